What follows belongs to an exercise in optimizing a design on an open flow for small area, a short achievable clock period and few clock cycles; a production flow would make more cautious choices.
At most, simulation tests tie the RTL to the original design; equivalence was not proved.
Order is by start time. A run may have started before the one above it ended, and the first run may already hold edits.
Some runs may be left out. An edit can pass the tests and still lose a function that they never use.
No functional check of the RTL was part of runs 5 to 12, 17 to 19, 21 to 23, 29 to 36, 38 and 39.
No activity file was given, so power comes from the tool's default toggle rates.

--- design/flow/run.sh ---
#!/bin/bash
# synth_recipe.tcl (not shown) runs the flow's synth.tcl, then flattens the netlist and writes it again
# the make line also repeats each setting of config.mk as NAME=value (left out here)
make -C /OpenROAD-flow-scripts/flow DESIGN_CONFIG=/design/flow/config.mk WORK_HOME=/design/flow/orfs CLKGATE_MAP_FILE= SYNTH_SCRIPT=/design/flow/synth_recipe.tcl finish
--- design/flow/config.mk ---
export PLATFORM = sky130hd
export DESIGN_NAME = np_read_req_gen
export DESIGN_NICKNAME = np_read_req_gen
export VERILOG_FILES = /design/flow/design.v
export SDC_FILE = /design/flow/constraint.sdc
export NUM_CORES = 4
export LEC_CHECK = 0
export CAP_MARGIN = 20
export CORE_MARGIN = 2
export CORE_UTILIZATION = 40
export PLACE_DENSITY = 0.6
export SLEW_MARGIN = 20
--- design/flow/constraint.sdc ---
create_clock -name core_clock -period 4.5 [get_ports {clk}]
set_input_delay 0.9000 -clock core_clock [delete_from_list [all_inputs] [get_ports {clk}]]
set_output_delay 0.9000 -clock core_clock [all_outputs]
set_load 0.01 [all_outputs]
--- design/flow/design.v ---
`timescale 1ns / 1ps
module non_posted_pkt_slicer(
    input         clk,
    input         rst,
    input         transferstart,	 
    input         rd_dma_start,
    input [31:0]  dmarad,
    input [31:0]  dmarxs,
    input [63:0]  dmaras,
    input [2:0]   read_req_size, 
	 input         rd_TX_des_start_one,
	 input [63:0]  TX_des_addr,
	 output reg    isDes,
    input         ack,
    output reg    go,
    output reg [31:0] dmarad_reg,
    output reg [63:0] dmaras_reg,
    output [9:0]  length,
    output        idle
);
    localparam IDLE = 4'h0; 
    localparam IDLE_WAIT = 4'h1;
    localparam START = 4'h2; 
    localparam NORMAL = 4'h3; 
    localparam CROSS = 4'h4; 
    localparam LAST = 4'h5;
    localparam WAIT_FOR_ACK = 4'h6;
    localparam REGISTER_DMA_REG = 4'h7;
	 localparam START_TX_DES_REQ = 4'h8;
    (*EQUIVALENT_REGISTER_REMOVAL="NO"*)    reg [31:0]  dmarad_new,dmarad_reg2;
    (*EQUIVALENT_REGISTER_REMOVAL="NO"*)    reg [31:0]  dmarxs_new,dmarxs_reg,
                                                        dmarxs_reg2;
    (*EQUIVALENT_REGISTER_REMOVAL="NO"*)    reg [63:0]  dmaras_new,dmaras_reg2;
    wire [31:0] dmarad_add, dmarad_term;
    wire [31:0] dmarxs_sub, dmarxs_term;
    wire [63:0] dmaras_add, dmaras_term;
    reg [3:0]   state;
    reg         update_dma_reg;
    reg         stay_2x;  
    reg [12:0]   length_byte;
    wire [63:0] dmaras_temp;
    wire        four_kb_cross;  
    (*EQUIVALENT_REGISTER_REMOVAL="NO"*)    reg [12:0] four_kb_xfer, 
                                                       four_kb_xfer2;
    wire        less_than_rrs; 
    wire [12:0] read_req_size_bytes;
    reg         last_flag;
    reg   rst_reg;
    always@(posedge clk) rst_reg <= rst;
assign read_req_size_bytes =13'h0001<<(read_req_size+7);
assign dmaras_temp = dmaras_reg + read_req_size_bytes;
assign four_kb_cross = (dmaras_temp[12] == dmaras_reg2[12]) ? 1'b0 : 1'b1;
assign less_than_rrs = (dmarxs_reg <= read_req_size_bytes) ? 1'b1 : 1'b0; 
always@(posedge clk)begin
    four_kb_xfer[12:0] <= 13'h1000 - dmaras_reg[11:0]; 
    four_kb_xfer2[12:0] <= 13'h1000 - dmaras_reg2[11:0]; 
end
  always @ (posedge clk) begin
  if (rst_reg | (~transferstart)) begin
      state <= IDLE;
      update_dma_reg <= 0;
      stay_2x <= 1'b0;
      go <= 0;
      last_flag <= 1'b0;
  end else begin
      case (state)
        IDLE : begin
           update_dma_reg <= 0;
           stay_2x <= 1'b0;
           go <= 0;
           last_flag <= 1'b0;
           if(rd_dma_start) 
             state <= IDLE_WAIT;
           else if(rd_TX_des_start_one)     
			    state <= START_TX_DES_REQ;     
			  else                            
             state <= IDLE;
           end
         IDLE_WAIT: begin  
             state <= START;
         end
			START_TX_DES_REQ: begin
			  go <= 1;   
           if(stay_2x == 1'b0)begin
              state <= START_TX_DES_REQ;
              stay_2x <= 1'b1;
           end else begin
			     last_flag <= 1;
              stay_2x <= 1'b0; 
              state <= WAIT_FOR_ACK;
           end
			end
         START : begin         
           update_dma_reg <= 0;
           stay_2x <= 1'b0;
           go <= 0;
            case ({four_kb_cross, less_than_rrs})
               2'b00:
                  state <= NORMAL;
               2'b01:
                  state <= LAST;
               2'b10:
                  state <= CROSS;
               2'b11: 
                 if(dmarxs_reg > four_kb_xfer)
                  state <= CROSS;
                 else
                  state <= LAST;
            endcase      
         end
         NORMAL : begin  
           go <= 1;   
           if(stay_2x == 1'b0)begin
              state <= NORMAL;
              stay_2x <= 1'b1;
           end else begin
              stay_2x <= 1'b0; 
              state <= WAIT_FOR_ACK;
           end
          end
         CROSS : begin  
           go <= 1;           
           if(stay_2x == 1'b0)begin
              state <= CROSS;
              stay_2x <= 1'b1;
           end else begin
              stay_2x <= 1'b0; 
              state <= WAIT_FOR_ACK;
           end
         end
         LAST : begin  
           go <= 1;          
           last_flag <= 1'b1;           
           if(stay_2x == 1'b0)begin
              state <= LAST;
              stay_2x <= 1'b1;
           end else begin
              stay_2x <= 1'b0; 
              state <= WAIT_FOR_ACK;
           end
          end
         WAIT_FOR_ACK : begin
           if(ack)begin
             update_dma_reg <= 1'b1;
             go <= 1'b0;
             if(last_flag)begin
               state <= IDLE;
             end else begin
               state <= REGISTER_DMA_REG;
             end
           end else begin 
             update_dma_reg <= 1'b0;
             go <= 1'b1;
             state <= WAIT_FOR_ACK;
           end
         end
         REGISTER_DMA_REG: begin
           update_dma_reg <= 1'b0;
           state <= IDLE_WAIT;
         end
         default : begin
           update_dma_reg <= 0;
           go <= 0;
           state <= IDLE;
         end
      endcase   
     end
    end
assign dmarad_term = (state == NORMAL) ? read_req_size_bytes : 
                     (state == CROSS)  ? four_kb_xfer : 
                     (state == LAST)   ? dmarxs_reg : 
                                         read_req_size_bytes;
assign dmarad_add = dmarad_reg2 + dmarad_term;
assign dmaras_term = (state == NORMAL) ? read_req_size_bytes : 
                     (state == CROSS)  ? four_kb_xfer2 : 
                     (state == LAST)   ? dmarxs_reg : 
                                         read_req_size_bytes;
assign dmaras_add = dmaras_reg2 + dmaras_term;
assign dmarxs_term = (state == NORMAL) ? read_req_size_bytes : 
                     (state == CROSS)  ? four_kb_xfer2 : 
                     (state == LAST)   ? dmarxs_reg : 
                                         read_req_size_bytes;
assign dmarxs_sub = dmarxs_reg2 - dmarxs_term;
always@(posedge clk)begin
   if(stay_2x)begin
           dmarad_new <= dmarad_add;
           dmaras_new <= dmaras_add;
           dmarxs_new <= dmarxs_sub;
   end
end
always@(posedge clk)begin
   if(rst_reg)begin
      dmarad_reg <= 32'h0000_0000;
      dmarxs_reg <= 32'h0000_0000;
      dmaras_reg <= 64'h0000_0000_0000_0000;
      dmarad_reg2 <= 32'h0000_0000;
      dmarxs_reg2 <= 32'h0000_0000;
      dmaras_reg2 <= 64'h0000_0000_0000_0000;      
   end else if(rd_dma_start)begin
      dmarad_reg <= dmarad;
      dmarxs_reg <= dmarxs;
      dmaras_reg <= dmaras;
      dmarad_reg2 <= dmarad;
      dmarxs_reg2 <= dmarxs;
      dmaras_reg2 <= dmaras;      
   end else if(update_dma_reg)begin
      dmarad_reg <= dmarad_new; 
      dmarxs_reg <= dmarxs_new;
      dmaras_reg <= dmaras_new;   
      dmarad_reg2 <= dmarad_new; 
      dmarxs_reg2 <= dmarxs_new;
      dmaras_reg2 <= dmaras_new;      
   end else if(rd_TX_des_start_one)begin     
	   dmaras_reg <= TX_des_addr;             
	end
end   
always@(posedge clk)begin
   if(rst_reg)
      length_byte[12:0] <= 0;
   else if(state == NORMAL)
      length_byte[12:0] <= read_req_size_bytes[12:0];
   else if (state == LAST)
      length_byte[12:0] <= dmarxs_reg2[12:0];
   else if (state == CROSS)
      length_byte[12:0] <= four_kb_xfer2[12:0];
   else if (state == START_TX_DES_REQ)       
	   length_byte[12:0] <= 13'h0020;         
	else
      length_byte <= length_byte;
end
assign length[9:0] = length_byte[11:2];  
assign idle = (state == IDLE) & ~update_dma_reg & ~rst_reg;
always@ (posedge clk)begin
   if(rst_reg)
	   isDes <= 0;
	else if ((state == NORMAL) | (state == LAST) | (state == CROSS))
	   isDes <= 0;
	else if (state == START_TX_DES_REQ)
	   isDes <= 1;
	else
	   isDes <= isDes;
end 
endmodule
`timescale 1ns / 1ps
module non_posted_pkt_builder(
    input clk,
    input rst,
    input [15:0] req_id,  
    input go,
    output reg ack,
    input [63:0] dmaras,
    input [31:0] dmarad,
    input [9:0] length,
	 input isDes,
    input [7:0] tag_value,
    input tag_gnt,
    output reg tag_inc,
    output reg [63:0] header_data_out,
    output reg header_data_wren,
    output reg [4:0] tx_waddr,
    output reg [31:0] tx_wdata,
    output reg tx_we,
    output idle
);
localparam IDLE = 4'h0; 
localparam HEAD1 = 4'h1; 
localparam HEAD2 = 4'h2;    
localparam WAIT_FOR_GO_DEASSERT = 4'h3;
localparam rsvd = 1'b0;  
localparam MRd = 5'b00000;  
localparam TC = 3'b000;     
localparam TD = 1'b0;       
localparam EP = 1'b0;       
localparam ATTR = 2'b00;      
localparam LastBE = 4'b1111;  
localparam FirstBE = 4'b1111; 
wire [1:0] fmt;
reg [3:0] state;
reg [63:0] dmaras_reg;
reg [31:0] dmarad_reg;
reg   rst_reg;
always@(posedge clk) rst_reg <= rst;
assign idle = (state == IDLE);
assign fmt[1:0] = (dmaras_reg[63:32] == 0) ? 2'b00 : 2'b01;
always@(posedge clk)begin
  if(rst_reg)begin
    dmaras_reg[63:0] <= 0;
  end else if(go)begin
    dmaras_reg <= dmaras;
  end
end
always@(posedge clk)begin
  if(rst_reg)begin
    dmarad_reg[31:0] <= 0;
  end else if(go)begin
    dmarad_reg <= dmarad;
  end
end
always @ (posedge clk) begin
  if (rst_reg) begin
      header_data_out <= 0;
      header_data_wren <= 1'b0;
      ack <= 1'b0;
      tag_inc <=1'b0;   
      tx_waddr[4:0] <= 0;
      tx_wdata[31:0] <= 0;
      tx_we <= 1'b0;
      state <= IDLE;
  end else begin
      case (state)
        IDLE : begin
           header_data_out <= 0;
           header_data_wren <= 1'b0;
           ack <= 1'b0;
           tag_inc <=1'b0;   
           tx_waddr[4:0] <= 0;
           tx_wdata[31:0] <= 0;
           tx_we <= 1'b0;
           if(go)
             state<= HEAD1;
           else
             state<= IDLE;
         end
         HEAD1 : begin
           header_data_out <= {rsvd,fmt[1:0],MRd,rsvd,TC,rsvd,rsvd,rsvd,rsvd,
                               TD,EP,ATTR,rsvd,rsvd,length[9:0],req_id[15:0],
                               tag_value[7:0],LastBE,FirstBE};
           ack <= 0;
           tag_inc <=1'b0;   
           tx_waddr[4:0] <= 0;
           tx_wdata[31:0] <= 0;
           tx_we <= 1'b0;
           if(tag_gnt == 1'b0)begin
             state <= HEAD1;
             header_data_wren <= 1'b0;
           end else begin
             header_data_wren <= 1'b1;
             state <= HEAD2;
           end
         end
         HEAD2 : begin
             header_data_out <= (fmt[0]==1'b1) 
                                ? {dmaras_reg[63:2],2'b00} 
                                : {dmaras_reg[31:2], 2'b00, dmaras_reg[63:32]};
             header_data_wren <= 1'b1;
             tx_waddr[4:0] <= tag_value[4:0];
             tx_wdata[31:0] <= {isDes,9'b0_0000_0000,dmarad_reg[27:6]};
             tx_we <= 1'b1;
             ack <= 1'b1;  
             tag_inc <=1'b1; 
             state <= WAIT_FOR_GO_DEASSERT;
         end
         WAIT_FOR_GO_DEASSERT : begin
             header_data_wren <= 1'b0;
             tx_we <= 1'b0;
             tag_inc <=1'b0; 
             ack <= 1'b0;                
             state <= IDLE;
         end
         default : begin
             header_data_out <= 0;
             header_data_wren <= 1'b0;
             ack <= 1'b0;
             tag_inc <=1'b0;  
             tx_waddr[4:0] <= 0;
             tx_wdata[31:0] <= 0;
             tx_we <= 1'b0;
             state <= IDLE;
         end
      endcase
   end
 end
endmodule
`timescale 1ns / 1ps
module non_posted_pkt_gen(
    input         clk,
    input         rst,
	 input         transferstart,
    input [63:0]  dmaras,
    input [31:0]  dmarad,
    input [31:0]  dmarxs,
    input         rd_dma_start_one,
	 input         rd_TX_des_start_one,
	 input [63:0]  TX_des_addr,
    input [2:0]   read_req_size,
    input [15:0]  req_id,
    output        non_posted_fifo_wren,
    output [63:0] non_posted_fifo_data,
    output        tag_inc,
    input         tag_gnt,
    input [7:0]   tag_value,
    output [4:0] tx_waddr,
    output [31:0] tx_wdata,
    output tx_we,
    output ready
    );
wire [31:0] dmarad_reg;
wire [63:0] dmaras_reg;
wire [9:0]  length;
wire ack,go;  
wire isDes;
wire slicer_idle, builder_idle;
assign ready = slicer_idle & builder_idle;
non_posted_pkt_slicer non_posted_pkt_slicer_inst(
                .clk(clk), 
                .rst(rst), 
					 .transferstart(transferstart),
					 .rd_TX_des_start_one(rd_TX_des_start_one), 
                .TX_des_addr(TX_des_addr),                 
					 .isDes(isDes),                             
					 .rd_dma_start(rd_dma_start_one), 
                .dmarad(dmarad), 
                .dmarxs(dmarxs), 
                .dmaras(dmaras), 
                .read_req_size(read_req_size),  
                .ack(ack), 
                .go(go), 
                .dmarad_reg(dmarad_reg[31:0]), 
                .dmaras_reg(dmaras_reg[63:0]), 
                .length(length[9:0]),
                .idle(slicer_idle)
                );
non_posted_pkt_builder non_posted_pkt_builder_inst(    
                .clk(clk),
                .rst(rst),
                .req_id(req_id[15:0]),  
                .go(go),
                .ack(ack),
                .dmaras(dmaras_reg[63:0]),
                .dmarad(dmarad_reg[31:0]),
                .length(length[9:0]),
					 .isDes(isDes),                             
                .tag_value(tag_value[7:0]),
                .tag_gnt(tag_gnt),
                .tag_inc(tag_inc),
                .header_data_out(non_posted_fifo_data[63:0]),
                .header_data_wren(non_posted_fifo_wren),
                .tx_waddr(tx_waddr[4:0]),
                .tx_wdata(tx_wdata[31:0]),
                .tx_we(tx_we),
                .idle(builder_idle)
                );
endmodule
`timescale 1ns / 1ps
module tag_generator(
    input clk,
    input rst,
    output reg np_tag_gnt,
    input np_tag_inc,
    output [7:0] tag_value,
    input [31:0] completion_pending);
reg   rst_reg;
reg [4:0] tag_value_i;
always@(posedge clk) rst_reg <= rst;
always@(posedge clk)begin
  if(completion_pending[tag_value_i[4:0]])
     np_tag_gnt <= 1'b0;
  else
     np_tag_gnt <= 1'b1;
end
assign tag_value[7:0] = {3'b000,tag_value_i[4:0]};
  always@(posedge clk)begin   
    if(rst_reg)begin
       tag_value_i[4:0] <= 5'b00000;
    end else if(np_tag_inc)begin
       tag_value_i <= tag_value_i + 1;
    end
  end
endmodule
`timescale 1ns / 1ps
module np_read_req_gen(
    input         clk,
    input         rst,
    input         transferstart,
    input         rd_dma_start_one,
    input  [63:0] dmaras,
    input  [31:0] dmarad,
    input  [31:0] dmarxs,
    input         rd_TX_des_start_one,
    input  [63:0] TX_des_addr,
    input  [2:0]  read_req_size,
    input  [15:0] req_id,
    input  [31:0] completion_pending,
    output        ready,
    output        non_posted_fifo_wren,
    output [63:0] non_posted_fifo_data,
    output [4:0]  tx_waddr,
    output [31:0] tx_wdata,
    output        tx_we
    );
wire       tag_inc, tag_gnt;
wire [7:0] tag_value;
non_posted_pkt_gen non_posted_pkt_gen_inst(
    .clk(clk),
    .rst(rst),
    .transferstart(transferstart),
    .dmaras(dmaras),
    .dmarad(dmarad),
    .dmarxs(dmarxs),
    .rd_dma_start_one(rd_dma_start_one),
    .rd_TX_des_start_one(rd_TX_des_start_one),
    .TX_des_addr(TX_des_addr),
    .read_req_size(read_req_size),
    .req_id(req_id),
    .non_posted_fifo_wren(non_posted_fifo_wren),
    .non_posted_fifo_data(non_posted_fifo_data),
    .tag_inc(tag_inc),
    .tag_gnt(tag_gnt),
    .tag_value(tag_value),
    .tx_waddr(tx_waddr),
    .tx_wdata(tx_wdata),
    .tx_we(tx_we),
    .ready(ready)
    );
tag_generator tag_generator_inst(
    .clk(clk),
    .rst(rst),
    .np_tag_gnt(tag_gnt),
    .np_tag_inc(tag_inc),
    .tag_value(tag_value),
    .completion_pending(completion_pending)
    );
endmodule
==> results of run 1 <==
cell families (layout without fill, tap and decap cells):
logic type,count (synthesis),in the layout
buf+inv,280,687
flops,544,544
simple gates,992,992
mux,158,158
other cells,2,22
compound gates,831,831
xor+xnor,132,132
fa+ha+maj,138,138
metrics by stage:
stage / setup TNS (ns) / hold slack, ns / power [mW] / utilization, % / instances
6_report: 0 / 0.444 / 12.0 / 51.1 / 4377
5_1_grt: 0 / 0.455 / 12.4 / 51.1 / 4377
4_1_cts: 0 / 0.442 / 12.0 / 51.1 / 4377
3_5_place_dp: -1.36 / 0.409 / 6.86 / 47.9 / 4261
3_3_place_gp: -1.04 / 0.414 / 6.84 / 47.9 / 4261
2_1_floorplan: 0 / 0.377 / 6.21 / - / 3097
cell type report:
class / count / area share, %
Clock buffer: 95 / 5.38
Clock inverter: 21 / 0.794
Inverter: 90 / 0.983
Multi-Input combinational cell: 2273 / 41.1
Sequential cell: 544 / 35.4
Tap cell: 873 / 3.18
Timing Repair Buffer: 481 / 13.2
cell usage after synthesis, types with 26 or more instances:
| library cell | count |
|---|---|
| a211oi_1 | 75 |
| a21o_1 | 63 |
| a21oi_1 | 341 |
| a22oi_1 | 97 |
| buf_1 | 26 |
| clkbuf_1 | 146 |
| dfxtp_1 | 420 |
| edfxtp_1 | 124 |
| ha_1 | 135 |
| inv_1 | 90 |
| mux2i_1 | 148 |
| nand2_1 | 231 |
| nand3_1 | 28 |
| nor2_1 | 546 |
| nor3_1 | 30 |
| o21ai_0 | 137 |
| xnor2_1 | 80 |
| xor2_1 | 52 |
worst min-delay path by stage:
stage / startpoint / end / cells after the start
global placement: register / register / 0
floorplan: register / register / 0
detailed placement: register / register / 0
global route: register / register / 0
finish: register / register / 0
CTS: register / register / 0
metal layers:
layer	share of wire (%)	global-route usage [%]	wire length [um]	up-vias
li1	-	-	-	11600
met1	45	36.2	42300	11700
met2	44	39.8	40800	862
met3	7.5	4.79	6990	176
met4	3.7	9.59	3430	8
met5	0.052	0	49	-
worst max-delay path, stage by stage (launching register included):
cell	delay, ns
dfxtp_1	0.31
nand2b_1	0.16
nor2_1	0.34
buf_4	0.27
nand2_1	0.25
ha_1	0.47
nand4_1	0.16
a2111oi_0	0.63
buf_4	0.23
nor2_1	0.04
a21boi_0	0.22
o21a_1	0.17
o21ai_0	0.11
a22oi_1	0.26
mux2i_1	0.22
o2111ai_1	0.13
power groups by stage:
stage | logic (mW) | registers (mW) | clock network, mW
global route | 1.56 | 5.37 | 5.50
CTS | 1.41 | 5.36 | 5.28
floorplan | 0.827 | 5.38 | 0
global placement | 1.38 | 5.46 | 0
finish | 1.42 | 5.36 | 5.21
detailed placement | 1.40 | 5.46 | 0
==> results.txt, run 1 <==
max frequency - 236 MHz
worst slew pin tran - 1.09 ns
number of global-route vias before repair - 23400
worst reg2reg path depth - 15
MaxCap Viol Count - 0
All-Layer GR Usage - 25.9%
number of flops mapped to enable cells by yosys - 124
WL final - 93600 um
Yosys Warn Count - 3
Top FF cell, synth - dfxtp_1
Hold Fails Final Rpt - 0
power density over the cells - 349 mW/mm^2
post-synthesis sequential area ratio - 44.6%
remaining global-route overflow - 0
TritonCTS clock tree - built
antenna-violating nets left - 0
area grow syn2layout - 26.2%
CTS clock-pin slew for the worst setup and hold paths - 0.06 ns
die width - 265 um
CORE AREA - 0.0673 sq mm
switching part of the total - 25.6%
commonest cells after routing, fill and taps aside - nor2_1, dfxtp_1, a21oi_1
clk buf depth - 3
status - timing/DRC/antenna clean
die area - 0.0702 sq mm
Post-Synth XOR/XNOR Area - 4.25%
Crit. End Element - register
mux contribution to synthesized area - 6.27%
Rel. slew slack - 27.4%
DR WL/cell - 21.4 um
# rows - 95
Final Max Slew Viols - 0
Die H - 265 um
synthesized flop and latch total - 544
# nets final - 3837
layout cells sized above 1 - 7.93%
H-tree levels - 2
DRC errors left - 0
critical path type - reg -> reg
combinational family with the most area after synthesis - compound AO/OA/AOI/OAI gates
ant diodes - 0
Reg2Reg Setup Slack - 0.27 ns
adder-cell share of the synthesized area - 6.42%
Worst Path Max Fanout - 13
Synth Area in Compound Gates - 18.9%
Detailed Route Iter0 Violations - 2058
synthesized area - 0.0272 sq mm
cell taking the most area after synthesis - dfxtp_1
async set-reset flop share out of synthesis - 0%
WP data required - 4.88 ns
distinct cell type count after synthesis - 77
largest net degree at the start of global routing - 206
Clk Latency, worst-skew pair - 0.65 ns
clock share of power - 43.4%
detailed placer's ending HPWL - 69700 um
post-CTS setup buffers - 0
Psw - 3.07 mW
Post-DP Area - 0.0322 sq mm
# fillers - 6187
combinational power share - 11.8%
PnR worst setup slack - 0.266 ns
PostCTS Resize Cnt - 0
number of antenna violations at the first check in global routing - 5
static leakage - 13.6 nW
Final Setup Violations - 0
Synth top area share - 30.9%
arrival time at the worst endpoint - 4.61 ns
peak supply drop - 269 uV
vias per std cell - 5.56
CP startpoint kind - register
crit path time final - 4.23 ns
Setup Skew - 0.0241 ns
TritonCTS Buffers - 61
multi-input logic area - 0.0141 sq mm
commonest non-fill, non-tap cell in the layout - nor2_1
Reg area - 0.0121 sq mm
Boundary Pins - 352
hold_buf cts - 0
Synth Area per Inst - 8.85 sq um
HP Class - reg -> reg
IO Port Bufs - 338
root buf cell - clkbuf_16
Vias - 24300
Cell Int Power - 8.91 mW
unrepaired setup endpoints after global routing - no
sequential share of power - 44.7%
period utilization - 94.1%
Synth Instances - 3077
CTS sink count - 544
Initial Util - 40.5%
Synth Area in Simple Gates - 15.6%
final instance area - 0.0344 sq mm
first-pass GRT wire length - 140000 um
pre-CTS setup slack - -0.229 ns
Final GP Congestion - 0.950
top area cells in the synthesized netlist - dfxtp_1, edfxtp_1, nor2_1
DR pass1 iterations - 5
Testbench counts, summed over its fixed seeds: cycles 200,680.
==> run 2, diff against run 1 <==
==> design/flow/design.v (replaced) <==
`timescale 1ns / 1ps
module np_read_req_gen(
    input         clk,
    input         rst,
    input         transferstart,
    input         rd_dma_start_one,
    input  [63:0] dmaras,
    input  [31:0] dmarad,
    input  [31:0] dmarxs,
    input         rd_TX_des_start_one,
    input  [63:0] TX_des_addr,
    input  [2:0]  read_req_size,
    input  [15:0] req_id,
    input  [31:0] completion_pending,
    output        ready,
    output        non_posted_fifo_wren,
    output [63:0] non_posted_fifo_data,
    output [4:0]  tx_waddr,
    output [31:0] tx_wdata,
    output        tx_we
    );
reg        rdy, s_calc, s_w1, s_w2;
reg        des;           
reg        last;          
reg        ok;            
reg        fmt;           
reg [63:2] a;             
reg [27:2] d;             
reg [31:2] n;             
reg [12:2] fkb;           
reg [12:2] L;             
reg [4:0]  T;             
wire start_dma = rdy & rd_dma_start_one;
wire start_des = rdy & rd_TX_des_start_one;
wire fire1 = s_w1 & ok;   
wire [12:2] R = 11'd1 << ({1'b0, read_req_size} + 4'd5);
wire nR = (n <= {19'd0, R});
wire nF = (n[31:13] == 19'd0) & (n[12:2] <= fkb);
wire FR = (fkb <= R);
wire lst = nR & nF;
wire [12:2] Lnx = lst ? n[12:2] : (FR ? fkb : R);
wire [12:2] lo_sum = {1'b0, a[11:2]} + {1'b0, L[11:2]};
wire        inc = lo_sum[12] | L[12];
wire [63:12] hi_sum = a[63:12] + {51'd0, inc};
wire        c32 = inc & (&a[31:12]);
wire [63:0] ld_addr = rd_dma_start_one ? dmaras : TX_des_addr;
always @(posedge clk) begin
    if (rst) begin
        rdy <= 1'b1;
        s_calc <= 1'b0;
        s_w1 <= 1'b0;
        s_w2 <= 1'b0;
    end else begin
        if (start_dma) begin
            rdy <= 1'b0;
            s_calc <= 1'b1;
        end else if (start_des) begin
            rdy <= 1'b0;
            s_w1 <= 1'b1;
        end
        if (s_calc) begin
            s_calc <= 1'b0;
            if (transferstart) s_w1 <= 1'b1;
            else rdy <= 1'b1;
        end
        if (s_w1) begin
            if (ok) begin
                s_w1 <= 1'b0;
                s_w2 <= 1'b1;
            end else if (!transferstart) begin
                s_w1 <= 1'b0;
                rdy <= 1'b1;
            end
        end
        if (s_w2) begin
            s_w2 <= 1'b0;
            if (last | ~transferstart) rdy <= 1'b1;
            else s_w1 <= 1'b1;
        end
    end
end
always @(posedge clk) begin
    if (s_w2) T <= T + 5'd1;
    ok <= ~completion_pending[s_w2 ? T + 5'd1 : T];
    if (start_dma | start_des) begin
        a <= ld_addr[63:2];
        fmt <= |ld_addr[63:32];
    end else if (s_w2) begin
        a <= {hi_sum, lo_sum[11:2]};
        if (c32) fmt <= ~(&a[63:32]);
    end
    if (start_dma) d <= dmarad[27:2];
    else if (s_w2) d <= d + {15'd0, L};
    if (start_dma | start_des) des <= start_des;
    if (start_dma) begin
        n <= dmarxs[31:2];
        fkb <= 11'd1024 - {1'b0, dmaras[11:2]};
    end else if (fire1) begin
        n <= n - {19'd0, L};
        fkb <= (fkb == L) ? 11'd1024 : fkb - L;
    end
    if (start_des) begin
        L <= 11'd8;
        last <= 1'b1;
    end else if (s_calc | s_w2) begin
        L <= Lnx;
        last <= lst;
    end else if (s_w1 & ~transferstart) begin
        last <= 1'b1;
    end
end
wire [63:0] word1 = {1'b0, 1'b0, fmt, 5'b0, 1'b0, 3'b0, 4'b0, 1'b0, 1'b0, 2'b00, 2'b00,
                     L[11:2], req_id, 3'b000, T, 4'hF, 4'hF};
wire [63:0] word2 = fmt ? {a[63:2], 2'b00} : {a[31:2], 2'b00, 32'h0};
assign ready = rdy;
assign non_posted_fifo_wren = fire1 | s_w2;
assign non_posted_fifo_data = s_w2 ? word2 : word1;
assign tx_we = s_w2;
assign tx_waddr = T;
assign tx_wdata = {des, 9'b0, d[27:6]};
endmodule
==> run 2 against run 1 <==
Compared with the run above:
- design area fell by 50%
- flip-flop and latch count fell by 391
- critical path type unchanged
- largest power group is now combinational logic
- fmax rose by 4.6%
- still clean
- global-route usage fell by 0.37 points
- core utilization rose by 2.8 points
- critical path depth rose by 1
- sequential share of layout area fell by 9.7 points
==> results.txt, run 2 <==
Reg with most FFs - a
Hold Fails Final Rpt - 0 (unchanged)
max frequency - 247 MHz (+4.6%)
Die H - 183 um (-31%)
hold_buf cts - 0 (unchanged)
Synth Instances - 1464 (-52%)
Detailed Route Iter0 Violations - 853 (-59%)
Synth Area per Inst - 8.78 sq um (-0.72%)
Setup Skew - 0.0190 ns (-0.00517 ns)
vias per std cell - 5.56 (about the same)
# fillers - 2964 (-52%)
# nets final - 2086 (-46%)
post-synthesis sequential area ratio - 34.0% (-11 points)
synthesized flop and latch total - 153 (-72%)
H-tree levels - 4 (+2)
clk buf depth - 2 (-1)
top post-synthesis cells by count - nand2_1, edfxtp_1, nor2_1
crit path time final - 4.05 ns (-0.187 ns)
die width - 183 um (-31%)
first-pass GRT wire length - 66000 um (-53%)
HP Class - reg -> reg
unrepaired setup endpoints after global routing - no
Boundary Pins - 352 (unchanged)
DR pass1 iterations - 5 (unchanged)
largest net degree at the start of global routing - 63 (-69%)
IO Port Bufs - 330 (-2.4%)
period utilization - 89.9% (-4.2 points)
Hold Crit Start - s_calc
met2 global-route usage - 42.2% (+2.4 points)
Top Registers - a (62), n (30), d (26)
Top FF cell, synth - edfxtp_1
CTS clock-pin slew for the worst setup and hold paths - 0.07 ns (about the same)
Final Max Slew Viols - 0 (unchanged)
GRT busiest layer - met2
worst reg2reg path depth - 16 (+1)
Crit. End Element - register
Initial Util - 40.7% (+0.18 points)
commonest non-fill, non-tap cell in the layout - clkdlybuf4s50_1
number of antenna violations at the first check in global routing - 1 (-4)
commonest cells after routing, fill and taps aside - clkdlybuf4s50_1, nand2_1, edfxtp_1
top-count cell post-synth - nand2_1
cell taking the most area after synthesis - edfxtp_1
hold depth - 1 (+1)
Clk Latency, worst-skew pair - 0.43 ns (-0.22 ns)
TritonCTS clock tree - built
Final GP Congestion - 0.885 (-6.9%)
antenna-violating nets left - 0 (unchanged)
DR WL/cell - 20.3 um (-5.3%)
All-Layer GR Usage - 25.5% (-0.37 points)
number of global-route vias before repair - 11600 (-50%)
# rows - 65 (-32%)
synthesized area - 0.0129 sq mm (-53%)
Reg-to-Reg End - a[60]
WP data required - 4.66 ns (-0.22 ns)
PostCTS Resize Cnt - 0 (unchanged)
worst slew pin tran - 1.04 ns (-0.0486 ns)
Reg area - 0.00438 sq mm (-64%)
area grow syn2layout - 32.5%
status - timing/DRC/antenna clean
WL final - 44000 um (-53%)
power density over the cells - 392 mW/mm^2 (+12%)
Yosys Warn Count - 1 (-2)
DRC errors left - 0 (unchanged)
distinct cell type count after synthesis - 70 (-9.1%)
layout cells sized above 1 - 4.69% (-3.2 points)
Final Setup Violations - 0 (unchanged)
CP startpoint kind - register
hold path endpoint - s_calc
root buf cell - clkbuf_16
Worst Path Max Fanout - 6 (-7)
async set-reset flop share out of synthesis - 0% (unchanged)
number of flops mapped to enable cells by yosys - 131 (+5.6%)
static leakage - 6.69 nW (-51%)
max FFs per register - 62
Rel. slew slack - 30.4% (+3.0 points)
MaxCap Viol Count - 0 (unchanged)
die area - 0.0336 sq mm (-52%)
remaining global-route overflow - 0 (unchanged)
Post-Layout Cell Count - 2171 (-50%)
detailed placer's ending HPWL - 34500 um (-50%)
RR Startpoint - a[2]
Synth top area share - 30.6% (-0.29 points)
met3 Track Usage GR - 4.63% (-0.17 points)
post-placement cell count - 2138 (-50%)
CORE AREA - 0.0316 sq mm (-53%)
GRT met1 Usage - 33.9% (-2.3 points)
post-CTS setup buffers - 0 (unchanged)
post-route total power - 6.68 mW (-44%)
multi-input logic area - 0.00782 sq mm (-45%)
top area cells in the synthesized netlist - edfxtp_1, ha_1, mux2i_1
Post-Route Setup TNS - 0 ns (unchanged)
peak supply drop - 179 uV (-33%)
CTS sink count - 153 (-72%)
arrival time at the worst endpoint - 4.21 ns (-0.40 ns)
TritonCTS Buffers - 17 (-72%)
Reg2Reg Setup Slack - 0.45 ns (+0.19 ns)
critical path type - reg -> reg
Vias - 12100 (-50%)
run 2: cell count changes after synthesis, sizes merged, moves of 26 or more:
cell / change
nor2: -430
dfxtp: -398
a21oi: -236
a22oi: -95
clkbuf: -93
nand2: -81
mux2i: -64
ha: -56
a21o: -51
a211oi: -49
nand3: +34
o21ai: -27
inv: -26
run 2: power by group:
part           leakage (nW)  switching (mW)  internal, mW
Clock                 0.298           0.614         0.930
Sequential             1.45           0.367          1.94
Combinational          4.94            1.48          1.35
Total                  6.69            2.46          4.21
run 2: routing by layer:
metal,up-vias,part of all wire [%]
li1,5872,-
met1,5720,43
met2,426,47
met3,58,7.2
met4,2,2.6
met5,-,0.030
run 2: how the worst max path moves through the flow:
stage,end,start,cells after the start,slack (ns)
final,a[60],a[2],16,0.45
after global routing,a[60],a[2],16,0.23
after floorplan,a[10],rd_dma_start_one,6,0.25
after CTS,a[60],a[2],16,0.47
after global placement,L[5],read_req_size[2],11,0.53
after detailed placement,a[60],a[2],16,0.49
run 2: worst max-delay path: stages (launching register included):
cell and delay (ns):
edfxtp_1 0.39, ha_1 0.21, fa_1 0.22, a21o_1 0.16, a21oi_1 0.09, o21ai_0 0.20, nand2_1 0.11, o21ai_0 0.30
ha_1 0.25, ha_1 0.19, and4_1 0.35, nand2_1 0.15, or4_4 0.57, nor3_2 0.23, nand4_1 0.14, xor2_1 0.16
a21oi_1 0.08
run 2: logic make-up after synthesis:
family                     count (synthesis)  share of synthesized area, %
and+or+nand+nor                          518                          20.0
AOI/OAI and AO/OA                        334                          15.4
buffers and inverters                    164                          5.91
DFF                                      153                          34.0
xor gates and xnor gates                 112                          7.63
muxes                                     98                          8.76
adders and majority gates                 83                          8.31
other                                      2                        0.0584
run 2: through the flow:
step	area, sq um	setup WS [ns]	hold slack (ns)	utilization [%]
3_5_place_dp	16400	0.488	0.508	51.9
2_1_floorplan	12900	0.253	0.467	-
3_3_place_gp	16400	0.532	0.503	51.9
6_report	17000	0.453	0.517	53.8
5_1_grt	17000	0.228	0.549	53.8
4_1_cts	17000	0.465	0.517	53.8
run 2: cell type report:
type / count / area share (%)
Sequential cell: 153 / 25.7
Multi-Input combinational cell: 1164 / 45.9
Inverter: 65 / 1.43
Clock buffer: 20 / 2.56
Tap cell: 402 / 2.95
Timing Repair Buffer: 354 / 20.4
Clock inverter: 12 / 1.02
Antenna cell: 1 / 0.0147
Testbench counts for the RTL of run 2, summed over its fixed seeds: cycles 52,910.
==> run 3, diff against run 2 <==
==> design/flow/flow/run.sh (new file) <==
#!/bin/bash
# Standard layout, with small drive-2 buffers on the ports instead of the default delay buffers.
set -euo pipefail
export BUFFER_PORTS_ARGS="-buffer_cell sky130_fd_sc_hd__buf_2"
bash standard.sh > standard_flow.log 2>&1
==> design/flow/standard.sh (new file) <==
#!/bin/bash
# synth_recipe.tcl (not shown) runs the flow's synth.tcl, then flattens the netlist and writes it again
# the make line also repeats each setting of config.mk as NAME=value (left out here)
make -C /OpenROAD-flow-scripts/flow DESIGN_CONFIG=/design/flow/config.mk WORK_HOME=/design/flow/orfs CLKGATE_MAP_FILE= SYNTH_SCRIPT=/design/flow/synth_recipe.tcl "${@:-finish}"
removed: design/flow/run.sh
==> run 3 against run 2 <==
Compared with the run above:
- still clean
- count of clock-buffer cells in the layout down 3
- area after synthesis unchanged
- clock skew fell by 0.0038 ns
- wire length shrank 5.5%
- global-route usage shrank 1.4 points
- sequential share of layout area is 2.8 points higher
- core utilization decreased by 5.3 points
- sequential power barely moved
- critical path type unchanged
- largest power group unchanged
- highest routed layer unchanged
==> results.txt, run 3 <==
Final GP Congestion - 0.875 (-1.1%)
TritonCTS Buffers - 17 (unchanged)
critical path type - reg -> reg
Die H - 183 um (unchanged)
unrepaired setup endpoints after global routing - no
PnR worst setup slack - 0.439 ns (-0.0144 ns)
area grow syn2layout - 19.4%
Reg with most FFs - a
H-tree levels - 4 (unchanged)
# nets final - 2080 (-0.29%)
peak supply drop - 250 uV (+39%)
worst reg2reg path depth - 16 (unchanged)
largest net degree at the start of global routing - 70 (+11%)
sequential share of power - 36.0% (+1.5 points)
TritonCTS clock tree - built
Final Setup Violations - 0 (unchanged)
Setup Skew - 0.0152 ns (-0.00380 ns)
detailed placer's ending HPWL - 32200 um (-6.8%)
Rel. slew slack - 27.9% (-2.5 points)
top-count cell post-synth - nand2_1
# rows - 65 (unchanged)
MaxCap Viol Count - 0 (unchanged)
HP Class - reg -> reg
Final Max Slew Viols - 0 (unchanged)
vias per std cell - 5.52 (-0.80%)
synthesized area - 0.0129 sq mm (unchanged)
status - timing/DRC/antenna clean
commonest non-fill, non-tap cell in the layout - buf_2
hold depth - 1 (unchanged)
worst slew pin tran - 1.08 ns (+0.0375 ns)
DRC errors left - 0 (unchanged)
hold_buf cts - 0 (unchanged)
Post-Synth XOR/XNOR Area - 7.63% (unchanged)
IO Port Bufs - 330 (unchanged)
Synth Area per Inst - 8.78 sq um (unchanged)
WP data required - 4.68 ns (+0.02 ns)
DR WL/cell - 19.2 um (-5.3%)
hold_ws - 0.528 ns (+0.0101 ns)
number of antenna violations at the first check in global routing - 4 (+3)
root buf cell - clkbuf_16
All-Layer GR Usage - 24.2% (-1.4 points)
first-pass GRT wire length - 63000 um (-4.6%)
Synth top area share - 30.6% (unchanged)
combinational family with the most area after synthesis - simple AND/OR/NAND/NOR gates
pre-CTS setup slack - 0.488 ns (-0.000156 ns)
Initial Util - 40.7% (unchanged)
Synth Instances - 1464 (unchanged)
WL final - 41500 um (-5.5%)
die width - 183 um (unchanged)
DR pass1 iterations - 5 (unchanged)
CORE AREA - 0.0316 sq mm (unchanged)
top area cells in the synthesized netlist - edfxtp_1, ha_1, mux2i_1
Hold Crit Start - s_calc
combinational power share - 40.8% (-1.6 points)
Reg2Reg Setup Slack - 0.44 ns (about the same)
CP startpoint kind - register
die area - 0.0336 sq mm (unchanged)
distinct cell type count after synthesis - 70 (unchanged)
switching part of the total - 39.3% (+2.4 points)
Cell Int Power - 3.87 mW (-8.3%)
clk buf depth - 2 (unchanged)
CTS sink count - 153 (unchanged)
Synth Area in Simple Gates - 20.0% (unchanged)
Worst Path Max Fanout - 6 (unchanged)
antenna-violating nets left - 0 (unchanged)
hold path endpoint - s_calc
layout cells sized above 1 - 23.2% (+19 points)
max FFs per register - 62 (unchanged)
remaining global-route overflow - 0 (unchanged)
Top Registers - a (62), n (30), d (26)
commonest cells after routing, fill and taps aside - buf_2, nand2_1, edfxtp_1
Detailed Route Iter0 Violations - 836 (-2.0%)
Hold Fails Final Rpt - 0 (unchanged)
# fillers - 3120 (+5.3%)
period utilization - 90.2% (+0.32 points)
Yosys Warn Count - 1 (unchanged)
post-placement cell count - 2131 (-0.33%)
post-synthesis sequential area ratio - 34.0% (unchanged)
adder-cell share of the synthesized area - 8.31% (unchanged)
top post-synthesis cells by count - nand2_1, edfxtp_1, nor2_1
number of global-route vias before repair - 11300 (-3.0%)
Vias - 11900 (-1.1%)
Post-Route Setup TNS - 0 ns (unchanged)
Reg-to-Reg End - a[60]
RR Startpoint - a[2]
CTS clock-pin slew for the worst setup and hold paths - 0.08 ns (about the same)
crit path time final - 4.06 ns (+0.0144 ns)
max frequency - 246 MHz (-0.35%)
post-CTS setup buffers - 0 (unchanged)
cell taking the most area after synthesis - edfxtp_1
clock share of power - 23.2% (about the same)
power density over the cells - 415 mW/mm^2 (+5.9%)
Psw - 2.51 mW (+1.7%)
synthesized flop and latch total - 153 (unchanged)
Post-Layout Cell Count - 2165 (-0.28%)
Crit. End Element - register
mux contribution to synthesized area - 8.76% (unchanged)
Top FF cell, synth - edfxtp_1
number of flops mapped to enable cells by yosys - 131 (unchanged)
Synth Area in Compound Gates - 15.4% (unchanged)
static leakage - 6.73 nW (+0.59%)
Boundary Pins - 352 (unchanged)
PostCTS Resize Cnt - 0 (unchanged)
arrival time at the worst endpoint - 4.24 ns (+0.03 ns)
Clk Latency, worst-skew pair - 0.44 ns (about the same)
async set-reset flop share out of synthesis - 0% (unchanged)
## run 3: cell count changes in the layout (fill, tap and decap cells not counted), sizes merged
cell,previous run,this run
inv,65,71
buf,25,347
clkdlybuf4s50,329,0
bufinv,4,1
clkbuf,20,18
## run 3: worst max path at each step
stage	startpoint	endpoint	slack, ns	depth (start not counted)
finish	a[2]	a[60]	0.44	16
CTS	a[2]	a[60]	0.48	16
global route	a[2]	a[62]	0.07	17
global placement	a[2]	a[60]	0.55	16
detailed placement	a[2]	a[60]	0.49	16
floorplan	rd_dma_start_one	a[10]	0.25	6
## run 3: cell families (layout without fill, tap and decap cells)
| kind of cell | count (synthesis) | after routing |
|---|---|---|
| AO/OA/AOI/OAI | 334 | 334 |
| XOR/XNOR | 112 | 112 |
| multiplexers | 98 | 98 |
| AND/OR/NAND/NOR | 518 | 518 |
| flip-flops | 153 | 153 |
| buffers and inverters | 164 | 445 |
| adder cells (fa/ha/maj) | 83 | 83 |
| other | 2 | 20 |
## run 3: power groups by stage
| stage | Sequential (mW) | Combinational (mW) | Clock (mW) |
|---|---|---|---|
| 5_1_grt | 2.33 | 2.91 | 1.55 |
| 3_3_place_gp | 2.31 | 2.53 | 0 |
| 4_1_cts | 2.29 | 2.60 | 1.50 |
| 3_5_place_dp | 2.32 | 2.58 | 0 |
| 6_report | 2.29 | 2.60 | 1.48 |
| 2_1_floorplan | 2.18 | 1.90 | 0 |
## run 3: worst max-delay path, stage by stage (launching register included)
cell and delay [ns]:
edfxtp_1 0.39, ha_1 0.21, fa_1 0.22, a21o_1 0.15, a21oi_1 0.09, o21ai_0 0.19, nand2_1 0.11, o21ai_0 0.33
ha_1 0.27, ha_1 0.22, and4_1 0.33, nand2_1 0.15, or4_4 0.57, nor3_2 0.21, nand4_1 0.13, xor2_1 0.15
a21oi_1 0.08
## run 3: area by class of cell
type                            count  area (sq um)  area share [%]
Tap cell                          402           503            3.28
Clock buffer                       17           425            2.77
Timing Repair Buffer              348          1820            11.8
Sequential cell                   153          4380            28.5
Clock inverter                     15           159            1.03
Inverter                           65           244            1.59
Multi-Input combinational cell   1164          7830            51.0
Antenna cell                        1          2.50          0.0163
## run 3: per-stage QoR
stage | area [sq um] | utilization [%] | power [mW]
after floorplan | 12900 | - | 4.08
final | 15400 | 48.5 | 6.37
after global placement | 14700 | 46.6 | 4.84
after global routing | 15400 | 48.5 | 6.80
after CTS | 15300 | 48.4 | 6.38
after detailed placement | 14700 | 46.6 | 4.90
## run 3: per-layer routing
metal	global-route usage, %	up-vias	routed length, um
met5	0	-	38
met4	7.39	6	1050
met3	4.92	56	2620
met2	40.3	398	19800
met1	31.6	5622	18100
li1	-	5866	-
==> run 4, diff against run 3 <==
--- a/design/flow/config.mk
+++ b/design/flow/config.mk
@@ -7,2 +7,3 @@
 export LEC_CHECK = 0
+export ABC_CLOCK_PERIOD_IN_PS = 2000
 export CAP_MARGIN = 20
@@ -11,2 +12,3 @@
 export PLACE_DENSITY = 0.6
+export SETUP_SLACK_MARGIN = 2.0
 export SLEW_MARGIN = 20
==> run 4 against run 3 <==
Compared with the run above:
- wire length increased by 13%
- core utilization increased by 8.5 points
- power increased by 14%
- largest power group unchanged
==> results.txt, run 4 <==
status - timing/DRC/antenna clean
TritonCTS clock tree - built
Post-DP Area - 0.0148 sq mm (+0.59%)
hold_ws - 0.565 ns (+0.0376 ns)
CP startpoint kind - register
detailed placer's ending HPWL - 32300 um (+0.43%)
Setup Skew - 0.0181 ns (+0.00294 ns)
Synth Area per Inst - 8.78 sq um (unchanged)
Worst path max stage delay - 0.40 ns (-0.17 ns)
Final Setup Violations - 0 (unchanged)
number of flops mapped to enable cells by yosys - 131 (unchanged)
commonest cells after routing, fill and taps aside - buf_2, nand2_1, edfxtp_1
Top FF cell, synth - edfxtp_1
DR pass1 iterations - 5 (unchanged)
power density over the cells - 403 mW/mm^2 (-2.8%)
synthesized flop and latch total - 153 (unchanged)
Post-Layout Cell Count - 2275 (+5.1%)
WP data required - 4.68 ns (about the same)
crit path time final - 3.39 ns (-0.666 ns)
switching part of the total - 39.8% (+0.48 points)
worst slew pin tran - 0.964 ns (-0.114 ns)
Hold Fails Final Rpt - 0 (unchanged)
first-pass GRT wire length - 67600 um (+7.4%)
remaining global-route overflow - 0 (unchanged)
TritonCTS Buffers - 17 (unchanged)
final instance area - 0.0180 sq mm (+17%)
number of antenna violations at the first check in global routing - 5 (+1)
post-layout util - 57.0% (+8.5 points)
die width - 183 um (unchanged)
async set-reset flop share out of synthesis - 0% (unchanged)
Initial Util - 40.7% (unchanged)
All-Layer GR Usage - 26.2% (+2.0 points)
Top Registers - a (62), n (30), d (26)
post-synthesis sequential area ratio - 34.0% (unchanged)
static leakage - 7.75 nW (+15%)
critical path, cell by cell - ha_2, fa_2, a21o_1, a21oi_2, o21ai_1, nand2_1, o21ai_2, ha_2, ha_4, and4_4, buf_4, buf_6, buf_6, and3_1, and3_1, xor2_1, nor2_1, a21oi_1
die area - 0.0336 sq mm (unchanged)
multi-input logic area - 0.00902 sq mm (+15%)
arrival time at the worst endpoint - 3.58 ns (-0.66 ns)
cell taking the most area after synthesis - edfxtp_1
top-count cell post-synth - nand2_1
layout cells sized above 1 - 37.7% (+15 points)
synthesized area - 0.0129 sq mm (unchanged)
critical path type - reg -> reg
antenna-violating nets left - 0 (unchanged)
Reg area - 0.00440 sq mm (+0.51%)
combinational power share - 46.9% (+6.1 points)
Boundary Pins - 352 (unchanged)
Rel. slew slack - 35.5% (+7.6 points)
HP Class - reg -> reg
unrepaired setup endpoints after global routing - yes
vias per std cell - 5.65 (+2.5%)
root buf cell - clkbuf_16
kind of cell adding the most delay to the critical path - adder cells
CTS sink count - 153 (unchanged)
Final GP Congestion - 0.861 (-1.7%)
Post-Route Setup TNS - 0 ns (unchanged)
Synth Instances - 1464 (unchanged)
commonest non-fill, non-tap cell in the layout - buf_2
max FFs per register - 62 (unchanged)
area grow syn2layout - 40.2%
Psw - 2.90 mW (+16%)
top post-synthesis cells by count - nand2_1, edfxtp_1, nor2_1
H-tree levels - 4 (unchanged)
period utilization - 75.4% (-15 points)
peak supply drop - 245 uV (-2.1%)
distinct cell type count after synthesis - 70 (unchanged)
Clk Latency, worst-skew pair - 0.45 ns (about the same)
CORE AREA - 0.0316 sq mm (unchanged)
DR WL/cell - 20.6 um (+7.5%)
max frequency - 295 MHz (+20%)
top area cells in the synthesized netlist - edfxtp_1, ha_1, mux2i_1
Yosys Warn Count - 1 (unchanged)
Reg with most FFs - a
Final Max Slew Viols - 0 (unchanged)
sequential share of power - 32.2% (-3.8 points)
Crit. End Element - register
clk buf depth - 2 (unchanged)
Synth top area share - 30.6% (unchanged)
post-placement cell count - 2125 (-0.28%)
Worst Path Max Fanout - 4 (-2)
# rows - 65 (unchanged)
IO Port Bufs - 330 (unchanged)
Vias - 12900 (+7.7%)
# nets final - 2189 (+5.2%)
CTS clock-pin slew for the worst setup and hold paths - 0.07 ns (about the same)
Detailed Route Iter0 Violations - 919 (+9.9%)
DRC errors left - 0 (unchanged)
# fillers - 2801 (-10%)
Buf/Inv on CP - 3 (+3)
slowest CP cell - edfxtp_1
number of global-route vias before repair - 12100 (+7.2%)
MaxCap Viol Count - 0 (unchanged)
Cell Int Power - 4.38 mW (+13%)
largest net degree at the start of global routing - 66 (-5.7%)
clock share of power - 21.0% (-2.2 points)
WL final - 46900 um (+13%)
Die H - 183 um (unchanged)
[run 4: cell counts after synthesis]
Identical to the previous run, type by type.
[run 4: final cells by class]
type                            instances  share of cell area (%)
Antenna cell                            2                  0.0277
Clock buffer                           17                    2.36
Clock inverter                         15                   0.916
Inverter                               65                    1.39
Multi-Input combinational cell       1166                    50.0
Sequential cell                       153                    24.4
Tap cell                              402                    2.79
Timing Repair Buffer                  454                    18.1
Timing Repair inverter                  1                  0.0416
[run 4: per-layer routing]
layer | track usage, % | wire length [um] | vias to the layer above | part of all wire, %
li1 | - | - | 6103 | -
met1 | 31.8 | 18700 | 6115 | 40
met3 | 4.41 | 3270 | 93 | 7.0
met4 | 10.7 | 1700 | 6 | 3.6
met2 | 46.1 | 23300 | 548 | 50
met5 | 0 | 40 | - | 0.085
[run 4: repair_timing]
action,CTS,global route
resized for setup,182,185
cloned,12,4
endpoints found under the hold margin,0,0
setup buffers,61,39
pin swaps,67,100
hold buffers,0,0
endpoints found under the setup margin,224,219
[run 4: cells by family (layout without fill, tap and decap cells)]
kind of cell / count (synthesis) / count (layout) / synth area share, %
fa+ha+maj: 83 / 83 / 8.31
flops: 153 / 153 / 34.0
other cells: 2 / 21 / 0.0584
mux: 98 / 98 / 8.76
xor+xnor: 112 / 112 / 7.63
simple gates: 518 / 518 / 20.0
compound gates: 334 / 336 / 15.4
buf+inv: 164 / 552 / 5.91
[run 4: stage by stage]
step           power, mW  worst slack, ns
2_1_floorplan       4.11             1.34
3_3_place_gp        4.87            0.925
3_5_place_dp        4.93            0.883
4_1_cts             6.89             1.13
5_1_grt             7.70            0.944
6_report            7.28             1.11
[run 4: power by group through the flow]
stage | Combinational, mW | Sequential, mW | Clock [mW]
6_report | 3.41 | 2.34 | 1.52
5_1_grt | 3.73 | 2.38 | 1.59
4_1_cts | 3.03 | 2.32 | 1.54
3_5_place_dp | 2.58 | 2.34 | 0
3_3_place_gp | 2.53 | 2.34 | 0
2_1_floorplan | 1.93 | 2.19 | 0
[run 4: path summary, 6_finish.rpt]
path | startpoint | cells past startpoint | slack, ns | end
max reg2reg | a[2] | 18 | 1.11 | a[26]
max | a[2] | 18 | 1.11 | a[26]
min reg2reg | s_calc | 1 | 0.57 | s_calc
min | s_calc | 1 | 0.57 | s_calc
==> run 5, diff against run 4 <==
==> design/flow/design.v (replaced) <==
`timescale 1ns / 1ps
module np_read_req_gen(
    input         clk,
    input         rst,
    input         transferstart,
    input         rd_dma_start_one,
    input  [63:0] dmaras,
    input  [31:0] dmarad,
    input  [31:0] dmarxs,
    input         rd_TX_des_start_one,
    input  [63:0] TX_des_addr,
    input  [2:0]  read_req_size,
    input  [15:0] req_id,
    input  [31:0] completion_pending,
    output        ready,
    output        non_posted_fifo_wren,
    output [63:0] non_posted_fifo_data,
    output [4:0]  tx_waddr,
    output [31:0] tx_wdata,
    output        tx_we
    );
function [11:0] add11(input [10:0] x, input [10:0] y, input cin);
    reg [10:0] g, p, G, P;
    integer l, i, j;
    begin
        g = x & y;
        p = x ^ y;
        G = g;
        P = p;
        G[0] = g[0] | (p[0] & cin);
        for (l = 0; l < 4; l = l + 1)
            for (i = 0; i < 11; i = i + 1)
                if (i & (1 << l)) begin
                    j = ((i >> l) << l) - 1;
                    G[i] = G[i] | (P[i] & G[j]);
                    P[i] = P[i] & P[j];
                end
        add11 = {G[10], p ^ {G[9:0], cin}};
    end
endfunction
function [51:0] pand52(input [51:0] x);
    reg [51:0] s;
    integer l, i, j;
    begin
        s = x;
        for (l = 0; l < 6; l = l + 1)
            for (i = 0; i < 52; i = i + 1)
                if (i & (1 << l)) begin
                    j = ((i >> l) << l) - 1;
                    s[i] = s[i] & s[j];
                end
        pand52 = s;
    end
endfunction
function le11(input [10:0] x, input [10:0] y);
    reg [11:0] r;
    begin
        r = add11(y, ~x, 1'b1);    
        le11 = r[11];
    end
endfunction
reg        rdy, s_calc, s_w1, s_w2;
reg        des;           
reg        last;          
reg        ok;            
reg        fmt;           
reg        inc;           
reg [63:2] a;             
reg [27:2] d;             
reg [31:2] n;             
reg [12:2] fkb;           
reg [12:2] L;             
reg [4:0]  T;             
reg        wren;
reg [63:0] data;
wire start_dma = rdy & rd_dma_start_one;
wire start_des = rdy & rd_TX_des_start_one;
wire fire1 = s_w1 & ok;   
wire [12:2] R = 11'd1 << ({1'b0, read_req_size} + 4'd5);
reg nR, FR;
integer k;
always @(*) begin
    nR = 1'b0;
    FR = 1'b0;
    for (k = 0; k < 6; k = k + 1)
        if (read_req_size == k) begin
            nR = ((n & ~((30'd2 << (k + 5)) - 30'd1)) == 30'd0)
               & (((n & (30'd1 << (k + 5))) == 30'd0) | ((n & ((30'd1 << (k + 5)) - 30'd1)) == 30'd0));
            FR = ((fkb & ~((11'd2 << (k + 5)) - 11'd1)) == 11'd0)
               & (((fkb & (11'd1 << (k + 5))) == 11'd0) | ((fkb & ((11'd1 << (k + 5)) - 11'd1)) == 11'd0));
        end
end
wire nF = (n[31:13] == 19'd0) & le11(n[12:2], fkb);
wire lst = nR & nF;
wire [12:2] Lnx = lst ? n[12:2] : (FR ? fkb : R);
wire s_calc_d = ~rst & start_dma;
wire s_w1_d = ~rst & (start_des | (transferstart & (s_calc | (s_w1 & ~ok) | (s_w2 & ~last))));
wire s_w2_d = ~rst & fire1;
wire rdy_d = rst | (rdy & ~rd_dma_start_one & ~rd_TX_des_start_one)
           | (~transferstart & (s_calc | (s_w1 & ~ok))) | (s_w2 & (last | ~transferstart));
wire [12:2] L_d = start_des ? 11'd8 : (s_calc | s_w2) ? Lnx : L;
wire [4:0] T_d = s_w2 ? T + 5'd1 : T;
wire ok_d = ~completion_pending[T_d];
wire [11:0] lo_sum = add11({1'b0, a[11:2]}, {1'b0, L[11:2]}, 1'b0);
wire [51:0] hi_all = pand52(a[63:12]);
wire [63:12] hi_sum = a[63:12] ^ ({hi_all[50:0], 1'b1} & {52{inc}});
wire c32 = inc & hi_all[19];
wire [63:0] ld_addr = rd_dma_start_one ? dmaras : TX_des_addr;
wire ld_fmt = |ld_addr[63:32];
wire fmt_d = start_dma | start_des ? ld_fmt
           : (s_w2 & c32) ? ~hi_all[51] : fmt;
wire [11:0] d_lo = add11(d[12:2], L, 1'b0);
wire [14:0] d_hiall = pand52({37'd0, d[27:13]});
wire [27:13] d_hi = d[27:13] ^ ({d_hiall[13:0], 1'b1} & {15{d_lo[11]}});
wire [11:0] n_lo = add11(n[12:2], ~L, 1'b1);            
wire [18:0] n_hiz = pand52({33'd0, ~n[31:13]});
wire [31:13] n_hi = n[31:13] ^ ({n_hiz[17:0], 1'b1} & {19{~n_lo[11]}});
wire [11:0] f_lo = add11(fkb, ~L, 1'b1);
wire [11:0] f0 = add11(11'd0, {1'b0, ~dmaras[11:2]}, 1'b1);  
wire [63:0] word1_d = {1'b0, 1'b0, fmt_d, 5'b0, 1'b0, 3'b0, 4'b0, 1'b0, 1'b0, 2'b00, 2'b00,
                       L_d[11:2], req_id, 3'b000, T_d, 4'hF, 4'hF};
wire [63:0] word2_d = fmt ? {a[63:2], 2'b00} : {a[31:2], 2'b00, 32'h0};
always @(posedge clk) begin
    rdy <= rdy_d;
    s_calc <= s_calc_d;
    s_w1 <= s_w1_d;
    s_w2 <= s_w2_d;
    wren <= s_w2_d | (s_w1_d & ok_d);
    data <= fire1 ? word2_d : word1_d;
    T <= T_d;
    ok <= ok_d;
    L <= L_d;
    fmt <= fmt_d;
    if (start_dma | start_des) a <= ld_addr[63:2];
    else if (s_w2) a <= {hi_sum, lo_sum[9:0]};
    if (fire1) inc <= lo_sum[10] | L[12];
    if (start_dma) d <= dmarad[27:2];
    else if (s_w2) d <= {d_hi, d_lo[10:0]};
    if (start_dma | start_des) des <= start_des;
    if (start_dma) begin
        n <= dmarxs[31:2];
        fkb <= f0[10:0];
    end else if (fire1) begin
        n <= {n_hi, n_lo[10:0]};
        fkb <= (f_lo[10:0] == 11'd0) ? 11'd1024 : f_lo[10:0];
    end
    if (start_des) last <= 1'b1;
    else if (s_calc | s_w2) last <= lst;
    else if (s_w1 & ~transferstart) last <= 1'b1;
end
assign ready = rdy;
assign non_posted_fifo_wren = wren;
assign non_posted_fifo_data = data;
assign tx_we = s_w2;
assign tx_waddr = T;
assign tx_wdata = {des, 9'b0, d[27:6]};
endmodule
--- a/design/flow/config.mk
+++ b/design/flow/config.mk
@@ -7,3 +7,2 @@
 export LEC_CHECK = 0
-export ABC_CLOCK_PERIOD_IN_PS = 2000
 export CAP_MARGIN = 20
@@ -12,3 +11,2 @@
 export PLACE_DENSITY = 0.6
-export SETUP_SLACK_MARGIN = 2.0
 export SLEW_MARGIN = 20
==> run 5 against run 4 <==
Compared with the run above:
- critical path depth down 4
- non-clock buffer count down 102
- clock power up 38%
- flip-flop and latch count up 65
- die area up 6.2%
- register-to-register slack worse by 0.04 ns
- setup slack worse by 0.038 ns
- area after synthesis up 6.3%
- critical path type unchanged
- largest cell class unchanged
==> results.txt, run 5 <==
Final Max Slew Viols - 0 (unchanged)
IO Port Bufs - 330 (unchanged)
Crit. End Element - register
Reg-to-Reg End - fkb[12]
power density over the cells - 517 mW/mm^2 (+28%)
antenna-violating nets left - 0 (unchanged)
crit path time final - 3.43 ns (+0.0378 ns)
PostCTS Resize Cnt - 0 (-100%)
number of flops mapped to enable cells by yosys - 131 (unchanged)
static leakage - 7.28 nW (-6.0%)
first-pass GRT wire length - 63100 um (-6.7%)
period utilization - 76.3% (+0.84 points)
Final Setup Violations - 0 (unchanged)
async set-reset flop share out of synthesis - 0% (unchanged)
DR pass1 iterations - 5 (unchanged)
All-Layer GR Usage - 22.6% (-3.6 points)
DRC errors left - 0 (unchanged)
Vias - 11700 (-9.4%)
Top Registers - data (63), a (62), n (30)
worst slew pin tran - 0.856 ns (-0.108 ns)
detailed placer's ending HPWL - 31600 um (-2.2%)
Reg with most FFs - data
distinct cell type count after synthesis - 71 (+1.4%)
synthesized area - 0.0137 sq mm (+6.3%)
Hold Fails Final Rpt - 0 (unchanged)
Detailed Route Iter0 Violations - 760 (-17%)
# rows - 67 (+3.1%)
root buf cell - clkbuf_16
TritonCTS Buffers - 27 (+10)
hold path endpoint - data[3]
Yosys Warn Count - 1 (unchanged)
layout cells sized above 1 - 24.8% (-13 points)
post-synthesis sequential area ratio - 41.5% (+7.5 points)
die width - 189 um (+3.0%)
clk buf depth - 3 (+1)
post-CTS setup buffers - 0 (-100%)
top-count cell post-synth - nand2_1
vias per std cell - 5.27 (-6.8%)
Worst Path Max Fanout - 5 (+1)
CORE AREA - 0.0336 sq mm (+6.3%)
hold_buf cts - 0 (unchanged)
Synth Area per Inst - 9.42 sq um (+7.3%)
number of global-route vias before repair - 11200 (-7.3%)
Boundary Pins - 352 (unchanged)
TritonCTS clock tree - built
max FFs per register - 63 (+1.6%)
Synth Instances - 1451 (-0.89%)
DR WL/cell - 18.6 um (-10%)
MaxCap Viol Count - 0 (unchanged)
Reg2Reg Setup Slack - 1.07 ns (-0.04 ns)
cell taking the most area after synthesis - edfxtp_1
Post-Route Setup TNS - 0 ns (unchanged)
Die H - 189 um (+3.0%)
unrepaired setup endpoints after global routing - no
CTS sink count - 218 (+42%)
DRT met1 WL - 17700 um (-5.3%)
area grow syn2layout - 20.6%
Top FF cell, synth - edfxtp_1
top post-synthesis cells by count - nand2_1, edfxtp_1, nor2_1
commonest cells after routing, fill and taps aside - buf_2, nand2_1, edfxtp_1
WP data required - 4.79 ns (+0.11 ns)
Rel. slew slack - 42.4% (+6.9 points)
remaining global-route overflow - 0 (unchanged)
Synth top area share - 28.8% (-1.8 points)
arrival time at the worst endpoint - 3.72 ns (+0.14 ns)
DR WL met3 - 2700 um (-17%)
Final GP Congestion - 0.909 (+5.6%)
HP Class - reg -> reg
largest net degree at the start of global routing - 73 (+11%)
synthesized flop and latch total - 218 (+42%)
commonest non-fill, non-tap cell in the layout - buf_2
status - timing/DRC/antenna clean
CP startpoint kind - register
number of antenna violations at the first check in global routing - 6 (+1)
Setup Skew - 0.0111 ns (-0.00701 ns)
critical path type - reg -> reg
RR Startpoint - L[2]
highest routed layer - met5
Clk Latency, worst-skew pair - 0.54 ns (+0.09 ns)
WL final - 41100 um (-12%)
die area - 0.0357 sq mm (+6.2%)
Initial Util - 40.7% (about the same)
# nets final - 2060 (-5.9%)
peak supply drop - 311 uV (+27%)
wire length on met2 - 19400 um (-17%)
pre-CTS setup slack - 0.910 ns (+0.0274 ns)
max frequency - 291 MHz (-1.1%)
H-tree levels - 1 (-3)
top area cells in the synthesized netlist - edfxtp_1, dfxtp_1, mux2i_1
hold depth - 2 (+1)
PnR worst setup slack - 1.07 ns (-0.0378 ns)
worst reg2reg path depth - 14 (-4)
Hold Crit Start - a[3]
CTS clock-pin slew for the worst setup and hold paths - 0.06 ns (about the same)
==> run 5: cell count changes after synthesis, sizes merged, moves of 21 or more <==
| cell | delta |
|---|---|
| and3 | -21 |
| a21oi | -24 |
| xnor2 | -30 |
| dfxtp | +65 |
| ha | -22 |
| o21ai | -26 |
| nand2 | +43 |
==> run 5: logic make-up (layout without fill, tap and decap cells) <==
logic type,after synthesis,after routing,share of synthesized area [%]
adders and majority gates,73,73,7.56
buffers and inverters,158,459,5.34
AOI/OAI and AO/OA,270,270,12.2
other,1,12,0.0274
muxes,104,104,8.12
and+or+nand+nor,525,525,18.6
DFF,218,218,41.5
xor gates and xnor gates,102,102,6.59
==> run 5: area by class of cell <==
class	instances	area, sq um
diodes	3	7.51
well taps	448	561
clock buffers	40	818
repair buffers	352	1830
fillers	3217	17100
clock inverters	10	52.6
inverters	57	214
multi-input cells	1083	7320
flip-flops and latches	218	5680
==> run 5: metrics by stage <==
step	hold slack, ns	utilization, %	instances	total power, mW	cell area (sq um)
CTS	0.478	49.0	2208	8.58	16500
global placement	0.459	46.4	2158	6.38	15600
detailed placement	0.467	46.4	2158	6.45	15600
finish	0.476	49.0	2211	8.52	16500
floorplan	0.443	-	1459	5.40	13700
global route	0.512	49.0	2209	9.12	16500
==> run 5: per-layer routing <==
| layer | vias up | track usage (%) |
|---|---|---|
| met3 | 71 | 4.15 |
| met1 | 5455 | 29.3 |
| met4 | 4 | 7.15 |
| met2 | 394 | 38.2 |
| met5 | - | 0 |
| li1 | 5729 | - |
==> run 5: power breakdown <==
group | internal (mW) | total (mW) | leakage, nW | switching (mW)
registers | 2.76 | 3.31 | 2.00 | 0.557
clock network | 1.25 | 2.10 | 0.437 | 0.847
logic | 1.39 | 3.11 | 4.85 | 1.72
total | 5.40 | 8.52 | 7.28 | 3.13
==> run 5: critical path: stages, from the launching register on <==
cell and delay [ns]:
dfxtp_1 0.53, ha_1 0.23, fa_1 0.17, inv_1 0.06
a21o_1 0.15, a21o_1 0.19, a2111oi_0 0.55, nor4b_1 0.15
nor2_1 0.15, fa_1 0.47, nand3_1 0.09, nor3_1 0.06
nand3_1 0.09, nor3_1 0.05, a221o_1 0.26
==> run 5: worst max path at each step <==
stage	from	to	slack [ns]	cells past startpoint
after floorplan	rd_dma_start_one	a[10]	1.17	4
after global placement	read_req_size[0]	data[32]	0.92	9
after detailed placement	read_req_size[0]	data[32]	0.91	9
after CTS	L[2]	fkb[12]	1.08	14
after global routing	L[2]	fkb[12]	0.68	14
final	L[2]	fkb[12]	1.07	14
==> run 6, diff against run 5 <==
--- a/design/flow/design.v
+++ b/design/flow/design.v
@@ -100,20 +100,24 @@
            | (~transferstart & (s_calc | (s_w1 & ~ok))) | (s_w2 & (last | ~transferstart));
-wire [12:2] L_d = start_des ? 11'd8 : (s_calc | s_w2) ? Lnx : L;
-wire [4:0] T_d = s_w2 ? T + 5'd1 : T;
+wire [12:2] L_d = (start_des | des) ? 11'd8 : Lnx;    
+wire [4:0] T_d = T + {4'd0, s_w2};
 wire ok_d = ~completion_pending[T_d];
-wire [11:0] lo_sum = add11({1'b0, a[11:2]}, {1'b0, L[11:2]}, 1'b0);
+wire [12:2] Lw2 = L & {11{s_w2}};
+wire [11:0] lo_sum = add11({1'b0, a[11:2]}, {1'b0, Lw2[11:2]}, 1'b0);
+wire [11:0] lo_cy = add11({1'b0, a[11:2]}, {1'b0, L[11:2]}, 1'b0);
+wire inc_w2 = inc & s_w2;
 wire [51:0] hi_all = pand52(a[63:12]);
-wire [63:12] hi_sum = a[63:12] ^ ({hi_all[50:0], 1'b1} & {52{inc}});
-wire c32 = inc & hi_all[19];
+wire [63:12] hi_sum = a[63:12] ^ ({hi_all[50:0], 1'b1} & {52{inc_w2}});
+wire c32 = inc_w2 & hi_all[19];
 wire [63:0] ld_addr = rd_dma_start_one ? dmaras : TX_des_addr;
 wire ld_fmt = |ld_addr[63:32];
-wire fmt_d = start_dma | start_des ? ld_fmt
-           : (s_w2 & c32) ? ~hi_all[51] : fmt;
-wire [11:0] d_lo = add11(d[12:2], L, 1'b0);
+wire start = start_dma | start_des;
+wire fmt_d = start ? ld_fmt : c32 ? ~hi_all[51] : fmt;
+wire [11:0] d_lo = add11(d[12:2], Lw2, 1'b0);
 wire [14:0] d_hiall = pand52({37'd0, d[27:13]});
 wire [27:13] d_hi = d[27:13] ^ ({d_hiall[13:0], 1'b1} & {15{d_lo[11]}});
-wire [11:0] n_lo = add11(n[12:2], ~L, 1'b1);            
+wire [12:2] Lw1 = L & {11{fire1}};
+wire [11:0] n_lo = add11(n[12:2], ~Lw1, 1'b1);            
 wire [18:0] n_hiz = pand52({33'd0, ~n[31:13]});
 wire [31:13] n_hi = n[31:13] ^ ({n_hiz[17:0], 1'b1} & {19{~n_lo[11]}});
-wire [11:0] f_lo = add11(fkb, ~L, 1'b1);
+wire [11:0] f_lo = add11(fkb, ~Lw1, 1'b1);
 wire [11:0] f0 = add11(11'd0, {1'b0, ~dmaras[11:2]}, 1'b1);  
@@ -132,19 +136,10 @@
     L <= L_d;
+    last <= lst | start_des | des | (s_w1 & ~transferstart);
     fmt <= fmt_d;
-    if (start_dma | start_des) a <= ld_addr[63:2];
-    else if (s_w2) a <= {hi_sum, lo_sum[9:0]};
-    if (fire1) inc <= lo_sum[10] | L[12];
-    if (start_dma) d <= dmarad[27:2];
-    else if (s_w2) d <= {d_hi, d_lo[10:0]};
-    if (start_dma | start_des) des <= start_des;
-    if (start_dma) begin
-        n <= dmarxs[31:2];
-        fkb <= f0[10:0];
-    end else if (fire1) begin
-        n <= {n_hi, n_lo[10:0]};
-        fkb <= (f_lo[10:0] == 11'd0) ? 11'd1024 : f_lo[10:0];
-    end
-    if (start_des) last <= 1'b1;
-    else if (s_calc | s_w2) last <= lst;
-    else if (s_w1 & ~transferstart) last <= 1'b1;
+    inc <= lo_cy[10] | L[12];
+    des <= start_des | (des & ~start_dma);
+    a <= start ? ld_addr[63:2] : {hi_sum, lo_sum[9:0]};
+    d <= start_dma ? dmarad[27:2] : {d_hi, d_lo[10:0]};
+    n <= start_dma ? dmarxs[31:2] : {n_hi, n_lo[10:0]};
+    fkb <= start_dma ? f0[10:0] : (f_lo[10:0] == 11'd0) ? 11'd1024 : f_lo[10:0];
 end
==> run 6 against run 5 <==
Compared with the run above:
- still clean on timing, DRC and antenna
- global-route usage is 0.85 points higher
- first-iteration DRC count is 10% lower
- final cell count is 1.9% lower
- setup slack worse by 0.25 ns
- sequential share of layout area is 5.6 points lower
- wire length is 4.1% lower
- count of clock-buffer cells in the layout is 4 lower
- synthesized cell count is 1.4% higher
- design area is 8.2% lower
- core utilization is 0.42 points higher
- clock power is 6% higher
- largest power group unchanged
- highest routed layer unchanged
==> results.txt, run 6 <==
# rows - 64 (-4.5%)
power density over the cells - 501 mW/mm^2 (-3.2%)
Detailed Route Iter0 Violations - 683 (-10%)
Boundary Pins - 352 (unchanged)
worst slew pin tran - 0.938 ns (+0.0823 ns)
Reg with most FFs - data
DR pass1 iterations - 5 (unchanged)
Setup Skew - 0.0244 ns (+0.0133 ns)
Post-DP Area - 0.0142 sq mm (-8.9%)
clk buf depth - 3 (unchanged)
post-CTS setup buffers - 0 (unchanged)
WL final - 39400 um (-4.1%)
Synth Instances - 1472 (+1.4%)
unrepaired setup endpoints after global routing - no
vias per std cell - 5.31 (+0.80%)
H-tree levels - 1 (unchanged)
commonest cells after routing, fill and taps aside - buf_2, dfxtp_1, nand2_1
Reg-to-Reg End - fkb[12]
MaxCap Viol Count - 0 (unchanged)
Final GP Congestion - 0.918 (+0.99%)
post-synthesis sequential area ratio - 35.1% (-6.4 points)
Hold Crit Start - n[15]
kind of cell adding the most delay to the critical path - simple AND/OR/NAND/NOR gates
die width - 180 um (-4.5%)
Top Registers - data (63), a (62), n (30)
async set-reset flop share out of synthesis - 0% (unchanged)
Levels on crit path - 14 (unchanged)
static leakage - 7.19 nW (-1.3%)
Critical Path End - fkb[12]
Final Setup Violations - 0 (unchanged)
distinct cell type count after synthesis - 71 (unchanged)
final instance area - 0.0151 sq mm (-8.2%)
Final Max Slew Viols - 0 (unchanged)
max FFs per register - 63 (unchanged)
IO Port Bufs - 330 (unchanged)
critical path type - reg -> reg
Clk Latency, worst-skew pair - 0.54 ns (about the same)
CORE AREA - 0.0306 sq mm (-9.0%)
first-pass GRT wire length - 61400 um (-2.7%)
TritonCTS Buffers - 26 (-3.7%)
crit path time final - 3.69 ns (+0.254 ns)
post-route total power - 7.57 mW (-11%)
detailed placer's ending HPWL - 30900 um (-2.1%)
cell taking the most area after synthesis - dfxtp_1
synthesized area - 0.0124 sq mm (-9.1%)
Worst Path Max Fanout - 7 (+2)
# fillers - 2984 (-7.2%)
peak supply drop - 281 uV (-9.7%)
worst reg2reg path depth - 14 (unchanged)
Crit. End Element - register
CP Launch Point - s_w1
largest net degree at the start of global routing - 96 (+32%)
Synth Area per Inst - 8.44 sq um (-10%)
DRC errors left - 0 (unchanged)
number of flops mapped to enable cells by yosys - 0 (-100%)
DR WL/cell - 18.2 um (-2.2%)
Vias - 11500 (-1.2%)
Synth top area share - 35.1% (+6.3 points)
CTS sink count - 218 (unchanged)
PostCTS Resize Cnt - 0 (unchanged)
synthesized flop and latch total - 218 (unchanged)
Top FF cell, synth - dfxtp_1
Initial Util - 40.6% (about the same)
CTS clock-pin slew for the worst setup and hold paths - 0.06 ns (about the same)
PnR worst setup slack - 0.813 ns (-0.254 ns)
commonest non-fill, non-tap cell in the layout - buf_2
HP Class - reg -> reg
RR Startpoint - s_w1
top-count cell post-synth - dfxtp_1
CP startpoint kind - register
number of antenna violations at the first check in global routing - 5 (-1)
hold_ws - 0.483 ns (+0.00718 ns)
arrival time at the worst endpoint - 4.15 ns (+0.43 ns)
Die H - 180 um (-4.5%)
Buf/Inv on CP - 0 (-1)
All-Layer GR Usage - 23.4% (+0.85 points)
area grow syn2layout - 21.7%
Yosys Warn Count - 1 (unchanged)
number of global-route vias before repair - 11200 (+0.21%)
# nets final - 2078 (+0.87%)
Reg2Reg Setup Slack - 0.81 ns (-0.25 ns)
critical path, cell by cell - and2_1, nand2_1, ha_1, nor2b_1, o21ai_0, a21oi_1, o21ai_0, fa_1, xnor2_1, or3b_2, or3_1, nor3_1, nor3_1, a21oi_1
Reg area - 0.00437 sq mm (-23%)
hold_buf cts - 0 (unchanged)
remaining global-route overflow - 0 (unchanged)
WP data required - 4.96 ns (+0.17 ns)
Worst path max stage delay - 0.50 ns (-0.05 ns)
Hold Fails Final Rpt - 0 (unchanged)
top area cells in the synthesized netlist - dfxtp_1, mux2i_1, ha_1
multi-input logic area - 0.00741 sq mm (+1.2%)
slowest CP cell - or3b_2
pre-CTS setup slack - 0.841 ns (-0.0693 ns)
root buf cell - clkbuf_16
Post-Route Setup TNS - 0 ns (unchanged)
layout cells sized above 1 - 23.7% (-1.1 points)
Rel. slew slack - 37.5% (-5.0 points)
top post-synthesis cells by count - dfxtp_1, nand2_1, nor2_1
status - timing/DRC/antenna clean
TritonCTS clock tree - built
antenna-violating nets left - 0 (unchanged)
die area - 0.0325 sq mm (-8.9%)
period utilization - 81.9% (+5.7 points)
max frequency - 271 MHz (-6.9%)
-- run 6: layer usage --
metal / wire [um] / global-route usage [%] / vias up
met3: 2850 / 5.01 / 88
met5: 37 / 0 / -
met4: 1400 / 8.32 / 6
li1: - / - / 5694
met2: 18300 / 39.0 / 407
met1: 16800 / 30.0 / 5323
-- run 6: worst register-to-register path, delay by kind of cell, from the launching register on --
| family | cells | cell delay, ns |
|---|---|---|
| flip-flops | 1 | 0.41 |
| XOR/XNOR | 1 | 0.16 |
| adder cells (fa/ha/maj) | 2 | 0.73 |
| AND/OR/NAND/NOR | 7 | 1.73 |
| AO/OA/AOI/OAI | 4 | 0.60 |
-- run 6: cells by family after synthesis --
kind of cell | after synthesis | synth area share [%]
AND/OR/NAND/NOR | 551 | 21.0
AO/OA/AOI/OAI | 272 | 13.3
flip-flops | 218 | 35.1
buffers and inverters | 151 | 5.64
XOR/XNOR | 100 | 7.05
multiplexers | 98 | 8.77
adder cells (fa/ha/maj) | 81 | 9.12
other | 1 | 0.0302
-- run 6: layout make-up --
| class | count | share of cell area, % |
|---|---|---|
| Antenna cell | 3 | 0.0496 |
| Multi-Input combinational cell | 1111 | 49.0 |
| Timing Repair Buffer | 342 | 11.5 |
| Clock buffer | 36 | 5.02 |
| Clock inverter | 12 | 1.03 |
| Tap cell | 396 | 3.28 |
| Sequential cell | 218 | 28.9 |
| Inverter | 50 | 1.25 |
-- run 6: stage by stage --
| step | utilization [%] | cells |
|---|---|---|
| floorplan | - | 1480 |
| global placement | 46.4 | 2117 |
| detailed placement | 46.4 | 2117 |
| CTS | 49.4 | 2165 |
| global route | 49.4 | 2165 |
| finish | 49.5 | 2168 |
-- run 6: worst min-delay path by stage --
stage,end,slack [ns],depth (start not counted)
final,n[15],0.48,2
after detailed placement,n[15],0.48,2
after global placement,n[15],0.47,2
after global routing,n[21],0.50,2
after CTS,n[15],0.48,2
after floorplan,inc,0.43,1
-- run 6: power breakdown --
| part | internal, mW | total [mW] | switching [mW] | leakage (nW) |
|---|---|---|---|---|
| registers | 2.37 | 2.91 | 0.538 | 1.82 |
| logic | 1.10 | 2.44 | 1.34 | 4.93 |
| clock network | 1.36 | 2.22 | 0.868 | 0.442 |
| total | 4.83 | 7.57 | 2.74 | 7.19 |
==> run 7, diff against run 6 <==
--- a/design/flow/config.mk
+++ b/design/flow/config.mk
@@ -7,2 +7,3 @@
 export LEC_CHECK = 0
+export ABC_CLOCK_PERIOD_IN_PS = 2000
 export CAP_MARGIN = 20
@@ -11,2 +12,3 @@
 export PLACE_DENSITY = 0.6
+export SETUP_SLACK_MARGIN = 2.0
 export SLEW_MARGIN = 20
==> run 7 against run 6 <==
Compared with the run above:
- worst hold slack improved by 0.0043 ns
- fmax increased by 13%
- global-route usage increased by 1.1 points
- clock skew increased by 0.0025 ns
- clock power about the same
- core utilization increased by 5.4 points
- wire length increased by 5.9%
- largest power group is now combinational logic
- setup slack improved by 0.43 ns
- die area unchanged
==> results.txt, run 7 <==
first-pass GRT wire length - 63800 um (+3.9%)
CORE AREA - 0.0306 sq mm (unchanged)
unrepaired setup endpoints after global routing - yes
remaining global-route overflow - 0 (unchanged)
distinct cell type count after synthesis - 71 (unchanged)
cell taking the most area after synthesis - dfxtp_1
Cell Int Power - 5.18 mW (+7.2%)
top post-synthesis cells by count - dfxtp_1, nand2_1, nor2_1
Post-Layout Cell Count - 2228 (+2.8%)
synthesized area - 0.0124 sq mm (unchanged)
Worst path max stage delay - 0.40 ns (-0.10 ns)
post-layout util - 54.9% (+5.4 points)
Final GP Congestion - 0.854 (-7.0%)
synthesized flop and latch total - 218 (unchanged)
Reg-to-Reg End - fkb[12]
DRC errors left - 0 (unchanged)
DR pass1 iterations - 7 (+2)
Final Setup Violations - 0 (unchanged)
post-synthesis sequential area ratio - 35.1% (unchanged)
Setup Skew - 0.0268 ns (+0.00247 ns)
Crit. End Element - register
Top Registers - data (63), a (62), n (30)
worst slew pin tran - 0.948 ns (+0.0102 ns)
IO Port Bufs - 330 (unchanged)
Detailed Route Iter0 Violations - 673 (-1.5%)
worst reg2reg path depth - 14 (unchanged)
H-tree levels - 1 (unchanged)
root buf cell - clkbuf_16
MaxCap Viol Count - 0 (unchanged)
post-placement cell count - 2117 (unchanged)
number of flops mapped to enable cells by yosys - 0 (unchanged)
critical path, cell by cell - and3_4, ha_1, fa_2, nor2b_1, o21ai_1, a21oi_2, o21ai_2, fa_2, xnor2_2, or3b_4, or3_1, nor3_2, nor3_1, a21oi_1
# rows - 64 (unchanged)
number of global-route vias before repair - 11600 (+3.0%)
sequential share of power - 36.0% (-2.4 points)
Worst Path Max Fanout - 4 (-3)
vias per std cell - 5.37 (+1.0%)
Synth top area share - 35.1% (unchanged)
die width - 180 um (unchanged)
status - timing/DRC/antenna clean
most used cell, CP - fa_2
CTS clock-pin slew for the worst setup and hold paths - 0.06 ns (about the same)
Rel. slew slack - 36.8% (-0.68 points)
die area - 0.0325 sq mm (unchanged)
clock share of power - 26.9% (-2.5 points)
CP startpoint kind - register
Hold Fails Final Rpt - 0 (unchanged)
Reg with most FFs - data
period utilization - 72.4% (-9.5 points)
Yosys Warn Count - 1 (unchanged)
clk buf depth - 3 (unchanged)
power density over the cells - 490 mW/mm^2 (-2.2%)
# nets final - 2135 (+2.7%)
WL final - 41700 um (+5.9%)
wire length on met2 - 21100 um (+15%)
max frequency - 307 MHz (+13%)
Psw - 3.04 mW (+11%)
CTS sink count - 218 (unchanged)
antenna-violating nets left - 0 (unchanged)
WP data required - 4.95 ns (about the same)
number of antenna violations at the first check in global routing - 6 (+1)
crit path time final - 3.26 ns (-0.428 ns)
highest routed layer - met4
All-Layer GR Usage - 24.6% (+1.1 points)
arrival time at the worst endpoint - 3.71 ns (-0.44 ns)
RR Startpoint - ok
commonest cells after routing, fill and taps aside - buf_2, nand2_1, dfxtp_1
Post-Route Setup TNS - 0 ns (unchanged)
DR WL/cell - 18.7 um (+3.1%)
TritonCTS Buffers - 26 (unchanged)
Clk Latency, worst-skew pair - 0.54 ns (about the same)
Top FF cell, synth - dfxtp_1
largest net degree at the start of global routing - 96 (unchanged)
layout cells sized above 1 - 34.7% (+11 points)
Boundary Pins - 352 (unchanged)
top-count cell post-synth - dfxtp_1
critical path type - reg -> reg
Initial Util - 40.6% (unchanged)
hold path endpoint - n[23]
pre-CTS setup slack - 0.975 ns (+0.133 ns)
TritonCTS clock tree - built
HP Class - reg -> reg
top area cells in the synthesized netlist - dfxtp_1, mux2i_1, ha_1
DRT met1 WL - 16900 um (+0.57%)
detailed placer's ending HPWL - 30600 um (-0.97%)
slowest CP cell - or3b_4
Reg2Reg Setup Slack - 1.24 ns (+0.43 ns)
Final Max Slew Viols - 0 (unchanged)
Hold Crit Start - n[23]
DR WL met3 - 2170 um (-24%)
Die H - 180 um (unchanged)
Vias - 12000 (+3.8%)
area grow syn2layout - 35.0%
Synth Instances - 1472 (unchanged)
PnR worst setup slack - 1.24 ns (+0.428 ns)
peak supply drop - 413 uV (+47%)
commonest non-fill, non-tap cell in the layout - buf_2
static leakage - 7.79 nW (+8.3%)
hold depth - 2 (unchanged)
async set-reset flop share out of synthesis - 0% (unchanged)
Synth Area per Inst - 8.44 sq um (unchanged)
combinational power share - 37.1% (+4.9 points)
max FFs per register - 63 (unchanged)
switching part of the total - 37.0% (+0.73 points)
## run 7: cell count changes in the layout (fill, tap and decap cells not counted), sizes merged
cell,previous run,this run
clkbuf,36,37
bufbuf,0,1
diode,3,6
clkinvlp,3,0
clkinv,6,8
a21oi,67,68
inv,50,51
buf,342,396
## run 7: cell families (layout without fill, tap and decap cells)
group,after synthesis,count (layout),share of synthesized area [%]
simple gates,551,551,21.0
compound gates,272,273,13.3
flops,218,218,35.1
buf+inv,151,496,5.64
xor+xnor,100,100,7.05
mux,98,98,8.77
fa+ha+maj,81,81,9.12
other cells,1,15,0.0302
## run 7: layout make-up
| class | instances | area [sq um] |
|---|---|---|
| clock inverter | 12 | 154 |
| tap | 396 | 495 |
| timing repair buffer | 398 | 2400 |
| sequential | 218 | 4410 |
| fill | 2914 | 13800 |
| multi-input combinational | 1112 | 8370 |
| clock buffer | 36 | 748 |
| antenna | 6 | 15.0 |
| inverter | 50 | 188 |
## run 7: critical path: cells and delay by family, from the launching register on
family	cells	cell delay (ns)
XOR/XNOR	1	0.15
adder cells (fa/ha/maj)	3	0.89
AO/OA/AOI/OAI	4	0.51
AND/OR/NAND/NOR	6	1.27
flip-flops	1	0.36
## run 7: per-layer routing
layer	up-vias	track usage (%)
met1	5660	29.1
met4	0	8.71
li1	5817	-
met5	-	0
met2	394	44.6
met3	88	4.00
## run 7: worst max path at each step
| stage | startpoint | cells after the start | to |
|---|---|---|---|
| floorplan | s_w1 | 16 | fkb[12] |
| finish | ok | 14 | fkb[12] |
| global placement | s_w1 | 14 | fkb[12] |
| global route | ok | 14 | fkb[12] |
| CTS | ok | 14 | fkb[12] |
| detailed placement | fkb[2] | 13 | fkb[12] |
## run 7: metrics by stage
stage | hold slack [ns] | cell area, sq um | power, mW
finish | 0.487 | 16800 | 8.22
global route | 0.517 | 16800 | 8.69
CTS | 0.490 | 16300 | 8.06
detailed placement | 0.468 | 14500 | 5.48
global placement | 0.469 | 14500 | 5.42
floorplan | 0.425 | 12800 | 4.66
## run 7: repair_timing
item	4_1_cts	5_1_grt
pin swaps	34	51
gates resized for setup	133	80
hold endpoints to repair	0	0
hold buffers	0	0
gates cloned	3	1
endpoints found under the setup margin	88	84
buffers inserted	37	16
## run 7: power groups by stage
stage	Sequential (mW)	Clock [mW]	Combinational [mW]
2_1_floorplan	2.79	0	1.87
3_3_place_gp	2.95	0	2.48
3_5_place_dp	2.95	0	2.53
4_1_cts	2.93	2.24	2.89
5_1_grt	3.01	2.32	3.36
6_report	2.96	2.21	3.05
==> run 8, diff against run 7 <==
--- a/design/flow/design.v
+++ b/design/flow/design.v
@@ -71,3 +71,5 @@
 reg [12:2] fkb;           
-reg [12:2] L;             
+reg [12:2] LA;            
+reg [12:2] LB;            
+reg [5:0]  rsh;           
 reg [4:0]  T;             
@@ -77,4 +79,5 @@
 wire start_des = rdy & rd_TX_des_start_one;
+wire start = start_dma | start_des;
 wire fire1 = s_w1 & ok;   
-wire [12:2] R = 11'd1 << ({1'b0, read_req_size} + 4'd5);
+wire [12:2] R = {rsh, 5'd0};
 reg nR, FR;
@@ -84,9 +87,8 @@
     FR = 1'b0;
-    for (k = 0; k < 6; k = k + 1)
-        if (read_req_size == k) begin
-            nR = ((n & ~((30'd2 << (k + 5)) - 30'd1)) == 30'd0)
-               & (((n & (30'd1 << (k + 5))) == 30'd0) | ((n & ((30'd1 << (k + 5)) - 30'd1)) == 30'd0));
-            FR = ((fkb & ~((11'd2 << (k + 5)) - 11'd1)) == 11'd0)
-               & (((fkb & (11'd1 << (k + 5))) == 11'd0) | ((fkb & ((11'd1 << (k + 5)) - 11'd1)) == 11'd0));
-        end
+    for (k = 0; k < 6; k = k + 1) begin
+        nR = nR | (rsh[k] & ((n & ~((30'd2 << (k + 5)) - 30'd1)) == 30'd0)
+               & (((n & (30'd1 << (k + 5))) == 30'd0) | ((n & ((30'd1 << (k + 5)) - 30'd1)) == 30'd0)));
+        FR = FR | (rsh[k] & ((fkb & ~((11'd2 << (k + 5)) - 11'd1)) == 11'd0)
+               & (((fkb & (11'd1 << (k + 5))) == 11'd0) | ((fkb & ((11'd1 << (k + 5)) - 11'd1)) == 11'd0)));
+    end
 end
@@ -100,24 +102,21 @@
            | (~transferstart & (s_calc | (s_w1 & ~ok))) | (s_w2 & (last | ~transferstart));
-wire [12:2] L_d = (start_des | des) ? 11'd8 : Lnx;    
+wire [12:2] L_d = (start_des | des) ? 11'd8 : Lnx;
 wire [4:0] T_d = T + {4'd0, s_w2};
 wire ok_d = ~completion_pending[T_d];
-wire [12:2] Lw2 = L & {11{s_w2}};
-wire [11:0] lo_sum = add11({1'b0, a[11:2]}, {1'b0, Lw2[11:2]}, 1'b0);
-wire [11:0] lo_cy = add11({1'b0, a[11:2]}, {1'b0, L[11:2]}, 1'b0);
-wire inc_w2 = inc & s_w2;
+wire fire1_d = s_w1_d & ok_d;
+wire [11:0] lo_sum = add11({1'b0, a[11:2]}, {1'b0, LB[11:2]}, 1'b0);
+wire [11:0] lo_cy = add11({1'b0, a[11:2]}, {1'b0, LA[11:2]}, 1'b0);
 wire [51:0] hi_all = pand52(a[63:12]);
-wire [63:12] hi_sum = a[63:12] ^ ({hi_all[50:0], 1'b1} & {52{inc_w2}});
-wire c32 = inc_w2 & hi_all[19];
+wire [63:12] hi_sum = a[63:12] ^ ({hi_all[50:0], 1'b1} & {52{inc}});
+wire c32 = inc & hi_all[19];
 wire [63:0] ld_addr = rd_dma_start_one ? dmaras : TX_des_addr;
 wire ld_fmt = |ld_addr[63:32];
-wire start = start_dma | start_des;
 wire fmt_d = start ? ld_fmt : c32 ? ~hi_all[51] : fmt;
-wire [11:0] d_lo = add11(d[12:2], Lw2, 1'b0);
+wire [11:0] d_lo = add11(d[12:2], LB, 1'b0);
 wire [14:0] d_hiall = pand52({37'd0, d[27:13]});
 wire [27:13] d_hi = d[27:13] ^ ({d_hiall[13:0], 1'b1} & {15{d_lo[11]}});
-wire [12:2] Lw1 = L & {11{fire1}};
-wire [11:0] n_lo = add11(n[12:2], ~Lw1, 1'b1);            
+wire [11:0] n_lo = add11(n[12:2], ~LA, 1'b1);            
 wire [18:0] n_hiz = pand52({33'd0, ~n[31:13]});
 wire [31:13] n_hi = n[31:13] ^ ({n_hiz[17:0], 1'b1} & {19{~n_lo[11]}});
-wire [11:0] f_lo = add11(fkb, ~Lw1, 1'b1);
+wire [11:0] f_lo = add11(fkb, ~LA, 1'b1);
 wire [11:0] f0 = add11(11'd0, {1'b0, ~dmaras[11:2]}, 1'b1);  
@@ -131,3 +130,3 @@
     s_w2 <= s_w2_d;
-    wren <= s_w2_d | (s_w1_d & ok_d);
+    wren <= s_w2_d | fire1_d;
     data <= fire1 ? word2_d : word1_d;
@@ -135,7 +134,9 @@
     ok <= ok_d;
-    L <= L_d;
+    LA <= fire1_d ? L_d : 11'd0;
+    LB <= LA;
     last <= lst | start_des | des | (s_w1 & ~transferstart);
     fmt <= fmt_d;
-    inc <= lo_cy[10] | L[12];
+    inc <= lo_cy[10] | LA[12];
     des <= start_des | (des & ~start_dma);
+    rsh <= 6'd1 << read_req_size;
     a <= start ? ld_addr[63:2] : {hi_sum, lo_sum[9:0]};
@@ -143,3 +144,3 @@
     n <= start_dma ? dmarxs[31:2] : {n_hi, n_lo[10:0]};
-    fkb <= start_dma ? f0[10:0] : (f_lo[10:0] == 11'd0) ? 11'd1024 : f_lo[10:0];
+    fkb <= start_dma ? f0[10:0] : (fkb == LA) ? 11'd1024 : f_lo[10:0];
 end
--- a/design/flow/config.mk
+++ b/design/flow/config.mk
@@ -7,3 +7,2 @@
 export LEC_CHECK = 0
-export ABC_CLOCK_PERIOD_IN_PS = 2000
 export CAP_MARGIN = 20
@@ -12,3 +11,2 @@
 export PLACE_DENSITY = 0.6
-export SETUP_SLACK_MARGIN = 2.0
 export SLEW_MARGIN = 20
==> run 8 against run 7 <==
Compared with the run above:
- worst hold slack worse by 0.10 ns
- final cell count is 3.4% lower
- fmax decreased by 13%
- sequential share of layout area up 4.4 points
- die area is 1.6% higher
- via count down 5.0%
- register-to-register slack worse by 0.48 ns
- global-route usage decreased by 0.95 points
- power down 6.5%
- largest cell class unchanged
==> results.txt, run 8 <==
status - timing/DRC/antenna clean
# fillers - 3085 (+5.9%)
commonest cells after routing, fill and taps aside - buf_2, dfxtp_1, nand2_1
DR pass1 iterations - 7 (unchanged)
All-Layer GR Usage - 23.6% (-0.95 points)
largest net degree at the start of global routing - 49 (-49%)
MaxCap Viol Count - 0 (unchanged)
final instance area - 0.0153 sq mm (-8.6%)
max FFs per register - 63 (unchanged)
Initial Util - 40.3% (-0.30 points)
Worst Path Max Fanout - 16 (+12)
layout cells sized above 1 - 24.1% (-11 points)
cell taking the most area after synthesis - dfxtp_1
number of flops mapped to enable cells by yosys - 0 (unchanged)
Synth Instances - 1451 (-1.4%)
remaining global-route overflow - 0 (unchanged)
die width - 182 um (+0.78%)
synthesized area - 0.0126 sq mm (+1.6%)
Reg area - 0.00471 sq mm (+6.8%)
area grow syn2layout - 21.4%
period utilization - 83.2% (+11 points)
static leakage - 7.04 nW (-9.6%)
vias per std cell - 5.27 (-1.7%)
post-placement cell count - 2106 (-0.52%)
first-pass GRT wire length - 61100 um (-4.2%)
async set-reset flop share out of synthesis - 0% (unchanged)
Detailed Route Iter0 Violations - 638 (-5.2%)
Post-DP Area - 0.0144 sq mm (-0.20%)
unrepaired setup endpoints after global routing - no
Final GP Congestion - 0.898 (+5.1%)
post-route total power - 7.68 mW (-6.5%)
Setup Skew - 0.0135 ns (-0.0133 ns)
CTS clock-pin slew for the worst setup and hold paths - 0.06 ns (about the same)
top area cells in the synthesized netlist - dfxtp_1, ha_1, mux2i_1
# nets final - 2062 (-3.4%)
DRC errors left - 0 (unchanged)
Reg with most FFs - data
top-count cell post-synth - dfxtp_1
crit path time final - 3.74 ns (+0.483 ns)
CP startpoint kind - register
Worst path max stage delay - 0.70 ns (+0.30 ns)
WP data required - 4.95 ns (about the same)
die area - 0.0330 sq mm (+1.6%)
Top FF cell, synth - dfxtp_1
slowest CP cell - or4_4
Top Registers - data (63), a (62), n (30)
hold_buf cts - 0 (unchanged)
IO Port Bufs - 330 (unchanged)
post-CTS setup buffers - 0 (-100%)
# rows - 65 (+1.6%)
Die H - 182 um (+0.78%)
WL final - 40300 um (-3.4%)
TritonCTS clock tree - built
clk buf depth - 3 (unchanged)
top post-synthesis cells by count - dfxtp_1, nand2_1, nor2_1
most used cell, CP - or4_4
Clk Latency, worst-skew pair - 0.54 ns (about the same)
Crit. End Element - register
TritonCTS Buffers - 27 (+3.8%)
Hold Fails Final Rpt - 0 (unchanged)
worst slew pin tran - 0.941 ns (-0.00743 ns)
Rel. slew slack - 37.0% (+0.21 points)
Final Max Slew Viols - 0 (unchanged)
antenna-violating nets left - 0 (unchanged)
root buf cell - clkbuf_16
CTS sink count - 235 (+7.8%)
number of global-route vias before repair - 10900 (-5.7%)
peak supply drop - 294 uV (-29%)
arrival time at the worst endpoint - 4.20 ns (+0.49 ns)
post-synthesis sequential area ratio - 37.2% (+2.1 points)
HP Class - reg -> reg
Post-Route Setup TNS - 0 ns (unchanged)
CORE AREA - 0.0313 sq mm (+2.4%)
distinct cell type count after synthesis - 64 (-9.9%)
Boundary Pins - 352 (unchanged)
max frequency - 267 MHz (-13%)
power density over the cells - 501 mW/mm^2 (+2.4%)
Final Setup Violations - 0 (unchanged)
multi-input logic area - 0.00725 sq mm (-13%)
DR WL/cell - 18.7 um (about the same)
commonest non-fill, non-tap cell in the layout - buf_2
Yosys Warn Count - 1 (unchanged)
PostCTS Resize Cnt - 0 (-100%)
H-tree levels - 1 (unchanged)
Post-Layout Cell Count - 2153 (-3.4%)
Synth top area share - 37.2% (+2.1 points)
synthesized flop and latch total - 235 (+7.8%)
critical path, cell by cell - or4_4, or4_4, or3_1, or4_4, or4_4, mux2_4, o22ai_2
Synth Area per Inst - 8.70 sq um (+3.1%)
detailed placer's ending HPWL - 31900 um (+4.1%)
critical path type - reg -> reg
number of antenna violations at the first check in global routing - 1 (-5)
Vias - 11400 (-5.0%)
==> run 8: cell count changes after synthesis, sizes merged, moves of 11 or more <==
cell and delta:
xor2 -13, nand2 -49, nor2b +11, a21oi +15, mux2i -14, a211oi +18, o21ai -27, dfxtp +17
==> run 8: path summary, 6_finish.rpt <==
check,from,endpoint,slack (ns),cells past startpoint
setup reg to reg,n[17],data[41],0.76,7
setup / recovery,n[17],data[41],0.76,7
hold / removal,LA[5],LB[5],0.39,0
hold reg to reg,LA[5],LB[5],0.39,0
==> run 8: area by class of cell <==
type | instances | share of cell area [%]
multi-input combinational | 1068 | 47.3
sequential | 235 | 30.7
timing repair buffer | 346 | 11.6
clock buffer | 40 | 5.25
tap | 402 | 3.28
inverter | 55 | 1.35
clock inverter | 6 | 0.563
antenna | 1 | 0.0163
==> run 8: per-stage QoR <==
step           utilization (%)  setup WS (ns)  hold slack, ns
2_1_floorplan                -          0.894           0.355
3_3_place_gp              46.1          0.781           0.365
3_5_place_dp              46.1          0.766           0.371
4_1_cts                   49.0          0.743           0.383
5_1_grt                   49.0          0.644           0.397
6_report                  49.0          0.758           0.387
==> run 8: critical path, delay by kind of cell, from the launching register on <==
family,cells,cell delay (ns)
simple gates,5,2.84
mux,1,0.36
flops,1,0.32
compound gates,1,0.13
==> run 8: kinds of logic after synthesis <==
kind of cell | share of synthesized area (%)
flip-flops | 37.2
AO/OA/AOI/OAI | 14.5
AND/OR/NAND/NOR | 19.6
other | 0.0297
XOR/XNOR | 6.66
multiplexers | 7.28
adder cells (fa/ha/maj) | 8.97
buffers and inverters | 5.76
==> run 8: metal layers <==
layer / up-vias / GRT usage, % / wire length, um
met5: - / 0 / 0
met1: 5314 / 29.8 / 17600
met2: 327 / 42.0 / 19600
met4: 0 / 6.96 / 1180
met3: 60 / 3.11 / 1880
li1: 5656 / - / -
==> run 8: report_power, final <==
group	switching (mW)	internal, mW	total, mW
clock	0.865	1.34	2.20
combinational	1.34	1.09	2.43
sequential	0.523	2.53	3.05
==> run 9, diff against run 8 <==
--- a/design/flow/design.v
+++ b/design/flow/design.v
@@ -82,15 +82,8 @@
 wire [12:2] R = {rsh, 5'd0};
-reg nR, FR;
-integer k;
-always @(*) begin
-    nR = 1'b0;
-    FR = 1'b0;
-    for (k = 0; k < 6; k = k + 1) begin
-        nR = nR | (rsh[k] & ((n & ~((30'd2 << (k + 5)) - 30'd1)) == 30'd0)
-               & (((n & (30'd1 << (k + 5))) == 30'd0) | ((n & ((30'd1 << (k + 5)) - 30'd1)) == 30'd0)));
-        FR = FR | (rsh[k] & ((fkb & ~((11'd2 << (k + 5)) - 11'd1)) == 11'd0)
-               & (((fkb & (11'd1 << (k + 5))) == 11'd0) | ((fkb & ((11'd1 << (k + 5)) - 11'd1)) == 11'd0)));
-    end
-end
-wire nF = (n[31:13] == 19'd0) & le11(n[12:2], fkb);
+wire [10:0] m_lo = {rsh, 5'd0} - 11'd1;
+wire [10:0] m_hi = ~(m_lo | {rsh, 5'd0});
+wire n_hz = ~|n[31:13];
+wire nR = n_hz & ~|(n[12:2] & m_hi) & (~|(n[12:2] & R) | ~|(n[12:2] & m_lo));
+wire FR = ~|(fkb & m_hi) & (~|(fkb & R) | ~|(fkb & m_lo));
+wire nF = n_hz & le11(n[12:2], fkb);
 wire lst = nR & nF;
==> run 9 against run 8 <==
Compared with the run above:
- power increased by 5.7%
- non-clock buffer count decreased by 3
- still clean
- sequential power about the same
- register-to-register slack improved by 0.34 ns
- highest routed layer unchanged
- wire length decreased by 1.6%
- count of clock-buffer cells in the layout decreased by 4
- largest power group unchanged
==> results.txt, run 9 <==
status - timing/DRC/antenna clean
Post-Synth XOR/XNOR Area - 6.10% (-0.55 points)
Clk Latency, worst-skew pair - 0.55 ns (about the same)
Buf/Inv on CP - 0 (unchanged)
remaining global-route overflow - 0 (unchanged)
cell taking the most area after synthesis - dfxtp_1
Reg with most FFs - data
number of flops mapped to enable cells by yosys - 0 (unchanged)
antenna-violating nets left - 0 (unchanged)
Setup Skew - 0.0134 ns (-0.0000999 ns)
synthesized area - 0.0128 sq mm (+1.1%)
first-pass GRT wire length - 60900 um (-0.35%)
static leakage - 7.12 nW (+1.2%)
distinct cell type count after synthesis - 71 (+11%)
DR WL/cell - 18.3 um (-2.4%)
adder-cell share of the synthesized area - 9.46% (+0.49 points)
pre-CTS setup slack - 1.04 ns (+0.274 ns)
# nets final - 2076 (+0.68%)
HP Class - reg -> reg
top post-synthesis cells by count - dfxtp_1, nand2_1, nor2_1
MaxCap Viol Count - 0 (unchanged)
PostCTS Resize Cnt - 0 (unchanged)
die width - 183 um (+0.56%)
post-placement cell count - 2113 (+0.33%)
Crit. End Element - register
post-layout util - 49.5% (+0.52 points)
hold_buf cts - 0 (unchanged)
Synth Area in Compound Gates - 15.9% (+1.4 points)
Top FF cell, synth - dfxtp_1
post-synthesis sequential area ratio - 36.8% (-0.42 points)
Rel. slew slack - 30.0% (-7.0 points)
arrival time at the worst endpoint - 3.86 ns (-0.34 ns)
H-tree levels - 1 (unchanged)
unrepaired setup endpoints after global routing - no
Post-Route Setup TNS - 0 ns (unchanged)
TritonCTS clock tree - built
crit path time final - 3.40 ns (-0.339 ns)
vias per std cell - 5.32 (+0.80%)
detailed placer's ending HPWL - 30600 um (-4.0%)
WL final - 39600 um (-1.6%)
critical path, cell by cell - ha_1, mux4_2, mux4_2, mux2i_1, nand3_1, a211oi_1
Final Max Slew Viols - 0 (unchanged)
combinational family with the most area after synthesis - simple AND/OR/NAND/NOR gates
IO Port Bufs - 330 (unchanged)
CTS sink count - 235 (unchanged)
Boundary Pins - 352 (unchanged)
TritonCTS Buffers - 28 (+3.7%)
synthesized flop and latch total - 235 (unchanged)
async set-reset flop share out of synthesis - 0% (unchanged)
top area cells in the synthesized netlist - dfxtp_1, ha_1, mux2i_1
critical path type - reg -> reg
slowest CP cell - ha_1
# fillers - 3073 (-0.39%)
final instance area - 0.0156 sq mm (+1.6%)
Reg area - 0.00471 sq mm (about the same)
area grow syn2layout - 21.9%
Worst path max stage delay - 0.64 ns (-0.06 ns)
CTS clock-pin slew for the worst setup and hold paths - 0.06 ns (about the same)
Post-DP Area - 0.0146 sq mm (+0.79%)
WP data required - 4.96 ns (about the same)
Final GP Congestion - 0.929 (+3.5%)
post-route total power - 8.12 mW (+5.7%)
DR pass1 iterations - 7 (unchanged)
number of antenna violations at the first check in global routing - 5 (+4)
mux contribution to synthesized area - 7.05% (-0.23 points)
Synth Area per Inst - 8.73 sq um (+0.24%)
Synth Area in Simple Gates - 18.6% (-0.95 points)
# rows - 65 (unchanged)
PnR worst setup slack - 1.10 ns (+0.339 ns)
Yosys Warn Count - 1 (unchanged)
DRC errors left - 0 (unchanged)
power density over the cells - 521 mW/mm^2 (+4.0%)
period utilization - 75.6% (-7.5 points)
Top Registers - data (63), a (62), n (30)
peak supply drop - 352 uV (+20%)
most used cell, CP - mux4_2
top-count cell post-synth - dfxtp_1
number of global-route vias before repair - 11300 (+3.1%)
Hold Fails Final Rpt - 0 (unchanged)
Worst Path Max Fanout - 10 (-6)
Final Setup Violations - 0 (unchanged)
worst slew pin tran - 1.04 ns (+0.0994 ns)
post-CTS setup buffers - 0 (unchanged)
max frequency - 294 MHz (+10%)
All-Layer GR Usage - 23.1% (-0.47 points)
Synth Instances - 1464 (+0.90%)
Die H - 183 um (+0.56%)
die area - 0.0334 sq mm (+1.1%)
commonest non-fill, non-tap cell in the layout - buf_2
clk buf depth - 3 (unchanged)
multi-input logic area - 0.00735 sq mm (+1.4%)
Initial Util - 40.6% (+0.25 points)
hold_ws - 0.392 ns (+0.00477 ns)
CORE AREA - 0.0315 sq mm (+0.52%)
max FFs per register - 63 (unchanged)
Post-Layout Cell Count - 2169 (+0.74%)
CP startpoint kind - register
Vias - 11500 (+1.5%)
root buf cell - clkbuf_16
commonest cells after routing, fill and taps aside - buf_2, dfxtp_1, nand2_1
largest net degree at the start of global routing - 65 (+33%)
Detailed Route Iter0 Violations - 688 (+7.8%)
layout cells sized above 1 - 24.4% (+0.28 points)
Synth top area share - 36.8% (-0.42 points)
kind of cell adding the most delay to the critical path - multiplexers
[run 9: cell types whose count changed after synthesis, sizes merged, moves of 7 or more]
| cell | previous run | this run |
|---|---|---|
| nand2 | 167 | 152 |
| nor2 | 100 | 114 |
| mux2i | 69 | 57 |
| xnor2 | 52 | 42 |
| a22oi | 3 | 11 |
| clkbuf | 54 | 61 |
| inv | 55 | 62 |
| nor2b | 36 | 29 |
[run 9: area by class of cell]
class                      count  area share [%]
inverter                      63            1.52
clock buffer                  36            5.01
multi-input combinational   1070            47.2
antenna                        4          0.0643
clock inverter                16            1.49
tap                          402            3.23
sequential                   235            30.2
timing repair buffer         343            11.2
[run 9: path summary, 6_finish.rpt]
check	startpoint	endpoint	slack, ns	cells after the start
worst min-delay path	LA[4]	LB[4]	0.39	0
worst min register to register	LA[4]	LB[4]	0.39	0
worst max register to register	s_w2	LA[12]	1.10	6
worst max-delay path	s_w2	LA[12]	1.10	6
[run 9: kinds of logic (layout without fill, tap and decap cells)]
family,count (synthesis),count (layout)
compound gates,317,317
buf+inv,167,458
other cells,1,13
flops,235,235
xor+xnor,89,89
fa+ha+maj,87,87
mux,76,76
simple gates,492,492
[run 9: per-layer routing]
layer	share of wire (%)	GRT usage (%)	vias to the layer above
li1	-	-	5723
met4	3.4	7.94	0
met1	43	29.0	5358
met2	47	40.1	370
met3	5.8	3.97	82
met5	0	0	-
[run 9: where the power goes]
part	internal, mW	switching, mW	total [mW]
Combinational	1.15	1.45	2.60
Sequential	2.54	0.525	3.06
Clock	1.52	0.943	2.46
Total	5.20	2.92	8.12
==> run 10, diff against run 9 <==
--- a/design/flow/config.mk
+++ b/design/flow/config.mk
@@ -11,2 +11,3 @@
 export PLACE_DENSITY = 0.6
+export SETUP_SLACK_MARGIN = 1.5
 export SLEW_MARGIN = 20
==> run 10 against run 9 <==
Compared with the run above:
- global-route usage hardly changed
- die area stayed put
- flip-flop and latch count stayed put
- largest power group unchanged
==> results.txt, run 10 <==
Crit. End Element - register
Post-Route Setup TNS - 0 ns (unchanged)
power density over the cells - 522 mW/mm^2 (about the same)
clk buf depth - 3 (unchanged)
Top FF cell, synth - dfxtp_1
worst slew pin tran - 0.893 ns (-0.147 ns)
period utilization - 63.2% (-12 points)
WP data required - 4.96 ns (about the same)
DR pass1 iterations - 7 (unchanged)
Vias - 11600 (+0.53%)
detailed placer's ending HPWL - 30600 um (unchanged)
CP startpoint kind - register
post-layout util - 49.9% (+0.39 points)
H-tree levels - 1 (unchanged)
number of antenna violations at the first check in global routing - 5 (unchanged)
root buf cell - clkbuf_16
Final Max Slew Viols - 0 (unchanged)
MaxCap Viol Count - 0 (unchanged)
post-placement cell count - 2113 (unchanged)
async set-reset flop share out of synthesis - 0% (unchanged)
first-pass GRT wire length - 61000 um (+0.12%)
Hold Fails Final Rpt - 0 (unchanged)
Die H - 183 um (unchanged)
number of global-route vias before repair - 11300 (+0.12%)
IO Port Bufs - 330 (unchanged)
area grow syn2layout - 22.9%
top-count cell post-synth - dfxtp_1
TritonCTS Buffers - 28 (unchanged)
Rel. slew slack - 40.5% (+10 points)
number of flops mapped to enable cells by yosys - 0 (unchanged)
Worst Path Max Fanout - 13 (+3)
All-Layer GR Usage - 23.2% (+0.031 points)
layout cells sized above 1 - 25.2% (+0.82 points)
cell taking the most area after synthesis - dfxtp_1
DRC errors left - 0 (unchanged)
Final GP Congestion - 0.929 (unchanged)
DR WL/cell - 18.2 um (-0.14%)
combinational power share - 32.5% (+0.5 points)
antenna-violating nets left - 0 (unchanged)
Final Setup Violations - 0 (unchanged)
crit path time final - 2.85 ns (-0.558 ns)
# fillers - 3062 (-0.36%)
# nets final - 2086 (+0.48%)
distinct cell type count after synthesis - 71 (unchanged)
max frequency - 351 MHz (+20%)
Cell Int Power - 5.24 mW (+0.82%)
Reg with most FFs - data
Post-Layout Cell Count - 2179 (+0.46%)
static leakage - 7.17 nW (+0.63%)
CTS sink count - 235 (unchanged)
hold_ws - 0.392 ns (+0.000257 ns)
CTS clock-pin slew for the worst setup and hold paths - 0.06 ns (about the same)
Psw - 2.94 mW (+0.78%)
arrival time at the worst endpoint - 3.31 ns (-0.55 ns)
remaining global-route overflow - 0 (unchanged)
Synth Area per Inst - 8.73 sq um (unchanged)
switching part of the total - 35.9% (about the same)
Synth top area share - 36.8% (unchanged)
Yosys Warn Count - 1 (unchanged)
Initial Util - 40.6% (unchanged)
TritonCTS clock tree - built
die width - 183 um (unchanged)
post-route total power - 8.18 mW (+0.81%)
Clk Latency, worst-skew pair - 0.55 ns (about the same)
# rows - 65 (unchanged)
max FFs per register - 63 (unchanged)
top area cells in the synthesized netlist - dfxtp_1, ha_1, mux2i_1
post-synthesis sequential area ratio - 36.8% (unchanged)
HP Class - reg -> reg
WL final - 39700 um (+0.32%)
vias per std cell - 5.32 (about the same)
Hold Crit Start - LA[4]
CORE AREA - 0.0315 sq mm (unchanged)
top post-synthesis cells by count - dfxtp_1, nand2_1, nor2_1
Top Registers - data (63), a (62), n (30)
largest net degree at the start of global routing - 65 (unchanged)
commonest non-fill, non-tap cell in the layout - buf_2
unrepaired setup endpoints after global routing - no
die area - 0.0334 sq mm (unchanged)
synthesized area - 0.0128 sq mm (unchanged)
critical path type - reg -> reg
synthesized flop and latch total - 235 (unchanged)
status - timing/DRC/antenna clean
CP Launch Point - n[15]
clock share of power - 30.1% (-0.2 points)
RR Startpoint - n[15]
commonest cells after routing, fill and taps aside - buf_2, dfxtp_1, nand2_1
Synth Instances - 1464 (unchanged)
Boundary Pins - 352 (unchanged)
Setup Skew - 0.0130 ns (-0.000427 ns)
Detailed Route Iter0 Violations - 653 (-5.1%)
peak supply drop - 351 uV (-0.29%)
sequential share of power - 37.4% (-0.3 points)
## run 10: final timing paths
check | end | slack, ns | depth (start not counted)
max reg2reg | data[36] | 1.65 | 6
min | LB[4] | 0.39 | 0
max | data[36] | 1.65 | 6
min reg2reg | LB[4] | 0.39 | 0
## run 10: kinds of logic after synthesis
| logic type | synth area share, % |
|---|---|
| other cells | 0.0294 |
| mux | 7.05 |
| fa+ha+maj | 9.46 |
| xor+xnor | 6.10 |
| simple gates | 18.6 |
| flops | 36.8 |
| buf+inv | 5.98 |
| compound gates | 15.9 |
## run 10: worst max-delay path, cell delays in order (launching register included)
cell and delay [ns]:
dfxtp_1 0.33, or4_4 0.54, or3_4 0.46, nor4b_4 0.50, o2111ai_4 0.35, mux2_4 0.42, o22ai_2 0.14
## run 10: layout make-up
cell class              instances  area, sq um  share of cell area [%]
diodes                          4         10.0                  0.0638
clock buffers                  36          781                    4.97
clock inverters                16          231                    1.47
inverters                      63          236                    1.51
multi-input cells            1070         7400                    47.1
flip-flops and latches        235         4710                    30.0
well taps                     402          503                    3.20
repair buffers                353         1830                    11.6
## run 10: power groups by stage
stage / clock (mW) / combinational (mW) / sequential (mW)
finish: 2.46 / 2.66 / 3.06
CTS: 2.50 / 2.63 / 3.06
detailed placement: 0 / 2.57 / 3.10
global route: 2.59 / 2.98 / 3.12
floorplan: 0 / 1.82 / 2.96
global placement: 0 / 2.54 / 3.09
## run 10: what timing repair did
item                                    4_1_cts  5_1_grt
resized for setup                             6        4
hold buffers                                  0        0
setup buffers                                 0       10
endpoints found under the setup margin       19       22
pin swaps                                     0        3
## run 10: stage by stage
| stage | worst slack [ns] | area (sq um) |
|---|---|---|
| 2_1_floorplan | 1.80 | 12800 |
| 3_3_place_gp | 1.12 | 14600 |
| 3_5_place_dp | 1.04 | 14600 |
| 4_1_cts | 1.52 | 15600 |
| 5_1_grt | 1.50 | 15700 |
| 6_report | 1.65 | 15700 |
## run 10: metal layers
| layer | track usage (%) | up-vias | share of wire, % |
|---|---|---|---|
| li1 | - | 5756 | - |
| met1 | 29.1 | 5391 | 43 |
| met2 | 40.1 | 373 | 48 |
| met3 | 3.97 | 74 | 6.0 |
| met4 | 7.94 | 0 | 3.2 |
| met5 | 0 | - | 0 |
==> run 11, diff against run 10 <==
--- a/design/flow/design.v
+++ b/design/flow/design.v
@@ -66,3 +66,2 @@
 reg        fmt;           
-reg        inc;           
 reg [63:2] a;             
@@ -75,4 +74,5 @@
 reg [4:0]  T;             
+reg [4:0]  T1;            
 reg        wren;
-reg [63:0] data;
+reg        w2f, w2n;      
 wire start_dma = rdy & rd_dma_start_one;
@@ -96,3 +96,3 @@
 wire [12:2] L_d = (start_des | des) ? 11'd8 : Lnx;
-wire [4:0] T_d = T + {4'd0, s_w2};
+wire [4:0] T_d = s_w2 ? T1 : T;
 wire ok_d = ~completion_pending[T_d];
@@ -100,3 +100,3 @@
 wire [11:0] lo_sum = add11({1'b0, a[11:2]}, {1'b0, LB[11:2]}, 1'b0);
-wire [11:0] lo_cy = add11({1'b0, a[11:2]}, {1'b0, LA[11:2]}, 1'b0);
+wire inc = lo_sum[10] | LB[12];    
 wire [51:0] hi_all = pand52(a[63:12]);
@@ -115,5 +115,2 @@
 wire [11:0] f0 = add11(11'd0, {1'b0, ~dmaras[11:2]}, 1'b1);  
-wire [63:0] word1_d = {1'b0, 1'b0, fmt_d, 5'b0, 1'b0, 3'b0, 4'b0, 1'b0, 1'b0, 2'b00, 2'b00,
-                       L_d[11:2], req_id, 3'b000, T_d, 4'hF, 4'hF};
-wire [63:0] word2_d = fmt ? {a[63:2], 2'b00} : {a[31:2], 2'b00, 32'h0};
 always @(posedge clk) begin
@@ -124,4 +121,6 @@
     wren <= s_w2_d | fire1_d;
-    data <= fire1 ? word2_d : word1_d;
+    w2f <= fire1 & fmt;
+    w2n <= fire1 & ~fmt;
     T <= T_d;
+    T1 <= T_d + 5'd1;
     ok <= ok_d;
@@ -131,3 +130,2 @@
     fmt <= fmt_d;
-    inc <= lo_cy[10] | LA[12];
     des <= start_des | (des & ~start_dma);
@@ -141,3 +139,13 @@
 assign non_posted_fifo_wren = wren;
-assign non_posted_fifo_data = data;
+assign non_posted_fifo_data[63]    = (w2f & a[63]) | (w2n & a[31]);
+assign non_posted_fifo_data[62]    = (w2f & a[62]) | (w2n & a[30]);
+assign non_posted_fifo_data[61]    = (w2f & a[61]) | (w2n & a[29]) | (s_w1 & fmt);
+assign non_posted_fifo_data[60:42] = ({19{w2f}} & a[60:42]) | ({19{w2n}} & a[28:10]);
+assign non_posted_fifo_data[41:34] = ({8{w2f}} & a[41:34]) | ({8{w2n}} & a[9:2]) | ({8{s_w1}} & LA[11:4]);
+assign non_posted_fifo_data[33:32] = ({2{w2f}} & a[33:32]) | ({2{s_w1}} & LA[3:2]);
+assign non_posted_fifo_data[31:16] = ({16{w2f}} & a[31:16]) | ({16{s_w1}} & req_id);
+assign non_posted_fifo_data[15:13] = {3{w2f}} & a[15:13];
+assign non_posted_fifo_data[12:8]  = ({5{w2f}} & a[12:8]) | ({5{s_w1}} & T);
+assign non_posted_fifo_data[7:2]   = ({6{w2f}} & a[7:2]) | {6{s_w1}};
+assign non_posted_fifo_data[1:0]   = {2{s_w1}};
 assign tx_we = s_w2;
--- a/design/flow/config.mk
+++ b/design/flow/config.mk
@@ -11,3 +11,3 @@
 export PLACE_DENSITY = 0.6
-export SETUP_SLACK_MARGIN = 1.5
+export SETUP_SLACK_MARGIN = 2.2
 export SLEW_MARGIN = 20
==> run 11 against run 10 <==
Compared with the run above:
- register-to-register slack better by 0.20 ns
- wire length up 7.7%
- design area increased by 4.3%
- non-clock buffer count up 88
- core utilization grew 7.2 points
- synthesized cell count decreased by 6.3%
- worst hold slack lost 0.0022 ns
- critical endpoint is now LA[8]
==> results.txt, run 11 <==
Reg with most FFs - a
MaxCap Viol Count - 0 (unchanged)
critical path type - reg -> reg
commonest cells after routing, fill and taps aside - buf_2, dfxtp_1, nand2_1
number of flops mapped to enable cells by yosys - 1 (+1)
layout cells sized above 1 - 37.8% (+13 points)
Synth Instances - 1372 (-6.3%)
Rel. slew slack - 32.0% (-8.4 points)
number of antenna violations at the first check in global routing - 4 (-1)
CORE AREA - 0.0287 sq mm (-8.8%)
status - timing/DRC/antenna clean
DR pass1 iterations - 8 (+1)
distinct cell type count after synthesis - 71 (unchanged)
peak supply drop - 323 uV (-7.8%)
first-pass GRT wire length - 63300 um (+3.7%)
power density over the cells - 457 mW/mm^2 (-12%)
largest net degree at the start of global routing - 77 (+18%)
Clk Latency, worst-skew pair - 0.43 ns (-0.12 ns)
IO Port Bufs - 330 (unchanged)
top-count cell post-synth - dfxtp_1
multi-input logic area - 0.00817 sq mm (+10%)
Boundary Pins - 352 (unchanged)
mux contribution to synthesized area - 4.67% (-2.4 points)
die width - 175 um (-4.4%)
TritonCTS Buffers - 17 (-39%)
hold_ws - 0.390 ns (-0.00216 ns)
critical path, cell by cell - or3_4, nand4b_4, or4_4, or4_4, nand4b_4, buf_12, buf_16, nor2_4, a211oi_2
TritonCTS clock tree - built
crit path time final - 2.64 ns (-0.201 ns)
Setup Skew - 0.0148 ns (+0.00181 ns)
Post-Route Setup TNS - 0 ns (unchanged)
CTS clock-pin slew for the worst setup and hold paths - 0.08 ns (+0.02 ns)
unrepaired setup endpoints after global routing - yes
detailed placer's ending HPWL - 29000 um (-5.1%)
async set-reset flop share out of synthesis - 0% (unchanged)
Worst Path Max Fanout - 4 (-9)
cell taking the most area after synthesis - dfxtp_1
# fillers - 2612 (-15%)
Synth top area share - 30.4% (-6.4 points)
Synth Area per Inst - 8.49 sq um (-2.7%)
worst slew pin tran - 1.02 ns (+0.124 ns)
number of global-route vias before repair - 11500 (+1.9%)
Final Setup Violations - 0 (unchanged)
Worst path max stage delay - 0.45 ns (-0.09 ns)
vias per std cell - 5.59 (+5.1%)
Die H - 175 um (-4.4%)
# nets final - 2063 (-1.1%)
period utilization - 58.8% (-4.5 points)
die area - 0.0305 sq mm (-8.6%)
Final Max Slew Viols - 0 (unchanged)
post-placement cell count - 1998 (-5.4%)
Vias - 12000 (+3.1%)
hold_buf cts - 0 (unchanged)
H-tree levels - 4 (+3)
met2 global-route usage - 46.6% (+6.5 points)
met3 Track Usage GR - 4.22% (+0.25 points)
top area cells in the synthesized netlist - dfxtp_1, ha_1, xor2_1
All-Layer GR Usage - 26.6% (+3.5 points)
Initial Util - 40.6% (about the same)
Synth Area in Compound Gates - 21.9% (+5.9 points)
Crit. End Element - register
top post-synthesis cells by count - dfxtp_1, nand2_1, nor2_1
kind of cell adding the most delay to the critical path - simple AND/OR/NAND/NOR gates
Detailed Route Iter0 Violations - 1082 (+66%)
post-route total power - 7.48 mW (-8.6%)
Post-Layout Cell Count - 2137 (-1.9%)
max frequency - 378 MHz (+7.6%)
CP startpoint kind - register
DRC errors left - 0 (unchanged)
Top FF cell, synth - dfxtp_1
adder-cell share of the synthesized area - 9.52% (+0.057 points)
Yosys Warn Count - 1 (unchanged)
GRT met1 Usage - 31.9% (+2.8 points)
# rows - 62 (-4.6%)
WL final - 42800 um (+7.7%)
Buf/Inv on CP - 2 (+2)
area grow syn2layout - 40.6%
synthesized flop and latch total - 178 (-24%)
synthesized area - 0.0116 sq mm (-8.8%)
root buf cell - clkbuf_16
Final GP Congestion - 0.874 (-5.9%)
CTS sink count - 178 (-24%)
static leakage - 7.31 nW (+2.0%)
HP Class - reg -> reg
antenna-violating nets left - 0 (unchanged)
Hold Fails Final Rpt - 0 (unchanged)
Top Registers - a (62), n (30), d (26)
commonest non-fill, non-tap cell in the layout - buf_2
post-synthesis sequential area ratio - 30.7% (-6.1 points)
post-layout util - 57.1% (+7.2 points)
slowest CP cell - or4_4
DR WL/cell - 20.0 um (+9.8%)
remaining global-route overflow - 0 (unchanged)
clk buf depth - 2 (-1)
Reg area - 0.00365 sq mm (-22%)
GRT busiest layer - met2
WP data required - 4.77 ns (-0.19 ns)
Synth Area in Simple Gates - 19.4% (+0.78 points)
max FFs per register - 62 (-1.6%)
arrival time at the worst endpoint - 2.92 ns (-0.39 ns)
combinational family with the most area after synthesis - compound AO/OA/AOI/OAI gates
Post-Synth XOR/XNOR Area - 6.84% (+0.74 points)
## run 11: cell types whose count changed after synthesis, sizes merged, moves of 15 or more
cell / delta
a22o: +45
nor2: -37
nand2: -52
mux2i: -15
nand3: -18
nand2b: +28
dfxtp: -58
## run 11: final timing paths
kind,from,to,slack [ns],cells after the start
max,n[19],LA[8],1.86,9
min,LA[4],LB[4],0.39,0
max reg2reg,n[19],LA[8],1.86,9
min reg2reg,LA[4],LB[4],0.39,0
## run 11: cell type report
type / instances / area share, %
Antenna cell: 4 / 0.0611
Clock buffer: 18 / 2.62
Clock inverter: 14 / 0.810
Inverter: 74 / 1.71
Multi-Input combinational cell: 1024 / 49.9
Sequential cell: 178 / 22.3
Tap cell: 384 / 2.93
Timing Repair Buffer: 441 / 19.7
## run 11: logic make-up (layout without fill, tap and decap cells)
| kind of cell | after synthesis | after routing |
|---|---|---|
| other | 1 | 13 |
| adder cells (fa/ha/maj) | 79 | 79 |
| AO/OA/AOI/OAI | 362 | 362 |
| XOR/XNOR | 91 | 91 |
| multiplexers | 52 | 52 |
| buffers and inverters | 179 | 547 |
| flip-flops | 178 | 178 |
| AND/OR/NAND/NOR | 430 | 431 |
## run 11: what timing repair did
item	CTS	global route
endpoints found under the hold margin	0	0
setup endpoints to repair	184	172
setup buffers	55	30
pin swaps	133	70
gates cloned	16	2
gates resized for setup	213	94
## run 11: metal layers
metal  part of all wire, %  vias to the layer above
met2                    49                      477
li1                      -                     5698
met3                   6.1                       92
met1                    40                     5683
met5                     0                        -
met4                   4.5                        0
## run 11: through the flow
stage	setup WS, ns	cell area [sq um]
after floorplan	1.93	11900
after global placement	1.23	13500
after detailed placement	1.15	13500
after CTS	1.83	15700
after global routing	1.79	16400
final	1.86	16400
## run 11: where the power goes
group          internal [mW]  total [mW]  switching [mW]
Combinational           1.69        3.43            1.74
Clock                  0.740        1.46           0.716
Sequential              1.98        2.59           0.617
Total                   4.40        7.48            3.08
==> run 12, diff against run 11 <==
--- a/design/flow/config.mk
+++ b/design/flow/config.mk
@@ -11,3 +11,3 @@
 export PLACE_DENSITY = 0.6
-export SETUP_SLACK_MARGIN = 2.2
+export SETUP_SLACK_MARGIN = 1.5
 export SLEW_MARGIN = 20
==> run 12 against run 11 <==
Compared with the run above:
- still clean on timing, DRC and antenna
- synthesized cell count unchanged
- flip-flop and latch count unchanged
- via count down 7.6%
- non-clock buffer count down 92
- register-to-register slack worse by 0.19 ns
- sequential share of layout area up 3.1 points
- worst hold slack worse by 0.0066 ns
- clock power about the same
- critical path type is now reg -> out
==> results.txt, run 12 <==
CORE AREA - 0.0287 sq mm (unchanged)
root buf cell - clkbuf_16
Yosys Warn Count - 1 (unchanged)
async set-reset flop share out of synthesis - 0% (unchanged)
adder-cell share of the synthesized area - 9.52% (unchanged)
final instance area - 0.0141 sq mm (-14%)
DR WL/cell - 18.7 um (-6.4%)
synthesized area - 0.0116 sq mm (unchanged)
post-placement cell count - 2002 (+0.20%)
CTS sink count - 178 (unchanged)
Post-DP Area - 0.0134 sq mm (-0.64%)
Crit. End Element - output port
MaxCap Viol Count - 0 (unchanged)
TritonCTS clock tree - built
Rel. slew slack - 28.7% (-3.4 points)
status - timing/DRC/antenna clean
max frequency - 342 MHz (-9.5%)
DRC errors left - 0 (unchanged)
mux contribution to synthesized area - 4.67% (unchanged)
layout cells sized above 1 - 25.7% (-12 points)
number of global-route vias before repair - 10800 (-6.3%)
detailed placer's ending HPWL - 29500 um (+1.7%)
die area - 0.0305 sq mm (unchanged)
number of flops mapped to enable cells by yosys - 1 (unchanged)
Initial Util - 40.6% (unchanged)
static leakage - 6.43 nW (-12%)
Die H - 175 um (unchanged)
Synth Area per Inst - 8.49 sq um (unchanged)
worst reg2reg path depth - 12 (+3)
Synth Area in Compound Gates - 21.9% (unchanged)
worst slew pin tran - 1.06 ns (+0.0386 ns)
max FFs per register - 62 (unchanged)
Reg with most FFs - a
# nets final - 1970 (-4.5%)
hold_buf cts - 0 (unchanged)
hold depth - 0 (unchanged)
Reg-to-Reg End - n[26]
cell taking the most area after synthesis - dfxtp_1
Final Setup Violations - 0 (unchanged)
arrival time at the worst endpoint - 2.02 ns (-0.90 ns)
distinct cell type count after synthesis - 71 (unchanged)
top-count cell post-synth - dfxtp_1
RR Startpoint - n[2]
Final Max Slew Viols - 0 (unchanged)
Vias - 11000 (-7.6%)
remaining global-route overflow - 0 (unchanged)
Hold Crit Start - LA[5]
combinational power share - 40.2% (-5.7 points)
combinational family with the most area after synthesis - compound AO/OA/AOI/OAI gates
critical path, cell by cell - buf_4, a22o_1, buf_2
post-synthesis sequential area ratio - 30.7% (unchanged)
WL final - 38200 um (-11%)
clock share of power - 21.8% (+2.3 points)
Reg2Reg Setup Slack - 1.67 ns (-0.19 ns)
Synth Area in Simple Gates - 19.4% (unchanged)
peak supply drop - 199 uV (-38%)
unrepaired setup endpoints after global routing - no
antenna-violating nets left - 0 (unchanged)
commonest cells after routing, fill and taps aside - buf_2, dfxtp_1, nand2_1
period utilization - 64.9% (+6.2 points)
top post-synthesis cells by count - dfxtp_1, nand2_1, nor2_1
Synth top area share - 30.4% (unchanged)
first-pass GRT wire length - 58400 um (-7.6%)
area grow syn2layout - 21.0%
Worst path max stage delay - 0.84 ns (+0.39 ns)
critical path type - reg -> out
Detailed Route Iter0 Violations - 720 (-33%)
Setup Skew - 0.0168 ns (+0.00202 ns)
commonest non-fill, non-tap cell in the layout - buf_2
hold_ws - 0.384 ns (-0.00658 ns)
DR pass1 iterations - 6 (-2)
H-tree levels - 4 (unchanged)
crit path time final - 2.92 ns (+0.278 ns)
TritonCTS Buffers - 17 (unchanged)
Top FF cell, synth - dfxtp_1
power density over the cells - 482 mW/mm^2 (+5.5%)
Cell Int Power - 4.07 mW (-7.7%)
vias per std cell - 5.41 (-3.3%)
IO Port Bufs - 330 (unchanged)
clk buf depth - 2 (unchanged)
WP data required - 3.60 ns (-1.17 ns)
Post-Synth XOR/XNOR Area - 6.84% (unchanged)
All-Layer GR Usage - 24.4% (-2.2 points)
die width - 175 um (unchanged)
largest net degree at the start of global routing - 106 (+38%)
Post-Route Setup TNS - 0 ns (unchanged)
# rows - 62 (unchanged)
Boundary Pins - 352 (unchanged)
CP startpoint kind - register
synthesized flop and latch total - 178 (unchanged)
sequential share of power - 38.0% (+3.3 points)
hold path endpoint - LB[5]
HP Class - reg -> reg
top area cells in the synthesized netlist - dfxtp_1, ha_1, xor2_1
switching part of the total - 40.1% (-1.0 points)
number of antenna violations at the first check in global routing - 2 (-2)
CTS clock-pin slew for the worst setup and hold paths - 0.07 ns (about the same)
Synth Instances - 1372 (unchanged)
Post-Layout Cell Count - 2042 (-4.4%)
Final GP Congestion - 0.908 (+3.8%)
Psw - 2.72 mW (-12%)
Top Registers - a (62), n (30), d (26)
Hold Fails Final Rpt - 0 (unchanged)
post-route total power - 6.79 mW (-9.3%)
slowest CP cell - dfxtp_2
Clk Latency, worst-skew pair - 0.43 ns (about the same)
Worst Path Max Fanout - 39 (+35)
## run 12: what timing repair did
action / CTS / global route
resized for setup: 2 / 12
setup endpoints to repair: 13 / 28
buffers inserted: 0 / 6
pin swaps: 1 / 3
## run 12: worst max path at each step
stage / start / to / slack [ns]
6_report: w2f / non_posted_fifo_data[55] / 1.58
5_1_grt: n[2] / n[26] / 1.50
4_1_cts: n[2] / n[14] / 1.44
3_5_place_dp: rd_dma_start_one / fmt / 1.16
3_3_place_gp: rd_dma_start_one / fmt / 1.18
2_1_floorplan: rd_dma_start_one / fmt / 1.68
## run 12: area by class of cell
| class | count | area, sq um |
|---|---|---|
| fillers | 2899 | 14600 |
| multi-input cells | 1023 | 7350 |
| flip-flops and latches | 178 | 3580 |
| repair buffers | 349 | 1830 |
| well taps | 384 | 480 |
| clock buffers | 19 | 433 |
| inverters | 74 | 278 |
| clock inverters | 13 | 136 |
| diodes | 2 | 5.00 |
## run 12: kinds of logic (layout without fill, tap and decap cells)
family,Yosys count,count (layout)
and+or+nand+nor,430,430
AOI/OAI and AO/OA,362,362
buffers and inverters,179,455
DFF,178,178
xor gates and xnor gates,91,91
adders and majority gates,79,79
muxes,52,52
other,1,11
## run 12: power by group through the flow
stage	clock, mW	sequential (mW)	combinational [mW]
finish	1.48	2.58	2.73
global route	1.58	2.63	3.05
CTS	1.52	2.57	2.64
detailed placement	0	2.60	2.61
global placement	0	2.60	2.56
floorplan	0	2.32	2.03
## run 12: per-layer routing
| layer | GRT usage (%) | wire, um |
|---|---|---|
| met1 | 30.1 | 16000 |
| met2 | 43.4 | 19200 |
| met3 | 4.11 | 2060 |
| met4 | 7.71 | 969 |
| met5 | 0 | 0 |
## run 12: metrics by stage
stage	worst slack [ns]	util (%)
after global routing	1.50	49.1
after detailed placement	1.16	46.7
final	1.58	49.1
after floorplan	1.68	-
after global placement	1.18	46.7
after CTS	1.44	48.7
## run 12: critical path: cells and delay by family (launching register included)
kind | cells | cell delay [ns]
DFF | 1 | 0.84
buffers and inverters | 2 | 0.54
AOI/OAI and AO/OA | 1 | 0.22
==> run 13, diff against run 12 <==
--- a/design/flow/design.v
+++ b/design/flow/design.v
@@ -82,4 +82,4 @@
 wire [12:2] R = {rsh, 5'd0};
-wire [10:0] m_lo = {rsh, 5'd0} - 11'd1;
-wire [10:0] m_hi = ~(m_lo | {rsh, 5'd0});
+wire [10:0] m_lo = {|rsh[5:5], |rsh[5:4], |rsh[5:3], |rsh[5:2], |rsh[5:1], 5'b11111};
+wire [10:0] m_hi = {|rsh[4:0], |rsh[3:0], |rsh[2:0], |rsh[1:0], rsh[0], 6'b0};
 wire n_hz = ~|n[31:13];
@@ -96,3 +96,3 @@
 wire [12:2] L_d = (start_des | des) ? 11'd8 : Lnx;
-wire [4:0] T_d = s_w2 ? T1 : T;
+wire [4:0] T_d = rst ? 5'd0 : s_w2 ? T1 : T;
 wire ok_d = ~completion_pending[T_d];
@@ -106,3 +106,3 @@
 wire ld_fmt = |ld_addr[63:32];
-wire fmt_d = start ? ld_fmt : c32 ? ~hi_all[51] : fmt;
+wire fmt_d = start ? ld_fmt : (fmt & ~(c32 & hi_all[51])) | (c32 & ~hi_all[51]);
 wire [11:0] d_lo = add11(d[12:2], LB, 1'b0);
==> run 13 against run 12 <==
Compared with the run above:
- non-clock buffer count increased by 6
- count of clock-buffer cells in the layout is 1 lower
- setup slack improved by 0.077 ns
- register-to-register slack is essentially flat
- synthesized cell count is essentially flat
- still clean
- core utilization rose by 0.094 points
- critical endpoint is now fkb[11]
- fmax up 2.7%
- global-route usage grew 0.87 points
- flip-flop and latch count did not move
- wire length increased by 3.2%
- power down 15%
==> results.txt, run 13 <==
slowest CP cell - fa_1
CTS sink count - 178 (unchanged)
peak supply drop - 246 uV (+24%)
synthesized flop and latch total - 178 (unchanged)
Setup Skew - 0.0155 ns (-0.00139 ns)
Worst Path Max Fanout - 3 (-92%)
MaxCap Viol Count - 0 (unchanged)
max frequency - 352 MHz (+2.7%)
TritonCTS Buffers - 17 (unchanged)
post-placement cell count - 1999 (-0.15%)
critical path type - reg -> reg
Post-Route Setup TNS - 0 ns (unchanged)
kind of cell adding the most delay to the critical path - compound AO/OA/AOI/OAI gates
WP data required - 4.76 ns (+1.16 ns)
antenna-violating nets left - 0 (unchanged)
Detailed Route Iter0 Violations - 640 (-11%)
power density over the cells - 410 mW/mm^2 (-15%)
largest net degree at the start of global routing - 51 (-52%)
PnR worst setup slack - 1.66 ns (+0.0775 ns)
post-synthesis sequential area ratio - 30.8% (+0.12 points)
Synth Area per Inst - 8.45 sq um (-0.45%)
die area - 0.0304 sq mm (-0.37%)
Yosys Warn Count - 1 (unchanged)
WL final - 39500 um (+3.2%)
max FFs per register - 62 (unchanged)
die width - 174 um (-0.18%)
commonest non-fill, non-tap cell in the layout - buf_2
distinct cell type count after synthesis - 80 (+13%)
number of antenna violations at the first check in global routing - 0 (-2)
CTS clock-pin slew for the worst setup and hold paths - 0.08 ns (about the same)
most used cell, CP - a21o_1
TritonCTS clock tree - built
ant diodes - 0 (-2)
crit path time final - 2.84 ns (-0.0775 ns)
Boundary Pins - 352 (unchanged)
# nets final - 1966 (-0.20%)
root buf cell - clkbuf_16
Post-Layout Cell Count - 2041 (-0.049%)
CORE AREA - 0.0286 sq mm (-0.27%)
DRC errors left - 0 (unchanged)
All-Layer GR Usage - 25.3% (+0.87 points)
Initial Util - 40.5% (-0.043 points)
cell taking the most area after synthesis - dfxtp_1
Synth top area share - 30.5% (+0.11 points)
worst slew pin tran - 1.04 ns (-0.0134 ns)
CP startpoint kind - register
Buf/Inv on CP - 2 (unchanged)
period utilization - 63.2% (-1.7 points)
first-pass GRT wire length - 60300 um (+3.3%)
Final GP Congestion - 0.924 (+1.8%)
IO Port Bufs - 330 (unchanged)
Vias - 11300 (+2.3%)
H-tree levels - 4 (unchanged)
top area cells in the synthesized netlist - dfxtp_1, ha_1, a21oi_1
Clk Latency, worst-skew pair - 0.43 ns (about the same)
remaining global-route overflow - 0 (unchanged)
vias per std cell - 5.53 (+2.3%)
Hold Fails Final Rpt - 0 (unchanged)
DR WL/cell - 19.3 um (+3.2%)
Synth Instances - 1373 (+0.073%)
detailed placer's ending HPWL - 31000 um (+5.0%)
Reg2Reg Setup Slack - 1.66 ns (about the same)
worst reg2reg path depth - 12 (unchanged)
top post-synthesis cells by count - dfxtp_1, nand2_1, a21oi_1
status - timing/DRC/antenna clean
Crit. End Element - register
Die H - 174 um (-0.18%)
Reg with most FFs - a
Final Setup Violations - 0 (unchanged)
hold depth - 0 (unchanged)
static leakage - 6.21 nW (-3.5%)
arrival time at the worst endpoint - 3.11 ns (+1.09 ns)
synthesized area - 0.0116 sq mm (-0.38%)
Rel. slew slack - 29.6% (+0.91 points)
hold_buf cts - 0 (unchanged)
commonest cells after routing, fill and taps aside - buf_2, dfxtp_1, nand2_1
Final Max Slew Viols - 0 (unchanged)
DR pass1 iterations - 6 (unchanged)
clk buf depth - 2 (unchanged)
# rows - 62 (unchanged)
number of flops mapped to enable cells by yosys - 1 (unchanged)
top-count cell post-synth - dfxtp_1
pre-CTS setup slack - 1.09 ns (-0.0681 ns)
Levels on crit path - 12 (+9)
area grow syn2layout - 21.3%
number of global-route vias before repair - 10600 (-1.0%)
layout cells sized above 1 - 25.9% (+0.17 points)
unrepaired setup endpoints after global routing - yes
async set-reset flop share out of synthesis - 0% (unchanged)
Top FF cell, synth - dfxtp_1
critical path, cell by cell - inv_1, ha_1, inv_1, fa_1, a21o_1, a21o_1, a21o_1, o31a_1, a21o_1, fa_1, xnor2_1, o22ai_1
Top Registers - a (62), n (30), d (26)
Worst path max stage delay - 0.39 ns (-0.45 ns)
HP Class - reg -> reg
==> run 13: power breakdown <==
group / switching (mW) / internal, mW / leakage, nW / total, mW
combinational: 1.03 / 0.894 / 4.42 / 1.92
clock: 0.698 / 0.843 / 0.294 / 1.54
sequential: 0.424 / 1.88 / 1.49 / 2.30
==> run 13: what timing repair did <==
action	CTS	global route
resized for setup	4	7
hold endpoints to repair	0	0
setup buffers	5	6
setup endpoints to repair	14	19
pin swaps	1	3
==> run 13: routing by layer <==
layer  global-route usage (%)  routed length, um  part of all wire [%]  up-vias
met1                     32.1              16800                    43     5325
met5                        0                  0                     0        -
met4                     8.30               1080                   2.7        0
met3                     3.30               2210                   5.6       53
li1                         -                  -                     -     5524
met2                     44.3              19400                    49      391
==> run 13: layout make-up <==
class | count | area [sq um]
clock buffers | 18 | 429
clock inverters | 13 | 164
fillers | 2841 | 14500
inverters | 60 | 228
multi-input cells | 1033 | 7320
flip-flops and latches | 178 | 3580
well taps | 384 | 480
repair buffers | 355 | 1870
==> run 13: cells by family after synthesis <==
family / after synthesis / share of synthesized area (%)
simple gates: 426 / 19.3
compound gates: 387 / 23.1
flops: 178 / 30.8
buf+inv: 170 / 6.70
xor+xnor: 99 / 7.47
fa+ha+maj: 73 / 8.91
mux: 39 / 3.73
other cells: 1 / 0.0323
==> run 13: per-stage QoR <==
step	total power, mW	utilization (%)	instance area (sq um)	hold WS [ns]
2_1_floorplan	3.59	-	11600	0.350
3_3_place_gp	4.17	46.6	13400	0.380
3_5_place_dp	4.21	46.6	13400	0.388
4_1_cts	5.77	48.9	14000	0.401
5_1_grt	6.12	49.2	14100	0.412
6_report	5.77	49.2	14100	0.404
==> run 13: worst paths after layout <==
check,from,endpoint
hold / removal,LA[8],LB[8]
hold reg to reg,LA[8],LB[8]
setup reg to reg,fkb[2],fkb[11]
setup / recovery,fkb[2],fkb[11]
Testbench counts for the RTL of run 13, summed over its fixed seeds: cycles 52,910.
==> run 14, diff against run 13 <==
--- a/design/flow/config.mk
+++ b/design/flow/config.mk
@@ -11,3 +11,4 @@
 export PLACE_DENSITY = 0.6
-export SETUP_SLACK_MARGIN = 1.5
+export SETUP_SLACK_MARGIN = 2.0
 export SLEW_MARGIN = 20
+export TNS_END_PERCENT = 10
==> run 14 against run 13 <==
Compared with the run above:
- design area rose by 3.6%
- combinational power increased by 8%
- sequential power about the same
- synthesized cell count unchanged
- core utilization increased by 1.8 points
- sequential share of layout area decreased by 0.72 points
- register-to-register slack gained 0.10 ns
- wire length grew 4.6%
- first-iteration DRC count grew 23%
- area after synthesis stayed put
- fmax increased by 3.8%
- clock skew is 0.0024 ns higher
- highest routed layer is now met5
==> results.txt, run 14 <==
DRC errors left - 0 (unchanged)
commonest non-fill, non-tap cell in the layout - buf_2
detailed placer's ending HPWL - 31200 um (+0.61%)
root buf cell - clkbuf_16
max FFs per register - 62 (unchanged)
top area cells in the synthesized netlist - dfxtp_1, ha_1, a21oi_1
clk buf depth - 2 (unchanged)
antenna-violating nets left - 0 (unchanged)
# fillers - 2849 (+0.28%)
cell taking the most area after synthesis - dfxtp_1
Setup Skew - 0.0179 ns (+0.00243 ns)
WP data required - 4.82 ns (+0.06 ns)
top-count cell post-synth - dfxtp_1
Reg with most FFs - a
MaxCap Viol Count - 0 (unchanged)
async set-reset flop share out of synthesis - 0% (unchanged)
synthesized flop and latch total - 178 (unchanged)
Boundary Pins - 352 (unchanged)
Synth Area per Inst - 8.45 sq um (unchanged)
Yosys Warn Count - 1 (unchanged)
CTS clock-pin slew for the worst setup and hold paths - 0.07 ns (about the same)
static leakage - 6.42 nW (+3.5%)
layout cells sized above 1 - 29.7% (+3.8 points)
Final Max Slew Viols - 0 (unchanged)
vias per std cell - 5.53 (about the same)
Clk Latency, worst-skew pair - 0.44 ns (about the same)
Detailed Route Iter0 Violations - 790 (+23%)
area grow syn2layout - 25.7%
status - timing/DRC/antenna clean
max frequency - 365 MHz (+3.8%)
first-pass GRT wire length - 61700 um (+2.2%)
Worst Path Max Fanout - 3 (unchanged)
peak supply drop - 277 uV (+13%)
Vias - 11500 (+1.7%)
power density over the cells - 402 mW/mm^2 (-1.7%)
WL final - 41300 um (+4.6%)
IO Port Bufs - 330 (unchanged)
commonest cells after routing, fill and taps aside - buf_2, dfxtp_1, nand2_1
Synth Instances - 1373 (unchanged)
post-layout util - 50.9% (+1.8 points)
DR WL/cell - 19.9 um (+2.7%)
DR pass1 iterations - 7 (+1)
# rows - 62 (unchanged)
Crit. End Element - register
number of antenna violations at the first check in global routing - 3 (+3)
post-synthesis sequential area ratio - 30.8% (unchanged)
HP Class - reg -> reg
crit path time final - 2.74 ns (-0.105 ns)
unrepaired setup endpoints after global routing - yes
Die H - 174 um (unchanged)
die area - 0.0304 sq mm (unchanged)
remaining global-route overflow - 0 (unchanged)
All-Layer GR Usage - 26.0% (+0.72 points)
Final Setup Violations - 0 (unchanged)
critical path type - reg -> reg
arrival time at the worst endpoint - 3.06 ns (-0.05 ns)
Synth top area share - 30.5% (unchanged)
die width - 174 um (unchanged)
Post-Layout Cell Count - 2078 (+1.8%)
# nets final - 2001 (+1.8%)
Top FF cell, synth - dfxtp_1
synthesized area - 0.0116 sq mm (unchanged)
Initial Util - 40.5% (unchanged)
Final GP Congestion - 0.918 (-0.56%)
Post-Route Setup TNS - 0 ns (unchanged)
distinct cell type count after synthesis - 80 (unchanged)
CORE AREA - 0.0286 sq mm (unchanged)
CP startpoint kind - register
number of flops mapped to enable cells by yosys - 1 (unchanged)
post-placement cell count - 2000 (+0.050%)
Top Registers - a (62), n (30), d (26)
TritonCTS clock tree - built
worst slew pin tran - 1.02 ns (-0.0271 ns)
CTS sink count - 178 (unchanged)
period utilization - 60.9% (-2.3 points)
largest net degree at the start of global routing - 94 (+84%)
TritonCTS Buffers - 17 (unchanged)
number of global-route vias before repair - 11000 (+3.7%)
Rel. slew slack - 31.4% (+1.8 points)
top post-synthesis cells by count - dfxtp_1, nand2_1, a21oi_1
H-tree levels - 4 (unchanged)
Hold Fails Final Rpt - 0 (unchanged)
==> run 14: what timing repair did <==
| action | in CTS | in global routing |
|---|---|---|
| buffers inserted | 26 | 16 |
| pin swaps | 19 | 22 |
| hold buffers | 0 | 0 |
| cloned | 1 | 2 |
| setup endpoints to repair | 155 | 120 |
| endpoints found under the hold margin | 0 | 0 |
| gates resized for setup | 29 | 34 |
==> run 14: kinds of logic (layout without fill, tap and decap cells) <==
kind of cell | Yosys count | in the layout | synth area share [%]
simple gates | 426 | 426 | 19.3
compound gates | 387 | 387 | 23.1
flops | 178 | 178 | 30.8
buf+inv | 170 | 481 | 6.70
xor+xnor | 99 | 99 | 7.47
fa+ha+maj | 73 | 73 | 8.91
mux | 39 | 39 | 3.73
other cells | 1 | 11 | 0.0323
==> run 14: layer usage <==
metal  global-route usage, %  wire length [um]  vias to the layer above
met5                       0                14                        -
met4                    9.80              1390                        2
met3                    4.00              2420                       76
met2                    45.6             20000                      390
met1                    32.1             17400                     5434
li1                        -                 -                     5585
==> run 14: path summary, 6_finish.rpt <==
kind                            startpoint    end  slack [ns]  cells after the start
worst max-delay path                  a[2]  a[11]        1.76                     13
worst min-delay path                 LA[9]  LB[9]        0.40                      0
worst max register to register        a[2]  a[11]        1.76                     13
worst min register to register       LA[9]  LB[9]        0.40                      0
==> run 14: worst max-delay path, stage by stage (launching register included) <==
cell	delay, ns
dfxtp_2	0.34
ha_4	0.16
fa_2	0.38
a21o_1	0.16
a21o_1	0.21
a21oi_2	0.16
o21a_1	0.19
nor2b_1	0.07
o21ai_1	0.18
nand2b_1	0.12
fa_2	0.37
xor2_1	0.17
nand2_1	0.06
o21ai_1	0.05
==> run 14: where the power goes <==
part | switching, mW | internal (mW) | leakage, nW | total (mW)
Sequential | 0.413 | 1.88 | 1.49 | 2.30
Clock | 0.697 | 0.803 | 0.279 | 1.50
Combinational | 1.10 | 0.969 | 4.65 | 2.07
==> run 14: area by class of cell <==
class,count,area (sq um),share of cell area (%)
multi-input combinational,1033,7450,51.1
tap,384,480,3.30
sequential,178,3610,24.7
clock inverter,12,123,0.841
inverter,60,243,1.66
timing repair buffer,390,2220,15.2
antenna,2,5.00,0.0343
clock buffer,19,453,3.11
==> run 14: per-stage QoR <==
stage / total power [mW] / cell area, sq um / worst slack, ns / hold slack [ns]
2_1_floorplan: 3.60 / 11700 / 1.95 / 0.350
3_3_place_gp: 4.18 / 13400 / 1.33 / 0.397
3_5_place_dp: 4.24 / 13400 / 1.29 / 0.399
4_1_cts: 5.81 / 14300 / 1.85 / 0.397
5_1_grt: 6.21 / 14600 / 1.69 / 0.413
6_report: 5.87 / 14600 / 1.76 / 0.397
==> run 15, diff against run 14 <==
==> design/flow/flow/run.sh (replaced) <==
#!/bin/bash
# Standard layout, with small drive-1 buffers on the ports instead of the default delay buffers.
set -euo pipefail
export BUFFER_PORTS_ARGS="-buffer_cell sky130_fd_sc_hd__buf_1"
bash standard.sh > standard_flow.log 2>&1
--- a/design/flow/config.mk
+++ b/design/flow/config.mk
@@ -9,6 +9,5 @@
 export CORE_MARGIN = 2
-export CORE_UTILIZATION = 40
-export PLACE_DENSITY = 0.6
-export SETUP_SLACK_MARGIN = 2.0
+export CORE_UTILIZATION = 55
+export PLACE_DENSITY = 0.7
+export SETUP_SLACK_MARGIN = 1.5
 export SLEW_MARGIN = 20
-export TNS_END_PERCENT = 10
==> run 15 against run 14 <==
Compared with the run above:
- design area fell by 6.9%
- clock power grew 11%
- clock skew fell by 0.0079 ns
- setup slack got worse by 0.15 ns
- still clean on timing, DRC and antenna
- largest cell class unchanged
- highest routed layer is now met4
- largest power group unchanged
- global-route usage is 4.7 points higher
==> results.txt, run 15 <==
WL final - 35700 um (-14%)
Final Setup Violations - 0 (unchanged)
power density over the cells - 429 mW/mm^2 (+6.7%)
max FFs per register - 62 (unchanged)
DR pass1 iterations - 5 (-2)
async set-reset flop share out of synthesis - 0% (unchanged)
first-pass GRT wire length - 53400 um (-13%)
DR WL/cell - 18.5 um (-7.1%)
critical path type - reg -> reg
Die H - 149 um (-14%)
number of flops mapped to enable cells by yosys - 1 (unchanged)
Setup Skew - 0.0100 ns (-0.00786 ns)
# nets final - 1963 (-1.9%)
Crit. End Element - register
unrepaired setup endpoints after global routing - no
CORE AREA - 0.0209 sq mm (-27%)
critical path, cell by cell - ha_1, fa_1, a21o_1, a21o_1, a21oi_2, o31a_1, buf_4, inv_4, nand4_1, a41oi_1, a21o_1
area grow syn2layout - 17.0%
clk buf depth - 2 (unchanged)
root buf cell - clkbuf_16
cell taking the most area after synthesis - dfxtp_1
Initial Util - 55.5% (+15 points)
Worst path max stage delay - 0.40 ns (+0.02 ns)
Reg with most FFs - a
layout cells sized above 1 - 6.04% (-24 points)
max frequency - 346 MHz (-5.2%)
clock share of power - 28.7% (+3.1 points)
Final Max Slew Viols - 0 (unchanged)
commonest non-fill, non-tap cell in the layout - buf_1
largest net degree at the start of global routing - 86 (-8.5%)
period utilization - 64.2% (+3.3 points)
MaxCap Viol Count - 0 (unchanged)
Final GP Congestion - 0.934 (+1.7%)
Synth Instances - 1373 (unchanged)
Detailed Route Iter0 Violations - 881 (+12%)
top area cells in the synthesized netlist - dfxtp_1, ha_1, a21oi_1
combinational power share - 31.8% (-3.5 points)
All-Layer GR Usage - 30.7% (+4.7 points)
switching part of the total - 36.2% (-1.5 points)
Top FF cell, synth - dfxtp_1
vias per std cell - 5.82 (+5.3%)
post-synthesis sequential area ratio - 30.8% (unchanged)
Clk Latency, worst-skew pair - 0.43 ns (about the same)
synthesized flop and latch total - 178 (unchanged)
arrival time at the worst endpoint - 3.08 ns (+0.02 ns)
distinct cell type count after synthesis - 80 (unchanged)
DRC errors left - 0 (unchanged)
PnR worst setup slack - 1.61 ns (-0.149 ns)
number of antenna violations at the first check in global routing - 4 (+1)
top-count cell post-synth - dfxtp_1
crit path time final - 2.89 ns (+0.149 ns)
HP Class - reg -> reg
die width - 149 um (-14%)
H-tree levels - 4 (unchanged)
Psw - 2.11 mW (-4.5%)
CTS sink count - 178 (unchanged)
Synth Area per Inst - 8.45 sq um (unchanged)
# rows - 53 (-15%)
Top Registers - a (62), n (30), d (26)
Boundary Pins - 352 (unchanged)
Synth top area share - 30.5% (unchanged)
# fillers - 1914 (-33%)
number of global-route vias before repair - 10200 (-7.5%)
Cell Int Power - 3.72 mW (+1.7%)
pre-CTS setup slack - 0.863 ns (-0.423 ns)
remaining global-route overflow - 0 (unchanged)
static leakage - 5.20 nW (-19%)
CTS clock-pin slew for the worst setup and hold paths - 0.07 ns (about the same)
Worst Path Max Fanout - 29 (+26)
Hold Fails Final Rpt - 0 (unchanged)
Rel. slew slack - 37.0% (+5.6 points)
CP startpoint kind - register
Vias - 11300 (-2.0%)
worst slew pin tran - 0.933 ns (-0.0826 ns)
TritonCTS clock tree - built
synthesized area - 0.0116 sq mm (unchanged)
Post-Route Setup TNS - 0 ns (unchanged)
top post-synthesis cells by count - dfxtp_1, nand2_1, a21oi_1
WP data required - 4.69 ns (-0.13 ns)
detailed placer's ending HPWL - 27400 um (-12%)
antenna-violating nets left - 0 (unchanged)
slowest CP cell - fa_1
IO Port Bufs - 330 (unchanged)
peak supply drop - 309 uV (+11%)
die area - 0.0223 sq mm (-27%)
status - timing/DRC/antenna clean
commonest cells after routing, fill and taps aside - buf_1, dfxtp_1, nand2_1
TritonCTS Buffers - 17 (unchanged)
sequential share of power - 39.5% (+0.4 points)
most used cell, CP - a21o_1
Yosys Warn Count - 1 (unchanged)
==> run 15: cell types whose count changed in the layout (fill, tap and decap cells not counted), sizes merged <==
cell,delta
bufinv,+4
bufbuf,-1
clkinvlp,-1
clkinv,+1
buf,-37
clkbuf,-2
nor2,+1
inv,-2
diode,+2
==> run 15: layer usage <==
metal | up-vias | part of all wire, % | track usage (%)
met4 | 0 | 2.9 | 11.4
met1 | 5220 | 40 | 38.1
met2 | 453 | 48 | 51.5
met3 | 67 | 8.6 | 8.04
met5 | - | 0 | 0
li1 | 5517 | - | -
==> run 15: final timing paths <==
path,from,endpoint,slack [ns],cells after the start
worst min register to register,LA[2],LB[2],0.41,0
worst max register to register,a[2],register,1.61,11
worst max-delay path,a[2],register,1.61,11
worst min-delay path,LA[2],LB[2],0.41,0
==> run 15: per-stage QoR <==
step / instances / power [mW] / cell area [sq um] / hold WS [ns] / util [%]
3_3_place_gp: 1887 / 4.08 / 12800 / 0.406 / 61.2
4_1_cts: 1922 / 5.80 / 13500 / 0.414 / 64.6
5_1_grt: 1930 / 6.18 / 13600 / 0.420 / 64.9
2_1_floorplan: 1381 / 3.59 / 11600 / 0.350 / -
3_5_place_dp: 1887 / 4.13 / 12800 / 0.402 / 61.2
6_report: 1934 / 5.83 / 13600 / 0.412 / 65.0
==> run 15: layout make-up <==
class,count,area (sq um),area share (%)
multi-input combinational,1034,7340,54.1
sequential,178,3580,26.4
timing repair buffer,351,1410,10.4
clock buffer,18,429,3.16
tap,275,344,2.53
inverter,60,230,1.70
clock inverter,14,224,1.65
antenna,4,10.0,0.0737
==> run 15: cell families after synthesis <==
kind of cell | Yosys count | share of synthesized area [%]
flip-flops | 178 | 30.8
buffers and inverters | 170 | 6.70
adder cells (fa/ha/maj) | 73 | 8.91
multiplexers | 39 | 3.73
XOR/XNOR | 99 | 7.47
AO/OA/AOI/OAI | 387 | 23.1
other | 1 | 0.0323
AND/OR/NAND/NOR | 426 | 19.3
==> run 15: power by group through the flow <==
stage	combinational (mW)	sequential, mW	clock, mW
4_1_cts	1.82	2.29	1.68
2_1_floorplan	1.44	2.16	0
3_3_place_gp	1.76	2.32	0
3_5_place_dp	1.80	2.33	0
5_1_grt	2.09	2.34	1.75
6_report	1.86	2.30	1.67
==> run 15: what timing repair did <==
item | CTS | global route
resized for setup | 8 | 9
gates cloned | 0 | 1
pin swaps | 1 | 6
hold buffers | 0 | 0
buffers inserted | 3 | 7
endpoints found under the setup margin | 25 | 49
==> run 15: critical path, delay by kind of cell, from the launching register on <==
family,cells,cell delay [ns]
buffers and inverters,2,0.49
flip-flops,1,0.33
AO/OA/AOI/OAI,6,0.99
adder cells (fa/ha/maj),2,0.62
AND/OR/NAND/NOR,1,0.20
==> run 16, diff against run 15 <==
--- a/design/flow/design.v
+++ b/design/flow/design.v
@@ -106,3 +106,3 @@
 wire ld_fmt = |ld_addr[63:32];
-wire fmt_d = start ? ld_fmt : (fmt & ~(c32 & hi_all[51])) | (c32 & ~hi_all[51]);
+wire fmt_d = start ? ld_fmt : ((|a[63:32]) & ~(c32 & hi_all[51])) | (c32 & ~hi_all[51]);
 wire [11:0] d_lo = add11(d[12:2], LB, 1'b0);
==> design/flow/flow/run.sh (replaced) <==
#!/bin/bash
# Layout flow: the standard flow (standard.sh) with two changes.
#  1. Synthesis runs the standard script (synth_recipe.tcl) except that ABC maps with
#     flow/abc_delay.script (delay-driven) and adders are not pre-mapped to ripple
#     full/half-adder cells (ADDER_MAP_FILE empty). The registers, their names and cell
#     types are the same as in the standard synthesis.
#  2. Ports get sky130_fd_sc_hd__buf_1 buffers instead of the default delay-buffer cell.
# Each tool's output goes to a log file in this folder (synth.log, standard_flow.log) and
# ORFS's own logs under orfs/logs.
set -euo pipefail
here=$(pwd)
sed 's|^source \$::env(SCRIPTS_DIR)/synth.tcl$|source '"$here"'/flow/synth_delay.tcl|' synth_recipe.tcl > synth_delay_top.tcl
grep -q 'flow/synth_delay.tcl' synth_delay_top.tcl
sed 's|SYNTH_SCRIPT=[^ ]*|SYNTH_SCRIPT='"$here"'/synth_delay_top.tcl|' standard.sh > standard_delay.sh
grep -q 'synth_delay_top.tcl' standard_delay.sh
MY_ABC_SCRIPT=$here/flow/abc_delay.script ADDER_MAP_FILE= bash standard_delay.sh synth > synth.log 2>&1
export BUFFER_PORTS_ARGS="-buffer_cell sky130_fd_sc_hd__buf_1"
bash standard.sh > standard_flow.log 2>&1
==> design/flow/flow/abc_delay.script (new file) <==
strash
dch
map -D 1500
buffer -p
upsize -D 1500
dnsize -D 1500
stime -p
==> design/flow/flow/synth_delay.tcl (new file) <==
# ORFS's synth.tcl, with its ABC call given flow/abc_delay.script (a delay-driven mapping)
# in place of the platform's default ABC script. Everything else is unchanged.
set f [open $::env(SCRIPTS_DIR)/synth.tcl]
set txt [read $f]
close $f
set old {log_cmd abc {*}$abc_args}
if {[string first $old $txt] < 0} { error "synth_delay.tcl: ABC call not found in synth.tcl" }
set txt [string map [list $old {log_cmd abc -script $::env(MY_ABC_SCRIPT) {*}[lrange $abc_args 2 end]}] $txt]
uplevel #0 $txt
==> run 16 against run 15 <==
Compared with the run above:
- final cell count up 13%
- clock power down 8%
- combinational power is essentially flat
- register-to-register slack better by 0.12 ns
- sequential share of layout area rose by 1.9 points
- flip-flop and latch count stayed put
==> results.txt, run 16 <==
peak supply drop - 330 uV (+7.0%)
distinct cell type count after synthesis - 56 (-30%)
Top Registers - a (62), n (30), d (26)
number of flops mapped to enable cells by yosys - 0 (-1)
DR WL met3 - 3170 um (+2.8%)
Cell Int Power - 3.34 mW (-10%)
max FFs per register - 62 (unchanged)
Worst Path Max Fanout - 21 (-28%)
antenna-violating nets left - 0 (unchanged)
top post-synthesis cells by count - nand2_1, nor2_1, dfxtp_1
Post-Route Setup TNS - 0 ns (unchanged)
critical path type - reg -> out
TritonCTS Buffers - 17 (unchanged)
layout cells sized above 1 - 4.50% (-1.5 points)
Setup Skew - 0.0162 ns (+0.00618 ns)
DRC errors left - 0 (unchanged)
# fillers - 1906 (-0.42%)
TritonCTS clock tree - built
# rows - 51 (-3.8%)
PnR worst setup slack - 1.61 ns (-0.00466 ns)
die width - 144 um (-3.5%)
highest routed layer - met5
DR WL/cell - 17.1 um (-7.4%)
final instance area - 0.0126 sq mm (-6.9%)
CTS clock-pin slew for the worst setup and hold paths - 0.08 ns (about the same)
commonest non-fill, non-tap cell in the layout - buf_1
hold_buf cts - 0 (unchanged)
Initial Util - 55.8% (+0.27 points)
Final Setup Violations - 0 (unchanged)
Hold Fails Final Rpt - 0 (unchanged)
Detailed Route Iter0 Violations - 940 (+6.7%)
area grow syn2layout - 17.1% (about the same)
Die H - 144 um (-3.5%)
pre-CTS setup slack - 0.888 ns (+0.0255 ns)
DR pass1 iterations - 7 (+2)
Post-DP Area - 0.0120 sq mm (-6.0%)
H-tree levels - 4 (unchanged)
Reg with most FFs - a
commonest cells after routing, fill and taps aside - buf_1, nand2_1, nor2_1
arrival time at the worst endpoint - 1.99 ns (-1.09 ns)
clk buf depth - 2 (unchanged)
top area cells in the synthesized netlist - dfxtp_1, nand2_1, nor2_1
Boundary Pins - 352 (unchanged)
Clk Latency, worst-skew pair - 0.44 ns (about the same)
Psw - 2.24 mW (+5.9%)
top-count cell post-synth - nand2_1
HP Class - reg -> reg
Final Max Slew Viols - 0 (unchanged)
post-route total power - 5.58 mW (-4.3%)
unrepaired setup endpoints after global routing - yes
Worst path max stage delay - 0.55 ns (+0.15 ns)
Rel. slew slack - 42.4% (+5.4 points)
async set-reset flop share out of synthesis - 0% (unchanged)
IO Port Bufs - 330 (unchanged)
crit path time final - 2.89 ns (+0.00466 ns)
switching part of the total - 40.1% (+3.9 points)
die area - 0.0208 sq mm (-6.8%)
critical path, cell by cell - inv_1, o22ai_1, buf_1
sequential share of power - 39.6% (about the same)
worst slew pin tran - 0.864 ns (-0.0689 ns)
cell taking the most area after synthesis - dfxtp_1
vias per std cell - 5.59 (-4.0%)
Crit. End Element - output port
number of antenna violations at the first check in global routing - 1 (-3)
Synth Area per Inst - 6.66 sq um (-21%)
combinational power share - 33.1% (+1.3 points)
MaxCap Viol Count - 0 (unchanged)
detailed placer's ending HPWL - 28700 um (+4.8%)
CTS sink count - 178 (unchanged)
# nets final - 2146 (+9.3%)
period utilization - 64.3% (+0.10 points)
Vias - 12200 (+8.0%)
slowest CP cell - dfxtp_1
number of global-route vias before repair - 10900 (+7.2%)
remaining global-route overflow - 0 (unchanged)
Yosys Warn Count - 1 (unchanged)
Final GP Congestion - 0.957 (+2.5%)
post-synthesis sequential area ratio - 33.0% (+2.2 points)
WL final - 37200 um (+4.2%)
synthesized area - 0.0108 sq mm (-7.0%)
ant diodes - 0 (-4)
root buf cell - clkbuf_16
largest net degree at the start of global routing - 85 (-1.2%)
hold_ws - 0.414 ns (+0.00152 ns)
DRT met1 WL - 14400 um (-0.34%)
first-pass GRT wire length - 55700 um (+4.4%)
max frequency - 346 MHz (-0.16%)
status - timing/DRC/antenna clean
WP data required - 3.60 ns (-1.09 ns)
All-Layer GR Usage - 34.8% (+4.0 points)
static leakage - 5.27 nW (+1.2%)
clock share of power - 27.3% (-1.4 points)
synthesized flop and latch total - 178 (unchanged)
CP startpoint kind - register
Top FF cell, synth - dfxtp_1
CORE AREA - 0.0193 sq mm (-7.4%)
power density over the cells - 442 mW/mm^2 (+2.9%)
Synth Instances - 1621 (+18%)
wire length on met2 - 17800 um (+3.7%)
Synth top area share - 33.0% (+2.5 points)
==> run 16: metal layers <==
metal / global-route usage [%] / vias to the layer above
met5: 0 / -
met4: 18.8 / 2
met3: 7.55 / 107
met2: 59.3 / 548
met1: 40.7 / 5513
li1: - / 5985
==> run 16: cells by family after synthesis <==
group                  Yosys count  share of synthesized area, %
AND/OR/NAND/NOR                696                          27.1
AO/OA/AOI/OAI                  385                          21.3
buffers and inverters          268                          10.6
multiplexers                    39                          3.62
XOR/XNOR                        54                          4.38
flip-flops                     178                          33.0
other                            1                        0.0347
==> run 16: metrics by stage <==
stage | utilization [%] | std cells
6_report | 65.4 | 2176
5_1_grt | 65.4 | 2176
4_1_cts | 65.3 | 2175
3_5_place_dp | 62.1 | 2143
3_3_place_gp | 62.1 | 2143
2_1_floorplan | - | 1629
==> run 16: worst max-delay path: cells and delay by family (launching register included) <==
| family | cells | cell delay, ns |
|---|---|---|
| AOI/OAI and AO/OA | 1 | 0.39 |
| buffers and inverters | 2 | 0.62 |
| DFF | 1 | 0.55 |
==> run 16: path summary, 6_finish.rpt <==
check / startpoint / endpoint / slack [ns] / depth (start not counted)
setup reg to reg: a[17] / a[62] / 1.73 / 11
hold reg to reg: LA[2] / LB[2] / 0.41 / 0
hold / removal: LA[2] / LB[2] / 0.41 / 0
setup / recovery: w2n / non_posted_fifo_data[63] / 1.61 / 3
==> run 16: layout make-up <==
class                   instances  area (sq um)  share of cell area, %
multi-input cells            1183          6140                   48.6
flip-flops and latches        178          3570                   28.2
repair buffers                339          1310                   10.4
inverters                     178           684                   5.42
clock buffers                  18           439                   3.47
well taps                     265           332                   2.62
clock inverters                14           163                   1.29
repair inverters                1          5.00                 0.0396
==> run 16: timing repair <==
item / in CTS / in global routing
gates resized for setup: 6 / 5
cloned: 0 / 1
pin swaps: 0 / 0
buffers inserted: 0 / 0
setup endpoints to repair: 63 / 20
hold endpoints to repair: 0 / 0
==> run 16: power groups by stage <==
stage	sequential (mW)	clock, mW	combinational, mW
after floorplan	2.12	0	1.39
after global routing	2.24	1.60	2.08
after detailed placement	2.22	0	1.81
final	2.21	1.53	1.85
after CTS	2.19	1.55	1.82
after global placement	2.22	0	1.78
Testbench counts for the RTL of run 16, summed over its fixed seeds: cycles 52,910.
==> run 17, diff against run 16 <==
--- a/design/flow/design.v
+++ b/design/flow/design.v
@@ -96,3 +96,3 @@
 wire [12:2] L_d = (start_des | des) ? 11'd8 : Lnx;
-wire [4:0] T_d = rst ? 5'd0 : s_w2 ? T1 : T;
+wire [4:0] T_d = s_w2 ? T1 : T;
 wire ok_d = ~completion_pending[T_d];
@@ -123,4 +123,4 @@
     w2n <= fire1 & ~fmt;
-    T <= T_d;
-    T1 <= T_d + 5'd1;
+    T <= rst ? 5'd0 : T_d;
+    T1 <= rst ? 5'd1 : T_d + 5'd1;
     ok <= ok_d;
==> run 17 against run 16 <==
Compared with the run above:
- global-route usage fell by 2.4 points
- still clean
- die area up 1.5%
- wire length shrank 4.6%
- register-to-register slack about the same
- sequential share of layout area shrank 0.52 points
- critical path type unchanged
- count of clock-buffer cells in the layout up 2
- clock power is 7% higher
- power increased by 7.4%
- final cell count is 0.64% higher
- fmax down 1.5%
==> results.txt, run 17 <==
Die H - 145 um (+0.74%)
synthesized area - 0.0110 sq mm (+1.5%)
Clk Latency, worst-skew pair - 0.43 ns (about the same)
TritonCTS clock tree - built
kind of cell adding the most delay to the critical path - buffers and inverters
post-synthesis sequential area ratio - 32.5% (-0.50 points)
Initial Util - 56.1% (+0.30 points)
post-placement cell count - 2150 (+0.33%)
async set-reset flop share out of synthesis - 0% (unchanged)
hold_buf cts - 0 (unchanged)
Hold Fails Final Rpt - 0 (unchanged)
die area - 0.0211 sq mm (+1.5%)
Detailed Route Iter0 Violations - 939 (-0.11%)
vias per std cell - 5.52 (-1.2%)
antenna-violating nets left - 0 (unchanged)
# fillers - 1917 (+0.58%)
hold_ws - 0.401 ns (-0.0124 ns)
top area cells in the synthesized netlist - dfxtp_1, nand2_1, nor2_1
top-count cell post-synth - nand2_1
critical path, cell by cell - clkinvlp_2, o22ai_1, buf_1
Crit. End Element - output port
number of flops mapped to enable cells by yosys - 0 (unchanged)
Final GP Congestion - 0.953 (-0.43%)
DRC errors left - 0 (unchanged)
layout cells sized above 1 - 4.73% (+0.23 points)
Boundary Pins - 352 (unchanged)
commonest cells after routing, fill and taps aside - buf_1, nand2_1, nor2_1
Worst path max stage delay - 0.59 ns (+0.04 ns)
Synth Area per Inst - 6.72 sq um (+0.91%)
Reg with most FFs - a
IO Port Bufs - 330 (unchanged)
CORE AREA - 0.0195 sq mm (+0.99%)
first-pass GRT wire length - 55300 um (-0.74%)
WP data required - 3.60 ns (about the same)
cell taking the most area after synthesis - dfxtp_1
period utilization - 65.3% (+0.97 points)
root buf cell - clkbuf_16
Final Setup Violations - 0 (unchanged)
Post-Route Setup TNS - 0 ns (unchanged)
commonest non-fill, non-tap cell in the layout - buf_1
worst reg2reg path depth - 12 (+1)
slowest CP cell - clkinvlp_2
largest net degree at the start of global routing - 84 (-1.2%)
WL final - 35500 um (-4.6%)
peak supply drop - 284 uV (-14%)
area grow syn2layout - 17.4%
H-tree levels - 4 (unchanged)
Levels on crit path - 3 (unchanged)
max FFs per register - 62 (unchanged)
synthesized flop and latch total - 178 (unchanged)
PnR worst setup slack - 1.56 ns (-0.0435 ns)
CTS sink count - 178 (unchanged)
worst slew pin tran - 1.03 ns (+0.168 ns)
CP startpoint kind - register
Final Max Slew Viols - 0 (unchanged)
power density over the cells - 466 mW/mm^2 (+5.5%)
Rel. slew slack - 31.2% (-11 points)
Buf/Inv on CP - 2 (unchanged)
HP Class - reg -> reg
DR WL/cell - 16.2 um (-5.2%)
# rows - 51 (unchanged)
Synth top area share - 32.5% (-0.50 points)
Vias - 12100 (-0.58%)
die width - 145 um (+0.74%)
Setup Skew - 0.0108 ns (-0.00540 ns)
distinct cell type count after synthesis - 62 (+11%)
# nets final - 2159 (+0.61%)
Post-DP Area - 0.0121 sq mm (+1.0%)
crit path time final - 2.94 ns (+0.0435 ns)
static leakage - 5.44 nW (+3.2%)
All-Layer GR Usage - 32.4% (-2.4 points)
CTS clock-pin slew for the worst setup and hold paths - 0.07 ns (about the same)
DR pass1 iterations - 8 (+1)
Top Registers - a (62), n (30), d (26)
arrival time at the worst endpoint - 2.04 ns (+0.05 ns)
hold depth - 0 (unchanged)
top post-synthesis cells by count - nand2_1, nor2_1, dfxtp_1
Synth Instances - 1631 (+0.62%)
clk buf depth - 2 (unchanged)
remaining global-route overflow - 0 (unchanged)
number of global-route vias before repair - 11000 (+0.56%)
critical path type - reg -> out
Worst Path Max Fanout - 14 (-33%)
MaxCap Viol Count - 0 (unchanged)
Yosys Warn Count - 1 (unchanged)
TritonCTS Buffers - 17 (unchanged)
detailed placer's ending HPWL - 27000 um (-5.9%)
max frequency - 340 MHz (-1.5%)
Top FF cell, synth - dfxtp_1
final instance area - 0.0129 sq mm (+1.8%)
number of antenna violations at the first check in global routing - 3 (+2)
status - timing/DRC/antenna clean
Post-Layout Cell Count - 2190 (+0.64%)
pre-CTS setup slack - 1.38 ns (+0.496 ns)
unrepaired setup endpoints after global routing - yes
[run 17: cells by family (layout without fill, tap and decap cells)]
family                    count (synthesis)  count (layout)  synth area share [%]
AOI/OAI and AO/OA                       366             366                  19.9
xor gates and xnor gates                 49              49                  3.92
buffers and inverters                   274             557                  10.9
DFF                                     178             178                  32.5
muxes                                    51              51                  4.66
other                                     1              12                0.0342
and+or+nand+nor                         712             712                  28.0
[run 17: layout make-up]
cell class / count / area [sq um] / area share [%]
repair inverters: 2 / 10.0 / 0.0778
flip-flops and latches: 178 / 3570 / 27.7
well taps: 265 / 332 / 2.58
multi-input cells: 1187 / 6260 / 48.7
clock buffers: 20 / 457 / 3.55
clock inverters: 10 / 183 / 1.42
repair buffers: 343 / 1360 / 10.5
diodes: 3 / 7.51 / 0.0583
inverters: 182 / 694 / 5.40
[run 17: path summary, 6_finish.rpt]
kind	start	to	slack (ns)
setup / recovery	w2f	non_posted_fifo_data[49]	1.56
hold / removal	LA[5]	LB[5]	0.40
setup reg to reg	a[14]	a[55]	1.73
hold reg to reg	LA[5]	LB[5]	0.40
[run 17: worst reg2reg max path: stages, from the launching register on]
cell	delay [ns]
dfxtp_1	0.33
inv_1	0.09
nor4_2	0.36
nand4_1	0.25
nor3_2	0.32
inv_2	0.14
nor2_4	0.17
nand4_4	0.15
inv_1	0.20
nand3_1	0.15
nor3_2	0.23
xor2_1	0.19
mux2i_1	0.08
[run 17: repair_timing]
item / CTS / global route
endpoints found under the setup margin: 16 / 30
gates resized for setup: 2 / 9
buffers inserted: 4 / 0
gates cloned: 0 / 2
[run 17: where the power goes]
group          switching, mW  internal [mW]
logic                   1.33          0.758
clock network          0.627           1.01
registers              0.355           1.91
total                   2.31           3.68
[run 17: metal layers]
| layer | global-route usage [%] | share of wire (%) |
|---|---|---|
| met3 | 7.48 | 8.3 |
| met4 | 11.6 | 2.9 |
| met2 | 53.1 | 46 |
| met1 | 41.8 | 43 |
| met5 | 0 | 0 |
[run 17: metrics by stage]
step / util (%) / power, mW
after floorplan: - / 3.78
after global placement: 62.1 / 4.28
after detailed placement: 62.1 / 4.31
after CTS: 65.6 / 5.96
after global routing: 65.9 / 6.37
final: 65.9 / 5.99
==> run 18, diff against run 17 <==
--- a/design/flow/config.mk
+++ b/design/flow/config.mk
@@ -11,3 +11,3 @@
 export PLACE_DENSITY = 0.7
-export SETUP_SLACK_MARGIN = 1.5
+export SETUP_SLACK_MARGIN = 2.4
 export SLEW_MARGIN = 20
==> run 18 against run 17 <==
Compared with the run above:
- wire length increased by 42%
- sequential share of layout area decreased by 5.7 points
- register-to-register slack improved by 0.06 ns
- critical path type is now reg -> reg
- final cell count increased by 7.4%
- still clean
- largest cell class unchanged
- combinational power increased by 46%
- fmax increased by 8.4%
- highest routed layer is now met5
- count of clock-buffer cells in the layout decreased by 2
- critical endpoint is now fmt
- clock power decreased by 11%
- flip-flop and latch count unchanged
==> results.txt, run 18 <==
peak supply drop - 352 uV (+24%)
Top Registers - a (62), n (30), d (26)
hold_ws - 0.385 ns (-0.0163 ns)
period utilization - 60.2% (-5.1 points)
pre-CTS setup slack - 1.31 ns (-0.0757 ns)
max frequency - 369 MHz (+8.4%)
largest net degree at the start of global routing - 84 (unchanged)
Final GP Congestion - 0.939 (-1.4%)
H-tree levels - 4 (unchanged)
async set-reset flop share out of synthesis - 0% (unchanged)
Crit. End Element - register
# fillers - 1128 (-41%)
PnR worst setup slack - 1.79 ns (+0.228 ns)
number of global-route vias before repair - 12800 (+16%)
post-synthesis sequential area ratio - 32.5% (unchanged)
Post-Route Setup TNS - 0 ns (unchanged)
DRC errors left - 0 (unchanged)
Top FF cell, synth - dfxtp_1
critical path type - reg -> reg
Reg with most FFs - a
IO Port Bufs - 330 (unchanged)
arrival time at the worst endpoint - 3.03 ns (+0.99 ns)
# nets final - 2320 (+7.5%)
worst slew pin tran - 0.778 ns (-0.254 ns)
Final Setup Violations - 0 (unchanged)
die area - 0.0211 sq mm (unchanged)
layout cells sized above 1 - 29.3% (+25 points)
Yosys Warn Count - 1 (unchanged)
commonest non-fill, non-tap cell in the layout - buf_1
distinct cell type count after synthesis - 62 (unchanged)
Setup Skew - 0.0193 ns (+0.00846 ns)
WL final - 50400 um (+42%)
DR WL/cell - 21.4 um (+32%)
MaxCap Viol Count - 0 (unchanged)
HP Class - reg -> reg
unrepaired setup endpoints after global routing - yes
vias per std cell - 6.24 (+13%)
cell taking the most area after synthesis - dfxtp_1
critical path, cell by cell - inv_1, nor2_1, nand4_1, buf_4, nor3_2, nand3_1, nor4_1, o21ai_1, nor2_1, a31oi_1
Clk Latency, worst-skew pair - 0.46 ns (+0.03 ns)
# rows - 51 (unchanged)
detailed placer's ending HPWL - 26700 um (-1.2%)
Final Max Slew Viols - 0 (unchanged)
Worst Path Max Fanout - 4 (-10)
number of flops mapped to enable cells by yosys - 0 (unchanged)
CTS clock-pin slew for the worst setup and hold paths - 0.07 ns (about the same)
most used cell, CP - nor2_1
synthesized flop and latch total - 178 (unchanged)
Post-DP Area - 0.0122 sq mm (+0.59%)
CORE AREA - 0.0195 sq mm (unchanged)
clk buf depth - 2 (unchanged)
synthesized area - 0.0110 sq mm (unchanged)
top area cells in the synthesized netlist - dfxtp_1, nand2_1, nor2_1
CTS sink count - 178 (unchanged)
multi-input logic area - 0.00784 sq mm (+25%)
Initial Util - 56.1% (unchanged)
DR pass1 iterations - 13 (+5)
CP startpoint kind - register
commonest cells after routing, fill and taps aside - buf_1, nand2_1, nor2_1
top post-synthesis cells by count - nand2_1, nor2_1, dfxtp_1
first-pass GRT wire length - 66100 um (+19%)
top-count cell post-synth - nand2_1
Synth top area share - 32.5% (unchanged)
status - timing/DRC/antenna clean
TritonCTS clock tree - built
crit path time final - 2.71 ns (-0.228 ns)
Die H - 145 um (unchanged)
power density over the cells - 417 mW/mm^2 (-11%)
TritonCTS Buffers - 17 (unchanged)
Synth Area per Inst - 6.72 sq um (unchanged)
Worst path max stage delay - 0.53 ns (-0.06 ns)
Detailed Route Iter0 Violations - 1880 (+100%)
area grow syn2layout - 50.7%
slowest CP cell - nor3_2
number of antenna violations at the first check in global routing - 3 (unchanged)
WP data required - 4.82 ns (+1.22 ns)
hold_buf cts - 0 (unchanged)
post-route total power - 6.88 mW (+15%)
final instance area - 0.0165 sq mm (+28%)
antenna-violating nets left - 0 (unchanged)
Reg area - 0.00363 sq mm (+1.8%)
Vias - 14700 (+21%)
Boundary Pins - 352 (unchanged)
Hold Fails Final Rpt - 0 (unchanged)
Rel. slew slack - 48.1% (+17 points)
die width - 145 um (unchanged)
remaining global-route overflow - 0 (unchanged)
static leakage - 7.16 nW (+32%)
Synth Instances - 1631 (unchanged)
max FFs per register - 62 (unchanged)
root buf cell - clkbuf_16
All-Layer GR Usage - 38.7% (+6.3 points)
==> run 18: cell counts after synthesis <==
No cell type changed its count.
==> run 18: repair_timing <==
| item | in CTS | in global routing |
|---|---|---|
| buffers inserted | 98 | 44 |
| cloned | 17 | 5 |
| endpoints found under the setup margin | 181 | 177 |
| pin swaps | 107 | 97 |
| gates resized for setup | 449 | 211 |
==> run 18: metrics by stage <==
step / cells / utilization [%]
global placement: 2154 / 62.5
CTS: 2301 / 78.1
detailed placement: 2154 / 62.5
global route: 2351 / 84.5
finish: 2351 / 84.5
floorplan: 1639 / -
==> run 18: path summary, 6_finish.rpt <==
path	to	startpoint	cells past startpoint	slack, ns
min	LB[4]	LA[4]	0	0.39
max	fmt	a[17]	10	1.79
min reg2reg	LB[4]	LA[4]	0	0.39
max reg2reg	fmt	a[17]	10	1.79
==> run 18: layer usage <==
layer  vias up  wire length [um]  global-route usage [%]
met4         4              4160                    17.6
met3       429              6170                    7.23
met5         -                27                       0
met1      6640             17200                    47.3
li1       6368                 -                       -
met2      1233             22800                    66.2
==> run 18: final cells by class <==
cell class | count | share of cell area [%]
timing repair inverter | 5 | 0.296
antenna | 1 | 0.0152
multi-input combinational | 1189 | 47.5
sequential | 178 | 22.0
clock inverter | 14 | 0.720
tap | 265 | 2.01
inverter | 182 | 4.55
timing repair buffer | 499 | 20.3
clock buffer | 18 | 2.60
==> run 18: power by group <==
part	leakage, nW	internal [mW]	switching (mW)
combinational	5.41	1.20	1.85
sequential	1.50	1.92	0.452
clock	0.259	0.725	0.734
==> run 18: worst max-delay path: cells and delay by family, from the launching register on <==
family / cells / cell delay [ns]
buf+inv: 2 / 0.31
flops: 1 / 0.37
compound gates: 2 / 0.21
simple gates: 6 / 1.68
==> run 18: kinds of logic after synthesis <==
logic type,synth area share [%]
muxes,4.66
xor gates and xnor gates,3.92
other,0.0342
AOI/OAI and AO/OA,19.9
buffers and inverters,10.9
DFF,32.5
and+or+nand+nor,28.0
==> run 19, diff against run 18 <==
--- a/design/flow/design.v
+++ b/design/flow/design.v
@@ -71,2 +71,3 @@
 reg [12:2] LA;            
+reg        inc, dinc;     
 reg [12:2] LB;            
@@ -100,3 +101,2 @@
 wire [11:0] lo_sum = add11({1'b0, a[11:2]}, {1'b0, LB[11:2]}, 1'b0);
-wire inc = lo_sum[10] | LB[12];    
 wire [51:0] hi_all = pand52(a[63:12]);
@@ -109,7 +109,10 @@
 wire [14:0] d_hiall = pand52({37'd0, d[27:13]});
-wire [27:13] d_hi = d[27:13] ^ ({d_hiall[13:0], 1'b1} & {15{d_lo[11]}});
-wire [11:0] n_lo = add11(n[12:2], ~LA, 1'b1);            
+wire [27:13] d_hi = d[27:13] ^ ({d_hiall[13:0], 1'b1} & {15{dinc}});
+wire [12:2] LF = LA & {11{ok}};    
+wire [11:0] a_cy = add11({1'b0, a[11:2]}, {1'b0, LF[11:2]}, 1'b0);
+wire [11:0] d_cy = add11(d[12:2], LF, 1'b0);
+wire [11:0] n_lo = add11(n[12:2], ~LF, 1'b1);            
 wire [18:0] n_hiz = pand52({33'd0, ~n[31:13]});
 wire [31:13] n_hi = n[31:13] ^ ({n_hiz[17:0], 1'b1} & {19{~n_lo[11]}});
-wire [11:0] f_lo = add11(fkb, ~LA, 1'b1);
+wire [11:0] f_lo = add11(fkb, ~LF, 1'b1);
 wire [11:0] f0 = add11(11'd0, {1'b0, ~dmaras[11:2]}, 1'b1);  
@@ -126,4 +129,6 @@
     ok <= ok_d;
-    LA <= fire1_d ? L_d : 11'd0;
-    LB <= LA;
+    LA <= s_w1_d ? L_d : 11'd0;
+    LB <= LF;
+    inc <= a_cy[10] | LF[12];
+    dinc <= d_cy[11];
     last <= lst | start_des | des | (s_w1 & ~transferstart);
@@ -135,3 +140,3 @@
     n <= start_dma ? dmarxs[31:2] : {n_hi, n_lo[10:0]};
-    fkb <= start_dma ? f0[10:0] : (fkb == LA) ? 11'd1024 : f_lo[10:0];
+    fkb <= start_dma ? f0[10:0] : (fkb == LF) ? 11'd1024 : f_lo[10:0];
 end
--- a/design/flow/config.mk
+++ b/design/flow/config.mk
@@ -11,3 +11,3 @@
 export PLACE_DENSITY = 0.7
-export SETUP_SLACK_MARGIN = 2.4
+export SETUP_SLACK_MARGIN = 2.0
 export SLEW_MARGIN = 20
==> run 19 against run 18 <==
Compared with the run above:
- critical path depth is 6 lower
- first-iteration DRC count is 46% lower
- flip-flop and latch count is 2 higher
- fmax is 7.2% higher
- count of clock-buffer cells in the layout stayed put
- largest cell class unchanged
- still clean on timing, DRC and antenna
- core utilization is 14 points lower
- global-route usage is 5.1 points lower
- via count is 12% lower
- register-to-register slack better by 0.23 ns
- critical endpoint is now non_posted_fifo_data[39]
==> results.txt, run 19 <==
Die H - 146 um (+0.47%)
CORE AREA - 0.0196 sq mm (+0.33%)
number of antenna violations at the first check in global routing - 0 (-3)
H-tree levels - 4 (unchanged)
top post-synthesis cells by count - nand2_1, nor2_1, dfxtp_1, o21ai_0, inv_1
period utilization - 56.1% (-4.1 points)
Final Max Slew Viols - 0 (unchanged)
distinct cell type count after synthesis - 58 (-6.5%)
clk buf depth - 2 (unchanged)
async set-reset flop share out of synthesis - 0% (unchanged)
status - timing/DRC/antenna clean
Vias - 12900 (-12%)
Buf/Inv on CP - 3 (+1)
Hold Fails Final Rpt - 0 (unchanged)
die area - 0.0213 sq mm (+0.93%)
clock share of power - 23.8% (+2.6 points)
kind of cell adding the most delay to the critical path - buffers and inverters
Psw - 2.73 mW (-10%)
CP startpoint kind - register
detailed placer's ending HPWL - 28500 um (+6.9%)
post-synthesis sequential area ratio - 32.6% (+0.053 points)
peak supply drop - 334 uV (-5.0%)
area grow syn2layout - 25.4%
adder-cell share of the synthesized area - 0% (unchanged)
Top Registers - a (62), n (30), d (26)
Post-Route Setup TNS - 0 ns (unchanged)
Reg with most FFs - a
root buf cell - clkbuf_16
critical path type - reg -> out
Cell Int Power - 3.76 mW (-2.3%)
vias per std cell - 5.67 (-9.2%)
combinational family with the most area after synthesis - simple AND/OR/NAND/NOR gates
Detailed Route Iter0 Violations - 1014 (-46%)
DR pass1 iterations - 5 (-8)
switching part of the total - 42.1% (-2.0 points)
Clk Latency, worst-skew pair - 0.44 ns (-0.02 ns)
WL final - 38500 um (-24%)
Final Setup Violations - 0 (unchanged)
HP Class - reg -> reg
# nets final - 2253 (-2.9%)
Crit. End Element - output port
max FFs per register - 62 (unchanged)
largest net degree at the start of global routing - 79 (-6.0%)
ant diodes - 0 (-1)
antenna-violating nets left - 0 (unchanged)
Initial Util - 56.5% (+0.35 points)
synthesized flop and latch total - 180 (+1.1%)
commonest cells after routing, fill and taps aside - nand2_1, buf_1, nor2_1
Synth top area share - 32.6% (+0.053 points)
Setup Skew - 0.0102 ns (-0.00909 ns)
combinational power share - 39.5% (-4.8 points)
CTS clock-pin slew for the worst setup and hold paths - 0.07 ns (about the same)
Top FF cell, synth - dfxtp_1
static leakage - 5.76 nW (-20%)
Boundary Pins - 352 (unchanged)
worst slew pin tran - 0.762 ns (-0.0160 ns)
TritonCTS Buffers - 17 (unchanged)
crit path time final - 2.53 ns (-0.183 ns)
first-pass GRT wire length - 57800 um (-13%)
remaining global-route overflow - 0 (unchanged)
mux contribution to synthesized area - 2.17% (-2.5 points)
Synth Area per Inst - 6.55 sq um (-2.6%)
number of flops mapped to enable cells by yosys - 0 (unchanged)
Synth Instances - 1690 (+3.6%)
Final GP Congestion - 0.982 (+4.5%)
max frequency - 396 MHz (+7.2%)
TritonCTS clock tree - built
cell taking the most area after synthesis - dfxtp_1
# fillers - 1770 (+57%)
number of global-route vias before repair - 11300 (-12%)
top-count cell post-synth - nand2_1
All-Layer GR Usage - 33.6% (-5.1 points)
Worst path max stage delay - 0.38 ns (-0.15 ns)
slowest CP cell - dfxtp_2
Synth Area in Simple Gates - 28.1% (+0.073 points)
# rows - 51 (unchanged)
post-route total power - 6.49 mW (-5.8%)
die width - 146 um (+0.47%)
sequential share of power - 36.7% (+2.2 points)
arrival time at the worst endpoint - 1.63 ns (-1.40 ns)
unrepaired setup endpoints after global routing - yes
power density over the cells - 468 mW/mm^2 (+12%)
synthesized area - 0.0111 sq mm (+0.96%)
WP data required - 3.60 ns (-1.22 ns)
Post-Synth XOR/XNOR Area - 4.20% (+0.28 points)
Synth Area in Compound Gates - 22.1% (+2.1 points)
post-layout util - 70.8% (-14 points)
DRC errors left - 0 (unchanged)
Yosys Warn Count - 1 (unchanged)
CTS sink count - 180 (+1.1%)
Worst Path Max Fanout - 8 (+4)
layout cells sized above 1 - 11.4% (-18 points)
DR WL/cell - 16.8 um (-21%)
top area cells in the synthesized netlist - dfxtp_1, nand2_1, nor2_1
Rel. slew slack - 49.2% (+1.1 points)
critical path, cell by cell - buf_12, clkinvlp_4, o21ai_1, buf_1
IO Port Bufs - 330 (unchanged)
MaxCap Viol Count - 0 (unchanged)
run 19: path summary, 6_finish.rpt:
check,from,slack (ns),end,depth (start not counted)
max,s_w1,1.97,non_posted_fifo_data[39],4
min,fmt,0.42,w2n,1
max reg2reg,ok,2.02,n[25],15
min reg2reg,fmt,0.42,w2n,1
run 19: what timing repair did:
item,4_1_cts,5_1_grt
gates resized for setup,58,129
setup endpoints to repair,124,99
pin swaps,1,35
setup buffers,8,28
cloned,3,4
hold buffers,0,0
run 19: area by class of cell:
| cell class | instances | area, sq um | area share, % |
|---|---|---|---|
| repair buffers | 376 | 1680 | 12.1 |
| multi-input cells | 1239 | 6840 | 49.3 |
| repair inverters | 6 | 48.8 | 0.352 |
| clock buffers | 18 | 429 | 3.09 |
| well taps | 265 | 332 | 2.39 |
| clock inverters | 14 | 168 | 1.21 |
| flip-flops and latches | 180 | 3620 | 26.1 |
| inverters | 185 | 749 | 5.40 |
run 19: worst register-to-register path: cells and delay by family, from the launching register on:
kind	cells	cell delay, ns
AO/OA/AOI/OAI	3	0.62
buffers and inverters	4	0.40
flip-flops	1	0.38
AND/OR/NAND/NOR	8	0.96
run 19: per-stage QoR:
stage / hold slack, ns / worst slack (ns) / instances / area (sq um)
2_1_floorplan: 0.393 / 2.04 / 1698 / 11100
3_3_place_gp: 0.416 / 1.52 / 2208 / 12300
3_5_place_dp: 0.419 / 1.50 / 2208 / 12300
4_1_cts: 0.418 / 2.00 / 2251 / 13100
5_1_grt: 0.433 / 1.87 / 2283 / 13900
6_report: 0.417 / 1.97 / 2283 / 13900
run 19: power by group through the flow:
stage | logic [mW] | registers (mW) | clock network (mW)
after detailed placement | 2.08 | 2.38 | 0
after global placement | 2.04 | 2.37 | 0
after global routing | 2.83 | 2.43 | 1.61
final | 2.56 | 2.38 | 1.54
after floorplan | 1.66 | 2.23 | 0
after CTS | 2.17 | 2.36 | 1.55
run 19: cell families after synthesis:
| family | after synthesis |
|---|---|
| and+or+nand+nor | 744 |
| AOI/OAI and AO/OA | 409 |
| buffers and inverters | 279 |
| DFF | 180 |
| xor gates and xnor gates | 53 |
| muxes | 24 |
| other | 1 |
run 19: routing by layer:
| metal | track usage [%] | vias up | routed length [um] |
|---|---|---|---|
| li1 | - | 6291 | - |
| met3 | 4.55 | 80 | 2990 |
| met2 | 55.5 | 608 | 18300 |
| met4 | 12.7 | 0 | 1310 |
| met5 | 0 | - | 0 |
| met1 | 44.7 | 5966 | 15800 |
==> run 20, diff against run 19 <==
--- a/design/flow/design.v
+++ b/design/flow/design.v
@@ -71,3 +71,2 @@
 reg [12:2] LA;            
-reg        inc, dinc;     
 reg [12:2] LB;            
@@ -97,3 +96,3 @@
 wire [12:2] L_d = (start_des | des) ? 11'd8 : Lnx;
-wire [4:0] T_d = s_w2 ? T1 : T;
+wire [4:0] T_d = rst ? 5'd0 : s_w2 ? T1 : T;
 wire ok_d = ~completion_pending[T_d];
@@ -101,2 +100,3 @@
 wire [11:0] lo_sum = add11({1'b0, a[11:2]}, {1'b0, LB[11:2]}, 1'b0);
+wire inc = lo_sum[10] | LB[12];    
 wire [51:0] hi_all = pand52(a[63:12]);
@@ -109,10 +109,7 @@
 wire [14:0] d_hiall = pand52({37'd0, d[27:13]});
-wire [27:13] d_hi = d[27:13] ^ ({d_hiall[13:0], 1'b1} & {15{dinc}});
-wire [12:2] LF = LA & {11{ok}};    
-wire [11:0] a_cy = add11({1'b0, a[11:2]}, {1'b0, LF[11:2]}, 1'b0);
-wire [11:0] d_cy = add11(d[12:2], LF, 1'b0);
-wire [11:0] n_lo = add11(n[12:2], ~LF, 1'b1);            
+wire [27:13] d_hi = d[27:13] ^ ({d_hiall[13:0], 1'b1} & {15{d_lo[11]}});
+wire [11:0] n_lo = add11(n[12:2], ~LA, 1'b1);            
 wire [18:0] n_hiz = pand52({33'd0, ~n[31:13]});
 wire [31:13] n_hi = n[31:13] ^ ({n_hiz[17:0], 1'b1} & {19{~n_lo[11]}});
-wire [11:0] f_lo = add11(fkb, ~LF, 1'b1);
+wire [11:0] f_lo = add11(fkb, ~LA, 1'b1);
 wire [11:0] f0 = add11(11'd0, {1'b0, ~dmaras[11:2]}, 1'b1);  
@@ -126,9 +123,7 @@
     w2n <= fire1 & ~fmt;
-    T <= rst ? 5'd0 : T_d;
-    T1 <= rst ? 5'd1 : T_d + 5'd1;
+    T <= T_d;
+    T1 <= T_d + 5'd1;
     ok <= ok_d;
-    LA <= s_w1_d ? L_d : 11'd0;
-    LB <= LF;
-    inc <= a_cy[10] | LF[12];
-    dinc <= d_cy[11];
+    LA <= fire1_d ? L_d : 11'd0;
+    LB <= LA;
     last <= lst | start_des | des | (s_w1 & ~transferstart);
@@ -140,3 +135,3 @@
     n <= start_dma ? dmarxs[31:2] : {n_hi, n_lo[10:0]};
-    fkb <= start_dma ? f0[10:0] : (fkb == LF) ? 11'd1024 : f_lo[10:0];
+    fkb <= start_dma ? f0[10:0] : (fkb == LA) ? 11'd1024 : f_lo[10:0];
 end
==> run 20 against run 19 <==
Compared with the run above:
- largest power group is now registers
- critical endpoint is now non_posted_fifo_data[38]
- setup slack better by 0.025 ns
- design area is 3.3% lower
- first-iteration DRC count is 6.9% lower
- via count is 4.3% lower
- clock power hardly changed
- register-to-register slack better by 0.05 ns
- sequential power is 7% lower
- wire length hardly changed
- highest routed layer is now met5
==> results.txt, run 20 <==
status - timing/DRC/antenna clean
Rel. slew slack - 54.7% (+5.5 points)
first-pass GRT wire length - 57000 um (-1.4%)
largest net degree at the start of global routing - 85 (+7.6%)
Clk Latency, worst-skew pair - 0.45 ns (about the same)
top area cells in the synthesized netlist - dfxtp_1, nand2_1, nor2_1
Worst path max stage delay - 0.38 ns (about the same)
Boundary Pins - 352 (unchanged)
layout cells sized above 1 - 10.3% (-1.1 points)
DRC errors left - 0 (unchanged)
static leakage - 5.55 nW (-3.6%)
Yosys Warn Count - 1 (unchanged)
Synth top area share - 33.0% (+0.44 points)
post-route total power - 5.72 mW (-12%)
Crit. End Element - output port
critical path type - reg -> out
Final Max Slew Viols - 0 (unchanged)
Synth Area per Inst - 6.66 sq um (+1.7%)
remaining global-route overflow - 0 (unchanged)
async set-reset flop share out of synthesis - 0% (unchanged)
TritonCTS Buffers - 17 (unchanged)
period utilization - 55.6% (-0.55 points)
max frequency - 400 MHz (+0.98%)
# nets final - 2194 (-2.6%)
Post-Route Setup TNS - 0 ns (unchanged)
Final Setup Violations - 0 (unchanged)
arrival time at the worst endpoint - 1.60 ns (-0.03 ns)
peak supply drop - 360 uV (+8.0%)
Detailed Route Iter0 Violations - 944 (-6.9%)
Top Registers - a (62), n (30), d (26)
# rows - 51 (unchanged)
WP data required - 3.60 ns (about the same)
cell taking the most area after synthesis - dfxtp_1
multi-input logic area - 0.00641 sq mm (-6.2%)
Reg with most FFs - a
die area - 0.0208 sq mm (-2.4%)
Synth Instances - 1621 (-4.1%)
Top FF cell, synth - dfxtp_1
Die H - 144 um (-1.2%)
antenna-violating nets left - 0 (unchanged)
Initial Util - 55.8% (-0.65 points)
pre-CTS setup slack - 0.844 ns (-0.657 ns)
worst slew pin tran - 0.680 ns (-0.0824 ns)
DR pass1 iterations - 8 (+3)
Vias - 12400 (-4.3%)
All-Layer GR Usage - 35.5% (+2.0 points)
hold_ws - 0.396 ns (-0.0201 ns)
synthesized area - 0.0108 sq mm (-2.4%)
distinct cell type count after synthesis - 56 (-3.4%)
Final GP Congestion - 0.936 (-4.6%)
detailed placer's ending HPWL - 28500 um (-0.15%)
commonest non-fill, non-tap cell in the layout - buf_1
top-count cell post-synth - nand2_1
Post-DP Area - 0.0120 sq mm (-2.2%)
unrepaired setup endpoints after global routing - yes
slowest CP cell - dfxtp_4
synthesized flop and latch total - 178 (-1.1%)
commonest cells after routing, fill and taps aside - buf_1, nand2_1, nor2_1
number of antenna violations at the first check in global routing - 3 (+3)
area grow syn2layout - 24.2%
die width - 144 um (-1.2%)
HP Class - reg -> reg
H-tree levels - 4 (unchanged)
MaxCap Viol Count - 0 (unchanged)
TritonCTS clock tree - built
final instance area - 0.0134 sq mm (-3.3%)
# fillers - 1783 (+0.73%)
hold_buf cts - 0 (unchanged)
number of flops mapped to enable cells by yosys - 0 (unchanged)
PnR worst setup slack - 2.00 ns (+0.0246 ns)
post-synthesis sequential area ratio - 33.0% (+0.44 points)
vias per std cell - 5.56 (-1.9%)
CTS sink count - 178 (-1.1%)
Hold Fails Final Rpt - 0 (unchanged)
CP startpoint kind - register
Worst Path Max Fanout - 8 (unchanged)
clk buf depth - 2 (unchanged)
power density over the cells - 426 mW/mm^2 (-8.8%)
critical path, cell by cell - buf_12, a22oi_1, o21ai_0, buf_1
DR WL/cell - 17.3 um (+2.6%)
Reg area - 0.00360 sq mm (-0.76%)
CORE AREA - 0.0193 sq mm (-1.3%)
root buf cell - clkbuf_16
top post-synthesis cells by count - nand2_1, nor2_1, dfxtp_1
Setup Skew - 0.0161 ns (+0.00597 ns)
Reg2Reg Setup Slack - 2.07 ns (+0.05 ns)
WL final - 38500 um (about the same)
crit path time final - 2.50 ns (-0.0246 ns)
CTS clock-pin slew for the worst setup and hold paths - 0.09 ns (+0.02 ns)
number of global-route vias before repair - 10900 (-3.4%)
IO Port Bufs - 330 (unchanged)
max FFs per register - 62 (unchanged)
run 20: cell count changes in the layout (fill, tap and decap cells not counted), sizes merged, moves of 6 or more:
cell	change
o21ai	-26
a21oi	+7
mux2i	+15
nand2	-30
a221oi	-7
buf	+9
inv	-11
o22ai	+19
nand3	-11
a22oi	-8
nor2	-6
nand4	+13
run 20: cell type report:
type                    count  area share [%]
repair inverters            4           0.224
multi-input cells        1185            47.8
flip-flops and latches    178            26.8
clock inverters            15            1.35
well taps                 265            2.47
clock buffers              17            3.17
inverters                 178            5.23
diodes                      2          0.0373
repair buffers            382            12.9
run 20: routing by layer:
| metal | track usage [%] | wire length (um) |
|---|---|---|
| met4 | 21.7 | 2370 |
| met3 | 7.32 | 3250 |
| met2 | 60.0 | 18200 |
| met5 | 0 | 13 |
| met1 | 41.5 | 14600 |
run 20: timing repair:
action                                  CTS  global route
setup buffers                            26            18
endpoints found under the setup margin  141            99
resized for setup                        42            79
cloned                                    6             0
pin swaps                                 8            20
hold endpoints to repair                  0             0
run 20: report_power, final:
| part | internal [mW] | switching (mW) | leakage [nW] |
|---|---|---|---|
| clock network | 0.758 | 0.770 | 0.290 |
| logic | 0.722 | 1.25 | 3.77 |
| registers | 1.88 | 0.338 | 1.49 |
run 20: worst paths after layout:
path,cells past startpoint,from,to
max,4,w2n,non_posted_fifo_data[38]
min,0,LA[3],LB[3]
max reg2reg,13,a[3],fmt
min reg2reg,0,LA[3],LB[3]
run 20: cell families after synthesis:
kind of cell / share of synthesized area (%)
simple gates: 27.1
compound gates: 21.3
buf+inv: 10.6
flops: 33.0
xor+xnor: 4.38
mux: 3.62
other cells: 0.0347
run 20: worst max-delay path, delay by kind of cell (launching register included):
kind,cells,cell delay [ns]
flops,1,0.38
buf+inv,2,0.32
compound gates,2,0.46
run 20: through the flow:
stage | util, % | instances
after floorplan | - | 1629
after global placement | 62.0 | 2142
after detailed placement | 62.0 | 2142
after CTS | 67.2 | 2206
after global routing | 69.3 | 2224
final | 69.3 | 2226
Testbench counts for the RTL of run 20, summed over its fixed seeds: cycles 52,910.
==> run 21, diff against run 20 <==
--- a/design/flow/design.v
+++ b/design/flow/design.v
@@ -96,3 +96,3 @@
 wire [12:2] L_d = (start_des | des) ? 11'd8 : Lnx;
-wire [4:0] T_d = rst ? 5'd0 : s_w2 ? T1 : T;
+wire [4:0] T_d = s_w2 ? T1 : T;
 wire ok_d = ~completion_pending[T_d];
@@ -123,4 +123,4 @@
     w2n <= fire1 & ~fmt;
-    T <= T_d;
-    T1 <= T_d + 5'd1;
+    T <= rst ? 5'd0 : T_d;
+    T1 <= rst ? 5'd1 : T_d + 5'd1;
     ok <= ok_d;
--- a/design/flow/config.mk
+++ b/design/flow/config.mk
@@ -9,4 +9,4 @@
 export CORE_MARGIN = 2
-export CORE_UTILIZATION = 55
-export PLACE_DENSITY = 0.7
+export CORE_UTILIZATION = 65
+export PLACE_DENSITY = 0.8
 export SETUP_SLACK_MARGIN = 2.0
==> run 21 against run 20 <==
Compared with the run above:
- die area fell by 14%
- clock skew fell by 0.0058 ns
- register-to-register slack worse by 0.03 ns
- synthesized cell count is 0.62% higher
- final cell count decreased by 2.5%
- area after synthesis rose by 1.5%
- count of clock-buffer cells in the layout unchanged
- setup slack worse by 0.0071 ns
- worst hold slack better by 0.0060 ns
- largest cell class unchanged
==> results.txt, run 21 <==
synthesized flop and latch total - 178 (unchanged)
post-synthesis sequential area ratio - 32.5% (-0.50 points)
Worst path max stage delay - 0.49 ns (+0.11 ns)
CORE AREA - 0.0165 sq mm (-15%)
Final Max Slew Viols - 0 (unchanged)
critical path type - reg -> out
root buf cell - clkbuf_16
number of global-route vias before repair - 11500 (+4.6%)
# rows - 47 (-7.8%)
max FFs per register - 62 (unchanged)
CTS clock-pin slew for the worst setup and hold paths - 0.07 ns (-0.02 ns)
power density over the cells - 460 mW/mm^2 (+7.8%)
Vias - 13100 (+5.9%)
first-pass GRT wire length - 57900 um (+1.7%)
Die H - 134 um (-7.1%)
unrepaired setup endpoints after global routing - yes
H-tree levels - 4 (unchanged)
Worst Path Max Fanout - 12 (+4)
DR pass1 iterations - 6 (-2)
Reg with most FFs - a
top-count cell post-synth - nand2_1
WP data required - 3.60 ns (about the same)
Synth Instances - 1631 (+0.62%)
hold_buf cts - 0 (unchanged)
async set-reset flop share out of synthesis - 0% (unchanged)
PnR worst setup slack - 1.99 ns (-0.00705 ns)
top post-synthesis cells by count - nand2_1, nor2_1, dfxtp_1
Detailed Route Iter0 Violations - 1689 (+79%)
layout cells sized above 1 - 10.5% (+0.20 points)
combinational power share - 37.1% (+2.6 points)
max frequency - 399 MHz (-0.28%)
Top FF cell, synth - dfxtp_1
peak supply drop - 385 uV (+6.9%)
slowest CP cell - dfxtp_4
Post-Route Setup TNS - 0 ns (unchanged)
switching part of the total - 41.4% (+0.16 points)
Cell Int Power - 3.62 mW (+7.6%)
number of flops mapped to enable cells by yosys - 0 (unchanged)
Final Setup Violations - 0 (unchanged)
ant diodes - 0 (-2)
commonest cells after routing, fill and taps aside - buf_1, nand2_1, nor2_1
Setup Skew - 0.0104 ns (-0.00576 ns)
WL final - 38900 um (+1.1%)
pre-CTS setup slack - 1.38 ns (+0.533 ns)
TritonCTS Buffers - 17 (unchanged)
Synth top area share - 32.5% (-0.50 points)
CP Launch Point - w2n
status - timing/DRC/antenna clean
Rel. slew slack - 33.3% (-21 points)
IO Port Bufs - 330 (unchanged)
Yosys Warn Count - 1 (unchanged)
top area cells in the synthesized netlist - dfxtp_1, nand2_1, nor2_1
Final GP Congestion - 0.973 (+4.0%)
Top Registers - a (62), n (30), d (26)
commonest non-fill, non-tap cell in the layout - buf_1
Post-DP Area - 0.0121 sq mm (+0.71%)
Synth Area per Inst - 6.72 sq um (+0.91%)
vias per std cell - 6.04 (+8.6%)
# nets final - 2186 (-0.36%)
CTS sink count - 178 (unchanged)
antenna-violating nets left - 0 (unchanged)
hold_ws - 0.402 ns (+0.00602 ns)
HP Class - reg -> reg
largest net degree at the start of global routing - 83 (-2.4%)
Boundary Pins - 352 (unchanged)
worst slew pin tran - 1.00 ns (+0.321 ns)
DRC errors left - 0 (unchanged)
arrival time at the worst endpoint - 1.61 ns (about the same)
die width - 134 um (-7.1%)
synthesized area - 0.0110 sq mm (+1.5%)
multi-input logic area - 0.00659 sq mm (+2.8%)
clock share of power - 25.9% (-0.8 points)
Reg area - 0.00359 sq mm (-0.28%)
post-layout util - 81.2% (+12 points)
MaxCap Viol Count - 0 (unchanged)
period utilization - 55.8% (+0.16 points)
Crit. End Element - output port
static leakage - 5.73 nW (+3.2%)
cell taking the most area after synthesis - dfxtp_1
Hold Fails Final Rpt - 0 (unchanged)
die area - 0.0179 sq mm (-14%)
DR WL/cell - 17.9 um (+3.6%)
# fillers - 1233 (-31%)
sequential share of power - 36.9% (-1.9 points)
All-Layer GR Usage - 40.7% (+5.1 points)
detailed placer's ending HPWL - 27800 um (-2.4%)
Hold Crit Start - LA[3]
area grow syn2layout - 22.5%
distinct cell type count after synthesis - 62 (+11%)
CP startpoint kind - register
number of antenna violations at the first check in global routing - 1 (-2)
TritonCTS clock tree - built
crit path time final - 2.51 ns (+0.00705 ns)
critical path, cell by cell - clkinvlp_4, o22ai_1, buf_1
RR Startpoint - a[12]
clk buf depth - 2 (unchanged)
Clk Latency, worst-skew pair - 0.44 ns (about the same)
Initial Util - 66.3% (+10 points)
Psw - 2.55 mW (+8.4%)
remaining global-route overflow - 0 (unchanged)
final instance area - 0.0134 sq mm (+0.11%)
run 21: cell types whose count changed after synthesis, moves of 5 or more:
cell      change
nand2_1       -6
xnor2_1       -8
a22oi_1       -5
nor2_1        -8
a21oi_1      -15
o22ai_1      -14
o221ai_1      +6
nand3_1      +14
mux2i_1      +12
run 21: final cells by class:
| cell class | instances | area share [%] |
|---|---|---|
| clock inverter | 15 | 1.43 |
| sequential | 178 | 26.7 |
| timing repair buffer | 367 | 12.0 |
| tap | 220 | 2.05 |
| timing repair inverter | 4 | 0.196 |
| multi-input combinational | 1188 | 49.1 |
| inverter | 182 | 5.29 |
| clock buffer | 17 | 3.17 |
run 21: what timing repair did:
action                                  in CTS  in global routing
endpoints found under the hold margin        0                  0
cloned                                       4                  2
buffers inserted                             8                 19
gates resized for setup                     57                 95
endpoints found under the setup margin     151                114
pin swaps                                    5                 25
run 21: cells by family after synthesis:
group	count (synthesis)	share of synthesized area [%]
simple gates	712	28.0
compound gates	366	19.9
buf+inv	274	10.9
flops	178	32.5
mux	51	4.66
xor+xnor	49	3.92
other cells	1	0.0342
run 21: worst max-delay path, delay by kind of cell (launching register included):
kind	cells	cell delay [ns]
AOI/OAI and AO/OA	1	0.26
buffers and inverters	2	0.42
DFF	1	0.49
run 21: final timing paths:
path,cells after the start,slack (ns),end
setup reg to reg,11,2.04,a[60]
hold / removal,0,0.40,LB[3]
setup / recovery,3,1.99,non_posted_fifo_data[43]
hold reg to reg,0,0.40,LB[3]
run 21: routing by layer:
layer / wire, um / track usage [%] / up-vias / share of wire [%]
li1: - / - / 6086 / -
met1: 15100 / 55.5 / 5932 / 39
met2: 17400 / 64.3 / 971 / 45
met3: 4930 / 8.81 / 124 / 13
met4: 1420 / 13.3 / 2 / 3.6
met5: 14 / 0 / - / 0.036
run 21: stage by stage:
stage | std cells | power, mW
3_5_place_dp | 2106 | 4.34
2_1_floorplan | 1639 | 3.78
4_1_cts | 2150 | 5.97
5_1_grt | 2171 | 6.47
6_report | 2171 | 6.17
3_3_place_gp | 2106 | 4.28
run 21: power groups by stage:
stage | combinational [mW] | clock, mW | sequential (mW)
2_1_floorplan | 1.60 | 0 | 2.18
3_3_place_gp | 2.01 | 0 | 2.28
3_5_place_dp | 2.05 | 0 | 2.28
4_1_cts | 2.13 | 1.59 | 2.25
5_1_grt | 2.50 | 1.65 | 2.32
6_report | 2.29 | 1.60 | 2.28
==> run 22, diff against run 21 <==
--- a/design/flow/design.v
+++ b/design/flow/design.v
@@ -74,3 +74,2 @@
 reg [4:0]  T;             
-reg [4:0]  T1;            
 reg        wren;
@@ -96,3 +95,3 @@
 wire [12:2] L_d = (start_des | des) ? 11'd8 : Lnx;
-wire [4:0] T_d = s_w2 ? T1 : T;
+wire [4:0] T_d = T + {4'd0, s_w2};
 wire ok_d = ~completion_pending[T_d];
@@ -124,3 +123,2 @@
     T <= rst ? 5'd0 : T_d;
-    T1 <= rst ? 5'd1 : T_d + 5'd1;
     ok <= ok_d;
--- a/design/flow/config.mk
+++ b/design/flow/config.mk
@@ -9,4 +9,4 @@
 export CORE_MARGIN = 2
-export CORE_UTILIZATION = 65
-export PLACE_DENSITY = 0.8
+export CORE_UTILIZATION = 55
+export PLACE_DENSITY = 0.7
 export SETUP_SLACK_MARGIN = 2.0
==> run 22 against run 21 <==
Compared with the run above:
- still clean
- setup slack worse by 0.00076 ns
- clock skew is 0.0028 ns higher
- synthesized cell count is 0.67% lower
- non-clock buffer count is 19 higher
- register-to-register slack better by 0.03 ns
- final cell count is 2.6% higher
- critical path depth is 1 higher
- count of clock-buffer cells in the layout stayed put
- clock power is 3% lower
- first-iteration DRC count is 49% lower
- power is 8.0% lower
- design area is 1.3% higher
- highest routed layer is now met4
==> results.txt, run 22 <==
top post-synthesis cells by count - nand2_1, nor2_1, inv_1
async set-reset flop share out of synthesis - 0% (unchanged)
commonest cells after routing, fill and taps aside - buf_1, nand2_1, nor2_1
layout cells sized above 1 - 11.6% (+1.1 points)
Hold Fails Final Rpt - 0 (unchanged)
Detailed Route Iter0 Violations - 869 (-49%)
Worst Path Max Fanout - 14 (+2)
Reg with most FFs - a
static leakage - 5.68 nW (-0.79%)
synthesized flop and latch total - 173 (-2.8%)
Top Registers - a (62), n (30), d (26)
WL final - 38300 um (-1.6%)
peak supply drop - 329 uV (-15%)
worst reg2reg path depth - 12 (+1)
critical path type - reg -> out
Final GP Congestion - 0.967 (-0.68%)
Post-Synth XOR/XNOR Area - 3.82% (-0.092 points)
max FFs per register - 62 (unchanged)
period utilization - 55.8% (about the same)
DRC errors left - 0 (unchanged)
DR WL/cell - 17.2 um (-4.1%)
WP data required - 3.60 ns (about the same)
Synth top area share - 32.2% (-0.34 points)
Die H - 144 um (+7.5%)
All-Layer GR Usage - 34.2% (-6.4 points)
Reg area - 0.00349 sq mm (-2.6%)
detailed placer's ending HPWL - 27600 um (-0.54%)
MaxCap Viol Count - 0 (unchanged)
Hold Crit Start - LA[3]
CORE AREA - 0.0193 sq mm (+17%)
hold_ws - 0.386 ns (-0.0162 ns)
synthesized area - 0.0108 sq mm (-1.8%)
Synth Area per Inst - 6.64 sq um (-1.1%)
Vias - 12600 (-4.2%)
# rows - 51 (+8.5%)
CTS clock-pin slew for the worst setup and hold paths - 0.08 ns (about the same)
Synth Area in Simple Gates - 27.5% (-0.51 points)
post-synthesis sequential area ratio - 32.2% (-0.34 points)
antenna-violating nets left - 0 (unchanged)
unrepaired setup endpoints after global routing - yes
Synth Instances - 1620 (-0.67%)
top-count cell post-synth - nand2_1
power density over the cells - 418 mW/mm^2 (-9.2%)
Setup Skew - 0.0132 ns (+0.00279 ns)
IO Port Bufs - 330 (unchanged)
Initial Util - 55.7% (-11 points)
area grow syn2layout - 26.3%
remaining global-route overflow - 0 (unchanged)
Crit. End Element - output port
Post-Route Setup TNS - 0 ns (unchanged)
largest net degree at the start of global routing - 72 (-13%)
DR pass1 iterations - 8 (+2)
RR Startpoint - a[13]
TritonCTS Buffers - 17 (unchanged)
worst slew pin tran - 0.727 ns (-0.274 ns)
post-route total power - 5.68 mW (-8.0%)
crit path time final - 2.51 ns (+0.000760 ns)
die width - 144 um (+7.5%)
cell taking the most area after synthesis - dfxtp_1
Synth Area in Compound Gates - 20.4% (+0.49 points)
distinct cell type count after synthesis - 53 (-15%)
combinational family with the most area after synthesis - simple AND/OR/NAND/NOR gates
CTS sink count - 173 (-2.8%)
TritonCTS clock tree - built
Reg2Reg Setup Slack - 2.07 ns (+0.03 ns)
number of global-route vias before repair - 11000 (-4.2%)
H-tree levels - 4 (unchanged)
Yosys Warn Count - 1 (unchanged)
Top FF cell, synth - dfxtp_1
number of flops mapped to enable cells by yosys - 0 (unchanged)
arrival time at the worst endpoint - 1.61 ns (about the same)
status - timing/DRC/antenna clean
mux contribution to synthesized area - 4.93% (+0.27 points)
root buf cell - clkbuf_16
first-pass GRT wire length - 55200 um (-4.8%)
multi-input logic area - 0.00662 sq mm (+0.44%)
CP startpoint kind - register
CP Launch Point - w2f
number of antenna violations at the first check in global routing - 0 (-1)
HP Class - reg -> reg
clk buf depth - 2 (unchanged)
Final Setup Violations - 0 (unchanged)
Clk Latency, worst-skew pair - 0.44 ns (about the same)
commonest non-fill, non-tap cell in the layout - buf_1
vias per std cell - 5.64 (-6.7%)
# nets final - 2198 (+0.55%)
Boundary Pins - 352 (unchanged)
adder-cell share of the synthesized area - 0% (unchanged)
Critical Path End - non_posted_fifo_data[6]
top area cells in the synthesized netlist - dfxtp_1, nand2_1, nor2_1
die area - 0.0207 sq mm (+16%)
max frequency - 398 MHz (about the same)
# fillers - 1785 (+45%)
Reg-to-Reg End - a[34]
Final Max Slew Viols - 0 (unchanged)
Rel. slew slack - 51.5% (+18 points)
ant diodes - 0 (unchanged)
==> run 22: through the flow <==
step / util (%) / instances / setup slack (ns) / instance area [sq um]
finish: 70.3 / 2228 / 1.99 / 13600
floorplan: - / 1628 / 2.06 / 10800
CTS: 66.8 / 2193 / 1.99 / 12900
global route: 70.3 / 2228 / 1.91 / 13600
detailed placement: 61.8 / 2139 / 1.07 / 12000
global placement: 61.8 / 2139 / 1.15 / 12000
==> run 22: kinds of logic (layout without fill, tap and decap cells) <==
family                 after synthesis  count (layout)
AND/OR/NAND/NOR                    695             697
AO/OA/AOI/OAI                      373             373
buffers and inverters              278             611
flip-flops                         173             173
multiplexers                        53              53
XOR/XNOR                            47              47
other                                1               9
==> run 22: worst min path at each step <==
stage | to | slack (ns) | depth (start not counted)
3_3_place_gp | LB[5] | 0.38 | 0
5_1_grt | LB[3] | 0.40 | 0
3_5_place_dp | LB[5] | 0.40 | 0
2_1_floorplan | LB[4] | 0.36 | 0
4_1_cts | LB[3] | 0.40 | 0
6_report | LB[3] | 0.39 | 0
==> run 22: report_power, final <==
group	leakage, nW	switching (mW)	total [mW]	internal [mW]
combinational	3.93	1.25	1.97	0.720
clock	0.304	0.746	1.55	0.809
sequential	1.45	0.320	2.15	1.83
==> run 22: what timing repair did <==
| action | 4_1_cts | 5_1_grt |
|---|---|---|
| resized for setup | 50 | 119 |
| buffers inserted | 17 | 30 |
| cloned | 5 | 5 |
| setup endpoints to repair | 146 | 127 |
| hold buffers | 0 | 0 |
| pin swaps | 3 | 33 |
==> run 22: layout make-up <==
cell class,instances,share of cell area [%]
Timing Repair inverter,7,0.341
Multi-Input combinational cell,1179,48.7
Timing Repair Buffer,386,12.9
Clock buffer,17,3.13
Tap cell,265,2.44
Clock inverter,15,1.42
Inverter,186,5.38
Sequential cell,173,25.7
==> run 22: layer usage <==
layer	track usage, %	part of all wire, %	vias to the layer above
met5	0	0	-
met1	40.3	39	5703
met4	20.8	6.0	0
li1	-	-	6084
met2	57.2	47	616
met3	7.06	8.1	156
==> run 22: critical path, cell delays in order, from the launching register on <==
cell and delay (ns):
dfxtp_4 0.38, clkinvlp_4 0.09, buf_4 0.19, o21ai_0 0.31, buf_1 0.19
==> run 23, diff against run 22 <==
--- a/design/flow/design.v
+++ b/design/flow/design.v
@@ -74,2 +74,3 @@
 reg [4:0]  T;             
+reg [4:0]  T1;            
 reg        wren;
@@ -95,3 +96,3 @@
 wire [12:2] L_d = (start_des | des) ? 11'd8 : Lnx;
-wire [4:0] T_d = T + {4'd0, s_w2};
+wire [4:0] T_d = s_w2 ? T1 : T;
 wire ok_d = ~completion_pending[T_d];
@@ -123,2 +124,3 @@
     T <= rst ? 5'd0 : T_d;
+    T1 <= rst ? 5'd1 : T_d + 5'd1;
     ok <= ok_d;
--- a/design/flow/config.mk
+++ b/design/flow/config.mk
@@ -11,3 +11,3 @@
 export PLACE_DENSITY = 0.7
-export SETUP_SLACK_MARGIN = 2.0
+export SETUP_SLACK_MARGIN = 1.8
 export SLEW_MARGIN = 20
==> run 23 against run 22 <==
Compared with the run above:
- clock power is 5% higher
- synthesized cell count increased by 0.68%
- setup slack got worse by 0.12 ns
- first-iteration DRC count grew 2.2%
- critical path type unchanged
- sequential share of layout area is 1.5 points higher
- critical endpoint is now non_posted_fifo_data[43]
- fmax is 4.6% lower
- die area up 1.8%
==> results.txt, run 23 <==
status - timing/DRC/antenna clean
TritonCTS clock tree - built
Post-Route Setup TNS - 0 ns (unchanged)
CORE AREA - 0.0195 sq mm (+0.99%)
top post-synthesis cells by count - nand2_1, nor2_1, dfxtp_1
CTS sink count - 178 (+2.9%)
remaining global-route overflow - 0 (unchanged)
final instance area - 0.0132 sq mm (-3.2%)
Reg with most FFs - a
post-synthesis sequential area ratio - 32.5% (+0.34 points)
# rows - 51 (unchanged)
top area cells in the synthesized netlist - dfxtp_1, nand2_1, nor2_1
critical path, cell by cell - clkinvlp_4, buf_4, o22ai_1, buf_1
RR Startpoint - a[14]
H-tree levels - 4 (unchanged)
distinct cell type count after synthesis - 62 (+17%)
HP Class - reg -> reg
cell taking the most area after synthesis - dfxtp_1
Synth top area share - 32.5% (+0.34 points)
WL final - 35900 um (-6.1%)
Worst Path Max Fanout - 10 (-4)
async set-reset flop share out of synthesis - 0% (unchanged)
Initial Util - 56.1% (+0.45 points)
die width - 145 um (+0.87%)
vias per std cell - 5.52 (-2.1%)
peak supply drop - 285 uV (-13%)
DRC errors left - 0 (unchanged)
Crit. End Element - output port
slowest CP cell - dfxtp_2
number of antenna violations at the first check in global routing - 2 (+2)
Setup Skew - 0.0126 ns (-0.000600 ns)
Final Max Slew Viols - 0 (unchanged)
hold_buf cts - 0 (unchanged)
commonest cells after routing, fill and taps aside - buf_1, nand2_1, nor2_1
post-layout util - 67.4% (-3.0 points)
Final GP Congestion - 0.953 (-1.5%)
IO Port Bufs - 330 (unchanged)
arrival time at the worst endpoint - 1.73 ns (+0.12 ns)
Buf/Inv on CP - 3 (unchanged)
Clk Latency, worst-skew pair - 0.43 ns (about the same)
number of flops mapped to enable cells by yosys - 0 (unchanged)
WP data required - 3.60 ns (about the same)
MaxCap Viol Count - 0 (unchanged)
synthesized area - 0.0110 sq mm (+1.8%)
CTS clock-pin slew for the worst setup and hold paths - 0.07 ns (about the same)
hold_ws - 0.397 ns (+0.0110 ns)
DR WL/cell - 16.3 um (-5.3%)
kind of cell adding the most delay to the critical path - buffers and inverters
largest net degree at the start of global routing - 84 (+17%)
max FFs per register - 62 (unchanged)
Yosys Warn Count - 1 (unchanged)
max frequency - 380 MHz (-4.6%)
die area - 0.0211 sq mm (+1.8%)
Hold Fails Final Rpt - 0 (unchanged)
synthesized flop and latch total - 178 (+2.9%)
TritonCTS Buffers - 17 (unchanged)
power density over the cells - 458 mW/mm^2 (+9.8%)
unrepaired setup endpoints after global routing - yes
Vias - 12200 (-2.9%)
top-count cell post-synth - nand2_1
Boundary Pins - 352 (unchanged)
crit path time final - 2.63 ns (+0.121 ns)
CP Launch Point - w2f
Die H - 145 um (+0.87%)
critical path type - reg -> out
All-Layer GR Usage - 32.7% (-1.5 points)
worst slew pin tran - 0.819 ns (+0.0923 ns)
antenna-violating nets left - 0 (unchanged)
number of global-route vias before repair - 11100 (+1.1%)
layout cells sized above 1 - 6.74% (-4.8 points)
area grow syn2layout - 20.0%
period utilization - 58.5% (+2.7 points)
DR pass1 iterations - 7 (-1)
clk buf depth - 2 (unchanged)
Detailed Route Iter0 Violations - 888 (+2.2%)
static leakage - 5.59 nW (-1.5%)
first-pass GRT wire length - 55800 um (+1.2%)
commonest non-fill, non-tap cell in the layout - buf_1
Worst path max stage delay - 0.42 ns (+0.04 ns)
Final Setup Violations - 0 (unchanged)
Synth Instances - 1631 (+0.68%)
root buf cell - clkbuf_16
Top Registers - a (62), n (30), d (26)
CP startpoint kind - register
detailed placer's ending HPWL - 27000 um (-2.3%)
post-route total power - 6.03 mW (+6.2%)
Synth Area per Inst - 6.72 sq um (+1.1%)
Hold Crit Start - LA[5]
Rel. slew slack - 45.4% (-6.2 points)
Top FF cell, synth - dfxtp_1
Post-DP Area - 0.0121 sq mm (+1.5%)
# nets final - 2180 (-0.82%)
-- run 23: changes by cell type after synthesis, sizes merged, moves of 6 or more --
| cell | delta |
|---|---|
| a21oi | -14 |
| a221oi | +7 |
| nand2 | +6 |
| nand3 | +9 |
| nor2 | -14 |
| o21ai | +11 |
| o22ai | -12 |
| or2 | +7 |
-- run 23: final cells by class --
type                       instances  area (sq um)
antenna                            2          5.00
clock buffer                      20           457
clock inverter                    10           183
fill                            1882          6370
inverter                         182           703
multi-input combinational       1187          6360
sequential                       178          3580
tap                              265           332
timing repair buffer             364          1520
timing repair inverter             2          15.0
-- run 23: power breakdown --
part           switching, mW  total, mW  leakage [nW]  internal, mW
combinational           1.36       2.13          3.79         0.772
clock                  0.625       1.63         0.316          1.01
sequential             0.356       2.27          1.49          1.91
-- run 23: timing repair --
item | CTS | global route
setup buffers | 10 | 15
gates cloned | 2 | 0
pin swaps | 0 | 9
endpoints found under the setup margin | 72 | 119
resized for setup | 13 | 36
-- run 23: cell families after synthesis --
family	after synthesis	synth area share [%]
xor gates and xnor gates	49	3.92
other	1	0.0342
DFF	178	32.5
AOI/OAI and AO/OA	366	19.9
and+or+nand+nor	712	28.0
buffers and inverters	274	10.9
muxes	51	4.66
-- run 23: final timing paths --
| check | end | slack (ns) | cells past startpoint |
|---|---|---|---|
| worst max-delay path | non_posted_fifo_data[43] | 1.87 | 4 |
| worst min-delay path | LB[5] | 0.40 | 0 |
| worst max register to register | a[47] | 1.93 | 11 |
| worst min register to register | LB[5] | 0.40 | 0 |
-- run 23: through the flow --
stage / instances / worst slack, ns
finish: 2210 / 1.87
global route: 2210 / 1.78
detailed placement: 2150 / 1.38
floorplan: 1639 / 1.99
CTS: 2192 / 1.79
global placement: 2150 / 1.41
-- run 23: routing by layer --
| layer | part of all wire (%) | GRT usage [%] | vias to the layer above |
|---|---|---|---|
| li1 | - | - | 6075 |
| met1 | 42 | 42.2 | 5542 |
| met3 | 8.1 | 7.33 | 71 |
| met4 | 3.2 | 12.9 | 0 |
| met2 | 46 | 53.4 | 507 |
| met5 | 0 | 0 | - |
==> run 24, diff against run 23 <==
--- a/design/flow/design.v
+++ b/design/flow/design.v
@@ -72,5 +72,6 @@
 reg [12:2] LB;            
+reg        inc, dinc;     
 reg [5:0]  rsh;           
 reg [4:0]  T;             
-reg [4:0]  T1;            
+reg [5:0]  blk;           
 reg        wren;
@@ -96,3 +97,3 @@
 wire [12:2] L_d = (start_des | des) ? 11'd8 : Lnx;
-wire [4:0] T_d = s_w2 ? T1 : T;
+wire [4:0] T_d = T + {4'd0, s_w2};
 wire ok_d = ~completion_pending[T_d];
@@ -100,12 +101,25 @@
 wire [11:0] lo_sum = add11({1'b0, a[11:2]}, {1'b0, LB[11:2]}, 1'b0);
-wire inc = lo_sum[10] | LB[12];    
-wire [51:0] hi_all = pand52(a[63:12]);
-wire [63:12] hi_sum = a[63:12] ^ ({hi_all[50:0], 1'b1} & {52{inc}});
-wire c32 = inc & hi_all[19];
+wire [11:0] a_cy = add11({1'b0, a[11:2]}, {1'b0, LA[11:2]}, 1'b0);    
+wire [5:0] blk_d = {&a[63:56], &a[55:48], &a[47:40], &a[39:32], &a[31:22], &a[21:12]};
+wire [5:0] bcin = {&blk[4:0], &blk[3:0], &blk[2:0], &blk[1:0], blk[0], 1'b1};    
+reg [63:12] bpre;    
+integer bi;
+always @(*) begin
+    for (bi = 12; bi < 64; bi = bi + 1)
+        if (bi == 12 || bi == 22 || bi == 32 || bi == 40 || bi == 48 || bi == 56)
+            bpre[bi] = 1'b1;
+        else
+            bpre[bi] = bpre[bi-1] & a[bi-1];
+end
+wire [63:12] hcy = bpre & {{8{bcin[5]}}, {8{bcin[4]}}, {8{bcin[3]}}, {8{bcin[2]}}, {10{bcin[1]}}, {10{bcin[0]}}};
+wire [63:12] hi_sum = a[63:12] ^ (hcy & {52{inc}});
+wire c32 = inc & blk[0] & blk[1];
+wire hi_ones = &blk[5:2];    
 wire [63:0] ld_addr = rd_dma_start_one ? dmaras : TX_des_addr;
 wire ld_fmt = |ld_addr[63:32];
-wire fmt_d = start ? ld_fmt : ((|a[63:32]) & ~(c32 & hi_all[51])) | (c32 & ~hi_all[51]);
+wire fmt_d = start ? ld_fmt : ((|a[63:32]) & ~(c32 & hi_ones)) | (c32 & ~hi_ones);
 wire [11:0] d_lo = add11(d[12:2], LB, 1'b0);
+wire [11:0] d_cy = add11(d[12:2], LA, 1'b0);    
 wire [14:0] d_hiall = pand52({37'd0, d[27:13]});
-wire [27:13] d_hi = d[27:13] ^ ({d_hiall[13:0], 1'b1} & {15{d_lo[11]}});
+wire [27:13] d_hi = d[27:13] ^ ({d_hiall[13:0], 1'b1} & {15{dinc}});
 wire [11:0] n_lo = add11(n[12:2], ~LA, 1'b1);            
@@ -124,3 +138,3 @@
     T <= rst ? 5'd0 : T_d;
-    T1 <= rst ? 5'd1 : T_d + 5'd1;
+    blk <= blk_d;
     ok <= ok_d;
@@ -128,2 +142,4 @@
     LB <= LA;
+    inc <= a_cy[10] | LA[12];
+    dinc <= d_cy[11];
     last <= lst | start_des | des | (s_w1 & ~transferstart);
--- a/design/flow/config.mk
+++ b/design/flow/config.mk
@@ -11,3 +11,3 @@
 export PLACE_DENSITY = 0.7
-export SETUP_SLACK_MARGIN = 1.8
+export SETUP_SLACK_MARGIN = 2.3
 export SLEW_MARGIN = 20
==> run 24 against run 23 <==
Compared with the run above:
- still clean
- non-clock buffer count rose by 56
- combinational power is 12% higher
- die area fell by 1.4%
- global-route usage grew 3.2 points
- final cell count grew 3.0%
- clock skew down 0.0010 ns
- sequential power is essentially flat
- critical path depth unchanged
- wire length grew 13%
- register-to-register slack improved by 0.14 ns
- critical endpoint is now non_posted_fifo_data[44]
==> results.txt, run 24 <==
IO Port Bufs - 330 (unchanged)
WP data required - 3.60 ns (about the same)
commonest non-fill, non-tap cell in the layout - buf_1
Clk Latency, worst-skew pair - 0.44 ns (about the same)
root buf cell - clkbuf_16
remaining global-route overflow - 0 (unchanged)
Synth top area share - 33.5% (+1.0 points)
TritonCTS Buffers - 17 (unchanged)
status - timing/DRC/antenna clean
number of antenna violations at the first check in global routing - 3 (+1)
antenna-violating nets left - 0 (unchanged)
Synth Area in Simple Gates - 25.7% (-2.4 points)
DR WL/cell - 17.9 um (+10%)
commonest cells after routing, fill and taps aside - buf_1, nor2_1, nand2_1
Vias - 13100 (+7.3%)
Hold Fails Final Rpt - 0 (unchanged)
hold_buf cts - 0 (unchanged)
CTS clock-pin slew for the worst setup and hold paths - 0.07 ns (about the same)
synthesized flop and latch total - 181 (+1.7%)
worst reg2reg path depth - 13 (+2)
crit path time final - 2.58 ns (-0.0483 ns)
CTS sink count - 181 (+1.7%)
Synth Instances - 1626 (-0.31%)
# rows - 51 (unchanged)
TritonCTS clock tree - built
adder-cell share of the synthesized area - 0% (unchanged)
Rel. slew slack - 55.8% (+10 points)
max FFs per register - 62 (unchanged)
area grow syn2layout - 36.5%
static leakage - 6.11 nW (+9.2%)
number of global-route vias before repair - 11300 (+1.8%)
Top FF cell, synth - dfxtp_1
Boundary Pins - 352 (unchanged)
Final GP Congestion - 0.959 (+0.66%)
Setup Skew - 0.0116 ns (-0.00101 ns)
Reg-to-Reg End - LA[12]
DRC errors left - 0 (unchanged)
period utilization - 57.4% (-1.1 points)
All-Layer GR Usage - 35.9% (+3.2 points)
arrival time at the worst endpoint - 1.68 ns (-0.05 ns)
post-synthesis sequential area ratio - 33.5% (+1.0 points)
die area - 0.0208 sq mm (-1.4%)
detailed placer's ending HPWL - 28100 um (+3.9%)
Synth Area in Compound Gates - 23.0% (+3.1 points)
combinational family with the most area after synthesis - simple AND/OR/NAND/NOR gates
max frequency - 387 MHz (+1.9%)
hold path endpoint - LB[7]
Die H - 144 um (-0.68%)
Detailed Route Iter0 Violations - 1191 (+34%)
vias per std cell - 5.75 (+4.2%)
Top Registers - a (62), n (30), d (26)
number of flops mapped to enable cells by yosys - 0 (unchanged)
synthesized area - 0.0108 sq mm (-1.4%)
RR Startpoint - n[15]
Initial Util - 55.7% (-0.42 points)
Post-Synth XOR/XNOR Area - 3.08% (-0.84 points)
mux contribution to synthesized area - 3.52% (-1.1 points)
Reg2Reg Setup Slack - 2.07 ns (+0.14 ns)
Final Max Slew Viols - 0 (unchanged)
HP Class - reg -> reg
PnR worst setup slack - 1.92 ns (+0.0483 ns)
hold depth - 0 (unchanged)
critical path type - reg -> out
top area cells in the synthesized netlist - dfxtp_1, nor2_1, nand2_1
layout cells sized above 1 - 21.8% (+15 points)
top-count cell post-synth - nor2_1
top post-synthesis cells by count - nor2_1, nand2_1, inv_1
CORE AREA - 0.0194 sq mm (-0.65%)
# nets final - 2242 (+2.8%)
CP startpoint kind - register
Worst Path Max Fanout - 7 (-3)
peak supply drop - 339 uV (+19%)
die width - 144 um (-0.68%)
async set-reset flop share out of synthesis - 0% (unchanged)
Yosys Warn Count - 1 (unchanged)
WL final - 40800 um (+13%)
unrepaired setup endpoints after global routing - yes
power density over the cells - 418 mW/mm^2 (-8.8%)
MaxCap Viol Count - 0 (unchanged)
Reg with most FFs - a
DR pass1 iterations - 6 (-1)
worst slew pin tran - 0.664 ns (-0.156 ns)
clk buf depth - 2 (unchanged)
largest net degree at the start of global routing - 95 (+13%)
distinct cell type count after synthesis - 53 (-15%)
Synth Area per Inst - 6.64 sq um (-1.1%)
Final Setup Violations - 0 (unchanged)
multi-input logic area - 0.00701 sq mm (+10%)
cell taking the most area after synthesis - dfxtp_1
pre-CTS setup slack - 1.35 ns (-0.0371 ns)
# fillers - 1561 (-17%)
Reg area - 0.00368 sq mm (+2.9%)
H-tree levels - 4 (unchanged)
Crit. End Element - output port
Post-Route Setup TNS - 0 ns (unchanged)
Hold Crit Start - LA[7]
first-pass GRT wire length - 57600 um (+3.3%)
## run 24: cell count changes after synthesis, sizes merged, moves of 12 or more
cell	previous run	this run
nand2	304	274
inv	179	194
o22ai	44	69
a21oi	55	69
nor2	250	288
nand3	52	32
mux2i	51	38
o21ai	158	172
a31oi	39	27
## run 24: worst max path at each step
stage                                 from                        to  slack, ns
final                                  w2f  non_posted_fifo_data[44]       1.92
after detailed placement  rd_dma_start_one                       fmt       1.35
after floorplan           rd_dma_start_one                       fmt       2.26
after CTS                              w2f  non_posted_fifo_data[23]       2.03
after global routing                   w2f  non_posted_fifo_data[44]       1.92
after global placement    rd_dma_start_one                       fmt       1.43
## run 24: through the flow
step	hold slack, ns	total power [mW]	utilization [%]	cell area [sq um]	std cells
finish	0.415	6.16	76.0	14700	2276
detailed placement	0.405	4.06	61.9	12000	2147
floorplan	0.364	3.57	-	10900	1634
global placement	0.398	4.03	61.9	12000	2147
global route	0.417	6.48	76.0	14700	2275
CTS	0.413	5.81	70.8	13700	2236
## run 24: final cells by class
cell class                      count  area share, %
Tap cell                          265           2.25
Clock inverter                     12          0.798
Sequential cell                   181           25.0
Clock buffer                       20           3.17
Inverter                          194           5.39
Multi-Input combinational cell   1173           47.5
Timing Repair Buffer              420           15.5
Timing Repair inverter              7          0.365
Antenna cell                        4         0.0679
## run 24: power breakdown
| group | internal (mW) | total [mW] | switching (mW) |
|---|---|---|---|
| Combinational | 0.947 | 2.39 | 1.44 |
| Clock | 0.815 | 1.50 | 0.688 |
| Sequential | 1.91 | 2.27 | 0.360 |
## run 24: timing repair
action | 4_1_cts | 5_1_grt
buffers inserted | 47 | 31
resized for setup | 264 | 189
setup endpoints to repair | 118 | 163
pin swaps | 38 | 40
cloned | 10 | 5
## run 24: cell families (layout without fill, tap and decap cells)
family / after synthesis / after routing
DFF: 181 / 181
and+or+nand+nor: 671 / 674
other: 1 / 13
muxes: 38 / 38
AOI/OAI and AO/OA: 414 / 414
xor gates and xnor gates: 38 / 38
buffers and inverters: 283 / 653
## run 24: worst max-delay path: stages (launching register included)
cell        delay, ns
dfxtp_4          0.40
clkinvlp_4       0.23
buf_6            0.22
o22ai_1          0.20
buf_2            0.18
## run 24: routing by layer
metal	part of all wire [%]	routed length, um	GRT usage, %	vias to the layer above
li1	-	-	-	6203
met1	40	16500	46.9	6050
met2	46	18700	56.4	707
met3	10	4060	9.11	131
met4	3.8	1570	15.5	0
met5	0	0	0	-
Testbench counts for the RTL of run 24, summed over its fixed seeds: cycles 52,910.
==> run 25, diff against run 24 <==
--- a/design/flow/config.mk
+++ b/design/flow/config.mk
@@ -11,3 +11,3 @@
 export PLACE_DENSITY = 0.7
-export SETUP_SLACK_MARGIN = 2.3
+export SETUP_SLACK_MARGIN = 2.0
 export SLEW_MARGIN = 20
==> run 25 against run 24 <==
Compared with the run above:
- critical path depth fell by 1
- die area did not move
- design area fell by 11%
- worst hold slack barely moved
- fmax rose by 2.5%
- core utilization fell by 8.5 points
- area after synthesis did not move
- via count fell by 5.9%
- setup slack improved by 0.062 ns
- non-clock buffer count fell by 61
- global-route usage fell by 1.7 points
- clock power barely moved
- largest cell class unchanged
- highest routed layer unchanged
==> results.txt, run 25 <==
max FFs per register - 62 (unchanged)
Setup Skew - 0.00883 ns (-0.00274 ns)
power density over the cells - 435 mW/mm^2 (+4.1%)
Vias - 12300 (-5.9%)
WL final - 37200 um (-8.7%)
arrival time at the worst endpoint - 1.62 ns (-0.06 ns)
TritonCTS Buffers - 17 (unchanged)
Clk Latency, worst-skew pair - 0.44 ns (about the same)
post-placement cell count - 2147 (unchanged)
Reg-to-Reg End - n[21]
hold path endpoint - w2n
top post-synthesis cells by count - nor2_1, nand2_1, inv_1
Worst Path Max Fanout - 12 (+5)
# fillers - 1819 (+17%)
Synth Area per Inst - 6.64 sq um (unchanged)
DR WL met3 - 3630 um (-11%)
Final Max Slew Viols - 0 (unchanged)
synthesized flop and latch total - 181 (unchanged)
hold depth - 1 (+1)
# nets final - 2176 (-2.9%)
WP data required - 3.60 ns (about the same)
status - timing/DRC/antenna clean
Post-Route Setup TNS - 0 ns (unchanged)
Final Setup Violations - 0 (unchanged)
async set-reset flop share out of synthesis - 0% (unchanged)
number of global-route vias before repair - 10800 (-4.2%)
antenna-violating nets left - 0 (unchanged)
CTS clock-pin slew for the worst setup and hold paths - 0.07 ns (about the same)
Reg2Reg Setup Slack - 2.11 ns (+0.04 ns)
commonest non-fill, non-tap cell in the layout - buf_1
cell taking the most area after synthesis - dfxtp_1
worst slew pin tran - 0.958 ns (+0.294 ns)
CP startpoint kind - register
wire length on met2 - 16500 um (-12%)
clk buf depth - 2 (unchanged)
Crit. End Element - output port
Hold Fails Final Rpt - 0 (unchanged)
highest routed layer - met4
static leakage - 5.31 nW (-13%)
die area - 0.0208 sq mm (unchanged)
# rows - 51 (unchanged)
Post-DP Area - 0.0120 sq mm (about the same)
root buf cell - clkbuf_16
Post-Layout Cell Count - 2208 (-3.0%)
Detailed Route Iter0 Violations - 1028 (-14%)
hold_ws - 0.415 ns (-0.0000520 ns)
period utilization - 56.0% (-1.4 points)
commonest cells after routing, fill and taps aside - buf_1, nor2_1, nand2_1
critical path, cell by cell - clkinvlp_4, o221ai_1, buf_1
hold_buf cts - 0 (unchanged)
critical path type - reg -> out
CTS sink count - 181 (unchanged)
TritonCTS clock tree - built
Boundary Pins - 352 (unchanged)
synthesized area - 0.0108 sq mm (unchanged)
Hold Crit Start - fmt
top-count cell post-synth - nor2_1
DR WL/cell - 16.9 um (-5.9%)
number of antenna violations at the first check in global routing - 2 (-1)
layout cells sized above 1 - 8.14% (-14 points)
unrepaired setup endpoints after global routing - yes
Worst path max stage delay - 0.49 ns (+0.09 ns)
first-pass GRT wire length - 55000 um (-4.5%)
remaining global-route overflow - 0 (unchanged)
top area cells in the synthesized netlist - dfxtp_1, nor2_1, nand2_1
Rel. slew slack - 36.1% (-20 points)
crit path time final - 2.52 ns (-0.0622 ns)
post-synthesis sequential area ratio - 33.5% (unchanged)
RR Startpoint - LA[2]
Synth top area share - 33.5% (unchanged)
DRT met1 WL - 15900 um (-3.2%)
Reg with most FFs - a
final instance area - 0.0131 sq mm (-11%)
Yosys Warn Count - 1 (unchanged)
Initial Util - 55.7% (unchanged)
detailed placer's ending HPWL - 27800 um (-1.1%)
DRC errors left - 0 (unchanged)
number of flops mapped to enable cells by yosys - 0 (unchanged)
IO Port Bufs - 330 (unchanged)
peak supply drop - 397 uV (+17%)
slowest CP cell - dfxtp_4
CORE AREA - 0.0194 sq mm (unchanged)
Synth Instances - 1626 (unchanged)
HP Class - reg -> reg
MaxCap Viol Count - 0 (unchanged)
largest net degree at the start of global routing - 95 (unchanged)
vias per std cell - 5.58 (-3.0%)
worst reg2reg path depth - 11 (-2)
Final GP Congestion - 0.990 (+3.3%)
DR pass1 iterations - 6 (unchanged)
distinct cell type count after synthesis - 53 (unchanged)
Die H - 144 um (unchanged)
max frequency - 397 MHz (+2.5%)
area grow syn2layout - 21.1%
H-tree levels - 4 (unchanged)
Top FF cell, synth - dfxtp_1
All-Layer GR Usage - 34.2% (-1.7 points)
Top Registers - a (62), n (30), d (26)
die width - 144 um (unchanged)
## run 25: cell types whose count changed in the layout (fill, tap and decap cells not counted), moves of 14 or more
cell,change
buf_1,+53
buf_2,-44
buf_4,-38
o21ai_0,+37
buf_6,-25
o21ai_2,-24
nand2_1,+23
nor2_1,+22
inv_1,+14
mux2i_1,+14
## run 25: report_power, final
| part | leakage [nW] | switching [mW] | internal [mW] |
|---|---|---|---|
| Clock | 0.273 | 0.669 | 0.811 |
| Combinational | 3.52 | 1.25 | 0.734 |
| Sequential | 1.52 | 0.329 | 1.90 |
## run 25: stage by stage
stage	setup slack, ns	total power, mW	util (%)
global route	1.96	6.02	67.5
detailed placement	1.32	4.05	61.8
CTS	1.91	5.55	66.0
floorplan	2.03	3.57	-
finish	1.98	5.69	67.5
global placement	1.36	4.01	61.8
## run 25: cell type report
cell class	count	area [sq um]	share of cell area, %
clock inverters	10	97.6	0.746
repair inverters	4	27.5	0.210
inverters	194	754	5.76
repair buffers	359	1550	11.8
well taps	265	332	2.53
diodes	2	5.00	0.0382
flip-flops and latches	181	3650	27.9
multi-input cells	1171	6200	47.4
clock buffers	22	474	3.62
## run 25: worst max path at each step
stage,start,to,slack [ns],cells past startpoint
after detailed placement,rd_dma_start_one,fmt,1.32,8
after CTS,LA[11],non_posted_fifo_data[41],1.91,3
after floorplan,rd_dma_start_one,fmt,2.03,8
after global placement,rd_dma_start_one,fmt,1.36,8
final,w2n,non_posted_fifo_data[61],1.98,3
after global routing,blk[0],a[47],1.96,13
## run 25: cells by family after synthesis
kind of cell	synth area share, %
muxes	3.52
and+or+nand+nor	25.7
buffers and inverters	11.2
AOI/OAI and AO/OA	23.0
DFF	33.5
other	0.0347
xor gates and xnor gates	3.08
## run 25: timing repair
item / 4_1_cts / 5_1_grt
endpoints found under the hold margin: 0 / 0
setup endpoints to repair: 87 / 53
pin swaps: 1 / 5
gates resized for setup: 54 / 49
cloned: 4 / 2
setup buffers: 9 / 12
## run 25: critical path: cells and delay by family, from the launching register on
| family | cells | cell delay, ns |
|---|---|---|
| compound gates | 1 | 0.25 |
| flops | 1 | 0.49 |
| buf+inv | 2 | 0.44 |
## run 25: layer usage
metal  vias to the layer above  GRT usage [%]
met2                       614           52.8
met5                         -              0
li1                       6044              -
met1                      5569           47.5
met3                        88           6.72
met4                         0           12.8
==> run 26, diff against run 25 <==
--- a/design/flow/config.mk
+++ b/design/flow/config.mk
@@ -10,2 +10,4 @@
 export CORE_UTILIZATION = 55
+export CTS_CLUSTER_DIAMETER = 150
+export CTS_CLUSTER_SIZE = 50
 export PLACE_DENSITY = 0.7
==> run 26 against run 25 <==
Compared with the run above:
- critical endpoint unchanged
- flip-flop and latch count stayed put
- non-clock buffer count unchanged
- register-to-register slack about the same
- design area stayed put
- critical path type unchanged
- setup slack stayed put
==> results.txt, run 26 <==
number of antenna violations at the first check in global routing - 2 (unchanged)
vias per std cell - 5.58 (unchanged)
CORE AREA - 0.0194 sq mm (unchanged)
status - timing/DRC/antenna clean
cell taking the most area after synthesis - dfxtp_1
number of global-route vias before repair - 10800 (unchanged)
die width - 144 um (unchanged)
DR pass1 iterations - 6 (unchanged)
peak supply drop - 397 uV (unchanged)
H-tree levels - 4 (unchanged)
multi-input logic area - 0.00620 sq mm (unchanged)
max FFs per register - 62 (unchanged)
Top Registers - a (62), n (30), d (26)
commonest non-fill, non-tap cell in the layout - buf_1
distinct cell type count after synthesis - 53 (unchanged)
Synth Area in Compound Gates - 23.0% (unchanged)
Initial Util - 55.7% (unchanged)
Synth Instances - 1626 (unchanged)
IO Port Bufs - 330 (unchanged)
arrival time at the worst endpoint - 1.62 ns (about the same)
# rows - 51 (unchanged)
largest net degree at the start of global routing - 95 (unchanged)
TritonCTS Buffers - 17 (unchanged)
TritonCTS clock tree - built
Cell Int Power - 3.45 mW (unchanged)
first-pass GRT wire length - 55000 um (unchanged)
CTS clock-pin slew for the worst setup and hold paths - 0.07 ns (about the same)
die area - 0.0208 sq mm (unchanged)
HP Class - reg -> reg
Post-Route Setup TNS - 0 ns (unchanged)
# fillers - 1819 (unchanged)
sequential share of power - 39.2% (about the same)
Reg area - 0.00365 sq mm (unchanged)
clk buf depth - 2 (unchanged)
Hold Fails Final Rpt - 0 (unchanged)
Setup Skew - 0.00883 ns (unchanged)
top area cells in the synthesized netlist - dfxtp_1, nor2_1, nand2_1
power density over the cells - 435 mW/mm^2 (unchanged)
Synth Area per Inst - 6.64 sq um (unchanged)
Final GP Congestion - 0.990 (unchanged)
Worst Path Max Fanout - 12 (unchanged)
Boundary Pins - 352 (unchanged)
period utilization - 56.0% (unchanged)
switching part of the total - 39.4% (unchanged)
worst slew pin tran - 0.958 ns (unchanged)
Yosys Warn Count - 1 (unchanged)
# nets final - 2176 (unchanged)
async set-reset flop share out of synthesis - 0% (unchanged)
final instance area - 0.0131 sq mm (unchanged)
remaining global-route overflow - 0 (unchanged)
WL final - 37200 um (unchanged)
Clk Latency, worst-skew pair - 0.44 ns (about the same)
CTS sink count - 181 (unchanged)
WP data required - 3.60 ns (about the same)
Vias - 12300 (unchanged)
adder-cell share of the synthesized area - 0% (unchanged)
post-synthesis sequential area ratio - 33.5% (unchanged)
layout cells sized above 1 - 8.14% (unchanged)
max frequency - 397 MHz (unchanged)
DR WL/cell - 16.9 um (unchanged)
commonest cells after routing, fill and taps aside - buf_1, nor2_1, nand2_1
synthesized area - 0.0108 sq mm (unchanged)
Die H - 144 um (unchanged)
Reg with most FFs - a
combinational family with the most area after synthesis - simple AND/OR/NAND/NOR gates
MaxCap Viol Count - 0 (unchanged)
Post-Synth XOR/XNOR Area - 3.08% (unchanged)
number of flops mapped to enable cells by yosys - 0 (unchanged)
CP startpoint kind - register
hold_ws - 0.415 ns (unchanged)
synthesized flop and latch total - 181 (unchanged)
All-Layer GR Usage - 34.2% (unchanged)
Post-DP Area - 0.0120 sq mm (unchanged)
Crit. End Element - output port
top-count cell post-synth - nor2_1
area grow syn2layout - 21.1% (unchanged)
Synth top area share - 33.5% (unchanged)
Final Max Slew Viols - 0 (unchanged)
clock share of power - 26.0% (about the same)
top post-synthesis cells by count - nor2_1, nand2_1, inv_1
Synth Area in Simple Gates - 25.7% (unchanged)
Top FF cell, synth - dfxtp_1
Final Setup Violations - 0 (unchanged)
crit path time final - 2.52 ns (unchanged)
Detailed Route Iter0 Violations - 1028 (unchanged)
mux contribution to synthesized area - 3.52% (unchanged)
static leakage - 5.31 nW (unchanged)
detailed placer's ending HPWL - 27800 um (unchanged)
unrepaired setup endpoints after global routing - yes
root buf cell - clkbuf_16
critical path type - reg -> out
Psw - 2.25 mW (unchanged)
Rel. slew slack - 36.1% (unchanged)
combinational power share - 34.8% (about the same)
DRC errors left - 0 (unchanged)
antenna-violating nets left - 0 (unchanged)
==> run 26: cell counts after synthesis <==
Identical to the previous run, type by type.
==> run 26: cells by family (layout without fill, tap and decap cells) <==
| logic type | Yosys count | after routing |
|---|---|---|
| simple gates | 671 | 672 |
| compound gates | 414 | 414 |
| mux | 38 | 38 |
| other cells | 1 | 11 |
| xor+xnor | 38 | 38 |
| buf+inv | 283 | 589 |
| flops | 181 | 181 |
==> run 26: area by class of cell <==
cell class	count	area share [%]
multi-input cells	1171	47.4
flip-flops and latches	181	27.9
repair buffers	359	11.8
inverters	194	5.76
clock buffers	22	3.62
well taps	265	2.53
clock inverters	10	0.746
repair inverters	4	0.210
diodes	2	0.0382
==> run 26: worst paths after layout <==
| path | endpoint | slack, ns | cells past startpoint | start |
|---|---|---|---|---|
| max | non_posted_fifo_data[61] | 1.98 | 3 | w2n |
| min | w2n | 0.41 | 1 | fmt |
| max reg2reg | n[21] | 2.11 | 11 | LA[2] |
| min reg2reg | w2n | 0.41 | 1 | fmt |
==> run 26: timing repair <==
| item | 4_1_cts | 5_1_grt |
|---|---|---|
| pin swaps | 1 | 5 |
| gates resized for setup | 54 | 49 |
| setup endpoints to repair | 87 | 53 |
| gates cloned | 4 | 2 |
| setup buffers | 9 | 12 |
| hold buffers | 0 | 0 |
==> run 26: per-layer routing <==
metal	part of all wire (%)	up-vias	track usage (%)	wire length, um
met5	0	-	0	0
met4	3.2	0	12.8	1200
met3	9.7	88	6.72	3630
met2	44	614	52.8	16500
met1	43	5569	47.5	15900
li1	-	6044	-	-
==> run 26: per-stage QoR <==
stage,util [%],instances,worst slack (ns),power [mW]
final,67.5,2208,1.98,5.69
after floorplan,-,1634,2.03,3.57
after global routing,67.5,2208,1.96,6.02
after global placement,61.8,2147,1.36,4.01
after CTS,66.0,2192,1.91,5.55
after detailed placement,61.8,2147,1.32,4.05
==> run 26: critical path, stage by stage (launching register included) <==
cell	delay [ns]
dfxtp_4	0.49
clkinvlp_4	0.24
o221ai_1	0.25
buf_1	0.20
==> run 26: power groups by stage <==
| stage | sequential [mW] | combinational [mW] | clock [mW] |
|---|---|---|---|
| after global placement | 2.24 | 1.77 | 0 |
| after global routing | 2.27 | 2.20 | 1.55 |
| after floorplan | 2.15 | 1.42 | 0 |
| after CTS | 2.21 | 1.85 | 1.48 |
| after detailed placement | 2.25 | 1.80 | 0 |
| final | 2.23 | 1.98 | 1.48 |
==> run 27, diff against run 26 <==
==> design/flow/flow/abc_delay.script (replaced) <==
strash
dch
map -D 1200
buffer -p
upsize -D 1200
dnsize -D 1200
stime -p
--- a/design/flow/config.mk
+++ b/design/flow/config.mk
@@ -10,4 +10,2 @@
 export CORE_UTILIZATION = 55
-export CTS_CLUSTER_DIAMETER = 150
-export CTS_CLUSTER_SIZE = 50
 export PLACE_DENSITY = 0.7
==> run 27 against run 26 <==
Compared with the run above:
- largest power group unchanged
- area after synthesis up 4.1%
- global-route usage down 0.88 points
- via count up 3.9%
- die area up 4.0%
- setup slack worse by 0.038 ns
- worst hold slack worse by 0.017 ns
- wire length up 2.0%
==> results.txt, run 27 <==
die width - 147 um (+2.0%)
top-count cell post-synth - nand2_1
critical path, cell by cell - clkinvlp_4, buf_6, clkbuf_16, o221ai_1, buf_2
WL final - 38000 um (+2.0%)
Clk Latency, worst-skew pair - 0.45 ns (about the same)
HP Class - reg -> reg
CP startpoint kind - register
Top Registers - a (62), n (30), d (26)
CTS sink count - 181 (unchanged)
top area cells in the synthesized netlist - dfxtp_1, nand2_1, nor2_1
# fillers - 1916 (+5.3%)
die area - 0.0216 sq mm (+4.0%)
Detailed Route Iter0 Violations - 1191 (+16%)
distinct cell type count after synthesis - 68 (+28%)
cell taking the most area after synthesis - dfxtp_1
CTS clock-pin slew for the worst setup and hold paths - 0.07 ns (about the same)
TritonCTS Buffers - 17 (unchanged)
Yosys Warn Count - 1 (unchanged)
DR pass1 iterations - 6 (unchanged)
Synth Instances - 1679 (+3.3%)
peak supply drop - 308 uV (-22%)
root buf cell - clkbuf_16
Top FF cell, synth - dfxtp_1
post-route total power - 5.70 mW (about the same)
max frequency - 391 MHz (-1.5%)
number of antenna violations at the first check in global routing - 2 (unchanged)
WP data required - 3.60 ns (about the same)
top post-synthesis cells by count - nand2_1, nor2_1, inv_1
slowest CP cell - dfxtp_4
hold_buf cts - 0 (unchanged)
power density over the cells - 421 mW/mm^2 (-3.3%)
Synth Area per Inst - 6.70 sq um (+0.82%)
largest net degree at the start of global routing - 97 (+2.1%)
commonest non-fill, non-tap cell in the layout - buf_1
Die H - 147 um (+2.0%)
Reg area - 0.00364 sq mm (-0.24%)
IO Port Bufs - 330 (unchanged)
crit path time final - 2.56 ns (+0.0378 ns)
Hold Fails Final Rpt - 0 (unchanged)
All-Layer GR Usage - 33.3% (-0.88 points)
# nets final - 2226 (+2.3%)
synthesized flop and latch total - 181 (unchanged)
clk buf depth - 2 (unchanged)
Rel. slew slack - 39.9% (+3.9 points)
Vias - 12800 (+3.9%)
number of global-route vias before repair - 11200 (+3.2%)
kind of cell adding the most delay to the critical path - buffers and inverters
antenna-violating nets left - 0 (unchanged)
critical path type - reg -> out
detailed placer's ending HPWL - 28200 um (+1.6%)
arrival time at the worst endpoint - 1.66 ns (+0.04 ns)
post-synthesis sequential area ratio - 32.2% (-1.3 points)
max FFs per register - 62 (unchanged)
multi-input logic area - 0.00656 sq mm (+5.9%)
CORE AREA - 0.0202 sq mm (+4.0%)
DRC errors left - 0 (unchanged)
Synth top area share - 32.2% (-1.3 points)
TritonCTS clock tree - built
Reg with most FFs - a
Final Max Slew Viols - 0 (unchanged)
vias per std cell - 5.66 (+1.4%)
# rows - 52 (+2.0%)
first-pass GRT wire length - 57600 um (+4.7%)
Final Setup Violations - 0 (unchanged)
Initial Util - 55.8% (+0.074 points)
static leakage - 5.76 nW (+8.4%)
period utilization - 56.9% (+0.84 points)
commonest cells after routing, fill and taps aside - buf_1, nand2_1, nor2_1
layout cells sized above 1 - 10.6% (+2.5 points)
number of flops mapped to enable cells by yosys - 0 (unchanged)
Worst path max stage delay - 0.38 ns (-0.11 ns)
async set-reset flop share out of synthesis - 0% (unchanged)
Boundary Pins - 352 (unchanged)
unrepaired setup endpoints after global routing - yes
Setup Skew - 0.0185 ns (+0.00967 ns)
Crit. End Element - output port
H-tree levels - 4 (unchanged)
DR WL/cell - 16.8 um (-0.47%)
Post-Route Setup TNS - 0 ns (unchanged)
status - timing/DRC/antenna clean
Final GP Congestion - 0.967 (-2.3%)
worst slew pin tran - 0.901 ns (-0.0567 ns)
Buf/Inv on CP - 4 (+2)
MaxCap Viol Count - 0 (unchanged)
synthesized area - 0.0112 sq mm (+4.1%)
Worst Path Max Fanout - 11 (-1)
remaining global-route overflow - 0 (unchanged)
area grow syn2layout - 20.4%
run 27: changes by cell type in the layout (fill, tap and decap cells not counted), moves of 15 or more:
| cell | delta |
|---|---|
| a31oi_1 | +15 |
| nand3_1 | +26 |
| clkbuf_2 | +17 |
| nand2_1 | +18 |
| buf_1 | -30 |
| o21ai_1 | +23 |
| o21ai_0 | -36 |
run 27: cell families after synthesis:
logic type / Yosys count / synth area share [%]
AO/OA/AOI/OAI: 403 / 21.7
XOR/XNOR: 27 / 2.10
buffers and inverters: 298 / 11.4
flip-flops: 181 / 32.2
multiplexers: 40 / 3.56
other: 1 / 0.0333
AND/OR/NAND/NOR: 729 / 29.0
run 27: metrics by stage:
step	hold WS [ns]	util, %	setup WS [ns]	instances	cell area (sq um)
final	0.398	67.2	1.94	2263	13500
after CTS	0.394	65.4	2.00	2246	13200
after detailed placement	0.389	61.7	1.52	2204	12400
after floorplan	0.351	-	2.09	1687	11300
after global routing	0.418	67.1	1.92	2262	13500
after global placement	0.387	61.7	1.58	2204	12400
run 27: routing by layer:
metal	part of all wire, %	GRT usage [%]	vias up	wire [um]
met5	0.032	0	-	12
met4	2.4	9.09	2	920
met3	9.8	6.52	69	3740
met2	45	52.8	636	17100
met1	43	46.6	5848	16200
li1	-	-	6245	-
run 27: final timing paths:
kind / slack [ns] / from / depth (start not counted) / end
worst max-delay path: 1.94 / w2f / 5 / non_posted_fifo_data[61]
worst min-delay path: 0.40 / LA[7] / 0 / LB[7]
worst max register to register: 2.19 / rsh[5] / 11 / LA[9]
worst min register to register: 0.40 / LA[7] / 0 / LB[7]
run 27: final cells by class:
cell class	count	share of cell area (%)
inverters	204	5.80
clock inverters	14	0.961
multi-input cells	1208	48.5
clock buffers	18	3.24
well taps	270	2.49
repair buffers	364	12.0
repair inverters	2	0.111
flip-flops and latches	181	26.9
diodes	2	0.0370
run 27: report_power, final:
group / internal (mW) / switching [mW] / total [mW] / leakage (nW)
clock network: 0.748 / 0.736 / 1.48 / 0.276
logic: 0.717 / 1.27 / 1.98 / 3.97
registers: 1.89 / 0.339 / 2.23 / 1.51
total: 3.36 / 2.34 / 5.70 / 5.76
run 27: what timing repair did:
item,4_1_cts,5_1_grt
pin swaps,0,2
buffers inserted,8,12
gates resized for setup,34,88
cloned,2,3
endpoints found under the setup margin,75,60
==> run 28, diff against run 27 <==
==> design/flow/flow/abc_delay.script (replaced) <==
strash
dch
map -D 2000
buffer -p
upsize -D 2000
dnsize -D 2000
stime -p
==> run 28 against run 27 <==
Compared with the run above:
- design area grew 1.3%
- power down 0.33%
- sequential power about the same
- critical endpoint is now non_posted_fifo_data[15]
- via count decreased by 3.1%
- highest routed layer is now met4
- area after synthesis down 4.6%
- final cell count fell by 0.88%
- fmax up 1.3%
- core utilization up 3.8 points
- non-clock buffer count grew 19
==> results.txt, run 28 <==
status - timing/DRC/antenna clean
Synth Instances - 1634 (-2.7%)
Final GP Congestion - 0.948 (-2.0%)
Final Setup Violations - 0 (unchanged)
commonest cells after routing, fill and taps aside - buf_1, nor2_1, nand2_1
Hold Fails Final Rpt - 0 (unchanged)
hold path endpoint - LB[7]
largest net degree at the start of global routing - 82 (-15%)
distinct cell type count after synthesis - 46 (-32%)
# nets final - 2213 (-0.58%)
WP data required - 3.60 ns (about the same)
H-tree levels - 4 (unchanged)
remaining global-route overflow - 0 (unchanged)
root buf cell - clkbuf_16
pre-CTS setup slack - 1.19 ns (-0.331 ns)
post-placement cell count - 2157 (-2.1%)
async set-reset flop share out of synthesis - 0% (unchanged)
period utilization - 56.1% (-0.70 points)
CP startpoint kind - register
Detailed Route Iter0 Violations - 719 (-40%)
Synth top area share - 33.8% (+1.5 points)
first-pass GRT wire length - 55700 um (-3.3%)
MaxCap Viol Count - 0 (unchanged)
Synth Area per Inst - 6.57 sq um (-2.0%)
detailed placer's ending HPWL - 28000 um (-0.87%)
max FFs per register - 62 (unchanged)
DR WL/cell - 16.9 um (+0.58%)
worst slew pin tran - 0.706 ns (-0.194 ns)
crit path time final - 2.53 ns (-0.0317 ns)
Worst Path Max Fanout - 10 (-1)
hold depth - 0 (unchanged)
synthesized area - 0.0107 sq mm (-4.6%)
Buf/Inv on CP - 4 (unchanged)
arrival time at the worst endpoint - 1.63 ns (-0.03 ns)
Psw - 2.31 mW (-1.3%)
Vias - 12400 (-3.1%)
area grow syn2layout - 27.9%
peak supply drop - 310 uV (+0.73%)
number of global-route vias before repair - 10900 (-2.2%)
Reg with most FFs - a
Clk Latency, worst-skew pair - 0.44 ns (about the same)
Worst path max stage delay - 0.42 ns (+0.04 ns)
Yosys Warn Count - 1 (unchanged)
combinational power share - 35.6% (+0.8 points)
die width - 144 um (-2.3%)
Final Max Slew Viols - 0 (unchanged)
power density over the cells - 414 mW/mm^2 (-1.6%)
layout cells sized above 1 - 12.8% (+2.2 points)
clock share of power - 25.0% (-1.0 points)
Cell Int Power - 3.37 mW (+0.37%)
HP Class - reg -> reg
unrepaired setup endpoints after global routing - yes
commonest non-fill, non-tap cell in the layout - buf_1
vias per std cell - 5.53 (-2.3%)
kind of cell adding the most delay to the critical path - buffers and inverters
Top FF cell, synth - dfxtp_1
Rel. slew slack - 52.9% (+13 points)
Setup Skew - 0.0119 ns (-0.00658 ns)
sequential share of power - 39.5% (+0.4 points)
Post-Layout Cell Count - 2243 (-0.88%)
top post-synthesis cells by count - nor2_1, nand2_1, inv_1
Post-DP Area - 0.0119 sq mm (-4.0%)
max frequency - 396 MHz (+1.3%)
Top Registers - a (62), n (30), d (26)
All-Layer GR Usage - 34.7% (+1.4 points)
CORE AREA - 0.0193 sq mm (-4.1%)
Die H - 144 um (-2.3%)
synthesized flop and latch total - 181 (unchanged)
Post-Route Setup TNS - 0 ns (unchanged)
TritonCTS Buffers - 17 (unchanged)
RR Startpoint - n[14]
switching part of the total - 40.7% (-0.41 points)
final instance area - 0.0137 sq mm (+1.3%)
Boundary Pins - 352 (unchanged)
antenna-violating nets left - 0 (unchanged)
DR pass1 iterations - 5 (-1)
critical path type - reg -> out
top area cells in the synthesized netlist - dfxtp_1, nor2_1, o21ai_0
PnR worst setup slack - 1.97 ns (+0.0317 ns)
post-layout util - 71.0% (+3.8 points)
WL final - 37800 um (-0.31%)
IO Port Bufs - 330 (unchanged)
critical path, cell by cell - buf_12, clkinvlp_4, buf_4, nor2_1, buf_1
static leakage - 5.51 nW (-4.3%)
number of flops mapped to enable cells by yosys - 0 (unchanged)
post-synthesis sequential area ratio - 33.8% (+1.5 points)
Reg2Reg Setup Slack - 2.03 ns (-0.16 ns)
slowest CP cell - dfxtp_4
CTS clock-pin slew for the worst setup and hold paths - 0.07 ns (about the same)
cell taking the most area after synthesis - dfxtp_1
die area - 0.0206 sq mm (-4.5%)
TritonCTS clock tree - built
ant diodes - 0 (-2)
Hold Crit Start - LA[7]
top-count cell post-synth - nor2_1
# rows - 51 (-1.9%)
Crit. End Element - output port
number of antenna violations at the first check in global routing - 0 (-2)
clk buf depth - 2 (unchanged)
DRC errors left - 0 (unchanged)
Reg-to-Reg End - LA[11]
Initial Util - 55.5% (-0.26 points)
worst reg2reg path depth - 14 (+3)
CTS sink count - 181 (unchanged)
run 28: cell count changes in the layout (fill, tap and decap cells not counted), moves of 12 or more:
cell	change
nand2_1	-71
o21ai_0	+22
inv_1	+21
nand3_1	-19
a31oi_1	-17
nor2_1	+17
buf_1	+14
clkbuf_2	-13
nor2_2	+13
buf_4	+12
o21ai_1	-12
run 28: routing by layer:
layer / track usage [%] / vias up / share of wire, %
li1: - / 6115 / -
met1: 40.8 / 5612 / 38
met2: 59.1 / 533 / 48
met3: 5.53 / 137 / 7.0
met4: 21.7 / 0 / 6.4
met5: 0 / - / 0
run 28: final cells by class:
class / instances / area, sq um
Fill cell: 1724 / 5610
Tap cell: 265 / 332
Inverter: 223 / 867
Timing Repair inverter: 8 / 55.1
Timing Repair Buffer: 383 / 1860
Multi-Input combinational cell: 1151 / 6410
Clock inverter: 14 / 115
Clock buffer: 18 / 429
Sequential cell: 181 / 3660
run 28: timing repair:
action | in CTS | in global routing
buffers inserted | 26 | 18
endpoints found under the setup margin | 126 | 93
hold buffers | 0 | 0
gates cloned | 7 | 3
pin swaps | 12 | 33
endpoints found under the hold margin | 0 | 0
resized for setup | 86 | 157
run 28: worst reg2reg max path, stage by stage (launching register included):
cell and delay (ns):
dfxtp_2 0.33, nor3_2 0.21, nand3b_1 0.17, nor3_4 0.22, nand3_2 0.12, nor2_2 0.10, inv_2 0.05, nor3_2 0.13
inv_2 0.08, a2111oi_4 0.29, nand2_2 0.19, buf_6 0.16, clkinvlp_4 0.16, nand2_1 0.07, a21oi_1 0.11
run 28: worst max-delay path by stage:
stage / startpoint / cells past startpoint / to / slack, ns
detailed placement: rd_dma_start_one / 7 / fkb[9] / 1.19
global placement: rd_dma_start_one / 7 / fkb[9] / 1.26
CTS: w2f / 5 / non_posted_fifo_data[44] / 1.93
finish: w2f / 5 / non_posted_fifo_data[15] / 1.97
global route: inc / 20 / a[63] / 1.87
floorplan: rd_dma_start_one / 8 / fmt / 2.07
run 28: per-stage QoR:
step | total power [mW] | hold slack (ns)
after global placement | 3.97 | 0.399
after detailed placement | 4.00 | 0.397
after CTS | 5.51 | 0.412
after floorplan | 3.50 | 0.364
final | 5.68 | 0.411
after global routing | 6.02 | 0.427
run 28: power by group through the flow:
stage               sequential [mW]  clock, mW  combinational (mW)
floorplan                      2.14          0                1.36
global placement               2.24          0                1.73
detailed placement             2.24          0                1.76
finish                         2.24       1.42                2.02
global route                   2.28       1.49                2.25
CTS                            2.21       1.42                1.88
run 28: kinds of logic (layout without fill, tap and decap cells):
| group | count (synthesis) | count (layout) | synth area share, % |
|---|---|---|---|
| buf+inv | 311 | 646 | 12.1 |
| other cells | 1 | 9 | 0.0349 |
| xor+xnor | 35 | 35 | 2.86 |
| simple gates | 660 | 661 | 25.2 |
| mux | 42 | 42 | 3.92 |
| flops | 181 | 181 | 33.8 |
| compound gates | 404 | 404 | 22.2 |
==> run 29, diff against run 28 <==
--- a/design/flow/design.v
+++ b/design/flow/design.v
@@ -69,2 +69,3 @@
 reg [31:2] n;             
+reg        nhz;           
 reg [12:2] fkb;           
@@ -85,6 +86,5 @@
 wire [10:0] m_hi = {|rsh[4:0], |rsh[3:0], |rsh[2:0], |rsh[1:0], rsh[0], 6'b0};
-wire n_hz = ~|n[31:13];
-wire nR = n_hz & ~|(n[12:2] & m_hi) & (~|(n[12:2] & R) | ~|(n[12:2] & m_lo));
+wire nR = nhz & ~|(n[12:2] & m_hi) & (~|(n[12:2] & R) | ~|(n[12:2] & m_lo));
 wire FR = ~|(fkb & m_hi) & (~|(fkb & R) | ~|(fkb & m_lo));
-wire nF = n_hz & le11(n[12:2], fkb);
+wire nF = nhz & le11(n[12:2], fkb);
 wire lst = nR & nF;
@@ -127,2 +127,4 @@
 wire [31:13] n_hi = n[31:13] ^ ({n_hiz[17:0], 1'b1} & {19{~n_lo[11]}});
+wire n_is1 = n[13] & ~|n[31:14];
+wire nhz_d = start_dma ? ~|dmarxs[31:13] : n_lo[11] ? nhz : n_is1;
 wire [11:0] f_lo = add11(fkb, ~LA, 1'b1);
@@ -151,2 +153,3 @@
     n <= start_dma ? dmarxs[31:2] : {n_hi, n_lo[10:0]};
+    nhz <= nhz_d;
     fkb <= start_dma ? f0[10:0] : (fkb == LA) ? 11'd1024 : f_lo[10:0];
==> design/flow/flow/abc_delay.script (replaced) <==
strash
dch
map -D 1500
buffer -p
upsize -D 1500
dnsize -D 1500
stime -p
==> run 29 against run 28 <==
Compared with the run above:
- synthesized cell count rose by 0.55%
- fmax fell by 0.14%
- combinational power rose by 4%
- final cell count fell by 0.58%
- sequential share of layout area rose by 1.1 points
- area after synthesis rose by 1.4%
- clock skew fell by 0.0014 ns
- largest power group unchanged
==> results.txt, run 29 <==
period utilization - 56.2% (+0.077 points)
die area - 0.0209 sq mm (+1.4%)
status - timing/DRC/antenna clean
H-tree levels - 4 (unchanged)
Setup Skew - 0.0105 ns (-0.00144 ns)
commonest cells after routing, fill and taps aside - buf_1, nand2_1, nor2_1
antenna-violating nets left - 0 (unchanged)
distinct cell type count after synthesis - 57 (+24%)
arrival time at the worst endpoint - 1.63 ns (about the same)
max FFs per register - 62 (unchanged)
crit path time final - 2.53 ns (+0.00345 ns)
unrepaired setup endpoints after global routing - yes
Rel. slew slack - 47.5% (-5.4 points)
# nets final - 2198 (-0.68%)
detailed placer's ending HPWL - 28100 um (+0.39%)
TritonCTS Buffers - 17 (unchanged)
power density over the cells - 443 mW/mm^2 (+7.0%)
WL final - 37800 um (-0.26%)
static leakage - 5.39 nW (-2.1%)
Synth Instances - 1643 (+0.55%)
Worst Path Max Fanout - 10 (unchanged)
Post-Route Setup TNS - 0 ns (unchanged)
die width - 145 um (+0.69%)
Top FF cell, synth - dfxtp_1
commonest non-fill, non-tap cell in the layout - buf_1
slowest CP cell - dfxtp_4
Boundary Pins - 352 (unchanged)
Hold Fails Final Rpt - 0 (unchanged)
# rows - 51 (unchanged)
number of flops mapped to enable cells by yosys - 1 (+1)
root buf cell - clkbuf_16
remaining global-route overflow - 0 (unchanged)
Cell Int Power - 3.50 mW (+4.0%)
combinational power share - 35.9% (+0.3 points)
layout cells sized above 1 - 8.30% (-4.5 points)
Psw - 2.37 mW (+2.7%)
critical path, cell by cell - clkinvlp_4, buf_4, o22ai_2, clkbuf_2
largest net degree at the start of global routing - 79 (-3.7%)
async set-reset flop share out of synthesis - 0% (unchanged)
IO Port Bufs - 330 (unchanged)
switching part of the total - 40.4% (-0.29 points)
Top Registers - a (62), n (30), d (26)
top post-synthesis cells by count - nand2_1, nor2_1, inv_1
first-pass GRT wire length - 56800 um (+1.9%)
worst slew pin tran - 0.788 ns (+0.0811 ns)
Final GP Congestion - 0.949 (about the same)
All-Layer GR Usage - 34.9% (+0.23 points)
number of antenna violations at the first check in global routing - 2 (+2)
Die H - 145 um (+0.69%)
CP startpoint kind - register
cell taking the most area after synthesis - dfxtp_1
CTS clock-pin slew for the worst setup and hold paths - 0.07 ns (about the same)
area grow syn2layout - 21.8%
hold_buf cts - 0 (unchanged)
post-route total power - 5.88 mW (+3.5%)
critical path type - reg -> out
Final Max Slew Viols - 0 (unchanged)
Detailed Route Iter0 Violations - 947 (+32%)
MaxCap Viol Count - 0 (unchanged)
WP data required - 3.60 ns (about the same)
DR pass1 iterations - 6 (+1)
Final Setup Violations - 0 (unchanged)
Vias - 12500 (+0.67%)
peak supply drop - 415 uV (+34%)
Worst path max stage delay - 0.40 ns (-0.02 ns)
clock share of power - 25.5% (+0.5 points)
Crit. End Element - output port
sequential share of power - 38.6% (-0.9 points)
clk buf depth - 2 (unchanged)
synthesized area - 0.0109 sq mm (+1.4%)
DR WL/cell - 16.9 um (+0.33%)
CTS sink count - 182 (+0.55%)
number of global-route vias before repair - 11100 (+1.5%)
Reg with most FFs - a
top-count cell post-synth - nand2_1
Initial Util - 55.9% (+0.43 points)
post-synthesis sequential area ratio - 33.6% (-0.20 points)
TritonCTS clock tree - built
synthesized flop and latch total - 182 (+0.55%)
Synth top area share - 33.3% (-0.48 points)
Synth Area per Inst - 6.63 sq um (+0.88%)
max frequency - 395 MHz (-0.14%)
Clk Latency, worst-skew pair - 0.44 ns (about the same)
Yosys Warn Count - 1 (unchanged)
CORE AREA - 0.0195 sq mm (+0.66%)
vias per std cell - 5.60 (+1.3%)
HP Class - reg -> reg
DRC errors left - 0 (unchanged)
top area cells in the synthesized netlist - dfxtp_1, nand2_1, nor2_1
[run 29: routing by layer]
metal / vias up / track usage, % / part of all wire (%)
met4: 0 / 15.2 / 3.9
met3: 106 / 6.02 / 7.6
met2: 573 / 57.9 / 47
li1: 6111 / - / -
met1: 5690 / 44.9 / 42
met5: - / 0 / 0
[run 29: worst max-delay path, delay by kind of cell (launching register included)]
family	cells	cell delay (ns)
buf+inv	3	0.50
flops	1	0.40
compound gates	1	0.29
[run 29: path summary, 6_finish.rpt]
kind                              end  cells after the start    from  slack, ns
max          non_posted_fifo_data[44]                      4     w2f       1.97
min                             LB[2]                      0   LA[2]       0.41
max reg2reg                    LA[10]                     10  rsh[4]       2.13
min reg2reg                     LB[2]                      0   LA[2]       0.41
[run 29: cells by family (layout without fill, tap and decap cells)]
kind of cell | after synthesis | count (layout) | synth area share [%]
compound gates | 392 | 392 | 21.8
xor+xnor | 46 | 46 | 3.70
buf+inv | 275 | 585 | 10.8
flops | 182 | 182 | 33.6
mux | 33 | 33 | 3.03
other cells | 1 | 11 | 0.0344
simple gates | 714 | 716 | 27.1
[run 29: power by group through the flow]
stage	clock network [mW]	registers, mW	logic [mW]
finish	1.50	2.27	2.11
global route	1.56	2.31	2.35
CTS	1.50	2.25	2.04
detailed placement	0	2.28	1.94
global placement	0	2.28	1.91
floorplan	0	2.18	1.54
[run 29: area by class of cell]
type	instances	area, sq um
Multi-Input combinational cell	1196	6340
Fill cell	1864	6200
Sequential cell	182	3670
Timing Repair Buffer	362	1590
Inverter	187	726
Clock buffer	19	453
Tap cell	265	332
Clock inverter	13	124
Timing Repair inverter	4	30.0
Antenna cell	2	5.00
[run 29: repair_timing]
action,4_1_cts,5_1_grt
resized for setup,46,68
pin swaps,3,4
gates cloned,6,1
setup buffers,19,2
setup endpoints to repair,106,80
[run 29: per-stage QoR]
step | setup slack (ns) | instance area (sq um) | util, % | hold slack, ns | std cells
floorplan | 2.04 | 10900 | - | 0.365 | 1651
global placement | 1.36 | 12100 | 62.2 | 0.407 | 2168
detailed placement | 1.31 | 12100 | 62.2 | 0.402 | 2168
CTS | 1.98 | 13000 | 67.0 | 0.412 | 2225
global route | 1.95 | 13300 | 68.2 | 0.431 | 2230
finish | 1.97 | 13300 | 68.2 | 0.414 | 2230
==> run 30, diff against run 29 <==
--- a/design/flow/config.mk
+++ b/design/flow/config.mk
@@ -11,3 +11,3 @@
 export PLACE_DENSITY = 0.7
-export SETUP_SLACK_MARGIN = 2.0
+export SETUP_SLACK_MARGIN = 2.3
 export SLEW_MARGIN = 20
==> run 30 against run 29 <==
Compared with the run above:
- critical path type unchanged
- power increased by 7.1%
- still clean on timing, DRC and antenna
- flip-flop and latch count unchanged
- wire length increased by 1.5%
- non-clock buffer count increased by 41
- combinational power increased by 14%
- core utilization increased by 5.5 points
==> results.txt, run 30 <==
status - timing/DRC/antenna clean
Boundary Pins - 352 (unchanged)
kind of cell adding the most delay to the critical path - buffers and inverters
Die H - 145 um (unchanged)
crit path time final - 2.44 ns (-0.0941 ns)
pre-CTS setup slack - 1.17 ns (-0.140 ns)
Vias - 12800 (+2.2%)
DRC errors left - 0 (unchanged)
post-layout util - 73.6% (+5.5 points)
Setup Skew - 0.0107 ns (+0.000265 ns)
Buf/Inv on CP - 4 (+1)
post-route total power - 6.29 mW (+7.1%)
MaxCap Viol Count - 0 (unchanged)
slowest CP cell - dfxtp_4
layout cells sized above 1 - 18.8% (+10 points)
first-pass GRT wire length - 56200 um (-0.98%)
peak supply drop - 339 uV (-18%)
static leakage - 5.96 nW (+10%)
CTS sink count - 182 (unchanged)
Rel. slew slack - 51.6% (+4.1 points)
largest net degree at the start of global routing - 86 (+8.9%)
synthesized area - 0.0109 sq mm (unchanged)
async set-reset flop share out of synthesis - 0% (unchanged)
area grow syn2layout - 31.6%
CTS clock-pin slew for the worst setup and hold paths - 0.07 ns (about the same)
DR WL/cell - 16.9 um (-0.30%)
number of antenna violations at the first check in global routing - 1 (-1)
synthesized flop and latch total - 182 (unchanged)
max frequency - 411 MHz (+3.9%)
Worst Path Max Fanout - 6 (-4)
# nets final - 2240 (+1.9%)
WL final - 38300 um (+1.5%)
Initial Util - 55.9% (unchanged)
All-Layer GR Usage - 34.7% (-0.26 points)
Top FF cell, synth - dfxtp_1
multi-input logic area - 0.00682 sq mm (+7.6%)
Post-Route Setup TNS - 0 ns (unchanged)
post-synthesis sequential area ratio - 33.6% (unchanged)
detailed placer's ending HPWL - 27600 um (-1.5%)
arrival time at the worst endpoint - 1.54 ns (-0.09 ns)
Final GP Congestion - 0.939 (-1.1%)
PnR worst setup slack - 2.06 ns (+0.0941 ns)
die width - 145 um (unchanged)
clk buf depth - 2 (unchanged)
Hold Fails Final Rpt - 0 (unchanged)
TritonCTS clock tree - built
Synth top area share - 33.3% (unchanged)
DR pass1 iterations - 8 (+2)
Worst path max stage delay - 0.40 ns (about the same)
# rows - 51 (unchanged)
top area cells in the synthesized netlist - dfxtp_1, nand2_1, nor2_1
IO Port Bufs - 330 (unchanged)
antenna-violating nets left - 0 (unchanged)
top post-synthesis cells by count - nand2_1, nor2_1, inv_1
Final Max Slew Viols - 0 (unchanged)
CORE AREA - 0.0195 sq mm (unchanged)
WP data required - 3.60 ns (about the same)
period utilization - 54.1% (-2.1 points)
Detailed Route Iter0 Violations - 1016 (+7.3%)
HP Class - reg -> reg
Crit. End Element - output port
Synth Instances - 1643 (unchanged)
Synth Area per Inst - 6.63 sq um (unchanged)
Reg with most FFs - a
vias per std cell - 5.62 (+0.37%)
commonest cells after routing, fill and taps aside - nand2_1, buf_1, nor2_1
Final Setup Violations - 0 (unchanged)
# fillers - 1685 (-9.6%)
max FFs per register - 62 (unchanged)
power density over the cells - 439 mW/mm^2 (-0.81%)
TritonCTS Buffers - 17 (unchanged)
number of flops mapped to enable cells by yosys - 1 (unchanged)
unrepaired setup endpoints after global routing - yes
worst slew pin tran - 0.723 ns (-0.0646 ns)
CP startpoint kind - register
commonest non-fill, non-tap cell in the layout - nand2_1
H-tree levels - 4 (unchanged)
Reg area - 0.00371 sq mm (+1.0%)
Yosys Warn Count - 1 (unchanged)
critical path, cell by cell - buf_4, buf_6, clkinvlp_4, o22ai_2, buf_2
number of global-route vias before repair - 11100 (+0.17%)
Clk Latency, worst-skew pair - 0.44 ns (about the same)
Top Registers - a (62), n (30), d (26)
distinct cell type count after synthesis - 57 (unchanged)
critical path type - reg -> out
cell taking the most area after synthesis - dfxtp_1
remaining global-route overflow - 0 (unchanged)
top-count cell post-synth - nand2_1
root buf cell - clkbuf_16
die area - 0.0209 sq mm (unchanged)
[run 30: changes by cell type in the layout (fill, tap and decap cells not counted), moves of 14 or more]
cell and change:
buf_1 -43, buf_2 +49, buf_4 +28, dfxtp_1 -18, inv_1 -14, nand2_1 -14
nor2_1 -22, nor2_2 +18, o21ai_0 -26, o21ai_2 +19
[run 30: area by class of cell]
type	instances	share of cell area [%]
Antenna cell	1	0.0175
Clock buffer	19	3.24
Clock inverter	13	1.01
Inverter	187	5.29
Multi-Input combinational cell	1195	47.6
Sequential cell	182	25.9
Tap cell	265	2.31
Timing Repair Buffer	403	14.3
Timing Repair inverter	6	0.323
[run 30: power by group]
group	leakage, nW	internal, mW	switching, mW
registers	1.53	1.93	0.369
logic	4.13	0.927	1.49
clock network	0.297	0.874	0.702
[run 30: repair_timing]
action                                  CTS  global route
pin swaps                                22            57
hold buffers                              0             0
endpoints found under the setup margin  207           119
resized for setup                       199           176
cloned                                    7             1
buffers inserted                         39            23
[run 30: per-stage QoR]
stage          hold WS, ns  std cells  area (sq um)
2_1_floorplan        0.365       1651         10900
6_report             0.422       2271         14300
5_1_grt              0.425       2271         14300
4_1_cts              0.402       2246         13600
3_3_place_gp         0.400       2168         12100
3_5_place_dp         0.408       2168         12100
[run 30: worst paths after layout]
kind | start | slack, ns | endpoint | depth (start not counted)
max | w2f | 2.06 | non_posted_fifo_data[63] | 5
min | fmt | 0.42 | w2n | 1
max reg2reg | s_w1 | 2.17 | LA[10] | 9
min reg2reg | fmt | 0.42 | w2n | 1
[run 30: cell families after synthesis]
logic type             count (synthesis)  synth area share (%)
buffers and inverters                275                  10.8
XOR/XNOR                              46                  3.70
flip-flops                           182                  33.6
multiplexers                          33                  3.03
AND/OR/NAND/NOR                      714                  27.1
AO/OA/AOI/OAI                        392                  21.8
other                                  1                0.0344
[run 30: metal layers]
metal	routed length [um]	part of all wire [%]	track usage (%)
met1	15300	40	43.8
met5	0	0	0
met2	18300	48	59.4
met3	3250	8.5	5.86
met4	1470	3.8	13.3
==> run 31, diff against run 30 <==
--- a/design/flow/config.mk
+++ b/design/flow/config.mk
@@ -9,5 +9,5 @@
 export CORE_MARGIN = 2
-export CORE_UTILIZATION = 55
-export PLACE_DENSITY = 0.7
-export SETUP_SLACK_MARGIN = 2.3
+export CORE_UTILIZATION = 50
+export PLACE_DENSITY = 0.6
+export SETUP_SLACK_MARGIN = 2.0
 export SLEW_MARGIN = 20
==> run 31 against run 30 <==
Compared with the run above:
- synthesized cell count unchanged
- still clean
- largest cell class unchanged
- flip-flop and latch count unchanged
- worst hold slack got worse by 0.0048 ns
- clock power fell by 7%
- fmax fell by 2.7%
- via count is 4.0% lower
- first-iteration DRC count shrank 23%
- wire length decreased by 3.3%
- global-route usage is 3.5 points lower
- largest power group is now registers
- sequential share of layout area up 1.7 points
- power down 7.7%
==> results.txt, run 31 <==
status - timing/DRC/antenna clean
CP startpoint kind - register
DRC errors left - 0 (unchanged)
Setup Skew - 0.0120 ns (+0.00121 ns)
Synth Area per Inst - 6.63 sq um (unchanged)
Buf/Inv on CP - 3 (-1)
Detailed Route Iter0 Violations - 782 (-23%)
H-tree levels - 4 (unchanged)
mux contribution to synthesized area - 3.03% (unchanged)
Boundary Pins - 352 (unchanged)
hold path endpoint - LB[9]
synthesized flop and latch total - 182 (unchanged)
worst reg2reg path depth - 14 (+5)
async set-reset flop share out of synthesis - 0% (unchanged)
DR WL/cell - 16.5 um (-2.0%)
layout cells sized above 1 - 8.24% (-11 points)
Reg2Reg Setup Slack - 2.19 ns (+0.02 ns)
commonest cells after routing, fill and taps aside - buf_1, nand2_1, nor2_1
IO Port Bufs - 330 (unchanged)
Top Registers - a (62), n (30), d (26)
switching part of the total - 39.2% (-1.4 points)
MaxCap Viol Count - 0 (unchanged)
sequential share of power - 39.1% (+2.5 points)
WP data required - 3.60 ns (about the same)
max FFs per register - 62 (unchanged)
Reg with most FFs - a
Final GP Congestion - 0.948 (+0.99%)
CORE AREA - 0.0212 sq mm (+9.0%)
unrepaired setup endpoints after global routing - yes
Vias - 12300 (-4.0%)
Crit. End Element - output port
hold depth - 0 (-1)
number of flops mapped to enable cells by yosys - 1 (unchanged)
# nets final - 2201 (-1.7%)
post-synthesis sequential area ratio - 33.6% (unchanged)
root buf cell - clkbuf_16
die width - 152 um (+4.7%)
CTS sink count - 182 (unchanged)
crit path time final - 2.50 ns (+0.0671 ns)
CTS clock-pin slew for the worst setup and hold paths - 0.06 ns (about the same)
clk buf depth - 2 (unchanged)
max frequency - 399 MHz (-2.7%)
TritonCTS clock tree - built
Yosys Warn Count - 1 (unchanged)
PnR worst setup slack - 2.00 ns (-0.0671 ns)
WL final - 37100 um (-3.3%)
critical path, cell by cell - buf_12, clkinvlp_4, o21ai_1, buf_1
combinational family with the most area after synthesis - simple AND/OR/NAND/NOR gates
Initial Util - 51.3% (-4.6 points)
combinational power share - 35.6% (-2.7 points)
critical path type - reg -> out
period utilization - 55.6% (+1.5 points)
final instance area - 0.0133 sq mm (-7.3%)
# fillers - 2116 (+26%)
top area cells in the synthesized netlist - dfxtp_1, nand2_1, nor2_1
Synth Area in Compound Gates - 21.8% (unchanged)
largest net degree at the start of global routing - 79 (-8.1%)
clock share of power - 25.3% (+0.3 points)
Clk Latency, worst-skew pair - 0.43 ns (about the same)
Post-DP Area - 0.0121 sq mm (+0.24%)
antenna-violating nets left - 0 (unchanged)
Reg area - 0.00367 sq mm (-1.0%)
synthesized area - 0.0109 sq mm (unchanged)
peak supply drop - 359 uV (+5.9%)
Post-Route Setup TNS - 0 ns (unchanged)
Rel. slew slack - 47.7% (-3.9 points)
vias per std cell - 5.47 (-2.7%)
Hold Crit Start - LA[9]
Synth top area share - 33.3% (unchanged)
remaining global-route overflow - 0 (unchanged)
Final Setup Violations - 0 (unchanged)
worst slew pin tran - 0.784 ns (+0.0614 ns)
post-layout util - 62.6% (-11 points)
top-count cell post-synth - nand2_1
slowest CP cell - dfxtp_4
Worst Path Max Fanout - 6 (unchanged)
Final Max Slew Viols - 0 (unchanged)
Reg-to-Reg End - LA[10]
Cell Int Power - 3.53 mW (-5.5%)
hold_buf cts - 0 (unchanged)
number of global-route vias before repair - 10900 (-1.6%)
arrival time at the worst endpoint - 1.60 ns (+0.06 ns)
RR Startpoint - T[0]
commonest non-fill, non-tap cell in the layout - buf_1
Synth Area in Simple Gates - 27.1% (unchanged)
distinct cell type count after synthesis - 57 (unchanged)
detailed placer's ending HPWL - 28100 um (+1.8%)
Worst path max stage delay - 0.38 ns (-0.02 ns)
# rows - 53 (+3.9%)
TritonCTS Buffers - 17 (unchanged)
Post-Synth XOR/XNOR Area - 3.70% (unchanged)
power density over the cells - 437 mW/mm^2 (-0.43%)
ant diodes - 0 (-1)
pre-CTS setup slack - 1.38 ns (+0.211 ns)
first-pass GRT wire length - 55600 um (-1.2%)
HP Class - reg -> reg
All-Layer GR Usage - 31.1% (-3.5 points)
Top FF cell, synth - dfxtp_1
kind of cell adding the most delay to the critical path - buffers and inverters
static leakage - 5.40 nW (-9.3%)
Hold Fails Final Rpt - 0 (unchanged)
Psw - 2.28 mW (-11%)
DR pass1 iterations - 6 (-2)
multi-input logic area - 0.00630 sq mm (-7.6%)
adder-cell share of the synthesized area - 0% (unchanged)
Synth Instances - 1643 (unchanged)
Die H - 152 um (+4.7%)
die area - 0.0230 sq mm (+9.7%)
area grow syn2layout - 22.0%
top post-synthesis cells by count - nand2_1, nor2_1, inv_1
number of antenna violations at the first check in global routing - 0 (-1)
cell taking the most area after synthesis - dfxtp_1
==> run 31: cell types whose count changed in the layout (fill, tap and decap cells not counted), sizes merged <==
cell,before,now
clkinv,7,4
clkbuf,20,36
clkinvlp,14,13
bufbuf,0,1
diode,1,0
inv,183,180
buf,402,353
==> run 31: through the flow <==
step,total power [mW],hold WS (ns),cells
global route,6.20,0.427,2241
detailed placement,4.22,0.422,2181
global placement,4.20,0.424,2181
floorplan,3.72,0.365,1651
finish,5.81,0.417,2241
CTS,5.75,0.428,2230
==> run 31: layout make-up <==
cell class / count / area share, %
inverter: 187 / 5.45
timing repair inverter: 4 / 0.226
clock inverter: 8 / 0.754
sequential: 182 / 27.6
multi-input combinational: 1195 / 47.4
tap: 275 / 2.59
clock buffer: 24 / 3.48
timing repair buffer: 366 / 12.4
==> run 31: per-layer routing <==
layer	track usage, %	wire (um)	vias up
li1	-	-	6115
met1	39.4	15500	5607
met2	53.5	17700	468
met3	5.27	2780	60
met4	11.1	1070	0
met5	0	0	-
==> run 31: cells by family after synthesis <==
group	count (synthesis)
multiplexers	33
XOR/XNOR	46
AO/OA/AOI/OAI	392
other	1
buffers and inverters	275
flip-flops	182
AND/OR/NAND/NOR	714
==> run 31: timing repair <==
action | 4_1_cts | 5_1_grt
cloned | 5 | 2
pin swaps | 1 | 8
resized for setup | 47 | 75
endpoints found under the setup margin | 96 | 76
buffers inserted | 12 | 9
==> run 31: power by group through the flow <==
stage / Combinational [mW] / Sequential [mW] / Clock [mW]
6_report: 2.07 / 2.27 / 1.47
5_1_grt: 2.33 / 2.31 / 1.55
4_1_cts: 2.02 / 2.25 / 1.48
3_5_place_dp: 1.94 / 2.28 / 0
3_3_place_gp: 1.92 / 2.28 / 0
2_1_floorplan: 1.54 / 2.18 / 0
==> run 31: worst max-delay path by stage <==
stage | start | to | depth (start not counted)
floorplan | rd_dma_start_one | a[15] | 6
global placement | rd_dma_start_one | nhz | 9
detailed placement | rd_dma_start_one | nhz | 9
CTS | w2f | non_posted_fifo_data[42] | 5
global route | w2f | non_posted_fifo_data[7] | 5
finish | s_w1 | non_posted_fifo_data[41] | 4
==> run 31: worst register-to-register path: cells and delay by family (launching register included) <==
kind | cells | cell delay (ns)
AOI/OAI and AO/OA | 4 | 0.78
buffers and inverters | 4 | 0.38
DFF | 1 | 0.34
and+or+nand+nor | 6 | 0.69
==> run 32, diff against run 31 <==
--- a/design/flow/config.mk
+++ b/design/flow/config.mk
@@ -9,5 +9,5 @@
 export CORE_MARGIN = 2
-export CORE_UTILIZATION = 50
-export PLACE_DENSITY = 0.6
-export SETUP_SLACK_MARGIN = 2.0
+export CORE_UTILIZATION = 55
+export PLACE_DENSITY = 0.7
+export SETUP_SLACK_MARGIN = 2.15
 export SLEW_MARGIN = 20
==> run 32 against run 31 <==
Compared with the run above:
- design area up 5.9%
- sequential share of layout area decreased by 1.3 points
- via count grew 3.6%
- wire length grew 1.6%
- flip-flop and latch count unchanged
- critical path type unchanged
- critical endpoint is now non_posted_fifo_data[60]
- largest power group unchanged
==> results.txt, run 32 <==
status - timing/DRC/antenna clean
Top FF cell, synth - dfxtp_1
remaining global-route overflow - 0 (unchanged)
sequential share of power - 37.6% (-1.5 points)
Rel. slew slack - 47.5% (-0.17 points)
number of flops mapped to enable cells by yosys - 1 (unchanged)
synthesized flop and latch total - 182 (unchanged)
Psw - 2.40 mW (+5.4%)
hold_buf cts - 0 (unchanged)
combinational family with the most area after synthesis - simple AND/OR/NAND/NOR gates
MaxCap Viol Count - 0 (unchanged)
top-count cell post-synth - nand2_1
final instance area - 0.0141 sq mm (+5.9%)
arrival time at the worst endpoint - 1.54 ns (-0.06 ns)
All-Layer GR Usage - 33.8% (+2.6 points)
DR WL/cell - 16.7 um (+0.95%)
vias per std cell - 5.63 (+2.9%)
post-route total power - 6.07 mW (+4.5%)
number of antenna violations at the first check in global routing - 3 (+3)
async set-reset flop share out of synthesis - 0% (unchanged)
CORE AREA - 0.0195 sq mm (-8.3%)
pre-CTS setup slack - 1.25 ns (-0.134 ns)
commonest non-fill, non-tap cell in the layout - nand2_1
HP Class - reg -> reg
CTS sink count - 182 (unchanged)
top area cells in the synthesized netlist - dfxtp_1, nand2_1, nor2_1
max frequency - 410 MHz (+2.5%)
distinct cell type count after synthesis - 57 (unchanged)
commonest cells after routing, fill and taps aside - nand2_1, buf_1, nor2_1
period utilization - 54.3% (-1.4 points)
combinational power share - 36.6% (+1.0 points)
number of global-route vias before repair - 11000 (+0.70%)
Reg area - 0.00370 sq mm (+0.75%)
die area - 0.0209 sq mm (-8.9%)
adder-cell share of the synthesized area - 0% (unchanged)
die width - 145 um (-4.5%)
TritonCTS clock tree - built
H-tree levels - 4 (unchanged)
clk buf depth - 2 (unchanged)
# rows - 51 (-3.8%)
layout cells sized above 1 - 15.5% (+7.3 points)
Final GP Congestion - 0.921 (-2.9%)
Final Max Slew Viols - 0 (unchanged)
multi-input logic area - 0.00666 sq mm (+5.7%)
Top Registers - a (62), n (30), d (26)
power density over the cells - 432 mW/mm^2 (-1.3%)
crit path time final - 2.44 ns (-0.0612 ns)
Hold Fails Final Rpt - 0 (unchanged)
# fillers - 1699 (-20%)
peak supply drop - 427 uV (+19%)
Boundary Pins - 352 (unchanged)
Die H - 145 um (-4.5%)
worst slew pin tran - 0.787 ns (+0.00253 ns)
CP startpoint kind - register
top post-synthesis cells by count - nand2_1, nor2_1, inv_1
CTS clock-pin slew for the worst setup and hold paths - 0.07 ns (about the same)
detailed placer's ending HPWL - 27600 um (-1.9%)
WP data required - 3.60 ns (about the same)
DRC errors left - 0 (unchanged)
TritonCTS Buffers - 17 (unchanged)
first-pass GRT wire length - 54600 um (-1.7%)
Synth Area per Inst - 6.63 sq um (unchanged)
# nets final - 2222 (+0.95%)
antenna-violating nets left - 0 (unchanged)
Reg2Reg Setup Slack - 2.26 ns (+0.07 ns)
Post-DP Area - 0.0121 sq mm (-0.19%)
Reg with most FFs - a
Initial Util - 55.9% (+4.6 points)
Cell Int Power - 3.67 mW (+3.9%)
Clk Latency, worst-skew pair - 0.45 ns (+0.02 ns)
Worst Path Max Fanout - 39 (+33)
worst reg2reg path depth - 12 (-2)
Crit. End Element - output port
Synth Area in Simple Gates - 27.1% (unchanged)
WL final - 37700 um (+1.6%)
Detailed Route Iter0 Violations - 971 (+24%)
area grow syn2layout - 29.2%
DR pass1 iterations - 6 (unchanged)
cell taking the most area after synthesis - dfxtp_1
static leakage - 5.82 nW (+7.6%)
Setup Skew - 0.00844 ns (-0.00351 ns)
Synth top area share - 33.3% (unchanged)
Synth Area in Compound Gates - 21.8% (unchanged)
IO Port Bufs - 330 (unchanged)
clock share of power - 25.8% (+0.5 points)
Final Setup Violations - 0 (unchanged)
hold depth - 0 (unchanged)
mux contribution to synthesized area - 3.03% (unchanged)
max FFs per register - 62 (unchanged)
synthesized area - 0.0109 sq mm (unchanged)
largest net degree at the start of global routing - 86 (+8.9%)
Post-Route Setup TNS - 0 ns (unchanged)
PnR worst setup slack - 2.06 ns (+0.0611 ns)
Post-Synth XOR/XNOR Area - 3.70% (unchanged)
Vias - 12700 (+3.6%)
Synth Instances - 1643 (unchanged)
root buf cell - clkbuf_16
switching part of the total - 39.6% (+0.34 points)
post-synthesis sequential area ratio - 33.6% (unchanged)
Yosys Warn Count - 1 (unchanged)
critical path type - reg -> out
unrepaired setup endpoints after global routing - yes
## run 32: cell counts after synthesis
No cell type changed its count.
## run 32: layout make-up
class | count | share of cell area (%)
well taps | 265 | 2.36
clock inverters | 10 | 0.845
repair buffers | 386 | 14.0
inverters | 187 | 5.28
flip-flops and latches | 182 | 26.3
repair inverters | 5 | 0.231
clock buffers | 22 | 3.52
multi-input cells | 1195 | 47.4
diodes | 4 | 0.0712
## run 32: power by group through the flow
stage | clock network, mW | registers [mW] | logic (mW)
final | 1.57 | 2.28 | 2.22
after global routing | 1.63 | 2.32 | 2.48
after CTS | 1.57 | 2.25 | 2.05
after detailed placement | 0 | 2.28 | 1.93
after global placement | 0 | 2.28 | 1.90
after floorplan | 0 | 2.18 | 1.54
## run 32: worst max-delay path: stages, from the launching register on
cell        delay [ns]
dfxtp_4           0.38
clkinvlp_4        0.12
buf_12            0.20
o22ai_2           0.21
buf_2             0.16
## run 32: through the flow
step,utilization [%],std cells,hold WS (ns)
final,72.3,2256,0.406
after global routing,72.2,2255,0.414
after CTS,68.7,2223,0.411
after detailed placement,62.3,2168,0.412
after global placement,62.3,2168,0.412
after floorplan,-,1651,0.365
## run 32: logic make-up (layout without fill, tap and decap cells)
family / after synthesis / after routing
buffers and inverters: 275 / 610
DFF: 182 / 182
and+or+nand+nor: 714 / 715
other: 1 / 13
muxes: 33 / 33
xor gates and xnor gates: 46 / 46
AOI/OAI and AO/OA: 392 / 392
## run 32: layer usage
| layer | wire [um] | GRT usage, % |
|---|---|---|
| met1 | 15400 | 42.5 |
| met2 | 18200 | 57.5 |
| met3 | 2960 | 4.87 |
| met4 | 1120 | 15.0 |
| met5 | 0 | 0 |
## run 32: repair_timing
| item | in CTS | in global routing |
|---|---|---|
| buffers inserted | 19 | 25 |
| setup endpoints to repair | 203 | 116 |
| pin swaps | 8 | 27 |
| gates resized for setup | 160 | 136 |
| gates cloned | 4 | 4 |
## run 32: worst paths after layout
kind / startpoint / endpoint
setup reg to reg: T[0] / LA[10]
hold / removal: LA[2] / LB[2]
hold reg to reg: LA[2] / LB[2]
setup / recovery: w2f / non_posted_fifo_data[60]
==> run 33, diff against run 32 <==
--- a/design/flow/config.mk
+++ b/design/flow/config.mk
@@ -10,4 +10,5 @@
 export CORE_UTILIZATION = 55
+export GPL_TIMING_DRIVEN = 0
 export PLACE_DENSITY = 0.7
-export SETUP_SLACK_MARGIN = 2.15
+export SETUP_SLACK_MARGIN = 2.0
 export SLEW_MARGIN = 20
==> run 33 against run 32 <==
Compared with the run above:
- clock power rose by 8%
- non-clock buffer count is 31 higher
- power up 1.2%
- sequential power hardly changed
- final cell count is 1.0% higher
- synthesized cell count is the same
- still clean on timing, DRC and antenna
- count of clock-buffer cells in the layout fell by 1
- clock skew rose by 0.0031 ns
==> results.txt, run 33 <==
Hold Crit Start - LA[7]
DR pass1 iterations - 5 (-1)
Die H - 145 um (unchanged)
synthesized flop and latch total - 182 (unchanged)
post-route total power - 6.14 mW (+1.2%)
root buf cell - clkbuf_16
worst slew pin tran - 0.769 ns (-0.0180 ns)
Final Max Slew Viols - 0 (unchanged)
IO Port Bufs - 328 (-0.61%)
Reg2Reg Setup Slack - 2.13 ns (-0.13 ns)
TritonCTS clock tree - built
CORE AREA - 0.0195 sq mm (unchanged)
synthesized area - 0.0109 sq mm (unchanged)
die width - 145 um (unchanged)
first-pass GRT wire length - 60700 um (+11%)
Detailed Route Iter0 Violations - 1162 (+20%)
max FFs per register - 62 (unchanged)
# rows - 51 (unchanged)
Post-Route Setup TNS - 0 ns (unchanged)
RR Startpoint - LA[4]
critical path type - reg -> out
vias per std cell - 5.74 (+2.0%)
Vias - 13100 (+3.0%)
Clk Latency, worst-skew pair - 0.44 ns (about the same)
Synth top area share - 33.3% (unchanged)
Reg area - 0.00367 sq mm (-0.85%)
die area - 0.0209 sq mm (unchanged)
Reg with most FFs - a
CTS clock-pin slew for the worst setup and hold paths - 0.07 ns (about the same)
hold_buf cts - 0 (unchanged)
number of global-route vias before repair - 11600 (+5.5%)
Rel. slew slack - 48.7% (+1.2 points)
top-count cell post-synth - nand2_1
largest net degree at the start of global routing - 17 (-80%)
number of antenna violations at the first check in global routing - 1 (-2)
unrepaired setup endpoints after global routing - yes
Synth Area per Inst - 6.63 sq um (unchanged)
Crit. End Element - output port
crit path time final - 2.49 ns (+0.0491 ns)
met2 global-route usage - 63.6% (+6.1 points)
Synth Instances - 1643 (unchanged)
GRT met1 Usage - 46.5% (+4.0 points)
# nets final - 2248 (+1.2%)
hold depth - 0 (unchanged)
CP startpoint kind - register
number of flops mapped to enable cells by yosys - 1 (unchanged)
multi-input logic area - 0.00631 sq mm (-5.2%)
Hold Fails Final Rpt - 0 (unchanged)
detailed placer's ending HPWL - 32100 um (+16%)
DR WL/cell - 18.1 um (+8.6%)
worst reg2reg path depth - 13 (+1)
Initial Util - 55.9% (unchanged)
Final GP Congestion - 0.996 (+8.1%)
antenna-violating nets left - 0 (unchanged)
power density over the cells - 455 mW/mm^2 (+5.3%)
WL final - 41300 um (+9.7%)
layout cells sized above 1 - 9.44% (-6.1 points)
peak supply drop - 343 uV (-20%)
area grow syn2layout - 24.1%
hold path endpoint - LB[7]
post-synthesis sequential area ratio - 33.6% (unchanged)
arrival time at the worst endpoint - 1.59 ns (+0.05 ns)
DRC errors left - 0 (unchanged)
TritonCTS Buffers - 17 (unchanged)
Boundary Pins - 352 (unchanged)
commonest cells after routing, fill and taps aside - buf_1, nand2_1, nor2_1
Worst Path Max Fanout - 10 (-74%)
Top Registers - a (62), n (30), d (26)
Yosys Warn Count - 1 (unchanged)
async set-reset flop share out of synthesis - 0% (unchanged)
CTS sink count - 182 (unchanged)
cell taking the most area after synthesis - dfxtp_1
remaining global-route overflow - 0 (unchanged)
top post-synthesis cells by count - nand2_1, nor2_1, inv_1
MaxCap Viol Count - 0 (unchanged)
static leakage - 5.62 nW (-3.3%)
Top FF cell, synth - dfxtp_1
Reg-to-Reg End - n[27]
clk buf depth - 2 (unchanged)
max frequency - 401 MHz (-2.0%)
All-Layer GR Usage - 38.0% (+4.2 points)
status - timing/DRC/antenna clean
Setup Skew - 0.0116 ns (+0.00312 ns)
HP Class - reg -> reg
Final Setup Violations - 0 (unchanged)
GRT busiest layer - met2
distinct cell type count after synthesis - 57 (unchanged)
commonest non-fill, non-tap cell in the layout - buf_1
period utilization - 55.4% (+1.1 points)
H-tree levels - 4 (unchanged)
# fillers - 1794 (+5.6%)
top area cells in the synthesized netlist - dfxtp_1, nand2_1, nor2_1
met3 Track Usage GR - 7.04% (+2.2 points)
WP data required - 3.60 ns (about the same)
## run 33: cell counts after synthesis
Identical to the previous run, type by type.
## run 33: worst max-delay path, cell delays in order (launching register included)
cell and delay, ns:
dfxtp_4 0.36, clkbuf_2 0.23, a22oi_1 0.27, o21ai_2 0.14, buf_1 0.16
## run 33: worst max path at each step
stage	startpoint	end	slack (ns)	cells past startpoint
after global routing	s_w1	non_posted_fifo_data[7]	1.95	4
after global placement	rd_dma_start_one	fmt	0.88	7
after CTS	w2f	non_posted_fifo_data[46]	1.97	5
after detailed placement	rd_dma_start_one	fmt	0.90	7
final	w2f	non_posted_fifo_data[40]	2.01	4
after floorplan	rd_dma_start_one	a[15]	2.04	6
## run 33: metrics by stage
stage | worst slack (ns) | hold WS, ns | cells | utilization (%) | area (sq um)
after floorplan | 2.04 | 0.365 | 1651 | - | 10900
after global placement | 0.877 | 0.408 | 2244 | 64.1 | 12500
after detailed placement | 0.896 | 0.415 | 2244 | 64.1 | 12500
after CTS | 1.97 | 0.428 | 2277 | 68.6 | 13400
after global routing | 1.95 | 0.418 | 2279 | 69.4 | 13500
final | 2.01 | 0.413 | 2279 | 69.4 | 13500
## run 33: logic make-up after synthesis
| kind of cell | synth area share (%) |
|---|---|
| and+or+nand+nor | 27.1 |
| AOI/OAI and AO/OA | 21.8 |
| buffers and inverters | 10.8 |
| DFF | 33.6 |
| xor gates and xnor gates | 3.70 |
| muxes | 3.03 |
| other | 0.0344 |
## run 33: cell type report
| class | instances | area share [%] |
|---|---|---|
| buffer | 88 | 4.16 |
| inverter | 187 | 5.20 |
| clock buffer | 21 | 3.64 |
| clock inverter | 11 | 1.25 |
| multi-input combinational | 1195 | 46.7 |
| antenna | 1 | 0.0185 |
| tap | 265 | 2.45 |
| sequential | 182 | 27.1 |
| timing repair buffer | 329 | 9.41 |
## run 33: timing repair
action / CTS / global route
buffers inserted: 1 / 0
gates resized for setup: 82 / 69
gates cloned: 0 / 1
setup endpoints to repair: 173 / 136
## run 33: per-layer routing
metal | part of all wire, % | routed length [um]
met1 | 39 | 16300
met2 | 46 | 19100
met3 | 8.9 | 3690
met4 | 5.4 | 2230
met5 | 0 | 0
## run 33: power by group
group	internal [mW]	leakage, nW	switching [mW]
sequential	1.93	1.52	0.347
combinational	0.809	3.77	1.37
clock	1.01	0.324	0.686
==> run 34, diff against run 33 <==
--- a/design/flow/config.mk
+++ b/design/flow/config.mk
@@ -7,8 +7,7 @@
 export LEC_CHECK = 0
-export CAP_MARGIN = 20
+export CAP_MARGIN = 5
 export CORE_MARGIN = 2
 export CORE_UTILIZATION = 55
-export GPL_TIMING_DRIVEN = 0
 export PLACE_DENSITY = 0.7
 export SETUP_SLACK_MARGIN = 2.0
-export SLEW_MARGIN = 20
+export SLEW_MARGIN = 5
==> run 34 against run 33 <==
Compared with the run above:
- wire length decreased by 8.7%
- fmax is 1.5% lower
- sequential share of layout area rose by 0.55 points
- register-to-register slack about the same
- design area down 1.8%
- clock skew is 0.0011 ns lower
- global-route usage fell by 3.0 points
- critical endpoint is now non_posted_fifo_data[44]
==> results.txt, run 34 <==
status - timing/DRC/antenna clean
sequential share of power - 38.6% (+1.6 points)
H-tree levels - 4 (unchanged)
Setup Skew - 0.0105 ns (-0.00108 ns)
Clk Latency, worst-skew pair - 0.44 ns (about the same)
Crit. End Element - output port
Final Max Slew Viols - 0 (unchanged)
die width - 145 um (unchanged)
DR WL/cell - 16.9 um (-6.6%)
top-count cell post-synth - nand2_1
adder-cell share of the synthesized area - 0% (unchanged)
Reg area - 0.00367 sq mm (+0.14%)
arrival time at the worst endpoint - 1.63 ns (+0.04 ns)
area grow syn2layout - 21.8%
Reg with most FFs - a
critical path, cell by cell - clkinvlp_4, buf_4, o22ai_2, clkbuf_2
max frequency - 395 MHz (-1.5%)
RR Startpoint - rsh[4]
# fillers - 1864 (+3.9%)
Final Setup Violations - 0 (unchanged)
Detailed Route Iter0 Violations - 947 (-19%)
CP startpoint kind - register
top post-synthesis cells by count - nand2_1, nor2_1, inv_1
Boundary Pins - 352 (unchanged)
die area - 0.0209 sq mm (unchanged)
Yosys Warn Count - 1 (unchanged)
combinational power share - 35.9% (+0.5 points)
All-Layer GR Usage - 34.9% (-3.0 points)
cell taking the most area after synthesis - dfxtp_1
Synth Area per Inst - 6.63 sq um (unchanged)
CORE AREA - 0.0195 sq mm (unchanged)
CP Launch Point - w2f
power density over the cells - 443 mW/mm^2 (-2.6%)
PnR worst setup slack - 1.97 ns (-0.0391 ns)
mux contribution to synthesized area - 3.03% (unchanged)
combinational family with the most area after synthesis - simple AND/OR/NAND/NOR gates
# nets final - 2198 (-2.2%)
Vias - 12500 (-4.6%)
synthesized area - 0.0109 sq mm (unchanged)
largest net degree at the start of global routing - 79 (+62)
pre-CTS setup slack - 1.31 ns (+0.414 ns)
vias per std cell - 5.60 (-2.5%)
IO Port Bufs - 330 (+0.61%)
commonest non-fill, non-tap cell in the layout - buf_1
async set-reset flop share out of synthesis - 0% (unchanged)
root buf cell - clkbuf_16
commonest cells after routing, fill and taps aside - buf_1, nand2_1, nor2_1
crit path time final - 2.53 ns (+0.0391 ns)
peak supply drop - 415 uV (+21%)
Die H - 145 um (unchanged)
multi-input logic area - 0.00634 sq mm (+0.34%)
critical path type - reg -> out
Worst Path Max Fanout - 10 (unchanged)
Top FF cell, synth - dfxtp_1
number of flops mapped to enable cells by yosys - 1 (unchanged)
TritonCTS Buffers - 17 (unchanged)
hold depth - 0 (unchanged)
CTS sink count - 182 (unchanged)
Post-Synth XOR/XNOR Area - 3.70% (unchanged)
Post-Route Setup TNS - 0 ns (unchanged)
distinct cell type count after synthesis - 57 (unchanged)
DR pass1 iterations - 6 (+1)
number of global-route vias before repair - 11100 (-4.4%)
number of antenna violations at the first check in global routing - 2 (+1)
clock share of power - 25.5% (-2.1 points)
worst slew pin tran - 0.788 ns (+0.0187 ns)
clk buf depth - 2 (unchanged)
WP data required - 3.60 ns (about the same)
max FFs per register - 62 (unchanged)
Top Registers - a (62), n (30), d (26)
Initial Util - 55.9% (unchanged)
MaxCap Viol Count - 0 (unchanged)
worst reg2reg path depth - 10 (-3)
switching part of the total - 40.4% (+1.4 points)
CTS clock-pin slew for the worst setup and hold paths - 0.07 ns (about the same)
static leakage - 5.39 nW (-4.1%)
Synth Instances - 1643 (unchanged)
detailed placer's ending HPWL - 28100 um (-12%)
Rel. slew slack - 47.5% (-1.2 points)
antenna-violating nets left - 0 (unchanged)
synthesized flop and latch total - 182 (unchanged)
Synth Area in Simple Gates - 27.1% (unchanged)
first-pass GRT wire length - 56800 um (-6.4%)
Psw - 2.37 mW (-0.98%)
Worst path max stage delay - 0.40 ns (+0.04 ns)
TritonCTS clock tree - built
unrepaired setup endpoints after global routing - yes
period utilization - 56.2% (+0.87 points)
HP Class - reg -> reg
Synth Area in Compound Gates - 21.8% (unchanged)
Synth top area share - 33.3% (unchanged)
post-synthesis sequential area ratio - 33.6% (unchanged)
Cell Int Power - 3.50 mW (-6.6%)
# rows - 51 (unchanged)
Hold Fails Final Rpt - 0 (unchanged)
top area cells in the synthesized netlist - dfxtp_1, nand2_1, nor2_1
remaining global-route overflow - 0 (unchanged)
DRC errors left - 0 (unchanged)
Hold Crit Start - LA[2]
slowest CP cell - dfxtp_4
Final GP Congestion - 0.949 (-4.7%)
WL final - 37800 um (-8.7%)
layout cells sized above 1 - 8.30% (-1.1 points)
[run 34: cell counts after synthesis]
Identical to the previous run, type by type.
[run 34: what timing repair did]
item	in CTS	in global routing
setup endpoints to repair	106	80
gates cloned	6	1
pin swaps	3	4
endpoints found under the hold margin	0	0
hold buffers	0	0
setup buffers	19	2
resized for setup	46	68
[run 34: cells by family after synthesis]
kind of cell | count (synthesis)
other | 1
muxes | 33
and+or+nand+nor | 714
buffers and inverters | 275
xor gates and xnor gates | 46
DFF | 182
AOI/OAI and AO/OA | 392
[run 34: layer usage]
metal  share of wire, %  GRT usage (%)  vias to the layer above
li1                   -              -                     6111
met1                 42           44.9                     5690
met2                 47           57.9                      573
met3                7.6           6.02                      106
met4                3.9           15.2                        0
met5                  0              0                        -
[run 34: area by class of cell]
cell class | count | share of cell area (%)
multi-input combinational | 1196 | 47.8
clock buffer | 19 | 3.41
timing repair buffer | 362 | 12.0
tap | 265 | 2.50
antenna | 2 | 0.0377
clock inverter | 13 | 0.934
sequential | 182 | 27.7
timing repair inverter | 4 | 0.226
inverter | 187 | 5.47
[run 34: worst paths after layout]
| kind | endpoint | slack (ns) |
|---|---|---|
| worst max-delay path | non_posted_fifo_data[44] | 1.97 |
| worst min-delay path | LB[2] | 0.41 |
| worst max register to register | LA[10] | 2.13 |
| worst min register to register | LB[2] | 0.41 |
[run 34: power groups by stage]
stage	Clock, mW	Sequential, mW	Combinational [mW]
4_1_cts	1.50	2.25	2.04
3_3_place_gp	0	2.28	1.91
5_1_grt	1.56	2.31	2.35
3_5_place_dp	0	2.28	1.94
2_1_floorplan	0	2.18	1.54
6_report	1.50	2.27	2.11
[run 34: stage by stage]
stage          hold WS (ns)  instance area, sq um  power [mW]  util, %  cells
6_report              0.414                 13300        5.88     68.2   2230
3_3_place_gp          0.407                 12100        4.19     62.2   2168
2_1_floorplan         0.365                 10900        3.72        -   1651
5_1_grt               0.431                 13300        6.22     68.2   2230
3_5_place_dp          0.402                 12100        4.22     62.2   2168
4_1_cts               0.412                 13000        5.79     67.0   2225
[run 34: worst max-delay path: cells and delay by family (launching register included)]
kind / cells / cell delay (ns)
flops: 1 / 0.40
buf+inv: 3 / 0.50
compound gates: 1 / 0.29
==> run 35, diff against run 34 <==
--- a/design/flow/config.mk
+++ b/design/flow/config.mk
@@ -7,7 +7,8 @@
 export LEC_CHECK = 0
-export CAP_MARGIN = 5
+export CAP_MARGIN = 20
 export CORE_MARGIN = 2
 export CORE_UTILIZATION = 55
+export CTS_BUF_LIST = sky130_fd_sc_hd__clkbuf_8
 export PLACE_DENSITY = 0.7
 export SETUP_SLACK_MARGIN = 2.0
-export SLEW_MARGIN = 5
+export SLEW_MARGIN = 20
==> run 35 against run 34 <==
Compared with the run above:
- register-to-register slack improved by 0.06 ns
- die area stayed put
- clock skew rose by 0.0047 ns
- design area rose by 0.17%
- power fell by 5.9%
- fmax shrank 0.11%
- first-iteration DRC count shrank 6.9%
- core utilization is 0.12 points higher
- area after synthesis did not move
- synthesized cell count unchanged
- non-clock buffer count up 5
- critical path type unchanged
- critical endpoint is now non_posted_fifo_data[2]
- largest cell class unchanged
==> results.txt, run 35 <==
TritonCTS clock tree - built
Buf/Inv on CP - 2 (-1)
die width - 145 um (unchanged)
Final Max Slew Viols - 0 (unchanged)
largest net degree at the start of global routing - 79 (unchanged)
Top FF cell, synth - dfxtp_1
CP startpoint kind - register
power density over the cells - 416 mW/mm^2 (-6.0%)
arrival time at the worst endpoint - 1.63 ns (about the same)
unrepaired setup endpoints after global routing - yes
hold_buf cts - 0 (unchanged)
Worst Path Max Fanout - 10 (unchanged)
Clk Latency, worst-skew pair - 0.49 ns (+0.05 ns)
Reg with most FFs - a
commonest cells after routing, fill and taps aside - nand2_1, buf_1, nor2_1
commonest non-fill, non-tap cell in the layout - nand2_1
Final GP Congestion - 0.949 (unchanged)
CTS clock-pin slew for the worst setup and hold paths - 0.10 ns (+0.03 ns)
sequential share of power - 41.0% (+2.4 points)
IO Port Bufs - 330 (unchanged)
Cell Int Power - 3.20 mW (-8.7%)
top area cells in the synthesized netlist - dfxtp_1, nand2_1, nor2_1
CORE AREA - 0.0195 sq mm (unchanged)
clock share of power - 20.4% (-5.1 points)
Yosys Warn Count - 1 (unchanged)
top-count cell post-synth - nand2_1
post-placement cell count - 2168 (unchanged)
Reg-to-Reg End - LA[10]
period utilization - 56.3% (+0.061 points)
Synth Area per Inst - 6.63 sq um (unchanged)
Crit. End Element - output port
clk buf depth - 2 (unchanged)
hold depth - 0 (unchanged)
Vias - 12500 (-0.22%)
Boundary Pins - 352 (unchanged)
MaxCap Viol Count - 0 (unchanged)
WP data required - 3.60 ns (about the same)
Top Registers - a (62), n (30), d (26)
critical path type - reg -> out
remaining global-route overflow - 0 (unchanged)
antenna-violating nets left - 0 (unchanged)
number of antenna violations at the first check in global routing - 3 (+1)
Die H - 145 um (unchanged)
status - timing/DRC/antenna clean
DR WL/cell - 16.8 um (-1.1%)
Worst path max stage delay - 0.42 ns (+0.02 ns)
first-pass GRT wire length - 56200 um (-1.1%)
# nets final - 2203 (+0.23%)
Rel. slew slack - 47.9% (+0.42 points)
TritonCTS Buffers - 17 (unchanged)
root buf cell - clkbuf_8
max frequency - 395 MHz (-0.11%)
Psw - 2.33 mW (-1.7%)
DRC errors left - 0 (unchanged)
Reg2Reg Setup Slack - 2.19 ns (+0.06 ns)
number of global-route vias before repair - 11000 (-1.1%)
Post-Route Setup TNS - 0 ns (unchanged)
detailed placer's ending HPWL - 28100 um (unchanged)
worst reg2reg path depth - 12 (+2)
RR Startpoint - s_w2
switching part of the total - 42.2% (+1.8 points)
crit path time final - 2.53 ns (+0.00275 ns)
distinct cell type count after synthesis - 57 (unchanged)
async set-reset flop share out of synthesis - 0% (unchanged)
hold path endpoint - LB[2]
kind of cell adding the most delay to the critical path - buffers and inverters
critical path, cell by cell - clkinvlp_4, o21ai_0, buf_1
Setup Skew - 0.0152 ns (+0.00472 ns)
CTS sink count - 182 (unchanged)
post-route total power - 5.53 mW (-5.9%)
All-Layer GR Usage - 34.5% (-0.40 points)
# rows - 51 (unchanged)
vias per std cell - 5.57 (-0.49%)
static leakage - 5.50 nW (+1.9%)
Hold Fails Final Rpt - 0 (unchanged)
Initial Util - 55.9% (unchanged)
H-tree levels - 4 (unchanged)
Synth Instances - 1643 (unchanged)
die area - 0.0209 sq mm (unchanged)
slowest CP cell - dfxtp_4
Post-Layout Cell Count - 2236 (+0.27%)
synthesized area - 0.0109 sq mm (unchanged)
WL final - 37500 um (-0.78%)
Synth top area share - 33.3% (unchanged)
worst slew pin tran - 0.781 ns (-0.00627 ns)
Final Setup Violations - 0 (unchanged)
synthesized flop and latch total - 182 (unchanged)
combinational power share - 38.6% (+2.7 points)
DR pass1 iterations - 8 (+2)
number of flops mapped to enable cells by yosys - 1 (unchanged)
post-synthesis sequential area ratio - 33.6% (unchanged)
Detailed Route Iter0 Violations - 882 (-6.9%)
layout cells sized above 1 - 11.0% (+2.7 points)
HP Class - reg -> reg
Hold Crit Start - LA[2]
top post-synthesis cells by count - nand2_1, nor2_1, inv_1
max FFs per register - 62 (unchanged)
cell taking the most area after synthesis - dfxtp_1
area grow syn2layout - 22.1%
peak supply drop - 393 uV (-5.4%)
run 35: cell count changes in the layout (fill, tap and decap cells not counted), sizes merged:
cell	previous run	this run
buf	350	353
clkbuf	30	32
diode	2	3
run 35: worst max-delay path by stage:
stage / startpoint / end / depth (start not counted)
finish: w2f / non_posted_fifo_data[2] / 3
detailed placement: rd_dma_start_one / nhz / 7
floorplan: rd_dma_start_one / a[15] / 6
global route: w2f / non_posted_fifo_data[2] / 3
global placement: rd_dma_start_one / nhz / 7
CTS: w2f / non_posted_fifo_data[62] / 4
run 35: stage by stage:
step / instance area, sq um / hold WS [ns] / util, % / setup WS [ns]
after floorplan: 10900 / 0.365 / - / 2.04
after global placement: 12100 / 0.407 / 62.2 / 1.36
after detailed placement: 12100 / 0.402 / 62.2 / 1.31
after CTS: 12900 / 0.415 / 66.4 / 1.99
after global routing: 13300 / 0.436 / 68.3 / 1.90
final: 13300 / 0.420 / 68.3 / 1.97
run 35: timing repair:
item / 4_1_cts / 5_1_grt
gates cloned: 6 / 1
buffers inserted: 18 / 8
setup endpoints to repair: 101 / 111
gates resized for setup: 91 / 97
pin swaps: 3 / 9
run 35: metal layers:
layer	track usage [%]	vias to the layer above	routed length, um
li1	-	6127	-
met1	44.7	5673	15600
met2	56.8	554	17400
met3	5.96	98	2890
met4	15.0	0	1510
met5	0	-	0
run 35: logic make-up after synthesis:
logic type,Yosys count,synth area share [%]
XOR/XNOR,46,3.70
flip-flops,182,33.6
AO/OA/AOI/OAI,392,21.8
multiplexers,33,3.03
other,1,0.0344
AND/OR/NAND/NOR,714,27.1
buffers and inverters,275,10.8
run 35: area by class of cell:
type	instances	area (sq um)
Multi-Input combinational cell	1196	6420
Fill cell	1860	6170
Sequential cell	182	3680
Timing Repair Buffer	367	1710
Inverter	187	723
Tap cell	265	332
Clock buffer	19	262
Clock inverter	13	124
Timing Repair inverter	4	30.0
Antenna cell	3	7.51
run 35: power groups by stage:
stage	clock, mW	sequential, mW	combinational, mW
floorplan	0	2.18	1.54
global placement	0	2.28	1.91
detailed placement	0	2.28	1.94
CTS	1.13	2.25	2.04
global route	1.19	2.31	2.39
finish	1.13	2.27	2.14
==> run 36, diff against run 35 <==
--- a/design/flow/config.mk
+++ b/design/flow/config.mk
@@ -10,3 +10,3 @@
 export CORE_UTILIZATION = 55
-export CTS_BUF_LIST = sky130_fd_sc_hd__clkbuf_8
+export CTS_BUF_LIST = sky130_fd_sc_hd__clkbuf_4 sky130_fd_sc_hd__clkbuf_8
 export PLACE_DENSITY = 0.7
==> run 36 against run 35 <==
Compared with the run above:
- sequential power about the same
- sequential share of layout area unchanged
- still clean
- worst hold slack unchanged
- final cell count unchanged
- wire length unchanged
- flip-flop and latch count unchanged
==> results.txt, run 36 <==
Reg with most FFs - a
arrival time at the worst endpoint - 1.63 ns (about the same)
first-pass GRT wire length - 56200 um (unchanged)
# nets final - 2203 (unchanged)
Final Max Slew Viols - 0 (unchanged)
power density over the cells - 416 mW/mm^2 (unchanged)
root buf cell - clkbuf_8
number of flops mapped to enable cells by yosys - 1 (unchanged)
distinct cell type count after synthesis - 57 (unchanged)
# rows - 51 (unchanged)
area grow syn2layout - 22.1% (unchanged)
number of global-route vias before repair - 11000 (unchanged)
antenna-violating nets left - 0 (unchanged)
period utilization - 56.3% (unchanged)
Detailed Route Iter0 Violations - 882 (unchanged)
MaxCap Viol Count - 0 (unchanged)
cell taking the most area after synthesis - dfxtp_1
layout cells sized above 1 - 11.0% (unchanged)
Boundary Pins - 352 (unchanged)
die area - 0.0209 sq mm (unchanged)
hold depth - 0 (unchanged)
H-tree levels - 4 (unchanged)
critical path type - reg -> out
Final GP Congestion - 0.949 (unchanged)
WL final - 37500 um (unchanged)
DR WL/cell - 16.8 um (unchanged)
Top Registers - a (62), n (30), d (26)
Reg-to-Reg End - LA[10]
top area cells in the synthesized netlist - dfxtp_1, nand2_1, nor2_1
clk buf depth - 2 (unchanged)
largest net degree at the start of global routing - 79 (unchanged)
Reg2Reg Setup Slack - 2.19 ns (about the same)
crit path time final - 2.53 ns (unchanged)
Synth top area share - 33.3% (unchanged)
synthesized area - 0.0109 sq mm (unchanged)
commonest cells after routing, fill and taps aside - nand2_1, buf_1, nor2_1
DR pass1 iterations - 8 (unchanged)
hold path endpoint - LB[2]
Yosys Warn Count - 1 (unchanged)
DRC errors left - 0 (unchanged)
number of antenna violations at the first check in global routing - 3 (unchanged)
WP data required - 3.60 ns (about the same)
status - timing/DRC/antenna clean
commonest non-fill, non-tap cell in the layout - nand2_1
Crit. End Element - output port
clock share of power - 20.4% (about the same)
CTS clock-pin slew for the worst setup and hold paths - 0.10 ns (about the same)
CP startpoint kind - register
Hold Crit Start - LA[2]
Post-Route Setup TNS - 0 ns (unchanged)
hold_ws - 0.420 ns (unchanged)
worst reg2reg path depth - 12 (unchanged)
sequential share of power - 41.0% (about the same)
Vias - 12500 (unchanged)
Psw - 2.33 mW (unchanged)
IO Port Bufs - 330 (unchanged)
Rel. slew slack - 47.9% (unchanged)
TritonCTS Buffers - 17 (unchanged)
# fillers - 1860 (unchanged)
switching part of the total - 42.2% (unchanged)
top-count cell post-synth - nand2_1
HP Class - reg -> reg
Worst Path Max Fanout - 10 (unchanged)
Clk Latency, worst-skew pair - 0.49 ns (about the same)
peak supply drop - 393 uV (unchanged)
Top FF cell, synth - dfxtp_1
Hold Fails Final Rpt - 0 (unchanged)
detailed placer's ending HPWL - 28100 um (unchanged)
Setup Skew - 0.0152 ns (unchanged)
Die H - 145 um (unchanged)
max FFs per register - 62 (unchanged)
unrepaired setup endpoints after global routing - yes
RR Startpoint - s_w2
Cell Int Power - 3.20 mW (unchanged)
remaining global-route overflow - 0 (unchanged)
Initial Util - 55.9% (unchanged)
worst slew pin tran - 0.781 ns (unchanged)
combinational power share - 38.6% (about the same)
TritonCTS clock tree - built
All-Layer GR Usage - 34.5% (unchanged)
Synth Area per Inst - 6.63 sq um (unchanged)
synthesized flop and latch total - 182 (unchanged)
Final Setup Violations - 0 (unchanged)
die width - 145 um (unchanged)
static leakage - 5.50 nW (unchanged)
vias per std cell - 5.57 (unchanged)
Synth Instances - 1643 (unchanged)
async set-reset flop share out of synthesis - 0% (unchanged)
CORE AREA - 0.0195 sq mm (unchanged)
post-synthesis sequential area ratio - 33.6% (unchanged)
CTS sink count - 182 (unchanged)
top post-synthesis cells by count - nand2_1, nor2_1, inv_1
max frequency - 395 MHz (unchanged)
[run 36: cell counts after synthesis]
No cell type changed its count.
[run 36: kinds of logic (layout without fill, tap and decap cells)]
logic type | count (synthesis) | count (layout) | share of synthesized area [%]
AO/OA/AOI/OAI | 392 | 392 | 21.8
XOR/XNOR | 46 | 46 | 3.70
buffers and inverters | 275 | 590 | 10.8
flip-flops | 182 | 182 | 33.6
multiplexers | 33 | 33 | 3.03
other | 1 | 12 | 0.0344
AND/OR/NAND/NOR | 714 | 716 | 27.1
[run 36: routing by layer]
layer	share of wire, %	global-route usage [%]
met5	0	0
met4	4.0	15.0
met3	7.7	5.96
met2	47	56.8
met1	42	44.7
[run 36: how the worst max path moves through the flow]
stage | to | depth (start not counted) | from
after CTS | non_posted_fifo_data[62] | 4 | w2f
after detailed placement | nhz | 7 | rd_dma_start_one
final | non_posted_fifo_data[2] | 3 | w2f
after global routing | non_posted_fifo_data[2] | 3 | w2f
after global placement | nhz | 7 | rd_dma_start_one
after floorplan | a[15] | 6 | rd_dma_start_one
[run 36: what timing repair did]
| action | CTS | global route |
|---|---|---|
| hold endpoints to repair | 0 | 0 |
| pin swaps | 3 | 9 |
| gates resized for setup | 91 | 97 |
| setup endpoints to repair | 101 | 111 |
| setup buffers | 18 | 8 |
| cloned | 6 | 1 |
| hold buffers | 0 | 0 |
[run 36: critical path: stages (launching register included)]
cell and delay [ns]:
dfxtp_4 0.42, clkinvlp_4 0.27, o21ai_0 0.28, buf_1 0.18
[run 36: power by group through the flow]
stage / clock network [mW] / logic, mW / registers, mW
finish: 1.13 / 2.14 / 2.27
global placement: 0 / 1.91 / 2.28
CTS: 1.13 / 2.04 / 2.25
detailed placement: 0 / 1.94 / 2.28
global route: 1.19 / 2.39 / 2.31
floorplan: 0 / 1.54 / 2.18
[run 36: metrics by stage]
stage	setup slack (ns)	utilization [%]	power [mW]	instances	instance area [sq um]
6_report	1.97	68.3	5.53	2236	13300
5_1_grt	1.90	68.3	5.88	2236	13300
4_1_cts	1.99	66.4	5.42	2224	12900
3_5_place_dp	1.31	62.2	4.22	2168	12100
3_3_place_gp	1.36	62.2	4.19	2168	12100
2_1_floorplan	2.04	-	3.72	1651	10900
[run 36: area by class of cell]
class                   instances  area, sq um  area share, %
well taps                     265          332           2.50
multi-input cells            1196         6420           48.4
diodes                          3         7.51         0.0565
clock inverters                13          124          0.932
repair buffers                367         1710           12.9
inverters                     187          723           5.44
clock buffers                  19          262           1.97
flip-flops and latches        182         3680           27.7
repair inverters                4         30.0          0.226
==> run 37, diff against run 36 <==
--- a/design/flow/design.v
+++ b/design/flow/design.v
@@ -158,8 +158,8 @@
 assign non_posted_fifo_wren = wren;
-assign non_posted_fifo_data[63]    = (w2f & a[63]) | (w2n & a[31]);
-assign non_posted_fifo_data[62]    = (w2f & a[62]) | (w2n & a[30]);
-assign non_posted_fifo_data[61]    = (w2f & a[61]) | (w2n & a[29]) | (s_w1 & fmt);
-assign non_posted_fifo_data[60:42] = ({19{w2f}} & a[60:42]) | ({19{w2n}} & a[28:10]);
-assign non_posted_fifo_data[41:34] = ({8{w2f}} & a[41:34]) | ({8{w2n}} & a[9:2]) | ({8{s_w1}} & LA[11:4]);
-assign non_posted_fifo_data[33:32] = ({2{w2f}} & a[33:32]) | ({2{s_w1}} & LA[3:2]);
+assign non_posted_fifo_data[63]    = (s_w2 & a[63]) | (w2n & a[31]);
+assign non_posted_fifo_data[62]    = (s_w2 & a[62]) | (w2n & a[30]);
+assign non_posted_fifo_data[61]    = (s_w2 & a[61]) | (w2n & a[29]) | (s_w1 & fmt);
+assign non_posted_fifo_data[60:42] = ({19{s_w2}} & a[60:42]) | ({19{w2n}} & a[28:10]);
+assign non_posted_fifo_data[41:34] = ({8{s_w2}} & a[41:34]) | ({8{w2n}} & a[9:2]) | LA[11:4];
+assign non_posted_fifo_data[33:32] = ({2{s_w2}} & a[33:32]) | LA[3:2];
 assign non_posted_fifo_data[31:16] = ({16{w2f}} & a[31:16]) | ({16{s_w1}} & req_id);
--- a/design/flow/config.mk
+++ b/design/flow/config.mk
@@ -10,5 +10,4 @@
 export CORE_UTILIZATION = 55
-export CTS_BUF_LIST = sky130_fd_sc_hd__clkbuf_4 sky130_fd_sc_hd__clkbuf_8
 export PLACE_DENSITY = 0.7
-export SETUP_SLACK_MARGIN = 2.0
+export SETUP_SLACK_MARGIN = 2.15
 export SLEW_MARGIN = 20
==> run 37 against run 36 <==
Compared with the run above:
- wire length grew 6.8%
- setup slack better by 0.034 ns
- largest power group unchanged
- die area shrank 0.12%
- critical path type unchanged
- final cell count is 0.58% higher
- design area increased by 4.9%
==> results.txt, run 37 <==
status - timing/DRC/antenna clean
TritonCTS Buffers - 17 (unchanged)
top post-synthesis cells by count - nand2_1, nor2_1, dfxtp_1
peak supply drop - 322 uV (-18%)
Initial Util - 55.9% (-0.071 points)
ant diodes - 0 (-3)
top area cells in the synthesized netlist - dfxtp_1, nand2_1, nor2_1
# nets final - 2219 (+0.73%)
antenna-violating nets left - 0 (unchanged)
HP Class - reg -> reg
hold_ws - 0.430 ns (+0.0102 ns)
PnR worst setup slack - 2.00 ns (+0.0337 ns)
area grow syn2layout - 28.2%
# fillers - 1692 (-9.0%)
Reg with most FFs - a
WL final - 40000 um (+6.8%)
DR WL/cell - 17.8 um (+6.2%)
arrival time at the worst endpoint - 1.60 ns (-0.03 ns)
Clk Latency, worst-skew pair - 0.45 ns (-0.04 ns)
CTS sink count - 182 (unchanged)
Final Max Slew Viols - 0 (unchanged)
DRC errors left - 0 (unchanged)
max FFs per register - 62 (unchanged)
CORE AREA - 0.0195 sq mm (unchanged)
number of flops mapped to enable cells by yosys - 1 (unchanged)
vias per std cell - 5.78 (+3.7%)
Final GP Congestion - 0.940 (-0.97%)
H-tree levels - 4 (unchanged)
commonest cells after routing, fill and taps aside - nand2_1, buf_1, nor2_1
Final Setup Violations - 0 (unchanged)
Synth Instances - 1649 (+0.37%)
unrepaired setup endpoints after global routing - yes
power density over the cells - 427 mW/mm^2 (+2.6%)
IO Port Bufs - 330 (unchanged)
post-placement cell count - 2172 (+0.18%)
clk buf depth - 2 (unchanged)
async set-reset flop share out of synthesis - 0% (unchanged)
post-layout util - 71.6% (+3.4 points)
Setup Skew - 0.0111 ns (-0.00407 ns)
# rows - 51 (unchanged)
Synth Area per Inst - 6.59 sq um (-0.49%)
Post-Route Setup TNS - 0 ns (unchanged)
cell taking the most area after synthesis - dfxtp_1
static leakage - 5.80 nW (+5.5%)
commonest non-fill, non-tap cell in the layout - nand2_1
Boundary Pins - 352 (unchanged)
WP data required - 3.60 ns (about the same)
final instance area - 0.0139 sq mm (+4.9%)
DR pass1 iterations - 7 (-1)
number of global-route vias before repair - 11100 (+1.4%)
crit path time final - 2.50 ns (-0.0337 ns)
Worst Path Max Fanout - 6 (-4)
first-pass GRT wire length - 57000 um (+1.4%)
largest net degree at the start of global routing - 82 (+3.8%)
Crit. End Element - output port
period utilization - 55.5% (-0.75 points)
TritonCTS clock tree - built
All-Layer GR Usage - 35.3% (+0.77 points)
Detailed Route Iter0 Violations - 1174 (+33%)
Die H - 145 um (about the same)
Hold Fails Final Rpt - 0 (unchanged)
post-synthesis sequential area ratio - 33.6% (+0.042 points)
Synth top area share - 33.3% (+0.042 points)
CTS clock-pin slew for the worst setup and hold paths - 0.08 ns (-0.02 ns)
Rel. slew slack - 47.6% (-0.33 points)
remaining global-route overflow - 0 (unchanged)
synthesized area - 0.0109 sq mm (-0.13%)
CP startpoint kind - register
hold_buf cts - 0 (unchanged)
synthesized flop and latch total - 182 (unchanged)
multi-input logic area - 0.00667 sq mm (+3.8%)
number of antenna violations at the first check in global routing - 1 (-2)
detailed placer's ending HPWL - 28100 um (+0.23%)
Reg area - 0.00368 sq mm (+0.17%)
root buf cell - clkbuf_16
Vias - 13000 (+4.3%)
die width - 145 um (about the same)
Post-Layout Cell Count - 2249 (+0.58%)
die area - 0.0209 sq mm (-0.12%)
distinct cell type count after synthesis - 57 (unchanged)
worst slew pin tran - 0.786 ns (+0.00490 ns)
Top FF cell, synth - dfxtp_1
layout cells sized above 1 - 15.2% (+4.2 points)
pre-CTS setup slack - 1.27 ns (-0.0444 ns)
MaxCap Viol Count - 0 (unchanged)
top-count cell post-synth - nand2_1
critical path type - reg -> out
max frequency - 400 MHz (+1.3%)
Yosys Warn Count - 1 (unchanged)
Post-DP Area - 0.0121 sq mm (-0.23%)
Top Registers - a (62), n (30), d (26)
post-route total power - 5.96 mW (+7.7%)
[run 37: cell count changes after synthesis, sizes merged, moves of 4 or more]
| cell | previous run | this run |
|---|---|---|
| a21oi | 61 | 71 |
| a22oi | 16 | 6 |
| nand2 | 304 | 311 |
| nor3 | 28 | 23 |
| a221oi | 4 | 8 |
| clkbuf | 46 | 50 |
| o221ai | 9 | 13 |
| o22ai | 64 | 60 |
[run 37: area by class of cell]
type	instances	share of cell area, %
Inverter	189	5.52
Clock inverter	15	1.15
Multi-Input combinational cell	1198	47.8
Clock buffer	17	3.05
Sequential cell	182	26.4
Tap cell	265	2.38
Timing Repair Buffer	378	13.4
Timing Repair inverter	5	0.296
[run 37: final timing paths]
check	startpoint	to	slack, ns	cells after the start
setup / recovery	s_w1	non_posted_fifo_data[9]	2.00	4
hold / removal	LA[2]	LB[2]	0.43	0
setup reg to reg	s_w2	LA[10]	2.04	11
hold reg to reg	LA[2]	LB[2]	0.43	0
[run 37: metal layers]
layer	share of wire [%]	vias to the layer above	GRT usage (%)
li1	-	6175	-
met1	39	5952	43.0
met2	46	704	57.8
met3	8.6	160	7.15
met4	5.8	2	20.8
met5	0.050	-	0
[run 37: cell families (layout without fill, tap and decap cells)]
| logic type | count (synthesis) | in the layout | synth area share, % |
|---|---|---|---|
| compound gates | 388 | 388 | 21.3 |
| simple gates | 724 | 725 | 27.7 |
| mux | 31 | 31 | 2.85 |
| flops | 182 | 182 | 33.6 |
| xor+xnor | 45 | 45 | 3.62 |
| buf+inv | 278 | 604 | 10.9 |
| other cells | 1 | 9 | 0.0345 |
[run 37: critical path, cell delays in order, from the launching register on]
cell,delay [ns]
dfxtp_4,0.38
buf_12,0.13
clkinvlp_4,0.23
o22ai_2,0.24
buf_2,0.17
[run 37: power breakdown]
group	internal (mW)	switching [mW]
clock network	0.747	0.764
registers	1.92	0.347
logic	0.783	1.39
total	3.45	2.50
[run 37: timing repair]
| item | CTS | global route |
|---|---|---|
| gates cloned | 4 | 5 |
| buffers inserted | 15 | 21 |
| setup endpoints to repair | 107 | 110 |
| resized for setup | 111 | 182 |
| pin swaps | 5 | 23 |
Testbench counts for the RTL of run 37, summed over its fixed seeds: cycles 52,910.
==> run 38, diff against run 37 <==
--- a/design/flow/design.v
+++ b/design/flow/design.v
@@ -76,2 +76,3 @@
 reg [4:0]  T;             
+reg [4:0]  T1;            
 reg [5:0]  blk;           
@@ -97,3 +98,3 @@
 wire [12:2] L_d = (start_des | des) ? 11'd8 : Lnx;
-wire [4:0] T_d = T + {4'd0, s_w2};
+wire [4:0] T_d = s_w2 ? T1 : T;
 wire ok_d = ~completion_pending[T_d];
@@ -118,3 +119,3 @@
 wire [63:0] ld_addr = rd_dma_start_one ? dmaras : TX_des_addr;
-wire ld_fmt = |ld_addr[63:32];
+wire ld_fmt = rd_dma_start_one ? |dmaras[63:32] : |TX_des_addr[63:32];
 wire fmt_d = start ? ld_fmt : ((|a[63:32]) & ~(c32 & hi_ones)) | (c32 & ~hi_ones);
@@ -140,2 +141,3 @@
     T <= rst ? 5'd0 : T_d;
+    T1 <= rst ? 5'd1 : T_d + 5'd1;
     blk <= blk_d;
--- a/design/flow/config.mk
+++ b/design/flow/config.mk
@@ -11,3 +11,3 @@
 export PLACE_DENSITY = 0.7
-export SETUP_SLACK_MARGIN = 2.15
+export SETUP_SLACK_MARGIN = 2.0
 export SLEW_MARGIN = 20
==> run 38 against run 37 <==
Compared with the run above:
- area after synthesis up 1.9%
- count of clock-buffer cells in the layout is 1 higher
- register-to-register slack is essentially flat
- core utilization is 3.4 points lower
- clock power grew 5%
- via count down 1.4%
- worst hold slack improved by 0.010 ns
- critical path type unchanged
- critical endpoint is now non_posted_fifo_data[42]
- largest cell class unchanged
==> results.txt, run 38 <==
status - timing/DRC/antenna clean
largest net degree at the start of global routing - 89 (+8.5%)
DRC errors left - 0 (unchanged)
Vias - 12800 (-1.4%)
top area cells in the synthesized netlist - dfxtp_1, nand2_1, nor2_1
first-pass GRT wire length - 60200 um (+5.6%)
max frequency - 406 MHz (+1.4%)
slowest CP cell - dfxtp_2
Post-Layout Cell Count - 2272 (+1.0%)
max FFs per register - 62 (unchanged)
static leakage - 5.41 nW (-6.7%)
# nets final - 2241 (+0.99%)
hold_buf cts - 0 (unchanged)
post-placement cell count - 2212 (+1.8%)
Detailed Route Iter0 Violations - 836 (-29%)
Hold Fails Final Rpt - 0 (unchanged)
WL final - 38300 um (-4.4%)
# fillers - 1827 (+8.0%)
commonest cells after routing, fill and taps aside - nand2_1, buf_1, nor2_1
Post-Route Setup TNS - 0 ns (unchanged)
Buf/Inv on CP - 3 (unchanged)
number of global-route vias before repair - 12100 (+9.0%)
CTS sink count - 187 (+2.7%)
critical path type - reg -> out
Setup Skew - 0.0149 ns (+0.00374 ns)
critical path, cell by cell - clkinvlp_4, buf_4, o21ai_0, buf_1
Initial Util - 56.5% (+0.68 points)
peak supply drop - 348 uV (+8.0%)
Top Registers - a (62), n (30), d (26)
TritonCTS Buffers - 17 (unchanged)
Die H - 146 um (+0.91%)
remaining global-route overflow - 0 (unchanged)
top post-synthesis cells by count - nand2_1, nor2_1, dfxtp_1
kind of cell adding the most delay to the critical path - buffers and inverters
Rel. slew slack - 39.5% (-8.1 points)
antenna-violating nets left - 0 (unchanged)
die area - 0.0213 sq mm (+1.8%)
number of antenna violations at the first check in global routing - 1 (unchanged)
layout cells sized above 1 - 7.13% (-8.1 points)
commonest non-fill, non-tap cell in the layout - nand2_1
root buf cell - clkbuf_16
CP startpoint kind - register
Synth top area share - 33.6% (+0.29 points)
post-route total power - 6.44 mW (+8.1%)
Synth Area per Inst - 6.56 sq um (-0.58%)
post-synthesis sequential area ratio - 33.9% (+0.28 points)
WP data required - 3.60 ns (about the same)
Top FF cell, synth - dfxtp_1
# rows - 51 (unchanged)
unrepaired setup endpoints after global routing - yes
synthesized area - 0.0111 sq mm (+1.9%)
TritonCTS clock tree - built
Final Setup Violations - 0 (unchanged)
DR pass1 iterations - 5 (-2)
clk buf depth - 2 (unchanged)
arrival time at the worst endpoint - 1.57 ns (-0.03 ns)
hold_ws - 0.441 ns (+0.0102 ns)
number of flops mapped to enable cells by yosys - 1 (unchanged)
Final Max Slew Viols - 0 (unchanged)
Reg with most FFs - a
H-tree levels - 4 (unchanged)
IO Port Bufs - 330 (unchanged)
area grow syn2layout - 20.7%
HP Class - reg -> reg
CORE AREA - 0.0196 sq mm (+0.66%)
Synth Instances - 1690 (+2.5%)
cell taking the most area after synthesis - dfxtp_1
synthesized flop and latch total - 187 (+2.7%)
Final GP Congestion - 1.06 (+13%)
detailed placer's ending HPWL - 28400 um (+1.1%)
vias per std cell - 5.64 (-2.4%)
distinct cell type count after synthesis - 59 (+3.5%)
top-count cell post-synth - nand2_1
worst slew pin tran - 0.903 ns (+0.116 ns)
All-Layer GR Usage - 34.8% (-0.50 points)
Worst path max stage delay - 0.40 ns (+0.02 ns)
crit path time final - 2.47 ns (-0.0338 ns)
period utilization - 54.8% (-0.75 points)
Worst Path Max Fanout - 9 (+3)
Crit. End Element - output port
Clk Latency, worst-skew pair - 0.44 ns (about the same)
DR WL/cell - 16.8 um (-5.3%)
die width - 146 um (+0.91%)
power density over the cells - 481 mW/mm^2 (+13%)
Boundary Pins - 352 (unchanged)
async set-reset flop share out of synthesis - 0% (unchanged)
MaxCap Viol Count - 0 (unchanged)
Yosys Warn Count - 1 (unchanged)
CTS clock-pin slew for the worst setup and hold paths - 0.07 ns (about the same)
==> run 38: cell count changes after synthesis, sizes merged, moves of 13 or more <==
cell,change
a31oi,+13
mux2i,-28
nand2,+34
nand3,-14
nor4,+13
o22ai,-27
o32ai,+13
==> run 38: logic make-up after synthesis <==
logic type             share of synthesized area [%]
flip-flops                                      33.9
buffers and inverters                           10.4
other                                         0.0339
AND/OR/NAND/NOR                                 29.2
AO/OA/AOI/OAI                                   22.6
XOR/XNOR                                        3.64
multiplexers                                   0.271
==> run 38: where the power goes <==
group          switching [mW]  internal (mW)
sequential              0.382           2.02
clock                   0.729          0.860
combinational            1.56          0.893
==> run 38: path summary, 6_finish.rpt <==
path	from	end	slack (ns)	cells after the start
worst min-delay path	fmt	w2n	0.44	1
worst max register to register	s_w2	LA[7]	2.04	12
worst min register to register	fmt	w2n	0.44	1
worst max-delay path	w2n	non_posted_fifo_data[42]	2.03	4
==> run 38: metrics by stage <==
stage | setup WS (ns) | utilization (%) | area, sq um
2_1_floorplan | 2.21 | - | 11100
5_1_grt | 1.95 | 68.3 | 13400
3_5_place_dp | 1.44 | 62.7 | 12300
4_1_cts | 2.00 | 66.7 | 13100
3_3_place_gp | 1.46 | 62.7 | 12300
6_report | 2.03 | 68.3 | 13400
==> run 38: layer usage <==
layer	routed length, um	up-vias	GRT usage, %	part of all wire (%)
li1	-	6281	-	-
met1	15400	5845	42.4	40
met2	18300	577	59.5	48
met3	2860	102	6.87	7.5
met4	1640	0	15.8	4.3
met5	0	-	0	0
==> run 38: layout make-up <==
type,instances,area (sq um),area share [%]
antenna,1,2.50,0.0187
clock buffer,18,439,3.28
clock inverter,14,179,1.34
inverter,178,691,5.17
multi-input combinational,1243,6400,47.9
sequential,187,3770,28.2
tap,265,332,2.48
timing repair buffer,363,1530,11.5
timing repair inverter,3,20.0,0.150
==> run 38: repair_timing <==
item                       CTS  global route
pin swaps                    1            10
resized for setup           29            45
buffers inserted             7            16
setup endpoints to repair   96            50
cloned                       3             1
==> run 39, diff against run 38 <==
--- a/design/flow/config.mk
+++ b/design/flow/config.mk
@@ -11,3 +11,3 @@
 export PLACE_DENSITY = 0.7
-export SETUP_SLACK_MARGIN = 2.0
+export SETUP_SLACK_MARGIN = 2.15
 export SLEW_MARGIN = 20
==> run 39 against run 38 <==
Compared with the run above:
- still clean
- critical path depth did not move
- wire length rose by 3.7%
- setup slack improved by 0.046 ns
- clock power barely moved
- critical path type unchanged
- highest routed layer unchanged
==> results.txt, run 39 <==
status - timing/DRC/antenna clean
Final GP Congestion - 1.06 (unchanged)
worst reg2reg path depth - 12 (unchanged)
Reg area - 0.00379 sq mm (+0.60%)
Setup Skew - 0.0140 ns (-0.000853 ns)
H-tree levels - 4 (unchanged)
All-Layer GR Usage - 35.4% (+0.55 points)
CORE AREA - 0.0196 sq mm (unchanged)
layout cells sized above 1 - 14.2% (+7.0 points)
# fillers - 1703 (-6.8%)
Detailed Route Iter0 Violations - 924 (+11%)
worst slew pin tran - 0.834 ns (-0.0688 ns)
mux contribution to synthesized area - 0.271% (unchanged)
# nets final - 2262 (+0.94%)
Top Registers - a (62), n (30), d (26)
slowest CP cell - dfxtp_4
PnR worst setup slack - 2.08 ns (+0.0465 ns)
Synth top area share - 33.6% (unchanged)
Die H - 146 um (unchanged)
Clk Latency, worst-skew pair - 0.44 ns (about the same)
CTS sink count - 187 (unchanged)
synthesized area - 0.0111 sq mm (unchanged)
top area cells in the synthesized netlist - dfxtp_1, nand2_1, nor2_1
static leakage - 5.83 nW (+7.8%)
Post-Synth XOR/XNOR Area - 3.64% (unchanged)
kind of cell adding the most delay to the critical path - buffers and inverters
top-count cell post-synth - nand2_1
Reg with most FFs - a
adder-cell share of the synthesized area - 0% (unchanged)
Post-Layout Cell Count - 2293 (+0.92%)
pre-CTS setup slack - 1.44 ns (unchanged)
number of antenna violations at the first check in global routing - 1 (unchanged)
IO Port Bufs - 330 (unchanged)
CTS clock-pin slew for the worst setup and hold paths - 0.07 ns (about the same)
TritonCTS clock tree - built
Post-DP Area - 0.0123 sq mm (unchanged)
Buf/Inv on CP - 3 (unchanged)
DRC errors left - 0 (unchanged)
Final Setup Violations - 0 (unchanged)
post-placement cell count - 2212 (unchanged)
max FFs per register - 62 (unchanged)
hold depth - 1 (unchanged)
detailed placer's ending HPWL - 28400 um (unchanged)
Worst path max stage delay - 0.42 ns (+0.02 ns)
multi-input logic area - 0.00673 sq mm (+5.1%)
die width - 146 um (unchanged)
Post-Route Setup TNS - 0 ns (unchanged)
hold_ws - 0.439 ns (-0.00135 ns)
Yosys Warn Count - 1 (unchanged)
top post-synthesis cells by count - nand2_1, nor2_1, dfxtp_1
unrepaired setup endpoints after global routing - yes
Synth Area in Compound Gates - 22.6% (unchanged)
largest net degree at the start of global routing - 89 (unchanged)
TritonCTS Buffers - 17 (unchanged)
critical path, cell by cell - clkinvlp_4, clkbuf_16, o21ai_4, buf_6
antenna-violating nets left - 0 (unchanged)
distinct cell type count after synthesis - 59 (unchanged)
synthesized flop and latch total - 187 (unchanged)
Rel. slew slack - 44.4% (+5.0 points)
DR WL/cell - 17.3 um (+2.8%)
Hold Fails Final Rpt - 0 (unchanged)
post-synthesis sequential area ratio - 33.9% (unchanged)
first-pass GRT wire length - 61000 um (+1.4%)
remaining global-route overflow - 0 (unchanged)
die area - 0.0213 sq mm (unchanged)
Levels on crit path - 4 (unchanged)
arrival time at the worst endpoint - 1.52 ns (-0.05 ns)
vias per std cell - 5.70 (+1.2%)
final instance area - 0.0141 sq mm (+5.2%)
Synth Area per Inst - 6.56 sq um (unchanged)
WP data required - 3.60 ns (about the same)
Boundary Pins - 352 (unchanged)
Top FF cell, synth - dfxtp_1
area grow syn2layout - 27.0%
Synth Area in Simple Gates - 29.2% (unchanged)
DR pass1 iterations - 5 (unchanged)
WL final - 39700 um (+3.7%)
number of global-route vias before repair - 12300 (+1.1%)
combinational family with the most area after synthesis - simple AND/OR/NAND/NOR gates
period utilization - 53.8% (-1.0 points)
clk buf depth - 2 (unchanged)
Reg2Reg Setup Slack - 2.16 ns (+0.12 ns)
CP startpoint kind - register
HP Class - reg -> reg
hold_buf cts - 0 (unchanged)
# rows - 51 (unchanged)
Final Max Slew Viols - 0 (unchanged)
async set-reset flop share out of synthesis - 0% (unchanged)
max frequency - 413 MHz (+1.9%)
Vias - 13100 (+2.1%)
critical path type - reg -> out
power density over the cells - 474 mW/mm^2 (-1.6%)
Initial Util - 56.5% (unchanged)
commonest non-fill, non-tap cell in the layout - nand2_1
Worst Path Max Fanout - 7 (-2)
Synth Instances - 1690 (unchanged)
MaxCap Viol Count - 0 (unchanged)
peak supply drop - 354 uV (+1.9%)
crit path time final - 2.42 ns (-0.0465 ns)
Crit. End Element - output port
number of flops mapped to enable cells by yosys - 1 (unchanged)
root buf cell - clkbuf_16
cell taking the most area after synthesis - dfxtp_1
commonest cells after routing, fill and taps aside - nand2_1, nor2_1, buf_1
==> run 39: cell count changes in the layout (fill, tap and decap cells not counted), moves of 10 or more <==
cell	change
buf_1	-52
buf_2	+31
buf_4	+11
buf_6	+14
clkbuf_2	+13
dfxtp_1	-10
o21ai_0	-31
o21ai_2	+13
==> run 39: timing repair <==
item,4_1_cts,5_1_grt
setup endpoints to repair,102,119
resized for setup,105,187
setup buffers,17,24
pin swaps,7,35
cloned,4,3
==> run 39: final timing paths <==
check,from,to
worst max register to register,s_w2,LA[7]
worst min-delay path,fmt,w2n
worst min register to register,fmt,w2n
worst max-delay path,w2f,non_posted_fifo_data[26]
==> run 39: final cells by class <==
cell class	count	area share [%]
Antenna cell	1	0.0178
Clock buffer	18	3.12
Clock inverter	14	1.27
Inverter	178	4.97
Multi-Input combinational cell	1244	47.8
Sequential cell	187	27.0
Tap cell	265	2.36
Timing Repair Buffer	383	13.3
Timing Repair inverter	3	0.160
==> run 39: where the power goes <==
group	total, mW	internal (mW)	switching (mW)
Sequential	2.41	2.02	0.391
Combinational	2.67	1.01	1.66
Clock	1.59	0.860	0.731
Total	6.67	3.89	2.78
==> run 39: stage by stage <==
stage	power [mW]	util, %
3_5_place_dp	4.62	62.7
4_1_cts	6.34	68.0
5_1_grt	7.07	71.8
6_report	6.67	71.8
2_1_floorplan	4.01	-
3_3_place_gp	4.58	62.7
==> run 39: cell families (layout without fill, tap and decap cells) <==
| family | Yosys count | after routing |
|---|---|---|
| AO/OA/AOI/OAI | 404 | 404 |
| XOR/XNOR | 46 | 46 |
| other | 1 | 10 |
| flip-flops | 187 | 187 |
| multiplexers | 3 | 3 |
| AND/OR/NAND/NOR | 780 | 782 |
| buffers and inverters | 269 | 596 |
==> run 39: per-layer routing <==
layer  track usage (%)  share of wire [%]  vias up
li1                  -                  -     6344
met1              42.8                 39     5952
met2              60.4                 48      653
met3              6.71                8.4      128
met4              17.1                4.9        0
met5                 0                  0        -
==> run 40, diff against run 39 <==
--- a/design/flow/design.v
+++ b/design/flow/design.v
@@ -76,3 +76,2 @@
 reg [4:0]  T;             
-reg [4:0]  T1;            
 reg [5:0]  blk;           
@@ -98,3 +97,3 @@
 wire [12:2] L_d = (start_des | des) ? 11'd8 : Lnx;
-wire [4:0] T_d = s_w2 ? T1 : T;
+wire [4:0] T_d = T + {4'd0, s_w2};
 wire ok_d = ~completion_pending[T_d];
@@ -119,3 +118,3 @@
 wire [63:0] ld_addr = rd_dma_start_one ? dmaras : TX_des_addr;
-wire ld_fmt = rd_dma_start_one ? |dmaras[63:32] : |TX_des_addr[63:32];
+wire ld_fmt = |ld_addr[63:32];
 wire fmt_d = start ? ld_fmt : ((|a[63:32]) & ~(c32 & hi_ones)) | (c32 & ~hi_ones);
@@ -141,3 +140,2 @@
     T <= rst ? 5'd0 : T_d;
-    T1 <= rst ? 5'd1 : T_d + 5'd1;
     blk <= blk_d;
--- a/design/flow/config.mk
+++ b/design/flow/config.mk
@@ -11,3 +11,3 @@
 export PLACE_DENSITY = 0.7
-export SETUP_SLACK_MARGIN = 2.15
+export SETUP_SLACK_MARGIN = 2.0
 export SLEW_MARGIN = 20
==> run 40 against run 39 <==
Compared with the run above:
- register-to-register slack got worse by 0.04 ns
- critical endpoint is now non_posted_fifo_data[34]
- combinational power fell by 24%
- count of clock-buffer cells in the layout rose by 2
- global-route usage fell by 0.36 points
- sequential share of layout area rose by 0.95 points
- core utilization fell by 4.3 points
- synthesized cell count fell by 2.4%
- fmax fell by 4.2%
- critical path depth did not move
- critical path type unchanged
- design area fell by 6.6%
==> results.txt, run 40 <==
post-synthesis sequential area ratio - 33.6% (-0.28 points)
max frequency - 396 MHz (-4.2%)
Post-Synth XOR/XNOR Area - 3.62% (-0.012 points)
die area - 0.0209 sq mm (-1.8%)
Hold Fails Final Rpt - 0 (unchanged)
# nets final - 2202 (-2.7%)
top area cells in the synthesized netlist - dfxtp_1, nand2_1, nor2_1
Post-Layout Cell Count - 2232 (-2.7%)
static leakage - 5.34 nW (-8.4%)
DR WL/cell - 17.1 um (-1.2%)
synthesized flop and latch total - 182 (-2.7%)
CTS clock-pin slew for the worst setup and hold paths - 0.07 ns (about the same)
layout cells sized above 1 - 7.73% (-6.4 points)
# fillers - 1881 (+10%)
IO Port Bufs - 330 (unchanged)
commonest cells after routing, fill and taps aside - buf_1, nand2_1, nor2_1
unrepaired setup endpoints after global routing - yes
multi-input logic area - 0.00625 sq mm (-7.1%)
mux contribution to synthesized area - 2.85% (+2.6 points)
clk buf depth - 2 (unchanged)
H-tree levels - 4 (unchanged)
top post-synthesis cells by count - nand2_1, nor2_1, dfxtp_1
number of antenna violations at the first check in global routing - 0 (-1)
remaining global-route overflow - 0 (unchanged)
status - timing/DRC/antenna clean
Final Setup Violations - 0 (unchanged)
Boundary Pins - 352 (unchanged)
WP data required - 3.60 ns (about the same)
Yosys Warn Count - 1 (unchanged)
DR pass1 iterations - 5 (unchanged)
Reg-to-Reg End - LA[9]
Rel. slew slack - 47.9% (+3.4 points)
worst reg2reg path depth - 12 (unchanged)
hold_buf cts - 0 (unchanged)
Clk Latency, worst-skew pair - 0.44 ns (about the same)
commonest non-fill, non-tap cell in the layout - buf_1
distinct cell type count after synthesis - 57 (-3.4%)
Synth top area share - 33.3% (-0.29 points)
CP startpoint kind - register
combinational family with the most area after synthesis - simple AND/OR/NAND/NOR gates
Vias - 12400 (-4.8%)
crit path time final - 2.53 ns (+0.106 ns)
CTS sink count - 182 (-2.7%)
Final Max Slew Viols - 0 (unchanged)
# rows - 51 (unchanged)
All-Layer GR Usage - 35.0% (-0.36 points)
period utilization - 56.1% (+2.4 points)
detailed placer's ending HPWL - 28500 um (+0.19%)
die width - 145 um (-0.90%)
Top FF cell, synth - dfxtp_1
Post-Route Setup TNS - 0 ns (unchanged)
hold path endpoint - LB[2]
Top Registers - a (62), n (30), d (26)
antenna-violating nets left - 0 (unchanged)
Initial Util - 55.9% (-0.68 points)
vias per std cell - 5.57 (-2.2%)
peak supply drop - 301 uV (-15%)
root buf cell - clkbuf_16
Synth Area per Inst - 6.59 sq um (+0.59%)
Setup Skew - 0.0137 ns (-0.000286 ns)
largest net degree at the start of global routing - 85 (-4.5%)
hold depth - 0 (-1)
TritonCTS Buffers - 17 (unchanged)
ant diodes - 0 (-1)
power density over the cells - 438 mW/mm^2 (-7.6%)
DRC errors left - 0 (unchanged)
area grow syn2layout - 20.9%
TritonCTS clock tree - built
adder-cell share of the synthesized area - 0% (unchanged)
number of global-route vias before repair - 11000 (-10%)
MaxCap Viol Count - 0 (unchanged)
cell taking the most area after synthesis - dfxtp_1
max FFs per register - 62 (unchanged)
Die H - 145 um (-0.90%)
WL final - 38200 um (-3.8%)
Hold Crit Start - LA[2]
Reg with most FFs - a
async set-reset flop share out of synthesis - 0% (unchanged)
Detailed Route Iter0 Violations - 1020 (+10%)
Reg area - 0.00367 sq mm (-3.3%)
worst slew pin tran - 0.782 ns (-0.0517 ns)
post-placement cell count - 2171 (-1.9%)
Synth Area in Simple Gates - 27.7% (-1.5 points)
Final GP Congestion - 0.936 (-12%)
Crit. End Element - output port
RR Startpoint - s_w2
Synth Instances - 1649 (-2.4%)
Synth Area in Compound Gates - 21.3% (-1.3 points)
critical path type - reg -> out
arrival time at the worst endpoint - 1.63 ns (+0.11 ns)
top-count cell post-synth - nand2_1
Reg2Reg Setup Slack - 2.12 ns (-0.04 ns)
CORE AREA - 0.0195 sq mm (-0.65%)
HP Class - reg -> reg
number of flops mapped to enable cells by yosys - 1 (unchanged)
Worst Path Max Fanout - 15 (+8)
synthesized area - 0.0109 sq mm (-1.9%)
first-pass GRT wire length - 56500 um (-7.4%)
run 40: kinds of logic after synthesis:
logic type             count (synthesis)
buffers and inverters                278
flip-flops                           182
multiplexers                          31
XOR/XNOR                              45
other                                  1
AO/OA/AOI/OAI                        388
AND/OR/NAND/NOR                      724
run 40: cell type report:
type | count | area share, %
clock inverters | 12 | 0.923
inverters | 189 | 5.70
repair buffers | 362 | 11.7
clock buffers | 20 | 3.40
repair inverters | 4 | 0.238
flip-flops and latches | 182 | 27.9
well taps | 265 | 2.52
multi-input cells | 1198 | 47.6
run 40: worst max-delay path by stage:
| stage | startpoint | end | slack (ns) | cells after the start |
|---|---|---|---|---|
| after floorplan | rd_dma_start_one | a[5] | 2.11 | 5 |
| after global placement | s_w2 | LA[7] | 1.29 | 12 |
| after detailed placement | s_w2 | LA[8] | 1.25 | 12 |
| after CTS | s_w2 | LA[8] | 2.00 | 14 |
| after global routing | rsh[1] | LA[10] | 1.93 | 12 |
| final | w2n | non_posted_fifo_data[34] | 1.97 | 4 |
run 40: critical path, cell delays in order (launching register included):
cell	delay, ns
dfxtp_2	0.43
clkinvlp_4	0.14
buf_12	0.17
o21ai_0	0.27
buf_1	0.19
run 40: per-layer routing:
layer | track usage (%) | wire length (um) | up-vias
met5 | 0 | 0 | -
met4 | 18.7 | 1640 | 0
met3 | 7.22 | 3220 | 111
met2 | 57.2 | 18000 | 625
met1 | 43.4 | 15300 | 5576
li1 | - | - | 6131
run 40: repair_timing:
| action | in CTS | in global routing |
|---|---|---|
| cloned | 2 | 3 |
| setup buffers | 10 | 14 |
| gates resized for setup | 29 | 46 |
| setup endpoints to repair | 100 | 54 |
| pin swaps | 1 | 7 |
run 40: power by group:
group / total [mW] / internal, mW / switching, mW
clock network: 1.46 / 0.787 / 0.676
logic: 2.03 / 0.730 / 1.30
registers: 2.26 / 1.92 / 0.337
total: 5.76 / 3.44 / 2.32
run 40: stage by stage:
stage | hold WS [ns] | utilization, % | total power [mW] | area, sq um | setup WS [ns]
after floorplan | 0.386 | - | 3.66 | 10900 | 2.11
after detailed placement | 0.443 | 62.0 | 4.16 | 12100 | 1.25
after global placement | 0.434 | 62.0 | 4.13 | 12100 | 1.29
after CTS | 0.458 | 66.0 | 5.64 | 12900 | 2.00
final | 0.420 | 67.5 | 5.76 | 13100 | 1.97
after global routing | 0.424 | 67.5 | 6.11 | 13100 | 1.93
Testbench counts for the RTL of run 40, summed over its fixed seeds: cycles 52,910.
==> run 41, diff against run 40 <==
--- a/design/flow/config.mk
+++ b/design/flow/config.mk
@@ -11,3 +11,3 @@
 export PLACE_DENSITY = 0.7
-export SETUP_SLACK_MARGIN = 2.0
+export SETUP_SLACK_MARGIN = 1.9
 export SLEW_MARGIN = 20
==> run 41 against run 40 <==
Compared with the run above:
- still clean
- die area unchanged
- setup slack worse by 0.054 ns
- largest power group unchanged
- synthesized cell count unchanged
- clock power about the same
- highest routed layer unchanged
- critical path depth unchanged
- clock skew up 0.00053 ns
- fmax down 2.1%
- sequential share of layout area up 0.42 points
- count of clock-buffer cells in the layout unchanged
==> results.txt, run 41 <==
Reg2Reg Setup Slack - 2.05 ns (-0.07 ns)
Vias - 12300 (-0.79%)
area grow syn2layout - 19.0%
async set-reset flop share out of synthesis - 0% (unchanged)
crit path time final - 2.58 ns (+0.0541 ns)
antenna-violating nets left - 0 (unchanged)
hold depth - 0 (unchanged)
CTS sink count - 182 (unchanged)
peak supply drop - 300 uV (-0.20%)
Cell Int Power - 3.42 mW (-0.67%)
die width - 145 um (unchanged)
number of global-route vias before repair - 11000 (-0.29%)
CORE AREA - 0.0195 sq mm (unchanged)
post-synthesis sequential area ratio - 33.6% (unchanged)
# rows - 51 (unchanged)
commonest non-fill, non-tap cell in the layout - buf_1
# nets final - 2192 (-0.45%)
critical path type - reg -> out
Rel. slew slack - 47.3% (-0.56 points)
Hold Fails Final Rpt - 0 (unchanged)
Synth top area share - 33.3% (unchanged)
DR WL/cell - 17.1 um (-0.28%)
period utilization - 57.3% (+1.2 points)
TritonCTS clock tree - built
top post-synthesis cells by count - nand2_1, nor2_1, dfxtp_1
Post-DP Area - 0.0121 sq mm (unchanged)
All-Layer GR Usage - 34.8% (-0.19 points)
unrepaired setup endpoints after global routing - yes
worst slew pin tran - 0.791 ns (+0.00846 ns)
distinct cell type count after synthesis - 57 (unchanged)
synthesized area - 0.0109 sq mm (unchanged)
Reg with most FFs - a
Crit. End Element - output port
arrival time at the worst endpoint - 1.68 ns (+0.05 ns)
Final GP Congestion - 0.936 (unchanged)
Synth Instances - 1649 (unchanged)
CP startpoint kind - register
Detailed Route Iter0 Violations - 993 (-2.6%)
top-count cell post-synth - nand2_1
root buf cell - clkbuf_16
Final Setup Violations - 0 (unchanged)
largest net degree at the start of global routing - 85 (unchanged)
Post-Layout Cell Count - 2222 (-0.45%)
WL final - 37900 um (-0.73%)
H-tree levels - 4 (unchanged)
MaxCap Viol Count - 0 (unchanged)
Yosys Warn Count - 1 (unchanged)
DR pass1 iterations - 6 (+1)
Reg-to-Reg End - LA[6]
synthesized flop and latch total - 182 (unchanged)
Synth Area per Inst - 6.59 sq um (unchanged)
ant diodes - 0 (unchanged)
Top FF cell, synth - dfxtp_1
status - timing/DRC/antenna clean
cell taking the most area after synthesis - dfxtp_1
Hold Crit Start - LA[2]
IO Port Bufs - 330 (unchanged)
die area - 0.0209 sq mm (unchanged)
CTS clock-pin slew for the worst setup and hold paths - 0.07 ns (about the same)
final instance area - 0.0129 sq mm (-1.6%)
WP data required - 3.60 ns (about the same)
HP Class - reg -> reg
first-pass GRT wire length - 56300 um (-0.33%)
RR Startpoint - rsh[1]
layout cells sized above 1 - 6.03% (-1.7 points)
post-route total power - 5.71 mW (-0.86%)
Psw - 2.29 mW (-1.1%)
combinational power share - 34.7% (-0.6 points)
static leakage - 5.26 nW (-1.5%)
Die H - 145 um (unchanged)
vias per std cell - 5.56 (-0.34%)
number of antenna violations at the first check in global routing - 0 (unchanged)
commonest cells after routing, fill and taps aside - buf_1, nand2_1, nor2_1
Setup Skew - 0.0143 ns (+0.000530 ns)
Clk Latency, worst-skew pair - 0.44 ns (about the same)
max FFs per register - 62 (unchanged)
remaining global-route overflow - 0 (unchanged)
switching part of the total - 40.1% (-0.11 points)
DRC errors left - 0 (unchanged)
clk buf depth - 2 (unchanged)
Final Max Slew Viols - 0 (unchanged)
top area cells in the synthesized netlist - dfxtp_1, nand2_1, nor2_1
hold_ws - 0.420 ns (-0.000222 ns)
power density over the cells - 441 mW/mm^2 (+0.73%)
TritonCTS Buffers - 17 (unchanged)
clock share of power - 25.7% (+0.3 points)
post-placement cell count - 2171 (unchanged)
Post-Route Setup TNS - 0 ns (unchanged)
worst reg2reg path depth - 11 (-1)
number of flops mapped to enable cells by yosys - 1 (unchanged)
Initial Util - 55.9% (unchanged)
Top Registers - a (62), n (30), d (26)
CP Launch Point - s_w1
sequential share of power - 39.7% (+0.4 points)
hold path endpoint - LB[2]
Worst Path Max Fanout - 22 (+7)
hold_buf cts - 0 (unchanged)
Boundary Pins - 352 (unchanged)
detailed placer's ending HPWL - 28500 um (unchanged)
max frequency - 388 MHz (-2.1%)
[run 41: stage by stage]
step	setup slack [ns]	util (%)
finish	1.92	66.5
global route	1.80	66.5
CTS	1.90	65.7
detailed placement	1.25	62.0
global placement	1.29	62.0
floorplan	2.11	-
[run 41: logic make-up after synthesis]
logic type | after synthesis | share of synthesized area [%]
XOR/XNOR | 45 | 3.62
AND/OR/NAND/NOR | 724 | 27.7
other | 1 | 0.0345
flip-flops | 182 | 33.6
buffers and inverters | 278 | 10.9
multiplexers | 31 | 2.85
AO/OA/AOI/OAI | 388 | 21.3
[run 41: metal layers]
| metal | GRT usage (%) | vias up | share of wire, % |
|---|---|---|---|
| li1 | - | 6101 | - |
| met1 | 43.7 | 5531 | 41 |
| met2 | 57.3 | 600 | 47 |
| met3 | 6.32 | 113 | 8.0 |
| met4 | 17.7 | 0 | 4.7 |
| met5 | 0 | - | 0 |
[run 41: final cells by class]
| type | count | area [sq um] |
|---|---|---|
| clock buffers | 20 | 447 |
| clock inverters | 12 | 121 |
| fillers | 1911 | 6530 |
| inverters | 189 | 736 |
| multi-input cells | 1198 | 6160 |
| flip-flops and latches | 182 | 3670 |
| well taps | 265 | 332 |
| repair buffers | 353 | 1450 |
| repair inverters | 3 | 20.0 |
[run 41: power groups by stage]
stage / logic [mW] / registers [mW] / clock network [mW]
final: 1.98 / 2.26 / 1.46
after CTS: 1.90 / 2.25 / 1.47
after global routing: 2.22 / 2.30 / 1.53
after detailed placement: 1.88 / 2.28 / 0
after floorplan: 1.48 / 2.17 / 0
after global placement: 1.85 / 2.28 / 0
[run 41: critical path, cell delays in order (launching register included)]
cell        delay [ns]
dfxtp_4           0.54
clkinvlp_4        0.24
buf_12            0.19
o21ai_0           0.08
buf_1             0.18
[run 41: timing repair]
action / CTS / global route
gates cloned: 2 / 2
buffers inserted: 8 / 7
pin swaps: 1 / 2
resized for setup: 16 / 24
endpoints found under the setup margin: 84 / 43
[run 41: worst max-delay path by stage]
stage / cells past startpoint / to
floorplan: 5 / a[5]
global placement: 12 / LA[7]
detailed placement: 12 / LA[8]
CTS: 12 / LA[8]
global route: 11 / LA[12]
finish: 4 / non_posted_fifo_data[6]

-- separate check: timing with driven ports --
How much do the figures lean on ideal ports? The routed layouts below were timed once more, with nothing changed but the port constraints. Step 1, drivers: a clkbuf_16 drives clk and a buf_2 each remaining input, both assumed. Step 2 moves the port delays by t, midway between the first and last clock arrival at a register: inputs arrive t later, outputs are due t later. That takes back most of the time a late clock gives input paths. Three values: no drivers, after step 1, after step 2; two values: the first two.
run	shift t [ns]	slack for setup (ns)	worst register clock-pin slew, ns
run 1	0.700	0.266 / 0.266 / -0.398	0.07 / 0.07
run 2	0.466	0.453 / 0.453 / 0.389	0.07 / 0.07
run 3	0.480	0.439 / 0.439 / 0.439	0.08 / 0.08
run 4	0.484	1.105 / 1.105 / 1.105	0.08 / 0.08
run 5	0.585	1.067 / 1.067 / 0.829	0.06 / 0.06
run 6	0.578	0.813 / 0.813 / 0.813	0.07 / 0.07
run 7	0.581	1.240 / 1.240 / 1.240	0.07 / 0.07
run 8	0.582	0.758 / 0.758 / 0.758	0.06 / 0.06
run 9	0.592	1.097 / 1.097 / 1.097	0.06 / 0.06
run 10	0.591	1.655 / 1.655 / 1.499	0.07 / 0.07
run 11	0.473	1.855 / 1.855 / 1.634	0.08 / 0.08
run 12	0.476	1.578 / 1.525 / 1.251	0.08 / 0.08
run 13	0.473	1.655 / 1.655 / 1.250	0.08 / 0.08
run 14	0.479	1.760 / 1.760 / 1.598	0.08 / 0.08
run 15	0.472	1.611 / 1.611 / 1.409	0.07 / 0.07
run 16	0.482	1.606 / 1.557 / 1.192	0.08 / 0.08
run 17	0.473	1.563 / 1.515 / 1.452	0.07 / 0.07
run 18	0.500	1.791 / 1.790 / 1.715	0.08 / 0.08
run 19	0.486	1.973 / 1.924 / 1.569	0.08 / 0.08
run 20	0.490	1.998 / 1.950 / 1.565	0.09 / 0.09
run 21	0.481	1.991 / 1.944 / 1.633	0.08 / 0.08
run 22	0.487	1.990 / 1.942 / 1.619	0.08 / 0.08
run 23	0.472	1.869 / 1.822 / 1.640	0.07 / 0.07
run 24	0.487	1.917 / 1.867 / 1.738	0.07 / 0.07
run 25	0.485	1.979 / 1.931 / 1.653	0.07 / 0.07
run 26	0.485	1.979 / 1.931 / 1.653	0.07 / 0.07
run 27	0.494	1.942 / 1.892 / 1.683	0.09 / 0.09
run 28	0.478	1.973 / 1.925 / 1.613	0.08 / 0.08
run 29	0.482	1.970 / 1.923 / 1.627	0.07 / 0.07
run 30	0.489	2.064 / 2.014 / 1.823	0.08 / 0.08
run 31	0.474	1.997 / 1.951 / 1.684	0.07 / 0.07
run 32	0.494	2.058 / 2.009 / 1.705	0.07 / 0.07
run 33	0.484	2.009 / 1.962 / 1.641	0.07 / 0.07
run 34	0.482	1.970 / 1.923 / 1.627	0.07 / 0.07
run 35	0.524	1.967 / 1.924 / 1.606	0.10 / 0.10
run 36	0.524	1.967 / 1.924 / 1.606	0.10 / 0.10
run 37	0.492	2.001 / 1.951 / 1.709	0.08 / 0.08
run 38	0.481	2.035 / 1.985 / 1.697	0.08 / 0.08
run 39	0.483	2.081 / 2.032 / 1.837	0.08 / 0.08
run 40	0.478	1.975 / 1.926 / 1.675	0.07 / 0.07
run 41	0.478	1.921 / 1.873 / 1.653	0.07 / 0.07
Met with ideal ports but missed after step 2: setup timing in run 1. The setup slack of run 1, which loses most, moves by 0.000 ns with the drivers and by -0.664 ns with both steps.
